Source: an optimization exercise on an open RTL-to-GDS flow (aim: small area, a short achievable clock period and few clock cycles). Production flows keep margins and buffers that such runs may drop. RTL that was checked went through simulation tests only; none was proved equivalent to the original. Runs are listed by start time; runs that overlapped did not see each other's results, and the first one shown may already differ from the original design. The series may have gaps, and a smaller design here may also do less where the tests do not look. For runs 1, 2, 4 to 9, 12, 16 and 17, only the layout was checked, not whether the RTL still works. Power and IR drop assume default switching activity.

--- flow/design.v ---
module stack_machine (
    clk,
    rst,
    start,
    ready,
    x_input,
    y_output,
    skip_pixel,
    output_queue_index,
    output_queue_get,
    output_queue_length,
    output_queue_data_out,
    output_queue_ready
);
input clk;
input rst;
input      start;
output     ready;
input      [9:0] x_input;
output reg [8:0] y_output;
output reg       skip_pixel;
output reg [5:0]  output_queue_index;
output reg        output_queue_get;
input      [6:0]  output_queue_length;
input      [19:0] output_queue_data_out;
input             output_queue_ready;
localparam NS = 10;               
localparam [18:0] VMAX = 19'h3ffff;
localparam [18:0] VMIN = 19'h40000;
localparam [3:0] ST_IDLE  = 4'd0,
                 ST_RUN   = 4'd1,
                 ST_FIN   = 4'd2,
                 ST_SINIT = 4'd3,
                 ST_TSCAN = 4'd4,
                 ST_ROOTS = 4'd5,
                 ST_DN    = 4'd6,
                 ST_FS1   = 4'd7,
                 ST_FS2   = 4'd8,
                 ST_UPB   = 4'd9,
                 ST_UPS   = 4'd10,
                 ST_FS3   = 4'd11,
                 ST_SWAP  = 4'd12,
                 ST_OPX   = 4'd13,
                 ST_OPW   = 4'd14,
                 ST_ROOT  = 4'd15;
localparam [1:0] U_MUL = 2'd0, U_POW = 2'd1, U_DIV = 2'd2;
reg  [3:0]  state;
reg         rdy;
reg  [9:0]  xr;
reg  [18:0] S [0:NS-1];
reg  [3:0]  dp;                   
reg  [6:0]  c;                    
reg         pend;                 
reg         rv;                   
reg         u_busy;
reg  [1:0]  u_kind;
reg  [3:0]  u_cnt;
reg         u_wb;                 
reg  [10:0] pw;                   
reg  signed [20:0] acc;           
reg  [5:0]  ml1;                  
reg  [6:0]  ml2;                  
reg  [18:0] rem;                  
reg         dsign;
reg         dovf;
reg  [6:0]  T;
reg  [6:0]  si;
reg  [6:0]  cnt;
reg  [6:0]  q;
reg  [6:0]  sq;
reg  [6:0]  sr;
reg  [6:0]  sj;
wire [18:0] S0 = S[0];
wire [18:0] S1 = S[1];
assign ready = rdy;
wire signed [10:0] xd  = $signed({1'b0, xr}) - 11'sd320;
wire        [9:0]  xad = xd[10] ? 10'(-xd) : xd[9:0];
wire        [25:0] xm  = xad * 16'd52429;           
wire        [13:0] xq  = xm[25:12];
wire        [18:0] X   = xd[10] ? -{5'd0, xq} : {5'd0, xq};
wire [19:0] qd     = output_queue_data_out;
wire        it_op  = qd[19] & (qd[2:0] != 3'd6);
wire [2:0]  opc    = qd[2:0];
wire [18:0] pv     = qd[19] ? X : qd[18:0];
wire [19:0] sum   = {S1[18], S1} + {S0[18], S0};
wire [19:0] dif   = {S1[18], S1} - {S0[18], S0};
wire [18:0] r_add = (sum[19] != sum[18]) ? (sum[19] ? VMIN : VMAX) : sum[18:0];
wire [18:0] r_sub = (dif[19] != dif[18]) ? (dif[19] ? VMIN : VMAX) : dif[18:0];
wire [20:0]        yx   = {{2{S1[18]}}, S1};
wire [6:0]         ych  = (u_cnt[1:0] == 2'd0) ? yx[6:0] : (u_cnt[1:0] == 2'd1) ? yx[13:7] : yx[20:14];
wire signed [7:0]  ychs = (u_cnt[1:0] == 2'd2) ? {ych[6], ych} : {1'b0, ych};
wire signed [26:0] pp   = $signed(S0) * ychs;
wire signed [27:0] accin = (u_cnt[1:0] == 2'd0) ? (28'sd128 - {27'd0, S0[18] ^ S1[18]}) : {{7{acc[20]}}, acc};
wire signed [27:0] msum = accin + pp;
wire [18:0]        r_mul = (acc > 21'sd31)  ? VMAX :
                           (acc < -21'sd32) ? VMIN : {acc[5:0], ml2, ml1};
wire [18:0] aS0 = S0[18] ? -S0 : S0;
wire [18:0] aS1 = S1[18] ? -S1 : S1;
wire [19:0] d1  = {rem, S1[18]} - {1'b0, S0};
wire        q1  = ~d1[19];
wire [18:0] r1  = q1 ? d1[18:0] : {rem[17:0], S1[18]};
wire [19:0] d2  = {r1, S1[17]} - {1'b0, S0};
wire        q2  = ~d2[19];
wire [18:0] r2  = q2 ? d2[18:0] : {r1[17:0], S1[17]};
wire [18:0] r_div = dovf ? (dsign ? VMIN : VMAX) : (dsign ? -{1'b0, S1[17:0]} : {1'b0, S1[17:0]});
wire        [18:0] s0v = (dp == 4'd0) ? 19'd0 : S0;
wire signed [24:0] yr  = 25'sd61440 + $signed({17'd0, s0v[7:0]}) - $signed(s0v) * 25'sd20;
wire               yskip = yr[24] | (yr >= 25'sd123136);
wire [6:0] L = output_queue_length;
localparam [3:0] MV_HOLD = 0, MV_PUSH = 1, MV_POP = 2, MV_DRAIN = 3, MV_SWAP = 4,
                 MV_SET0 = 5, MV_COPY = 6, MV_DIVA = 7, MV_DIVS = 8;
reg  [3:0]  mv;
reg  [18:0] res;
reg  [3:0]  state_n;
reg         get_n;
reg  [6:0]  f_n;
reg  [6:0]  f;                    
reg         pend_n;
reg         u_busy_n;
reg         ex;                   
reg         ex_done;              
reg         ustart;               
reg  [1:0]  ustart_kind;
reg         skip_set;
reg         slow;
always @(*) begin
    slow = (state != ST_RUN);
    ex   = ((state == ST_RUN) & pend & ~u_busy) |
           ((state == ST_DN) & rv & ~it_op) | ((state == ST_OPX) & rv);
    mv          = MV_HOLD;
    res         = r_add;
    ustart      = 1'b0;
    ustart_kind = U_MUL;
    ex_done     = 1'b0;
    skip_set    = 1'b0;
    state_n     = state;
    if (u_busy) begin
        if (u_wb) begin
            if (u_kind == U_DIV) begin
                mv  = MV_POP;
                res = r_div;
            end else begin
                res = r_mul;
                mv  = (u_kind == U_POW && pw != 11'd1) ? MV_SET0 : MV_POP;
            end
        end else if (u_kind == U_DIV) begin
            mv = MV_DIVS;
        end
    end
    if (ex) begin
        if (!it_op) begin
            if (!slow && dp == NS) begin
                state_n = ST_SINIT;
            end else begin
                mv = MV_PUSH;
                ex_done = 1'b1;
            end
        end else if (dp < 4'd2) begin
            state_n = ST_FIN;
        end else begin
            case (opc)
                3'd0: begin mv = MV_POP; res = r_add; ex_done = 1'b1; end
                3'd1: begin mv = MV_POP; res = r_sub; ex_done = 1'b1; end
                3'd2: begin ustart = 1'b1; ustart_kind = U_MUL; end
                3'd3: begin
                    if (S0 == 19'd0) begin
                        skip_set = 1'b1;
                        state_n  = ST_IDLE;
                    end else begin
                        mv = MV_DIVA;
                        ustart = 1'b1; ustart_kind = U_DIV;
                    end
                end
                3'd4: begin
                    if (S0[18:9] == 10'd0) begin
                        if (S0[8]) mv = MV_DRAIN;
                        else begin mv = MV_POP; res = 19'd256; end
                        ex_done = 1'b1;
                    end else begin
                        mv = MV_COPY;
                        ustart = 1'b1; ustart_kind = U_POW;
                    end
                end
                default: begin mv = MV_POP; res = r_sub; ex_done = 1'b1; end
            endcase
        end
    end
    if (state == ST_FIN && dp > 4'd1) mv = MV_DRAIN;
    if (state == ST_SWAP) mv = MV_SWAP;
    if (state == ST_ROOT && sq != 7'd0) mv = MV_DRAIN;
end
always @(*) begin
    if (ustart) u_busy_n = 1'b1;
    else if (u_busy && u_wb && !(u_kind == U_POW && pw != 11'd1)) u_busy_n = 1'b0;
    else u_busy_n = u_busy;
end
integer k;
always @(posedge clk) begin
    case (mv)
        MV_PUSH: begin
            S[0] <= pv;
            for (k = 1; k < NS; k = k + 1) S[k] <= S[k-1];
        end
        MV_POP: begin
            S[0] <= res;
            for (k = 1; k < NS - 1; k = k + 1) S[k] <= S[k+1];
        end
        MV_DRAIN: begin
            for (k = 0; k < NS - 1; k = k + 1) S[k] <= S[k+1];
        end
        MV_SWAP: begin
            S[0] <= S1;
            S[1] <= S0;
        end
        MV_SET0: S[0] <= res;
        MV_COPY: S[0] <= S1;
        MV_DIVA: begin
            S[0] <= aS0;
            S[1] <= {aS1[9:0], 9'd0};
        end
        MV_DIVS: S[1] <= {S1[16:0], q1, q2};
        default: ;
    endcase
    case (mv)
        MV_PUSH:           dp <= dp + 4'd1;
        MV_POP, MV_DRAIN:  dp <= dp - 4'd1;
        default: ;
    endcase
    u_busy <= u_busy_n;
    if (ustart) begin
        u_kind <= ustart_kind;
        u_cnt  <= 4'd0;
        u_wb   <= 1'b0;
        if (ustart_kind == U_MUL) begin
            acc   <= msum[27:7];
            u_cnt <= 4'd1;
        end
        if (ustart_kind == U_POW) pw <= S0[18:8] - 11'd1;
        if (ustart_kind == U_DIV) begin
            rem   <= {10'd0, aS1[18:10]};
            dsign <= S0[18] ^ S1[18];
        end
    end else if (u_busy) begin
        if (u_wb) begin
            u_wb  <= 1'b0;
            u_cnt <= 4'd0;
            if (u_kind == U_POW) pw <= pw - 11'd1;
        end else if (u_kind == U_DIV) begin
            if (u_cnt == 4'd0) dovf <= (rem >= S0);
            rem   <= r2;
            u_cnt <= u_cnt + 4'd1;
            if (u_cnt == 4'd8) u_wb <= 1'b1;
        end else begin
            acc   <= msum[27:7];
            if (u_cnt[1:0] == 2'd1) ml1 <= msum[6:1];
            if (u_cnt[1:0] == 2'd2) ml2 <= msum[6:0];
            u_cnt <= u_cnt + 4'd1;
            if (u_cnt[1:0] == 2'd2) u_wb <= 1'b1;
        end
    end
    if (skip_set) skip_pixel <= 1'b1;
    if (state == ST_FIN && dp <= 4'd1) begin
        skip_pixel <= yskip;
        y_output   <= yr[16:8];
    end
    if (state == ST_IDLE || state == ST_SINIT) dp <= 4'd0;
    if (rst) begin
        u_busy <= 1'b0;
        u_wb   <= 1'b0;
        u_cnt  <= 4'd0;
        dp     <= 4'd0;
    end
end
always @(posedge clk) begin
    rv   <= output_queue_get;
    rdy  <= 1'b0;
    output_queue_get <= 1'b0;
    case (state)
        ST_IDLE: begin
            rdy <= 1'b1;
            output_queue_get   <= 1'b1;
            output_queue_index <= 6'd0;
            f <= 7'd0;
            if (start) begin
                xr   <= x_input;
                c    <= 7'd0;
                pend <= 1'b1;
                rdy  <= 1'b0;
                if (L == 7'd0) begin
                    state <= ST_FIN;
                    output_queue_get <= 1'b0;
                end else begin
                    state <= ST_RUN;
                    f <= 7'd1;
                    output_queue_index <= 6'd1;
                    output_queue_get   <= (L > 7'd1);
                end
            end
        end
        ST_RUN: begin
            begin : run_blk
                reg p_n;
                reg [6:0] fn;
                reg [6:0] cn;
                p_n = output_queue_get | (pend & ~ex);
                fn  = f + {6'd0, output_queue_get};
                cn  = c + {6'd0, ex};
                pend <= p_n;
                f    <= fn;
                c    <= cn;
                output_queue_index <= fn[5:0];
                output_queue_get   <= (fn < L) & (~p_n | ~u_busy_n);
                if (state_n != ST_RUN) begin
                    state <= state_n;
                    output_queue_get <= 1'b0;
                    if (state_n == ST_IDLE) begin
                        rdy <= 1'b1;
                        output_queue_get   <= 1'b1;
                        output_queue_index <= 6'd0;
                        f <= 7'd0;
                    end
                end else if ((ex_done && cn == L) ||
                             (u_busy && !u_busy_n && c == L)) begin
                    state <= ST_FIN;
                    output_queue_get <= 1'b0;
                end
            end
        end
        ST_FIN: begin
            if (dp <= 4'd1) begin
                state <= ST_IDLE;
                rdy   <= 1'b1;
                output_queue_get   <= 1'b1;
                output_queue_index <= 6'd0;
                f <= 7'd0;
            end
        end
        ST_SINIT: begin
            si  <= 7'd0;
            cnt <= 7'd0;
            if (L == 7'd0) begin
                T <= 7'd0;
                state <= ST_ROOTS;
            end else begin
                output_queue_get   <= 1'b1;
                output_queue_index <= 6'd0;
                state <= ST_TSCAN;
            end
        end
        ST_TSCAN: if (rv) begin
            if (it_op && cnt < 7'd2) begin
                T <= si;
                state <= ST_ROOTS;
            end else begin
                cnt <= it_op ? cnt - 7'd1 : cnt + 7'd1;
                si  <= si + 7'd1;
                if (si + 7'd1 == L) begin
                    T <= L;
                    state <= ST_ROOTS;
                end else begin
                    output_queue_get   <= 1'b1;
                    output_queue_index <= 6'(si + 7'd1);
                end
            end
        end
        ST_ROOTS: begin
            if (T == 7'd0) state <= ST_FIN;
            else begin
                q <= T - 7'd1;
                output_queue_get   <= 1'b1;
                output_queue_index <= 6'(T - 7'd1);
                state <= ST_DN;
            end
        end
        ST_DN: if (rv) begin
            if (!it_op) begin
                sq <= q;
                state <= ST_UPB;
            end else begin
                si  <= q - 7'd1;
                cnt <= 7'd1;
                output_queue_get   <= 1'b1;
                output_queue_index <= 6'(q - 7'd1);
                state <= ST_FS1;
            end
        end
        ST_FS1, ST_FS2, ST_FS3: if (rv) begin
            begin : fs_blk
                reg [6:0] cn;
                cn = it_op ? cnt + 7'd1 : cnt - 7'd1;
                if (cn != 7'd0) begin
                    cnt <= cn;
                    si  <= si - 7'd1;
                    output_queue_get   <= 1'b1;
                    output_queue_index <= 6'(si - 7'd1);
                end else if (state == ST_FS1) begin
                    sr  <= si;
                    si  <= si - 7'd1;
                    cnt <= 7'd1;
                    output_queue_get   <= 1'b1;
                    output_queue_index <= 6'(si - 7'd1);
                    state <= ST_FS2;
                end else if (state == ST_FS2) begin
                    if ((sr - si) >= (q - sr)) begin
                        q <= sr - 7'd1;
                        output_queue_index <= 6'(sr - 7'd1);
                    end else begin
                        q <= q - 7'd1;
                        output_queue_index <= 6'(q - 7'd1);
                    end
                    output_queue_get <= 1'b1;
                    state <= ST_DN;
                end else begin
                    if ((q - sq + 7'd1) > (sq - si)) begin
                        q <= sq - 7'd1;
                        output_queue_index <= 6'(sq - 7'd1);
                        state <= ST_DN;
                    end else begin
                        q  <= sj;
                        sq <= si;
                        output_queue_index <= 6'(sj);
                        state <= ST_OPX;
                    end
                    output_queue_get <= 1'b1;
                end
            end
        end
        ST_UPB: begin
            if (q + 7'd1 == T) state <= ST_ROOT;
            else begin
                si  <= q + 7'd1;
                cnt <= 7'd0;
                output_queue_get   <= 1'b1;
                output_queue_index <= 6'(q + 7'd1);
                state <= ST_UPS;
            end
        end
        ST_UPS: if (rv) begin
            if (it_op && cnt == 7'd0) begin
                sj  <= si;
                si  <= sq - 7'd1;
                cnt <= 7'd1;
                output_queue_get   <= 1'b1;
                output_queue_index <= 6'(sq - 7'd1);
                state <= ST_FS3;
            end else if (it_op && cnt == 7'd1) begin
                sj <= si;
                if ((q - sq + 7'd1) >= (si - 7'd1 - q)) begin
                    q <= si - 7'd1;
                    output_queue_get   <= 1'b1;
                    output_queue_index <= 6'(si - 7'd1);
                    state <= ST_DN;
                end else begin
                    q <= si;
                    state <= ST_SWAP;
                end
            end else begin
                cnt <= it_op ? cnt - 7'd1 : cnt + 7'd1;
                si  <= si + 7'd1;
                if (si + 7'd1 == T) state <= ST_ROOT;
                else begin
                    output_queue_get   <= 1'b1;
                    output_queue_index <= 6'(si + 7'd1);
                end
            end
        end
        ST_SWAP: begin
            output_queue_get   <= 1'b1;
            output_queue_index <= 6'(q);
            state <= ST_OPX;
        end
        ST_OPX: if (rv) begin
            if (state_n == ST_IDLE) begin
                state <= ST_IDLE;
                rdy   <= 1'b1;
                output_queue_get   <= 1'b1;
                output_queue_index <= 6'd0;
                f <= 7'd0;
            end else if (ustart) state <= ST_OPW;
            else state <= ST_UPB;
        end
        ST_OPW: if (!u_busy_n) state <= ST_UPB;
        ST_ROOT: begin
            if (sq == 7'd0) state <= ST_FIN;
            else begin
                q <= sq - 7'd1;
                output_queue_get   <= 1'b1;
                output_queue_index <= 6'(sq - 7'd1);
                state <= ST_DN;
            end
        end
        default: state <= ST_IDLE;
    endcase
    if (rst) begin
        state <= ST_IDLE;
        rdy   <= 1'b1;
        output_queue_get <= 1'b1;
        pend  <= 1'b0;
        f     <= 7'd0;
        output_queue_index <= 6'd0;
    end
end
endmodule
--- flow/run.sh ---
#!/bin/bash
# synth_recipe.tcl (not shown) runs the flow's synth.tcl, then flattens the netlist and writes it again
# the make line also repeats each setting of config.mk as NAME=value (left out here)
make -C /OpenROAD-flow-scripts/flow DESIGN_CONFIG=/design/flow/config.mk WORK_HOME=/design/flow/orfs CLKGATE_MAP_FILE= SYNTH_SCRIPT=/design/flow/synth_recipe.tcl finish
--- flow/config.mk ---
export PLATFORM = sky130hd
export DESIGN_NAME = stack_machine
export DESIGN_NICKNAME = stack_machine
export VERILOG_FILES = /design/flow/design.v
export SDC_FILE = /design/flow/constraint.sdc
export NUM_CORES = 4
export LEC_CHECK = 0
export CAP_MARGIN = 20
export CORE_MARGIN = 2
export CORE_UTILIZATION = 40
export SLEW_MARGIN = 20
--- flow/constraint.sdc ---
create_clock -name core_clock -period 7.0 [get_ports {clk}]
set_input_delay 1.4000 -clock core_clock [delete_from_list [all_inputs] [get_ports {clk}]]
set_output_delay 1.4000 -clock core_clock [all_outputs]
set_load 0.01 [all_outputs]
==> results by group, run 1 <==
Die
  • Core Box Area: 94700 sq um
  • # rows: 113
  • Die Wd: 313 microns
  • Full die area: 97800 sq um
  • Die H: 313 microns
  • Num ports: 59
  • Starting Density: 0.402

Timing
  • Final setup viols: 0
  • RSZ-0062 raised after global routing: yes
  • Final hold violations: 0
  • Minimum clock period: 6.88 ns
  • Relative slew slack: 0.260
  • Fin. max-slew vios: 0
  • Worst-margin pin slew: 1.10 ns
  • Skew final: 0.0443 ns
  • Setup TNS Final: 0 ns
  • F_max: 145 MHz
  • Fraction of the cycle the final worst path needs: 0.983

Flow run
  • Max-cap violations: 0

Critical path
  • Worst EP required: 7.34 ns
  • Worst Setup SP: xr[0]$_DFFE_PP_
  • CP arrival: 7.22 ns
  • Crit. End Element: register
  • Critical path's largest stage delay: 0.56 ns
  • Crit path launch type: register
  • Worst r2r src: xr[0]$_DFFE_PP_
  • Reg2reg end: S[0][14]$_DFFE_PP_
  • R2R Setup Slk: 0.12 ns
  • Worst setup endpoint: S[0][14]$_DFFE_PP_
  • Slowest-stage cell, CP: fa_1
  • Crit path top cell by count: fa_1
  • CP max FO: 6
  • Reg2Reg Depth: 28
  • CP Class: reg2reg

Drt
  • Initial DRC count: 3454
  • ANT nets after route: 0
  • Final WL: 125 mm
  • Vias post-DR: 32.7k
  • Wire per inst: 22.2 microns
  • Via density: 5.80
  • DRC viols: 0
  • First-pass DRT Iterations: 7

Placed design
  • HPWL after detailed placement: 96.6 mm
  • PortBufs: 57
  • Routability cong.: 1.03

Synth
  • Main combinational cell family by area after synthesis: adder cells
  • Synth cell types: 95
  • Synth Instances: 4172
  • Adder-cell area share of the yosys netlist: 0.215
  • Xor/xnor share of the synthesized area: 0.0698
  • Syn_nets: 4756
  • Seq/Total Area, Yosys: 0.279
  • Async S/R FF share, synth: 0
  • Register bit total from synthesis: 365
  • Syn avg cell area: 9.14 sq um
  • Synthesized area: 38100 sq um
  • Multiplexer area fraction after synthesis: 0.0552
  • Simple-Gate Fraction of Synth Area: 0.157
  • Area contributors post-synth: edfxtp_1 (26%), ha_1 (12%), fa_1 (9.8%)
  • Syn. warnings: 2
  • Cell accounting for the most synthesized area: edfxtp_1
  • Post-synth EDFFs: 334
  • Share of the synthesized area in the top cell type: 0.263
  • Compound-cell area share of the yosys netlist: 0.165
  • Top FF cell, synth: edfxtp_1

CTS
  • TritonCTS clock tree: done
  • Clock latency on the worst-skew pair: 0.64 ns
  • Root Driver: clkbuf_16
  • Clock sinks: 365
  • Clk buf depth: 3
  • Clk pin slew, worst setup/hold paths: 0.06 ns
  • H-tree Lvls: 2
  • CTS buffer count: 47

Final layout
  • Layout Utilization: 0.463
  • Share of post-route cells with drive strength above 1: 0.149
  • # fillers: 9204
  • Synthesis-to-layout area growth: 15.1%
  • Nets: 4920

Global route
  • Largest net degree at the start of global routing: 74
  • Initial antenna violation count: 2
  • Vias in the first global route: 31.9k
  • Global-route wire length before repair: 192 mm
  • Gr ovfl total: 0
  • All-Layer GR Usage: 0.252

Hold path
  • Hold Crit Class: reg2reg

Outcome
  • Status: complete, no violations
repair_timing:
item / 4_1_cts / 5_1_grt
gates resized for setup: 23 / 103
pin swaps: 10 / 78
hold buffers: 0 / 0
buffers inserted: 3 / 15
gates cloned: 0 / 1
setup endpoints to repair: 33 / 42
area by class of cell:
type / instances / area, sq um / area share
sequential: 365 / 10700 / 0.243
inverter: 365 / 1380 / 0.0314
timing repair buffer: 327 / 2770 / 0.0631
multi-input combinational: 3230 / 25900 / 0.591
clock buffer: 57 / 1250 / 0.0286
antenna: 1 / 2.50 / 0.0000570
clock inverter: 31 / 297 / 0.00676
tap: 1265 / 1580 / 0.0361
worst min path at each step:
stage / from / end / slack, ns / cells after the start
floorplan: output_queue_get$_SDFF_PP1_ / rv$_DFF_P_ / 0.42 / 0
global placement: S[8][6]$_DFFE_PP_ / S[9][6]$_DFFE_PP_ / 0.42 / 0
detailed placement: S[8][6]$_DFFE_PP_ / S[9][6]$_DFFE_PP_ / 0.43 / 0
CTS: S[8][12]$_DFFE_PP_ / S[9][12]$_DFFE_PP_ / 0.42 / 0
global route: S[8][12]$_DFFE_PP_ / S[9][12]$_DFFE_PP_ / 0.44 / 0
finish: S[8][12]$_DFFE_PP_ / S[9][12]$_DFFE_PP_ / 0.41 / 0
layer usage:
metal,share of wire,track usage,vias up
met2,0.43,0.384,1415
li1,-,-,15300
met1,0.43,0.350,15700
met4,0.050,0.111,2
met3,0.089,0.0439,291
met5,0.000088,0,-
logic make-up (layout without fill, tap and decap cells):
group / count (synthesis) / in the layout
simple gates: 1247 / 1247
compound gates: 944 / 944
buf+inv: 577 / 780
fa+ha+maj: 543 / 543
flops: 365 / 365
xor+xnor: 304 / 304
mux: 192 / 192
other cells: 0 / 1
synth_stat cells, types with 39 or more instances:
cell type / count
o21ai_0: 139
fa_1: 186
nor3_1: 96
nand2_1: 326
nor2b_1: 47
xor2_1: 90
nand3_1: 120
and2_1: 41
ha_1: 357
a211oi_1: 49
nand2b_1: 48
mux2i_1: 46
o21a_1: 39
clkbuf_1: 169
a21oi_1: 279
a21o_1: 62
xnor2_1: 214
nor2_1: 359
edfxtp_1: 334
inv_1: 350
mux2_2: 140
stage by stage:
stage,area [sq um],setup slack (ns),hold WS [ns],cells
after floorplan,38300,0.00330,0.420,4172
after global placement,41600,-0.333,0.423,5535
after detailed placement,41600,-0.363,0.430,5535
after CTS,43300,0.00126,0.423,5626
after global routing,43900,-0.238,0.439,5640
final,43900,0.116,0.410,5641
state kept, by name (all words and copies together), names as in the netlist, 7 cells and up:
signal and flops:
cnt 7, T 7, si 7, sr 7
sj 7, f 7, S 190, c 7
pw 11, sq 7, xr 10, q 7
y_output 9, acc 21, ml2 7, rem 19
cells in the final DEF (no fill, tap or decap), drive strengths merged, types with 120 or more instances in the layout:
cell type	synthesis	routed
nand2	326	326
nand3	120	120
nor2	359	359
mux2	146	146
inv	352	356
edfxtp	334	334
fa	186	186
ha	357	357
buf	42	269
xnor2	214	214
a21oi	280	280
o21ai	145	145
critical path, delay by kind of cell (launching register included):
family,cells,cell delay [ns]
flops,1,0.47
compound gates,8,1.74
mux,2,0.46
fa+ha+maj,7,2.59
buf+inv,7,0.82
simple gates,3,0.39
xor+xnor,1,0.13
Power of run 1 is not shown: default switching activity piles up to over one toggle a cycle in this logic, so the estimate is an artifact.
==> inputs of run 2 (changes only) <==
--- a/flow/design.v
+++ b/flow/design.v
@@ -1,3 +1,371 @@
+module stack_machine_mulchunk (
+    input  [18:0] x,
+    input  [10:0] b,
+    input  [18:0] acc,
+    input         first,
+    input         s,
+    output [28:0] msum
+);
+wire [19:0] xe = {x[18], x};
+wire neg0 = b[2];
+wire one0 = b[1] ^ b[0];
+wire two0 = (b[2] & ~b[1] & ~b[0]) | (~b[2] & b[1] & b[0]);
+wire w0_0 = ((one0 & xe[0]) | (two0 & 1'b0)) ^ neg0;
+wire w0_1 = ((one0 & xe[1]) | (two0 & xe[0])) ^ neg0;
+wire w0_2 = ((one0 & xe[2]) | (two0 & xe[1])) ^ neg0;
+wire w0_3 = ((one0 & xe[3]) | (two0 & xe[2])) ^ neg0;
+wire w0_4 = ((one0 & xe[4]) | (two0 & xe[3])) ^ neg0;
+wire w0_5 = ((one0 & xe[5]) | (two0 & xe[4])) ^ neg0;
+wire w0_6 = ((one0 & xe[6]) | (two0 & xe[5])) ^ neg0;
+wire w0_7 = ((one0 & xe[7]) | (two0 & xe[6])) ^ neg0;
+wire w0_8 = ((one0 & xe[8]) | (two0 & xe[7])) ^ neg0;
+wire w0_9 = ((one0 & xe[9]) | (two0 & xe[8])) ^ neg0;
+wire w0_10 = ((one0 & xe[10]) | (two0 & xe[9])) ^ neg0;
+wire w0_11 = ((one0 & xe[11]) | (two0 & xe[10])) ^ neg0;
+wire w0_12 = ((one0 & xe[12]) | (two0 & xe[11])) ^ neg0;
+wire w0_13 = ((one0 & xe[13]) | (two0 & xe[12])) ^ neg0;
+wire w0_14 = ((one0 & xe[14]) | (two0 & xe[13])) ^ neg0;
+wire w0_15 = ((one0 & xe[15]) | (two0 & xe[14])) ^ neg0;
+wire w0_16 = ((one0 & xe[16]) | (two0 & xe[15])) ^ neg0;
+wire w0_17 = ((one0 & xe[17]) | (two0 & xe[16])) ^ neg0;
+wire w0_18 = ((one0 & xe[18]) | (two0 & xe[17])) ^ neg0;
+wire w0_19 = ((one0 & xe[19]) | (two0 & xe[18])) ^ neg0;
+wire neg1 = b[4];
+wire one1 = b[3] ^ b[2];
+wire two1 = (b[4] & ~b[3] & ~b[2]) | (~b[4] & b[3] & b[2]);
+wire w1_0 = ((one1 & xe[0]) | (two1 & 1'b0)) ^ neg1;
+wire w1_1 = ((one1 & xe[1]) | (two1 & xe[0])) ^ neg1;
+wire w1_2 = ((one1 & xe[2]) | (two1 & xe[1])) ^ neg1;
+wire w1_3 = ((one1 & xe[3]) | (two1 & xe[2])) ^ neg1;
+wire w1_4 = ((one1 & xe[4]) | (two1 & xe[3])) ^ neg1;
+wire w1_5 = ((one1 & xe[5]) | (two1 & xe[4])) ^ neg1;
+wire w1_6 = ((one1 & xe[6]) | (two1 & xe[5])) ^ neg1;
+wire w1_7 = ((one1 & xe[7]) | (two1 & xe[6])) ^ neg1;
+wire w1_8 = ((one1 & xe[8]) | (two1 & xe[7])) ^ neg1;
+wire w1_9 = ((one1 & xe[9]) | (two1 & xe[8])) ^ neg1;
+wire w1_10 = ((one1 & xe[10]) | (two1 & xe[9])) ^ neg1;
+wire w1_11 = ((one1 & xe[11]) | (two1 & xe[10])) ^ neg1;
+wire w1_12 = ((one1 & xe[12]) | (two1 & xe[11])) ^ neg1;
+wire w1_13 = ((one1 & xe[13]) | (two1 & xe[12])) ^ neg1;
+wire w1_14 = ((one1 & xe[14]) | (two1 & xe[13])) ^ neg1;
+wire w1_15 = ((one1 & xe[15]) | (two1 & xe[14])) ^ neg1;
+wire w1_16 = ((one1 & xe[16]) | (two1 & xe[15])) ^ neg1;
+wire w1_17 = ((one1 & xe[17]) | (two1 & xe[16])) ^ neg1;
+wire w1_18 = ((one1 & xe[18]) | (two1 & xe[17])) ^ neg1;
+wire w1_19 = ((one1 & xe[19]) | (two1 & xe[18])) ^ neg1;
+wire neg2 = b[6];
+wire one2 = b[5] ^ b[4];
+wire two2 = (b[6] & ~b[5] & ~b[4]) | (~b[6] & b[5] & b[4]);
+wire w2_0 = ((one2 & xe[0]) | (two2 & 1'b0)) ^ neg2;
+wire w2_1 = ((one2 & xe[1]) | (two2 & xe[0])) ^ neg2;
+wire w2_2 = ((one2 & xe[2]) | (two2 & xe[1])) ^ neg2;
+wire w2_3 = ((one2 & xe[3]) | (two2 & xe[2])) ^ neg2;
+wire w2_4 = ((one2 & xe[4]) | (two2 & xe[3])) ^ neg2;
+wire w2_5 = ((one2 & xe[5]) | (two2 & xe[4])) ^ neg2;
+wire w2_6 = ((one2 & xe[6]) | (two2 & xe[5])) ^ neg2;
+wire w2_7 = ((one2 & xe[7]) | (two2 & xe[6])) ^ neg2;
+wire w2_8 = ((one2 & xe[8]) | (two2 & xe[7])) ^ neg2;
+wire w2_9 = ((one2 & xe[9]) | (two2 & xe[8])) ^ neg2;
+wire w2_10 = ((one2 & xe[10]) | (two2 & xe[9])) ^ neg2;
+wire w2_11 = ((one2 & xe[11]) | (two2 & xe[10])) ^ neg2;
+wire w2_12 = ((one2 & xe[12]) | (two2 & xe[11])) ^ neg2;
+wire w2_13 = ((one2 & xe[13]) | (two2 & xe[12])) ^ neg2;
+wire w2_14 = ((one2 & xe[14]) | (two2 & xe[13])) ^ neg2;
+wire w2_15 = ((one2 & xe[15]) | (two2 & xe[14])) ^ neg2;
+wire w2_16 = ((one2 & xe[16]) | (two2 & xe[15])) ^ neg2;
+wire w2_17 = ((one2 & xe[17]) | (two2 & xe[16])) ^ neg2;
+wire w2_18 = ((one2 & xe[18]) | (two2 & xe[17])) ^ neg2;
+wire w2_19 = ((one2 & xe[19]) | (two2 & xe[18])) ^ neg2;
+wire neg3 = b[8];
+wire one3 = b[7] ^ b[6];
+wire two3 = (b[8] & ~b[7] & ~b[6]) | (~b[8] & b[7] & b[6]);
+wire w3_0 = ((one3 & xe[0]) | (two3 & 1'b0)) ^ neg3;
+wire w3_1 = ((one3 & xe[1]) | (two3 & xe[0])) ^ neg3;
+wire w3_2 = ((one3 & xe[2]) | (two3 & xe[1])) ^ neg3;
+wire w3_3 = ((one3 & xe[3]) | (two3 & xe[2])) ^ neg3;
+wire w3_4 = ((one3 & xe[4]) | (two3 & xe[3])) ^ neg3;
+wire w3_5 = ((one3 & xe[5]) | (two3 & xe[4])) ^ neg3;
+wire w3_6 = ((one3 & xe[6]) | (two3 & xe[5])) ^ neg3;
+wire w3_7 = ((one3 & xe[7]) | (two3 & xe[6])) ^ neg3;
+wire w3_8 = ((one3 & xe[8]) | (two3 & xe[7])) ^ neg3;
+wire w3_9 = ((one3 & xe[9]) | (two3 & xe[8])) ^ neg3;
+wire w3_10 = ((one3 & xe[10]) | (two3 & xe[9])) ^ neg3;
+wire w3_11 = ((one3 & xe[11]) | (two3 & xe[10])) ^ neg3;
+wire w3_12 = ((one3 & xe[12]) | (two3 & xe[11])) ^ neg3;
+wire w3_13 = ((one3 & xe[13]) | (two3 & xe[12])) ^ neg3;
+wire w3_14 = ((one3 & xe[14]) | (two3 & xe[13])) ^ neg3;
+wire w3_15 = ((one3 & xe[15]) | (two3 & xe[14])) ^ neg3;
+wire w3_16 = ((one3 & xe[16]) | (two3 & xe[15])) ^ neg3;
+wire w3_17 = ((one3 & xe[17]) | (two3 & xe[16])) ^ neg3;
+wire w3_18 = ((one3 & xe[18]) | (two3 & xe[17])) ^ neg3;
+wire w3_19 = ((one3 & xe[19]) | (two3 & xe[18])) ^ neg3;
+wire neg4 = b[10];
+wire one4 = b[9] ^ b[8];
+wire two4 = (b[10] & ~b[9] & ~b[8]) | (~b[10] & b[9] & b[8]);
+wire w4_0 = ((one4 & xe[0]) | (two4 & 1'b0)) ^ neg4;
+wire w4_1 = ((one4 & xe[1]) | (two4 & xe[0])) ^ neg4;
+wire w4_2 = ((one4 & xe[2]) | (two4 & xe[1])) ^ neg4;
+wire w4_3 = ((one4 & xe[3]) | (two4 & xe[2])) ^ neg4;
+wire w4_4 = ((one4 & xe[4]) | (two4 & xe[3])) ^ neg4;
+wire w4_5 = ((one4 & xe[5]) | (two4 & xe[4])) ^ neg4;
+wire w4_6 = ((one4 & xe[6]) | (two4 & xe[5])) ^ neg4;
+wire w4_7 = ((one4 & xe[7]) | (two4 & xe[6])) ^ neg4;
+wire w4_8 = ((one4 & xe[8]) | (two4 & xe[7])) ^ neg4;
+wire w4_9 = ((one4 & xe[9]) | (two4 & xe[8])) ^ neg4;
+wire w4_10 = ((one4 & xe[10]) | (two4 & xe[9])) ^ neg4;
+wire w4_11 = ((one4 & xe[11]) | (two4 & xe[10])) ^ neg4;
+wire w4_12 = ((one4 & xe[12]) | (two4 & xe[11])) ^ neg4;
+wire w4_13 = ((one4 & xe[13]) | (two4 & xe[12])) ^ neg4;
+wire w4_14 = ((one4 & xe[14]) | (two4 & xe[13])) ^ neg4;
+wire w4_15 = ((one4 & xe[15]) | (two4 & xe[14])) ^ neg4;
+wire w4_16 = ((one4 & xe[16]) | (two4 & xe[15])) ^ neg4;
+wire w4_17 = ((one4 & xe[17]) | (two4 & xe[16])) ^ neg4;
+wire w4_18 = ((one4 & xe[18]) | (two4 & xe[17])) ^ neg4;
+wire w4_19 = ((one4 & xe[19]) | (two4 & xe[18])) ^ neg4;
+wire [18:0] arow = first ? {11'd0, 8'd128 - {7'd0, s}} : {~acc[18], acc[17:0]};
+wire [28:0] kc = first ? 29'(-(29'd341 << 19)) : 29'(-(29'd341 << 19) - (29'd1 << 18));
+wire t1 = w0_6 ^ w1_4;
+wire t2 = w0_6 & w1_4;
+wire t3 = w0_7 ^ w1_5;
+wire t4 = w0_7 & w1_5;
+wire t5 = w0_8 ^ w1_6 ^ w2_4;
+wire t6 = (w0_8 & w1_6) | (w0_8 & w2_4) | (w1_6 & w2_4);
+wire t7 = w3_2 ^ w4_0;
+wire t8 = w3_2 & w4_0;
+wire t9 = w0_9 ^ w1_7 ^ w2_5;
+wire t10 = (w0_9 & w1_7) | (w0_9 & w2_5) | (w1_7 & w2_5);
+wire t11 = w3_3 ^ w4_1;
+wire t12 = w3_3 & w4_1;
+wire t13 = w0_10 ^ w1_8 ^ w2_6;
+wire t14 = (w0_10 & w1_8) | (w0_10 & w2_6) | (w1_8 & w2_6);
+wire t15 = w3_4 ^ w4_2;
+wire t16 = w3_4 & w4_2;
+wire t17 = w0_11 ^ w1_9 ^ w2_7;
+wire t18 = (w0_11 & w1_9) | (w0_11 & w2_7) | (w1_9 & w2_7);
+wire t19 = w3_5 ^ w4_3;
+wire t20 = w3_5 & w4_3;
+wire t21 = w0_12 ^ w1_10 ^ w2_8;
+wire t22 = (w0_12 & w1_10) | (w0_12 & w2_8) | (w1_10 & w2_8);
+wire t23 = w3_6 ^ w4_4;
+wire t24 = w3_6 & w4_4;
+wire t25 = w0_13 ^ w1_11 ^ w2_9;
+wire t26 = (w0_13 & w1_11) | (w0_13 & w2_9) | (w1_11 & w2_9);
+wire t27 = w3_7 ^ w4_5;
+wire t28 = w3_7 & w4_5;
+wire t29 = w0_14 ^ w1_12 ^ w2_10;
+wire t30 = (w0_14 & w1_12) | (w0_14 & w2_10) | (w1_12 & w2_10);
+wire t31 = w3_8 ^ w4_6;
+wire t32 = w3_8 & w4_6;
+wire t33 = w0_15 ^ w1_13 ^ w2_11;
+wire t34 = (w0_15 & w1_13) | (w0_15 & w2_11) | (w1_13 & w2_11);
+wire t35 = w3_9 ^ w4_7;
+wire t36 = w3_9 & w4_7;
+wire t37 = w0_16 ^ w1_14 ^ w2_12;
+wire t38 = (w0_16 & w1_14) | (w0_16 & w2_12) | (w1_14 & w2_12);
+wire t39 = w3_10 ^ w4_8;
+wire t40 = w3_10 & w4_8;
+wire t41 = w0_17 ^ w1_15 ^ w2_13;
+wire t42 = (w0_17 & w1_15) | (w0_17 & w2_13) | (w1_15 & w2_13);
+wire t43 = w3_11 ^ w4_9;
+wire t44 = w3_11 & w4_9;
+wire t45 = w0_18 ^ w1_16 ^ w2_14;
+wire t46 = (w0_18 & w1_16) | (w0_18 & w2_14) | (w1_16 & w2_14);
+wire t47 = w3_12 ^ w4_10;
+wire t48 = w3_12 & w4_10;
+wire t49 = ~w0_19 ^ w1_17 ^ w2_15;
+wire t50 = (~w0_19 & w1_17) | (~w0_19 & w2_15) | (w1_17 & w2_15);
+wire t51 = w0_2 ^ w1_0;
+wire t52 = w0_2 & w1_0;
+wire t53 = w0_3 ^ w1_1;
+wire t54 = w0_3 & w1_1;
+wire t55 = w0_4 ^ w1_2 ^ w2_0;
+wire t56 = (w0_4 & w1_2) | (w0_4 & w2_0) | (w1_2 & w2_0);
+wire t57 = neg2 ^ arow[4];
+wire t58 = neg2 & arow[4];
+wire t59 = w0_5 ^ w1_3 ^ w2_1;
+wire t60 = (w0_5 & w1_3) | (w0_5 & w2_1) | (w1_3 & w2_1);
+wire t61 = arow[5] ^ kc[5];
+wire t62 = arow[5] & kc[5];
+wire t63 = w2_2 ^ w3_0 ^ neg3;
+wire t64 = (w2_2 & w3_0) | (w2_2 & neg3) | (w3_0 & neg3);
+wire t65 = arow[6] ^ kc[6] ^ t1;
+wire t66 = (arow[6] & kc[6]) | (arow[6] & t1) | (kc[6] & t1);
+wire t67 = w2_3 ^ w3_1 ^ arow[7];
+wire t68 = (w2_3 & w3_1) | (w2_3 & arow[7]) | (w3_1 & arow[7]);
+wire t69 = kc[7] ^ t2 ^ t3;
+wire t70 = (kc[7] & t2) | (kc[7] & t3) | (t2 & t3);
+wire t71 = neg4 ^ arow[8] ^ kc[8];
+wire t72 = (neg4 & arow[8]) | (neg4 & kc[8]) | (arow[8] & kc[8]);
+wire t73 = t4 ^ t5 ^ t7;
+wire t74 = (t4 & t5) | (t4 & t7) | (t5 & t7);
+wire t75 = arow[9] ^ kc[9] ^ t6;
+wire t76 = (arow[9] & kc[9]) | (arow[9] & t6) | (kc[9] & t6);
+wire t77 = t8 ^ t9 ^ t11;
+wire t78 = (t8 & t9) | (t8 & t11) | (t9 & t11);
+wire t79 = arow[10] ^ kc[10] ^ t10;
+wire t80 = (arow[10] & kc[10]) | (arow[10] & t10) | (kc[10] & t10);
+wire t81 = t12 ^ t13 ^ t15;
+wire t82 = (t12 & t13) | (t12 & t15) | (t13 & t15);
+wire t83 = arow[11] ^ kc[11] ^ t14;
+wire t84 = (arow[11] & kc[11]) | (arow[11] & t14) | (kc[11] & t14);
+wire t85 = t16 ^ t17 ^ t19;
+wire t86 = (t16 & t17) | (t16 & t19) | (t17 & t19);
+wire t87 = arow[12] ^ kc[12] ^ t18;
+wire t88 = (arow[12] & kc[12]) | (arow[12] & t18) | (kc[12] & t18);
+wire t89 = t20 ^ t21 ^ t23;
+wire t90 = (t20 & t21) | (t20 & t23) | (t21 & t23);
+wire t91 = arow[13] ^ kc[13] ^ t22;
+wire t92 = (arow[13] & kc[13]) | (arow[13] & t22) | (kc[13] & t22);
+wire t93 = t24 ^ t25 ^ t27;
+wire t94 = (t24 & t25) | (t24 & t27) | (t25 & t27);
+wire t95 = arow[14] ^ kc[14] ^ t26;
+wire t96 = (arow[14] & kc[14]) | (arow[14] & t26) | (kc[14] & t26);
+wire t97 = t28 ^ t29 ^ t31;
+wire t98 = (t28 & t29) | (t28 & t31) | (t29 & t31);
+wire t99 = arow[15] ^ kc[15] ^ t30;
+wire t100 = (arow[15] & kc[15]) | (arow[15] & t30) | (kc[15] & t30);
+wire t101 = t32 ^ t33 ^ t35;
+wire t102 = (t32 & t33) | (t32 & t35) | (t33 & t35);
+wire t103 = arow[16] ^ kc[16] ^ t34;
+wire t104 = (arow[16] & kc[16]) | (arow[16] & t34) | (kc[16] & t34);
+wire t105 = t36 ^ t37 ^ t39;
+wire t106 = (t36 & t37) | (t36 & t39) | (t37 & t39);
+wire t107 = arow[17] ^ kc[17] ^ t38;
+wire t108 = (arow[17] & kc[17]) | (arow[17] & t38) | (kc[17] & t38);
+wire t109 = t40 ^ t41 ^ t43;
+wire t110 = (t40 & t41) | (t40 & t43) | (t41 & t43);
+wire t111 = arow[18] ^ kc[18] ^ t42;
+wire t112 = (arow[18] & kc[18]) | (arow[18] & t42) | (kc[18] & t42);
+wire t113 = t44 ^ t45 ^ t47;
+wire t114 = (t44 & t45) | (t44 & t47) | (t45 & t47);
+wire t115 = w3_13 ^ w4_11 ^ kc[19];
+wire t116 = (w3_13 & w4_11) | (w3_13 & kc[19]) | (w4_11 & kc[19]);
+wire t117 = t46 ^ t48 ^ t49;
+wire t118 = (t46 & t48) | (t46 & t49) | (t48 & t49);
+wire t119 = w1_18 ^ w2_16 ^ w3_14;
+wire t120 = (w1_18 & w2_16) | (w1_18 & w3_14) | (w2_16 & w3_14);
+wire t121 = w4_12 ^ kc[20] ^ t50;
+wire t122 = (w4_12 & kc[20]) | (w4_12 & t50) | (kc[20] & t50);
+wire t123 = ~w1_19 ^ w2_17 ^ w3_15;
+wire t124 = (~w1_19 & w2_17) | (~w1_19 & w3_15) | (w2_17 & w3_15);
+wire t125 = w4_13 ^ kc[21];
+wire t126 = w4_13 & kc[21];
+wire t127 = w2_18 ^ w3_16 ^ w4_14;
+wire t128 = (w2_18 & w3_16) | (w2_18 & w4_14) | (w3_16 & w4_14);
+wire t129 = ~w2_19 ^ w3_17;
+wire t130 = ~w2_19 & w3_17;
+wire t131 = w0_0 ^ neg0;
+wire t132 = w0_0 & neg0;
+wire t133 = w0_1 ^ arow[1];
+wire t134 = w0_1 & arow[1];
+wire t135 = neg1 ^ arow[2] ^ kc[2];
+wire t136 = (neg1 & arow[2]) | (neg1 & kc[2]) | (arow[2] & kc[2]);
+wire t137 = arow[3] ^ kc[3] ^ t52;
+wire t138 = (arow[3] & kc[3]) | (arow[3] & t52) | (kc[3] & t52);
+wire t139 = kc[4] ^ t54 ^ t55;
+wire t140 = (kc[4] & t54) | (kc[4] & t55) | (t54 & t55);
+wire t141 = t56 ^ t58 ^ t59;
+wire t142 = (t56 & t58) | (t56 & t59) | (t58 & t59);
+wire t143 = t60 ^ t62 ^ t63;
+wire t144 = (t60 & t62) | (t60 & t63) | (t62 & t63);
+wire t145 = t64 ^ t66 ^ t67;
+wire t146 = (t64 & t66) | (t64 & t67) | (t66 & t67);
+wire t147 = t68 ^ t70 ^ t71;
+wire t148 = (t68 & t70) | (t68 & t71) | (t70 & t71);
+wire t149 = t72 ^ t74 ^ t75;
+wire t150 = (t72 & t74) | (t72 & t75) | (t74 & t75);
+wire t151 = t76 ^ t78 ^ t79;
+wire t152 = (t76 & t78) | (t76 & t79) | (t78 & t79);
+wire t153 = t80 ^ t82 ^ t83;
+wire t154 = (t80 & t82) | (t80 & t83) | (t82 & t83);
+wire t155 = t84 ^ t86 ^ t87;
+wire t156 = (t84 & t86) | (t84 & t87) | (t86 & t87);
+wire t157 = t88 ^ t90 ^ t91;
+wire t158 = (t88 & t90) | (t88 & t91) | (t90 & t91);
+wire t159 = t92 ^ t94 ^ t95;
+wire t160 = (t92 & t94) | (t92 & t95) | (t94 & t95);
+wire t161 = t96 ^ t98 ^ t99;
+wire t162 = (t96 & t98) | (t96 & t99) | (t98 & t99);
+wire t163 = t100 ^ t102 ^ t103;
+wire t164 = (t100 & t102) | (t100 & t103) | (t102 & t103);
+wire t165 = t104 ^ t106 ^ t107;
+wire t166 = (t104 & t106) | (t104 & t107) | (t106 & t107);
+wire t167 = t108 ^ t110 ^ t111;
+wire t168 = (t108 & t110) | (t108 & t111) | (t110 & t111);
+wire t169 = t112 ^ t114 ^ t115;
+wire t170 = (t112 & t114) | (t112 & t115) | (t114 & t115);
+wire t171 = t116 ^ t118 ^ t119;
+wire t172 = (t116 & t118) | (t116 & t119) | (t118 & t119);
+wire t173 = t120 ^ t122 ^ t123;
+wire t174 = (t120 & t122) | (t120 & t123) | (t122 & t123);
+wire t175 = kc[22] ^ t124 ^ t126;
+wire t176 = (kc[22] & t124) | (kc[22] & t126) | (t124 & t126);
+wire t177 = w4_15 ^ kc[23] ^ t128;
+wire t178 = (w4_15 & kc[23]) | (w4_15 & t128) | (kc[23] & t128);
+wire t179 = w3_18 ^ w4_16 ^ kc[24];
+wire t180 = (w3_18 & w4_16) | (w3_18 & kc[24]) | (w4_16 & kc[24]);
+wire t181 = ~w3_19 ^ w4_17;
+wire t182 = ~w3_19 & w4_17;
+wire t183 = arow[0] ^ kc[0];
+wire t184 = arow[0] & kc[0];
+wire t185 = kc[1] ^ t132 ^ t133;
+wire t186 = (kc[1] & t132) | (kc[1] & t133) | (t132 & t133);
+wire t187 = t51 ^ t134 ^ t135;
+wire t188 = (t51 & t134) | (t51 & t135) | (t134 & t135);
+wire t189 = t53 ^ t136 ^ t137;
+wire t190 = (t53 & t136) | (t53 & t137) | (t136 & t137);
+wire t191 = t57 ^ t138 ^ t139;
+wire t192 = (t57 & t138) | (t57 & t139) | (t138 & t139);
+wire t193 = t61 ^ t140 ^ t141;
+wire t194 = (t61 & t140) | (t61 & t141) | (t140 & t141);
+wire t195 = t65 ^ t142 ^ t143;
+wire t196 = (t65 & t142) | (t65 & t143) | (t142 & t143);
+wire t197 = t69 ^ t144 ^ t145;
+wire t198 = (t69 & t144) | (t69 & t145) | (t144 & t145);
+wire t199 = t73 ^ t146 ^ t147;
+wire t200 = (t73 & t146) | (t73 & t147) | (t146 & t147);
+wire t201 = t77 ^ t148 ^ t149;
+wire t202 = (t77 & t148) | (t77 & t149) | (t148 & t149);
+wire t203 = t81 ^ t150 ^ t151;
+wire t204 = (t81 & t150) | (t81 & t151) | (t150 & t151);
+wire t205 = t85 ^ t152 ^ t153;
+wire t206 = (t85 & t152) | (t85 & t153) | (t152 & t153);
+wire t207 = t89 ^ t154 ^ t155;
+wire t208 = (t89 & t154) | (t89 & t155) | (t154 & t155);
+wire t209 = t93 ^ t156 ^ t157;
+wire t210 = (t93 & t156) | (t93 & t157) | (t156 & t157);
+wire t211 = t97 ^ t158 ^ t159;
+wire t212 = (t97 & t158) | (t97 & t159) | (t158 & t159);
+wire t213 = t101 ^ t160 ^ t161;
+wire t214 = (t101 & t160) | (t101 & t161) | (t160 & t161);
+wire t215 = t105 ^ t162 ^ t163;
+wire t216 = (t105 & t162) | (t105 & t163) | (t162 & t163);
+wire t217 = t109 ^ t164 ^ t165;
+wire t218 = (t109 & t164) | (t109 & t165) | (t164 & t165);
+wire t219 = t113 ^ t166 ^ t167;
+wire t220 = (t113 & t166) | (t113 & t167) | (t166 & t167);
+wire t221 = t117 ^ t168 ^ t169;
+wire t222 = (t117 & t168) | (t117 & t169) | (t168 & t169);
+wire t223 = t121 ^ t170 ^ t171;
+wire t224 = (t121 & t170) | (t121 & t171) | (t170 & t171);
+wire t225 = t125 ^ t172 ^ t173;
+wire t226 = (t125 & t172) | (t125 & t173) | (t172 & t173);
+wire t227 = t127 ^ t174 ^ t175;
+wire t228 = (t127 & t174) | (t127 & t175) | (t174 & t175);
+wire t229 = t129 ^ t176 ^ t177;
+wire t230 = (t129 & t176) | (t129 & t177) | (t176 & t177);
+wire t231 = t130 ^ t178 ^ t179;
+wire t232 = (t130 & t178) | (t130 & t179) | (t178 & t179);
+wire t233 = kc[25] ^ t180 ^ t181;
+wire t234 = (kc[25] & t180) | (kc[25] & t181) | (t180 & t181);
+wire t235 = w4_18 ^ kc[26] ^ t182;
+wire t236 = (w4_18 & kc[26]) | (w4_18 & t182) | (kc[26] & t182);
+wire t237 = ~w4_19 ^ kc[27];
+wire t238 = ~w4_19 & kc[27];
+wire [28:0] ra = {kc[28], t236, t234, t232, t230, t228, t226, t224, t222, t220, t218, t216, t214, t212, t210, t208, t206, t204, t202, t200, t198, t196, t194, t192, t190, t188, t186, t184, t131};
+wire [28:0] rb = {t238, t237, t235, t233, t231, t229, t227, t225, t223, t221, t219, t217, t215, t213, t211, t209, t207, t205, t203, t201, t199, t197, t195, t193, t191, t189, t187, t185, t183};
+assign msum = ra + rb;
+endmodule
 module stack_machine (
     clk,
     rst,
@@ -57,27 +425,47 @@
 reg  [3:0]  u_cnt;
 reg         u_wb;                 
 reg  [10:0] pw;                   
-reg  signed [20:0] acc;           
-reg  [5:0]  ml1;                  
-reg  [6:0]  ml2;                  
-reg  [18:0] rem;                  
+reg  [18:0] acc;                  
+reg  [1:0]  ml;                   
+reg  [9:0]  mh;                   
 reg         dsign;
 reg         dovf;
-reg  [6:0]  T;
-reg  [6:0]  si;
 reg  [6:0]  cnt;
 reg  [6:0]  q;
 reg  [6:0]  sq;
 reg  [6:0]  sr;
-reg  [6:0]  sj;
 wire [18:0] S0 = S[0];
 wire [18:0] S1 = S[1];
 assign ready = rdy;
-wire signed [10:0] xd  = $signed({1'b0, xr}) - 11'sd320;
-wire        [9:0]  xad = xd[10] ? 10'(-xd) : xd[9:0];
-wire        [25:0] xm  = xad * 16'd52429;           
-wire        [13:0] xq  = xm[25:12];
-wire        [18:0] X   = xd[10] ? -{5'd0, xq} : {5'd0, xq};
+wire [6:0]  xm  = {1'b0, xr[9:6], 2'b0} + {1'b0, xr[5:0]};
+reg  [4:0]  xmq;
+reg  [2:0]  xb;
+integer xi;
+always @(*) begin
+    xmq = 5'd0;
+    xb  = 3'd0;
+    for (xi = 0; xi < 128; xi = xi + 1)
+        if (xm == xi[6:0]) begin
+            xmq = 5'(xi / 5);
+            xb  = 3'(xi % 5);
+        end
+end
+wire [7:0]  xa  = {2'b0, xr[9:6], 2'b0} + {1'b0, xr[9:6], 3'b0} + {3'd0, xmq};
+wire [3:0]  xt  = {xb, xr < 10'd320};
+reg  [5:0]  xlo;
+always @(*) begin
+    case (xt)
+        4'b0000: xlo = 6'd0;   4'b0001: xlo = 6'd0;
+        4'b0010: xlo = 6'd12;  4'b0011: xlo = 6'd13;
+        4'b0100: xlo = 6'd25;  4'b0101: xlo = 6'd26;
+        4'b0110: xlo = 6'd38;  4'b0111: xlo = 6'd39;
+        4'b1000: xlo = 6'd51;  4'b1001: xlo = 6'd52;
+        default: xlo = 6'd0;
+    endcase
+end
+wire [12:0] xhi = {5'd0, xa} - 13'd64;
+reg  [18:0] X;
+reg         xfix;
 wire [19:0] qd     = output_queue_data_out;
 wire        it_op  = qd[19] & (qd[2:0] != 3'd6);
 wire [2:0]  opc    = qd[2:0];
@@ -86,16 +474,23 @@
 wire [19:0] dif   = {S1[18], S1} - {S0[18], S0};
 wire [18:0] r_add = (sum[19] != sum[18]) ? (sum[19] ? VMIN : VMAX) : sum[18:0];
 wire [18:0] r_sub = (dif[19] != dif[18]) ? (dif[19] ? VMIN : VMAX) : dif[18:0];
-wire [20:0]        yx   = {{2{S1[18]}}, S1};
-wire [6:0]         ych  = (u_cnt[1:0] == 2'd0) ? yx[6:0] : (u_cnt[1:0] == 2'd1) ? yx[13:7] : yx[20:14];
-wire signed [7:0]  ychs = (u_cnt[1:0] == 2'd2) ? {ych[6], ych} : {1'b0, ych};
-wire signed [26:0] pp   = $signed(S0) * ychs;
-wire signed [27:0] accin = (u_cnt[1:0] == 2'd0) ? (28'sd128 - {27'd0, S0[18] ^ S1[18]}) : {{7{acc[20]}}, acc};
-wire signed [27:0] msum = accin + pp;
-wire [18:0]        r_mul = (acc > 21'sd31)  ? VMAX :
-                           (acc < -21'sd32) ? VMIN : {acc[5:0], ml2, ml1};
+wire [19:0] ye    = {S1[18], S1};
+wire [10:0] mb    = u_cnt[0] ? {ye[19:10], ye[9]} : {ye[9:0], 1'b0};
+wire [28:0] msum;
+stack_machine_mulchunk mulchunk (
+    .x     (S0),
+    .b     (mb),
+    .acc   (acc),
+    .first (~u_cnt[0]),
+    .s     (S0[18] ^ S1[18]),
+    .msum  (msum)
+);
+wire        m_hi  = ~mh[9] & ({mh[8:0], acc[18:16]} != 12'd0);
+wire        m_lo  =  mh[9] & ({mh[8:0], acc[18:16]} != 12'hfff);
+wire [18:0] r_mul = m_hi ? VMAX : m_lo ? VMIN : {acc[16:0], ml};
 wire [18:0] aS0 = S0[18] ? -S0 : S0;
 wire [18:0] aS1 = S1[18] ? -S1 : S1;
+wire [18:0] rem = acc;
 wire [19:0] d1  = {rem, S1[18]} - {1'b0, S0};
 wire        q1  = ~d1[19];
 wire [18:0] r1  = q1 ? d1[18:0] : {rem[17:0], S1[18]};
@@ -104,11 +499,12 @@
 wire [18:0] r2  = q2 ? d2[18:0] : {r1[17:0], S1[17]};
 wire [18:0] r_div = dovf ? (dsign ? VMIN : VMAX) : (dsign ? -{1'b0, S1[17:0]} : {1'b0, S1[17:0]});
 wire        [18:0] s0v = (dp == 4'd0) ? 19'd0 : S0;
-wire signed [24:0] yr  = 25'sd61440 + $signed({17'd0, s0v[7:0]}) - $signed(s0v) * 25'sd20;
+wire signed [24:0] sx  = {{6{s0v[18]}}, s0v};
+wire signed [24:0] yr  = 25'sd61440 + {17'd0, s0v[7:0]} - (sx <<< 4) - (sx <<< 2);
 wire               yskip = yr[24] | (yr >= 25'sd123136);
 wire [6:0] L = output_queue_length;
 localparam [3:0] MV_HOLD = 0, MV_PUSH = 1, MV_POP = 2, MV_DRAIN = 3, MV_SWAP = 4,
-                 MV_SET0 = 5, MV_COPY = 6, MV_DIVA = 7, MV_DIVS = 8;
+                 MV_SET0 = 5, MV_COPY = 6, MV_DIVA = 7, MV_DIVS = 8, MV_XFIX = 9;
 reg  [3:0]  mv;
 reg  [18:0] res;
 reg  [3:0]  state_n;
@@ -123,6 +519,8 @@
 reg  [1:0]  ustart_kind;
 reg         skip_set;
 reg         slow;
+reg         s0sm;                 
+wire        dz = u_busy & (u_kind == U_DIV) & ~u_wb & (u_cnt == 4'd0) & (S0 == 19'd0);
 always @(*) begin
     slow = (state != ST_RUN);
     ex   = ((state == ST_RUN) & pend & ~u_busy) |
@@ -139,12 +537,19 @@
             if (u_kind == U_DIV) begin
                 mv  = MV_POP;
                 res = r_div;
+            end else if (u_kind == U_POW && pw[10:1] == 10'd0) begin
+                res = pw[0] ? S0 : 19'd256;
+                mv  = MV_POP;
             end else begin
                 res = r_mul;
-                mv  = (u_kind == U_POW && pw != 11'd1) ? MV_SET0 : MV_POP;
+                mv  = (u_kind == U_POW && pw != 11'd2) ? MV_SET0 : MV_POP;
             end
         end else if (u_kind == U_DIV) begin
             mv = MV_DIVS;
+            if (dz) begin
+                skip_set = 1'b1;
+                state_n  = ST_IDLE;
+            end
         end
     end
     if (ex) begin
@@ -163,16 +568,11 @@
                 3'd1: begin mv = MV_POP; res = r_sub; ex_done = 1'b1; end
                 3'd2: begin ustart = 1'b1; ustart_kind = U_MUL; end
                 3'd3: begin
-                    if (S0 == 19'd0) begin
-                        skip_set = 1'b1;
-                        state_n  = ST_IDLE;
-                    end else begin
-                        mv = MV_DIVA;
-                        ustart = 1'b1; ustart_kind = U_DIV;
-                    end
+                    mv = MV_DIVA;
+                    ustart = 1'b1; ustart_kind = U_DIV;
                 end
                 3'd4: begin
-                    if (S0[18:9] == 10'd0) begin
+                    if (s0sm) begin
                         if (S0[8]) mv = MV_DRAIN;
                         else begin mv = MV_POP; res = 19'd256; end
                         ex_done = 1'b1;
@@ -185,13 +585,15 @@
             endcase
         end
     end
+    if (xfix && mv != MV_PUSH) mv = MV_XFIX;
     if (state == ST_FIN && dp > 4'd1) mv = MV_DRAIN;
     if (state == ST_SWAP) mv = MV_SWAP;
     if (state == ST_ROOT && sq != 7'd0) mv = MV_DRAIN;
 end
 always @(*) begin
     if (ustart) u_busy_n = 1'b1;
-    else if (u_busy && u_wb && !(u_kind == U_POW && pw != 11'd1)) u_busy_n = 1'b0;
+    else if (dz) u_busy_n = 1'b0;
+    else if (u_busy && u_wb && !(u_kind == U_POW && pw > 11'd2)) u_busy_n = 1'b0;
     else u_busy_n = u_busy;
 end
 integer k;
@@ -199,8 +601,10 @@
     case (mv)
         MV_PUSH: begin
             S[0] <= pv;
-            for (k = 1; k < NS; k = k + 1) S[k] <= S[k-1];
+            S[1] <= xfix ? X : S0;
+            for (k = 2; k < NS; k = k + 1) S[k] <= S[k-1];
         end
+        MV_XFIX: S[0] <= X;
         MV_POP: begin
             S[0] <= res;
             for (k = 1; k < NS - 1; k = k + 1) S[k] <= S[k+1];
@@ -222,6 +626,11 @@
         default: ;
     endcase
     case (mv)
+        MV_PUSH:           s0sm <= ~qd[19] & (qd[18:9] == 10'd0);
+        MV_HOLD, MV_DIVS:  s0sm <= s0sm;
+        default:           s0sm <= 1'b0;
+    endcase
+    case (mv)
         MV_PUSH:           dp <= dp + 4'd1;
         MV_POP, MV_DRAIN:  dp <= dp - 4'd1;
         default: ;
@@ -232,12 +641,16 @@
         u_cnt  <= 4'd0;
         u_wb   <= 1'b0;
         if (ustart_kind == U_MUL) begin
-            acc   <= msum[27:7];
+            acc   <= msum[28:10];
+            ml    <= msum[9:8];
             u_cnt <= 4'd1;
         end
-        if (ustart_kind == U_POW) pw <= S0[18:8] - 11'd1;
+        if (ustart_kind == U_POW) begin
+            pw   <= S0[18:8];
+            u_wb <= (S0[18:9] == 10'd0);
+        end
         if (ustart_kind == U_DIV) begin
-            rem   <= {10'd0, aS1[18:10]};
+            acc   <= {10'd0, aS1[18:10]};
             dsign <= S0[18] ^ S1[18];
         end
     end else if (u_busy) begin
@@ -247,24 +660,29 @@
             if (u_kind == U_POW) pw <= pw - 11'd1;
         end else if (u_kind == U_DIV) begin
             if (u_cnt == 4'd0) dovf <= (rem >= S0);
-            rem   <= r2;
-            u_cnt <= u_cnt + 4'd1;
+            acc   <= r2;
+            u_cnt <= dz ? 4'd0 : u_cnt + 4'd1;
             if (u_cnt == 4'd8) u_wb <= 1'b1;
+        end else if (!u_cnt[0]) begin
+            acc   <= msum[28:10];
+            ml    <= msum[9:8];
+            u_cnt <= 4'd1;
         end else begin
-            acc   <= msum[27:7];
-            if (u_cnt[1:0] == 2'd1) ml1 <= msum[6:1];
-            if (u_cnt[1:0] == 2'd2) ml2 <= msum[6:0];
-            u_cnt <= u_cnt + 4'd1;
-            if (u_cnt[1:0] == 2'd2) u_wb <= 1'b1;
+            acc   <= msum[18:0];
+            mh    <= msum[28:19];
+            u_wb  <= 1'b1;
         end
     end
+    X <= {xhi, xlo};
+    xfix <= (state == ST_RUN) && ex && !it_op && qd[19] && c == 7'd0;
     if (skip_set) skip_pixel <= 1'b1;
-    if (state == ST_FIN && dp <= 4'd1) begin
+    if (state == ST_FIN && dp <= 4'd1 && !xfix) begin
         skip_pixel <= yskip;
         y_output   <= yr[16:8];
     end
     if (state == ST_IDLE || state == ST_SINIT) dp <= 4'd0;
     if (rst) begin
+        xfix   <= 1'b0;
         u_busy <= 1'b0;
         u_wb   <= 1'b0;
         u_cnt  <= 4'd0;
@@ -327,7 +745,7 @@
             end
         end
         ST_FIN: begin
-            if (dp <= 4'd1) begin
+            if (dp <= 4'd1 && !xfix) begin
                 state <= ST_IDLE;
                 rdy   <= 1'b1;
                 output_queue_get   <= 1'b1;
@@ -336,10 +754,10 @@
             end
         end
         ST_SINIT: begin
-            si  <= 7'd0;
+            f  <= 7'd0;
             cnt <= 7'd0;
             if (L == 7'd0) begin
-                T <= 7'd0;
+                c <= 7'd0;
                 state <= ST_ROOTS;
             end else begin
                 output_queue_get   <= 1'b1;
@@ -349,26 +767,26 @@
         end
         ST_TSCAN: if (rv) begin
             if (it_op && cnt < 7'd2) begin
-                T <= si;
+                c <= f;
                 state <= ST_ROOTS;
             end else begin
                 cnt <= it_op ? cnt - 7'd1 : cnt + 7'd1;
-                si  <= si + 7'd1;
-                if (si + 7'd1 == L) begin
-                    T <= L;
+                f  <= f + 7'd1;
+                if (f + 7'd1 == L) begin
+                    c <= L;
                     state <= ST_ROOTS;
                 end else begin
                     output_queue_get   <= 1'b1;
-                    output_queue_index <= 6'(si + 7'd1);
+                    output_queue_index <= 6'(f + 7'd1);
                 end
             end
         end
         ST_ROOTS: begin
-            if (T == 7'd0) state <= ST_FIN;
+            if (c == 7'd0) state <= ST_FIN;
             else begin
-                q <= T - 7'd1;
+                q <= c - 7'd1;
                 output_queue_get   <= 1'b1;
-                output_queue_index <= 6'(T - 7'd1);
+                output_queue_index <= 6'(c - 7'd1);
                 state <= ST_DN;
             end
         end
@@ -377,7 +795,7 @@
                 sq <= q;
                 state <= ST_UPB;
             end else begin
-                si  <= q - 7'd1;
+                f  <= q - 7'd1;
                 cnt <= 7'd1;
                 output_queue_get   <= 1'b1;
                 output_queue_index <= 6'(q - 7'd1);
@@ -390,18 +808,18 @@
                 cn = it_op ? cnt + 7'd1 : cnt - 7'd1;
                 if (cn != 7'd0) begin
                     cnt <= cn;
-                    si  <= si - 7'd1;
+                    f  <= f - 7'd1;
                     output_queue_get   <= 1'b1;
-                    output_queue_index <= 6'(si - 7'd1);
+                    output_queue_index <= 6'(f - 7'd1);
                 end else if (state == ST_FS1) begin
-                    sr  <= si;
-                    si  <= si - 7'd1;
+                    sr  <= f;
+                    f  <= f - 7'd1;
                     cnt <= 7'd1;
                     output_queue_get   <= 1'b1;
-                    output_queue_index <= 6'(si - 7'd1);
+                    output_queue_index <= 6'(f - 7'd1);
                     state <= ST_FS2;
                 end else if (state == ST_FS2) begin
-                    if ((sr - si) >= (q - sr)) begin
+                    if ((sr - f) >= (q - sr)) begin
                         q <= sr - 7'd1;
                         output_queue_index <= 6'(sr - 7'd1);
                     end else begin
@@ -411,14 +829,14 @@
                     output_queue_get <= 1'b1;
                     state <= ST_DN;
                 end else begin
-                    if ((q - sq + 7'd1) > (sq - si)) begin
+                    if ((q - sq + 7'd1) > (sq - f)) begin
                         q <= sq - 7'd1;
                         output_queue_index <= 6'(sq - 7'd1);
                         state <= ST_DN;
                     end else begin
-                        q  <= sj;
-                        sq <= si;
-                        output_queue_index <= 6'(sj);
+                        q  <= sr;
+                        sq <= f;
+                        output_queue_index <= 6'(sr);
                         state <= ST_OPX;
                     end
                     output_queue_get <= 1'b1;
@@ -426,9 +844,9 @@
             end
         end
         ST_UPB: begin
-            if (q + 7'd1 == T) state <= ST_ROOT;
+            if (q + 7'd1 == c) state <= ST_ROOT;
             else begin
-                si  <= q + 7'd1;
+                f  <= q + 7'd1;
                 cnt <= 7'd0;
                 output_queue_get   <= 1'b1;
                 output_queue_index <= 6'(q + 7'd1);
@@ -437,30 +855,30 @@
         end
         ST_UPS: if (rv) begin
             if (it_op && cnt == 7'd0) begin
-                sj  <= si;
-                si  <= sq - 7'd1;
+                sr  <= f;
+                f  <= sq - 7'd1;
                 cnt <= 7'd1;
                 output_queue_get   <= 1'b1;
                 output_queue_index <= 6'(sq - 7'd1);
                 state <= ST_FS3;
             end else if (it_op && cnt == 7'd1) begin
-                sj <= si;
-                if ((q - sq + 7'd1) >= (si - 7'd1 - q)) begin
-                    q <= si - 7'd1;
+                sr <= f;
+                if ((q - sq + 7'd1) >= (f - 7'd1 - q)) begin
+                    q <= f - 7'd1;
                     output_queue_get   <= 1'b1;
-                    output_queue_index <= 6'(si - 7'd1);
+                    output_queue_index <= 6'(f - 7'd1);
                     state <= ST_DN;
                 end else begin
-                    q <= si;
+                    q <= f;
                     state <= ST_SWAP;
                 end
             end else begin
                 cnt <= it_op ? cnt - 7'd1 : cnt + 7'd1;
-                si  <= si + 7'd1;
-                if (si + 7'd1 == T) state <= ST_ROOT;
+                f  <= f + 7'd1;
+                if (f + 7'd1 == c) state <= ST_ROOT;
                 else begin
                     output_queue_get   <= 1'b1;
-                    output_queue_index <= 6'(si + 7'd1);
+                    output_queue_index <= 6'(f + 7'd1);
                 end
             end
         end
@@ -479,7 +897,15 @@
             end else if (ustart) state <= ST_OPW;
             else state <= ST_UPB;
         end
-        ST_OPW: if (!u_busy_n) state <= ST_UPB;
+        ST_OPW: begin
+            if (dz) begin
+                state <= ST_IDLE;
+                rdy   <= 1'b1;
+                output_queue_get   <= 1'b1;
+                output_queue_index <= 6'd0;
+                f <= 7'd0;
+            end else if (!u_busy_n) state <= ST_UPB;
+        end
         ST_ROOT: begin
             if (sq == 7'd0) state <= ST_FIN;
             else begin
--- a/flow/config.mk
+++ b/flow/config.mk
@@ -8,4 +8,5 @@
 export CAP_MARGIN = 20
 export CORE_MARGIN = 2
 export CORE_UTILIZATION = 40
+export SETUP_SLACK_MARGIN = 2.0
 export SLEW_MARGIN = 20
==> results by group, run 2 <==
Global route
  • Largest net degree at the start of global routing: 89 (+20%)
  • Initial antenna violation count: 3 (+1)
  • All-Layer GR Usage: 0.301 (+0.0493)
  • Global-route wire length before repair: 216 mm (+13%)
  • Vias in the first global route: 33.6k (+5.2%)
  • Gr ovfl total: 0 (unchanged)

Critical path
  • Crit. End Element: register
  • Worst EP required: 7.38 ns (+0.04 ns)
  • Reg2Reg Depth: 26 (-7.1%)
  • Critical path's largest stage delay: 0.52 ns (-0.04 ns)
  • CP arrival: 6.52 ns (-0.70 ns)
  • R2R Setup Slk: 0.86 ns (+0.74 ns)
  • Worst r2r src: u_cnt[0]$_SDFFE_PP0N_
  • Reg2reg end: acc[16]$_DFFE_PP_
  • Slowest-stage cell, CP: fa_1
  • CP max FO: 5 (-1)
  • CP Class: reg2reg
  • Crit path top cell by count: fa_1
  • Crit path launch type: register

Synth
  • Syn. warnings: 2 (unchanged)
  • Area contributors post-synth: edfxtp_1 (24%), ha_1 (11%), xnor2_1 (5.1%)
  • Adder-cell area share of the yosys netlist: 0.153 (-0.0623)
  • Cell accounting for the most synthesized area: edfxtp_1
  • Synth Instances: 4347 (+4.2%)
  • Count leader, synth: nor2_1
  • Syn_nets: 4785 (+0.61%)
  • Multiplexer area fraction after synthesis: 0.0556 (+0.000378)
  • Top cells by count, synth: nor2_1 (412), a21oi_1 (319), ha_1 (310), nand2_1 (305), edfxtp_1 (292)
  • Simple-Gate Fraction of Synth Area: 0.154 (-0.00223)
  • Syn avg cell area: 8.48 sq um (-7.2%)
  • Register bit total from synthesis: 339 (-7.1%)
  • Async S/R FF share, synth: 0 (unchanged)
  • Xor/xnor share of the synthesized area: 0.0703 (+0.000476)
  • Seq/Total Area, Yosys: 0.263 (-0.0159)
  • Compound-cell area share of the yosys netlist: 0.242 (+0.0769)
  • Post-synth EDFFs: 292 (-13%)
  • Top FF cell, synth: edfxtp_1
  • Main combinational cell family by area after synthesis: compound AO/OA/AOI/OAI gates
  • Share of the synthesized area in the top cell type: 0.238 (-0.0251)
  • Synthesized area: 36800 sq um (-3.3%)
  • Synth cell types: 105 (+11%)

CTS
  • Clock sinks: 339 (-7.1%)
  • H-tree Lvls: 2 (unchanged)
  • Clk buf depth: 3 (unchanged)
  • Hold Buf Count CTS: 0 (unchanged)
  • Clock latency on the worst-skew pair: 0.64 ns (about the same)
  • CTS buffer count: 44 (-6.4%)
  • Root Driver: clkbuf_16
  • Clk pin slew, worst setup/hold paths: 0.06 ns (about the same)
  • TritonCTS clock tree: done

Final layout
  • Most frequent cells in the layout: nor2_1 (398), nand2_1 (297), a21oi_1 (297)
  • Synthesis-to-layout area growth: 18.6%
  • Nets: 4905 (-0.30%)
  • Most common cell after layout, fill and taps aside: nor2_1
  • Biggest register: S
  • Share of post-route cells with drive strength above 1: 0.179 (+0.0302)
  • # diodes: 0 (-1)
  • Final Non-Filler Cells: 5688 (+0.83%)
  • Biggest regs: S (190), acc (19), X (15)
  • Max reg flops: 190 (unchanged)

Timing
  • Relative slew slack: 0.271 (+0.0114)
  • F_max: 163 MHz (+12%)
  • Worst-margin pin slew: 1.08 ns (-0.0186 ns)
  • Minimum clock period: 6.14 ns (-0.743 ns)
  • Setup TNS Final: 0 ns (unchanged)
  • Skew final: 0.0546 ns (+0.0103 ns)
  • Final hold violations: 0 (unchanged)
  • Final setup viols: 0 (unchanged)
  • Fraction of the cycle the final worst path needs: 0.877 (-0.106)
  • RSZ-0062 raised after global routing: yes
  • Fin. max-slew vios: 0 (unchanged)

Die
  • Die Wd: 308 microns (-1.7%)
  • Core Box Area: 91500 sq um (-3.4%)
  • Starting Density: 0.403 (about the same)
  • Die H: 308 microns (-1.7%)
  • Full die area: 94600 sq um (-3.3%)
  • Num ports: 59 (unchanged)
  • # rows: 111 (-1.8%)

Placed design
  • Routability cong.: 1.02 (-1.3%)
  • PortBufs: 57 (unchanged)
  • HPWL after detailed placement: 105 mm (+8.9%)
  • DP Cell Count: 5462 (-1.3%)

Outcome
  • Status: complete, no violations

Drt
  • Via density: 6.31 (+8.8%)
  • Final WL: 146 mm (+17%)
  • ANT nets after route: 0 (unchanged)
  • Initial DRC count: 4314 (+25%)
  • Wire per inst: 25.6 microns (+16%)
  • Vias post-DR: 35.9k (+9.7%)
  • DRC viols: 0 (unchanged)
  • First-pass DRT Iterations: 7 (unchanged)

Hold path
  • WHS Path Cells: 0 (unchanged)
  • Hold Path End: S[9][12]$_DFFE_PP_
  • Hold Crit Class: reg2reg
  • Hold Crit Start: S[8][12]$_DFFE_PP_

Flow run
  • Max-cap violations: 0 (unchanged)
[run 2: cell count changes after synthesis, moves of 30 or more]
cell / previous run / this run
inv_1: 350 / 267
edfxtp_1: 334 / 292
nand3_1: 120 / 90
fa_1: 186 / 87
o21ai_0: 139 / 274
a21oi_1: 279 / 319
a211oi_1: 49 / 112
ha_1: 357 / 310
nor2_1: 359 / 412
a221oi_1: 22 / 88
clkbuf_1: 169 / 225
a22oi_1: 24 / 75
[run 2: worst max-delay path by stage]
stage,end,from
floorplan,acc[18]$_DFFE_PP_,S[0][1]$_DFFE_PP_
global placement,acc[5]$_DFFE_PP_,u_cnt[0]$_SDFFE_PP0N_
detailed placement,acc[17]$_DFFE_PP_,u_cnt[0]$_SDFFE_PP0N_
CTS,acc[5]$_DFFE_PP_,u_cnt[0]$_SDFFE_PP0N_
global route,acc[5]$_DFFE_PP_,u_cnt[0]$_SDFFE_PP0N_
finish,acc[16]$_DFFE_PP_,u_cnt[0]$_SDFFE_PP0N_
[run 2: what timing repair did]
action / CTS / global route
pin swaps: 31 / 54
endpoints found under the setup margin: 353 / 229
endpoints found under the hold margin: 0 / 0
cloned: 13 / 3
buffers inserted: 92 / 36
gates resized for setup: 181 / 103
[run 2: cell families after synthesis]
kind of cell,count (synthesis)
compound gates,1341
xor+xnor,295
fa+ha+maj,397
buf+inv,583
flops,339
mux,187
simple gates,1205
[run 2: area by class of cell]
class,instances,area (sq um)
Inverter,288,1110
Fill cell,8787,47800
Clock inverter,29,324
Tap cell,1186,1480
Clock buffer,52,1150
Multi-Input combinational cell,3428,26400
Sequential cell,339,9710
Timing Repair inverter,1,5.00
Timing Repair Buffer,365,3550
[run 2: metal layers]
metal,up-vias,share of wire,GRT usage
met1,17100,0.40,0.387
met5,-,0,0
met2,1982,0.43,0.460
met3,539,0.095,0.0589
met4,0,0.082,0.198
li1,16300,-,-
[run 2: critical path, delay by kind of cell (launching register included)]
kind | cells | cell delay, ns
AND/OR/NAND/NOR | 3 | 0.55
adder cells (fa/ha/maj) | 5 | 2.11
AO/OA/AOI/OAI | 7 | 1.41
XOR/XNOR | 2 | 0.27
multiplexers | 1 | 0.37
buffers and inverters | 8 | 0.77
flip-flops | 1 | 0.43
[run 2: metrics by stage]
step                cell area (sq um)  setup slack [ns]  utilization  hold slack (ns)
floorplan                       37400              1.13            -            0.403
global placement                39600             0.408        0.432            0.423
detailed placement              39600             0.411        0.432            0.429
CTS                             42900              1.01        0.469            0.446
global route                    43700             0.653        0.478            0.457
finish                          43700             0.859        0.478            0.440
Power of run 2 is not shown: the default activity estimate is doubtful for this run.
==> inputs of run 3 (changes only) <==
--- a/flow/design.v
+++ b/flow/design.v
@@ -504,7 +504,8 @@
 wire               yskip = yr[24] | (yr >= 25'sd123136);
 wire [6:0] L = output_queue_length;
 localparam [3:0] MV_HOLD = 0, MV_PUSH = 1, MV_POP = 2, MV_DRAIN = 3, MV_SWAP = 4,
-                 MV_SET0 = 5, MV_COPY = 6, MV_DIVA = 7, MV_DIVS = 8, MV_XFIX = 9;
+                 MV_SET0 = 5, MV_COPY = 6, MV_DIVA = 7, MV_DIVS = 8, MV_XFIX = 9,
+                 MV_PP = 10;      
 reg  [3:0]  mv;
 reg  [18:0] res;
 reg  [3:0]  state_n;
@@ -515,6 +516,8 @@
 reg         u_busy_n;
 reg         ex;                   
 reg         ex_done;              
+reg         exo;                  
+reg         wbnext;               
 reg         ustart;               
 reg  [1:0]  ustart_kind;
 reg         skip_set;
@@ -532,6 +535,9 @@
     ex_done     = 1'b0;
     skip_set    = 1'b0;
     state_n     = state;
+    exo    = 1'b0;
+    wbnext = u_busy & ~u_wb &
+             ((u_kind == U_DIV) ? (u_cnt == 4'd8) : (u_cnt[0] & ~(u_kind == U_POW && pw > 11'd2)));
     if (u_busy) begin
         if (u_wb) begin
             if (u_kind == U_DIV) begin
@@ -552,6 +558,10 @@
             end
         end
     end
+    if ((state == ST_RUN) && pend && u_busy && u_wb && mv == MV_POP && !it_op) begin
+        exo = 1'b1;
+        mv  = MV_PP;
+    end
     if (ex) begin
         if (!it_op) begin
             if (!slow && dp == NS) begin
@@ -617,6 +627,10 @@
             S[1] <= S0;
         end
         MV_SET0: S[0] <= res;
+        MV_PP: begin
+            S[0] <= pv;
+            S[1] <= res;
+        end
         MV_COPY: S[0] <= S1;
         MV_DIVA: begin
             S[0] <= aS0;
@@ -626,7 +640,7 @@
         default: ;
     endcase
     case (mv)
-        MV_PUSH:           s0sm <= ~qd[19] & (qd[18:9] == 10'd0);
+        MV_PUSH, MV_PP:    s0sm <= ~qd[19] & (qd[18:9] == 10'd0);
         MV_HOLD, MV_DIVS:  s0sm <= s0sm;
         default:           s0sm <= 1'b0;
     endcase
@@ -720,14 +734,15 @@
                 reg p_n;
                 reg [6:0] fn;
                 reg [6:0] cn;
-                p_n = output_queue_get | (pend & ~ex);
+                p_n = output_queue_get | (pend & ~ex & ~exo);
                 fn  = f + {6'd0, output_queue_get};
-                cn  = c + {6'd0, ex};
+                cn  = c + {6'd0, ex | exo};
                 pend <= p_n;
                 f    <= fn;
                 c    <= cn;
                 output_queue_index <= fn[5:0];
-                output_queue_get   <= (fn < L) & (~p_n | ~u_busy_n);
+                output_queue_get   <= (fn < L) & (~p_n | ~u_busy_n |
+                                      (~output_queue_get & pend & ~ex & ~it_op & wbnext));
                 if (state_n != ST_RUN) begin
                     state <= state_n;
                     output_queue_get <= 1'b0;
@@ -738,7 +753,7 @@
                         f <= 7'd0;
                     end
                 end else if ((ex_done && cn == L) ||
-                             (u_busy && !u_busy_n && c == L)) begin
+                             (u_busy && !u_busy_n && cn == L)) begin
                     state <= ST_FIN;
                     output_queue_get <= 1'b0;
                 end
==> results by group, run 3 <==
Outcome
  • Status: complete, no violations

CTS
  • Clock latency on the worst-skew pair: 0.61 ns (-0.03 ns)
  • Root Driver: clkbuf_16
  • H-tree Lvls: 2 (unchanged)
  • Clk buf depth: 3 (unchanged)
  • Clk pin slew, worst setup/hold paths: 0.06 ns (about the same)
  • TritonCTS clock tree: done
  • Clock sinks: 339 (unchanged)
  • Hold Buf Count CTS: 0 (unchanged)
  • CTS buffer count: 41 (-6.8%)

Die
  • Num ports: 59 (unchanged)
  • Starting Density: 0.402 (-0.000522)
  • Core Box Area: 93000 sq um (+1.7%)
  • Full die area: 96000 sq um (+1.5%)
  • Die H: 310 microns (+0.75%)
  • # rows: 112 (+0.90%)
  • Die Wd: 310 microns (+0.75%)

Final layout
  • Max reg flops: 190 (unchanged)
  • Biggest regs: S (190), acc (19), X (15)
  • Most frequent cells in the layout: nand2_1 (332), nor2_1 (330), a21oi_1 (319)
  • Nets: 4954 (+1.0%)
  • # fillers: 9018 (+2.6%)
  • Biggest register: S
  • Synthesis-to-layout area growth: 19.5%
  • Share of post-route cells with drive strength above 1: 0.187 (+0.00765)
  • Most common cell after layout, fill and taps aside: nand2_1
  • Final Non-Filler Cells: 5809 (+2.1%)

Synth
  • Synth Instances: 4408 (+1.4%)
  • Seq/Total Area, Yosys: 0.260 (-0.00398)
  • Synthesized area: 37400 sq um (+1.5%)
  • Register bit total from synthesis: 339 (unchanged)
  • Async S/R FF share, synth: 0 (unchanged)
  • Syn. warnings: 2 (unchanged)
  • Syn_nets: 4842 (+1.2%)
  • Main combinational cell family by area after synthesis: compound AO/OA/AOI/OAI gates
  • Cell accounting for the most synthesized area: edfxtp_1
  • Compound-cell area share of the yosys netlist: 0.244 (+0.00209)
  • Multiplexer area fraction after synthesis: 0.0602 (+0.00461)
  • Count leader, synth: nor2_1
  • Area contributors post-synth: edfxtp_1 (23%), ha_1 (10%), xnor2_1 (5.1%)
  • Synth cell types: 102 (-2.9%)
  • Top cells by count, synth: nor2_1 (346), nand2_1 (338), a21oi_1 (334), ha_1 (306), edfxtp_1 (292)
  • Syn avg cell area: 8.49 sq um (+0.13%)
  • Simple-Gate Fraction of Synth Area: 0.154 (about the same)
  • Post-synth EDFFs: 292 (unchanged)
  • Adder-cell area share of the yosys netlist: 0.149 (-0.00338)
  • Share of the synthesized area in the top cell type: 0.234 (-0.00360)
  • Top FF cell, synth: edfxtp_1
  • Xor/xnor share of the synthesized area: 0.0707 (+0.000408)

Critical path
  • Worst Setup SP: u_cnt[0]$_SDFFE_PP0N_
  • Crit. End Element: register
  • Reg2reg end: acc[16]$_DFFE_PP_
  • Critical path's largest stage delay: 0.54 ns (+0.02 ns)
  • Reg2Reg Depth: 26 (unchanged)
  • CP max FO: 5 (unchanged)
  • Slowest-stage cell, CP: fa_1
  • CP arrival: 6.54 ns (+0.02 ns)
  • R2R Setup Slk: 0.83 ns (-0.03 ns)
  • Worst EP required: 7.36 ns (-0.02 ns)
  • Crit path launch type: register
  • Worst r2r src: u_cnt[0]$_SDFFE_PP0N_
  • CP Class: reg2reg
  • Worst setup endpoint: acc[16]$_DFFE_PP_

Drt
  • Vias post-DR: 36.9k (+2.8%)
  • Final WL: 149 mm (+1.9%)
  • Initial DRC count: 4387 (+1.7%)
  • Wire per inst: 25.6 microns (-0.23%)
  • Via density: 6.35 (+0.64%)
  • First-pass DRT Iterations: 8 (+1)
  • ANT nets after route: 0 (unchanged)
  • DRC viols: 0 (unchanged)

Timing
  • F_max: 162 MHz (-0.51%)
  • Fraction of the cycle the final worst path needs: 0.882 (+0.00451)
  • Setup TNS Final: 0 ns (unchanged)
  • Final setup viols: 0 (unchanged)
  • Skew final: 0.0246 ns (-0.0299 ns)
  • Fin. max-slew vios: 0 (unchanged)
  • Relative slew slack: 0.275 (+0.00402)
  • Worst-margin pin slew: 1.09 ns (+0.00397 ns)
  • Final hold violations: 0 (unchanged)
  • Minimum clock period: 6.17 ns (+0.0316 ns)
  • RSZ-0062 raised after global routing: yes

Global route
  • Global-route wire length before repair: 219 mm (+1.3%)
  • Initial antenna violation count: 7 (+4)
  • Gr ovfl total: 0 (unchanged)
  • Vias in the first global route: 34.4k (+2.6%)
  • All-Layer GR Usage: 0.300 (-0.00134)
  • Largest net degree at the start of global routing: 105 (+18%)

Placed design
  • PortBufs: 57 (unchanged)
  • DP Cell Count: 5573 (+2.0%)
  • HPWL after detailed placement: 105 mm (-0.24%)
  • Routability cong.: 1.01 (-0.65%)

Hold path
  • Hold Crit Class: reg2reg

Flow run
  • Max-cap violations: 0 (unchanged)
==> run 3: cell count changes in the layout (fill, tap and decap cells not counted), moves of 25 or more <==
| cell | delta |
|---|---|
| nand2_1 | +35 |
| nor2_1 | -68 |
| a211oi_1 | -35 |
| o21ai_0 | -29 |
| mux2i_1 | +25 |
==> run 3: cell type report <==
| type | instances | area, sq um | share of cell area |
|---|---|---|---|
| clock buffer | 44 | 1050 | 0.0234 |
| antenna | 2 | 5.00 | 0.000112 |
| sequential | 339 | 9720 | 0.217 |
| timing repair buffer | 366 | 3330 | 0.0745 |
| clock inverter | 32 | 447 | 0.00999 |
| tap | 1254 | 1570 | 0.0351 |
| multi-input combinational | 3479 | 27400 | 0.612 |
| inverter | 293 | 1210 | 0.0272 |
==> run 3: how the worst min path moves through the flow <==
| stage | startpoint | end | slack (ns) | cells past startpoint |
|---|---|---|---|---|
| 6_report | S[8][0]$_DFFE_PP_ | S[9][0]$_DFFE_PP_ | 0.44 | 0 |
| 5_1_grt | S[8][0]$_DFFE_PP_ | S[9][0]$_DFFE_PP_ | 0.45 | 0 |
| 4_1_cts | S[8][4]$_DFFE_PP_ | S[9][4]$_DFFE_PP_ | 0.44 | 0 |
| 3_5_place_dp | S[8][1]$_DFFE_PP_ | S[9][1]$_DFFE_PP_ | 0.43 | 0 |
| 3_3_place_gp | S[8][10]$_DFFE_PP_ | S[9][10]$_DFFE_PP_ | 0.42 | 0 |
| 2_1_floorplan | f[4]$_SDFFE_PP0P_ | sr[4]$_DFFE_PP_ | 0.41 | 0 |
==> run 3: metal layers <==
layer  track usage  up-vias  part of all wire
met4         0.148        8             0.061
met2         0.449     2151              0.42
met3        0.0618      538              0.11
met1         0.410    17600              0.41
li1              -    16600                 -
met5             0        -           0.00035
==> run 3: kinds of logic (layout without fill, tap and decap cells) <==
kind of cell	count (synthesis)	count (layout)
AO/OA/AOI/OAI	1355	1355
flip-flops	339	339
buffers and inverters	598	735
AND/OR/NAND/NOR	1215	1223
multiplexers	208	208
adder cells (fa/ha/maj)	394	394
XOR/XNOR	299	299
other	0	2
==> run 3: worst max-delay path: cells and delay by family (launching register included) <==
family / cells / cell delay [ns]
fa+ha+maj: 5 / 2.22
mux: 1 / 0.35
flops: 1 / 0.39
xor+xnor: 2 / 0.30
simple gates: 3 / 0.51
buf+inv: 7 / 0.67
compound gates: 8 / 1.46
==> run 3: stage by stage <==
| stage | hold slack, ns | worst slack (ns) | utilization | area (sq um) |
|---|---|---|---|---|
| floorplan | 0.406 | 1.25 | - | 38400 |
| global placement | 0.423 | 0.226 | 0.433 | 40300 |
| detailed placement | 0.428 | 0.164 | 0.433 | 40300 |
| CTS | 0.441 | 0.902 | 0.467 | 43500 |
| global route | 0.454 | 0.703 | 0.480 | 44700 |
| finish | 0.440 | 0.828 | 0.480 | 44700 |
==> run 3: repair_timing <==
item,in CTS,in global routing
pin swaps,50,70
cloned,11,3
gates resized for setup,159,164
endpoints found under the setup margin,46,155
setup buffers,89,55
Testbench counts for the RTL of run 3, summed over its fixed seeds: cycles 52,980.
Power of run 3 is not shown: the default activity estimate is doubtful for this run.
==> inputs of run 4 (changes only) <==
--- a/flow/design.v
+++ b/flow/design.v
@@ -4,6 +4,7 @@
     input  [18:0] acc,
     input         first,
     input         s,
+    input         n4next,
     output [28:0] msum
 );
 wire [19:0] xe = {x[18], x};
@@ -122,248 +123,187 @@
 wire w4_17 = ((one4 & xe[17]) | (two4 & xe[16])) ^ neg4;
 wire w4_18 = ((one4 & xe[18]) | (two4 & xe[17])) ^ neg4;
 wire w4_19 = ((one4 & xe[19]) | (two4 & xe[18])) ^ neg4;
-wire [18:0] arow = first ? {11'd0, 8'd128 - {7'd0, s}} : {~acc[18], acc[17:0]};
-wire [28:0] kc = first ? 29'(-(29'd341 << 19)) : 29'(-(29'd341 << 19) - (29'd1 << 18));
-wire t1 = w0_6 ^ w1_4;
-wire t2 = w0_6 & w1_4;
-wire t3 = w0_7 ^ w1_5;
-wire t4 = w0_7 & w1_5;
-wire t5 = w0_8 ^ w1_6 ^ w2_4;
-wire t6 = (w0_8 & w1_6) | (w0_8 & w2_4) | (w1_6 & w2_4);
-wire t7 = w3_2 ^ w4_0;
-wire t8 = w3_2 & w4_0;
-wire t9 = w0_9 ^ w1_7 ^ w2_5;
-wire t10 = (w0_9 & w1_7) | (w0_9 & w2_5) | (w1_7 & w2_5);
-wire t11 = w3_3 ^ w4_1;
-wire t12 = w3_3 & w4_1;
-wire t13 = w0_10 ^ w1_8 ^ w2_6;
-wire t14 = (w0_10 & w1_8) | (w0_10 & w2_6) | (w1_8 & w2_6);
-wire t15 = w3_4 ^ w4_2;
-wire t16 = w3_4 & w4_2;
-wire t17 = w0_11 ^ w1_9 ^ w2_7;
-wire t18 = (w0_11 & w1_9) | (w0_11 & w2_7) | (w1_9 & w2_7);
-wire t19 = w3_5 ^ w4_3;
-wire t20 = w3_5 & w4_3;
-wire t21 = w0_12 ^ w1_10 ^ w2_8;
-wire t22 = (w0_12 & w1_10) | (w0_12 & w2_8) | (w1_10 & w2_8);
-wire t23 = w3_6 ^ w4_4;
-wire t24 = w3_6 & w4_4;
-wire t25 = w0_13 ^ w1_11 ^ w2_9;
-wire t26 = (w0_13 & w1_11) | (w0_13 & w2_9) | (w1_11 & w2_9);
-wire t27 = w3_7 ^ w4_5;
-wire t28 = w3_7 & w4_5;
-wire t29 = w0_14 ^ w1_12 ^ w2_10;
-wire t30 = (w0_14 & w1_12) | (w0_14 & w2_10) | (w1_12 & w2_10);
-wire t31 = w3_8 ^ w4_6;
-wire t32 = w3_8 & w4_6;
-wire t33 = w0_15 ^ w1_13 ^ w2_11;
-wire t34 = (w0_15 & w1_13) | (w0_15 & w2_11) | (w1_13 & w2_11);
-wire t35 = w3_9 ^ w4_7;
-wire t36 = w3_9 & w4_7;
-wire t37 = w0_16 ^ w1_14 ^ w2_12;
-wire t38 = (w0_16 & w1_14) | (w0_16 & w2_12) | (w1_14 & w2_12);
-wire t39 = w3_10 ^ w4_8;
-wire t40 = w3_10 & w4_8;
-wire t41 = w0_17 ^ w1_15 ^ w2_13;
-wire t42 = (w0_17 & w1_15) | (w0_17 & w2_13) | (w1_15 & w2_13);
-wire t43 = w3_11 ^ w4_9;
-wire t44 = w3_11 & w4_9;
-wire t45 = w0_18 ^ w1_16 ^ w2_14;
-wire t46 = (w0_18 & w1_16) | (w0_18 & w2_14) | (w1_16 & w2_14);
-wire t47 = w3_12 ^ w4_10;
-wire t48 = w3_12 & w4_10;
-wire t49 = ~w0_19 ^ w1_17 ^ w2_15;
-wire t50 = (~w0_19 & w1_17) | (~w0_19 & w2_15) | (w1_17 & w2_15);
-wire t51 = w0_2 ^ w1_0;
-wire t52 = w0_2 & w1_0;
-wire t53 = w0_3 ^ w1_1;
-wire t54 = w0_3 & w1_1;
-wire t55 = w0_4 ^ w1_2 ^ w2_0;
-wire t56 = (w0_4 & w1_2) | (w0_4 & w2_0) | (w1_2 & w2_0);
-wire t57 = neg2 ^ arow[4];
-wire t58 = neg2 & arow[4];
-wire t59 = w0_5 ^ w1_3 ^ w2_1;
-wire t60 = (w0_5 & w1_3) | (w0_5 & w2_1) | (w1_3 & w2_1);
-wire t61 = arow[5] ^ kc[5];
-wire t62 = arow[5] & kc[5];
-wire t63 = w2_2 ^ w3_0 ^ neg3;
-wire t64 = (w2_2 & w3_0) | (w2_2 & neg3) | (w3_0 & neg3);
-wire t65 = arow[6] ^ kc[6] ^ t1;
-wire t66 = (arow[6] & kc[6]) | (arow[6] & t1) | (kc[6] & t1);
-wire t67 = w2_3 ^ w3_1 ^ arow[7];
-wire t68 = (w2_3 & w3_1) | (w2_3 & arow[7]) | (w3_1 & arow[7]);
-wire t69 = kc[7] ^ t2 ^ t3;
-wire t70 = (kc[7] & t2) | (kc[7] & t3) | (t2 & t3);
-wire t71 = neg4 ^ arow[8] ^ kc[8];
-wire t72 = (neg4 & arow[8]) | (neg4 & kc[8]) | (arow[8] & kc[8]);
-wire t73 = t4 ^ t5 ^ t7;
-wire t74 = (t4 & t5) | (t4 & t7) | (t5 & t7);
-wire t75 = arow[9] ^ kc[9] ^ t6;
-wire t76 = (arow[9] & kc[9]) | (arow[9] & t6) | (kc[9] & t6);
-wire t77 = t8 ^ t9 ^ t11;
-wire t78 = (t8 & t9) | (t8 & t11) | (t9 & t11);
-wire t79 = arow[10] ^ kc[10] ^ t10;
-wire t80 = (arow[10] & kc[10]) | (arow[10] & t10) | (kc[10] & t10);
-wire t81 = t12 ^ t13 ^ t15;
-wire t82 = (t12 & t13) | (t12 & t15) | (t13 & t15);
-wire t83 = arow[11] ^ kc[11] ^ t14;
-wire t84 = (arow[11] & kc[11]) | (arow[11] & t14) | (kc[11] & t14);
-wire t85 = t16 ^ t17 ^ t19;
-wire t86 = (t16 & t17) | (t16 & t19) | (t17 & t19);
-wire t87 = arow[12] ^ kc[12] ^ t18;
-wire t88 = (arow[12] & kc[12]) | (arow[12] & t18) | (kc[12] & t18);
-wire t89 = t20 ^ t21 ^ t23;
-wire t90 = (t20 & t21) | (t20 & t23) | (t21 & t23);
-wire t91 = arow[13] ^ kc[13] ^ t22;
-wire t92 = (arow[13] & kc[13]) | (arow[13] & t22) | (kc[13] & t22);
-wire t93 = t24 ^ t25 ^ t27;
-wire t94 = (t24 & t25) | (t24 & t27) | (t25 & t27);
-wire t95 = arow[14] ^ kc[14] ^ t26;
-wire t96 = (arow[14] & kc[14]) | (arow[14] & t26) | (kc[14] & t26);
-wire t97 = t28 ^ t29 ^ t31;
-wire t98 = (t28 & t29) | (t28 & t31) | (t29 & t31);
-wire t99 = arow[15] ^ kc[15] ^ t30;
-wire t100 = (arow[15] & kc[15]) | (arow[15] & t30) | (kc[15] & t30);
-wire t101 = t32 ^ t33 ^ t35;
-wire t102 = (t32 & t33) | (t32 & t35) | (t33 & t35);
-wire t103 = arow[16] ^ kc[16] ^ t34;
-wire t104 = (arow[16] & kc[16]) | (arow[16] & t34) | (kc[16] & t34);
-wire t105 = t36 ^ t37 ^ t39;
-wire t106 = (t36 & t37) | (t36 & t39) | (t37 & t39);
-wire t107 = arow[17] ^ kc[17] ^ t38;
-wire t108 = (arow[17] & kc[17]) | (arow[17] & t38) | (kc[17] & t38);
-wire t109 = t40 ^ t41 ^ t43;
-wire t110 = (t40 & t41) | (t40 & t43) | (t41 & t43);
-wire t111 = arow[18] ^ kc[18] ^ t42;
-wire t112 = (arow[18] & kc[18]) | (arow[18] & t42) | (kc[18] & t42);
-wire t113 = t44 ^ t45 ^ t47;
-wire t114 = (t44 & t45) | (t44 & t47) | (t45 & t47);
-wire t115 = w3_13 ^ w4_11 ^ kc[19];
-wire t116 = (w3_13 & w4_11) | (w3_13 & kc[19]) | (w4_11 & kc[19]);
-wire t117 = t46 ^ t48 ^ t49;
-wire t118 = (t46 & t48) | (t46 & t49) | (t48 & t49);
-wire t119 = w1_18 ^ w2_16 ^ w3_14;
-wire t120 = (w1_18 & w2_16) | (w1_18 & w3_14) | (w2_16 & w3_14);
-wire t121 = w4_12 ^ kc[20] ^ t50;
-wire t122 = (w4_12 & kc[20]) | (w4_12 & t50) | (kc[20] & t50);
-wire t123 = ~w1_19 ^ w2_17 ^ w3_15;
-wire t124 = (~w1_19 & w2_17) | (~w1_19 & w3_15) | (w2_17 & w3_15);
-wire t125 = w4_13 ^ kc[21];
-wire t126 = w4_13 & kc[21];
-wire t127 = w2_18 ^ w3_16 ^ w4_14;
-wire t128 = (w2_18 & w3_16) | (w2_18 & w4_14) | (w3_16 & w4_14);
-wire t129 = ~w2_19 ^ w3_17;
-wire t130 = ~w2_19 & w3_17;
-wire t131 = w0_0 ^ neg0;
-wire t132 = w0_0 & neg0;
-wire t133 = w0_1 ^ arow[1];
-wire t134 = w0_1 & arow[1];
-wire t135 = neg1 ^ arow[2] ^ kc[2];
-wire t136 = (neg1 & arow[2]) | (neg1 & kc[2]) | (arow[2] & kc[2]);
-wire t137 = arow[3] ^ kc[3] ^ t52;
-wire t138 = (arow[3] & kc[3]) | (arow[3] & t52) | (kc[3] & t52);
-wire t139 = kc[4] ^ t54 ^ t55;
-wire t140 = (kc[4] & t54) | (kc[4] & t55) | (t54 & t55);
-wire t141 = t56 ^ t58 ^ t59;
-wire t142 = (t56 & t58) | (t56 & t59) | (t58 & t59);
-wire t143 = t60 ^ t62 ^ t63;
-wire t144 = (t60 & t62) | (t60 & t63) | (t62 & t63);
-wire t145 = t64 ^ t66 ^ t67;
-wire t146 = (t64 & t66) | (t64 & t67) | (t66 & t67);
-wire t147 = t68 ^ t70 ^ t71;
-wire t148 = (t68 & t70) | (t68 & t71) | (t70 & t71);
-wire t149 = t72 ^ t74 ^ t75;
-wire t150 = (t72 & t74) | (t72 & t75) | (t74 & t75);
-wire t151 = t76 ^ t78 ^ t79;
-wire t152 = (t76 & t78) | (t76 & t79) | (t78 & t79);
-wire t153 = t80 ^ t82 ^ t83;
-wire t154 = (t80 & t82) | (t80 & t83) | (t82 & t83);
-wire t155 = t84 ^ t86 ^ t87;
-wire t156 = (t84 & t86) | (t84 & t87) | (t86 & t87);
-wire t157 = t88 ^ t90 ^ t91;
-wire t158 = (t88 & t90) | (t88 & t91) | (t90 & t91);
-wire t159 = t92 ^ t94 ^ t95;
-wire t160 = (t92 & t94) | (t92 & t95) | (t94 & t95);
-wire t161 = t96 ^ t98 ^ t99;
-wire t162 = (t96 & t98) | (t96 & t99) | (t98 & t99);
-wire t163 = t100 ^ t102 ^ t103;
-wire t164 = (t100 & t102) | (t100 & t103) | (t102 & t103);
-wire t165 = t104 ^ t106 ^ t107;
-wire t166 = (t104 & t106) | (t104 & t107) | (t106 & t107);
-wire t167 = t108 ^ t110 ^ t111;
-wire t168 = (t108 & t110) | (t108 & t111) | (t110 & t111);
-wire t169 = t112 ^ t114 ^ t115;
-wire t170 = (t112 & t114) | (t112 & t115) | (t114 & t115);
-wire t171 = t116 ^ t118 ^ t119;
-wire t172 = (t116 & t118) | (t116 & t119) | (t118 & t119);
-wire t173 = t120 ^ t122 ^ t123;
-wire t174 = (t120 & t122) | (t120 & t123) | (t122 & t123);
-wire t175 = kc[22] ^ t124 ^ t126;
-wire t176 = (kc[22] & t124) | (kc[22] & t126) | (t124 & t126);
-wire t177 = w4_15 ^ kc[23] ^ t128;
-wire t178 = (w4_15 & kc[23]) | (w4_15 & t128) | (kc[23] & t128);
-wire t179 = w3_18 ^ w4_16 ^ kc[24];
-wire t180 = (w3_18 & w4_16) | (w3_18 & kc[24]) | (w4_16 & kc[24]);
-wire t181 = ~w3_19 ^ w4_17;
-wire t182 = ~w3_19 & w4_17;
-wire t183 = arow[0] ^ kc[0];
-wire t184 = arow[0] & kc[0];
-wire t185 = kc[1] ^ t132 ^ t133;
-wire t186 = (kc[1] & t132) | (kc[1] & t133) | (t132 & t133);
-wire t187 = t51 ^ t134 ^ t135;
-wire t188 = (t51 & t134) | (t51 & t135) | (t134 & t135);
-wire t189 = t53 ^ t136 ^ t137;
-wire t190 = (t53 & t136) | (t53 & t137) | (t136 & t137);
-wire t191 = t57 ^ t138 ^ t139;
-wire t192 = (t57 & t138) | (t57 & t139) | (t138 & t139);
-wire t193 = t61 ^ t140 ^ t141;
-wire t194 = (t61 & t140) | (t61 & t141) | (t140 & t141);
-wire t195 = t65 ^ t142 ^ t143;
-wire t196 = (t65 & t142) | (t65 & t143) | (t142 & t143);
-wire t197 = t69 ^ t144 ^ t145;
-wire t198 = (t69 & t144) | (t69 & t145) | (t144 & t145);
-wire t199 = t73 ^ t146 ^ t147;
-wire t200 = (t73 & t146) | (t73 & t147) | (t146 & t147);
-wire t201 = t77 ^ t148 ^ t149;
-wire t202 = (t77 & t148) | (t77 & t149) | (t148 & t149);
-wire t203 = t81 ^ t150 ^ t151;
-wire t204 = (t81 & t150) | (t81 & t151) | (t150 & t151);
-wire t205 = t85 ^ t152 ^ t153;
-wire t206 = (t85 & t152) | (t85 & t153) | (t152 & t153);
-wire t207 = t89 ^ t154 ^ t155;
-wire t208 = (t89 & t154) | (t89 & t155) | (t154 & t155);
-wire t209 = t93 ^ t156 ^ t157;
-wire t210 = (t93 & t156) | (t93 & t157) | (t156 & t157);
-wire t211 = t97 ^ t158 ^ t159;
-wire t212 = (t97 & t158) | (t97 & t159) | (t158 & t159);
-wire t213 = t101 ^ t160 ^ t161;
-wire t214 = (t101 & t160) | (t101 & t161) | (t160 & t161);
-wire t215 = t105 ^ t162 ^ t163;
-wire t216 = (t105 & t162) | (t105 & t163) | (t162 & t163);
-wire t217 = t109 ^ t164 ^ t165;
-wire t218 = (t109 & t164) | (t109 & t165) | (t164 & t165);
-wire t219 = t113 ^ t166 ^ t167;
-wire t220 = (t113 & t166) | (t113 & t167) | (t166 & t167);
-wire t221 = t117 ^ t168 ^ t169;
-wire t222 = (t117 & t168) | (t117 & t169) | (t168 & t169);
-wire t223 = t121 ^ t170 ^ t171;
-wire t224 = (t121 & t170) | (t121 & t171) | (t170 & t171);
-wire t225 = t125 ^ t172 ^ t173;
-wire t226 = (t125 & t172) | (t125 & t173) | (t172 & t173);
-wire t227 = t127 ^ t174 ^ t175;
-wire t228 = (t127 & t174) | (t127 & t175) | (t174 & t175);
-wire t229 = t129 ^ t176 ^ t177;
-wire t230 = (t129 & t176) | (t129 & t177) | (t176 & t177);
-wire t231 = t130 ^ t178 ^ t179;
-wire t232 = (t130 & t178) | (t130 & t179) | (t178 & t179);
-wire t233 = kc[25] ^ t180 ^ t181;
-wire t234 = (kc[25] & t180) | (kc[25] & t181) | (t180 & t181);
-wire t235 = w4_18 ^ kc[26] ^ t182;
-wire t236 = (w4_18 & kc[26]) | (w4_18 & t182) | (kc[26] & t182);
-wire t237 = ~w4_19 ^ kc[27];
-wire t238 = ~w4_19 & kc[27];
-wire [28:0] ra = {kc[28], t236, t234, t232, t230, t228, t226, t224, t222, t220, t218, t216, t214, t212, t210, t208, t206, t204, t202, t200, t198, t196, t194, t192, t190, t188, t186, t184, t131};
-wire [28:0] rb = {t238, t237, t235, t233, t231, t229, t227, t225, t223, t221, t219, t217, t215, t213, t211, t209, t207, t205, t203, t201, t199, t197, t195, t193, t191, t189, t187, t185, t183};
+wire [28:0] kc = 29'd358088704;
+wire [7:0] rnd = 8'd128 - {7'd0, s};
+wire [28:0] arow = {kc[28], kc[27], kc[26], kc[25], kc[24], kc[23], kc[22], kc[21], kc[20], (first ? kc[19] : ~acc[18]), (first ? n4next : acc[18]), (~first & acc[17]), (~first & acc[16]), (~first & acc[15]), (~first & acc[14]), (~first & acc[13]), (~first & acc[12]), (~first & acc[11]), (~first & acc[10]), (~first & acc[9]), (first ? b[10] : acc[8]), (first ? rnd[7] : acc[7]), (first ? rnd[6] : acc[6]), (first ? rnd[5] : acc[5]), (first ? rnd[4] : acc[4]), (first ? rnd[3] : acc[3]), (first ? rnd[2] : acc[2]), (first ? rnd[1] : acc[1]), (first ? rnd[0] : acc[0])};
+wire t1 = w0_4 ^ w1_2;
+wire t2 = w0_4 & w1_2;
+wire t3 = w0_5 ^ w1_3;
+wire t4 = w0_5 & w1_3;
+wire t5 = w0_6 ^ w1_4 ^ w2_2;
+wire t6 = (w0_6 & w1_4) | (w0_6 & w2_2) | (w1_4 & w2_2);
+wire t7 = w3_0 ^ neg3;
+wire t8 = w3_0 & neg3;
+wire t9 = w0_7 ^ w1_5 ^ w2_3;
+wire t10 = (w0_7 & w1_5) | (w0_7 & w2_3) | (w1_5 & w2_3);
+wire t11 = w3_1 ^ arow[7];
+wire t12 = w3_1 & arow[7];
+wire t13 = w0_8 ^ w1_6 ^ w2_4;
+wire t14 = (w0_8 & w1_6) | (w0_8 & w2_4) | (w1_6 & w2_4);
+wire t15 = w3_2 ^ w4_0 ^ arow[8];
+wire t16 = (w3_2 & w4_0) | (w3_2 & arow[8]) | (w4_0 & arow[8]);
+wire t17 = w0_9 ^ w1_7 ^ w2_5;
+wire t18 = (w0_9 & w1_7) | (w0_9 & w2_5) | (w1_7 & w2_5);
+wire t19 = w3_3 ^ w4_1 ^ arow[9];
+wire t20 = (w3_3 & w4_1) | (w3_3 & arow[9]) | (w4_1 & arow[9]);
+wire t21 = w0_10 ^ w1_8 ^ w2_6;
+wire t22 = (w0_10 & w1_8) | (w0_10 & w2_6) | (w1_8 & w2_6);
+wire t23 = w3_4 ^ w4_2 ^ arow[10];
+wire t24 = (w3_4 & w4_2) | (w3_4 & arow[10]) | (w4_2 & arow[10]);
+wire t25 = w0_11 ^ w1_9 ^ w2_7;
+wire t26 = (w0_11 & w1_9) | (w0_11 & w2_7) | (w1_9 & w2_7);
+wire t27 = w3_5 ^ w4_3 ^ arow[11];
+wire t28 = (w3_5 & w4_3) | (w3_5 & arow[11]) | (w4_3 & arow[11]);
+wire t29 = w0_12 ^ w1_10 ^ w2_8;
+wire t30 = (w0_12 & w1_10) | (w0_12 & w2_8) | (w1_10 & w2_8);
+wire t31 = w3_6 ^ w4_4 ^ arow[12];
+wire t32 = (w3_6 & w4_4) | (w3_6 & arow[12]) | (w4_4 & arow[12]);
+wire t33 = w0_13 ^ w1_11 ^ w2_9;
+wire t34 = (w0_13 & w1_11) | (w0_13 & w2_9) | (w1_11 & w2_9);
+wire t35 = w3_7 ^ w4_5 ^ arow[13];
+wire t36 = (w3_7 & w4_5) | (w3_7 & arow[13]) | (w4_5 & arow[13]);
+wire t37 = w0_14 ^ w1_12 ^ w2_10;
+wire t38 = (w0_14 & w1_12) | (w0_14 & w2_10) | (w1_12 & w2_10);
+wire t39 = w3_8 ^ w4_6 ^ arow[14];
+wire t40 = (w3_8 & w4_6) | (w3_8 & arow[14]) | (w4_6 & arow[14]);
+wire t41 = w0_15 ^ w1_13 ^ w2_11;
+wire t42 = (w0_15 & w1_13) | (w0_15 & w2_11) | (w1_13 & w2_11);
+wire t43 = w3_9 ^ w4_7 ^ arow[15];
+wire t44 = (w3_9 & w4_7) | (w3_9 & arow[15]) | (w4_7 & arow[15]);
+wire t45 = w0_16 ^ w1_14 ^ w2_12;
+wire t46 = (w0_16 & w1_14) | (w0_16 & w2_12) | (w1_14 & w2_12);
+wire t47 = w3_10 ^ w4_8 ^ arow[16];
+wire t48 = (w3_10 & w4_8) | (w3_10 & arow[16]) | (w4_8 & arow[16]);
+wire t49 = w0_17 ^ w1_15 ^ w2_13;
+wire t50 = (w0_17 & w1_15) | (w0_17 & w2_13) | (w1_15 & w2_13);
+wire t51 = w3_11 ^ w4_9 ^ arow[17];
+wire t52 = (w3_11 & w4_9) | (w3_11 & arow[17]) | (w4_9 & arow[17]);
+wire t53 = w0_18 ^ w1_16 ^ w2_14;
+wire t54 = (w0_18 & w1_16) | (w0_18 & w2_14) | (w1_16 & w2_14);
+wire t55 = w3_12 ^ w4_10 ^ arow[18];
+wire t56 = (w3_12 & w4_10) | (w3_12 & arow[18]) | (w4_10 & arow[18]);
+wire t57 = ~w0_19 ^ w1_17 ^ w2_15;
+wire t58 = (~w0_19 & w1_17) | (~w0_19 & w2_15) | (w1_17 & w2_15);
+wire t59 = w3_13 ^ w4_11 ^ arow[19];
+wire t60 = (w3_13 & w4_11) | (w3_13 & arow[19]) | (w4_11 & arow[19]);
+wire t61 = w1_18 ^ w2_16 ^ w3_14;
+wire t62 = (w1_18 & w2_16) | (w1_18 & w3_14) | (w2_16 & w3_14);
+wire t63 = w4_12 ^ arow[20];
+wire t64 = w4_12 & arow[20];
+wire t65 = ~w1_19 ^ w2_17 ^ w3_15;
+wire t66 = (~w1_19 & w2_17) | (~w1_19 & w3_15) | (w2_17 & w3_15);
+wire t67 = w4_13 ^ arow[21];
+wire t68 = w4_13 & arow[21];
+wire t69 = w2_18 ^ w3_16 ^ w4_14;
+wire t70 = (w2_18 & w3_16) | (w2_18 & w4_14) | (w3_16 & w4_14);
+wire t71 = ~w2_19 ^ w3_17;
+wire t72 = ~w2_19 & w3_17;
+wire t73 = w0_2 ^ w1_0;
+wire t74 = w0_2 & w1_0;
+wire t75 = w0_3 ^ w1_1;
+wire t76 = w0_3 & w1_1;
+wire t77 = w2_0 ^ neg2 ^ arow[4];
+wire t78 = (w2_0 & neg2) | (w2_0 & arow[4]) | (neg2 & arow[4]);
+wire t79 = w2_1 ^ arow[5] ^ t2;
+wire t80 = (w2_1 & arow[5]) | (w2_1 & t2) | (arow[5] & t2);
+wire t81 = arow[6] ^ t4 ^ t5;
+wire t82 = (arow[6] & t4) | (arow[6] & t5) | (t4 & t5);
+wire t83 = t6 ^ t8 ^ t9;
+wire t84 = (t6 & t8) | (t6 & t9) | (t8 & t9);
+wire t85 = t10 ^ t12 ^ t13;
+wire t86 = (t10 & t12) | (t10 & t13) | (t12 & t13);
+wire t87 = t14 ^ t16 ^ t17;
+wire t88 = (t14 & t16) | (t14 & t17) | (t16 & t17);
+wire t89 = t18 ^ t20 ^ t21;
+wire t90 = (t18 & t20) | (t18 & t21) | (t20 & t21);
+wire t91 = t22 ^ t24 ^ t25;
+wire t92 = (t22 & t24) | (t22 & t25) | (t24 & t25);
+wire t93 = t26 ^ t28 ^ t29;
+wire t94 = (t26 & t28) | (t26 & t29) | (t28 & t29);
+wire t95 = t30 ^ t32 ^ t33;
+wire t96 = (t30 & t32) | (t30 & t33) | (t32 & t33);
+wire t97 = t34 ^ t36 ^ t37;
+wire t98 = (t34 & t36) | (t34 & t37) | (t36 & t37);
+wire t99 = t38 ^ t40 ^ t41;
+wire t100 = (t38 & t40) | (t38 & t41) | (t40 & t41);
+wire t101 = t42 ^ t44 ^ t45;
+wire t102 = (t42 & t44) | (t42 & t45) | (t44 & t45);
+wire t103 = t46 ^ t48 ^ t49;
+wire t104 = (t46 & t48) | (t46 & t49) | (t48 & t49);
+wire t105 = t50 ^ t52 ^ t53;
+wire t106 = (t50 & t52) | (t50 & t53) | (t52 & t53);
+wire t107 = t54 ^ t56 ^ t57;
+wire t108 = (t54 & t56) | (t54 & t57) | (t56 & t57);
+wire t109 = t58 ^ t60 ^ t61;
+wire t110 = (t58 & t60) | (t58 & t61) | (t60 & t61);
+wire t111 = t62 ^ t64 ^ t65;
+wire t112 = (t62 & t64) | (t62 & t65) | (t64 & t65);
+wire t113 = arow[22] ^ t66 ^ t68;
+wire t114 = (arow[22] & t66) | (arow[22] & t68) | (t66 & t68);
+wire t115 = w4_15 ^ arow[23] ^ t70;
+wire t116 = (w4_15 & arow[23]) | (w4_15 & t70) | (arow[23] & t70);
+wire t117 = w3_18 ^ w4_16 ^ arow[24];
+wire t118 = (w3_18 & w4_16) | (w3_18 & arow[24]) | (w4_16 & arow[24]);
+wire t119 = ~w3_19 ^ w4_17;
+wire t120 = ~w3_19 & w4_17;
+wire t121 = w0_0 ^ neg0;
+wire t122 = w0_0 & neg0;
+wire t123 = w0_1 ^ arow[1];
+wire t124 = w0_1 & arow[1];
+wire t125 = neg1 ^ arow[2] ^ t73;
+wire t126 = (neg1 & arow[2]) | (neg1 & t73) | (arow[2] & t73);
+wire t127 = arow[3] ^ t74 ^ t75;
+wire t128 = (arow[3] & t74) | (arow[3] & t75) | (t74 & t75);
+wire t129 = t1 ^ t76 ^ t77;
+wire t130 = (t1 & t76) | (t1 & t77) | (t76 & t77);
+wire t131 = t3 ^ t78 ^ t79;
+wire t132 = (t3 & t78) | (t3 & t79) | (t78 & t79);
+wire t133 = t7 ^ t80 ^ t81;
+wire t134 = (t7 & t80) | (t7 & t81) | (t80 & t81);
+wire t135 = t11 ^ t82 ^ t83;
+wire t136 = (t11 & t82) | (t11 & t83) | (t82 & t83);
+wire t137 = t15 ^ t84 ^ t85;
+wire t138 = (t15 & t84) | (t15 & t85) | (t84 & t85);
+wire t139 = t19 ^ t86 ^ t87;
+wire t140 = (t19 & t86) | (t19 & t87) | (t86 & t87);
+wire t141 = t23 ^ t88 ^ t89;
+wire t142 = (t23 & t88) | (t23 & t89) | (t88 & t89);
+wire t143 = t27 ^ t90 ^ t91;
+wire t144 = (t27 & t90) | (t27 & t91) | (t90 & t91);
+wire t145 = t31 ^ t92 ^ t93;
+wire t146 = (t31 & t92) | (t31 & t93) | (t92 & t93);
+wire t147 = t35 ^ t94 ^ t95;
+wire t148 = (t35 & t94) | (t35 & t95) | (t94 & t95);
+wire t149 = t39 ^ t96 ^ t97;
+wire t150 = (t39 & t96) | (t39 & t97) | (t96 & t97);
+wire t151 = t43 ^ t98 ^ t99;
+wire t152 = (t43 & t98) | (t43 & t99) | (t98 & t99);
+wire t153 = t47 ^ t100 ^ t101;
+wire t154 = (t47 & t100) | (t47 & t101) | (t100 & t101);
+wire t155 = t51 ^ t102 ^ t103;
+wire t156 = (t51 & t102) | (t51 & t103) | (t102 & t103);
+wire t157 = t55 ^ t104 ^ t105;
+wire t158 = (t55 & t104) | (t55 & t105) | (t104 & t105);
+wire t159 = t59 ^ t106 ^ t107;
+wire t160 = (t59 & t106) | (t59 & t107) | (t106 & t107);
+wire t161 = t63 ^ t108 ^ t109;
+wire t162 = (t63 & t108) | (t63 & t109) | (t108 & t109);
+wire t163 = t67 ^ t110 ^ t111;
+wire t164 = (t67 & t110) | (t67 & t111) | (t110 & t111);
+wire t165 = t69 ^ t112 ^ t113;
+wire t166 = (t69 & t112) | (t69 & t113) | (t112 & t113);
+wire t167 = t71 ^ t114 ^ t115;
+wire t168 = (t71 & t114) | (t71 & t115) | (t114 & t115);
+wire t169 = t72 ^ t116 ^ t117;
+wire t170 = (t72 & t116) | (t72 & t117) | (t116 & t117);
+wire t171 = arow[25] ^ t118 ^ t119;
+wire t172 = (arow[25] & t118) | (arow[25] & t119) | (t118 & t119);
+wire t173 = w4_18 ^ arow[26] ^ t120;
+wire t174 = (w4_18 & arow[26]) | (w4_18 & t120) | (arow[26] & t120);
+wire t175 = ~w4_19 ^ arow[27];
+wire t176 = ~w4_19 & arow[27];
+wire [28:0] ra = {arow[28], t174, t172, t170, t168, t166, t164, t162, t160, t158, t156, t154, t152, t150, t148, t146, t144, t142, t140, t138, t136, t134, t132, t130, t128, t126, t124, t122, arow[0]};
+wire [28:0] rb = {t176, t175, t173, t171, t169, t167, t165, t163, t161, t159, t157, t155, t153, t151, t149, t147, t145, t143, t141, t139, t137, t135, t133, t131, t129, t127, t125, t123, t121};
 assign msum = ra + rb;
 endmodule
 module stack_machine (
@@ -483,6 +423,7 @@
     .acc   (acc),
     .first (~u_cnt[0]),
     .s     (S0[18] ^ S1[18]),
+    .n4next(S1[18]),
     .msum  (msum)
 );
 wire        m_hi  = ~mh[9] & ({mh[8:0], acc[18:16]} != 12'd0);
@@ -493,10 +434,11 @@
 wire [18:0] rem = acc;
 wire [19:0] d1  = {rem, S1[18]} - {1'b0, S0};
 wire        q1  = ~d1[19];
-wire [18:0] r1  = q1 ? d1[18:0] : {rem[17:0], S1[18]};
-wire [19:0] d2  = {r1, S1[17]} - {1'b0, S0};
-wire        q2  = ~d2[19];
-wire [18:0] r2  = q2 ? d2[18:0] : {r1[17:0], S1[17]};
+wire [19:0] d2a = {d1[18:0], S1[17]} - {1'b0, S0};
+wire [19:0] d2b = {rem[17:0], S1[18], S1[17]} - {1'b0, S0};
+wire        q2  = q1 ? ~d2a[19] : ~d2b[19];
+wire [18:0] r2  = q1 ? (~d2a[19] ? d2a[18:0] : {d1[17:0], S1[17]}) :
+                       (~d2b[19] ? d2b[18:0] : {rem[16:0], S1[18], S1[17]});
 wire [18:0] r_div = dovf ? (dsign ? VMIN : VMAX) : (dsign ? -{1'b0, S1[17:0]} : {1'b0, S1[17:0]});
 wire        [18:0] s0v = (dp == 4'd0) ? 19'd0 : S0;
 wire signed [24:0] sx  = {{6{s0v[18]}}, s0v};
==> results by group, run 4 <==
Critical path
  • Reg2Reg Depth: 25 (-3.8%)
  • Worst Path Buf+Inv: 6 (-1)
  • Worst EP required: 7.29 ns (-0.07 ns)
  • Slowest-stage cell, CP: fa_1
  • Crit path launch type: register
  • Critical path's largest stage delay: 0.55 ns (about the same)
  • Cell family with the largest share of critical-path delay: compound AO/OA/AOI/OAI gates
  • CP arrival: 6.18 ns (-0.36 ns)
  • CP max FO: 4 (-1)
  • Worst r2r src: u_cnt[0]$_SDFFE_PP0N_
  • R2R Setup Slk: 1.11 ns (+0.28 ns)
  • Crit. End Element: register
  • CP Class: reg2reg
  • Reg2reg end: acc[17]$_DFFE_PP_

Synth
  • Cell accounting for the most synthesized area: edfxtp_1
  • Top FF cell, synth: edfxtp_1
  • Syn_nets: 4881 (+0.81%)
  • Post-synth EDFFs: 292 (unchanged)
  • Register bit total from synthesis: 339 (unchanged)
  • Multiplexer area fraction after synthesis: 0.0673 (+0.00711)
  • Share of the synthesized area in the top cell type: 0.232 (-0.00222)
  • Count leader, synth: nor2_1
  • Top cells by count, synth: nor2_1 (377), nand2_1 (308), a21oi_1 (295), ha_1 (295), inv_1 (294)
  • Async S/R FF share, synth: 0 (unchanged)
  • Compound-cell area share of the yosys netlist: 0.251 (+0.00679)
  • Area contributors post-synth: edfxtp_1 (23%), ha_1 (9.8%), xnor2_1 (4.9%)
  • Simple-Gate Fraction of Synth Area: 0.146 (-0.00888)
  • Main combinational cell family by area after synthesis: compound AO/OA/AOI/OAI gates
  • Synthesized area: 37800 sq um (+0.96%)
  • Syn. warnings: 2 (unchanged)
  • Syn avg cell area: 8.47 sq um (-0.15%)
  • Xor/xnor share of the synthesized area: 0.0714 (+0.000622)
  • Synth Instances: 4457 (+1.1%)
  • Seq/Total Area, Yosys: 0.257 (-0.00246)
  • Adder-cell area share of the yosys netlist: 0.145 (-0.00453)
  • Synth cell types: 97 (-4.9%)

Timing
  • Worst-margin pin slew: 1.31 ns (+0.220 ns)
  • Final hold violations: 0 (unchanged)
  • Fin worst setup slack: 1.11 ns (+0.284 ns)
  • Skew final: 0.0735 ns (+0.0488 ns)
  • RSZ-0062 raised after global routing: yes
  • Relative slew slack: 0.123 (-0.152)
  • Final setup viols: 0 (unchanged)
  • Setup TNS Final: 0 ns (unchanged)
  • Fraction of the cycle the final worst path needs: 0.841 (-0.0405)
  • Fin. max-slew vios: 0 (unchanged)
  • Minimum clock period: 5.89 ns (-0.284 ns)
  • Final Hold Slack: 0.431 ns (-0.00891 ns)
  • F_max: 170 MHz (+4.8%)

Hold path
  • WHS Path Cells: 0 (unchanged)
  • Hold Path End: S[9][4]$_DFFE_PP_
  • Hold Crit Start: S[8][4]$_DFFE_PP_
  • Hold Crit Class: reg2reg

Die
  • Die Wd: 311 microns (+0.47%)
  • # rows: 112 (unchanged)
  • Core Box Area: 93500 sq um (+0.45%)
  • Full die area: 96900 sq um (+0.94%)
  • Die H: 311 microns (+0.47%)
  • Num ports: 59 (unchanged)
  • Starting Density: 0.404 (+0.00202)

Placed design
  • PortBufs: 57 (unchanged)
  • Pre-CTS setup slack: 0.571 ns (+0.407 ns)
  • Routability cong.: 0.981 (-2.7%)
  • HPWL after detailed placement: 104 mm (-0.55%)

Drt
  • ANT nets after route: 0 (unchanged)
  • Wire per inst: 25.0 microns (-2.4%)
  • First-pass DRT Iterations: 9 (+1)
  • Vias post-DR: 36.6k (-0.78%)
  • Via density: 6.30 (-0.72%)
  • Final WL: 145 mm (-2.5%)
  • DRC viols: 0 (unchanged)
  • Initial DRC count: 4324 (-1.4%)

Final layout
  • Biggest regs: S (190), acc (19), X (15)
  • Most common cell after layout, fill and taps aside: nor2_1
  • Synthesis-to-layout area growth: 16.2%
  • Biggest register: S
  • Max reg flops: 190 (unchanged)
  • Most frequent cells in the layout: nor2_1 (367), nand2_1 (300), edfxtp_1 (292)
  • Nets: 4941 (-0.26%)
  • Share of post-route cells with drive strength above 1: 0.162 (-0.0247)

CTS
  • Clk pin slew, worst setup/hold paths: 0.07 ns (about the same)
  • Clock sinks: 339 (unchanged)
  • Clock latency on the worst-skew pair: 0.62 ns (about the same)
  • CTS buffer count: 41 (unchanged)
  • Clk buf depth: 3 (unchanged)
  • Root Driver: clkbuf_16
  • H-tree Lvls: 2 (unchanged)
  • TritonCTS clock tree: done

Global route
  • Gr ovfl total: 0 (unchanged)
  • All-Layer GR Usage: 0.286 (-0.0137)
  • Vias in the first global route: 34.5k (+0.13%)
  • Initial antenna violation count: 1 (-6)
  • Largest net degree at the start of global routing: 107 (+1.9%)
  • Global-route wire length before repair: 216 mm (-1.4%)

Outcome
  • Status: complete, no violations

Flow run
  • Max-cap violations: 0 (unchanged)
run 4: cell count changes after synthesis, moves of 12 or more:
cell and delta:
a22oi_1 +36, o22ai_1 +13, inv_1 +25, nor3_1 -20
a21oi_1 -39, o21a_1 +12, a221oi_1 -27, nand3_1 -14
nand2_1 -30, a211oi_1 +33, mux2_2 +14, o21ai_0 +29
nor2_1 +31
run 4: timing repair:
item                                   in CTS  in global routing
gates resized for setup                   150                145
hold buffers                                0                  0
setup buffers                              65                 45
cloned                                      4                  2
endpoints found under the hold margin       0                  0
pin swaps                                  77                 91
setup endpoints to repair                 158                310
run 4: cell families after synthesis:
logic type | after synthesis
and+or+nand+nor | 1162
xor gates and xnor gates | 303
muxes | 234
AOI/OAI and AO/OA | 1418
DFF | 339
buffers and inverters | 617
adders and majority gates | 384
run 4: how the worst max path moves through the flow:
stage	start	to	slack, ns	cells past startpoint
global route	u_cnt[0]$_SDFFE_PP0N_	acc[17]$_DFFE_PP_	0.93	25
global placement	u_cnt[0]$_SDFFE_PP0N_	acc[17]$_DFFE_PP_	0.64	20
finish	u_cnt[0]$_SDFFE_PP0N_	acc[17]$_DFFE_PP_	1.11	25
floorplan	S[1][1]$_DFFE_PP_	acc[17]$_DFFE_PP_	1.55	26
CTS	u_cnt[0]$_SDFFE_PP0N_	acc[17]$_DFFE_PP_	1.19	22
detailed placement	u_cnt[0]$_SDFFE_PP0N_	acc[17]$_DFFE_PP_	0.57	20
run 4: worst register-to-register path: stages, from the launching register on:
cell and delay [ns]:
dfxtp_4 0.39, buf_12 0.14, mux2i_4 0.33, inv_2 0.12, xnor2_4 0.17, and2_2 0.25
a22oi_1 0.18, o21ai_2 0.09, fa_1 0.51, inv_1 0.06, fa_1 0.55, inv_1 0.06
fa_1 0.48, inv_1 0.06, ha_4 0.17, a21o_1 0.18, buf_6 0.12, a2111oi_4 0.34
or2_4 0.20, a21boi_4 0.06, a311oi_4 0.30, a21oi_2 0.14, a31oi_1 0.19, xnor2_1 0.12
a22oi_1 0.21, o211ai_1 0.12
run 4: cell type report:
type	count	area, sq um
multi-input cells	3506	27000
flip-flops and latches	339	9710
repair buffers	322	2920
well taps	1254	1570
diodes	1	2.50
clock buffers	54	1090
fillers	9038	49600
clock inverters	22	405
inverters	307	1190
run 4: layer usage:
layer / vias up / track usage / share of wire
li1: 16600 / - / -
met1: 17500 / 0.390 / 0.41
met2: 2002 / 0.440 / 0.44
met3: 411 / 0.0502 / 0.098
met4: 2 / 0.133 / 0.055
met5: - / 0 / 0.000069
run 4: per-stage QoR:
| stage | cell area [sq um] | utilization | std cells |
|---|---|---|---|
| 2_1_floorplan | 38200 | - | 4457 |
| 3_3_place_gp | 40200 | 0.430 | 5612 |
| 3_5_place_dp | 40200 | 0.430 | 5612 |
| 4_1_cts | 42800 | 0.458 | 5757 |
| 5_1_grt | 43900 | 0.469 | 5804 |
| 6_report | 43900 | 0.470 | 5805 |
Power of run 4 is not shown: the default activity estimate is doubtful for this run.
==> inputs of run 5 (changes only) <==
--- a/flow/design.v
+++ b/flow/design.v
@@ -327,7 +327,7 @@
 input      [9:0] x_input;
 output reg [8:0] y_output;
 output reg       skip_pixel;
-output reg [5:0]  output_queue_index;
+output     [5:0]  output_queue_index;
 output reg        output_queue_get;
 input      [6:0]  output_queue_length;
 input      [19:0] output_queue_data_out;
@@ -335,7 +335,7 @@
 localparam NS = 10;               
 localparam [18:0] VMAX = 19'h3ffff;
 localparam [18:0] VMIN = 19'h40000;
-localparam [3:0] ST_IDLE  = 4'd0,
+localparam [4:0] ST_IDLE  = 5'd0,
                  ST_RUN   = 4'd1,
                  ST_FIN   = 4'd2,
                  ST_SINIT = 4'd3,
@@ -350,9 +350,12 @@
                  ST_SWAP  = 4'd12,
                  ST_OPX   = 4'd13,
                  ST_OPW   = 4'd14,
-                 ST_ROOT  = 4'd15;
+                 ST_ROOT  = 4'd15,
+                 ST_DEC   = 5'd16,
+                 ST_DEC3  = 5'd17,
+                 ST_UPA   = 5'd18;
 localparam [1:0] U_MUL = 2'd0, U_POW = 2'd1, U_DIV = 2'd2;
-reg  [3:0]  state;
+reg  [4:0]  state;
 reg         rdy;
 reg  [9:0]  xr;
 reg  [18:0] S [0:NS-1];
@@ -366,8 +369,9 @@
 reg         u_wb;                 
 reg  [10:0] pw;                   
 reg  [18:0] acc;                  
+reg  [18:0] rem;                  
 reg  [1:0]  ml;                   
-reg  [9:0]  mh;                   
+reg  [9:0]  mlo;                  
 reg         dsign;
 reg         dovf;
 reg  [6:0]  cnt;
@@ -377,18 +381,138 @@
 wire [18:0] S0 = S[0];
 wire [18:0] S1 = S[1];
 assign ready = rdy;
+assign output_queue_index = f[5:0];
 wire [6:0]  xm  = {1'b0, xr[9:6], 2'b0} + {1'b0, xr[5:0]};
 reg  [4:0]  xmq;
 reg  [2:0]  xb;
-integer xi;
 always @(*) begin
-    xmq = 5'd0;
-    xb  = 3'd0;
-    for (xi = 0; xi < 128; xi = xi + 1)
-        if (xm == xi[6:0]) begin
-            xmq = 5'(xi / 5);
-            xb  = 3'(xi % 5);
-        end
+    case (xm)
+        7'd0: begin xmq = 5'd0; xb = 3'd0; end
+        7'd1: begin xmq = 5'd0; xb = 3'd1; end
+        7'd2: begin xmq = 5'd0; xb = 3'd2; end
+        7'd3: begin xmq = 5'd0; xb = 3'd3; end
+        7'd4: begin xmq = 5'd0; xb = 3'd4; end
+        7'd5: begin xmq = 5'd1; xb = 3'd0; end
+        7'd6: begin xmq = 5'd1; xb = 3'd1; end
+        7'd7: begin xmq = 5'd1; xb = 3'd2; end
+        7'd8: begin xmq = 5'd1; xb = 3'd3; end
+        7'd9: begin xmq = 5'd1; xb = 3'd4; end
+        7'd10: begin xmq = 5'd2; xb = 3'd0; end
+        7'd11: begin xmq = 5'd2; xb = 3'd1; end
+        7'd12: begin xmq = 5'd2; xb = 3'd2; end
+        7'd13: begin xmq = 5'd2; xb = 3'd3; end
+        7'd14: begin xmq = 5'd2; xb = 3'd4; end
+        7'd15: begin xmq = 5'd3; xb = 3'd0; end
+        7'd16: begin xmq = 5'd3; xb = 3'd1; end
+        7'd17: begin xmq = 5'd3; xb = 3'd2; end
+        7'd18: begin xmq = 5'd3; xb = 3'd3; end
+        7'd19: begin xmq = 5'd3; xb = 3'd4; end
+        7'd20: begin xmq = 5'd4; xb = 3'd0; end
+        7'd21: begin xmq = 5'd4; xb = 3'd1; end
+        7'd22: begin xmq = 5'd4; xb = 3'd2; end
+        7'd23: begin xmq = 5'd4; xb = 3'd3; end
+        7'd24: begin xmq = 5'd4; xb = 3'd4; end
+        7'd25: begin xmq = 5'd5; xb = 3'd0; end
+        7'd26: begin xmq = 5'd5; xb = 3'd1; end
+        7'd27: begin xmq = 5'd5; xb = 3'd2; end
+        7'd28: begin xmq = 5'd5; xb = 3'd3; end
+        7'd29: begin xmq = 5'd5; xb = 3'd4; end
+        7'd30: begin xmq = 5'd6; xb = 3'd0; end
+        7'd31: begin xmq = 5'd6; xb = 3'd1; end
+        7'd32: begin xmq = 5'd6; xb = 3'd2; end
+        7'd33: begin xmq = 5'd6; xb = 3'd3; end
+        7'd34: begin xmq = 5'd6; xb = 3'd4; end
+        7'd35: begin xmq = 5'd7; xb = 3'd0; end
+        7'd36: begin xmq = 5'd7; xb = 3'd1; end
+        7'd37: begin xmq = 5'd7; xb = 3'd2; end
+        7'd38: begin xmq = 5'd7; xb = 3'd3; end
+        7'd39: begin xmq = 5'd7; xb = 3'd4; end
+        7'd40: begin xmq = 5'd8; xb = 3'd0; end
+        7'd41: begin xmq = 5'd8; xb = 3'd1; end
+        7'd42: begin xmq = 5'd8; xb = 3'd2; end
+        7'd43: begin xmq = 5'd8; xb = 3'd3; end
+        7'd44: begin xmq = 5'd8; xb = 3'd4; end
+        7'd45: begin xmq = 5'd9; xb = 3'd0; end
+        7'd46: begin xmq = 5'd9; xb = 3'd1; end
+        7'd47: begin xmq = 5'd9; xb = 3'd2; end
+        7'd48: begin xmq = 5'd9; xb = 3'd3; end
+        7'd49: begin xmq = 5'd9; xb = 3'd4; end
+        7'd50: begin xmq = 5'd10; xb = 3'd0; end
+        7'd51: begin xmq = 5'd10; xb = 3'd1; end
+        7'd52: begin xmq = 5'd10; xb = 3'd2; end
+        7'd53: begin xmq = 5'd10; xb = 3'd3; end
+        7'd54: begin xmq = 5'd10; xb = 3'd4; end
+        7'd55: begin xmq = 5'd11; xb = 3'd0; end
+        7'd56: begin xmq = 5'd11; xb = 3'd1; end
+        7'd57: begin xmq = 5'd11; xb = 3'd2; end
+        7'd58: begin xmq = 5'd11; xb = 3'd3; end
+        7'd59: begin xmq = 5'd11; xb = 3'd4; end
+        7'd60: begin xmq = 5'd12; xb = 3'd0; end
+        7'd61: begin xmq = 5'd12; xb = 3'd1; end
+        7'd62: begin xmq = 5'd12; xb = 3'd2; end
+        7'd63: begin xmq = 5'd12; xb = 3'd3; end
+        7'd64: begin xmq = 5'd12; xb = 3'd4; end
+        7'd65: begin xmq = 5'd13; xb = 3'd0; end
+        7'd66: begin xmq = 5'd13; xb = 3'd1; end
+        7'd67: begin xmq = 5'd13; xb = 3'd2; end
+        7'd68: begin xmq = 5'd13; xb = 3'd3; end
+        7'd69: begin xmq = 5'd13; xb = 3'd4; end
+        7'd70: begin xmq = 5'd14; xb = 3'd0; end
+        7'd71: begin xmq = 5'd14; xb = 3'd1; end
+        7'd72: begin xmq = 5'd14; xb = 3'd2; end
+        7'd73: begin xmq = 5'd14; xb = 3'd3; end
+        7'd74: begin xmq = 5'd14; xb = 3'd4; end
+        7'd75: begin xmq = 5'd15; xb = 3'd0; end
+        7'd76: begin xmq = 5'd15; xb = 3'd1; end
+        7'd77: begin xmq = 5'd15; xb = 3'd2; end
+        7'd78: begin xmq = 5'd15; xb = 3'd3; end
+        7'd79: begin xmq = 5'd15; xb = 3'd4; end
+        7'd80: begin xmq = 5'd16; xb = 3'd0; end
+        7'd81: begin xmq = 5'd16; xb = 3'd1; end
+        7'd82: begin xmq = 5'd16; xb = 3'd2; end
+        7'd83: begin xmq = 5'd16; xb = 3'd3; end
+        7'd84: begin xmq = 5'd16; xb = 3'd4; end
+        7'd85: begin xmq = 5'd17; xb = 3'd0; end
+        7'd86: begin xmq = 5'd17; xb = 3'd1; end
+        7'd87: begin xmq = 5'd17; xb = 3'd2; end
+        7'd88: begin xmq = 5'd17; xb = 3'd3; end
+        7'd89: begin xmq = 5'd17; xb = 3'd4; end
+        7'd90: begin xmq = 5'd18; xb = 3'd0; end
+        7'd91: begin xmq = 5'd18; xb = 3'd1; end
+        7'd92: begin xmq = 5'd18; xb = 3'd2; end
+        7'd93: begin xmq = 5'd18; xb = 3'd3; end
+        7'd94: begin xmq = 5'd18; xb = 3'd4; end
+        7'd95: begin xmq = 5'd19; xb = 3'd0; end
+        7'd96: begin xmq = 5'd19; xb = 3'd1; end
+        7'd97: begin xmq = 5'd19; xb = 3'd2; end
+        7'd98: begin xmq = 5'd19; xb = 3'd3; end
+        7'd99: begin xmq = 5'd19; xb = 3'd4; end
+        7'd100: begin xmq = 5'd20; xb = 3'd0; end
+        7'd101: begin xmq = 5'd20; xb = 3'd1; end
+        7'd102: begin xmq = 5'd20; xb = 3'd2; end
+        7'd103: begin xmq = 5'd20; xb = 3'd3; end
+        7'd104: begin xmq = 5'd20; xb = 3'd4; end
+        7'd105: begin xmq = 5'd21; xb = 3'd0; end
+        7'd106: begin xmq = 5'd21; xb = 3'd1; end
+        7'd107: begin xmq = 5'd21; xb = 3'd2; end
+        7'd108: begin xmq = 5'd21; xb = 3'd3; end
+        7'd109: begin xmq = 5'd21; xb = 3'd4; end
+        7'd110: begin xmq = 5'd22; xb = 3'd0; end
+        7'd111: begin xmq = 5'd22; xb = 3'd1; end
+        7'd112: begin xmq = 5'd22; xb = 3'd2; end
+        7'd113: begin xmq = 5'd22; xb = 3'd3; end
+        7'd114: begin xmq = 5'd22; xb = 3'd4; end
+        7'd115: begin xmq = 5'd23; xb = 3'd0; end
+        7'd116: begin xmq = 5'd23; xb = 3'd1; end
+        7'd117: begin xmq = 5'd23; xb = 3'd2; end
+        7'd118: begin xmq = 5'd23; xb = 3'd3; end
+        7'd119: begin xmq = 5'd23; xb = 3'd4; end
+        7'd120: begin xmq = 5'd24; xb = 3'd0; end
+        7'd121: begin xmq = 5'd24; xb = 3'd1; end
+        7'd122: begin xmq = 5'd24; xb = 3'd2; end
+        7'd123: begin xmq = 5'd24; xb = 3'd3; end
+        default: begin xmq = 5'd0; xb = 3'd0; end
+    endcase
 end
 wire [7:0]  xa  = {2'b0, xr[9:6], 2'b0} + {1'b0, xr[9:6], 3'b0} + {3'd0, xmq};
 wire [3:0]  xt  = {xb, xr < 10'd320};
@@ -404,8 +528,7 @@
     endcase
 end
 wire [12:0] xhi = {5'd0, xa} - 13'd64;
-reg  [18:0] X;
-reg         xfix;
+wire [18:0] X   = {xhi, xlo};
 wire [19:0] qd     = output_queue_data_out;
 wire        it_op  = qd[19] & (qd[2:0] != 3'd6);
 wire [2:0]  opc    = qd[2:0];
@@ -426,12 +549,11 @@
     .n4next(S1[18]),
     .msum  (msum)
 );
-wire        m_hi  = ~mh[9] & ({mh[8:0], acc[18:16]} != 12'd0);
-wire        m_lo  =  mh[9] & ({mh[8:0], acc[18:16]} != 12'hfff);
-wire [18:0] r_mul = m_hi ? VMAX : m_lo ? VMIN : {acc[16:0], ml};
+wire        m_hi  = ~acc[18] & (acc[17:6] != 12'd0);
+wire        m_lo  =  acc[18] & (acc[17:6] != 12'hfff);
+wire [18:0] r_mul = m_hi ? VMAX : m_lo ? VMIN : {acc[6:0], mlo, ml};
 wire [18:0] aS0 = S0[18] ? -S0 : S0;
 wire [18:0] aS1 = S1[18] ? -S1 : S1;
-wire [18:0] rem = acc;
 wire [19:0] d1  = {rem, S1[18]} - {1'b0, S0};
 wire        q1  = ~d1[19];
 wire [19:0] d2a = {d1[18:0], S1[17]} - {1'b0, S0};
@@ -445,12 +567,19 @@
 wire signed [24:0] yr  = 25'sd61440 + {17'd0, s0v[7:0]} - (sx <<< 4) - (sx <<< 2);
 wire               yskip = yr[24] | (yr >= 25'sd123136);
 wire [6:0] L = output_queue_length;
+wire [6:0] fp1 = f + 7'd1;
+wire [6:0] fm1 = f - 7'd1;
+wire [6:0] cmp_a = (state == ST_UPS) ? sq : q;
+wire [6:0] cmp_c = (state == ST_FS2) ? sr : (state == ST_FS3) ? sq : q;
+wire [8:0] cmp_d = {2'b0, cmp_a} + {2'b0, f} - {1'b0, cmp_c, 1'b0} - ((state == ST_UPS) ? 9'd2 : 9'd0);
+wire       cmp_le = cmp_d[8] | (cmp_d == 9'd0);
+wire       cmp_ge = ~cmp_d[8];
 localparam [3:0] MV_HOLD = 0, MV_PUSH = 1, MV_POP = 2, MV_DRAIN = 3, MV_SWAP = 4,
                  MV_SET0 = 5, MV_COPY = 6, MV_DIVA = 7, MV_DIVS = 8, MV_XFIX = 9,
                  MV_PP = 10;      
 reg  [3:0]  mv;
 reg  [18:0] res;
-reg  [3:0]  state_n;
+reg  [4:0]  state_n;
 reg         get_n;
 reg  [6:0]  f_n;
 reg  [6:0]  f;                    
@@ -537,7 +666,6 @@
             endcase
         end
     end
-    if (xfix && mv != MV_PUSH) mv = MV_XFIX;
     if (state == ST_FIN && dp > 4'd1) mv = MV_DRAIN;
     if (state == ST_SWAP) mv = MV_SWAP;
     if (state == ST_ROOT && sq != 7'd0) mv = MV_DRAIN;
@@ -553,10 +681,9 @@
     case (mv)
         MV_PUSH: begin
             S[0] <= pv;
-            S[1] <= xfix ? X : S0;
+            S[1] <= S0;
             for (k = 2; k < NS; k = k + 1) S[k] <= S[k-1];
         end
-        MV_XFIX: S[0] <= X;
         MV_POP: begin
             S[0] <= res;
             for (k = 1; k < NS - 1; k = k + 1) S[k] <= S[k+1];
@@ -606,7 +733,7 @@
             u_wb <= (S0[18:9] == 10'd0);
         end
         if (ustart_kind == U_DIV) begin
-            acc   <= {10'd0, aS1[18:10]};
+            rem   <= {10'd0, aS1[18:10]};
             dsign <= S0[18] ^ S1[18];
         end
     end else if (u_busy) begin
@@ -616,7 +743,7 @@
             if (u_kind == U_POW) pw <= pw - 11'd1;
         end else if (u_kind == U_DIV) begin
             if (u_cnt == 4'd0) dovf <= (rem >= S0);
-            acc   <= r2;
+            rem   <= r2;
             u_cnt <= dz ? 4'd0 : u_cnt + 4'd1;
             if (u_cnt == 4'd8) u_wb <= 1'b1;
         end else if (!u_cnt[0]) begin
@@ -624,21 +751,18 @@
             ml    <= msum[9:8];
             u_cnt <= 4'd1;
         end else begin
-            acc   <= msum[18:0];
-            mh    <= msum[28:19];
+            acc   <= msum[28:10];
+            mlo   <= msum[9:0];
             u_wb  <= 1'b1;
         end
     end
-    X <= {xhi, xlo};
-    xfix <= (state == ST_RUN) && ex && !it_op && qd[19] && c == 7'd0;
     if (skip_set) skip_pixel <= 1'b1;
-    if (state == ST_FIN && dp <= 4'd1 && !xfix) begin
+    if (state == ST_FIN && dp <= 4'd1) begin
         skip_pixel <= yskip;
         y_output   <= yr[16:8];
     end
     if (state == ST_IDLE || state == ST_SINIT) dp <= 4'd0;
     if (rst) begin
-        xfix   <= 1'b0;
         u_busy <= 1'b0;
         u_wb   <= 1'b0;
         u_cnt  <= 4'd0;
@@ -653,7 +777,6 @@
         ST_IDLE: begin
             rdy <= 1'b1;
             output_queue_get   <= 1'b1;
-            output_queue_index <= 6'd0;
             f <= 7'd0;
             if (start) begin
                 xr   <= x_input;
@@ -666,7 +789,6 @@
                 end else begin
                     state <= ST_RUN;
                     f <= 7'd1;
-                    output_queue_index <= 6'd1;
                     output_queue_get   <= (L > 7'd1);
                 end
             end
@@ -682,7 +804,6 @@
                 pend <= p_n;
                 f    <= fn;
                 c    <= cn;
-                output_queue_index <= fn[5:0];
                 output_queue_get   <= (fn < L) & (~p_n | ~u_busy_n |
                                       (~output_queue_get & pend & ~ex & ~it_op & wbnext));
                 if (state_n != ST_RUN) begin
@@ -691,8 +812,7 @@
                     if (state_n == ST_IDLE) begin
                         rdy <= 1'b1;
                         output_queue_get   <= 1'b1;
-                        output_queue_index <= 6'd0;
-                        f <= 7'd0;
+                                    f <= 7'd0;
                     end
                 end else if ((ex_done && cn == L) ||
                              (u_busy && !u_busy_n && cn == L)) begin
@@ -702,23 +822,21 @@
             end
         end
         ST_FIN: begin
-            if (dp <= 4'd1 && !xfix) begin
+            if (dp <= 4'd1) begin
                 state <= ST_IDLE;
                 rdy   <= 1'b1;
                 output_queue_get   <= 1'b1;
-                output_queue_index <= 6'd0;
-                f <= 7'd0;
+                    f <= 7'd0;
             end
         end
         ST_SINIT: begin
-            f  <= 7'd0;
+            f   <= 7'd0;
             cnt <= 7'd0;
             if (L == 7'd0) begin
                 c <= 7'd0;
                 state <= ST_ROOTS;
             end else begin
-                output_queue_get   <= 1'b1;
-                output_queue_index <= 6'd0;
+                output_queue_get <= 1'b1;
                 state <= ST_TSCAN;
             end
         end
@@ -728,34 +846,40 @@
                 state <= ST_ROOTS;
             end else begin
                 cnt <= it_op ? cnt - 7'd1 : cnt + 7'd1;
-                f  <= f + 7'd1;
-                if (f + 7'd1 == L) begin
+                f   <= fp1;
+                if (fp1 == L) begin
                     c <= L;
                     state <= ST_ROOTS;
-                end else begin
-                    output_queue_get   <= 1'b1;
-                    output_queue_index <= 6'(f + 7'd1);
-                end
+                end else output_queue_get <= 1'b1;
             end
         end
         ST_ROOTS: begin
             if (c == 7'd0) state <= ST_FIN;
             else begin
-                q <= c - 7'd1;
-                output_queue_get   <= 1'b1;
-                output_queue_index <= 6'(c - 7'd1);
-                state <= ST_DN;
+                f <= c;
+                state <= ST_DEC;
             end
         end
+        ST_DEC: begin
+            f <= fm1;
+            q <= fm1;
+            output_queue_get <= 1'b1;
+            state <= ST_DN;
+        end
+        ST_DEC3: begin
+            f   <= fm1;
+            cnt <= 7'd1;
+            output_queue_get <= 1'b1;
+            state <= ST_FS3;
+        end
         ST_DN: if (rv) begin
             if (!it_op) begin
-                sq <= q;
+                sq <= f;
                 state <= ST_UPB;
             end else begin
-                f  <= q - 7'd1;
+                f   <= fm1;
                 cnt <= 7'd1;
-                output_queue_get   <= 1'b1;
-                output_queue_index <= 6'(q - 7'd1);
+                output_queue_get <= 1'b1;
                 state <= ST_FS1;
             end
         end
@@ -765,92 +889,69 @@
                 cn = it_op ? cnt + 7'd1 : cnt - 7'd1;
                 if (cn != 7'd0) begin
                     cnt <= cn;
-                    f  <= f - 7'd1;
-                    output_queue_get   <= 1'b1;
-                    output_queue_index <= 6'(f - 7'd1);
+                    f   <= fm1;
+                    output_queue_get <= 1'b1;
                 end else if (state == ST_FS1) begin
                     sr  <= f;
-                    f  <= f - 7'd1;
+                    f   <= fm1;
                     cnt <= 7'd1;
-                    output_queue_get   <= 1'b1;
-                    output_queue_index <= 6'(f - 7'd1);
+                    output_queue_get <= 1'b1;
                     state <= ST_FS2;
                 end else if (state == ST_FS2) begin
-                    if ((sr - f) >= (q - sr)) begin
-                        q <= sr - 7'd1;
-                        output_queue_index <= 6'(sr - 7'd1);
-                    end else begin
-                        q <= q - 7'd1;
-                        output_queue_index <= 6'(q - 7'd1);
-                    end
-                    output_queue_get <= 1'b1;
-                    state <= ST_DN;
+                    f <= cmp_le ? sr : q;
+                    state <= ST_DEC;
                 end else begin
-                    if ((q - sq + 7'd1) > (sq - f)) begin
-                        q <= sq - 7'd1;
-                        output_queue_index <= 6'(sq - 7'd1);
-                        state <= ST_DN;
+                    if (cmp_ge) begin
+                        f <= sq;
+                        state <= ST_DEC;
                     end else begin
                         q  <= sr;
                         sq <= f;
-                        output_queue_index <= 6'(sr);
+                        f  <= sr;
+                        output_queue_get <= 1'b1;
                         state <= ST_OPX;
                     end
-                    output_queue_get <= 1'b1;
                 end
             end
         end
         ST_UPB: begin
-            if (q + 7'd1 == c) state <= ST_ROOT;
+            f   <= q;
+            cnt <= 7'd0;
+            state <= ST_UPA;
+        end
+        ST_UPA: begin
+            if (fp1 == c) state <= ST_ROOT;
             else begin
-                f  <= q + 7'd1;
-                cnt <= 7'd0;
-                output_queue_get   <= 1'b1;
-                output_queue_index <= 6'(q + 7'd1);
+                f <= fp1;
+                output_queue_get <= 1'b1;
                 state <= ST_UPS;
             end
         end
         ST_UPS: if (rv) begin
             if (it_op && cnt == 7'd0) begin
-                sr  <= f;
-                f  <= sq - 7'd1;
-                cnt <= 7'd1;
-                output_queue_get   <= 1'b1;
-                output_queue_index <= 6'(sq - 7'd1);
-                state <= ST_FS3;
+                sr <= f;
+                f  <= sq;
+                state <= ST_DEC3;
             end else if (it_op && cnt == 7'd1) begin
                 sr <= f;
-                if ((q - sq + 7'd1) >= (f - 7'd1 - q)) begin
-                    q <= f - 7'd1;
-                    output_queue_get   <= 1'b1;
-                    output_queue_index <= 6'(f - 7'd1);
-                    state <= ST_DN;
-                end else begin
+                if (cmp_le) state <= ST_DEC;
+                else begin
                     q <= f;
+                    output_queue_get <= 1'b1;
                     state <= ST_SWAP;
                 end
             end else begin
                 cnt <= it_op ? cnt - 7'd1 : cnt + 7'd1;
-                f  <= f + 7'd1;
-                if (f + 7'd1 == c) state <= ST_ROOT;
-                else begin
-                    output_queue_get   <= 1'b1;
-                    output_queue_index <= 6'(f + 7'd1);
-                end
+                state <= ST_UPA;
             end
         end
-        ST_SWAP: begin
-            output_queue_get   <= 1'b1;
-            output_queue_index <= 6'(q);
-            state <= ST_OPX;
-        end
+        ST_SWAP: state <= ST_OPX;
         ST_OPX: if (rv) begin
             if (state_n == ST_IDLE) begin
                 state <= ST_IDLE;
                 rdy   <= 1'b1;
                 output_queue_get   <= 1'b1;
-                output_queue_index <= 6'd0;
-                f <= 7'd0;
+                    f <= 7'd0;
             end else if (ustart) state <= ST_OPW;
             else state <= ST_UPB;
         end
@@ -859,17 +960,14 @@
                 state <= ST_IDLE;
                 rdy   <= 1'b1;
                 output_queue_get   <= 1'b1;
-                output_queue_index <= 6'd0;
-                f <= 7'd0;
+                    f <= 7'd0;
             end else if (!u_busy_n) state <= ST_UPB;
         end
         ST_ROOT: begin
             if (sq == 7'd0) state <= ST_FIN;
             else begin
-                q <= sq - 7'd1;
-                output_queue_get   <= 1'b1;
-                output_queue_index <= 6'(sq - 7'd1);
-                state <= ST_DN;
+                f <= sq;
+                state <= ST_DEC;
             end
         end
         default: state <= ST_IDLE;
@@ -880,7 +978,6 @@
         output_queue_get <= 1'b1;
         pend  <= 1'b0;
         f     <= 7'd0;
-        output_queue_index <= 6'd0;
     end
 end
 endmodule
==> results by group, run 5 <==
Outcome
  • Status: complete, no violations

Drt
  • Wire per inst: 22.6 microns (-9.3%)
  • WL met3: 10.5 mm (-26%)
  • Via density: 6.04 (-4.2%)
  • DRC viols: 0 (unchanged)
  • Initial DRC count: 3712 (-14%)
  • Final WL: 125 mm (-14%)
  • ANT nets after route: 0 (unchanged)
  • Vias post-DR: 33.4k (-8.7%)
  • First-pass DRT Iterations: 6 (-3)
  • Met2 wire length: 53.5 mm (-15%)
  • Top sig layer: met5
  • WL met1: 55.4 mm (-7.3%)

CTS
  • CTS buffer count: 43 (+4.9%)
  • Clock latency on the worst-skew pair: 0.62 ns (about the same)
  • Clk buf depth: 3 (unchanged)
  • H-tree Lvls: 2 (unchanged)
  • Clk pin slew, worst setup/hold paths: 0.07 ns (about the same)
  • Clock sinks: 337 (-0.59%)
  • Root Driver: clkbuf_16
  • Hold Buf Count CTS: 0 (unchanged)
  • TritonCTS clock tree: done

Pwr
  • Peak supply drop: 0.000596 V
  • Comb pwr share: 0.723
  • Net Switching: 0.00960 W
  • Switching share of power: 0.470
  • Pwr/cell area: 502 nW/um^2
  • Int Power: 0.0108 W
  • Total power: 0.0204 W
  • Clk pwr share: 0.114
  • Leakage power: 16.2 nW
  • Seq pwr share: 0.162

Timing
  • Minimum clock period: 5.57 ns (-0.320 ns)
  • Skew final: 0.0373 ns (-0.0362 ns)
  • Final hold violations: 0 (unchanged)
  • Relative slew slack: 0.248 (+0.125)
  • Setup TNS Final: 0 ns (unchanged)
  • Worst-margin pin slew: 1.13 ns (-0.180 ns)
  • Fin. max-slew vios: 0 (unchanged)
  • Fraction of the cycle the final worst path needs: 0.796 (-0.0457)
  • Final setup viols: 0 (unchanged)
  • RSZ-0062 raised after global routing: yes
  • F_max: 180 MHz (+5.7%)

Die
  • Die H: 301 microns (-3.4%)
  • Die Wd: 301 microns (-3.4%)
  • Num ports: 59 (unchanged)
  • # rows: 108 (-3.6%)
  • Full die area: 90400 sq um (-6.7%)
  • Starting Density: 0.404 (about the same)
  • Core Box Area: 87000 sq um (-6.9%)

Synth
  • Share of the synthesized area in the top cell type: 0.265 (+0.0332)
  • Syn. warnings: 2 (unchanged)
  • Xor/xnor share of the synthesized area: 0.0613 (-0.0101)
  • Syn avg cell area: 8.23 sq um (-2.9%)
  • Compound-cell area share of the yosys netlist: 0.245 (-0.00646)
  • Top FF cell, synth: edfxtp_1
  • Top cells by count, synth: nand2_1 (636), nor2_1 (341), edfxtp_1 (311), a21oi_1 (308), inv_1 (268)
  • Post-synth EDFFs: 311 (+6.5%)
  • Area contributors post-synth: edfxtp_1 (27%), ha_1 (9.2%), nand2_1 (6.8%)
  • Async S/R FF share, synth: 0 (unchanged)
  • Seq/Total Area, Yosys: 0.280 (+0.0231)
  • Count leader, synth: nand2_1
  • Multiplexer area fraction after synthesis: 0.0209 (-0.0464)
  • Synthesized area: 35200 sq um (-6.8%)
  • Register bit total from synthesis: 337 (-0.59%)
  • Syn_nets: 4666 (-4.4%)
  • Main combinational cell family by area after synthesis: compound AO/OA/AOI/OAI gates
  • Synth cell types: 119 (+23%)
  • Cell accounting for the most synthesized area: edfxtp_1
  • Synth Instances: 4277 (-4.0%)
  • Simple-Gate Fraction of Synth Area: 0.184 (+0.0389)
  • Adder-cell area share of the yosys netlist: 0.145 (+0.000602)

Critical path
  • CP arrival: 5.90 ns (-0.28 ns)
  • CP Class: reg2reg
  • CP max FO: 18 (+14)
  • Crit path launch type: register
  • Worst EP required: 7.33 ns (+0.04 ns)
  • Crit. End Element: register
  • Slowest-stage cell, CP: fa_1
  • Critical path's largest stage delay: 0.55 ns (about the same)
  • Cell Chain, Critical Path: buf_4 > mux2i_4 > xnor2_2 > nor2_4 > a22oi_1 > o21ai_1 > fa_1 > inv_1 > fa_1 > inv_1 > fa_1 > inv_2 > ha_4 > a21o_1 > a21o_1 > a21o_1 > a221o_1 > a22o_1 > o211a_1 > nor2_2 > o21bai_1 > xor2_1

Global route
  • Largest net degree at the start of global routing: 135 (+26%)
  • Vias in the first global route: 31.1k (-9.9%)
  • All-Layer GR Usage: 0.268 (-0.0185)
  • Initial antenna violation count: 1 (unchanged)
  • Global-route wire length before repair: 189 mm (-13%)
  • Gr ovfl total: 0 (unchanged)

Final layout
  • Layout Utilization: 0.468 (-0.00191)
  • Max reg flops: 190 (unchanged)
  • Biggest regs: S (190), acc (19), rem (19)
  • Most frequent cells in the layout: nand2_1 (626), nor2_1 (331), edfxtp_1 (311)
  • Synthesis-to-layout area growth: 15.6%
  • # fillers: 8592 (-4.9%)
  • Biggest register: S
  • Most common cell after layout, fill and taps aside: nand2_1
  • Nets: 4734 (-4.2%)
  • Share of post-route cells with drive strength above 1: 0.129 (-0.0335)

Placed design
  • HPWL after detailed placement: 90.4 mm (-13%)
  • Routability cong.: 0.996 (+1.5%)
  • PortBufs: 57 (unchanged)

Flow run
  • Max-cap violations: 0 (unchanged)

Hold path
  • Hold Crit Class: reg2reg
## run 5: cell count changes after synthesis, moves of 20 or more
cell and change:
a221oi_1 +20, nor2_1 -36, o22ai_1 -23, nand2_1 +328, ha_1 -37, o21ai_0 -37
xnor2_1 -50, mux2i_1 -32, mux2_2 -140, dfxtp_1 -21, a22oi_1 -20, inv_1 -26
clkbuf_1 -29
## run 5: timing repair
action	in CTS	in global routing
buffers inserted	65	34
gates cloned	4	3
endpoints found under the setup margin	105	89
pin swaps	48	50
resized for setup	118	119
## run 5: power by group through the flow
stage               Combinational [W]  Clock [W]  Sequential [W]
floorplan                     0.00961          0         0.00320
global placement               0.0124          0         0.00338
detailed placement             0.0125          0         0.00339
CTS                            0.0137    0.00237         0.00332
global route                   0.0161    0.00243         0.00335
finish                         0.0148    0.00234         0.00332
## run 5: path summary, 6_finish.rpt
| path | depth (start not counted) | endpoint | slack (ns) | from |
|---|---|---|---|---|
| hold reg to reg | 0 | S[9][12]$_DFFE_PP_ | 0.45 | S[8][12]$_DFFE_PP_ |
| setup / recovery | 22 | acc[14]$_DFFE_PP_ | 1.43 | u_cnt[0]$_SDFFE_PP0N_ |
| hold / removal | 0 | S[9][12]$_DFFE_PP_ | 0.45 | S[8][12]$_DFFE_PP_ |
| setup reg to reg | 22 | acc[14]$_DFFE_PP_ | 1.43 | u_cnt[0]$_SDFFE_PP0N_ |
## run 5: through the flow
step / cells / hold WS (ns) / setup WS [ns] / instance area, sq um
floorplan: 4277 / 0.420 / 1.61 / 35500
global placement: 5349 / 0.432 / 0.746 / 37400
detailed placement: 5349 / 0.436 / 0.826 / 37400
CTS: 5492 / 0.449 / 1.57 / 39900
global route: 5529 / 0.461 / 1.27 / 40700
finish: 5531 / 0.447 / 1.43 / 40700
## run 5: final cells by class
type	count	area (sq um)	area share
well taps	1155	1450	0.0355
repair buffers	302	2730	0.0671
multi-input cells	3377	24100	0.593
flip-flops and latches	337	9870	0.243
clock inverters	24	323	0.00793
clock buffers	50	1110	0.0273
inverters	284	1080	0.0264
diodes	2	5.00	0.000123
## run 5: layer usage
layer / global-route usage / vias to the layer above
met5: 0 / -
met2: 0.401 / 1540
met4: 0.111 / 2
li1: - / 15600
met3: 0.0394 / 262
met1: 0.384 / 15900
## run 5: cells by family (layout without fill, tap and decap cells)
logic type               count (synthesis)  count (layout)
other                                    0               2
AO/OA/AOI/OAI                         1284            1284
flip-flops                             337             337
adder cells (fa/ha/maj)                356             356
AND/OR/NAND/NOR                       1428            1432
XOR/XNOR                               239             239
multiplexers                            66              66
buffers and inverters                  567             660
## run 5: critical path: cells and delay by family, from the launching register on
kind | cells | cell delay [ns]
adder cells (fa/ha/maj) | 4 | 1.78
AO/OA/AOI/OAI | 9 | 1.77
flip-flops | 1 | 0.46
multiplexers | 1 | 0.35
buffers and inverters | 4 | 0.33
XOR/XNOR | 2 | 0.32
AND/OR/NAND/NOR | 2 | 0.29
==> inputs of run 6 (changes only) <==
--- a/flow/config.mk
+++ b/flow/config.mk
@@ -7,6 +7,6 @@
 export LEC_CHECK = 0
 export CAP_MARGIN = 20
 export CORE_MARGIN = 2
-export CORE_UTILIZATION = 40
-export SETUP_SLACK_MARGIN = 2.0
+export CORE_UTILIZATION = 60
+export SETUP_SLACK_MARGIN = 2.5
 export SLEW_MARGIN = 20
==> results by group, run 6 <==
Placed design
  • PortBufs: 57 (unchanged)
  • DP Cell Count: 4929 (-7.9%)
  • HPWL after detailed placement: 84.7 mm (-6.4%)
  • Routability cong.: 1.10 (+9.9%)

Die
  • Core Box Area: 57800 sq um (-34%)
  • Full die area: 60600 sq um (-33%)
  • Die Wd: 246 microns (-18%)
  • Starting Density: 0.609 (+0.204)
  • Die H: 246 microns (-18%)
  • # rows: 88 (-19%)
  • Num ports: 59 (unchanged)

Drt
  • Vias post-DR: 34.9k (+4.5%)
  • ANT nets after route: 0 (unchanged)
  • Wire per inst: 24.3 microns (+7.2%)
  • DRC viols: 0 (unchanged)
  • Via density: 6.70 (+11%)
  • First-pass DRT Iterations: 10 (+4)
  • Final WL: 127 mm (+1.0%)
  • Initial DRC count: 4481 (+21%)

Synth
  • Top cells by count, synth: nand2_1 (636), nor2_1 (341), edfxtp_1 (311), a21oi_1 (308), inv_1 (268)
  • Adder-cell area share of the yosys netlist: 0.145 (unchanged)
  • Count leader, synth: nand2_1
  • Synthesized area: 35200 sq um (unchanged)
  • Multiplexer area fraction after synthesis: 0.0209 (unchanged)
  • Share of the synthesized area in the top cell type: 0.265 (unchanged)
  • Top FF cell, synth: edfxtp_1
  • Compound-cell area share of the yosys netlist: 0.245 (unchanged)
  • Simple-Gate Fraction of Synth Area: 0.184 (unchanged)
  • Xor/xnor share of the synthesized area: 0.0613 (unchanged)
  • Synth Instances: 4277 (unchanged)
  • Main combinational cell family by area after synthesis: compound AO/OA/AOI/OAI gates
  • Seq/Total Area, Yosys: 0.280 (unchanged)
  • Post-synth EDFFs: 311 (unchanged)
  • Syn_nets: 4666 (unchanged)
  • Area contributors post-synth: edfxtp_1 (27%), ha_1 (9.2%), nand2_1 (6.8%)
  • Synth cell types: 119 (unchanged)
  • Syn. warnings: 2 (unchanged)
  • Cell accounting for the most synthesized area: edfxtp_1
  • Register bit total from synthesis: 337 (unchanged)
  • Syn avg cell area: 8.23 sq um (unchanged)
  • Async S/R FF share, synth: 0 (unchanged)

Flow run
  • Max-cap violations: 0 (unchanged)

Timing
  • Minimum clock period: 5.55 ns (-0.0236 ns)
  • F_max: 180 MHz (+0.43%)
  • Relative slew slack: 0.275 (+0.0272)
  • Final Hold Slack: 0.445 ns (-0.00198 ns)
  • Fraction of the cycle the final worst path needs: 0.792 (-0.00338)
  • Final setup viols: 0 (unchanged)
  • Final hold violations: 0 (unchanged)
  • Skew final: 0.0320 ns (-0.00527 ns)
  • RSZ-0062 raised after global routing: yes
  • Fin. max-slew vios: 0 (unchanged)
  • Worst-margin pin slew: 1.09 ns (-0.0408 ns)
  • Setup TNS Final: 0 ns (unchanged)

CTS
  • Clock latency on the worst-skew pair: 0.60 ns (-0.02 ns)
  • H-tree Lvls: 2 (unchanged)
  • Clk pin slew, worst setup/hold paths: 0.06 ns (about the same)
  • TritonCTS clock tree: done
  • CTS buffer count: 40 (-7.0%)
  • Root Driver: clkbuf_16
  • Clk buf depth: 3 (unchanged)
  • Clock sinks: 337 (unchanged)

Global route
  • All-Layer GR Usage: 0.400 (+0.132)
  • Gr ovfl total: 0 (unchanged)
  • Initial antenna violation count: 7 (+6)
  • Global-route wire length before repair: 188 mm (about the same)
  • Vias in the first global route: 32.4k (+4.1%)
  • Largest net degree at the start of global routing: 135 (unchanged)

Pwr
  • Peak supply drop: 0.00115 V (+93%)
  • Leakage power: 16.8 nW (+3.6%)
  • Pwr/cell area: 529 nW/um^2 (+5.3%)

Hold path
  • Hold Crit Class: reg2reg
  • Hold Crit Start: S[8][18]$_DFFE_PP_
  • WHS Path Cells: 0 (unchanged)
  • Hold Path End: S[9][18]$_DFFE_PP_

Critical path
  • Worst EP required: 7.34 ns (about the same)
  • Critical path's largest stage delay: 0.46 ns (-0.09 ns)
  • Crit. End Element: register
  • R2R Setup Slk: 1.45 ns (+0.02 ns)
  • Worst r2r src: u_cnt[0]$_SDFFE_PP0N_
  • Slowest-stage cell, CP: fa_1
  • CP max FO: 7 (-11)
  • CP arrival: 5.89 ns (about the same)
  • Reg2Reg Depth: 24 (+9.1%)
  • Cell Chain, Critical Path: buf_12 > buf_12 > mux2i_4 > and2_4 > clkbuf_16 > buf_6 > a211oi_1 > nor2_1 > a221oi_2 > fa_1 > inv_1 > fa_1 > inv_1 > fa_1 > inv_1 > ha_1 > a21o_1 > a21o_1 > a221o_1 > a22o_1 > o211a_1 > nor2_2 > o21ai_2 > xor2_1
  • Crit path launch type: register
  • Reg2reg end: acc[16]$_DFFE_PP_
  • CP Class: reg2reg

Final layout
  • Final Non-Filler Cells: 5210 (-5.8%)
  • Share of post-route cells with drive strength above 1: 0.167 (+0.0379)
  • Most common cell after layout, fill and taps aside: nand2_1
  • Nets: 4797 (+1.3%)
  • Biggest register: S
  • Biggest regs: S (190), acc (19), rem (19)
  • Max reg flops: 190 (unchanged)
  • Synthesis-to-layout area growth: 19.0%
  • Most frequent cells in the layout: nand2_1 (620), nor2_1 (323), edfxtp_1 (311)

Outcome
  • Status: complete, no violations
## run 6: kinds of logic (layout without fill, tap and decap cells)
group,Yosys count,count (layout)
compound gates,1284,1284
other cells,0,5
fa+ha+maj,356,356
flops,337,337
buf+inv,567,722
simple gates,1428,1435
mux,66,67
xor+xnor,239,239
## run 6: worst max-delay path, delay by kind of cell, from the launching register on
family	cells	cell delay (ns)
AO/OA/AOI/OAI	8	1.82
adder cells (fa/ha/maj)	4	1.56
buffers and inverters	7	0.79
AND/OR/NAND/NOR	3	0.42
flip-flops	1	0.36
multiplexers	1	0.18
XOR/XNOR	1	0.17
## run 6: routing by layer
layer | part of all wire | vias to the layer above | routed length, microns | global-route usage
met2 | 0.43 | 2173 | 54300 | 0.602
met3 | 0.12 | 608 | 15400 | 0.110
met1 | 0.38 | 16300 | 48200 | 0.521
li1 | - | 15800 | - | -
met4 | 0.067 | 8 | 8470 | 0.215
met5 | 0.0011 | - | 142 | 0
## run 6: timing repair
item                       CTS  global route
buffers inserted           115            68
pin swaps                   68            89
gates resized for setup    221           214
hold endpoints to repair     0             0
setup endpoints to repair  398           356
gates cloned                12             7
hold buffers                 0             0
## run 6: how the worst max path moves through the flow
stage,from,endpoint,slack [ns],depth (start not counted)
after floorplan,S[1][1]$_DFFE_PP_,acc[16]$_DFFE_PP_,1.62,24
after global placement,u_cnt[0]$_SDFFE_PP0N_,acc[16]$_DFFE_PP_,0.78,20
after global routing,u_cnt[0]$_SDFFE_PP0N_,acc[16]$_DFFE_PP_,1.26,25
after CTS,u_cnt[0]$_SDFFE_PP0N_,acc[16]$_DFFE_PP_,1.57,25
after detailed placement,u_cnt[0]$_SDFFE_PP0N_,acc[17]$_DFFE_PP_,0.58,20
final,u_cnt[0]$_SDFFE_PP0N_,acc[16]$_DFFE_PP_,1.45,24
## run 6: area by class of cell
cell class | count | area, sq um
clock inverters | 28 | 414
clock buffers | 46 | 1040
inverters | 284 | 1130
well taps | 765 | 957
fillers | 4484 | 15900
repair buffers | 364 | 3500
multi-input cells | 3381 | 24900
flip-flops and latches | 337 | 9880
diodes | 5 | 12.5
## run 6: where the power goes
group          switching, W  total, W  internal [W]
logic               0.00898    0.0165       0.00747
registers          0.000323   0.00333       0.00301
clock network      0.000982   0.00237       0.00138
total                0.0103    0.0222        0.0119
## run 6: through the flow
| stage | util | instance area [sq um] | total power, W | setup WS (ns) |
|---|---|---|---|---|
| 3_5_place_dp | 0.636 | 36800 | 0.0154 | 0.580 |
| 2_1_floorplan | - | 35600 | 0.0126 | 1.62 |
| 3_3_place_gp | 0.636 | 36800 | 0.0152 | 0.776 |
| 4_1_cts | 0.697 | 40300 | 0.0197 | 1.57 |
| 6_report | 0.724 | 41900 | 0.0222 | 1.45 |
| 5_1_grt | 0.724 | 41900 | 0.0235 | 1.26 |
==> inputs of run 7 (changes only) <==
--- a/flow/design.v
+++ b/flow/design.v
@@ -1,6 +1,8 @@
 module stack_machine_mulchunk (
     input  [18:0] x,
-    input  [10:0] b,
+    input  [4:0]  one,
+    input  [4:0]  two,
+    input  [4:0]  neg,
     input  [18:0] acc,
     input         first,
     input         s,
@@ -8,9 +10,9 @@
     output [28:0] msum
 );
 wire [19:0] xe = {x[18], x};
-wire neg0 = b[2];
-wire one0 = b[1] ^ b[0];
-wire two0 = (b[2] & ~b[1] & ~b[0]) | (~b[2] & b[1] & b[0]);
+wire neg0 = neg[0];
+wire one0 = one[0];
+wire two0 = two[0];
 wire w0_0 = ((one0 & xe[0]) | (two0 & 1'b0)) ^ neg0;
 wire w0_1 = ((one0 & xe[1]) | (two0 & xe[0])) ^ neg0;
 wire w0_2 = ((one0 & xe[2]) | (two0 & xe[1])) ^ neg0;
@@ -31,9 +33,9 @@
 wire w0_17 = ((one0 & xe[17]) | (two0 & xe[16])) ^ neg0;
 wire w0_18 = ((one0 & xe[18]) | (two0 & xe[17])) ^ neg0;
 wire w0_19 = ((one0 & xe[19]) | (two0 & xe[18])) ^ neg0;
-wire neg1 = b[4];
-wire one1 = b[3] ^ b[2];
-wire two1 = (b[4] & ~b[3] & ~b[2]) | (~b[4] & b[3] & b[2]);
+wire neg1 = neg[1];
+wire one1 = one[1];
+wire two1 = two[1];
 wire w1_0 = ((one1 & xe[0]) | (two1 & 1'b0)) ^ neg1;
 wire w1_1 = ((one1 & xe[1]) | (two1 & xe[0])) ^ neg1;
 wire w1_2 = ((one1 & xe[2]) | (two1 & xe[1])) ^ neg1;
@@ -54,9 +56,9 @@
 wire w1_17 = ((one1 & xe[17]) | (two1 & xe[16])) ^ neg1;
 wire w1_18 = ((one1 & xe[18]) | (two1 & xe[17])) ^ neg1;
 wire w1_19 = ((one1 & xe[19]) | (two1 & xe[18])) ^ neg1;
-wire neg2 = b[6];
-wire one2 = b[5] ^ b[4];
-wire two2 = (b[6] & ~b[5] & ~b[4]) | (~b[6] & b[5] & b[4]);
+wire neg2 = neg[2];
+wire one2 = one[2];
+wire two2 = two[2];
 wire w2_0 = ((one2 & xe[0]) | (two2 & 1'b0)) ^ neg2;
 wire w2_1 = ((one2 & xe[1]) | (two2 & xe[0])) ^ neg2;
 wire w2_2 = ((one2 & xe[2]) | (two2 & xe[1])) ^ neg2;
@@ -77,9 +79,9 @@
 wire w2_17 = ((one2 & xe[17]) | (two2 & xe[16])) ^ neg2;
 wire w2_18 = ((one2 & xe[18]) | (two2 & xe[17])) ^ neg2;
 wire w2_19 = ((one2 & xe[19]) | (two2 & xe[18])) ^ neg2;
-wire neg3 = b[8];
-wire one3 = b[7] ^ b[6];
-wire two3 = (b[8] & ~b[7] & ~b[6]) | (~b[8] & b[7] & b[6]);
+wire neg3 = neg[3];
+wire one3 = one[3];
+wire two3 = two[3];
 wire w3_0 = ((one3 & xe[0]) | (two3 & 1'b0)) ^ neg3;
 wire w3_1 = ((one3 & xe[1]) | (two3 & xe[0])) ^ neg3;
 wire w3_2 = ((one3 & xe[2]) | (two3 & xe[1])) ^ neg3;
@@ -100,9 +102,9 @@
 wire w3_17 = ((one3 & xe[17]) | (two3 & xe[16])) ^ neg3;
 wire w3_18 = ((one3 & xe[18]) | (two3 & xe[17])) ^ neg3;
 wire w3_19 = ((one3 & xe[19]) | (two3 & xe[18])) ^ neg3;
-wire neg4 = b[10];
-wire one4 = b[9] ^ b[8];
-wire two4 = (b[10] & ~b[9] & ~b[8]) | (~b[10] & b[9] & b[8]);
+wire neg4 = neg[4];
+wire one4 = one[4];
+wire two4 = two[4];
 wire w4_0 = ((one4 & xe[0]) | (two4 & 1'b0)) ^ neg4;
 wire w4_1 = ((one4 & xe[1]) | (two4 & xe[0])) ^ neg4;
 wire w4_2 = ((one4 & xe[2]) | (two4 & xe[1])) ^ neg4;
@@ -125,7 +127,7 @@
 wire w4_19 = ((one4 & xe[19]) | (two4 & xe[18])) ^ neg4;
 wire [28:0] kc = 29'd358088704;
 wire [7:0] rnd = 8'd128 - {7'd0, s};
-wire [28:0] arow = {kc[28], kc[27], kc[26], kc[25], kc[24], kc[23], kc[22], kc[21], kc[20], (first ? kc[19] : ~acc[18]), (first ? n4next : acc[18]), (~first & acc[17]), (~first & acc[16]), (~first & acc[15]), (~first & acc[14]), (~first & acc[13]), (~first & acc[12]), (~first & acc[11]), (~first & acc[10]), (~first & acc[9]), (first ? b[10] : acc[8]), (first ? rnd[7] : acc[7]), (first ? rnd[6] : acc[6]), (first ? rnd[5] : acc[5]), (first ? rnd[4] : acc[4]), (first ? rnd[3] : acc[3]), (first ? rnd[2] : acc[2]), (first ? rnd[1] : acc[1]), (first ? rnd[0] : acc[0])};
+wire [28:0] arow = {kc[28], kc[27], kc[26], kc[25], kc[24], kc[23], kc[22], kc[21], kc[20], (first ? kc[19] : ~acc[18]), (first ? n4next : acc[18]), (~first & acc[17]), (~first & acc[16]), (~first & acc[15]), (~first & acc[14]), (~first & acc[13]), (~first & acc[12]), (~first & acc[11]), (~first & acc[10]), (~first & acc[9]), (first ? neg[4] : acc[8]), (first ? rnd[7] : acc[7]), (first ? rnd[6] : acc[6]), (first ? rnd[5] : acc[5]), (first ? rnd[4] : acc[4]), (first ? rnd[3] : acc[3]), (first ? rnd[2] : acc[2]), (first ? rnd[1] : acc[1]), (first ? rnd[0] : acc[0])};
 wire t1 = w0_4 ^ w1_2;
 wire t2 = w0_4 & w1_2;
 wire t3 = w0_5 ^ w1_3;
@@ -357,7 +359,6 @@
 localparam [1:0] U_MUL = 2'd0, U_POW = 2'd1, U_DIV = 2'd2;
 reg  [4:0]  state;
 reg         rdy;
-reg  [9:0]  xr;
 reg  [18:0] S [0:NS-1];
 reg  [3:0]  dp;                   
 reg  [6:0]  c;                    
@@ -368,6 +369,7 @@
 reg  [3:0]  u_cnt;
 reg         u_wb;                 
 reg  [10:0] pw;                   
+reg         byp;                  
 reg  [18:0] acc;                  
 reg  [18:0] rem;                  
 reg  [1:0]  ml;                   
@@ -382,6 +384,7 @@
 wire [18:0] S1 = S[1];
 assign ready = rdy;
 assign output_queue_index = f[5:0];
+wire [9:0]  xr  = x_input;
 wire [6:0]  xm  = {1'b0, xr[9:6], 2'b0} + {1'b0, xr[5:0]};
 reg  [4:0]  xmq;
 reg  [2:0]  xb;
@@ -537,21 +540,37 @@
 wire [19:0] dif   = {S1[18], S1} - {S0[18], S0};
 wire [18:0] r_add = (sum[19] != sum[18]) ? (sum[19] ? VMIN : VMAX) : sum[18:0];
 wire [18:0] r_sub = (dif[19] != dif[18]) ? (dif[19] ? VMIN : VMAX) : dif[18:0];
-wire [19:0] ye    = {S1[18], S1};
-wire [10:0] mb    = u_cnt[0] ? {ye[19:10], ye[9]} : {ye[9:0], 1'b0};
+function [14:0] bdec;            
+    input [10:0] b;
+    integer j;
+    begin
+        for (j = 0; j < 5; j = j + 1) begin
+            bdec[10 + j] = b[2*j+2];
+            bdec[5 + j]  = (b[2*j+2] & ~b[2*j+1] & ~b[2*j]) | (~b[2*j+2] & b[2*j+1] & b[2*j]);
+            bdec[j]      = b[2*j+1] ^ b[2*j];
+        end
+    end
+endfunction
+reg  [14:0] bsel;
+reg         xs_s1;
 wire [28:0] msum;
+wire [18:0] r_mul;
+wire [18:0] mraw  = {acc[6:0], mlo, ml};
+wire [18:0] mx    = xs_s1 ? S1 : byp ? mraw : S0;
 stack_machine_mulchunk mulchunk (
-    .x     (S0),
-    .b     (mb),
+    .x     (mx),
+    .one   (bsel[4:0]),
+    .two   (bsel[9:5]),
+    .neg   (bsel[14:10]),
     .acc   (acc),
     .first (~u_cnt[0]),
-    .s     (S0[18] ^ S1[18]),
+    .s     (mx[18] ^ S1[18]),
     .n4next(S1[18]),
     .msum  (msum)
 );
 wire        m_hi  = ~acc[18] & (acc[17:6] != 12'd0);
 wire        m_lo  =  acc[18] & (acc[17:6] != 12'hfff);
-wire [18:0] r_mul = m_hi ? VMAX : m_lo ? VMIN : {acc[6:0], mlo, ml};
+assign      r_mul = m_hi ? VMAX : m_lo ? VMIN : mraw;
 wire [18:0] aS0 = S0[18] ? -S0 : S0;
 wire [18:0] aS1 = S1[18] ? -S1 : S1;
 wire [19:0] d1  = {rem, S1[18]} - {1'b0, S0};
@@ -594,6 +613,7 @@
 reg         skip_set;
 reg         slow;
 reg         s0sm;                 
+reg         s0pw;                 
 wire        dz = u_busy & (u_kind == U_DIV) & ~u_wb & (u_cnt == 4'd0) & (S0 == 19'd0);
 always @(*) begin
     slow = (state != ST_RUN);
@@ -619,8 +639,11 @@
                 mv  = MV_POP;
             end else begin
                 res = r_mul;
-                mv  = (u_kind == U_POW && pw != 11'd2) ? MV_SET0 : MV_POP;
+                mv  = MV_POP;
             end
+        end else if (byp) begin
+            res = r_mul;
+            mv  = MV_SET0;
         end else if (u_kind == U_DIV) begin
             mv = MV_DIVS;
             if (dz) begin
@@ -673,10 +696,27 @@
 always @(*) begin
     if (ustart) u_busy_n = 1'b1;
     else if (dz) u_busy_n = 1'b0;
-    else if (u_busy && u_wb && !(u_kind == U_POW && pw > 11'd2)) u_busy_n = 1'b0;
+    else if (u_busy && u_wb) u_busy_n = 1'b0;
     else u_busy_n = u_busy;
 end
 integer k;
+reg [18:0] s1b;
+always @(*) begin
+    case (mv)
+        MV_PUSH, MV_SWAP:  s1b = S0;
+        MV_POP, MV_DRAIN:  s1b = S[2];
+        MV_PP:             s1b = res;
+        MV_DIVA:           s1b = {aS1[9:0], 9'd0};
+        default:           s1b = S1;
+    endcase
+end
+reg nxt_hi;
+always @(*) begin
+    if (ustart)
+        nxt_hi = (ustart_kind == U_MUL && !s0pw) || (ustart_kind == U_POW && s0pw);
+    else
+        nxt_hi = u_busy && !u_wb && u_kind != U_DIV && !u_cnt[0] && !(byp && (m_hi || m_lo));
+end
 always @(posedge clk) begin
     case (mv)
         MV_PUSH: begin
@@ -708,11 +748,26 @@
         MV_DIVS: S[1] <= {S1[16:0], q1, q2};
         default: ;
     endcase
-    case (mv)
-        MV_PUSH, MV_PP:    s0sm <= ~qd[19] & (qd[18:9] == 10'd0);
-        MV_HOLD, MV_DIVS:  s0sm <= s0sm;
-        default:           s0sm <= 1'b0;
-    endcase
+    begin : s0flags
+        reg sm_n, pw_n;
+        sm_n = s0sm;
+        pw_n = s0pw;
+        case (mv)
+            MV_PUSH, MV_PP: begin
+                sm_n = ~qd[19] & (qd[18:9] == 10'd0);
+                pw_n = ~qd[19] & (qd[18:9] != 10'd0);
+            end
+            MV_HOLD, MV_DIVS: ;
+            default: begin
+                sm_n = 1'b0;
+                pw_n = 1'b0;
+            end
+        endcase
+        s0sm  <= sm_n;
+        s0pw  <= pw_n;
+        xs_s1 <= ~u_busy_n & pw_n;
+    end
+    bsel <= nxt_hi ? bdec({s1b[18], s1b[18:9]}) : bdec({s1b[9:0], 1'b0});
     case (mv)
         MV_PUSH:           dp <= dp + 4'd1;
         MV_POP, MV_DRAIN:  dp <= dp - 4'd1;
@@ -723,7 +778,8 @@
         u_kind <= ustart_kind;
         u_cnt  <= 4'd0;
         u_wb   <= 1'b0;
-        if (ustart_kind == U_MUL) begin
+        byp    <= 1'b0;
+        if ((ustart_kind == U_MUL && !s0pw) || (ustart_kind == U_POW && s0pw)) begin
             acc   <= msum[28:10];
             ml    <= msum[9:8];
             u_cnt <= 4'd1;
@@ -740,20 +796,26 @@
         if (u_wb) begin
             u_wb  <= 1'b0;
             u_cnt <= 4'd0;
-            if (u_kind == U_POW) pw <= pw - 11'd1;
         end else if (u_kind == U_DIV) begin
             if (u_cnt == 4'd0) dovf <= (rem >= S0);
             rem   <= r2;
             u_cnt <= dz ? 4'd0 : u_cnt + 4'd1;
             if (u_cnt == 4'd8) u_wb <= 1'b1;
         end else if (!u_cnt[0]) begin
-            acc   <= msum[28:10];
-            ml    <= msum[9:8];
-            u_cnt <= 4'd1;
+            if (!(byp && (m_hi || m_lo))) begin
+                acc   <= msum[28:10];
+                ml    <= msum[9:8];
+                u_cnt <= 4'd1;
+            end
+            byp   <= 1'b0;
         end else begin
             acc   <= msum[28:10];
             mlo   <= msum[9:0];
-            u_wb  <= 1'b1;
+            u_cnt <= 4'd0;
+            if (u_kind == U_POW && pw > 11'd2) begin
+                byp <= 1'b1;
+                pw  <= pw - 11'd1;
+            end else u_wb <= 1'b1;
         end
     end
     if (skip_set) skip_pixel <= 1'b1;
@@ -766,6 +828,7 @@
         u_busy <= 1'b0;
         u_wb   <= 1'b0;
         u_cnt  <= 4'd0;
+        byp    <= 1'b0;
         dp     <= 4'd0;
     end
 end
@@ -779,7 +842,6 @@
             output_queue_get   <= 1'b1;
             f <= 7'd0;
             if (start) begin
-                xr   <= x_input;
                 c    <= 7'd0;
                 pend <= 1'b1;
                 rdy  <= 1'b0;
--- a/flow/config.mk
+++ b/flow/config.mk
@@ -7,6 +7,6 @@
 export LEC_CHECK = 0
 export CAP_MARGIN = 20
 export CORE_MARGIN = 2
-export CORE_UTILIZATION = 60
-export SETUP_SLACK_MARGIN = 2.5
+export CORE_UTILIZATION = 40
+export SETUP_SLACK_MARGIN = 2.0
 export SLEW_MARGIN = 20
==> results by group, run 7 <==
Critical path
  • Worst EP required: 7.36 ns (+0.02 ns)
  • Worst Path Buf+Inv: 5 (-2)
  • CP arrival: 5.76 ns (-0.13 ns)
  • Worst r2r src: byp$_SDFFE_PP0P_
  • Cell Chain, Critical Path: buf_12 > mux2i_4 > o21ai_4 > buf_6 > a22oi_2 > xnor2_2 > fa_1 > inv_1 > fa_1 > inv_1 > fa_1 > inv_2 > ha_4 > a21oi_4 > nor2b_4 > a31o_4 > o211ai_1 > a41oi_2 > o41ai_4 > o21ai_1 > and2_4 > o31a_1
  • Crit. End Element: register
  • CP max FO: 8 (+1)
  • Crit path top cell by count: fa_1
  • CP Class: reg2reg
  • Slowest-stage cell, CP: fa_1
  • Crit path launch type: register
  • Critical path's largest stage delay: 0.51 ns (+0.05 ns)
  • Worst Setup SP: byp$_SDFFE_PP0P_
  • Cell family with the largest share of critical-path delay: compound AO/OA/AOI/OAI gates

Synth
  • Area contributors post-synth: edfxtp_1 (25%), ha_1 (9.0%), nand2_1 (7.1%)
  • Syn avg cell area: 8.18 sq um (-0.54%)
  • Top FF cell, synth: edfxtp_1
  • Syn_nets: 4749 (+1.8%)
  • Async S/R FF share, synth: 0 (unchanged)
  • Synth cell types: 97 (-18%)
  • Cell accounting for the most synthesized area: edfxtp_1
  • Post-synth EDFFs: 301 (-3.2%)
  • Synthesized area: 35700 sq um (+1.4%)
  • Count leader, synth: nand2_1
  • Syn. warnings: 2 (unchanged)
  • Seq/Total Area, Yosys: 0.278 (-0.00217)
  • Register bit total from synthesis: 345 (+2.4%)
  • Top cells by count, synth: nand2_1 (673), a21oi_1 (314), edfxtp_1 (301), nor2_1 (299), inv_1 (280)
  • Synth Instances: 4360 (+1.9%)
  • Share of the synthesized area in the top cell type: 0.253 (-0.0121)

CTS
  • Clock sinks: 345 (+2.4%)
  • H-tree Lvls: 2 (unchanged)
  • Hold Buf Count CTS: 0 (unchanged)
  • Clk buf depth: 3 (unchanged)
  • Root Driver: clkbuf_16
  • CTS buffer count: 42 (+5.0%)
  • Clk pin slew, worst setup/hold paths: 0.06 ns (about the same)
  • TritonCTS clock tree: done
  • Clock latency on the worst-skew pair: 0.61 ns (about the same)

Die
  • Die Wd: 303 microns (+23%)
  • Starting Density: 0.404 (-0.205)
  • Full die area: 91600 sq um (+51%)
  • Num ports: 59 (unchanged)
  • # rows: 109 (+24%)
  • Die H: 303 microns (+23%)
  • Core Box Area: 88400 sq um (+53%)

Final layout
  • # diodes: 0 (-5)
  • Synthesis-to-layout area growth: 19.7%
  • Most common cell after layout, fill and taps aside: nand2_1
  • Biggest regs: S (190), acc (19), rem (19)
  • Share of post-route cells with drive strength above 1: 0.157 (-0.00959)
  • Max reg flops: 190 (unchanged)
  • Nets: 4895 (+2.0%)
  • Biggest register: S
  • Most frequent cells in the layout: nand2_1 (663), edfxtp_1 (301), nor2_1 (288)

Timing
  • Fraction of the cycle the final worst path needs: 0.772 (-0.0207)
  • Final Hold Slack: 0.448 ns (+0.00306 ns)
  • Setup TNS Final: 0 ns (unchanged)
  • F_max: 185 MHz (+2.7%)
  • Skew final: 0.0249 ns (-0.00714 ns)
  • Minimum clock period: 5.40 ns (-0.145 ns)
  • Worst-margin pin slew: 1.11 ns (+0.0276 ns)
  • Fin. max-slew vios: 0 (unchanged)
  • Relative slew slack: 0.250 (-0.0253)
  • RSZ-0062 raised after global routing: yes
  • Final setup viols: 0 (unchanged)
  • Final hold violations: 0 (unchanged)

Hold path
  • Hold Crit Class: reg2reg
  • Hold Crit Start: S[8][12]$_DFFE_PP_

Global route
  • All-Layer GR Usage: 0.274 (-0.126)
  • Global-route wire length before repair: 195 mm (+3.7%)
  • Vias in the first global route: 32.6k (+0.84%)
  • Largest net degree at the start of global routing: 123 (-8.9%)
  • Gr ovfl total: 0 (unchanged)
  • Initial antenna violation count: 3 (-4)

Drt
  • Initial DRC count: 3694 (-18%)
  • Via density: 6.09 (-9.0%)
  • Wire per inst: 22.7 microns (-6.6%)
  • ANT nets after route: 0 (unchanged)
  • Final WL: 129 mm (+2.2%)
  • Vias post-DR: 34.7k (-0.41%)
  • First-pass DRT Iterations: 8 (-2)
  • DRC viols: 0 (unchanged)

Placed design
  • HPWL after detailed placement: 92.8 mm (+9.6%)
  • Routability cong.: 1.03 (-6.3%)
  • PortBufs: 57 (unchanged)

Flow run
  • Max-cap violations: 0 (unchanged)

Outcome
  • Status: complete, no violations
## run 7: per-stage QoR
stage                     area [sq um]  setup WS [ns]  utilization  std cells
final                            42700           1.60        0.484       5704
after global routing             42700           1.36        0.484       5704
after CTS                        41400           1.62        0.468       5647
after detailed placement         38100          0.666        0.431       5465
after global placement           38100          0.759        0.431       5465
after floorplan                  36000           1.75            -       4360
## run 7: logic make-up (layout without fill, tap and decap cells)
| logic type | count (synthesis) | after routing | synth area share |
|---|---|---|---|
| simple gates | 1466 | 1467 | 0.187 |
| compound gates | 1220 | 1220 | 0.224 |
| buf+inv | 547 | 724 | 0.0587 |
| fa+ha+maj | 364 | 364 | 0.145 |
| flops | 345 | 345 | 0.278 |
| xor+xnor | 316 | 317 | 0.0776 |
| mux | 102 | 102 | 0.0300 |
## run 7: per-layer routing
metal / share of wire / up-vias / wire (microns) / global-route usage
met2: 0.44 / 1547 / 56700 / 0.421
met5: 0.00010 / - / 13 / 0
met3: 0.089 / 329 / 11600 / 0.0530
met1: 0.42 / 16800 / 54800 / 0.374
met4: 0.048 / 2 / 6260 / 0.117
li1: - / 16000 / - / -
## run 7: area by class of cell
class,instances,area [sq um]
clock buffer,49,1090
multi-input combinational,3470,25600
inverter,286,1110
fill,8573,45600
timing repair buffer,361,3250
clock inverter,28,305
tap,1165,1460
sequential,345,9940
## run 7: worst paths after layout
kind | to | slack, ns | cells past startpoint
setup reg to reg | acc[16]$_DFFE_PP_ | 1.60 | 22
hold reg to reg | S[9][12]$_DFFE_PP_ | 0.45 | 0
hold / removal | S[9][12]$_DFFE_PP_ | 0.45 | 0
setup / recovery | acc[16]$_DFFE_PP_ | 1.60 | 22
## run 7: what timing repair did
action / in CTS / in global routing
buffers inserted: 98 / 56
gates cloned: 7 / 1
hold endpoints to repair: 0 / 0
endpoints found under the setup margin: 112 / 115
pin swaps: 64 / 110
resized for setup: 189 / 198
Power of run 7 is not shown: default switching activity piles up to over one toggle a cycle in this logic, so the estimate is an artifact.
==> inputs of run 8 (changes only) <==
--- a/flow/design.v
+++ b/flow/design.v
@@ -587,192 +587,93 @@
 wire               yskip = yr[24] | (yr >= 25'sd123136);
 wire [6:0] L = output_queue_length;
 wire [6:0] fp1 = f + 7'd1;
+wire       c_eq  = (c == L);
+wire       c1_eq = (c + 7'd1 == L);
 wire [6:0] fm1 = f - 7'd1;
 wire [6:0] cmp_a = (state == ST_UPS) ? sq : q;
 wire [6:0] cmp_c = (state == ST_FS2) ? sr : (state == ST_FS3) ? sq : q;
 wire [8:0] cmp_d = {2'b0, cmp_a} + {2'b0, f} - {1'b0, cmp_c, 1'b0} - ((state == ST_UPS) ? 9'd2 : 9'd0);
 wire       cmp_le = cmp_d[8] | (cmp_d == 9'd0);
 wire       cmp_ge = ~cmp_d[8];
-localparam [3:0] MV_HOLD = 0, MV_PUSH = 1, MV_POP = 2, MV_DRAIN = 3, MV_SWAP = 4,
-                 MV_SET0 = 5, MV_COPY = 6, MV_DIVA = 7, MV_DIVS = 8, MV_XFIX = 9,
-                 MV_PP = 10;      
-reg  [3:0]  mv;
-reg  [18:0] res;
 reg  [4:0]  state_n;
-reg         get_n;
-reg  [6:0]  f_n;
 reg  [6:0]  f;                    
-reg         pend_n;
-reg         u_busy_n;
-reg         ex;                   
-reg         ex_done;              
-reg         exo;                  
-reg         wbnext;               
-reg         ustart;               
-reg  [1:0]  ustart_kind;
-reg         skip_set;
-reg         slow;
 reg         s0sm;                 
 reg         s0pw;                 
-wire        dz = u_busy & (u_kind == U_DIV) & ~u_wb & (u_cnt == 4'd0) & (S0 == 19'd0);
+wire st_run = (state == ST_RUN);
+wire wb     = u_busy & u_wb;                                    
+wire exo    = st_run & pend & wb & ~it_op;                       
+wire wb_pop = wb & ~exo;
+wire byps   = u_busy & ~u_wb & byp;                              
+wire divs   = u_busy & ~u_wb & ~byp & (u_kind == U_DIV);         
+wire dz     = divs & (u_cnt == 4'd0) & (S0 == 19'd0);            
+wire wbnext = u_busy & ~u_wb &
+              ((u_kind == U_DIV) ? (u_cnt == 4'd8) : (u_cnt[0] & ~(u_kind == U_POW && pw > 11'd2)));
+wire exr    = st_run & pend & ~u_busy;                           
+wire ex     = exr | ((state == ST_DN) & rv & ~it_op) | ((state == ST_OPX) & rv);
+wire dpfull = (dp == NS);
+wire dplow  = (dp < 4'd2);
+wire ovf    = exr & ~it_op & dpfull;                             
+wire e_push = ex & ~it_op & ~(exr & dpfull);
+wire e_und  = ex & it_op & dplow;                                
+wire e_opv  = ex & it_op & ~dplow;
+wire o_add  = e_opv & (opc == 3'd0);
+wire o_mul  = e_opv & (opc == 3'd2);
+wire o_div  = e_opv & (opc == 3'd3);
+wire o_pow  = e_opv & (opc == 3'd4);
+wire o_sub  = e_opv & ~(opc == 3'd0 || opc == 3'd2 || opc == 3'd3 || opc == 3'd4);
+wire o_pd   = o_pow & s0sm & S0[8];                              
+wire o_p0   = o_pow & s0sm & ~S0[8];                             
+wire o_pc   = o_pow & ~s0sm;                                     
+wire fin_dr = (state == ST_FIN) & (dp > 4'd1);
+wire rt_dr  = (state == ST_ROOT) & (sq != 7'd0);
+wire swp    = (state == ST_SWAP);
+wire up     = o_add | o_sub | o_p0 | o_pd | wb_pop | fin_dr | rt_dr;    
+wire s0cpy  = o_pd | o_pc | fin_dr | rt_dr | swp;                       
+wire ustart = o_mul | o_div | o_pc;
+wire [1:0] ustart_kind = o_div ? U_DIV : o_pc ? U_POW : U_MUL;
+wire ex_done = e_push | o_add | o_sub | o_p0 | o_pd;
+wire [18:0] res_u = (u_kind == U_DIV) ? r_div :
+                    (u_kind == U_POW && pw[10:1] == 10'd0) ? (pw[0] ? S0 : 19'd256) : r_mul;
+wire s0chg = e_push | exo | o_add | o_sub | o_p0 | s0cpy | o_div | wb_pop | byps;
 always @(*) begin
-    slow = (state != ST_RUN);
-    ex   = ((state == ST_RUN) & pend & ~u_busy) |
-           ((state == ST_DN) & rv & ~it_op) | ((state == ST_OPX) & rv);
-    mv          = MV_HOLD;
-    res         = r_add;
-    ustart      = 1'b0;
-    ustart_kind = U_MUL;
-    ex_done     = 1'b0;
-    skip_set    = 1'b0;
-    state_n     = state;
-    exo    = 1'b0;
-    wbnext = u_busy & ~u_wb &
-             ((u_kind == U_DIV) ? (u_cnt == 4'd8) : (u_cnt[0] & ~(u_kind == U_POW && pw > 11'd2)));
-    if (u_busy) begin
-        if (u_wb) begin
-            if (u_kind == U_DIV) begin
-                mv  = MV_POP;
-                res = r_div;
-            end else if (u_kind == U_POW && pw[10:1] == 10'd0) begin
-                res = pw[0] ? S0 : 19'd256;
-                mv  = MV_POP;
-            end else begin
-                res = r_mul;
-                mv  = MV_POP;
-            end
-        end else if (byp) begin
-            res = r_mul;
-            mv  = MV_SET0;
-        end else if (u_kind == U_DIV) begin
-            mv = MV_DIVS;
-            if (dz) begin
-                skip_set = 1'b1;
-                state_n  = ST_IDLE;
-            end
-        end
-    end
-    if ((state == ST_RUN) && pend && u_busy && u_wb && mv == MV_POP && !it_op) begin
-        exo = 1'b1;
-        mv  = MV_PP;
-    end
-    if (ex) begin
-        if (!it_op) begin
-            if (!slow && dp == NS) begin
-                state_n = ST_SINIT;
-            end else begin
-                mv = MV_PUSH;
-                ex_done = 1'b1;
-            end
-        end else if (dp < 4'd2) begin
-            state_n = ST_FIN;
-        end else begin
-            case (opc)
-                3'd0: begin mv = MV_POP; res = r_add; ex_done = 1'b1; end
-                3'd1: begin mv = MV_POP; res = r_sub; ex_done = 1'b1; end
-                3'd2: begin ustart = 1'b1; ustart_kind = U_MUL; end
-                3'd3: begin
-                    mv = MV_DIVA;
-                    ustart = 1'b1; ustart_kind = U_DIV;
-                end
-                3'd4: begin
-                    if (s0sm) begin
-                        if (S0[8]) mv = MV_DRAIN;
-                        else begin mv = MV_POP; res = 19'd256; end
-                        ex_done = 1'b1;
-                    end else begin
-                        mv = MV_COPY;
-                        ustart = 1'b1; ustart_kind = U_POW;
-                    end
-                end
-                default: begin mv = MV_POP; res = r_sub; ex_done = 1'b1; end
-            endcase
-        end
-    end
-    if (state == ST_FIN && dp > 4'd1) mv = MV_DRAIN;
-    if (state == ST_SWAP) mv = MV_SWAP;
-    if (state == ST_ROOT && sq != 7'd0) mv = MV_DRAIN;
-end
-always @(*) begin
-    if (ustart) u_busy_n = 1'b1;
-    else if (dz) u_busy_n = 1'b0;
-    else if (u_busy && u_wb) u_busy_n = 1'b0;
-    else u_busy_n = u_busy;
+    state_n = state;
+    if (dz)         state_n = ST_IDLE;
+    else if (ovf)   state_n = ST_SINIT;
+    else if (e_und) state_n = ST_FIN;
 end
+wire u_busy_n = ustart | (u_busy & ~dz & ~u_wb);
 integer k;
-reg [18:0] s1b;
-always @(*) begin
-    case (mv)
-        MV_PUSH, MV_SWAP:  s1b = S0;
-        MV_POP, MV_DRAIN:  s1b = S[2];
-        MV_PP:             s1b = res;
-        MV_DIVA:           s1b = {aS1[9:0], 9'd0};
-        default:           s1b = S1;
-    endcase
-end
-reg nxt_hi;
-always @(*) begin
-    if (ustart)
-        nxt_hi = (ustart_kind == U_MUL && !s0pw) || (ustart_kind == U_POW && s0pw);
-    else
-        nxt_hi = u_busy && !u_wb && u_kind != U_DIV && !u_cnt[0] && !(byp && (m_hi || m_lo));
-end
+wire [18:0] s1b = (e_push | swp) ? S0 : up ? S[2] : exo ? res_u : o_div ? {aS1[9:0], 9'd0} : S1;
+wire nxt_hi = ustart ? ((o_mul & ~s0pw) | (o_pc & s0pw)) :
+              (u_busy & ~u_wb & (u_kind != U_DIV) & ~u_cnt[0] & ~(byp & (m_hi | m_lo)));
 always @(posedge clk) begin
-    case (mv)
-        MV_PUSH: begin
-            S[0] <= pv;
-            S[1] <= S0;
-            for (k = 2; k < NS; k = k + 1) S[k] <= S[k-1];
-        end
-        MV_POP: begin
-            S[0] <= res;
-            for (k = 1; k < NS - 1; k = k + 1) S[k] <= S[k+1];
-        end
-        MV_DRAIN: begin
-            for (k = 0; k < NS - 1; k = k + 1) S[k] <= S[k+1];
-        end
-        MV_SWAP: begin
-            S[0] <= S1;
-            S[1] <= S0;
-        end
-        MV_SET0: S[0] <= res;
-        MV_PP: begin
-            S[0] <= pv;
-            S[1] <= res;
-        end
-        MV_COPY: S[0] <= S1;
-        MV_DIVA: begin
-            S[0] <= aS0;
-            S[1] <= {aS1[9:0], 9'd0};
-        end
-        MV_DIVS: S[1] <= {S1[16:0], q1, q2};
-        default: ;
-    endcase
-    begin : s0flags
-        reg sm_n, pw_n;
-        sm_n = s0sm;
-        pw_n = s0pw;
-        case (mv)
-            MV_PUSH, MV_PP: begin
-                sm_n = ~qd[19] & (qd[18:9] == 10'd0);
-                pw_n = ~qd[19] & (qd[18:9] != 10'd0);
-            end
-            MV_HOLD, MV_DIVS: ;
-            default: begin
-                sm_n = 1'b0;
-                pw_n = 1'b0;
-            end
-        endcase
-        s0sm  <= sm_n;
-        s0pw  <= pw_n;
-        xs_s1 <= ~u_busy_n & pw_n;
+    if (e_push | exo)       S[0] <= pv;
+    else if (o_add)         S[0] <= r_add;
+    else if (o_sub)         S[0] <= r_sub;
+    else if (o_p0)          S[0] <= 19'd256;
+    else if (s0cpy)         S[0] <= S1;
+    else if (o_div)         S[0] <= aS0;
+    else if (wb_pop | byps) S[0] <= res_u;
+    if (e_push | swp)       S[1] <= S0;
+    else if (up)            S[1] <= S[2];
+    else if (exo)           S[1] <= res_u;
+    else if (o_div)         S[1] <= {aS1[9:0], 9'd0};
+    else if (divs)          S[1] <= {S1[16:0], q1, q2};
+    for (k = 2; k < NS; k = k + 1) begin
+        if (e_push)         S[k] <= S[k-1];
+        else if (up && k < NS - 1) S[k] <= S[k+1];
+    end
+    if (e_push | exo) begin
+        s0sm <= ~qd[19] & (qd[18:9] == 10'd0);
+        s0pw <= ~qd[19] & (qd[18:9] != 10'd0);
+    end else if (s0chg) begin
+        s0sm <= 1'b0;
+        s0pw <= 1'b0;
     end
+    xs_s1 <= ~u_busy_n & ((e_push | exo) ? (~qd[19] & (qd[18:9] != 10'd0)) : s0chg ? 1'b0 : s0pw);
     bsel <= nxt_hi ? bdec({s1b[18], s1b[18:9]}) : bdec({s1b[9:0], 1'b0});
-    case (mv)
-        MV_PUSH:           dp <= dp + 4'd1;
-        MV_POP, MV_DRAIN:  dp <= dp - 4'd1;
-        default: ;
-    endcase
+    if (e_push)  dp <= dp + 4'd1;
+    else if (up) dp <= dp - 4'd1;
     u_busy <= u_busy_n;
     if (ustart) begin
         u_kind <= ustart_kind;
@@ -818,7 +719,7 @@
             end else u_wb <= 1'b1;
         end
     end
-    if (skip_set) skip_pixel <= 1'b1;
+    if (dz) skip_pixel <= 1'b1;
     if (state == ST_FIN && dp <= 4'd1) begin
         skip_pixel <= yskip;
         y_output   <= yr[16:8];
@@ -860,14 +761,14 @@
                 reg p_n;
                 reg [6:0] fn;
                 reg [6:0] cn;
-                p_n = output_queue_get | (pend & ~ex & ~exo);
+                p_n = output_queue_get | (pend & ~exr & ~exo);
                 fn  = f + {6'd0, output_queue_get};
-                cn  = c + {6'd0, ex | exo};
+                cn  = c + {6'd0, exr | exo};
                 pend <= p_n;
                 f    <= fn;
                 c    <= cn;
                 output_queue_get   <= (fn < L) & (~p_n | ~u_busy_n |
-                                      (~output_queue_get & pend & ~ex & ~it_op & wbnext));
+                                      (~output_queue_get & pend & ~exr & ~it_op & wbnext));
                 if (state_n != ST_RUN) begin
                     state <= state_n;
                     output_queue_get <= 1'b0;
@@ -876,8 +777,7 @@
                         output_queue_get   <= 1'b1;
                                     f <= 7'd0;
                     end
-                end else if ((ex_done && cn == L) ||
-                             (u_busy && !u_busy_n && cn == L)) begin
+                end else if ((ex_done | (u_busy & ~u_busy_n)) & ((exr | exo) ? c1_eq : c_eq)) begin
                     state <= ST_FIN;
                     output_queue_get <= 1'b0;
                 end
==> results by group, run 8 <==
Synth
  • Share of the synthesized area in the top cell type: 0.257 (+0.00379)
  • Top FF cell, synth: edfxtp_1
  • Post-synth EDFFs: 301 (unchanged)
  • Async S/R FF share, synth: 0 (unchanged)
  • Cell accounting for the most synthesized area: edfxtp_1
  • Synth cell types: 97 (unchanged)
  • Syn avg cell area: 8.22 sq um (+0.42%)
  • Top cells by count, synth: nand2_1 (678), edfxtp_1 (301), nor2_1 (294), inv_1 (286), ha_1 (259)
  • Register bit total from synthesis: 345 (unchanged)
  • Synth Instances: 4278 (-1.9%)
  • Syn_nets: 4668 (-1.7%)
  • Seq/Total Area, Yosys: 0.282 (+0.00415)
  • Synthesized area: 35200 sq um (-1.5%)
  • Count leader, synth: nand2_1
  • Area contributors post-synth: edfxtp_1 (26%), ha_1 (9.2%), nand2_1 (7.2%)
  • Syn. warnings: 2 (unchanged)

Drt
  • Vias post-DR: 33.6k (-3.2%)
  • Wire per inst: 22.6 microns (-0.39%)
  • DRC viols: 0 (unchanged)
  • Final WL: 125 mm (-3.0%)
  • Via density: 6.05 (-0.62%)
  • ANT nets after route: 0 (unchanged)
  • Initial DRC count: 3636 (-1.6%)
  • First-pass DRT Iterations: 8 (unchanged)

Timing
  • Setup TNS Final: 0 ns (unchanged)
  • Final hold violations: 0 (unchanged)
  • F_max: 181 MHz (-2.1%)
  • Final setup viols: 0 (unchanged)
  • Relative slew slack: 0.265 (+0.0152)
  • Skew final: 0.0576 ns (+0.0327 ns)
  • Minimum clock period: 5.52 ns (+0.116 ns)
  • Worst-margin pin slew: 1.10 ns (-0.0174 ns)
  • Fin. max-slew vios: 0 (unchanged)
  • Fraction of the cycle the final worst path needs: 0.788 (+0.0165)
  • RSZ-0062 raised after global routing: yes

Critical path
  • CP max FO: 8 (unchanged)
  • Crit path launch type: register
  • Cell family with the largest share of critical-path delay: adder cells
  • Worst EP required: 7.32 ns (-0.04 ns)
  • Slowest-stage cell, CP: edfxtp_1
  • Critical path's largest stage delay: 0.67 ns (+0.16 ns)
  • Worst Path Buf+Inv: 3 (-2)
  • Cell Chain, Critical Path: mux2i_4 > o21ai_4 > buf_4 > a22oi_1 > xnor2_1 > fa_2 > fa_1 > inv_1 > fa_1 > inv_1 > ha_4 > o21ai_2 > a21oi_2 > or4b_4 > a21oi_4 > o31ai_4 > nor3_4 > o311ai_2 > a21bo_2 > nand2b_1 > xor2_1
  • CP Class: reg2reg
  • Crit. End Element: register
  • CP arrival: 5.84 ns (+0.08 ns)

Final layout
  • Post-Layout Inst Area: 41000 sq um (-4.0%)
  • # fillers: 8419 (-1.8%)
  • Most frequent cells in the layout: nand2_1 (674), edfxtp_1 (301), nor2_1 (289)
  • Final Non-Filler Cells: 5556 (-2.6%)
  • Biggest register: S
  • Biggest regs: S (190), acc (19), rem (19)
  • Most common cell after layout, fill and taps aside: nand2_1
  • Area occupied by multi-input gates: 24300 sq um (-4.9%)
  • Share of post-route cells with drive strength above 1: 0.124 (-0.0337)
  • Synthesis-to-layout area growth: 16.7%
  • Layout Utilization: 0.472 (-0.0114)
  • Max reg flops: 190 (unchanged)
  • Nets: 4755 (-2.9%)
  • Seq. cell area: 9930 sq um (about the same)

Global route
  • Initial antenna violation count: 1 (-2)
  • All-Layer GR Usage: 0.270 (-0.00360)
  • Gr ovfl total: 0 (unchanged)
  • Largest net degree at the start of global routing: 98 (-20%)
  • Vias in the first global route: 31.2k (-4.5%)
  • Global-route wire length before repair: 190 mm (-2.8%)

CTS
  • Clk buf depth: 3 (unchanged)
  • Hold Buf Count CTS: 0 (unchanged)
  • Clk pin slew, worst setup/hold paths: 0.06 ns (about the same)
  • Clock latency on the worst-skew pair: 0.62 ns (about the same)
  • H-tree Lvls: 2 (unchanged)
  • TritonCTS clock tree: done
  • CTS buffer count: 44 (+4.8%)
  • Root Driver: clkbuf_16
  • Clock sinks: 345 (unchanged)

Die
  • Core Box Area: 86900 sq um (-1.7%)
  • Starting Density: 0.405 (+0.000860)
  • # rows: 108 (-0.92%)
  • Full die area: 90300 sq um (-1.5%)
  • Num ports: 59 (unchanged)
  • Die H: 300 microns (-0.73%)
  • Die Wd: 300 microns (-0.73%)

Placed design
  • Placed cell areas: 37400 sq um (-1.9%)
  • HPWL after detailed placement: 91.0 mm (-2.0%)
  • Routability cong.: 1.01 (-1.7%)
  • DP Cell Count: 5346 (-2.2%)
  • PortBufs: 57 (unchanged)

Hold path
  • Hold Crit Class: reg2reg

Outcome
  • Status: complete, no violations

Flow run
  • Max-cap violations: 0 (unchanged)
==> run 8: cell count changes in the layout (fill, tap and decap cells not counted), moves of 14 or more <==
cell	before	now
a21oi_2	30	12
ha_1	233	247
a211oi_1	52	67
a21oi_1	279	229
mux2i_4	22	8
buf_4	259	208
maj3_1	16	1
inv_1	261	275
mux2_2	20	4
==> run 8: final timing paths <==
kind,start,to,slack (ns),cells after the start
max reg2reg,S[0][4]$_DFFE_PP_,acc[15]$_DFFE_PP_,1.48,21
max,S[0][4]$_DFFE_PP_,acc[15]$_DFFE_PP_,1.48,21
min reg2reg,S[8][14]$_DFFE_PP_,S[9][14]$_DFFE_PP_,0.44,0
min,S[8][14]$_DFFE_PP_,S[9][14]$_DFFE_PP_,0.44,0
==> run 8: area by class of cell <==
type | count | share of cell area
diodes | 1 | 0.0000610
clock buffers | 49 | 0.0273
inverters | 291 | 0.0270
well taps | 1155 | 0.0352
flip-flops and latches | 345 | 0.242
multi-input cells | 3381 | 0.593
clock inverters | 32 | 0.00982
repair buffers | 302 | 0.0656
==> run 8: timing repair <==
action                     CTS  global route
gates cloned                 2             2
buffers inserted            69            54
pin swaps                   66            42
setup endpoints to repair  123           114
gates resized for setup    152            80
==> run 8: worst register-to-register path, stage by stage (launching register included) <==
cell and delay (ns):
edfxtp_1 0.67, mux2i_4 0.14, o21ai_4 0.32, buf_4 0.18, a22oi_1 0.06, xnor2_1 0.21
fa_2 0.41, fa_1 0.51, inv_1 0.05, fa_1 0.49, inv_1 0.06, ha_4 0.28
o21ai_2 0.07, a21oi_2 0.18, or4b_4 0.52, a21oi_4 0.22, o31ai_4 0.09, nor3_4 0.28
o311ai_2 0.11, a21bo_2 0.23, nand2b_1 0.08, xor2_1 0.06
==> run 8: cell families after synthesis <==
| kind of cell | synth area share |
|---|---|
| adders and majority gates | 0.144 |
| xor gates and xnor gates | 0.0801 |
| buffers and inverters | 0.0601 |
| AOI/OAI and AO/OA | 0.223 |
| muxes | 0.0216 |
| DFF | 0.282 |
| and+or+nand+nor | 0.189 |
==> run 8: through the flow <==
stage          worst slack, ns  hold WS [ns]
4_1_cts                   1.56         0.448
2_1_floorplan             1.82         0.419
5_1_grt                   1.29         0.459
3_5_place_dp             0.830         0.437
6_report                  1.48         0.444
3_3_place_gp             0.847         0.431
==> run 8: metal layers <==
metal  vias to the layer above  part of all wire  global-route usage
met5                         -                 0                   0
met4                         0             0.063               0.145
met3                       364             0.088              0.0450
met2                      1638              0.43               0.405
met1                     16100              0.42               0.371
li1                      15600                 -                   -
Power of run 8 is not shown: the default activity estimate is doubtful for this run.
==> inputs of run 9 (changes only) <==
--- a/flow/config.mk
+++ b/flow/config.mk
@@ -8,5 +8,5 @@
 export CAP_MARGIN = 20
 export CORE_MARGIN = 2
 export CORE_UTILIZATION = 40
-export SETUP_SLACK_MARGIN = 2.0
+export SETUP_SLACK_MARGIN = 1.5
 export SLEW_MARGIN = 20
==> results by group, run 9 <==
Synth
  • Async S/R FF share, synth: 0 (unchanged)
  • Area contributors post-synth: edfxtp_1 (26%), ha_1 (9.2%), nand2_1 (7.2%)
  • Syn. warnings: 2 (unchanged)
  • Multiplexer area fraction after synthesis: 0.0216 (unchanged)
  • Syn_nets: 4668 (unchanged)
  • Post-synth EDFFs: 301 (unchanged)
  • Synthesized area: 35200 sq um (unchanged)
  • Top FF cell, synth: edfxtp_1
  • Share of the synthesized area in the top cell type: 0.257 (unchanged)
  • Synth Instances: 4278 (unchanged)
  • Seq/Total Area, Yosys: 0.282 (unchanged)
  • Xor/xnor share of the synthesized area: 0.0801 (unchanged)
  • Adder-cell area share of the yosys netlist: 0.144 (unchanged)
  • Synth cell types: 97 (unchanged)
  • Main combinational cell family by area after synthesis: compound AO/OA/AOI/OAI gates
  • Count leader, synth: nand2_1
  • Register bit total from synthesis: 345 (unchanged)
  • Cell accounting for the most synthesized area: edfxtp_1
  • Top cells by count, synth: nand2_1 (678), edfxtp_1 (301), nor2_1 (294), inv_1 (286), ha_1 (259)
  • Simple-Gate Fraction of Synth Area: 0.189 (unchanged)
  • Compound-cell area share of the yosys netlist: 0.223 (unchanged)
  • Syn avg cell area: 8.22 sq um (unchanged)

Timing
  • RSZ-0062 raised after global routing: yes
  • Final setup viols: 0 (unchanged)
  • Minimum clock period: 5.53 ns (+0.0149 ns)
  • Final hold violations: 0 (unchanged)
  • Fin. max-slew vios: 0 (unchanged)
  • Setup TNS Final: 0 ns (unchanged)
  • F_max: 181 MHz (-0.27%)
  • Relative slew slack: 0.174 (-0.0908)
  • Final Hold Slack: 0.449 ns (+0.00481 ns)
  • Skew final: 0.0477 ns (-0.00999 ns)
  • Worst-margin pin slew: 1.23 ns (+0.133 ns)
  • Fraction of the cycle the final worst path needs: 0.790 (+0.00214)

Final layout
  • Most frequent cells in the layout: nand2_1 (677), edfxtp_1 (301), nor2_1 (291)
  • # fillers: 8533 (+1.4%)
  • Share of post-route cells with drive strength above 1: 0.0942 (-0.0294)
  • Final Non-Filler Cells: 5487 (-1.2%)
  • Biggest regs: S (190), acc (19), rem (19)
  • Biggest register: S
  • Most common cell after layout, fill and taps aside: nand2_1
  • Max reg flops: 190 (unchanged)
  • Nets: 4688 (-1.4%)
  • Post-Layout Inst Area: 39900 sq um (-2.8%)
  • Synthesis-to-layout area growth: 13.4%

Drt
  • Initial DRC count: 4068 (+12%)
  • Via density: 6.06 (about the same)
  • Final WL: 125 mm (about the same)
  • First-pass DRT Iterations: 9 (+1)
  • DRC viols: 0 (unchanged)
  • ANT nets after route: 0 (unchanged)
  • Wire per inst: 22.9 microns (+1.2%)
  • Vias post-DR: 33.2k (-1.2%)

Global route
  • All-Layer GR Usage: 0.269 (-0.000595)
  • Vias in the first global route: 30.9k (-0.75%)
  • Largest net degree at the start of global routing: 121 (+23%)
  • Global-route wire length before repair: 189 mm (-0.59%)
  • Gr ovfl total: 0 (unchanged)
  • Initial antenna violation count: 2 (+1)

Critical path
  • Cell Chain, Critical Path: nand2_1 > o21ai_4 > buf_12 > a22oi_2 > xnor2_2 > fa_1 > inv_1 > fa_1 > inv_1 > fa_1 > inv_1 > ha_4 > and2_4 > a221o_1 > a21oi_2 > a21oi_4 > o31ai_4 > nor3_4 > o311ai_1 > a21bo_2 > nand2b_1 > xor2_1
  • Slowest-stage cell, CP: edfxtp_1
  • CP arrival: 5.87 ns (+0.03 ns)
  • Reg2Reg Depth: 22 (+4.8%)
  • Worst Setup SP: S[1][5]$_DFFE_PP_
  • R2R Setup Slk: 1.47 ns (about the same)
  • CP Class: reg2reg
  • Reg2reg end: acc[15]$_DFFE_PP_
  • Critical path's largest stage delay: 0.56 ns (-0.11 ns)
  • Worst r2r src: S[1][5]$_DFFE_PP_
  • CP max FO: 5 (-3)
  • Crit path launch type: register
  • Crit. End Element: register
  • Worst EP required: 7.34 ns (+0.02 ns)

Die
  • Num ports: 59 (unchanged)
  • Die Wd: 300 microns (unchanged)
  • Core Box Area: 86900 sq um (unchanged)
  • # rows: 108 (unchanged)
  • Starting Density: 0.405 (unchanged)
  • Full die area: 90300 sq um (unchanged)
  • Die H: 300 microns (unchanged)

CTS
  • H-tree Lvls: 2 (unchanged)
  • Root Driver: clkbuf_16
  • Clk pin slew, worst setup/hold paths: 0.06 ns (about the same)
  • TritonCTS clock tree: done
  • Clock latency on the worst-skew pair: 0.62 ns (about the same)
  • Clk buf depth: 3 (unchanged)
  • Clock sinks: 345 (unchanged)
  • CTS buffer count: 44 (unchanged)
  • Hold Buf Count CTS: 0 (unchanged)

Hold path
  • WHS Path Cells: 0 (unchanged)
  • Hold Crit Class: reg2reg
  • Hold Path End: S[9][16]$_DFFE_PP_
  • Hold Crit Start: S[8][16]$_DFFE_PP_

Outcome
  • Status: complete, no violations

Placed design
  • Placed cell areas: 37300 sq um (-0.32%)
  • PortBufs: 57 (unchanged)
  • DP Cell Count: 5356 (+0.19%)
  • Routability cong.: 1.02 (+0.99%)
  • HPWL after detailed placement: 92.5 mm (+1.7%)

Flow run
  • Max-cap violations: 0 (unchanged)
## run 9: cell counts after synthesis
No cell type changed its count.
## run 9: final cells by class
| type | instances | area [sq um] | area share |
|---|---|---|---|
| antenna | 1 | 2.50 | 0.0000628 |
| tap | 1155 | 1450 | 0.0363 |
| timing repair buffer | 235 | 2040 | 0.0512 |
| sequential | 345 | 9930 | 0.249 |
| inverter | 291 | 1100 | 0.0276 |
| clock inverter | 30 | 323 | 0.00810 |
| clock buffer | 49 | 1120 | 0.0281 |
| multi-input combinational | 3381 | 23900 | 0.600 |
## run 9: worst max-delay path by stage
stage / end / depth (start not counted)
after floorplan: acc[15]$_DFFE_PP_ / 23
after global placement: acc[15]$_DFFE_PP_ / 21
after CTS: acc[15]$_DFFE_PP_ / 23
final: acc[15]$_DFFE_PP_ / 22
after global routing: acc[15]$_DFFE_PP_ / 22
after detailed placement: acc[15]$_DFFE_PP_ / 21
## run 9: logic make-up after synthesis
group                    after synthesis
multiplexers                          75
buffers and inverters                553
AO/OA/AOI/OAI                       1181
flip-flops                           345
XOR/XNOR                             317
AND/OR/NAND/NOR                     1457
adder cells (fa/ha/maj)              350
## run 9: layer usage
metal | track usage | share of wire | vias to the layer above
li1 | - | - | 15400
met1 | 0.367 | 0.42 | 15700
met2 | 0.396 | 0.42 | 1734
met3 | 0.0543 | 0.10 | 396
met4 | 0.154 | 0.067 | 2
met5 | 0 | 0.00010 | -
## run 9: critical path, delay by kind of cell (launching register included)
family,cells,cell delay (ns)
compound gates,8,1.85
flops,1,0.56
xor+xnor,2,0.26
buf+inv,4,0.30
fa+ha+maj,4,1.74
simple gates,4,0.54
## run 9: timing repair
item,CTS,global route
pin swaps,12,42
cloned,1,1
gates resized for setup,41,92
setup endpoints to repair,38,58
setup buffers,23,26
## run 9: per-stage QoR
stage / setup slack (ns) / util
after floorplan: 1.50 / -
after global placement: 0.565 / 0.429
after detailed placement: 0.473 / 0.429
after CTS: 1.44 / 0.451
after global routing: 1.30 / 0.459
final: 1.47 / 0.459
Power of run 9 is not shown: the default activity estimate is doubtful for this run.
==> inputs of run 10 (changes only) <==
--- a/flow/design.v
+++ b/flow/design.v
@@ -327,8 +327,8 @@
 input      start;
 output     ready;
 input      [9:0] x_input;
-output reg [8:0] y_output;
-output reg       skip_pixel;
+output     [8:0] y_output;
+output           skip_pixel;
 output     [5:0]  output_queue_index;
 output reg        output_queue_get;
 input      [6:0]  output_queue_length;
@@ -585,6 +585,9 @@
 wire signed [24:0] sx  = {{6{s0v[18]}}, s0v};
 wire signed [24:0] yr  = 25'sd61440 + {17'd0, s0v[7:0]} - (sx <<< 4) - (sx <<< 2);
 wire               yskip = yr[24] | (yr >= 25'sd123136);
+reg                dzf;           
+assign y_output   = yr[16:8];
+assign skip_pixel = dzf | yskip;
 wire [6:0] L = output_queue_length;
 wire [6:0] fp1 = f + 7'd1;
 wire       c_eq  = (c == L);
@@ -639,7 +642,7 @@
     state_n = state;
     if (dz)         state_n = ST_IDLE;
     else if (ovf)   state_n = ST_SINIT;
-    else if (e_und) state_n = ST_FIN;
+    else if (e_und) state_n = ST_IDLE;
 end
 wire u_busy_n = ustart | (u_busy & ~dz & ~u_wb);
 integer k;
@@ -719,12 +722,9 @@
             end else u_wb <= 1'b1;
         end
     end
-    if (dz) skip_pixel <= 1'b1;
-    if (state == ST_FIN && dp <= 4'd1) begin
-        skip_pixel <= yskip;
-        y_output   <= yr[16:8];
-    end
-    if (state == ST_IDLE || state == ST_SINIT) dp <= 4'd0;
+    if (dz) dzf <= 1'b1;
+    if (state == ST_IDLE && start) dzf <= 1'b0;
+    if ((state == ST_IDLE && start) || state == ST_SINIT) dp <= 4'd0;
     if (rst) begin
         u_busy <= 1'b0;
         u_wb   <= 1'b0;
@@ -747,8 +747,7 @@
                 pend <= 1'b1;
                 rdy  <= 1'b0;
                 if (L == 7'd0) begin
-                    state <= ST_FIN;
-                    output_queue_get <= 1'b0;
+                    rdy <= 1'b1;
                 end else begin
                     state <= ST_RUN;
                     f <= 7'd1;
@@ -778,8 +777,15 @@
                                     f <= 7'd0;
                     end
                 end else if ((ex_done | (u_busy & ~u_busy_n)) & ((exr | exo) ? c1_eq : c_eq)) begin
-                    state <= ST_FIN;
-                    output_queue_get <= 1'b0;
+                    if (e_push ? (dp == 4'd0) : up ? (dp <= 4'd2) : (dp <= 4'd1)) begin
+                        state <= ST_IDLE;
+                        rdy   <= 1'b1;
+                        output_queue_get <= 1'b1;
+                        f <= 7'd0;
+                    end else begin
+                        state <= ST_FIN;
+                        output_queue_get <= 1'b0;
+                    end
                 end
             end
         end
--- a/flow/config.mk
+++ b/flow/config.mk
@@ -8,5 +8,5 @@
 export CAP_MARGIN = 20
 export CORE_MARGIN = 2
 export CORE_UTILIZATION = 40
-export SETUP_SLACK_MARGIN = 1.5
+export SETUP_SLACK_MARGIN = 2.0
 export SLEW_MARGIN = 20
==> results by group, run 10 <==
Outcome
  • Status: complete, no violations

Drt
  • Wire per inst: 22.3 microns (-2.4%)
  • Final WL: 119 mm (-4.8%)
  • First-pass DRT Iterations: 6 (-3)
  • Initial DRC count: 3718 (-8.6%)
  • ANT nets after route: 0 (unchanged)
  • Vias post-DR: 32.4k (-2.5%)
  • DRC viols: 0 (unchanged)
  • Via density: 6.06 (about the same)

Critical path
  • R2R Setup Slk: 1.48 ns (about the same)
  • CP arrival: 4.19 ns (-1.68 ns)
  • Worst r2r src: byp$_SDFFE_PP0P_
  • CP Class: reg2out
  • Reg2reg end: acc[15]$_DFFE_PP_
  • Crit path launch type: register
  • Crit. End Element: primary output
  • CP max FO: 7 (+2)
  • Reg2Reg Depth: 23 (+4.5%)
  • Worst EP required: 5.60 ns (-1.74 ns)

Synth
  • Syn_nets: 4433 (-5.0%)
  • Area contributors post-synth: edfxtp_1 (25%), ha_1 (9.1%), fa_1 (5.1%)
  • Synthesized area: 35400 sq um (+0.64%)
  • Syn avg cell area: 8.75 sq um (+6.5%)
  • Register bit total from synthesis: 336 (-2.6%)
  • Seq/Total Area, Yosys: 0.272 (-0.00971)
  • Count leader, synth: nor2_1
  • Post-synth EDFFs: 291 (-3.3%)
  • Syn. warnings: 2 (unchanged)
  • Top cells by count, synth: nor2_1 (303), edfxtp_1 (291), inv_1 (287), a21oi_1 (279), nand2_1 (259)
  • Share of the synthesized area in the top cell type: 0.247 (-0.0101)
  • Cell accounting for the most synthesized area: edfxtp_1
  • Top FF cell, synth: edfxtp_1
  • Synth Instances: 4044 (-5.5%)
  • Synth cell types: 114 (+18%)
  • Async S/R FF share, synth: 0 (unchanged)

Timing
  • Final setup viols: 0 (unchanged)
  • Skew final: 0.0338 ns (-0.0139 ns)
  • Worst-margin pin slew: 1.12 ns (-0.108 ns)
  • Minimum clock period: 5.59 ns (+0.0536 ns)
  • Fin worst setup slack: 1.41 ns (-0.0536 ns)
  • Fraction of the cycle the final worst path needs: 0.798 (+0.00766)
  • Final hold violations: 0 (unchanged)
  • RSZ-0062 raised after global routing: yes
  • Setup TNS Final: 0 ns (unchanged)
  • Fin. max-slew vios: 0 (unchanged)
  • F_max: 179 MHz (-0.96%)
  • Relative slew slack: 0.249 (+0.0746)

Global route
  • All-Layer GR Usage: 0.254 (-0.0151)
  • Global-route wire length before repair: 181 mm (-4.0%)
  • Gr ovfl total: 0 (unchanged)
  • Initial antenna violation count: 1 (-1)
  • Vias in the first global route: 30.3k (-1.9%)
  • Largest net degree at the start of global routing: 135 (+12%)

CTS
  • TritonCTS clock tree: done
  • CTS buffer count: 41 (-6.8%)
  • Clk buf depth: 3 (unchanged)
  • H-tree Lvls: 2 (unchanged)
  • Clock sinks: 336 (-2.6%)
  • Clock latency on the worst-skew pair: 0.61 ns (about the same)
  • Root Driver: clkbuf_16
  • Clk pin slew, worst setup/hold paths: 0.06 ns (about the same)

Flow run
  • Max-cap violations: 0 (unchanged)

Die
  • Full die area: 90900 sq um (+0.63%)
  • Die Wd: 301 microns (+0.31%)
  • Num ports: 59 (unchanged)
  • Core Box Area: 88000 sq um (+1.2%)
  • Starting Density: 0.402 (-0.00241)
  • # rows: 109 (+0.93%)
  • Die H: 301 microns (+0.31%)

Final layout
  • Biggest register: S
  • Max reg flops: 190 (unchanged)
  • Layout Utilization: 0.472 (+0.0134)
  • # fillers: 8312 (-2.6%)
  • Most common cell after layout, fill and taps aside: nor2_1
  • Synthesis-to-layout area growth: 17.4%
  • Nets: 4539 (-3.2%)
  • Biggest regs: S (190), acc (19), rem (19)
  • Share of post-route cells with drive strength above 1: 0.182 (+0.0875)
  • Most frequent cells in the layout: nor2_1 (295), edfxtp_1 (291), inv_1 (274)

Placed design
  • Pre-CTS setup slack: 0.830 ns (+0.357 ns)
  • Routability cong.: 1.02 (+0.27%)
  • PortBufs: 57 (unchanged)
  • HPWL after detailed placement: 86.5 mm (-6.6%)

Hold path
  • Hold Crit Start: S[8][2]$_DFFE_PP_
  • WHS Path Cells: 0 (unchanged)
  • Hold Path End: S[9][2]$_DFFE_PP_
  • Hold Crit Class: reg2reg
-- run 10: cell count changes after synthesis, moves of 15 or more --
cell	previous run	this run
nor4_1	28	43
nand2_1	678	259
a31oi_1	37	54
mux2_2	8	137
o21bai_1	9	24
mux2i_1	67	94
buf_2	12	38
xor2_1	118	102
clkbuf_1	212	174
a211oi_1	75	55
a21oi_1	243	279
-- run 10: worst max-delay path: stages, from the launching register on --
cell and delay, ns:
edfxtp_1 0.52, buf_4 0.26, nand2_2 0.08, inv_2 0.04, fa_1 0.53, inv_1 0.05
ha_1 0.27, o211ai_1 0.11, a21oi_2 0.08, o21a_2 0.26, a31oi_4 0.18, a21oi_2 0.09
a31oi_1 0.20, o21bai_1 0.14, a21oi_2 0.15, mux2_4 0.31, o2111ai_2 0.16, buf_2 0.16
-- run 10: logic make-up after synthesis --
group | share of synthesized area
adder cells (fa/ha/maj) | 0.142
XOR/XNOR | 0.0781
flip-flops | 0.272
AND/OR/NAND/NOR | 0.146
multiplexers | 0.0715
buffers and inverters | 0.0626
AO/OA/AOI/OAI | 0.227
-- run 10: cell type report --
class,count,area [sq um],area share
tap,1165,1460,0.0351
timing repair buffer,316,2820,0.0678
antenna,1,2.50,0.0000603
inverter,297,1140,0.0274
clock inverter,24,283,0.00681
multi-input combinational,3158,25000,0.603
sequential,336,9660,0.233
clock buffer,52,1140,0.0274
-- run 10: how the worst max path moves through the flow --
| stage | slack [ns] | depth (start not counted) | end | start |
|---|---|---|---|---|
| detailed placement | 0.83 | 15 | S[0][0]$_DFFE_PP_ | x_input[7] |
| floorplan | 1.93 | 23 | acc[17]$_DFFE_PP_ | byp$_SDFFE_PP0P_ |
| finish | 1.41 | 17 | skip_pixel | S[0][0]$_DFFE_PP_ |
| CTS | 1.32 | 19 | skip_pixel | dp[1]$_SDFFE_PP0P_ |
| global route | 1.25 | 23 | acc[17]$_DFFE_PP_ | byp$_SDFFE_PP0P_ |
| global placement | 0.87 | 15 | S[0][0]$_DFFE_PP_ | x_input[7] |
-- run 10: layer usage --
metal | up-vias | GRT usage | part of all wire | routed length [microns]
met2 | 1424 | 0.394 | 0.44 | 52400
li1 | 15100 | - | - | -
met1 | 15600 | 0.351 | 0.43 | 51600
met3 | 278 | 0.0445 | 0.082 | 9740
met5 | - | 0 | 0 | 0
met4 | 0 | 0.102 | 0.047 | 5580
-- run 10: timing repair --
item | CTS | global route
cloned | 2 | 1
endpoints found under the hold margin | 0 | 0
pin swaps | 61 | 84
resized for setup | 232 | 126
buffers inserted | 108 | 33
setup endpoints to repair | 94 | 106
hold buffers | 0 | 0
-- run 10: per-stage QoR --
stage | cell area, sq um | std cells | hold WS, ns
2_1_floorplan | 35600 | 4044 | 0.419
3_3_place_gp | 37400 | 5128 | 0.430
3_5_place_dp | 37400 | 5128 | 0.432
4_1_cts | 40700 | 5314 | 0.413
5_1_grt | 41500 | 5348 | 0.439
6_report | 41500 | 5349 | 0.424
Testbench counts for the RTL of run 10, summed over its fixed seeds: cycles 47,351.
Power of run 10 is not shown: default switching activity piles up to over one toggle a cycle in this logic, so the estimate is an artifact.
==> inputs of run 11 (changes only) <==
--- a/flow/config.mk
+++ b/flow/config.mk
@@ -8,5 +8,5 @@
 export CAP_MARGIN = 20
 export CORE_MARGIN = 2
 export CORE_UTILIZATION = 40
-export SETUP_SLACK_MARGIN = 2.0
+export SETUP_SLACK_MARGIN = 1.0
 export SLEW_MARGIN = 20
==> results by group, run 11 <==
Synth
  • Syn_nets: 4433 (unchanged)
  • Synthesized area: 35400 sq um (unchanged)
  • Async S/R FF share, synth: 0 (unchanged)
  • Syn avg cell area: 8.75 sq um (unchanged)
  • Area contributors post-synth: edfxtp_1 (25%), ha_1 (9.1%), fa_1 (5.1%)
  • Cell accounting for the most synthesized area: edfxtp_1
  • Top cells by count, synth: nor2_1 (303), edfxtp_1 (291), inv_1 (287), a21oi_1 (279), nand2_1 (259)
  • Synth Instances: 4044 (unchanged)
  • Share of the synthesized area in the top cell type: 0.247 (unchanged)
  • Seq/Total Area, Yosys: 0.272 (unchanged)
  • Count leader, synth: nor2_1
  • Register bit total from synthesis: 336 (unchanged)
  • Syn. warnings: 2 (unchanged)
  • Synth cell types: 114 (unchanged)
  • Post-synth EDFFs: 291 (unchanged)
  • Top FF cell, synth: edfxtp_1

CTS
  • H-tree Lvls: 2 (unchanged)
  • Clock latency on the worst-skew pair: 0.62 ns (about the same)
  • Clock sinks: 336 (unchanged)
  • Hold Buf Count CTS: 0 (unchanged)
  • Root Driver: clkbuf_16
  • TritonCTS clock tree: done
  • CTS buffer count: 42 (+2.4%)
  • Clk pin slew, worst setup/hold paths: 0.06 ns (about the same)
  • Clk buf depth: 3 (unchanged)

Final layout
  • Biggest register: S
  • Nets: 4439 (-2.2%)
  • Max reg flops: 190 (unchanged)
  • Share of post-route cells with drive strength above 1: 0.116 (-0.0655)
  • Most common cell after layout, fill and taps aside: nor2_1
  • # fillers: 8642 (+4.0%)
  • Biggest regs: S (190), acc (19), rem (19)
  • Synthesis-to-layout area growth: 10.9%
  • Seq. cell area: 9640 sq um (-0.16%)
  • Area occupied by multi-input gates: 23800 sq um (-5.1%)
  • Most frequent cells in the layout: nor2_1 (299), edfxtp_1 (291), inv_1 (285)

Global route
  • Initial antenna violation count: 4 (+3)
  • Gr ovfl total: 0 (unchanged)
  • Global-route wire length before repair: 185 mm (+2.0%)
  • Largest net degree at the start of global routing: 154 (+14%)
  • Vias in the first global route: 30.1k (-0.95%)
  • All-Layer GR Usage: 0.261 (+0.00668)

Timing
  • Minimum clock period: 5.82 ns (+0.234 ns)
  • Fin. max-slew vios: 0 (unchanged)
  • Fraction of the cycle the final worst path needs: 0.831 (+0.0335)
  • F_max: 172 MHz (-4.0%)
  • Final setup viols: 0 (unchanged)
  • Worst-margin pin slew: 1.24 ns (+0.118 ns)
  • Setup TNS Final: 0 ns (unchanged)
  • RSZ-0062 raised after global routing: yes
  • Fin worst setup slack: 1.18 ns (-0.234 ns)
  • Skew final: 0.0319 ns (-0.00186 ns)
  • Final hold violations: 0 (unchanged)
  • Relative slew slack: 0.164 (-0.0849)

Placed design
  • Routability cong.: 1.03 (+1.3%)
  • HPWL after detailed placement: 91.1 mm (+5.4%)
  • PortBufs: 57 (unchanged)
  • Pre-CTS setup slack: 0.381 ns (-0.449 ns)

Critical path
  • CP arrival: 6.15 ns (+1.96 ns)
  • Crit. End Element: register
  • CP Class: reg2reg
  • Crit path launch type: register
  • CP max FO: 16 (+9)
  • Worst EP required: 7.33 ns (+1.73 ns)

Drt
  • Final WL: 121 mm (+1.5%)
  • DRC viols: 0 (unchanged)
  • First-pass DRT Iterations: 6 (unchanged)
  • ANT nets after route: 0 (unchanged)
  • Initial DRC count: 3729 (+0.30%)
  • Wire per inst: 23.1 microns (+3.4%)
  • Vias post-DR: 32.0k (-1.4%)
  • Via density: 6.09 (+0.48%)

Flow run
  • Max-cap violations: 0 (unchanged)

Die
  • Core Box Area: 88000 sq um (unchanged)
  • # rows: 109 (unchanged)
  • Starting Density: 0.402 (unchanged)
  • Die H: 301 microns (unchanged)
  • Num ports: 59 (unchanged)
  • Full die area: 90900 sq um (unchanged)
  • Die Wd: 301 microns (unchanged)

Outcome
  • Status: complete, no violations

Hold path
  • Hold Crit Class: reg2reg
## run 11: cell counts after synthesis
Identical to the previous run, type by type.
## run 11: path summary, 6_finish.rpt
path         slack, ns                from               endpoint  depth (start not counted)
max reg2reg       1.18   S[0][3]$_DFFE_PP_  rem[10]$_SDFFCE_PN0P_                         21
min reg2reg       0.44  S[8][16]$_DFFE_PP_     S[9][16]$_DFFE_PP_                          0
min               0.44  S[8][16]$_DFFE_PP_     S[9][16]$_DFFE_PP_                          0
max               1.18   S[0][3]$_DFFE_PP_  rem[10]$_SDFFCE_PN0P_                         21
## run 11: cell families (layout without fill, tap and decap cells)
group,after synthesis,after routing,synth area share
AOI/OAI and AO/OA,1208,1208,0.227
buffers and inverters,551,588,0.0626
DFF,336,336,0.272
other,0,1,0
adders and majority gates,348,348,0.142
muxes,233,233,0.0715
and+or+nand+nor,1058,1058,0.146
xor gates and xnor gates,310,310,0.0781
## run 11: cell type report
| class | instances | share of cell area |
|---|---|---|
| clock buffers | 53 | 0.0286 |
| diodes | 1 | 0.0000638 |
| flip-flops and latches | 336 | 0.246 |
| repair buffers | 216 | 0.0469 |
| inverters | 297 | 0.0285 |
| clock inverters | 22 | 0.00702 |
| well taps | 1165 | 0.0372 |
| multi-input cells | 3157 | 0.606 |
## run 11: worst max-delay path: stages, from the launching register on
cell,delay [ns]
edfxtp_1,0.45
buf_4,0.24
inv_1,0.26
ha_1,0.32
o21a_1,0.12
o31a_1,0.13
o41a_1,0.40
o21a_1,0.21
o21ai_0,0.27
a21oi_1,0.13
xor2_1,0.22
ha_1,0.32
a21o_1,0.19
a21oi_1,0.25
o22ai_1,0.11
a211o_1,0.33
o21a_1,0.22
or3_1,0.45
and2_2,0.31
buf_12,0.18
mux2i_1,0.28
o22ai_1,0.12
## run 11: what timing repair did
action | 4_1_cts | 5_1_grt
setup buffers | 5 | 8
setup endpoints to repair | 21 | 23
resized for setup | 18 | 36
pin swaps | 2 | 5
hold endpoints to repair | 0 | 0
## run 11: layer usage
metal  vias to the layer above  part of all wire  GRT usage
met5                         -           0.00012          0
met4                         4             0.045      0.105
met3                       298             0.089     0.0419
met2                      1446              0.44      0.405
met1                     15300              0.43      0.361
li1                      14900                 -          -
## run 11: through the flow
stage                      util  std cells  area [sq um]  hold slack, ns
after floorplan               -       4044         35400           0.419
after global placement    0.426       5157         37500           0.424
after detailed placement  0.426       5157         37500           0.431
after CTS                 0.444       5237         39000           0.440
after global routing      0.446       5246         39200           0.455
final                     0.446       5247         39200           0.439
Power of run 11 is not shown: the default activity estimate is doubtful for this run.
==> inputs of run 12 (changes only) <==
--- a/flow/design.v
+++ b/flow/design.v
@@ -677,6 +677,9 @@
     bsel <= nxt_hi ? bdec({s1b[18], s1b[18:9]}) : bdec({s1b[9:0], 1'b0});
     if (e_push)  dp <= dp + 4'd1;
     else if (up) dp <= dp - 4'd1;
+    acc <= msum[28:10];
+    mlo <= msum[9:0];
+    rem <= (u_busy && u_kind == U_DIV) ? r2 : {10'd0, aS1[18:10]};
     u_busy <= u_busy_n;
     if (ustart) begin
         u_kind <= ustart_kind;
@@ -684,7 +687,6 @@
         u_wb   <= 1'b0;
         byp    <= 1'b0;
         if ((ustart_kind == U_MUL && !s0pw) || (ustart_kind == U_POW && s0pw)) begin
-            acc   <= msum[28:10];
             ml    <= msum[9:8];
             u_cnt <= 4'd1;
         end
@@ -693,7 +695,6 @@
             u_wb <= (S0[18:9] == 10'd0);
         end
         if (ustart_kind == U_DIV) begin
-            rem   <= {10'd0, aS1[18:10]};
             dsign <= S0[18] ^ S1[18];
         end
     end else if (u_busy) begin
@@ -702,19 +703,15 @@
             u_cnt <= 4'd0;
         end else if (u_kind == U_DIV) begin
             if (u_cnt == 4'd0) dovf <= (rem >= S0);
-            rem   <= r2;
             u_cnt <= dz ? 4'd0 : u_cnt + 4'd1;
             if (u_cnt == 4'd8) u_wb <= 1'b1;
         end else if (!u_cnt[0]) begin
             if (!(byp && (m_hi || m_lo))) begin
-                acc   <= msum[28:10];
                 ml    <= msum[9:8];
                 u_cnt <= 4'd1;
             end
             byp   <= 1'b0;
         end else begin
-            acc   <= msum[28:10];
-            mlo   <= msum[9:0];
             u_cnt <= 4'd0;
             if (u_kind == U_POW && pw > 11'd2) begin
                 byp <= 1'b1;
--- a/flow/config.mk
+++ b/flow/config.mk
@@ -8,5 +8,5 @@
 export CAP_MARGIN = 20
 export CORE_MARGIN = 2
 export CORE_UTILIZATION = 40
-export SETUP_SLACK_MARGIN = 1.0
+export SETUP_SLACK_MARGIN = 1.5
 export SLEW_MARGIN = 20
==> results by group, run 12 <==
Outcome
  • Status: complete, no violations

Drt
  • First-pass DRT Iterations: 9 (+3)
  • Final WL: 116 mm (-4.6%)
  • DRC viols: 0 (unchanged)
  • Via density: 6.01 (-1.4%)
  • Initial DRC count: 3393 (-9.0%)
  • Wire per inst: 22.0 microns (-4.8%)
  • ANT nets after route: 0 (unchanged)
  • Vias post-DR: 31.6k (-1.2%)

Pwr
  • Clk pwr share: 0.143
  • Seq pwr share: 0.171
  • Pwr/cell area: 412 nW/um^2
  • Total power: 0.0162 W
  • Comb pwr share: 0.686
  • Net Switching: 0.00749 W
  • Peak supply drop: 0.000681 V
  • Switching share of power: 0.464
  • Leakage power: 15.6 nW
  • Int Power: 0.00866 W

Final layout
  • Final Non-Filler Cells: 5257 (+0.19%)
  • Biggest regs: S (190), acc (19), rem (19)
  • Biggest register: S
  • Most common cell after layout, fill and taps aside: inv_1
  • Post-Layout Inst Area: 39200 sq um (about the same)
  • Synthesis-to-layout area growth: 12.9%
  • # fillers: 8475 (-1.9%)
  • Area occupied by multi-input gates: 24000 sq um (+0.91%)
  • Nets: 4455 (+0.36%)
  • Most frequent cells in the layout: inv_1 (300), a21oi_1 (274), nand2_1 (271)
  • Share of post-route cells with drive strength above 1: 0.134 (+0.0178)
  • Seq. cell area: 9180 sq um (-4.9%)
  • Max reg flops: 190 (unchanged)

Synth
  • Count leader, synth: inv_1
  • Syn avg cell area: 8.63 sq um (-1.4%)
  • Top cells by count, synth: inv_1 (303), a21oi_1 (285), nand2_1 (278), nor2_1 (270), ha_1 (258)
  • Register bit total from synthesis: 336 (unchanged)
  • Area contributors post-synth: edfxtp_1 (21%), ha_1 (9.3%), dfxtp_1 (5.4%)
  • Synth cell types: 108 (-5.3%)
  • Post-synth EDFFs: 243 (-16%)
  • Cell accounting for the most synthesized area: edfxtp_1
  • Seq/Total Area, Yosys: 0.264 (-0.00853)
  • Synthesized area: 34700 sq um (-1.9%)
  • Syn. warnings: 2 (unchanged)
  • Async S/R FF share, synth: 0 (unchanged)
  • Share of the synthesized area in the top cell type: 0.210 (-0.0367)
  • Top FF cell, synth: edfxtp_1
  • Synth Instances: 4023 (-0.52%)
  • Syn_nets: 4412 (-0.47%)

Placed design
  • HPWL after detailed placement: 86.7 mm (-4.8%)
  • Routability cong.: 0.985 (-4.8%)
  • PortBufs: 57 (unchanged)
  • DP Cell Count: 5131 (-0.50%)
  • Placed cell areas: 36800 sq um (-1.8%)

CTS
  • Clock latency on the worst-skew pair: 0.62 ns (about the same)
  • TritonCTS clock tree: done
  • Hold Buf Count CTS: 0 (unchanged)
  • Clk buf depth: 3 (unchanged)
  • H-tree Lvls: 2 (unchanged)
  • CTS buffer count: 42 (unchanged)
  • Clock sinks: 336 (unchanged)
  • Root Driver: clkbuf_16
  • Clk pin slew, worst setup/hold paths: 0.06 ns (about the same)

Timing
  • RSZ-0062 raised after global routing: yes
  • Worst-margin pin slew: 1.08 ns (-0.158 ns)
  • Fin. max-slew vios: 0 (unchanged)
  • Relative slew slack: 0.272 (+0.108)
  • Skew final: 0.0433 ns (+0.0114 ns)
  • Setup TNS Final: 0 ns (unchanged)
  • Final hold violations: 0 (unchanged)
  • Fraction of the cycle the final worst path needs: 0.822 (-0.00932)
  • Final setup viols: 0 (unchanged)
  • Final Hold Slack: 0.442 ns (+0.00238 ns)
  • Minimum clock period: 5.75 ns (-0.0652 ns)
  • F_max: 174 MHz (+1.1%)

Global route
  • Gr ovfl total: 0 (unchanged)
  • Vias in the first global route: 29.9k (-0.58%)
  • Global-route wire length before repair: 178 mm (-3.8%)
  • Largest net degree at the start of global routing: 154 (unchanged)
  • Initial antenna violation count: 0 (-4)
  • All-Layer GR Usage: 0.251 (-0.00978)

Die
  • Die Wd: 299 microns (-0.95%)
  • Starting Density: 0.402 (about the same)
  • Num ports: 59 (unchanged)
  • # rows: 108 (-0.92%)
  • Full die area: 89100 sq um (-1.9%)
  • Die H: 299 microns (-0.95%)
  • Core Box Area: 86300 sq um (-1.8%)

Critical path
  • Reg2reg end: acc[17]$_DFF_P_
  • CP arrival: 4.35 ns (-1.80 ns)
  • Reg2Reg Depth: 25 (+19%)
  • CP max FO: 6 (-10)
  • Worst EP required: 5.60 ns (-1.73 ns)
  • Worst Setup SP: dp[0]$_SDFFE_PP0P_
  • Worst r2r src: S[0][3]$_DFFE_PP_
  • Worst setup endpoint: skip_pixel
  • Crit. End Element: primary output
  • CP Class: reg2out
  • R2R Setup Slk: 1.61 ns (+0.43 ns)
  • Crit path launch type: register

Flow run
  • Max-cap violations: 0 (unchanged)

Hold path
  • Hold Crit Class: reg2reg
==> run 12: cell families (layout without fill, tap and decap cells) <==
| group | count (synthesis) | in the layout | synth area share |
|---|---|---|---|
| AO/OA/AOI/OAI | 1178 | 1178 | 0.223 |
| XOR/XNOR | 301 | 301 | 0.0778 |
| adder cells (fa/ha/maj) | 348 | 348 | 0.145 |
| buffers and inverters | 546 | 623 | 0.0612 |
| flip-flops | 336 | 336 | 0.264 |
| multiplexers | 238 | 238 | 0.0751 |
| other | 0 | 2 | 0 |
| AND/OR/NAND/NOR | 1076 | 1076 | 0.154 |
==> run 12: worst min-delay path by stage <==
stage | from | end | slack, ns | depth (start not counted)
after floorplan | output_queue_get$_SDFF_PP1_ | rv$_DFF_P_ | 0.42 | 0
after global placement | S[8][12]$_DFFE_PP_ | S[9][12]$_DFFE_PP_ | 0.42 | 0
after detailed placement | S[8][9]$_DFFE_PP_ | S[9][9]$_DFFE_PP_ | 0.43 | 0
after CTS | S[8][12]$_DFFE_PP_ | S[9][12]$_DFFE_PP_ | 0.45 | 0
after global routing | S[8][18]$_DFFE_PP_ | S[9][18]$_DFFE_PP_ | 0.46 | 0
final | S[8][12]$_DFFE_PP_ | S[9][12]$_DFFE_PP_ | 0.44 | 0
==> run 12: timing repair <==
action,4_1_cts,5_1_grt
setup buffers,29,17
resized for setup,71,65
hold endpoints to repair,0,0
gates cloned,0,0
pin swaps,19,24
endpoints found under the setup margin,49,53
==> run 12: worst max-delay path, stage by stage (launching register included) <==
cell and delay (ns):
dfxtp_4 0.35, inv_2 0.07, ha_4 0.17, nand2_8 0.10
buf_6 0.15, nand2_2 0.06, inv_2 0.05, fa_1 0.47
inv_1 0.05, ha_1 0.27, o211ai_1 0.12, a21o_1 0.23
a21oi_2 0.17, buf_4 0.15, a211oi_4 0.05, o31a_1 0.30
buf_4 0.15, o21bai_1 0.18, mux2i_1 0.10, a311oi_1 0.25
nand4_1 0.13, buf_2 0.16
==> run 12: metrics by stage <==
| step | worst slack, ns | util |
|---|---|---|
| after global routing | 1.09 | 0.454 |
| after detailed placement | 0.642 | 0.427 |
| after global placement | 0.630 | 0.427 |
| after floorplan | 1.50 | - |
| after CTS | 1.28 | 0.449 |
| final | 1.25 | 0.454 |
==> run 12: cell type report <==
class                           count  share of cell area
Multi-Input combinational cell   3141               0.612
Sequential cell                   336               0.234
Timing Repair Buffer              239              0.0513
Tap cell                         1155              0.0369
Inverter                          306              0.0294
Clock buffer                       49              0.0277
Clock inverter                     29             0.00862
Antenna cell                        2            0.000128
==> run 12: per-layer routing <==
| metal | GRT usage | routed length (microns) | vias to the layer above |
|---|---|---|---|
| met3 | 0.0472 | 9970 | 292 |
| met5 | 0 | 0 | - |
| li1 | - | - | 14800 |
| met2 | 0.390 | 50900 | 1368 |
| met4 | 0.0979 | 4890 | 0 |
| met1 | 0.345 | 49800 | 15100 |
==> run 12: power groups by stage <==
stage / registers (W) / clock network (W) / logic, W
6_report: 0.00276 / 0.00231 / 0.0111
5_1_grt: 0.00278 / 0.00242 / 0.0124
4_1_cts: 0.00276 / 0.00236 / 0.0106
3_5_place_dp: 0.00281 / 0 / 0.0103
3_3_place_gp: 0.00281 / 0 / 0.0103
2_1_floorplan: 0.00266 / 0 / 0.00787
==> inputs of run 13 (changes only) <==
--- a/flow/design.v
+++ b/flow/design.v
@@ -603,10 +603,12 @@
 reg         s0sm;                 
 reg         s0pw;                 
 wire st_run = (state == ST_RUN);
-wire wb     = u_busy & u_wb;                                    
+wire psat     = m_hi | m_lo;
+wire byps_fin = u_busy & ~u_wb & byp & psat;
+wire wb     = (u_busy & u_wb) | byps_fin;                        
 wire exo    = st_run & pend & wb & ~it_op;                       
 wire wb_pop = wb & ~exo;
-wire byps   = u_busy & ~u_wb & byp;                              
+wire byps   = u_busy & ~u_wb & byp & ~psat;                      
 wire divs   = u_busy & ~u_wb & ~byp & (u_kind == U_DIV);         
 wire dz     = divs & (u_cnt == 4'd0) & (S0 == 19'd0);            
 wire wbnext = u_busy & ~u_wb &
@@ -635,7 +637,8 @@
 wire ustart = o_mul | o_div | o_pc;
 wire [1:0] ustart_kind = o_div ? U_DIV : o_pc ? U_POW : U_MUL;
 wire ex_done = e_push | o_add | o_sub | o_p0 | o_pd;
-wire [18:0] res_u = (u_kind == U_DIV) ? r_div :
+wire [18:0] res_u = byps_fin ? ((m_hi ^ (S1[18] & ~pw[0])) ? VMAX : VMIN) :
+                    (u_kind == U_DIV) ? r_div :
                     (u_kind == U_POW && pw[10:1] == 10'd0) ? (pw[0] ? S0 : 19'd256) : r_mul;
 wire s0chg = e_push | exo | o_add | o_sub | o_p0 | s0cpy | o_div | wb_pop | byps;
 always @(*) begin
@@ -644,11 +647,11 @@
     else if (ovf)   state_n = ST_SINIT;
     else if (e_und) state_n = ST_IDLE;
 end
-wire u_busy_n = ustart | (u_busy & ~dz & ~u_wb);
+wire u_busy_n = ustart | (u_busy & ~dz & ~u_wb & ~byps_fin);
 integer k;
 wire [18:0] s1b = (e_push | swp) ? S0 : up ? S[2] : exo ? res_u : o_div ? {aS1[9:0], 9'd0} : S1;
 wire nxt_hi = ustart ? ((o_mul & ~s0pw) | (o_pc & s0pw)) :
-              (u_busy & ~u_wb & (u_kind != U_DIV) & ~u_cnt[0] & ~(byp & (m_hi | m_lo)));
+              (u_busy & ~u_wb & (u_kind != U_DIV) & ~u_cnt[0] & ~(byp & psat));
 always @(posedge clk) begin
     if (e_push | exo)       S[0] <= pv;
     else if (o_add)         S[0] <= r_add;
@@ -706,7 +709,7 @@
             u_cnt <= dz ? 4'd0 : u_cnt + 4'd1;
             if (u_cnt == 4'd8) u_wb <= 1'b1;
         end else if (!u_cnt[0]) begin
-            if (!(byp && (m_hi || m_lo))) begin
+            if (!byps_fin) begin
                 ml    <= msum[9:8];
                 u_cnt <= 4'd1;
             end
==> flow/flow/run.sh (new file) <==
#!/bin/bash
# The standard layout (standard.sh: ORFS from the standard synthesis to the
# routed design), with one change: the port buffers that ORFS's global
# placement inserts (buffer_ports) are sky130_fd_sc_hd__buf_4 cells instead of
# the clkdlybuf4s50_1 delay cells it picks by default. Every input and output
# port still gets its own buffer. The make output goes to standard_sh.log; ORFS
# keeps each step's log under orfs/logs/.
set -euo pipefail
export BUFFER_PORTS_ARGS="-buffer_cell sky130_fd_sc_hd__buf_4"
bash standard.sh > standard_sh.log 2>&1
==> flow/standard.sh (new file) <==
#!/bin/bash
# synth_recipe.tcl (not shown) runs the flow's synth.tcl, then flattens the netlist and writes it again
# the make line also repeats each setting of config.mk as NAME=value (left out here)
make -C /OpenROAD-flow-scripts/flow DESIGN_CONFIG=/design/flow/config.mk WORK_HOME=/design/flow/orfs CLKGATE_MAP_FILE= SYNTH_SCRIPT=/design/flow/synth_recipe.tcl "${@:-finish}"
removed: flow/run.sh
==> results by group, run 13 <==
CTS
  • Root Driver: clkbuf_16
  • Clock latency on the worst-skew pair: 0.61 ns (about the same)
  • TritonCTS clock tree: done
  • CTS buffer count: 41 (-2.4%)
  • Clk pin slew, worst setup/hold paths: 0.07 ns (about the same)
  • H-tree Lvls: 2 (unchanged)
  • Clock sinks: 336 (unchanged)
  • Clk buf depth: 3 (unchanged)

Final layout
  • Most common cell after layout, fill and taps aside: nand2_1
  • Nets: 4789 (+7.5%)
  • Share of post-route cells with drive strength above 1: 0.121 (-0.0133)
  • Biggest register: S
  • Most frequent cells in the layout: nand2_1 (658), nor2_1 (319), inv_1 (282)
  • # fillers: 8656 (+2.1%)
  • Synthesis-to-layout area growth: 13.7%
  • Biggest regs: S (190), acc (19), rem (19)
  • Max reg flops: 190 (unchanged)

Synth
  • Syn avg cell area: 8.03 sq um (-6.9%)
  • Share of the synthesized area in the top cell type: 0.209 (-0.000755)
  • Count leader, synth: nand2_1
  • Top FF cell, synth: edfxtp_1
  • Area contributors post-synth: edfxtp_1 (21%), ha_1 (9.3%), nand2_1 (7.2%)
  • Synth Instances: 4336 (+7.8%)
  • Async S/R FF share, synth: 0 (unchanged)
  • Syn. warnings: 2 (unchanged)
  • Cell accounting for the most synthesized area: edfxtp_1
  • Synthesized area: 34800 sq um (+0.36%)
  • Post-synth EDFFs: 243 (unchanged)
  • Top cells by count, synth: nand2_1 (668), nor2_1 (325), inv_1 (289), o21ai_0 (262), a21oi_1 (260)
  • Register bit total from synthesis: 336 (unchanged)
  • Synth cell types: 103 (-4.6%)
  • Seq/Total Area, Yosys: 0.263 (-0.000948)
  • Syn_nets: 4725 (+7.1%)

Die
  • Starting Density: 0.403 (+0.000819)
  • Die Wd: 299 microns (+0.18%)
  • Die H: 299 microns (+0.18%)
  • Num ports: 59 (unchanged)
  • Full die area: 89500 sq um (+0.36%)
  • # rows: 108 (unchanged)
  • Core Box Area: 86500 sq um (+0.16%)

Drt
  • Final WL: 121 mm (+4.7%)
  • DRC viols: 0 (unchanged)
  • Via density: 5.97 (-0.56%)
  • First-pass DRT Iterations: 9 (unchanged)
  • Wire per inst: 21.7 microns (-1.5%)
  • ANT nets after route: 0 (unchanged)
  • Vias post-DR: 33.4k (+5.7%)
  • Initial DRC count: 3587 (+5.7%)

Hold path
  • Hold Crit Start: S[8][0]$_DFFE_PP_
  • Hold Crit Class: reg2reg

Timing
  • F_max: 181 MHz (+4.0%)
  • Skew final: 0.0364 ns (-0.00688 ns)
  • Fraction of the cycle the final worst path needs: 0.790 (-0.0317)
  • RSZ-0062 raised after global routing: yes
  • Relative slew slack: 0.303 (+0.0311)
  • Setup TNS Final: 0 ns (unchanged)
  • Final hold violations: 0 (unchanged)
  • Fin. max-slew vios: 0 (unchanged)
  • Final setup viols: 0 (unchanged)
  • Minimum clock period: 5.53 ns (-0.222 ns)
  • Worst-margin pin slew: 1.04 ns (-0.0479 ns)

Critical path
  • Worst EP required: 7.47 ns (+1.87 ns)
  • CP max FO: 7 (+1)
  • CP arrival: 6.00 ns (+1.65 ns)
  • Worst Setup SP: byp$_SDFFE_PP0P_
  • Crit path launch type: register
  • CP Class: reg2reg
  • Worst r2r src: byp$_SDFFE_PP0P_
  • Crit. End Element: register

Global route
  • All-Layer GR Usage: 0.263 (+0.0118)
  • Initial antenna violation count: 4 (+4)
  • Vias in the first global route: 31.2k (+4.3%)
  • Gr ovfl total: 0 (unchanged)
  • Largest net degree at the start of global routing: 107 (-31%)
  • Global-route wire length before repair: 186 mm (+4.5%)

Placed design
  • HPWL after detailed placement: 89.8 mm (+3.5%)
  • Routability cong.: 0.995 (+1.0%)
  • PortBufs: 57 (unchanged)

Outcome
  • Status: complete, no violations

Flow run
  • Max-cap violations: 0 (unchanged)
[run 13: changes by cell type in the layout (fill, tap and decap cells not counted), sizes merged, moves of 16 or more]
| cell | previous run | this run |
|---|---|---|
| nor2 | 271 | 326 |
| mux2 | 149 | 9 |
| xor2 | 94 | 126 |
| clkdlybuf4s50 | 50 | 0 |
| a21oi | 289 | 261 |
| mux2i | 86 | 70 |
| buf | 183 | 278 |
| inv | 313 | 297 |
| nand2b | 54 | 38 |
| a211oi | 38 | 60 |
| nand2 | 279 | 669 |
[run 13: timing repair]
item	CTS	global route
setup endpoints to repair	61	49
hold endpoints to repair	0	0
pin swaps	26	37
resized for setup	71	87
cloned	1	0
hold buffers	0	0
setup buffers	36	30
[run 13: critical path, cell delays in order, from the launching register on]
cell	delay (ns)
dfxtp_4	0.40
buf_6	0.16
mux2i_4	0.26
o21ai_4	0.10
buf_6	0.12
a22oi_2	0.16
xor2_1	0.11
fa_1	0.53
inv_1	0.05
fa_1	0.49
inv_1	0.05
fa_1	0.47
inv_1	0.04
ha_2	0.17
or3_4	0.33
or4_4	0.42
o221a_4	0.25
a211o_1	0.30
nor3b_4	0.18
o21ai_2	0.17
o21ai_2	0.11
o41ai_4	0.25
o21ai_1	0.13
xor2_1	0.14
[run 13: final timing paths]
check / to / slack [ns] / cells after the start
min reg2reg: S[9][0]$_DFFE_PP_ / 0.44 / 0
max reg2reg: acc[17]$_DFF_P_ / 1.47 / 23
min: S[9][0]$_DFFE_PP_ / 0.44 / 0
max: acc[17]$_DFF_P_ / 1.47 / 23
[run 13: logic make-up (layout without fill, tap and decap cells)]
group	count (synthesis)	after routing	synth area share
AND/OR/NAND/NOR	1502	1503	0.197
flip-flops	336	336	0.263
buffers and inverters	554	646	0.0611
XOR/XNOR	325	325	0.0817
adder cells (fa/ha/maj)	348	348	0.144
AO/OA/AOI/OAI	1186	1186	0.225
other	0	2	0
multiplexers	85	85	0.0269
[run 13: stage by stage]
stage               area, sq um  worst slack (ns)  hold slack [ns]  std cells  utilization
floorplan                 34900              1.38            0.417       4336            -
global placement          37000             0.697            0.431       5443        0.427
detailed placement        37000             0.641            0.434       5445        0.428
CTS                       39000              1.30            0.448       5554        0.450
global route              39600              1.27            0.462       5584        0.458
finish                    39600              1.47            0.444       5586        0.458
[run 13: layout make-up]
cell class | instances | area, sq um | area share
inverter | 296 | 1130 | 0.0285
timing repair buffer | 278 | 2190 | 0.0553
antenna | 2 | 5.00 | 0.000126
multi-input combinational | 3447 | 24300 | 0.612
clock buffer | 45 | 1040 | 0.0263
sequential | 336 | 9190 | 0.232
tap | 1155 | 1450 | 0.0365
clock inverter | 27 | 367 | 0.00925
[run 13: metal layers]
layer / global-route usage / routed length [microns] / share of wire
met1: 0.354 / 51000 / 0.42
met4: 0.116 / 6440 / 0.053
met2: 0.408 / 52800 / 0.44
met5: 0 / 24 / 0.00020
met3: 0.0522 / 10800 / 0.089
Testbench counts for the RTL of run 13, summed over its fixed seeds: cycles 45,597.
Power of run 13 is not shown: the default activity estimate is doubtful for this run.
==> inputs of run 14 (changes only) <==
==> flow/run.sh (new file) <==
#!/bin/bash
# synth_recipe.tcl (not shown) runs the flow's synth.tcl, then flattens the netlist and writes it again
# the make line also repeats each setting of config.mk as NAME=value (left out here)
make -C /OpenROAD-flow-scripts/flow DESIGN_CONFIG=/design/flow/config.mk WORK_HOME=/design/flow/orfs CLKGATE_MAP_FILE= SYNTH_SCRIPT=/design/flow/synth_recipe.tcl finish
removed: flow/flow/run.sh
removed: flow/standard.sh
==> results by group, run 14 <==
Timing
  • F_max: 180 MHz (-0.21%)
  • Fin worst setup slack: 1.46 ns (-0.0117 ns)
  • Setup TNS Final: 0 ns (unchanged)
  • Worst-margin pin slew: 1.12 ns (+0.0895 ns)
  • Relative slew slack: 0.243 (-0.0602)
  • Skew final: 0.0423 ns (+0.00589 ns)
  • Final setup viols: 0 (unchanged)
  • Minimum clock period: 5.54 ns (+0.0117 ns)
  • Fin. max-slew vios: 0 (unchanged)
  • RSZ-0062 raised after global routing: yes
  • Final hold violations: 0 (unchanged)
  • Fraction of the cycle the final worst path needs: 0.792 (+0.00167)

CTS
  • CTS buffer count: 41 (unchanged)
  • H-tree Lvls: 2 (unchanged)
  • Root Driver: clkbuf_16
  • TritonCTS clock tree: done
  • Clk buf depth: 3 (unchanged)
  • Clock sinks: 336 (unchanged)
  • Clock latency on the worst-skew pair: 0.59 ns (-0.02 ns)
  • Hold Buf Count CTS: 0 (unchanged)
  • Clk pin slew, worst setup/hold paths: 0.07 ns (about the same)

Global route
  • Vias in the first global route: 31.6k (+1.3%)
  • Global-route wire length before repair: 187 mm (+0.74%)
  • Gr ovfl total: 0 (unchanged)
  • Largest net degree at the start of global routing: 134 (+25%)
  • All-Layer GR Usage: 0.264 (+0.00122)
  • Initial antenna violation count: 3 (-1)

Die
  • Die H: 299 microns (unchanged)
  • Full die area: 89500 sq um (unchanged)
  • Core Box Area: 86500 sq um (unchanged)
  • Num ports: 59 (unchanged)
  • Die Wd: 299 microns (unchanged)
  • # rows: 108 (unchanged)
  • Starting Density: 0.403 (unchanged)

Synth
  • Top cells by count, synth: nand2_1 (668), nor2_1 (325), inv_1 (289), o21ai_0 (262), a21oi_1 (260)
  • Synthesized area: 34800 sq um (unchanged)
  • Area contributors post-synth: edfxtp_1 (21%), ha_1 (9.3%), nand2_1 (7.2%)
  • Post-synth EDFFs: 243 (unchanged)
  • Share of the synthesized area in the top cell type: 0.209 (unchanged)
  • Cell accounting for the most synthesized area: edfxtp_1
  • Async S/R FF share, synth: 0 (unchanged)
  • Synth Instances: 4336 (unchanged)
  • Syn_nets: 4725 (unchanged)
  • Syn avg cell area: 8.03 sq um (unchanged)
  • Synth cell types: 103 (unchanged)
  • Register bit total from synthesis: 336 (unchanged)
  • Seq/Total Area, Yosys: 0.263 (unchanged)
  • Syn. warnings: 2 (unchanged)
  • Top FF cell, synth: edfxtp_1
  • Count leader, synth: nand2_1

Drt
  • Via density: 5.99 (+0.37%)
  • DRC viols: 0 (unchanged)
  • Final WL: 121 mm (+0.32%)
  • ANT nets after route: 0 (unchanged)
  • Vias post-DR: 33.4k (+0.030%)
  • Wire per inst: 21.8 microns (+0.66%)
  • Initial DRC count: 3703 (+3.2%)
  • First-pass DRT Iterations: 6 (-3)

Critical path
  • Cell family with the largest share of critical-path delay: adder cells
  • CP max FO: 4 (-3)
  • Cell Chain, Critical Path: buf_4 > mux2i_4 > o21ai_4 > buf_4 > a22oi_2 > xor2_2 > fa_1 > inv_2 > fa_1 > inv_1 > fa_1 > inv_1 > ha_2 > or3_4 > or4_4 > o221a_4 > a211o_1 > nor3b_4 > o21ai_2 > o21ai_2 > o41ai_2 > o21ai_1 > xor2_1
  • Crit. End Element: register
  • Reg2Reg Depth: 23 (unchanged)
  • Worst EP required: 7.47 ns (about the same)
  • CP Depth: 23 (unchanged)
  • Slowest-stage cell, CP: fa_1
  • Worst Path Buf+Inv: 5 (unchanged)
  • CP Class: reg2reg
  • CP arrival: 6.01 ns (about the same)
  • Crit path launch type: register
  • R2R Setup Slk: 1.46 ns (about the same)
  • Critical path's largest stage delay: 0.57 ns (+0.04 ns)
  • Crit path top cell by count: fa_1

Hold path
  • WHS Path Cells: 0 (unchanged)
  • Hold Crit Class: reg2reg

Final layout
  • Biggest register: S
  • Biggest regs: S (190), acc (19), rem (19)
  • Most frequent cells in the layout: nand2_1 (661), nor2_1 (320), inv_1 (283)
  • Max reg flops: 190 (unchanged)
  • Share of post-route cells with drive strength above 1: 0.100 (-0.0203)
  • # fillers: 8657 (+0.012%)
  • Nets: 4767 (-0.46%)
  • Synthesis-to-layout area growth: 13.4%
  • Most common cell after layout, fill and taps aside: nand2_1
  • Layout Utilization: 0.457 (-0.00124)
  • Final Non-Filler Cells: 5567 (-0.34%)

Placed design
  • HPWL after detailed placement: 90.8 mm (+1.2%)
  • Pre-CTS setup slack: 0.639 ns (-0.00200 ns)
  • Routability cong.: 1.00 (+0.77%)
  • DP Cell Count: 5446 (+0.018%)
  • PortBufs: 57 (unchanged)

Flow run
  • Max-cap violations: 0 (unchanged)

Outcome
  • Status: complete, no violations
[run 14: cell counts after synthesis]
Identical to the previous run, type by type.
[run 14: cell families (layout without fill, tap and decap cells)]
logic type	count (synthesis)	after routing	synth area share
other	0	2	0
and+or+nand+nor	1502	1502	0.197
adders and majority gates	348	348	0.144
xor gates and xnor gates	325	325	0.0817
buffers and inverters	554	628	0.0611
muxes	85	85	0.0269
AOI/OAI and AO/OA	1186	1186	0.225
DFF	336	336	0.263
[run 14: final cells by class]
cell class / instances / area [sq um] / area share
Timing Repair Buffer: 257 / 2190 / 0.0553
Inverter: 296 / 1130 / 0.0286
Multi-Input combinational cell: 3446 / 24200 / 0.612
Clock inverter: 26 / 293 / 0.00741
Clock buffer: 49 / 1100 / 0.0277
Sequential cell: 336 / 9180 / 0.232
Tap cell: 1155 / 1450 / 0.0366
Antenna cell: 2 / 5.00 / 0.000127
[run 14: worst paths after layout]
path | endpoint | from
setup / recovery | acc[17]$_DFF_P_ | S[0][2]$_DFFE_PP_
hold / removal | S[9][13]$_DFFE_PP_ | S[8][13]$_DFFE_PP_
setup reg to reg | acc[17]$_DFF_P_ | S[0][2]$_DFFE_PP_
hold reg to reg | S[9][13]$_DFFE_PP_ | S[8][13]$_DFFE_PP_
[run 14: metal layers]
metal / GRT usage / part of all wire / wire, microns / vias to the layer above
met5: 0.00317 / 0.00011 / 13 / -
met4: 0.106 / 0.046 / 5560 / 2
met3: 0.0414 / 0.082 / 9940 / 316
met2: 0.416 / 0.45 / 54100 / 1449
met1: 0.362 / 0.43 / 51800 / 16000
li1: - / - / - / 15600
[run 14: stage by stage]
stage,area [sq um],hold slack [ns]
2_1_floorplan,34900,0.417
3_3_place_gp,37100,0.431
3_5_place_dp,37100,0.436
4_1_cts,39000,0.448
5_1_grt,39500,0.464
6_report,39500,0.448
[run 14: timing repair]
action	CTS	global route
resized for setup	69	81
gates cloned	0	0
buffers inserted	20	24
setup endpoints to repair	61	54
hold endpoints to repair	0	0
pin swaps	17	31
Power of run 14 is not shown: the default activity estimate is doubtful for this run.
==> inputs of run 15 (changes only) <==
--- a/flow/config.mk
+++ b/flow/config.mk
@@ -8,5 +8,5 @@
 export CAP_MARGIN = 20
 export CORE_MARGIN = 2
 export CORE_UTILIZATION = 40
-export SETUP_SLACK_MARGIN = 1.5
+export SETUP_SLACK_MARGIN = 1.25
 export SLEW_MARGIN = 20
==> results by group, run 15 <==
Critical path
  • Crit. End Element: register
  • CP max FO: 4 (unchanged)
  • Crit path launch type: register
  • Reg2Reg Depth: 22 (-4.3%)
  • CP Class: reg2reg
  • Worst EP required: 7.48 ns (about the same)
  • CP arrival: 6.10 ns (+0.09 ns)

CTS
  • TritonCTS clock tree: done
  • Clk buf depth: 3 (unchanged)
  • Clock sinks: 336 (unchanged)
  • Clk pin slew, worst setup/hold paths: 0.06 ns (about the same)
  • Hold Buf Count CTS: 0 (unchanged)
  • CTS buffer count: 43 (+4.9%)
  • Clock latency on the worst-skew pair: 0.61 ns (+0.02 ns)
  • Root Driver: clkbuf_16
  • H-tree Lvls: 2 (unchanged)

Global route
  • All-Layer GR Usage: 0.259 (-0.00493)
  • Initial antenna violation count: 1 (-2)
  • Global-route wire length before repair: 184 mm (-1.9%)
  • Vias in the first global route: 31.2k (-1.1%)
  • Gr ovfl total: 0 (unchanged)
  • Largest net degree at the start of global routing: 135 (+0.75%)

Die
  • Starting Density: 0.403 (unchanged)
  • Num ports: 59 (unchanged)
  • Core Box Area: 86500 sq um (unchanged)
  • # rows: 108 (unchanged)
  • Die H: 299 microns (unchanged)
  • Full die area: 89500 sq um (unchanged)
  • Die Wd: 299 microns (unchanged)

Final layout
  • Biggest regs: S (190), acc (19), rem (19)
  • Most frequent cells in the layout: nand2_1 (663), nor2_1 (322), inv_1 (286)
  • Most common cell after layout, fill and taps aside: nand2_1
  • # diodes: 0 (-2)
  • Nets: 4745 (-0.46%)
  • # fillers: 8613 (-0.51%)
  • Share of post-route cells with drive strength above 1: 0.0882 (-0.0121)
  • Seq. cell area: 9170 sq um (about the same)
  • Biggest register: S
  • Max reg flops: 190 (unchanged)
  • Synthesis-to-layout area growth: 12.5%
  • Area occupied by multi-input gates: 24100 sq um (-0.49%)

Synth
  • Area contributors post-synth: edfxtp_1 (21%), ha_1 (9.3%), nand2_1 (7.2%)
  • Top FF cell, synth: edfxtp_1
  • Top cells by count, synth: nand2_1 (668), nor2_1 (325), inv_1 (289), o21ai_0 (262), a21oi_1 (260)
  • Count leader, synth: nand2_1
  • Syn. warnings: 2 (unchanged)
  • Seq/Total Area, Yosys: 0.263 (unchanged)
  • Cell accounting for the most synthesized area: edfxtp_1
  • Synthesized area: 34800 sq um (unchanged)
  • Register bit total from synthesis: 336 (unchanged)
  • Post-synth EDFFs: 243 (unchanged)
  • Syn avg cell area: 8.03 sq um (unchanged)
  • Share of the synthesized area in the top cell type: 0.209 (unchanged)
  • Synth Instances: 4336 (unchanged)
  • Syn_nets: 4725 (unchanged)
  • Synth cell types: 103 (unchanged)
  • Async S/R FF share, synth: 0 (unchanged)

Placed design
  • HPWL after detailed placement: 89.4 mm (-1.5%)
  • Routability cong.: 0.977 (-2.5%)
  • PortBufs: 57 (unchanged)

Drt
  • ANT nets after route: 0 (unchanged)
  • Wire per inst: 21.6 microns (-0.82%)
  • First-pass DRT Iterations: 8 (+2)
  • Vias post-DR: 32.8k (-1.6%)
  • Initial DRC count: 3569 (-3.6%)
  • DRC viols: 0 (unchanged)
  • Via density: 5.92 (-1.2%)
  • Final WL: 120 mm (-1.2%)

Timing
  • Skew final: 0.0471 ns (+0.00479 ns)
  • Minimum clock period: 5.62 ns (+0.0805 ns)
  • Final setup viols: 0 (unchanged)
  • Final hold violations: 0 (unchanged)
  • Relative slew slack: 0.279 (+0.0359)
  • Fraction of the cycle the final worst path needs: 0.803 (+0.0115)
  • Setup TNS Final: 0 ns (unchanged)
  • RSZ-0062 raised after global routing: yes
  • F_max: 178 MHz (-1.4%)
  • Worst-margin pin slew: 1.07 ns (-0.0524 ns)
  • Fin. max-slew vios: 0 (unchanged)

Flow run
  • Max-cap violations: 0 (unchanged)

Hold path
  • WHS Path Cells: 0 (unchanged)
  • Hold Crit Class: reg2reg

Outcome
  • Status: complete, no violations
==> run 15: cell counts after synthesis <==
No cell type changed its count.
==> run 15: timing repair <==
item                                    in CTS  in global routing
gates resized for setup                     50                 55
pin swaps                                   12                 22
buffers inserted                            15                 20
endpoints found under the setup margin      30                 44
==> run 15: cell families (layout without fill, tap and decap cells) <==
family,Yosys count,after routing,synth area share
mux,85,85,0.0269
compound gates,1186,1186,0.225
simple gates,1502,1502,0.197
buf+inv,554,607,0.0611
fa+ha+maj,348,348,0.144
flops,336,336,0.263
xor+xnor,325,325,0.0817
==> run 15: routing by layer <==
metal,share of wire,track usage
met1,0.42,0.347
met2,0.45,0.413
met3,0.083,0.0474
met4,0.043,0.103
met5,0,0
==> run 15: path summary, 6_finish.rpt <==
path / from / to / slack [ns]
worst max-delay path: byp$_SDFFE_PP0P_ / acc[17]$_DFF_P_ / 1.38
worst min-delay path: S[8][2]$_DFFE_PP_ / S[9][2]$_DFFE_PP_ / 0.44
worst min register to register: S[8][2]$_DFFE_PP_ / S[9][2]$_DFFE_PP_ / 0.44
worst max register to register: byp$_SDFFE_PP0P_ / acc[17]$_DFF_P_ / 1.38
==> run 15: area by class of cell <==
cell class                      instances  area share
Multi-Input combinational cell       3446       0.614
Clock inverter                         24     0.00740
Timing Repair Buffer                  233      0.0500
Clock buffer                           54      0.0293
Sequential cell                       336       0.234
Tap cell                             1155      0.0369
Inverter                              296      0.0287
==> run 15: critical path, stage by stage (launching register included) <==
cell and delay [ns]:
dfxtp_4 0.37, buf_4 0.16, mux2i_4 0.19, o21ai_4 0.21, a22oi_2 0.11, xor2_1 0.18
fa_1 0.56, inv_1 0.05, fa_1 0.48, inv_1 0.05, fa_1 0.48, inv_1 0.05
ha_2 0.20, or3_4 0.34, or4_4 0.42, o221a_4 0.25, a211o_1 0.31, nor3b_4 0.18
o21ai_2 0.25, o21ai_4 0.12, o41ai_4 0.26, o21ai_1 0.13, xor2_1 0.15
==> run 15: through the flow <==
step                       util  cell area (sq um)  setup slack, ns  hold WS [ns]  instances
after global routing      0.453              39200             1.20         0.454       5544
after floorplan               -              34900             1.21         0.417       4336
final                     0.453              39200             1.38         0.445       5544
after detailed placement  0.428              37000            0.437         0.432       5431
after CTS                 0.448              38800             1.22         0.446       5524
after global placement    0.428              37000            0.502         0.430       5431
Power of run 15 is not shown: the default activity estimate is doubtful for this run.
==> inputs of run 16 (changes only) <==
--- a/flow/design.v
+++ b/flow/design.v
@@ -580,7 +580,11 @@
 wire        q2  = q1 ? ~d2a[19] : ~d2b[19];
 wire [18:0] r2  = q1 ? (~d2a[19] ? d2a[18:0] : {d1[17:0], S1[17]}) :
                        (~d2b[19] ? d2b[18:0] : {rem[16:0], S1[18], S1[17]});
-wire [18:0] r_div = dovf ? (dsign ? VMIN : VMAX) : (dsign ? -{1'b0, S1[17:0]} : {1'b0, S1[17:0]});
+wire [19:0] da  = {aS1[18:9]} - {1'b0, aS0};
+wire        qa  = ~da[19];
+wire [18:0] ra  = qa ? da[18:0] : {9'd0, aS1[18:9]};
+wire [17:0] dq  = {S1[16:0], q1};
+wire [18:0] r_div = dovf ? (dsign ? VMIN : VMAX) : (dsign ? -{1'b0, dq} : {1'b0, dq});
 wire        [18:0] s0v = (dp == 4'd0) ? 19'd0 : S0;
 wire signed [24:0] sx  = {{6{s0v[18]}}, s0v};
 wire signed [24:0] yr  = 25'sd61440 + {17'd0, s0v[7:0]} - (sx <<< 4) - (sx <<< 2);
@@ -612,7 +616,7 @@
 wire divs   = u_busy & ~u_wb & ~byp & (u_kind == U_DIV);         
 wire dz     = divs & (u_cnt == 4'd0) & (S0 == 19'd0);            
 wire wbnext = u_busy & ~u_wb &
-              ((u_kind == U_DIV) ? (u_cnt == 4'd8) : (u_cnt[0] & ~(u_kind == U_POW && pw > 11'd2)));
+              ((u_kind == U_DIV) ? (u_cnt == 4'd7) : (u_cnt[0] & ~(u_kind == U_POW && pw > 11'd2)));
 wire exr    = st_run & pend & ~u_busy;                           
 wire ex     = exr | ((state == ST_DN) & rv & ~it_op) | ((state == ST_OPX) & rv);
 wire dpfull = (dp == NS);
@@ -649,7 +653,7 @@
 end
 wire u_busy_n = ustart | (u_busy & ~dz & ~u_wb & ~byps_fin);
 integer k;
-wire [18:0] s1b = (e_push | swp) ? S0 : up ? S[2] : exo ? res_u : o_div ? {aS1[9:0], 9'd0} : S1;
+wire [18:0] s1b = (e_push | swp) ? S0 : up ? S[2] : exo ? res_u : o_div ? {aS1[8:0], 9'd0, qa} : S1;
 wire nxt_hi = ustart ? ((o_mul & ~s0pw) | (o_pc & s0pw)) :
               (u_busy & ~u_wb & (u_kind != U_DIV) & ~u_cnt[0] & ~(byp & psat));
 always @(posedge clk) begin
@@ -663,7 +667,7 @@
     if (e_push | swp)       S[1] <= S0;
     else if (up)            S[1] <= S[2];
     else if (exo)           S[1] <= res_u;
-    else if (o_div)         S[1] <= {aS1[9:0], 9'd0};
+    else if (o_div)         S[1] <= {aS1[8:0], 9'd0, qa};
     else if (divs)          S[1] <= {S1[16:0], q1, q2};
     for (k = 2; k < NS; k = k + 1) begin
         if (e_push)         S[k] <= S[k-1];
@@ -682,7 +686,7 @@
     else if (up) dp <= dp - 4'd1;
     acc <= msum[28:10];
     mlo <= msum[9:0];
-    rem <= (u_busy && u_kind == U_DIV) ? r2 : {10'd0, aS1[18:10]};
+    rem <= (u_busy && u_kind == U_DIV) ? r2 : ra;
     u_busy <= u_busy_n;
     if (ustart) begin
         u_kind <= ustart_kind;
@@ -699,15 +703,15 @@
         end
         if (ustart_kind == U_DIV) begin
             dsign <= S0[18] ^ S1[18];
+            dovf  <= ({10'd0, aS1[18:10]} >= aS0);
         end
     end else if (u_busy) begin
         if (u_wb) begin
             u_wb  <= 1'b0;
             u_cnt <= 4'd0;
         end else if (u_kind == U_DIV) begin
-            if (u_cnt == 4'd0) dovf <= (rem >= S0);
             u_cnt <= dz ? 4'd0 : u_cnt + 4'd1;
-            if (u_cnt == 4'd8) u_wb <= 1'b1;
+            if (u_cnt == 4'd7) u_wb <= 1'b1;
         end else if (!u_cnt[0]) begin
             if (!byps_fin) begin
                 ml    <= msum[9:8];
--- a/flow/config.mk
+++ b/flow/config.mk
@@ -8,5 +8,5 @@
 export CAP_MARGIN = 20
 export CORE_MARGIN = 2
 export CORE_UTILIZATION = 40
-export SETUP_SLACK_MARGIN = 1.25
+export SETUP_SLACK_MARGIN = 1.5
 export SLEW_MARGIN = 20
==> results by group, run 16 <==
Outcome
  • Status: complete, no violations

Drt
  • Met2 wire length: 53.6 mm (-0.36%)
  • Initial DRC count: 3689 (+3.4%)
  • Vias post-DR: 34.2k (+4.2%)
  • Via density: 5.97 (+0.71%)
  • ANT nets after route: 0 (unchanged)
  • First-pass DRT Iterations: 7 (-1)
  • DRC viols: 0 (unchanged)
  • Wire per inst: 21.9 microns (+1.4%)
  • WL met1: 55.5 mm (+8.9%)
  • Final WL: 126 mm (+4.8%)
  • WL met3: 10.3 mm (+3.6%)
  • Top sig layer: met5

Global route
  • All-Layer GR Usage: 0.268 (+0.00924)
  • Vias in the first global route: 31.7k (+1.6%)
  • Largest net degree at the start of global routing: 135 (unchanged)
  • Gr ovfl total: 0 (unchanged)
  • Global-route wire length before repair: 191 mm (+3.8%)
  • Initial antenna violation count: 3 (+2)

Final layout
  • Layout Utilization: 0.465 (+0.0115)
  • Share of post-route cells with drive strength above 1: 0.123 (+0.0344)
  • Most common cell after layout, fill and taps aside: nand2_1
  • # diodes: 0 (unchanged)
  • Biggest regs: S (190), acc (19), rem (19)
  • # fillers: 8693 (+0.93%)
  • Synthesis-to-layout area growth: 15.6%
  • Biggest register: S
  • Max reg flops: 190 (unchanged)
  • Most frequent cells in the layout: nand2_1 (688), inv_1 (295), nor2_1 (286)
  • Nets: 4924 (+3.8%)

Flow run
  • Max-cap violations: 0 (unchanged)

Die
  • Full die area: 90800 sq um (+1.5%)
  • Num ports: 59 (unchanged)
  • Starting Density: 0.402 (-0.000815)
  • Core Box Area: 88000 sq um (+1.7%)
  • Die Wd: 301 microns (+0.74%)
  • # rows: 109 (+0.93%)
  • Die H: 301 microns (+0.74%)

CTS
  • CTS buffer count: 44 (+2.3%)
  • Clock latency on the worst-skew pair: 0.63 ns (+0.02 ns)
  • H-tree Lvls: 2 (unchanged)
  • Clk buf depth: 3 (unchanged)
  • Hold Buf Count CTS: 0 (unchanged)
  • Root Driver: clkbuf_16
  • Clk pin slew, worst setup/hold paths: 0.06 ns (about the same)
  • Clock sinks: 336 (unchanged)
  • TritonCTS clock tree: done

Synth
  • Share of the synthesized area in the top cell type: 0.206 (-0.00311)
  • Synthesized area: 35400 sq um (+1.5%)
  • Async S/R FF share, synth: 0 (unchanged)
  • Top FF cell, synth: edfxtp_1
  • Synth cell types: 99 (-3.9%)
  • Simple-Gate Fraction of Synth Area: 0.195 (-0.00244)
  • Count leader, synth: nand2_1
  • Compound-cell area share of the yosys netlist: 0.228 (+0.00206)
  • Adder-cell area share of the yosys netlist: 0.143 (-0.00123)
  • Syn_nets: 4830 (+2.2%)
  • Register bit total from synthesis: 336 (unchanged)
  • Cell accounting for the most synthesized area: edfxtp_1
  • Synth Instances: 4439 (+2.4%)
  • Main combinational cell family by area after synthesis: compound AO/OA/AOI/OAI gates
  • Syn avg cell area: 7.97 sq um (-0.85%)
  • Syn. warnings: 2 (unchanged)
  • Area contributors post-synth: edfxtp_1 (21%), ha_1 (9.2%), nand2_1 (7.4%)
  • Multiplexer area fraction after synthesis: 0.0316 (+0.00466)
  • Xor/xnor share of the synthesized area: 0.0812 (-0.000507)
  • Top cells by count, synth: nand2_1 (698), a21oi_1 (304), inv_1 (304), nor2_1 (300), o21ai_0 (272)
  • Seq/Total Area, Yosys: 0.259 (-0.00391)
  • Post-synth EDFFs: 243 (unchanged)

Placed design
  • HPWL after detailed placement: 92.6 mm (+3.6%)
  • Routability cong.: 0.989 (+1.2%)
  • PortBufs: 57 (unchanged)

Timing
  • Fraction of the cycle the final worst path needs: 0.882 (+0.0783)
  • Worst-margin pin slew: 1.23 ns (+0.156 ns)
  • Final hold violations: 0 (unchanged)
  • Final setup viols: 0 (unchanged)
  • Setup TNS Final: 0 ns (unchanged)
  • RSZ-0062 raised after global routing: yes
  • Skew final: 0.0777 ns (+0.0306 ns)
  • Minimum clock period: 6.17 ns (+0.548 ns)
  • Fin. max-slew vios: 0 (unchanged)
  • F_max: 162 MHz (-8.9%)
  • Relative slew slack: 0.180 (-0.0992)

Critical path
  • CP max FO: 5 (+1)
  • Crit path launch type: register
  • CP arrival: 4.77 ns (-1.33 ns)
  • Slowest-stage cell, CP: fa_1
  • Crit path top cell by count: a21o_1
  • Critical path's largest stage delay: 0.54 ns (-0.02 ns)
  • Crit. End Element: primary output
  • Cell Chain, Critical Path: nor2_4 > nand2_8 > nand2_4 > inv_2 > fa_1 > ha_4 > a21o_1 > a21o_1 > a221oi_2 > nor2b_1 > o21a_2 > nor4_4 > o21ai_2 > o41ai_4 > o21bai_1 > a21oi_1 > mux2_2 > nand4_1 > buf_2
  • Worst EP required: 5.60 ns (-1.88 ns)
  • CP Class: reg2out

Hold path
  • Hold Crit Class: reg2reg
## run 16: cell count changes after synthesis, moves of 12 or more
cell,before,now
xor2_1,126,105
a211oi_1,58,39
inv_1,289,304
a21oi_1,260,304
nor2_1,325,300
o221ai_1,29,16
a22oi_1,99,112
xnor2_1,199,221
nand2b_1,38,52
nand2_1,668,698
o211ai_1,54,41
buf_1,19,31
mux2i_1,70,89
## run 16: area by class of cell
| type | count | area (sq um) | area share |
|---|---|---|---|
| Timing Repair Buffer | 311 | 2600 | 0.0636 |
| Clock buffer | 65 | 1240 | 0.0303 |
| Sequential cell | 336 | 9180 | 0.225 |
| Clock inverter | 17 | 216 | 0.00529 |
| Inverter | 314 | 1220 | 0.0298 |
| Tap cell | 1165 | 1460 | 0.0357 |
| Multi-Input combinational cell | 3526 | 25000 | 0.611 |
## run 16: critical path: cells and delay by family, from the launching register on
kind | cells | cell delay (ns)
buf+inv | 2 | 0.17
fa+ha+maj | 2 | 0.75
flops | 1 | 0.35
simple gates | 6 | 0.85
compound gates | 8 | 1.69
mux | 1 | 0.35
## run 16: layer usage
layer	vias up	track usage
met4	4	0.113
li1	16000	-
met3	327	0.0406
met2	1463	0.408
met5	-	0
met1	16400	0.378
## run 16: metrics by stage
stage               setup slack [ns]  instance area [sq um]  hold WS (ns)  cells
floorplan                       1.47                  35600         0.417   4439
global placement               0.532                  37800         0.429   5562
detailed placement             0.493                  37800         0.435   5563
CTS                            0.898                  40200         0.418   5698
global route                   0.568                  40900         0.422   5734
finish                         0.827                  40900         0.428   5734
## run 16: final timing paths
check,start,endpoint,slack [ns],cells after the start
worst min register to register,S[8][18]$_DFFE_PP_,S[9][18]$_DFFE_PP_,0.43,0
worst min-delay path,S[8][18]$_DFFE_PP_,S[9][18]$_DFFE_PP_,0.43,0
worst max-delay path,dp[3]$_SDFFE_PP0P_,skip_pixel,0.83,19
worst max register to register,S[0][1]$_DFFE_PP_,S[0][12]$_DFFE_PP_,1.09,29
## run 16: repair_timing
| action | CTS | global route |
|---|---|---|
| buffers inserted | 52 | 35 |
| setup endpoints to repair | 82 | 87 |
| gates resized for setup | 108 | 139 |
| hold endpoints to repair | 0 | 0 |
| pin swaps | 37 | 64 |
| cloned | 1 | 1 |
## run 16: cells by family (layout without fill, tap and decap cells)
| kind of cell | Yosys count | count (layout) |
|---|---|---|
| simple gates | 1514 | 1515 |
| mux | 105 | 105 |
| xor+xnor | 327 | 327 |
| buf+inv | 578 | 707 |
| fa+ha+maj | 350 | 350 |
| flops | 336 | 336 |
| compound gates | 1229 | 1229 |
Power of run 16 is not shown: the default activity estimate is doubtful for this run.
==> inputs of run 17 (changes only) <==
--- a/flow/design.v
+++ b/flow/design.v
@@ -653,7 +653,7 @@
 end
 wire u_busy_n = ustart | (u_busy & ~dz & ~u_wb & ~byps_fin);
 integer k;
-wire [18:0] s1b = (e_push | swp) ? S0 : up ? S[2] : exo ? res_u : o_div ? {aS1[8:0], 9'd0, qa} : S1;
+wire [18:0] s1b = (e_push | swp) ? S0 : up ? S[2] : exo ? res_u : S1;    
 wire nxt_hi = ustart ? ((o_mul & ~s0pw) | (o_pc & s0pw)) :
               (u_busy & ~u_wb & (u_kind != U_DIV) & ~u_cnt[0] & ~(byp & psat));
 always @(posedge clk) begin
==> results by group, run 17 <==
Synth
  • Top cells by count, synth: nand2_1 (352), inv_1 (312), o21ai_0 (306), a21oi_1 (287), ha_1 (259)
  • Seq/Total Area, Yosys: 0.260 (+0.00120)
  • Syn avg cell area: 8.45 sq um (+6.1%)
  • Top FF cell, synth: edfxtp_1
  • Synth cell types: 93 (-6.1%)
  • Register bit total from synthesis: 336 (unchanged)
  • Area contributors post-synth: edfxtp_1 (21%), ha_1 (9.2%), xnor2_1 (5.9%)
  • Syn. warnings: 2 (unchanged)
  • Post-synth EDFFs: 243 (unchanged)
  • Share of the synthesized area in the top cell type: 0.207 (+0.000954)
  • Async S/R FF share, synth: 0 (unchanged)
  • Syn_nets: 4554 (-5.7%)
  • Count leader, synth: nand2_1
  • Synthesized area: 35200 sq um (-0.46%)
  • Cell accounting for the most synthesized area: edfxtp_1
  • Synth Instances: 4163 (-6.2%)

Outcome
  • Status: complete, no violations

Critical path
  • R2R Setup Slk: 1.42 ns (+0.33 ns)
  • Worst EP required: 5.60 ns (about the same)
  • Crit. End Element: primary output
  • CP Class: reg2out
  • Crit path launch type: register
  • CP max FO: 7 (+2)
  • Reg2Reg Depth: 24 (-17%)
  • CP arrival: 4.20 ns (-0.57 ns)
  • Worst r2r src: S[0][5]$_DFFE_PP_
  • Reg2reg end: acc[17]$_DFF_P_

Final layout
  • Biggest regs: S (190), acc (19), rem (19)
  • Share of post-route cells with drive strength above 1: 0.158 (+0.0349)
  • Most common cell after layout, fill and taps aside: nand2_1
  • Nets: 4649 (-5.6%)
  • Most frequent cells in the layout: nand2_1 (340), inv_1 (305), o21ai_0 (288)
  • Max reg flops: 190 (unchanged)
  • Synthesis-to-layout area growth: 15.7% (about the same)
  • Biggest register: S

Global route
  • All-Layer GR Usage: 0.265 (-0.00382)
  • Initial antenna violation count: 3 (unchanged)
  • Global-route wire length before repair: 187 mm (-1.8%)
  • Gr ovfl total: 0 (unchanged)
  • Vias in the first global route: 31.1k (-1.9%)
  • Largest net degree at the start of global routing: 81 (-40%)

Timing
  • F_max: 179 MHz (+10%)
  • Setup TNS Final: 0 ns (unchanged)
  • Final hold violations: 0 (unchanged)
  • Relative slew slack: 0.255 (+0.0746)
  • Fin. max-slew vios: 0 (unchanged)
  • Fraction of the cycle the final worst path needs: 0.800 (-0.0817)
  • Final setup viols: 0 (unchanged)
  • Worst-margin pin slew: 1.11 ns (-0.114 ns)
  • Minimum clock period: 5.60 ns (-0.572 ns)
  • RSZ-0062 raised after global routing: yes
  • Skew final: 0.0322 ns (-0.0455 ns)

Drt
  • First-pass DRT Iterations: 8 (+1)
  • DRC viols: 0 (unchanged)
  • ANT nets after route: 0 (unchanged)
  • Via density: 6.08 (+1.9%)
  • Initial DRC count: 3783 (+2.5%)
  • Final WL: 123 mm (-1.8%)
  • Vias post-DR: 33.1k (-3.1%)
  • Wire per inst: 22.7 microns (+3.3%)

Hold path
  • Hold Crit Class: reg2reg
  • WHS Path Cells: 0 (unchanged)
  • Hold Path End: S[9][6]$_DFFE_PP_
  • Hold Crit Start: S[8][6]$_DFFE_PP_

CTS
  • Hold Buf Count CTS: 0 (unchanged)
  • TritonCTS clock tree: done
  • Clock sinks: 336 (unchanged)
  • Root Driver: clkbuf_16
  • Clk pin slew, worst setup/hold paths: 0.06 ns (about the same)
  • CTS buffer count: 42 (-4.5%)
  • H-tree Lvls: 2 (unchanged)
  • Clk buf depth: 3 (unchanged)
  • Clock latency on the worst-skew pair: 0.62 ns (about the same)

Die
  • Num ports: 59 (unchanged)
  • # rows: 108 (-0.92%)
  • Core Box Area: 87000 sq um (-1.1%)
  • Die Wd: 301 microns (-0.23%)
  • Starting Density: 0.404 (+0.00248)
  • Full die area: 90400 sq um (-0.45%)
  • Die H: 301 microns (-0.23%)

Flow run
  • Max-cap violations: 0 (unchanged)

Placed design
  • PortBufs: 57 (unchanged)
  • HPWL after detailed placement: 91.1 mm (-1.6%)
  • Routability cong.: 1.02 (+3.6%)
[run 17: kinds of logic (layout without fill, tap and decap cells)]
logic type                 after synthesis  after routing  synth area share
AOI/OAI and AO/OA                     1258           1258             0.233
xor gates and xnor gates               329            329            0.0819
adders and majority gates              350            350             0.144
buffers and inverters                  571            700            0.0618
DFF                                    336            336             0.260
muxes                                  232            232            0.0722
other                                    0              3                 0
and+or+nand+nor                       1087           1087             0.147
[run 17: layout make-up]
| cell class | instances | area [sq um] |
|---|---|---|
| repair buffers | 305 | 2540 |
| diodes | 3 | 7.51 |
| fillers | 8508 | 46300 |
| clock inverters | 24 | 308 |
| inverters | 317 | 1200 |
| flip-flops and latches | 336 | 9170 |
| well taps | 1155 | 1450 |
| clock buffers | 54 | 1160 |
| multi-input cells | 3256 | 24900 |
[run 17: critical path, cell delays in order (launching register included)]
cell       delay (ns)
edfxtp_1         0.64
inv_1            0.38
a21oi_1          0.45
ha_1             0.30
inv_1            0.06
ha_1             0.31
and3_1           0.24
a21oi_4          0.20
buf_6            0.12
nor2b_2          0.03
nor2_2           0.10
o21bai_1         0.10
xor2_1           0.18
a31oi_1          0.18
o2111ai_1        0.11
buf_2            0.17
[run 17: worst max-delay path by stage]
stage | startpoint | end | cells past startpoint
6_report | S[0][10]$_DFFE_PP_ | skip_pixel | 15
5_1_grt | S[0][2]$_DFFE_PP_ | skip_pixel | 18
4_1_cts | dp[1]$_SDFFE_PP0P_ | skip_pixel | 20
3_5_place_dp | dp[0]$_SDFFE_PP0P_ | skip_pixel | 18
3_3_place_gp | dp[0]$_SDFFE_PP0P_ | skip_pixel | 17
2_1_floorplan | state[1]$_SDFFE_PP0P_ | output_queue_get$_SDFF_PP1_ | 24
[run 17: metrics by stage]
step	hold slack (ns)	setup slack (ns)	util	area (sq um)	std cells
after floorplan	0.417	1.51	-	35300	4163
after CTS	0.446	1.23	0.460	40000	5418
final	0.441	1.40	0.468	40700	5450
after detailed placement	0.431	0.455	0.432	37600	5283
after global placement	0.424	0.463	0.432	37600	5282
after global routing	0.454	1.15	0.468	40700	5448
[run 17: repair_timing]
item / in CTS / in global routing
resized for setup: 125 / 113
endpoints found under the setup margin: 61 / 96
cloned: 0 / 1
setup buffers: 57 / 28
pin swaps: 42 / 59
[run 17: metal layers]
| layer | global-route usage | vias up | part of all wire |
|---|---|---|---|
| met5 | 0.00265 | - | 0.00013 |
| met4 | 0.117 | 2 | 0.051 |
| met3 | 0.0610 | 392 | 0.098 |
| met2 | 0.410 | 1574 | 0.43 |
| met1 | 0.352 | 15800 | 0.42 |
| li1 | - | 15400 | - |
Power of run 17 is not shown: the default activity estimate is doubtful for this run.

[static timing again, ports no longer ideal]
In the flow no input, the clock included, has a driving cell. The finished layouts below were timed again as built, in two steps. Step 1 (the two cells are an assumption about what drives the block):
set clk [get_ports {clk}]
set_driving_cell -lib_cell sky130_fd_sc_hd__clkbuf_16 $clk
set_driving_cell -lib_cell sky130_fd_sc_hd__buf_2 [delete_from_list [all_inputs] $clk]
Step 2 moves the port delays by t, midway between the first and last clock arrival at a register: inputs arrive t later, outputs are due t later. That takes back most of the time a late clock gives input paths. a / b / c = ideal ports / drivers / drivers and shift; a / b = the first two.
run | t (ns) | setup slack, ns | worst setup path at the end
run 1 | 0.686 | 0.116 / 0.116 / 0.116 | register to register
run 2 | 0.680 | 0.859 / 0.859 / 0.859 | register to register
run 3 | 0.669 | 0.828 / 0.828 / 0.828 | register to register
run 4 | 0.658 | 1.111 / 1.111 / 1.111 | register to register
run 5 | 0.663 | 1.431 / 1.431 / 1.431 | register to register
run 6 | 0.655 | 1.454 / 1.454 / 1.454 | register to register
run 7 | 0.669 | 1.599 / 1.599 / 1.405 | input to register
run 8 | 0.660 | 1.483 / 1.483 / 1.426 | input to register
run 9 | 0.662 | 1.468 / 1.468 / 1.010 | input to register
run 10 | 0.659 | 1.415 / 1.348 / 1.478 | register to register
run 11 | 0.678 | 1.180 / 1.180 / 0.818 | input to register
run 12 | 0.661 | 1.246 / 1.181 / 1.093 | input to register
run 13 | 0.655 | 1.468 / 1.468 / 1.468 | register to register
run 14 | 0.631 | 1.456 / 1.456 / 1.168 | input to register
run 15 | 0.649 | 1.376 / 1.363 / 1.024 | input to register
run 16 | 0.662 | 0.827 / 0.752 / 0.863 | input to register
run 17 | 0.669 | 1.399 / 1.331 / 0.820 | input to register
After both steps setup and hold are still met in every run listed. The setup slack of run 17, which loses most, moves by -0.068 ns with the drivers and by -0.579 ns with both steps.
